Source: an optimization exercise on an open RTL-to-GDS flow (aim: small area). Production flows keep margins and buffers that such runs may drop. At most, simulation tests tie the RTL to the original design; equivalence was not proved. The runs stand in the order in which they began. Some may have run side by side, so a run need not build on the results above it, and the first need not be the original design. The series may have gaps, and a smaller design here may also do less where the tests do not look. Only the layout flow was run in run 1; the RTL was not checked for function there. Power is estimated from default activity; no workload was simulated.

## design/flow/design.v

```verilog
`timescale 1ns / 1ps
module mac_unit(clk,rst,load_wght,ifmap_in,wght_in,psum_in,ifmap_out,wght_out,psum_out);
parameter wd=8,in=4,fi=3;
input clk,rst,load_wght;
input signed [wd-1:0] ifmap_in,wght_in;
input signed [2*wd-1:0] psum_in;
output signed [wd-1:0] ifmap_out,wght_out;
output signed [2*wd-1:0] psum_out;
reg signed [2*wd-1:0] psum_out;
reg signed [wd-1:0] ifmap_r,wght_r;
wire signed [2*wd-1:0] mulout,psum;
wire signed [2*wd:0] addout;
always @(posedge clk or posedge rst) 
begin
    if (rst) 
    begin
        ifmap_r<={wd{1'd0}};  
        wght_r<={wd{1'd0}};  
        psum_out<={(2*wd-1){1'd0}};  
    end 
    else 
    begin
        ifmap_r<=ifmap_in;
        psum_out<=psum;
        if (load_wght) 
        begin
            wght_r<=wght_in;
        end 
        else 
        begin
            wght_r<=wght_r;
        end
    end
end
assign mulout=ifmap_r*wght_r;
assign addout={psum_in[2*wd-1],psum_in}+{mulout[2*wd-1],mulout};
assign psum=addout[2*wd-1:0];
assign ifmap_out=ifmap_r;
assign wght_out=wght_r;
endmodule
`timescale 1ns / 1ps
module tilting_registers(clk,rst,D0_in,D1_in,D2_in,D3_in,D4_in,D5_in,D6_in,D7_in,D0_out,D1_out,D2_out,D3_out,D4_out,D5_out,D6_out,D7_out);
parameter wl=8;
input clk,rst;
input [wl-1:0] D0_in,D1_in,D2_in,D3_in,D4_in,D5_in,D6_in,D7_in;
output [wl-1:0] D0_out,D1_out,D2_out,D3_out,D4_out,D5_out,D6_out,D7_out;
reg [wl-1:0] D1R0;
reg [wl-1:0] D2R0,D2R1;
reg [wl-1:0] D3R0,D3R1,D3R2;
reg [wl-1:0] D4R0,D4R1,D4R2,D4R3;
reg [wl-1:0] D5R0,D5R1,D5R2,D5R3,D5R4;
reg [wl-1:0] D6R0,D6R1,D6R2,D6R3,D6R4,D6R5;
reg [wl-1:0] D7R0,D7R1,D7R2,D7R3,D7R4,D7R5,D7R6;
always @(posedge clk or posedge rst) 
begin
    if (rst) 
    begin
        D1R0<={wl{1'b0}};
        D2R0<={wl{1'b0}};
        D2R1<={wl{1'b0}};
        D3R0<={wl{1'b0}};
        D3R1<={wl{1'b0}};
        D3R2<={wl{1'b0}};
        D4R0<={wl{1'b0}};
        D4R1<={wl{1'b0}};
        D4R2<={wl{1'b0}};
        D4R3<={wl{1'b0}};
        D5R0<={wl{1'b0}};
        D5R1<={wl{1'b0}};
        D5R2<={wl{1'b0}};
        D5R3<={wl{1'b0}};
        D5R4<={wl{1'b0}};
        D6R0<={wl{1'b0}};
        D6R1<={wl{1'b0}};
        D6R2<={wl{1'b0}};
        D6R3<={wl{1'b0}};
        D6R4<={wl{1'b0}};
        D6R5<={wl{1'b0}};
        D7R0<={wl{1'b0}};
        D7R1<={wl{1'b0}};
        D7R2<={wl{1'b0}};
        D7R3<={wl{1'b0}};
        D7R4<={wl{1'b0}};
        D7R5<={wl{1'b0}};
        D7R6<={wl{1'b0}};
    end 
    else 
    begin
        D1R0<=D1_in;
        D2R0<=D2_in;
        D2R1<=D2R0;
        D3R0<=D3_in;
        D3R1<=D3R0;
        D3R2<=D3R1;
        D4R0<=D4_in;
        D4R1<=D4R0;
        D4R2<=D4R1;
        D4R3<=D4R2;
        D5R0<=D5_in;
        D5R1<=D5R0;
        D5R2<=D5R1;
        D5R3<=D5R2;
        D5R4<=D5R3;
        D6R0<=D6_in;
        D6R1<=D6R0;
        D6R2<=D6R1;
        D6R3<=D6R2;
        D6R4<=D6R3;
        D6R5<=D6R4;
        D7R0<=D7_in;
        D7R1<=D7R0;
        D7R2<=D7R1;
        D7R3<=D7R2;
        D7R4<=D7R3;
        D7R5<=D7R4;
        D7R6<=D7R5;
    end
end
assign D0_out=D0_in;
assign D1_out=D1R0;
assign D2_out=D2R1;
assign D3_out=D3R2;
assign D4_out=D4R3;
assign D5_out=D5R4;
assign D6_out=D6R5;
assign D7_out=D7R6;
endmodule
`timescale 1ns / 1ps
module systolic_pe_array(clk,rst,load_wght,ifmap0,ifmap1,ifmap2,ifmap3,ifmap4,ifmap5,ifmap6,ifmap7,wght0,wght1,wght2,wght3,wght4,wght5,wght6,wght7,sum_in0,sum_in1,sum_in2,sum_in3,sum_in4,sum_in5,sum_in6,sum_in7,accum0,accum1,accum2,accum3,accum4,accum5,accum6,accum7);
parameter wd=8,in=4,fi=3;
input clk,rst,load_wght;
input signed [wd-1:0] ifmap0,ifmap1,ifmap2,ifmap3,ifmap4,ifmap5,ifmap6,ifmap7;
input signed [wd-1:0] wght0,wght1,wght2,wght3,wght4,wght5,wght6,wght7;
input signed [2*wd-1:0] sum_in0,sum_in1,sum_in2,sum_in3,sum_in4,sum_in5,sum_in6,sum_in7;
output signed [2*wd-1:0] accum0,accum1,accum2,accum3,accum4,accum5,accum6,accum7;
wire signed [wd-1:0] ifmap_tl0,ifmap_tl1,ifmap_tl2,ifmap_tl3,ifmap_tl4,ifmap_tl5,ifmap_tl6,ifmap_tl7;
wire signed [wd-1:0] ifmap_w00,ifmap_w01,ifmap_w02,ifmap_w03,ifmap_w04,ifmap_w05,ifmap_w06,ifmap_w07;
wire signed [wd-1:0] ifmap_w10,ifmap_w11,ifmap_w12,ifmap_w13,ifmap_w14,ifmap_w15,ifmap_w16,ifmap_w17;
wire signed [wd-1:0] ifmap_w20,ifmap_w21,ifmap_w22,ifmap_w23,ifmap_w24,ifmap_w25,ifmap_w26,ifmap_w27;
wire signed [wd-1:0] ifmap_w30,ifmap_w31,ifmap_w32,ifmap_w33,ifmap_w34,ifmap_w35,ifmap_w36,ifmap_w37;
wire signed [wd-1:0] ifmap_w40,ifmap_w41,ifmap_w42,ifmap_w43,ifmap_w44,ifmap_w45,ifmap_w46,ifmap_w47;
wire signed [wd-1:0] ifmap_w50,ifmap_w51,ifmap_w52,ifmap_w53,ifmap_w54,ifmap_w55,ifmap_w56,ifmap_w57;
wire signed [wd-1:0] ifmap_w60,ifmap_w61,ifmap_w62,ifmap_w63,ifmap_w64,ifmap_w65,ifmap_w66,ifmap_w67;
wire signed [wd-1:0] ifmap_w70,ifmap_w71,ifmap_w72,ifmap_w73,ifmap_w74,ifmap_w75,ifmap_w76,ifmap_w77;
wire signed [wd-1:0] wght_w00,wght_w01,wght_w02,wght_w03,wght_w04,wght_w05,wght_w06,wght_w07;
wire signed [wd-1:0] wght_w10,wght_w11,wght_w12,wght_w13,wght_w14,wght_w15,wght_w16,wght_w17;
wire signed [wd-1:0] wght_w20,wght_w21,wght_w22,wght_w23,wght_w24,wght_w25,wght_w26,wght_w27;
wire signed [wd-1:0] wght_w30,wght_w31,wght_w32,wght_w33,wght_w34,wght_w35,wght_w36,wght_w37;
wire signed [wd-1:0] wght_w40,wght_w41,wght_w42,wght_w43,wght_w44,wght_w45,wght_w46,wght_w47;
wire signed [wd-1:0] wght_w50,wght_w51,wght_w52,wght_w53,wght_w54,wght_w55,wght_w56,wght_w57;
wire signed [wd-1:0] wght_w60,wght_w61,wght_w62,wght_w63,wght_w64,wght_w65,wght_w66,wght_w67;
wire signed [wd-1:0] wght_w70,wght_w71,wght_w72,wght_w73,wght_w74,wght_w75,wght_w76,wght_w77;
wire signed [2*wd-1:0] psum_tl0,psum_tl1,psum_tl2,psum_tl3,psum_tl4,psum_tl5,psum_tl6,psum_tl7;
reg signed [2*wd-1:0] psum_bf0,psum_bf1,psum_bf2,psum_bf3,psum_bf4,psum_bf5,psum_bf6,psum_bf7;
wire signed [2*wd-1:0] psum_w00,psum_w01,psum_w02,psum_w03,psum_w04,psum_w05,psum_w06,psum_w07;
wire signed [2*wd-1:0] psum_w10,psum_w11,psum_w12,psum_w13,psum_w14,psum_w15,psum_w16,psum_w17;
wire signed [2*wd-1:0] psum_w20,psum_w21,psum_w22,psum_w23,psum_w24,psum_w25,psum_w26,psum_w27;
wire signed [2*wd-1:0] psum_w30,psum_w31,psum_w32,psum_w33,psum_w34,psum_w35,psum_w36,psum_w37;
wire signed [2*wd-1:0] psum_w40,psum_w41,psum_w42,psum_w43,psum_w44,psum_w45,psum_w46,psum_w47;
wire signed [2*wd-1:0] psum_w50,psum_w51,psum_w52,psum_w53,psum_w54,psum_w55,psum_w56,psum_w57;
wire signed [2*wd-1:0] psum_w60,psum_w61,psum_w62,psum_w63,psum_w64,psum_w65,psum_w66,psum_w67;
wire signed [2*wd-1:0] psum_w70,psum_w71,psum_w72,psum_w73,psum_w74,psum_w75,psum_w76,psum_w77;
mac_unit mac00(.clk(clk),.rst(rst),.load_wght(load_wght),.ifmap_in(ifmap_tl0),.wght_in(wght0),   .psum_in(psum_bf0),.ifmap_out(ifmap_w00),.wght_out(wght_w00),.psum_out(psum_w00));
mac_unit mac01(.clk(clk),.rst(rst),.load_wght(load_wght),.ifmap_in(ifmap_tl1),.wght_in(wght_w00),.psum_in(psum_w00),.ifmap_out(ifmap_w01),.wght_out(wght_w01),.psum_out(psum_w01));
mac_unit mac02(.clk(clk),.rst(rst),.load_wght(load_wght),.ifmap_in(ifmap_tl2),.wght_in(wght_w01),.psum_in(psum_w01),.ifmap_out(ifmap_w02),.wght_out(wght_w02),.psum_out(psum_w02));
mac_unit mac03(.clk(clk),.rst(rst),.load_wght(load_wght),.ifmap_in(ifmap_tl3),.wght_in(wght_w02),.psum_in(psum_w02),.ifmap_out(ifmap_w03),.wght_out(wght_w03),.psum_out(psum_w03));
mac_unit mac04(.clk(clk),.rst(rst),.load_wght(load_wght),.ifmap_in(ifmap_tl4),.wght_in(wght_w03),.psum_in(psum_w03),.ifmap_out(ifmap_w04),.wght_out(wght_w04),.psum_out(psum_w04));
mac_unit mac05(.clk(clk),.rst(rst),.load_wght(load_wght),.ifmap_in(ifmap_tl5),.wght_in(wght_w04),.psum_in(psum_w04),.ifmap_out(ifmap_w05),.wght_out(wght_w05),.psum_out(psum_w05));
mac_unit mac06(.clk(clk),.rst(rst),.load_wght(load_wght),.ifmap_in(ifmap_tl6),.wght_in(wght_w05),.psum_in(psum_w05),.ifmap_out(ifmap_w06),.wght_out(wght_w06),.psum_out(psum_w06));
mac_unit mac07(.clk(clk),.rst(rst),.load_wght(load_wght),.ifmap_in(ifmap_tl7),.wght_in(wght_w06),.psum_in(psum_w06),.ifmap_out(ifmap_w07),.wght_out(wght_w07),.psum_out(psum_w07));
mac_unit mac10(.clk(clk),.rst(rst),.load_wght(load_wght),.ifmap_in(ifmap_w00),.wght_in(wght1),   .psum_in(psum_bf1),.ifmap_out(ifmap_w10),.wght_out(wght_w10),.psum_out(psum_w10));
mac_unit mac11(.clk(clk),.rst(rst),.load_wght(load_wght),.ifmap_in(ifmap_w01),.wght_in(wght_w10),.psum_in(psum_w10),.ifmap_out(ifmap_w11),.wght_out(wght_w11),.psum_out(psum_w11));
mac_unit mac12(.clk(clk),.rst(rst),.load_wght(load_wght),.ifmap_in(ifmap_w02),.wght_in(wght_w11),.psum_in(psum_w11),.ifmap_out(ifmap_w12),.wght_out(wght_w12),.psum_out(psum_w12));
mac_unit mac13(.clk(clk),.rst(rst),.load_wght(load_wght),.ifmap_in(ifmap_w03),.wght_in(wght_w12),.psum_in(psum_w12),.ifmap_out(ifmap_w13),.wght_out(wght_w13),.psum_out(psum_w13));
mac_unit mac14(.clk(clk),.rst(rst),.load_wght(load_wght),.ifmap_in(ifmap_w04),.wght_in(wght_w13),.psum_in(psum_w13),.ifmap_out(ifmap_w14),.wght_out(wght_w14),.psum_out(psum_w14));
mac_unit mac15(.clk(clk),.rst(rst),.load_wght(load_wght),.ifmap_in(ifmap_w05),.wght_in(wght_w14),.psum_in(psum_w14),.ifmap_out(ifmap_w15),.wght_out(wght_w15),.psum_out(psum_w15));
mac_unit mac16(.clk(clk),.rst(rst),.load_wght(load_wght),.ifmap_in(ifmap_w06),.wght_in(wght_w15),.psum_in(psum_w15),.ifmap_out(ifmap_w16),.wght_out(wght_w16),.psum_out(psum_w16));
mac_unit mac17(.clk(clk),.rst(rst),.load_wght(load_wght),.ifmap_in(ifmap_w07),.wght_in(wght_w16),.psum_in(psum_w16),.ifmap_out(ifmap_w17),.wght_out(wght_w17),.psum_out(psum_w17));
mac_unit mac20(.clk(clk),.rst(rst),.load_wght(load_wght),.ifmap_in(ifmap_w10),.wght_in(wght2),   .psum_in(psum_bf2),.ifmap_out(ifmap_w20),.wght_out(wght_w20),.psum_out(psum_w20));
mac_unit mac21(.clk(clk),.rst(rst),.load_wght(load_wght),.ifmap_in(ifmap_w11),.wght_in(wght_w20),.psum_in(psum_w20),.ifmap_out(ifmap_w21),.wght_out(wght_w21),.psum_out(psum_w21));
mac_unit mac22(.clk(clk),.rst(rst),.load_wght(load_wght),.ifmap_in(ifmap_w12),.wght_in(wght_w21),.psum_in(psum_w21),.ifmap_out(ifmap_w22),.wght_out(wght_w22),.psum_out(psum_w22));
mac_unit mac23(.clk(clk),.rst(rst),.load_wght(load_wght),.ifmap_in(ifmap_w13),.wght_in(wght_w22),.psum_in(psum_w22),.ifmap_out(ifmap_w23),.wght_out(wght_w23),.psum_out(psum_w23));
mac_unit mac24(.clk(clk),.rst(rst),.load_wght(load_wght),.ifmap_in(ifmap_w14),.wght_in(wght_w23),.psum_in(psum_w23),.ifmap_out(ifmap_w24),.wght_out(wght_w24),.psum_out(psum_w24));
mac_unit mac25(.clk(clk),.rst(rst),.load_wght(load_wght),.ifmap_in(ifmap_w15),.wght_in(wght_w24),.psum_in(psum_w24),.ifmap_out(ifmap_w25),.wght_out(wght_w25),.psum_out(psum_w25));
mac_unit mac26(.clk(clk),.rst(rst),.load_wght(load_wght),.ifmap_in(ifmap_w16),.wght_in(wght_w25),.psum_in(psum_w25),.ifmap_out(ifmap_w26),.wght_out(wght_w26),.psum_out(psum_w26));
mac_unit mac27(.clk(clk),.rst(rst),.load_wght(load_wght),.ifmap_in(ifmap_w17),.wght_in(wght_w26),.psum_in(psum_w26),.ifmap_out(ifmap_w27),.wght_out(wght_w27),.psum_out(psum_w27));
mac_unit mac30(.clk(clk),.rst(rst),.load_wght(load_wght),.ifmap_in(ifmap_w20),.wght_in(wght3),   .psum_in(psum_bf3),.ifmap_out(ifmap_w30),.wght_out(wght_w30),.psum_out(psum_w30));
mac_unit mac31(.clk(clk),.rst(rst),.load_wght(load_wght),.ifmap_in(ifmap_w21),.wght_in(wght_w30),.psum_in(psum_w30),.ifmap_out(ifmap_w31),.wght_out(wght_w31),.psum_out(psum_w31));
mac_unit mac32(.clk(clk),.rst(rst),.load_wght(load_wght),.ifmap_in(ifmap_w22),.wght_in(wght_w31),.psum_in(psum_w31),.ifmap_out(ifmap_w32),.wght_out(wght_w32),.psum_out(psum_w32));
mac_unit mac33(.clk(clk),.rst(rst),.load_wght(load_wght),.ifmap_in(ifmap_w23),.wght_in(wght_w32),.psum_in(psum_w32),.ifmap_out(ifmap_w33),.wght_out(wght_w33),.psum_out(psum_w33));
mac_unit mac34(.clk(clk),.rst(rst),.load_wght(load_wght),.ifmap_in(ifmap_w24),.wght_in(wght_w33),.psum_in(psum_w33),.ifmap_out(ifmap_w34),.wght_out(wght_w34),.psum_out(psum_w34));
mac_unit mac35(.clk(clk),.rst(rst),.load_wght(load_wght),.ifmap_in(ifmap_w25),.wght_in(wght_w34),.psum_in(psum_w34),.ifmap_out(ifmap_w35),.wght_out(wght_w35),.psum_out(psum_w35));
mac_unit mac36(.clk(clk),.rst(rst),.load_wght(load_wght),.ifmap_in(ifmap_w26),.wght_in(wght_w35),.psum_in(psum_w35),.ifmap_out(ifmap_w36),.wght_out(wght_w36),.psum_out(psum_w36));
mac_unit mac37(.clk(clk),.rst(rst),.load_wght(load_wght),.ifmap_in(ifmap_w27),.wght_in(wght_w36),.psum_in(psum_w36),.ifmap_out(ifmap_w37),.wght_out(wght_w37),.psum_out(psum_w37));
mac_unit mac40(.clk(clk),.rst(rst),.load_wght(load_wght),.ifmap_in(ifmap_w30),.wght_in(wght4),   .psum_in(psum_bf4),.ifmap_out(ifmap_w40),.wght_out(wght_w40),.psum_out(psum_w40));
mac_unit mac41(.clk(clk),.rst(rst),.load_wght(load_wght),.ifmap_in(ifmap_w31),.wght_in(wght_w40),.psum_in(psum_w40),.ifmap_out(ifmap_w41),.wght_out(wght_w41),.psum_out(psum_w41));
mac_unit mac42(.clk(clk),.rst(rst),.load_wght(load_wght),.ifmap_in(ifmap_w32),.wght_in(wght_w41),.psum_in(psum_w41),.ifmap_out(ifmap_w42),.wght_out(wght_w42),.psum_out(psum_w42));
mac_unit mac43(.clk(clk),.rst(rst),.load_wght(load_wght),.ifmap_in(ifmap_w33),.wght_in(wght_w42),.psum_in(psum_w42),.ifmap_out(ifmap_w43),.wght_out(wght_w43),.psum_out(psum_w43));
mac_unit mac44(.clk(clk),.rst(rst),.load_wght(load_wght),.ifmap_in(ifmap_w34),.wght_in(wght_w43),.psum_in(psum_w43),.ifmap_out(ifmap_w44),.wght_out(wght_w44),.psum_out(psum_w44));
mac_unit mac45(.clk(clk),.rst(rst),.load_wght(load_wght),.ifmap_in(ifmap_w35),.wght_in(wght_w44),.psum_in(psum_w44),.ifmap_out(ifmap_w45),.wght_out(wght_w45),.psum_out(psum_w45));
mac_unit mac46(.clk(clk),.rst(rst),.load_wght(load_wght),.ifmap_in(ifmap_w36),.wght_in(wght_w45),.psum_in(psum_w45),.ifmap_out(ifmap_w46),.wght_out(wght_w46),.psum_out(psum_w46));
mac_unit mac47(.clk(clk),.rst(rst),.load_wght(load_wght),.ifmap_in(ifmap_w37),.wght_in(wght_w46),.psum_in(psum_w46),.ifmap_out(ifmap_w47),.wght_out(wght_w47),.psum_out(psum_w47));
mac_unit mac50(.clk(clk),.rst(rst),.load_wght(load_wght),.ifmap_in(ifmap_w40),.wght_in(wght5),   .psum_in(psum_bf5),.ifmap_out(ifmap_w50),.wght_out(wght_w50),.psum_out(psum_w50));
mac_unit mac51(.clk(clk),.rst(rst),.load_wght(load_wght),.ifmap_in(ifmap_w41),.wght_in(wght_w50),.psum_in(psum_w50),.ifmap_out(ifmap_w51),.wght_out(wght_w51),.psum_out(psum_w51));
mac_unit mac52(.clk(clk),.rst(rst),.load_wght(load_wght),.ifmap_in(ifmap_w42),.wght_in(wght_w51),.psum_in(psum_w51),.ifmap_out(ifmap_w52),.wght_out(wght_w52),.psum_out(psum_w52));
mac_unit mac53(.clk(clk),.rst(rst),.load_wght(load_wght),.ifmap_in(ifmap_w43),.wght_in(wght_w52),.psum_in(psum_w52),.ifmap_out(ifmap_w53),.wght_out(wght_w53),.psum_out(psum_w53));
mac_unit mac54(.clk(clk),.rst(rst),.load_wght(load_wght),.ifmap_in(ifmap_w44),.wght_in(wght_w53),.psum_in(psum_w53),.ifmap_out(ifmap_w54),.wght_out(wght_w54),.psum_out(psum_w54));
mac_unit mac55(.clk(clk),.rst(rst),.load_wght(load_wght),.ifmap_in(ifmap_w45),.wght_in(wght_w54),.psum_in(psum_w54),.ifmap_out(ifmap_w55),.wght_out(wght_w55),.psum_out(psum_w55));
mac_unit mac56(.clk(clk),.rst(rst),.load_wght(load_wght),.ifmap_in(ifmap_w46),.wght_in(wght_w55),.psum_in(psum_w55),.ifmap_out(ifmap_w56),.wght_out(wght_w56),.psum_out(psum_w56));
mac_unit mac57(.clk(clk),.rst(rst),.load_wght(load_wght),.ifmap_in(ifmap_w47),.wght_in(wght_w56),.psum_in(psum_w56),.ifmap_out(ifmap_w57),.wght_out(wght_w57),.psum_out(psum_w57));
mac_unit mac60(.clk(clk),.rst(rst),.load_wght(load_wght),.ifmap_in(ifmap_w50),.wght_in(wght6),   .psum_in(psum_bf6),.ifmap_out(ifmap_w60),.wght_out(wght_w60),.psum_out(psum_w60));
mac_unit mac61(.clk(clk),.rst(rst),.load_wght(load_wght),.ifmap_in(ifmap_w51),.wght_in(wght_w60),.psum_in(psum_w60),.ifmap_out(ifmap_w61),.wght_out(wght_w61),.psum_out(psum_w61));
mac_unit mac62(.clk(clk),.rst(rst),.load_wght(load_wght),.ifmap_in(ifmap_w52),.wght_in(wght_w61),.psum_in(psum_w61),.ifmap_out(ifmap_w62),.wght_out(wght_w62),.psum_out(psum_w62));
mac_unit mac63(.clk(clk),.rst(rst),.load_wght(load_wght),.ifmap_in(ifmap_w53),.wght_in(wght_w62),.psum_in(psum_w62),.ifmap_out(ifmap_w63),.wght_out(wght_w63),.psum_out(psum_w63));
mac_unit mac64(.clk(clk),.rst(rst),.load_wght(load_wght),.ifmap_in(ifmap_w54),.wght_in(wght_w63),.psum_in(psum_w63),.ifmap_out(ifmap_w64),.wght_out(wght_w64),.psum_out(psum_w64));
mac_unit mac65(.clk(clk),.rst(rst),.load_wght(load_wght),.ifmap_in(ifmap_w55),.wght_in(wght_w64),.psum_in(psum_w64),.ifmap_out(ifmap_w65),.wght_out(wght_w65),.psum_out(psum_w65));
mac_unit mac66(.clk(clk),.rst(rst),.load_wght(load_wght),.ifmap_in(ifmap_w56),.wght_in(wght_w65),.psum_in(psum_w65),.ifmap_out(ifmap_w66),.wght_out(wght_w66),.psum_out(psum_w66));
mac_unit mac67(.clk(clk),.rst(rst),.load_wght(load_wght),.ifmap_in(ifmap_w57),.wght_in(wght_w66),.psum_in(psum_w66),.ifmap_out(ifmap_w67),.wght_out(wght_w67),.psum_out(psum_w67));
mac_unit mac70(.clk(clk),.rst(rst),.load_wght(load_wght),.ifmap_in(ifmap_w60),.wght_in(wght7),   .psum_in(psum_bf7),.ifmap_out(ifmap_w70),.wght_out(wght_w70),.psum_out(psum_w70));
mac_unit mac71(.clk(clk),.rst(rst),.load_wght(load_wght),.ifmap_in(ifmap_w61),.wght_in(wght_w70),.psum_in(psum_w70),.ifmap_out(ifmap_w71),.wght_out(wght_w71),.psum_out(psum_w71));
mac_unit mac72(.clk(clk),.rst(rst),.load_wght(load_wght),.ifmap_in(ifmap_w62),.wght_in(wght_w71),.psum_in(psum_w71),.ifmap_out(ifmap_w72),.wght_out(wght_w72),.psum_out(psum_w72));
mac_unit mac73(.clk(clk),.rst(rst),.load_wght(load_wght),.ifmap_in(ifmap_w63),.wght_in(wght_w72),.psum_in(psum_w72),.ifmap_out(ifmap_w73),.wght_out(wght_w73),.psum_out(psum_w73));
mac_unit mac74(.clk(clk),.rst(rst),.load_wght(load_wght),.ifmap_in(ifmap_w64),.wght_in(wght_w73),.psum_in(psum_w73),.ifmap_out(ifmap_w74),.wght_out(wght_w74),.psum_out(psum_w74));
mac_unit mac75(.clk(clk),.rst(rst),.load_wght(load_wght),.ifmap_in(ifmap_w65),.wght_in(wght_w74),.psum_in(psum_w74),.ifmap_out(ifmap_w75),.wght_out(wght_w75),.psum_out(psum_w75));
mac_unit mac76(.clk(clk),.rst(rst),.load_wght(load_wght),.ifmap_in(ifmap_w66),.wght_in(wght_w75),.psum_in(psum_w75),.ifmap_out(ifmap_w76),.wght_out(wght_w76),.psum_out(psum_w76));
mac_unit mac77(.clk(clk),.rst(rst),.load_wght(load_wght),.ifmap_in(ifmap_w67),.wght_in(wght_w76),.psum_in(psum_w76),.ifmap_out(ifmap_w77),.wght_out(wght_w77),.psum_out(psum_w77));
tilting_registers #(.wl(wd)) tilt_in(.clk(clk),.rst(rst),.D0_in(ifmap0),.D1_in(ifmap1),.D2_in(ifmap2),.D3_in(ifmap3),.D4_in(ifmap4),.D5_in(ifmap5),.D6_in(ifmap6),.D7_in(ifmap7),.D0_out(ifmap_tl0),.D1_out(ifmap_tl1),.D2_out(ifmap_tl2),.D3_out(ifmap_tl3),.D4_out(ifmap_tl4),.D5_out(ifmap_tl5),.D6_out(ifmap_tl6),.D7_out(ifmap_tl7));
tilting_registers #(.wl(2*wd)) tilt_out(.clk(clk),.rst(rst),.D0_in(psum_w77),.D1_in(psum_w67),.D2_in(psum_w57),.D3_in(psum_w47),.D4_in(psum_w37),.D5_in(psum_w27),.D6_in(psum_w17),.D7_in(psum_w07),.D0_out(accum7),.D1_out(accum6),.D2_out(accum5),.D3_out(accum4),.D4_out(accum3),.D5_out(accum2),.D6_out(accum1),.D7_out(accum0));
tilting_registers #(.wl(2*wd)) tilt_sumin(.clk(clk),.rst(rst),.D0_in(sum_in0),.D1_in(sum_in1),.D2_in(sum_in2),.D3_in(sum_in3),.D4_in(sum_in4),.D5_in(sum_in5),.D6_in(sum_in6),.D7_in(sum_in7),.D0_out(psum_tl0),.D1_out(psum_tl1),.D2_out(psum_tl2),.D3_out(psum_tl3),.D4_out(psum_tl4),.D5_out(psum_tl5),.D6_out(psum_tl6),.D7_out(psum_tl7));
always @(posedge clk) 
begin
    psum_bf0<=psum_tl0;
    psum_bf1<=psum_tl1;
    psum_bf2<=psum_tl2;
    psum_bf3<=psum_tl3;
    psum_bf4<=psum_tl4;
    psum_bf5<=psum_tl5;
    psum_bf6<=psum_tl6;
    psum_bf7<=psum_tl7;
end
endmodule
```

## design/flow/run.sh

```bash
#!/bin/bash
# synth_recipe.tcl (not shown) runs the flow's synth.tcl, then flattens the netlist and writes it again
# the make line also repeats each setting of config.mk as NAME=value (left out here)
make -C /OpenROAD-flow-scripts/flow DESIGN_CONFIG=/design/flow/config.mk WORK_HOME=/design/flow/orfs CLKGATE_MAP_FILE= SYNTH_SCRIPT=/design/flow/synth_recipe.tcl finish
```

## design/flow/config.mk

```make
export PLATFORM = sky130hd
export DESIGN_NAME = systolic_pe_array
export DESIGN_NICKNAME = systolic_pe_array
export VERILOG_FILES = /design/flow/design.v
export SDC_FILE = /design/flow/constraint.sdc
export NUM_CORES = 4
export LEC_CHECK = 0
export CAP_MARGIN = 20
export CORE_MARGIN = 2
export CORE_UTILIZATION = 40
export SLEW_MARGIN = 20
```

## design/flow/constraint.sdc

```tcl
create_clock -name core_clock -period 5.5 [get_ports {clk}]
set_input_delay 1.1000 -clock core_clock [delete_from_list [all_inputs] [get_ports {clk}]]
set_output_delay 1.1000 -clock core_clock [all_outputs]
set_load 0.01 [all_outputs]
```

==> run_summary.xml, run 1 <==
<?xml version="1.0" encoding="UTF-8"?>
<metrics>
  <group name="outcome">
    <metric name="run_status" unit="">no timing/DRC/antenna violations</metric>
  </group>
  <group name="timing">
    <metric name="worst_slew_pin_slew" unit="ns">1.079</metric>
    <metric name="slew_headroom" unit="%">28.04</metric>
    <metric name="fin_skew" unit="ns">0.08348</metric>
    <metric name="fin_hold_ws" unit="ns">0.2989</metric>
    <metric name="rsz0062_at_grt" unit="">no</metric>
    <metric name="report.final.hold_viol_count" unit="">0</metric>
    <metric name="setup_tns" unit="ns">0</metric>
    <metric name="finalMaxSlewViolations" unit="">0</metric>
    <metric name="timing.fmax" unit="MHz">193.8</metric>
    <metric name="final.period_utilization" unit="%">93.82</metric>
    <metric name="setup_viol" unit="">0</metric>
    <metric name="final_period_minus_worst_setup_slack" unit="ns">5.160</metric>
  </group>
  <group name="synthesis">
    <metric name="synth_compound_gate_area_share" unit="%">3.258</metric>
    <metric name="synth.area.top_cells" unit="">sky130_fd_sc_hd__fa_1 (33%), sky130_fd_sc_hd__dfrtp_1 (29%), sky130_fd_sc_hd__ha_1 (11%), sky130_fd_sc_hd__inv_1 (6.4%), sky130_fd_sc_hd__and2_1 (4.7%)</metric>
    <metric name="synth.yosys.seq_area_share" unit="%">30.00</metric>
    <metric name="synth_top_family_by_area" unit="">adder cells</metric>
    <metric name="post_synth_mux_area_share" unit="%">2.323</metric>
    <metric name="netlist.top_cell.by_area" unit="">sky130_fd_sc_hd__fa_1</metric>
    <metric name="postSynthRegisterBits" unit="">3296</metric>
    <metric name="yosys_warnings" unit="">4</metric>
    <metric name="synth_xor_area_share" unit="%">4.148</metric>
    <metric name="mappedNetlistArea" unit="sq um">272800</metric>
    <metric name="synth_simple_gate_area_share" unit="%">9.105</metric>
    <metric name="count_of_flip_flops_with_a_built_in_enable_after_synthesis" unit="">0</metric>
    <metric name="postSynthCellCount" unit="">23230</metric>
    <metric name="asyncSetResetFlopFracSynth" unit="%">96.12</metric>
    <metric name="synth_most_common_cell" unit="">sky130_fd_sc_hd__inv_1</metric>
    <metric name="syn_avg_cell_area" unit="sq um">11.74</metric>
    <metric name="synthFlopType" unit="">sky130_fd_sc_hd__dfrtp_1</metric>
    <metric name="synth_cell_type_count" unit="">65</metric>
    <metric name="synth_adder_area_share" unit="%">44.20</metric>
    <metric name="synthDominantCellAreaShare" unit="%">33.34</metric>
    <metric name="synth_commonest_cells" unit="">sky130_fd_sc_hd__inv_1 (4684), sky130_fd_sc_hd__fa_1 (4544), sky130_fd_sc_hd__dfrtp_1 (3168)</metric>
  </group>
  <group name="min_path">
    <metric name="timing.hold.worst_endpoint" unit="">tilt_out.D3R2[0]</metric>
    <metric name="hold_path_class" unit="">reg2reg</metric>
    <metric name="hold_depth" unit="">0</metric>
    <metric name="hold_start" unit="">tilt_out.D3R1[0]</metric>
  </group>
  <group name="floorplanning">
    <metric name="ios" unit="">387</metric>
    <metric name="die_area" unit="sq um">688700</metric>
    <metric name="placement_rows" unit="">303</metric>
    <metric name="floorplan.initialDensity" unit="%">40.11</metric>
    <metric name="fp.coreArea" unit="sq um">680100</metric>
    <metric name="die-width" unit="microns">829.9</metric>
    <metric name="dieHeight" unit="microns">829.9</metric>
  </group>
  <group name="grt">
    <metric name="grt_overflow_total" unit="">0</metric>
    <metric name="first_global_vias" unit="">180500</metric>
    <metric name="antenna_found_initial" unit="">17</metric>
    <metric name="gr-usage-all-layers" unit="%">16.12</metric>
    <metric name="grt_max_degree" unit="">123</metric>
    <metric name="grt_pass1_wl" unit="microns">923600</metric>
  </group>
  <group name="clock_tree">
    <metric name="worstSkewPairLatency" unit="ns">1.05</metric>
    <metric name="numCtsBuffers" unit="">389</metric>
    <metric name="cts-htree-levels" unit="">5</metric>
    <metric name="cts_max_path_buffers" unit="">4</metric>
    <metric name="cts_tree" unit="">yes</metric>
    <metric name="cts.reportedPaths.clkPinSlew" unit="ns">0.06</metric>
    <metric name="postCtsHoldBufs" unit="">0</metric>
    <metric name="cts.root.buffer_cell" unit="">sky130_fd_sc_hd__clkbuf_16</metric>
    <metric name="tritoncts_num_sinks" unit="">3296</metric>
  </group>
  <group name="worst_setup_path">
    <metric name="endpoint_kind" unit="">flip-flop</metric>
    <metric name="path_delay_family" unit="">adder cells</metric>
    <metric name="timing.reg2reg.worst_path_depth" unit="">15</metric>
    <metric name="crit_chain" unit="">and2_1, fa_1, inv_1, fa_1, fa_1, fa_1, inv_1, fa_1, ha_1, inv_1, o21ai_0, a2111oi_0, o21bai_1, a21oi_1, xnor2_1</metric>
    <metric name="worst_setup_slack_for_register_to_register_paths" unit="ns">0.34</metric>
    <metric name="critical_path_peak_fanout" unit="">9</metric>
    <metric name="r2r-end" unit="">mac70.psum_out[14]</metric>
    <metric name="critical_path_class" unit="">reg2reg</metric>
    <metric name="r2r_start" unit="">mac70.ifmap_r[7]</metric>
    <metric name="worstSetupStartpointType" unit="">flip-flop</metric>
    <metric name="critPathMaxStageDelay" unit="ns">0.57</metric>
    <metric name="worstSetupPathDepth" unit="">15</metric>
    <metric name="critPathMostFrequentCell" unit="">sky130_fd_sc_hd__fa_1</metric>
    <metric name="worst-endpoint-required" unit="ns">6.46</metric>
    <metric name="critical_path.slowest_cell" unit="">sky130_fd_sc_hd__a2111oi_0</metric>
    <metric name="worst-path-buf-inv" unit="">3</metric>
    <metric name="worst_ep_arrival_time" unit="ns">6.12</metric>
  </group>
  <group name="route">
    <metric name="drtIter0Drc" unit="">5819</metric>
    <metric name="remaining_drc_errors" unit="">0</metric>
    <metric name="detail-route-antenna-nets" unit="">0</metric>
    <metric name="dr.pass1.iters" unit="">5</metric>
    <metric name="dr_total_vias" unit="">156300</metric>
    <metric name="routed_via_density" unit="">4.698</metric>
    <metric name="finalWirelength" unit="microns">526700</metric>
    <metric name="post_drt_wl_per_cell" unit="microns">15.83</metric>
  </group>
  <group name="placed_design">
    <metric name="port_buffers" unit="">386</metric>
    <metric name="place_inst" unit="">32560</metric>
    <metric name="gp_routability_congestion" unit="">0.8218</metric>
    <metric name="detailed_place_hpwl" unit="microns">424500</metric>
  </group>
  <group name="cells_and_area">
    <metric name="fillCellCount" unit="">62900</metric>
    <metric name="layout.cells.non_filler" unit="">33270</metric>
    <metric name="syn_to_final_growth" unit="%">11.15</metric>
    <metric name="design.final.nets" unit="">31120</metric>
    <metric name="drive_above_1_share" unit="%">6.728</metric>
  </group>
  <group name="flow_run">
    <metric name="max_cap_viol" unit="">0</metric>
  </group>
</metrics>
## cell families after synthesis
group           after synthesis
fa+ha+maj                  6912
buf+inv                    5062
flops                      3296
mux                         563
simple gates               4800
xor+xnor                   1292
compound gates             1306
## routing by layer
layer  wire length, microns  track usage [%]  up-vias
li1                       -                -    71700
met1                 235800            21.44    82230
met2                 265100            28.72     1683
met3                  14580            1.581      707
met4                  11150            3.349        8
met5                     54                0        -
## through the flow
step / worst slack, ns / util (%) / instance area, sq um
after global placement: 0.3594 / 42.54 / 289400
after detailed placement: 0.2966 / 42.54 / 289400
final: 0.3397 / 44.59 / 303200
after global routing: 0.003227 / 44.59 / 303200
after CTS: 0.2762 / 44.59 / 303200
after floorplan: -39.70 / - / 272800
## cell usage in the layout, fill, tap and decap left out, types with 128 or more instances in the layout
master / instances
sky130_fd_sc_hd__o21ai_0: 257
sky130_fd_sc_hd__mux2_2: 562
sky130_fd_sc_hd__inv_1: 4683
sky130_fd_sc_hd__and2_1: 2038
sky130_fd_sc_hd__buf_4: 291
sky130_fd_sc_hd__xor2_1: 165
sky130_fd_sc_hd__nor2_1: 332
sky130_fd_sc_hd__ha_1: 2368
sky130_fd_sc_hd__dfxtp_1: 128
sky130_fd_sc_hd__clkbuf_16: 390
sky130_fd_sc_hd__nand2_1: 1728
sky130_fd_sc_hd__fa_1: 4544
sky130_fd_sc_hd__dfrtp_1: 3168
sky130_fd_sc_hd__xnor2_1: 1127
sky130_fd_sc_hd__nand2b_1: 236
sky130_fd_sc_hd__nor2b_1: 370
sky130_fd_sc_hd__a21o_1: 160
sky130_fd_sc_hd__a21oi_1: 354
sky130_fd_sc_hd__clkdlybuf4s50_1: 385
## final cells by class
| cell class | instances | area (sq um) | share of cell area [%] |
|---|---|---|---|
| Antenna cell | 3 | 7.507 | 0.002476 |
| Sequential cell | 3296 | 81840 | 26.99 |
| Timing Repair Buffer | 709 | 6694 | 2.207 |
| Clock inverter | 209 | 3115 | 1.027 |
| Clock buffer | 502 | 10770 | 3.552 |
| Multi-Input combinational cell | 14870 | 172000 | 56.71 |
| Inverter | 4684 | 17590 | 5.799 |
| Tap cell | 8997 | 11260 | 3.712 |
## repair_timing
| action | 4_1_cts | 5_1_grt |
|---|---|---|
| buffers inserted | 0 | 0 |
| endpoints found under the setup margin | 0 | 2 |
| resized for setup | 0 | 2 |
## worst max-delay path by stage
stage | startpoint | to | slack, ns
after floorplan | rst | mac00.ifmap_r[0] | -39.70
after global placement | mac40.ifmap_r[7] | mac40.psum_out[14] | 0.36
after detailed placement | mac40.ifmap_r[7] | mac40.psum_out[14] | 0.30
after CTS | mac40.ifmap_r[7] | mac40.psum_out[14] | 0.28
after global routing | mac32.wght_r[1] | mac32.psum_out[15] | 0.003
final | mac70.ifmap_r[7] | mac70.psum_out[14] | 0.34
Power of run 1 is not shown: default switching activity piles up to over one toggle a cycle in this logic, so the estimate is an artifact.
==> inputs of run 2 (changes only) <==
==> design/flow/design.v (replaced) <==
module pe_first(x, w, pi, po);
input [7:0] x, w;
input [15:0] pi;
output [17:0] po;
wire n1, n2, n3, n4, n5, n6, n7, n8, n9, n10, n11, n12, n13, n14, n15, n16, n17, n18, n19, n20, n21, n22, n23, n24, n25, n26, n27, n28, n29, n30, n31, n32, n33, n34, n35, n36, n37, n38, n39, n40, n41, n42, n43, n44, n45, n46, n47, n48, n49, n50, n51, n52, n53, n54, n55, n56, n57, n58, n59, n60, n61, n62, n63, n64, n65, n66, n67, n68, n69, n70, n71, n72, n73, n74, n75, n76, n77, n78, n79, n80, n81, n82, n83, n84, n85, n86, n87, n88, n89, n90, n91, n92, n93, n94, n95, n96, n97, n98, n99, n100, n101, n102, n103, n104, n105, n106, n107, n108, n109, n110, n111, n112, n113, n114, n115, n116, n117, n118, n119, n120, n121, n122, n123, n124, n125, n126, n127, n128, n129, n130, n131, n132, n133, n134, n135, n136, n137, n138, n139, n140, n141, n142, n143, n144, n145, n146, n147, n148, n149, n150, n151, n152, n153, n154, n155, n156, n157, n158, n159, n160, n161, n162, n163, n164, n165, n166, n167, n168, n169, n170, n171, n172, n173, n174, n175, n176, n177, n178, n179, n180, n181, n182, n183, n184, n185, n186, n187, n188, n189, n190, n191, n192, n193, n194, n195, n196, n197, n198, n199, n200, n201, n202;
assign n1 = (x[0] & w[0]);
assign n2 = (x[0] & w[1]);
assign n3 = (x[0] & w[2]);
assign n4 = (x[0] & w[3]);
assign n5 = (x[0] & w[4]);
assign n6 = (x[0] & w[5]);
assign n7 = (x[0] & w[6]);
assign n8 = ~(x[0] & w[7]);
assign n9 = (x[1] & w[0]);
assign n10 = (x[1] & w[1]);
assign n11 = (x[1] & w[2]);
assign n12 = (x[1] & w[3]);
assign n13 = (x[1] & w[4]);
assign n14 = (x[1] & w[5]);
assign n15 = (x[1] & w[6]);
assign n16 = ~(x[1] & w[7]);
assign n17 = (x[2] & w[0]);
assign n18 = (x[2] & w[1]);
assign n19 = (x[2] & w[2]);
assign n20 = (x[2] & w[3]);
assign n21 = (x[2] & w[4]);
assign n22 = (x[2] & w[5]);
assign n23 = (x[2] & w[6]);
assign n24 = ~(x[2] & w[7]);
assign n25 = (x[3] & w[0]);
assign n26 = (x[3] & w[1]);
assign n27 = (x[3] & w[2]);
assign n28 = (x[3] & w[3]);
assign n29 = (x[3] & w[4]);
assign n30 = (x[3] & w[5]);
assign n31 = (x[3] & w[6]);
assign n32 = ~(x[3] & w[7]);
assign n33 = (x[4] & w[0]);
assign n34 = (x[4] & w[1]);
assign n35 = (x[4] & w[2]);
assign n36 = (x[4] & w[3]);
assign n37 = (x[4] & w[4]);
assign n38 = (x[4] & w[5]);
assign n39 = (x[4] & w[6]);
assign n40 = ~(x[4] & w[7]);
assign n41 = (x[5] & w[0]);
assign n42 = (x[5] & w[1]);
assign n43 = (x[5] & w[2]);
assign n44 = (x[5] & w[3]);
assign n45 = (x[5] & w[4]);
assign n46 = (x[5] & w[5]);
assign n47 = (x[5] & w[6]);
assign n48 = ~(x[5] & w[7]);
assign n49 = (x[6] & w[0]);
assign n50 = (x[6] & w[1]);
assign n51 = (x[6] & w[2]);
assign n52 = (x[6] & w[3]);
assign n53 = (x[6] & w[4]);
assign n54 = (x[6] & w[5]);
assign n55 = (x[6] & w[6]);
assign n56 = ~(x[6] & w[7]);
assign n57 = ~(x[7] & w[0]);
assign n58 = ~(x[7] & w[1]);
assign n59 = ~(x[7] & w[2]);
assign n60 = ~(x[7] & w[3]);
assign n61 = ~(x[7] & w[4]);
assign n62 = ~(x[7] & w[5]);
assign n63 = ~(x[7] & w[6]);
assign n64 = (x[7] & w[7]);
assign n65 = pi[0] ^ n1;
assign n66 = pi[0] & n1;
assign n67 = pi[1] ^ n2 ^ n9;
assign n68 = (pi[1] & n2) | (pi[1] & n9) | (n2 & n9);
assign n69 = n66 ^ n67;
assign n70 = n66 & n67;
assign n71 = pi[2] ^ n3 ^ n10;
assign n72 = (pi[2] & n3) | (pi[2] & n10) | (n3 & n10);
assign n73 = n17 ^ n68 ^ n71;
assign n74 = (n17 & n68) | (n17 & n71) | (n68 & n71);
assign n75 = n70 ^ n73;
assign n76 = n70 & n73;
assign n77 = pi[3] ^ n4 ^ n11;
assign n78 = (pi[3] & n4) | (pi[3] & n11) | (n4 & n11);
assign n79 = n18 ^ n25 ^ n72;
assign n80 = (n18 & n25) | (n18 & n72) | (n25 & n72);
assign n81 = n77 ^ n74 ^ n79;
assign n82 = (n77 & n74) | (n77 & n79) | (n74 & n79);
assign n83 = n76 ^ n81;
assign n84 = n76 & n81;
assign n85 = pi[4] ^ n5 ^ n12;
assign n86 = (pi[4] & n5) | (pi[4] & n12) | (n5 & n12);
assign n87 = n19 ^ n26 ^ n33;
assign n88 = (n19 & n26) | (n19 & n33) | (n26 & n33);
assign n89 = n78 ^ n85 ^ n87;
assign n90 = (n78 & n85) | (n78 & n87) | (n85 & n87);
assign n91 = n80 ^ n89 ^ n82;
assign n92 = (n80 & n89) | (n80 & n82) | (n89 & n82);
assign n93 = n84 ^ n91;
assign n94 = n84 & n91;
assign n95 = pi[5] ^ n6 ^ n13;
assign n96 = (pi[5] & n6) | (pi[5] & n13) | (n6 & n13);
assign n97 = n20 ^ n27 ^ n34;
assign n98 = (n20 & n27) | (n20 & n34) | (n27 & n34);
assign n99 = n41 ^ n86 ^ n88;
assign n100 = (n41 & n86) | (n41 & n88) | (n86 & n88);
assign n101 = n95 ^ n97 ^ n90;
assign n102 = (n95 & n97) | (n95 & n90) | (n97 & n90);
assign n103 = n99 ^ n101 ^ n92;
assign n104 = (n99 & n101) | (n99 & n92) | (n101 & n92);
assign n105 = n94 ^ n103;
assign n106 = n94 & n103;
assign n107 = pi[6] ^ n7 ^ n14;
assign n108 = (pi[6] & n7) | (pi[6] & n14) | (n7 & n14);
assign n109 = n21 ^ n28 ^ n35;
assign n110 = (n21 & n28) | (n21 & n35) | (n28 & n35);
assign n111 = n42 ^ n49 ^ n96;
assign n112 = (n42 & n49) | (n42 & n96) | (n49 & n96);
assign n113 = n98 ^ n107 ^ n109;
assign n114 = (n98 & n107) | (n98 & n109) | (n107 & n109);
assign n115 = n100 ^ n111 ^ n113;
assign n116 = (n100 & n111) | (n100 & n113) | (n111 & n113);
assign n117 = n102 ^ n115 ^ n104;
assign n118 = (n102 & n115) | (n102 & n104) | (n115 & n104);
assign n119 = pi[7] ^ n8 ^ n15;
assign n120 = (pi[7] & n8) | (pi[7] & n15) | (n8 & n15);
assign n121 = n22 ^ n29 ^ n36;
assign n122 = (n22 & n29) | (n22 & n36) | (n29 & n36);
assign n123 = n43 ^ n50 ^ n57;
assign n124 = (n43 & n50) | (n43 & n57) | (n50 & n57);
assign n125 = n108 ^ n110 ^ n119;
assign n126 = (n108 & n110) | (n108 & n119) | (n110 & n119);
assign n127 = n121 ^ n123 ^ n112;
assign n128 = (n121 & n123) | (n121 & n112) | (n123 & n112);
assign n129 = n114 ^ n125 ^ n127;
assign n130 = (n114 & n125) | (n114 & n127) | (n125 & n127);
assign n131 = n116 ^ n129 ^ n118;
assign n132 = (n116 & n129) | (n116 & n118) | (n129 & n118);
assign n133 = pi[8] ^ n16 ^ n23;
assign n134 = (pi[8] & n16) | (pi[8] & n23) | (n16 & n23);
assign n135 = n30 ^ n37 ^ n44;
assign n136 = (n30 & n37) | (n30 & n44) | (n37 & n44);
assign n137 = n51 ^ n58 ^ n120;
assign n138 = (n51 & n58) | (n51 & n120) | (n58 & n120);
assign n139 = n122 ^ n124 ^ n133;
assign n140 = (n122 & n124) | (n122 & n133) | (n124 & n133);
assign n141 = n135 ^ n126 ^ n137;
assign n142 = (n135 & n126) | (n135 & n137) | (n126 & n137);
assign n143 = n139 ^ n128 ^ n141;
assign n144 = (n139 & n128) | (n139 & n141) | (n128 & n141);
assign n145 = n130 ^ n143 ^ n132;
assign n146 = (n130 & n143) | (n130 & n132) | (n143 & n132);
assign n147 = pi[9] ^ n24 ^ n31;
assign n148 = (pi[9] & n24) | (pi[9] & n31) | (n24 & n31);
assign n149 = n38 ^ n45 ^ n52;
assign n150 = (n38 & n45) | (n38 & n52) | (n45 & n52);
assign n151 = n59 ^ n134 ^ n136;
assign n152 = (n59 & n134) | (n59 & n136) | (n134 & n136);
assign n153 = n147 ^ n149 ^ n138;
assign n154 = (n147 & n149) | (n147 & n138) | (n149 & n138);
assign n155 = n140 ^ n151 ^ n142;
assign n156 = (n140 & n151) | (n140 & n142) | (n151 & n142);
assign n157 = n153 ^ n144 ^ n155;
assign n158 = (n153 & n144) | (n153 & n155) | (n144 & n155);
assign n159 = n157 ^ n146;
assign n160 = n157 & n146;
assign n161 = pi[10] ^ n32 ^ n39;
assign n162 = (pi[10] & n32) | (pi[10] & n39) | (n32 & n39);
assign n163 = n46 ^ n53 ^ n60;
assign n164 = (n46 & n53) | (n46 & n60) | (n53 & n60);
assign n165 = n148 ^ n150 ^ n161;
assign n166 = (n148 & n150) | (n148 & n161) | (n150 & n161);
assign n167 = n163 ^ n152 ^ n165;
assign n168 = (n163 & n152) | (n163 & n165) | (n152 & n165);
assign n169 = n154 ^ n167 ^ n156;
assign n170 = (n154 & n167) | (n154 & n156) | (n167 & n156);
assign n171 = n158 ^ n169 ^ n160;
assign n172 = (n158 & n169) | (n158 & n160) | (n169 & n160);
assign n173 = pi[11] ^ n40 ^ n47;
assign n174 = (pi[11] & n40) | (pi[11] & n47) | (n40 & n47);
assign n175 = n54 ^ n61 ^ n162;
assign n176 = (n54 & n61) | (n54 & n162) | (n61 & n162);
assign n177 = n164 ^ n173 ^ n166;
assign n178 = (n164 & n173) | (n164 & n166) | (n173 & n166);
assign n179 = n175 ^ n168 ^ n177;
assign n180 = (n175 & n168) | (n175 & n177) | (n168 & n177);
assign n181 = n179 ^ n170;
assign n182 = n179 & n170;
assign n183 = pi[12] ^ n48 ^ n55;
assign n184 = (pi[12] & n48) | (pi[12] & n55) | (n48 & n55);
assign n185 = n62 ^ n174 ^ n183;
assign n186 = (n62 & n174) | (n62 & n183) | (n174 & n183);
assign n187 = n176 ^ n185 ^ n178;
assign n188 = (n176 & n185) | (n176 & n178) | (n185 & n178);
assign n189 = n180 ^ n187 ^ n182;
assign n190 = (n180 & n187) | (n180 & n182) | (n187 & n182);
assign n191 = pi[13] ^ n56 ^ n63;
assign n192 = (pi[13] & n56) | (pi[13] & n63) | (n56 & n63);
assign n193 = n184 ^ n191 ^ n186;
assign n194 = (n184 & n191) | (n184 & n186) | (n191 & n186);
assign n195 = n193 ^ n188 ^ n190;
assign n196 = (n193 & n188) | (n193 & n190) | (n188 & n190);
assign n197 = pi[14] ^ n64 ^ n192;
assign n198 = (pi[14] & n64) | (pi[14] & n192) | (n64 & n192);
assign n199 = n197 ^ n194 ^ n196;
assign n200 = (n197 & n194) | (n197 & n196) | (n194 & n196);
assign n201 = pi[15] ^ n198;
assign n202 = n201 ^ n200;
assign po = {n172, n117, n202, n199, n195, n189, n181, n171, n159, n145, n131, n106, n105, n93, n83, n75, n69, n65};
endmodule
module pe_mid(x, w, pi, po);
input [7:0] x, w;
input [17:0] pi;
output [17:0] po;
wire n1, n2, n3, n4, n5, n6, n7, n8, n9, n10, n11, n12, n13, n14, n15, n16, n17, n18, n19, n20, n21, n22, n23, n24, n25, n26, n27, n28, n29, n30, n31, n32, n33, n34, n35, n36, n37, n38, n39, n40, n41, n42, n43, n44, n45, n46, n47, n48, n49, n50, n51, n52, n53, n54, n55, n56, n57, n58, n59, n60, n61, n62, n63, n64, n65, n66, n67, n68, n69, n70, n71, n72, n73, n74, n75, n76, n77, n78, n79, n80, n81, n82, n83, n84, n85, n86, n87, n88, n89, n90, n91, n92, n93, n94, n95, n96, n97, n98, n99, n100, n101, n102, n103, n104, n105, n106, n107, n108, n109, n110, n111, n112, n113, n114, n115, n116, n117, n118, n119, n120, n121, n122, n123, n124, n125, n126, n127, n128, n129, n130, n131, n132, n133, n134, n135, n136, n137, n138, n139, n140, n141, n142, n143, n144, n145, n146, n147, n148, n149, n150, n151, n152, n153, n154, n155, n156, n157, n158, n159, n160, n161, n162, n163, n164, n165, n166, n167, n168, n169, n170, n171, n172, n173, n174, n175, n176, n177, n178, n179, n180, n181, n182, n183, n184, n185, n186, n187, n188, n189, n190, n191, n192, n193, n194, n195, n196, n197, n198, n199, n200, n201, n202, n203, n204, n205, n206, n207, n208;
assign n1 = (x[0] & w[0]);
assign n2 = (x[0] & w[1]);
assign n3 = (x[0] & w[2]);
assign n4 = (x[0] & w[3]);
assign n5 = (x[0] & w[4]);
assign n6 = (x[0] & w[5]);
assign n7 = (x[0] & w[6]);
assign n8 = ~(x[0] & w[7]);
assign n9 = (x[1] & w[0]);
assign n10 = (x[1] & w[1]);
assign n11 = (x[1] & w[2]);
assign n12 = (x[1] & w[3]);
assign n13 = (x[1] & w[4]);
assign n14 = (x[1] & w[5]);
assign n15 = (x[1] & w[6]);
assign n16 = ~(x[1] & w[7]);
assign n17 = (x[2] & w[0]);
assign n18 = (x[2] & w[1]);
assign n19 = (x[2] & w[2]);
assign n20 = (x[2] & w[3]);
assign n21 = (x[2] & w[4]);
assign n22 = (x[2] & w[5]);
assign n23 = (x[2] & w[6]);
assign n24 = ~(x[2] & w[7]);
assign n25 = (x[3] & w[0]);
assign n26 = (x[3] & w[1]);
assign n27 = (x[3] & w[2]);
assign n28 = (x[3] & w[3]);
assign n29 = (x[3] & w[4]);
assign n30 = (x[3] & w[5]);
assign n31 = (x[3] & w[6]);
assign n32 = ~(x[3] & w[7]);
assign n33 = (x[4] & w[0]);
assign n34 = (x[4] & w[1]);
assign n35 = (x[4] & w[2]);
assign n36 = (x[4] & w[3]);
assign n37 = (x[4] & w[4]);
assign n38 = (x[4] & w[5]);
assign n39 = (x[4] & w[6]);
assign n40 = ~(x[4] & w[7]);
assign n41 = (x[5] & w[0]);
assign n42 = (x[5] & w[1]);
assign n43 = (x[5] & w[2]);
assign n44 = (x[5] & w[3]);
assign n45 = (x[5] & w[4]);
assign n46 = (x[5] & w[5]);
assign n47 = (x[5] & w[6]);
assign n48 = ~(x[5] & w[7]);
assign n49 = (x[6] & w[0]);
assign n50 = (x[6] & w[1]);
assign n51 = (x[6] & w[2]);
assign n52 = (x[6] & w[3]);
assign n53 = (x[6] & w[4]);
assign n54 = (x[6] & w[5]);
assign n55 = (x[6] & w[6]);
assign n56 = ~(x[6] & w[7]);
assign n57 = ~(x[7] & w[0]);
assign n58 = ~(x[7] & w[1]);
assign n59 = ~(x[7] & w[2]);
assign n60 = ~(x[7] & w[3]);
assign n61 = ~(x[7] & w[4]);
assign n62 = ~(x[7] & w[5]);
assign n63 = ~(x[7] & w[6]);
assign n64 = (x[7] & w[7]);
assign n65 = pi[0] ^ n1;
assign n66 = pi[0] & n1;
assign n67 = pi[1] ^ n2 ^ n9;
assign n68 = (pi[1] & n2) | (pi[1] & n9) | (n2 & n9);
assign n69 = n66 ^ n67;
assign n70 = n66 & n67;
assign n71 = pi[2] ^ n3 ^ n10;
assign n72 = (pi[2] & n3) | (pi[2] & n10) | (n3 & n10);
assign n73 = n17 ^ n68 ^ n71;
assign n74 = (n17 & n68) | (n17 & n71) | (n68 & n71);
assign n75 = n70 ^ n73;
assign n76 = n70 & n73;
assign n77 = pi[3] ^ n4 ^ n11;
assign n78 = (pi[3] & n4) | (pi[3] & n11) | (n4 & n11);
assign n79 = n18 ^ n25 ^ n72;
assign n80 = (n18 & n25) | (n18 & n72) | (n25 & n72);
assign n81 = n77 ^ n74 ^ n79;
assign n82 = (n77 & n74) | (n77 & n79) | (n74 & n79);
assign n83 = n76 ^ n81;
assign n84 = n76 & n81;
assign n85 = pi[4] ^ n5 ^ n12;
assign n86 = (pi[4] & n5) | (pi[4] & n12) | (n5 & n12);
assign n87 = n19 ^ n26 ^ n33;
assign n88 = (n19 & n26) | (n19 & n33) | (n26 & n33);
assign n89 = n78 ^ n85 ^ n87;
assign n90 = (n78 & n85) | (n78 & n87) | (n85 & n87);
assign n91 = n80 ^ n89 ^ n82;
assign n92 = (n80 & n89) | (n80 & n82) | (n89 & n82);
assign n93 = n84 ^ n91;
assign n94 = n84 & n91;
assign n95 = pi[5] ^ n6 ^ n13;
assign n96 = (pi[5] & n6) | (pi[5] & n13) | (n6 & n13);
assign n97 = n20 ^ n27 ^ n34;
assign n98 = (n20 & n27) | (n20 & n34) | (n27 & n34);
assign n99 = n41 ^ n86 ^ n88;
assign n100 = (n41 & n86) | (n41 & n88) | (n86 & n88);
assign n101 = n95 ^ n97 ^ n90;
assign n102 = (n95 & n97) | (n95 & n90) | (n97 & n90);
assign n103 = n99 ^ n101 ^ n92;
assign n104 = (n99 & n101) | (n99 & n92) | (n101 & n92);
assign n105 = n94 ^ n103;
assign n106 = n94 & n103;
assign n107 = pi[6] ^ pi[16] ^ n7;
assign n108 = (pi[6] & pi[16]) | (pi[6] & n7) | (pi[16] & n7);
assign n109 = n14 ^ n21 ^ n28;
assign n110 = (n14 & n21) | (n14 & n28) | (n21 & n28);
assign n111 = n35 ^ n42 ^ n49;
assign n112 = (n35 & n42) | (n35 & n49) | (n42 & n49);
assign n113 = n96 ^ n98 ^ n107;
assign n114 = (n96 & n98) | (n96 & n107) | (n98 & n107);
assign n115 = n109 ^ n111 ^ n100;
assign n116 = (n109 & n111) | (n109 & n100) | (n111 & n100);
assign n117 = n113 ^ n102 ^ n115;
assign n118 = (n113 & n102) | (n113 & n115) | (n102 & n115);
assign n119 = n117 ^ n104;
assign n120 = n117 & n104;
assign n121 = pi[7] ^ n8 ^ n15;
assign n122 = (pi[7] & n8) | (pi[7] & n15) | (n8 & n15);
assign n123 = n22 ^ n29 ^ n36;
assign n124 = (n22 & n29) | (n22 & n36) | (n29 & n36);
assign n125 = n43 ^ n50 ^ n57;
assign n126 = (n43 & n50) | (n43 & n57) | (n50 & n57);
assign n127 = n108 ^ n110 ^ n112;
assign n128 = (n108 & n110) | (n108 & n112) | (n110 & n112);
assign n129 = n121 ^ n123 ^ n125;
assign n130 = (n121 & n123) | (n121 & n125) | (n123 & n125);
assign n131 = n114 ^ n127 ^ n129;
assign n132 = (n114 & n127) | (n114 & n129) | (n127 & n129);
assign n133 = n116 ^ n131 ^ n118;
assign n134 = (n116 & n131) | (n116 & n118) | (n131 & n118);
assign n135 = n133 ^ n120;
assign n136 = n133 & n120;
assign n137 = pi[8] ^ n16 ^ n23;
assign n138 = (pi[8] & n16) | (pi[8] & n23) | (n16 & n23);
assign n139 = n30 ^ n37 ^ n44;
assign n140 = (n30 & n37) | (n30 & n44) | (n37 & n44);
assign n141 = n51 ^ n58 ^ n122;
assign n142 = (n51 & n58) | (n51 & n122) | (n58 & n122);
assign n143 = n124 ^ n126 ^ n137;
assign n144 = (n124 & n126) | (n124 & n137) | (n126 & n137);
assign n145 = n139 ^ n128 ^ n130;
assign n146 = (n139 & n128) | (n139 & n130) | (n128 & n130);
assign n147 = n141 ^ n143 ^ n132;
assign n148 = (n141 & n143) | (n141 & n132) | (n143 & n132);
assign n149 = n145 ^ n147 ^ n134;
assign n150 = (n145 & n147) | (n145 & n134) | (n147 & n134);
assign n151 = n136 ^ n149;
assign n152 = n136 & n149;
assign n153 = pi[9] ^ n24 ^ n31;
assign n154 = (pi[9] & n24) | (pi[9] & n31) | (n24 & n31);
assign n155 = n38 ^ n45 ^ n52;
assign n156 = (n38 & n45) | (n38 & n52) | (n45 & n52);
assign n157 = n59 ^ n138 ^ n140;
assign n158 = (n59 & n138) | (n59 & n140) | (n138 & n140);
assign n159 = n153 ^ n155 ^ n142;
assign n160 = (n153 & n155) | (n153 & n142) | (n155 & n142);
assign n161 = n144 ^ n157 ^ n146;
assign n162 = (n144 & n157) | (n144 & n146) | (n157 & n146);
assign n163 = n159 ^ n148 ^ n161;
assign n164 = (n159 & n148) | (n159 & n161) | (n148 & n161);
assign n165 = n163 ^ n150 ^ n152;
assign n166 = (n163 & n150) | (n163 & n152) | (n150 & n152);
assign n167 = pi[10] ^ n32 ^ n39;
assign n168 = (pi[10] & n32) | (pi[10] & n39) | (n32 & n39);
assign n169 = n46 ^ n53 ^ n60;
assign n170 = (n46 & n53) | (n46 & n60) | (n53 & n60);
assign n171 = n154 ^ n156 ^ n167;
assign n172 = (n154 & n156) | (n154 & n167) | (n156 & n167);
assign n173 = n169 ^ n158 ^ n171;
assign n174 = (n169 & n158) | (n169 & n171) | (n158 & n171);
assign n175 = n160 ^ n173 ^ n162;
assign n176 = (n160 & n173) | (n160 & n162) | (n173 & n162);
assign n177 = n164 ^ n175 ^ n166;
assign n178 = (n164 & n175) | (n164 & n166) | (n175 & n166);
assign n179 = pi[11] ^ pi[17] ^ n40;
assign n180 = (pi[11] & pi[17]) | (pi[11] & n40) | (pi[17] & n40);
assign n181 = n47 ^ n54 ^ n61;
assign n182 = (n47 & n54) | (n47 & n61) | (n54 & n61);
assign n183 = n168 ^ n170 ^ n179;
assign n184 = (n168 & n170) | (n168 & n179) | (n170 & n179);
assign n185 = n181 ^ n172 ^ n183;
assign n186 = (n181 & n172) | (n181 & n183) | (n172 & n183);
assign n187 = n174 ^ n185 ^ n176;
assign n188 = (n174 & n185) | (n174 & n176) | (n185 & n176);
assign n189 = pi[12] ^ n48 ^ n55;
assign n190 = (pi[12] & n48) | (pi[12] & n55) | (n48 & n55);
assign n191 = n62 ^ n180 ^ n182;
assign n192 = (n62 & n180) | (n62 & n182) | (n180 & n182);
assign n193 = n189 ^ n184 ^ n191;
assign n194 = (n189 & n184) | (n189 & n191) | (n184 & n191);
assign n195 = n186 ^ n193 ^ n188;
assign n196 = (n186 & n193) | (n186 & n188) | (n193 & n188);
assign n197 = pi[13] ^ n56 ^ n63;
assign n198 = (pi[13] & n56) | (pi[13] & n63) | (n56 & n63);
assign n199 = n190 ^ n197 ^ n192;
assign n200 = (n190 & n197) | (n190 & n192) | (n197 & n192);
assign n201 = n194 ^ n199 ^ n196;
assign n202 = (n194 & n199) | (n194 & n196) | (n199 & n196);
assign n203 = pi[14] ^ n64 ^ n198;
assign n204 = (pi[14] & n64) | (pi[14] & n198) | (n64 & n198);
assign n205 = n203 ^ n200 ^ n202;
assign n206 = (n203 & n200) | (n203 & n202) | (n200 & n202);
assign n207 = pi[15] ^ n204;
assign n208 = n207 ^ n206;
assign po = {n178, n106, n208, n205, n201, n195, n187, n177, n165, n151, n135, n119, n105, n93, n83, n75, n69, n65};
endmodule
module pe_resolve(pi, po);
input [17:0] pi;
output [15:0] po;
wire r1, r2, r3, r4, r5, r6, r7, r8, r9, r10, r11, r12, r13, r14, r15, r16, r17, r18, r19, r20, r21;
assign r1 = pi[6] ^ pi[16];
assign r2 = pi[6] & pi[16];
assign r3 = pi[7] ^ r2;
assign r4 = pi[7] & r2;
assign r5 = pi[8] ^ r4;
assign r6 = pi[8] & r4;
assign r7 = pi[9] ^ r6;
assign r8 = pi[9] & r6;
assign r9 = pi[10] ^ r8;
assign r10 = pi[10] & r8;
assign r11 = 1'b1 ^ pi[11] ^ pi[17];
assign r12 = (1'b1 & pi[11]) | (1'b1 & pi[17]) | (pi[11] & pi[17]);
assign r13 = r11 ^ r10;
assign r14 = r11 & r10;
assign r15 = pi[12] ^ r12 ^ r14;
assign r16 = (pi[12] & r12) | (pi[12] & r14) | (r12 & r14);
assign r17 = pi[13] ^ r16;
assign r18 = pi[13] & r16;
assign r19 = pi[14] ^ r18;
assign r20 = pi[14] & r18;
assign r21 = pi[15] ^ r20;
assign po = {r21, r19, r17, r15, r13, r9, r7, r5, r3, r1, pi[5], pi[4], pi[3], pi[2], pi[1], pi[0]};
endmodule
module systolic_pe_array(clk,rst,load_wght,ifmap0,ifmap1,ifmap2,ifmap3,ifmap4,ifmap5,ifmap6,ifmap7,wght0,wght1,wght2,wght3,wght4,wght5,wght6,wght7,sum_in0,sum_in1,sum_in2,sum_in3,sum_in4,sum_in5,sum_in6,sum_in7,accum0,accum1,accum2,accum3,accum4,accum5,accum6,accum7);
input clk, rst, load_wght;
input [7:0] ifmap0, ifmap1, ifmap2, ifmap3, ifmap4, ifmap5, ifmap6, ifmap7;
input [7:0] wght0, wght1, wght2, wght3, wght4, wght5, wght6, wght7;
input [15:0] sum_in0, sum_in1, sum_in2, sum_in3, sum_in4, sum_in5, sum_in6, sum_in7;
output [15:0] accum0, accum1, accum2, accum3, accum4, accum5, accum6, accum7;
reg [4:0] cnt;
always @(posedge clk or posedge rst)
    if (rst) cnt <= 5'd0;
    else if (!cnt[4]) cnt <= cnt + 5'd1;
wire vld = cnt[4];
wire vld0 = cnt[4] | (&cnt[3:0]);
reg [7:0] w0_0, w0_1, w0_2, w0_3, w0_4, w0_5, w0_6, w0_7;
reg [7:0] w1_0, w1_1, w1_2, w1_3, w1_4, w1_5, w1_6, w1_7;
reg [7:0] w2_0, w2_1, w2_2, w2_3, w2_4, w2_5, w2_6, w2_7;
reg [7:0] w3_0, w3_1, w3_2, w3_3, w3_4, w3_5, w3_6, w3_7;
reg [7:0] w4_0, w4_1, w4_2, w4_3, w4_4, w4_5, w4_6, w4_7;
reg [7:0] w5_0, w5_1, w5_2, w5_3, w5_4, w5_5, w5_6, w5_7;
reg [7:0] w6_0, w6_1, w6_2, w6_3, w6_4, w6_5, w6_6, w6_7;
reg [7:0] w7_0, w7_1, w7_2, w7_3, w7_4, w7_5, w7_6, w7_7;
always @(posedge clk)
    if (rst) begin
        w0_0 <= 8'd0; w0_1 <= 8'd0; w0_2 <= 8'd0; w0_3 <= 8'd0; w0_4 <= 8'd0; w0_5 <= 8'd0; w0_6 <= 8'd0; w0_7 <= 8'd0;
        w1_0 <= 8'd0; w1_1 <= 8'd0; w1_2 <= 8'd0; w1_3 <= 8'd0; w1_4 <= 8'd0; w1_5 <= 8'd0; w1_6 <= 8'd0; w1_7 <= 8'd0;
        w2_0 <= 8'd0; w2_1 <= 8'd0; w2_2 <= 8'd0; w2_3 <= 8'd0; w2_4 <= 8'd0; w2_5 <= 8'd0; w2_6 <= 8'd0; w2_7 <= 8'd0;
        w3_0 <= 8'd0; w3_1 <= 8'd0; w3_2 <= 8'd0; w3_3 <= 8'd0; w3_4 <= 8'd0; w3_5 <= 8'd0; w3_6 <= 8'd0; w3_7 <= 8'd0;
        w4_0 <= 8'd0; w4_1 <= 8'd0; w4_2 <= 8'd0; w4_3 <= 8'd0; w4_4 <= 8'd0; w4_5 <= 8'd0; w4_6 <= 8'd0; w4_7 <= 8'd0;
        w5_0 <= 8'd0; w5_1 <= 8'd0; w5_2 <= 8'd0; w5_3 <= 8'd0; w5_4 <= 8'd0; w5_5 <= 8'd0; w5_6 <= 8'd0; w5_7 <= 8'd0;
        w6_0 <= 8'd0; w6_1 <= 8'd0; w6_2 <= 8'd0; w6_3 <= 8'd0; w6_4 <= 8'd0; w6_5 <= 8'd0; w6_6 <= 8'd0; w6_7 <= 8'd0;
        w7_0 <= 8'd0; w7_1 <= 8'd0; w7_2 <= 8'd0; w7_3 <= 8'd0; w7_4 <= 8'd0; w7_5 <= 8'd0; w7_6 <= 8'd0; w7_7 <= 8'd0;
    end else if (load_wght) begin
        w0_0 <= wght0; w0_1 <= w0_0; w0_2 <= w0_1; w0_3 <= w0_2; w0_4 <= w0_3; w0_5 <= w0_4; w0_6 <= w0_5; w0_7 <= w0_6;
        w1_0 <= wght1; w1_1 <= w1_0; w1_2 <= w1_1; w1_3 <= w1_2; w1_4 <= w1_3; w1_5 <= w1_4; w1_6 <= w1_5; w1_7 <= w1_6;
        w2_0 <= wght2; w2_1 <= w2_0; w2_2 <= w2_1; w2_3 <= w2_2; w2_4 <= w2_3; w2_5 <= w2_4; w2_6 <= w2_5; w2_7 <= w2_6;
        w3_0 <= wght3; w3_1 <= w3_0; w3_2 <= w3_1; w3_3 <= w3_2; w3_4 <= w3_3; w3_5 <= w3_4; w3_6 <= w3_5; w3_7 <= w3_6;
        w4_0 <= wght4; w4_1 <= w4_0; w4_2 <= w4_1; w4_3 <= w4_2; w4_4 <= w4_3; w4_5 <= w4_4; w4_6 <= w4_5; w4_7 <= w4_6;
        w5_0 <= wght5; w5_1 <= w5_0; w5_2 <= w5_1; w5_3 <= w5_2; w5_4 <= w5_3; w5_5 <= w5_4; w5_6 <= w5_5; w5_7 <= w5_6;
        w6_0 <= wght6; w6_1 <= w6_0; w6_2 <= w6_1; w6_3 <= w6_2; w6_4 <= w6_3; w6_5 <= w6_4; w6_6 <= w6_5; w6_7 <= w6_6;
        w7_0 <= wght7; w7_1 <= w7_0; w7_2 <= w7_1; w7_3 <= w7_2; w7_4 <= w7_3; w7_5 <= w7_4; w7_6 <= w7_5; w7_7 <= w7_6;
    end
reg [7:0] x0_1, x0_2, x0_3, x0_4, x0_5, x0_6, x0_7, x0_8;
reg [7:0] x1_1, x1_2, x1_3, x1_4, x1_5, x1_6, x1_7, x1_8, x1_9;
reg [7:0] x2_1, x2_2, x2_3, x2_4, x2_5, x2_6, x2_7, x2_8, x2_9, x2_10;
reg [7:0] x3_1, x3_2, x3_3, x3_4, x3_5, x3_6, x3_7, x3_8, x3_9, x3_10, x3_11;
reg [7:0] x4_1, x4_2, x4_3, x4_4, x4_5, x4_6, x4_7, x4_8, x4_9, x4_10, x4_11, x4_12;
reg [7:0] x5_1, x5_2, x5_3, x5_4, x5_5, x5_6, x5_7, x5_8, x5_9, x5_10, x5_11, x5_12, x5_13;
reg [7:0] x6_1, x6_2, x6_3, x6_4, x6_5, x6_6, x6_7, x6_8, x6_9, x6_10, x6_11, x6_12, x6_13, x6_14;
reg [7:0] x7_1, x7_2, x7_3, x7_4, x7_5, x7_6, x7_7, x7_8, x7_9, x7_10, x7_11, x7_12, x7_13, x7_14, x7_15;
always @(posedge clk) begin
    x0_1 <= ifmap0; x0_2 <= x0_1; x0_3 <= x0_2; x0_4 <= x0_3; x0_5 <= x0_4; x0_6 <= x0_5; x0_7 <= x0_6; x0_8 <= x0_7;
    x1_1 <= ifmap1; x1_2 <= x1_1; x1_3 <= x1_2; x1_4 <= x1_3; x1_5 <= x1_4; x1_6 <= x1_5; x1_7 <= x1_6; x1_8 <= x1_7; x1_9 <= x1_8;
    x2_1 <= ifmap2; x2_2 <= x2_1; x2_3 <= x2_2; x2_4 <= x2_3; x2_5 <= x2_4; x2_6 <= x2_5; x2_7 <= x2_6; x2_8 <= x2_7; x2_9 <= x2_8; x2_10 <= x2_9;
    x3_1 <= ifmap3; x3_2 <= x3_1; x3_3 <= x3_2; x3_4 <= x3_3; x3_5 <= x3_4; x3_6 <= x3_5; x3_7 <= x3_6; x3_8 <= x3_7; x3_9 <= x3_8; x3_10 <= x3_9; x3_11 <= x3_10;
    x4_1 <= ifmap4; x4_2 <= x4_1; x4_3 <= x4_2; x4_4 <= x4_3; x4_5 <= x4_4; x4_6 <= x4_5; x4_7 <= x4_6; x4_8 <= x4_7; x4_9 <= x4_8; x4_10 <= x4_9; x4_11 <= x4_10; x4_12 <= x4_11;
    x5_1 <= ifmap5; x5_2 <= x5_1; x5_3 <= x5_2; x5_4 <= x5_3; x5_5 <= x5_4; x5_6 <= x5_5; x5_7 <= x5_6; x5_8 <= x5_7; x5_9 <= x5_8; x5_10 <= x5_9; x5_11 <= x5_10; x5_12 <= x5_11; x5_13 <= x5_12;
    x6_1 <= ifmap6; x6_2 <= x6_1; x6_3 <= x6_2; x6_4 <= x6_3; x6_5 <= x6_4; x6_6 <= x6_5; x6_7 <= x6_6; x6_8 <= x6_7; x6_9 <= x6_8; x6_10 <= x6_9; x6_11 <= x6_10; x6_12 <= x6_11; x6_13 <= x6_12; x6_14 <= x6_13;
    x7_1 <= ifmap7; x7_2 <= x7_1; x7_3 <= x7_2; x7_4 <= x7_3; x7_5 <= x7_4; x7_6 <= x7_5; x7_7 <= x7_6; x7_8 <= x7_7; x7_9 <= x7_8; x7_10 <= x7_9; x7_11 <= x7_10; x7_12 <= x7_11; x7_13 <= x7_12; x7_14 <= x7_13; x7_15 <= x7_14;
end
reg [15:0] s0_1;
always @(posedge clk) begin
    s0_1 <= sum_in0;
end
wire [17:0] m0_0;
reg [17:0] p0_0;
pe_first u0_0(.x(x0_1), .w(w0_0), .pi(s0_1), .po(m0_0));
always @(posedge clk) p0_0 <= m0_0;
wire [17:0] m0_1;
reg [17:0] p0_1;
pe_mid u0_1(.x(x1_2), .w(w0_1), .pi(p0_0), .po(m0_1));
always @(posedge clk) p0_1 <= m0_1;
wire [17:0] m0_2;
reg [17:0] p0_2;
pe_mid u0_2(.x(x2_3), .w(w0_2), .pi(p0_1), .po(m0_2));
always @(posedge clk) p0_2 <= m0_2;
wire [17:0] m0_3;
reg [17:0] p0_3;
pe_mid u0_3(.x(x3_4), .w(w0_3), .pi(p0_2), .po(m0_3));
always @(posedge clk) p0_3 <= m0_3;
wire [17:0] m0_4;
reg [17:0] p0_4;
pe_mid u0_4(.x(x4_5), .w(w0_4), .pi(p0_3), .po(m0_4));
always @(posedge clk) p0_4 <= m0_4;
wire [17:0] m0_5;
reg [17:0] p0_5;
pe_mid u0_5(.x(x5_6), .w(w0_5), .pi(p0_4), .po(m0_5));
always @(posedge clk) p0_5 <= m0_5;
wire [17:0] m0_6;
reg [17:0] p0_6;
pe_mid u0_6(.x(x6_7), .w(w0_6), .pi(p0_5), .po(m0_6));
always @(posedge clk) p0_6 <= m0_6;
wire [17:0] m0_7;
reg [17:0] p0_7;
pe_mid u0_7(.x(x7_8), .w(w0_7), .pi(p0_6), .po(m0_7));
always @(posedge clk) p0_7 <= m0_7;
wire [15:0] f0;
pe_resolve v0(.pi(p0_7), .po(f0));
reg [15:0] q0_1, q0_2, q0_3, q0_4, q0_5, q0_6, q0_7;
always @(posedge clk) begin
    q0_1 <= f0; q0_2 <= q0_1; q0_3 <= q0_2; q0_4 <= q0_3; q0_5 <= q0_4; q0_6 <= q0_5; q0_7 <= q0_6;
end
assign accum0 = q0_7 & {16{vld0}};
reg [15:0] s1_1, s1_2;
always @(posedge clk) begin
    s1_1 <= sum_in1; s1_2 <= s1_1;
end
wire [17:0] m1_0;
reg [17:0] p1_0;
pe_first u1_0(.x(x0_2), .w(w1_0), .pi(s1_2), .po(m1_0));
always @(posedge clk) p1_0 <= m1_0;
wire [17:0] m1_1;
reg [17:0] p1_1;
pe_mid u1_1(.x(x1_3), .w(w1_1), .pi(p1_0), .po(m1_1));
always @(posedge clk) p1_1 <= m1_1;
wire [17:0] m1_2;
reg [17:0] p1_2;
pe_mid u1_2(.x(x2_4), .w(w1_2), .pi(p1_1), .po(m1_2));
always @(posedge clk) p1_2 <= m1_2;
wire [17:0] m1_3;
reg [17:0] p1_3;
pe_mid u1_3(.x(x3_5), .w(w1_3), .pi(p1_2), .po(m1_3));
always @(posedge clk) p1_3 <= m1_3;
wire [17:0] m1_4;
reg [17:0] p1_4;
pe_mid u1_4(.x(x4_6), .w(w1_4), .pi(p1_3), .po(m1_4));
always @(posedge clk) p1_4 <= m1_4;
wire [17:0] m1_5;
reg [17:0] p1_5;
pe_mid u1_5(.x(x5_7), .w(w1_5), .pi(p1_4), .po(m1_5));
always @(posedge clk) p1_5 <= m1_5;
wire [17:0] m1_6;
reg [17:0] p1_6;
pe_mid u1_6(.x(x6_8), .w(w1_6), .pi(p1_5), .po(m1_6));
always @(posedge clk) p1_6 <= m1_6;
wire [17:0] m1_7;
reg [17:0] p1_7;
pe_mid u1_7(.x(x7_9), .w(w1_7), .pi(p1_6), .po(m1_7));
always @(posedge clk) p1_7 <= m1_7;
wire [15:0] f1;
pe_resolve v1(.pi(p1_7), .po(f1));
reg [15:0] q1_1, q1_2, q1_3, q1_4, q1_5, q1_6;
always @(posedge clk) begin
    q1_1 <= f1; q1_2 <= q1_1; q1_3 <= q1_2; q1_4 <= q1_3; q1_5 <= q1_4; q1_6 <= q1_5;
end
assign accum1 = q1_6 & {16{vld}};
reg [15:0] s2_1, s2_2, s2_3;
always @(posedge clk) begin
    s2_1 <= sum_in2; s2_2 <= s2_1; s2_3 <= s2_2;
end
wire [17:0] m2_0;
reg [17:0] p2_0;
pe_first u2_0(.x(x0_3), .w(w2_0), .pi(s2_3), .po(m2_0));
always @(posedge clk) p2_0 <= m2_0;
wire [17:0] m2_1;
reg [17:0] p2_1;
pe_mid u2_1(.x(x1_4), .w(w2_1), .pi(p2_0), .po(m2_1));
always @(posedge clk) p2_1 <= m2_1;
wire [17:0] m2_2;
reg [17:0] p2_2;
pe_mid u2_2(.x(x2_5), .w(w2_2), .pi(p2_1), .po(m2_2));
always @(posedge clk) p2_2 <= m2_2;
wire [17:0] m2_3;
reg [17:0] p2_3;
pe_mid u2_3(.x(x3_6), .w(w2_3), .pi(p2_2), .po(m2_3));
always @(posedge clk) p2_3 <= m2_3;
wire [17:0] m2_4;
reg [17:0] p2_4;
pe_mid u2_4(.x(x4_7), .w(w2_4), .pi(p2_3), .po(m2_4));
always @(posedge clk) p2_4 <= m2_4;
wire [17:0] m2_5;
reg [17:0] p2_5;
pe_mid u2_5(.x(x5_8), .w(w2_5), .pi(p2_4), .po(m2_5));
always @(posedge clk) p2_5 <= m2_5;
wire [17:0] m2_6;
reg [17:0] p2_6;
pe_mid u2_6(.x(x6_9), .w(w2_6), .pi(p2_5), .po(m2_6));
always @(posedge clk) p2_6 <= m2_6;
wire [17:0] m2_7;
reg [17:0] p2_7;
pe_mid u2_7(.x(x7_10), .w(w2_7), .pi(p2_6), .po(m2_7));
always @(posedge clk) p2_7 <= m2_7;
wire [15:0] f2;
pe_resolve v2(.pi(p2_7), .po(f2));
reg [15:0] q2_1, q2_2, q2_3, q2_4, q2_5;
always @(posedge clk) begin
    q2_1 <= f2; q2_2 <= q2_1; q2_3 <= q2_2; q2_4 <= q2_3; q2_5 <= q2_4;
end
assign accum2 = q2_5 & {16{vld}};
reg [15:0] s3_1, s3_2, s3_3, s3_4;
always @(posedge clk) begin
    s3_1 <= sum_in3; s3_2 <= s3_1; s3_3 <= s3_2; s3_4 <= s3_3;
end
wire [17:0] m3_0;
reg [17:0] p3_0;
pe_first u3_0(.x(x0_4), .w(w3_0), .pi(s3_4), .po(m3_0));
always @(posedge clk) p3_0 <= m3_0;
wire [17:0] m3_1;
reg [17:0] p3_1;
pe_mid u3_1(.x(x1_5), .w(w3_1), .pi(p3_0), .po(m3_1));
always @(posedge clk) p3_1 <= m3_1;
wire [17:0] m3_2;
reg [17:0] p3_2;
pe_mid u3_2(.x(x2_6), .w(w3_2), .pi(p3_1), .po(m3_2));
always @(posedge clk) p3_2 <= m3_2;
wire [17:0] m3_3;
reg [17:0] p3_3;
pe_mid u3_3(.x(x3_7), .w(w3_3), .pi(p3_2), .po(m3_3));
always @(posedge clk) p3_3 <= m3_3;
wire [17:0] m3_4;
reg [17:0] p3_4;
pe_mid u3_4(.x(x4_8), .w(w3_4), .pi(p3_3), .po(m3_4));
always @(posedge clk) p3_4 <= m3_4;
wire [17:0] m3_5;
reg [17:0] p3_5;
pe_mid u3_5(.x(x5_9), .w(w3_5), .pi(p3_4), .po(m3_5));
always @(posedge clk) p3_5 <= m3_5;
wire [17:0] m3_6;
reg [17:0] p3_6;
pe_mid u3_6(.x(x6_10), .w(w3_6), .pi(p3_5), .po(m3_6));
always @(posedge clk) p3_6 <= m3_6;
wire [17:0] m3_7;
reg [17:0] p3_7;
pe_mid u3_7(.x(x7_11), .w(w3_7), .pi(p3_6), .po(m3_7));
always @(posedge clk) p3_7 <= m3_7;
wire [15:0] f3;
pe_resolve v3(.pi(p3_7), .po(f3));
reg [15:0] q3_1, q3_2, q3_3, q3_4;
always @(posedge clk) begin
    q3_1 <= f3; q3_2 <= q3_1; q3_3 <= q3_2; q3_4 <= q3_3;
end
assign accum3 = q3_4 & {16{vld}};
reg [15:0] s4_1, s4_2, s4_3, s4_4, s4_5;
always @(posedge clk) begin
    s4_1 <= sum_in4; s4_2 <= s4_1; s4_3 <= s4_2; s4_4 <= s4_3; s4_5 <= s4_4;
end
wire [17:0] m4_0;
reg [17:0] p4_0;
pe_first u4_0(.x(x0_5), .w(w4_0), .pi(s4_5), .po(m4_0));
always @(posedge clk) p4_0 <= m4_0;
wire [17:0] m4_1;
reg [17:0] p4_1;
pe_mid u4_1(.x(x1_6), .w(w4_1), .pi(p4_0), .po(m4_1));
always @(posedge clk) p4_1 <= m4_1;
wire [17:0] m4_2;
reg [17:0] p4_2;
pe_mid u4_2(.x(x2_7), .w(w4_2), .pi(p4_1), .po(m4_2));
always @(posedge clk) p4_2 <= m4_2;
wire [17:0] m4_3;
reg [17:0] p4_3;
pe_mid u4_3(.x(x3_8), .w(w4_3), .pi(p4_2), .po(m4_3));
always @(posedge clk) p4_3 <= m4_3;
wire [17:0] m4_4;
reg [17:0] p4_4;
pe_mid u4_4(.x(x4_9), .w(w4_4), .pi(p4_3), .po(m4_4));
always @(posedge clk) p4_4 <= m4_4;
wire [17:0] m4_5;
reg [17:0] p4_5;
pe_mid u4_5(.x(x5_10), .w(w4_5), .pi(p4_4), .po(m4_5));
always @(posedge clk) p4_5 <= m4_5;
wire [17:0] m4_6;
reg [17:0] p4_6;
pe_mid u4_6(.x(x6_11), .w(w4_6), .pi(p4_5), .po(m4_6));
always @(posedge clk) p4_6 <= m4_6;
wire [17:0] m4_7;
reg [17:0] p4_7;
pe_mid u4_7(.x(x7_12), .w(w4_7), .pi(p4_6), .po(m4_7));
always @(posedge clk) p4_7 <= m4_7;
wire [15:0] f4;
pe_resolve v4(.pi(p4_7), .po(f4));
reg [15:0] q4_1, q4_2, q4_3;
always @(posedge clk) begin
    q4_1 <= f4; q4_2 <= q4_1; q4_3 <= q4_2;
end
assign accum4 = q4_3 & {16{vld}};
reg [15:0] s5_1, s5_2, s5_3, s5_4, s5_5, s5_6;
always @(posedge clk) begin
    s5_1 <= sum_in5; s5_2 <= s5_1; s5_3 <= s5_2; s5_4 <= s5_3; s5_5 <= s5_4; s5_6 <= s5_5;
end
wire [17:0] m5_0;
reg [17:0] p5_0;
pe_first u5_0(.x(x0_6), .w(w5_0), .pi(s5_6), .po(m5_0));
always @(posedge clk) p5_0 <= m5_0;
wire [17:0] m5_1;
reg [17:0] p5_1;
pe_mid u5_1(.x(x1_7), .w(w5_1), .pi(p5_0), .po(m5_1));
always @(posedge clk) p5_1 <= m5_1;
wire [17:0] m5_2;
reg [17:0] p5_2;
pe_mid u5_2(.x(x2_8), .w(w5_2), .pi(p5_1), .po(m5_2));
always @(posedge clk) p5_2 <= m5_2;
wire [17:0] m5_3;
reg [17:0] p5_3;
pe_mid u5_3(.x(x3_9), .w(w5_3), .pi(p5_2), .po(m5_3));
always @(posedge clk) p5_3 <= m5_3;
wire [17:0] m5_4;
reg [17:0] p5_4;
pe_mid u5_4(.x(x4_10), .w(w5_4), .pi(p5_3), .po(m5_4));
always @(posedge clk) p5_4 <= m5_4;
wire [17:0] m5_5;
reg [17:0] p5_5;
pe_mid u5_5(.x(x5_11), .w(w5_5), .pi(p5_4), .po(m5_5));
always @(posedge clk) p5_5 <= m5_5;
wire [17:0] m5_6;
reg [17:0] p5_6;
pe_mid u5_6(.x(x6_12), .w(w5_6), .pi(p5_5), .po(m5_6));
always @(posedge clk) p5_6 <= m5_6;
wire [17:0] m5_7;
reg [17:0] p5_7;
pe_mid u5_7(.x(x7_13), .w(w5_7), .pi(p5_6), .po(m5_7));
always @(posedge clk) p5_7 <= m5_7;
wire [15:0] f5;
pe_resolve v5(.pi(p5_7), .po(f5));
reg [15:0] q5_1, q5_2;
always @(posedge clk) begin
    q5_1 <= f5; q5_2 <= q5_1;
end
assign accum5 = q5_2 & {16{vld}};
reg [15:0] s6_1, s6_2, s6_3, s6_4, s6_5, s6_6, s6_7;
always @(posedge clk) begin
    s6_1 <= sum_in6; s6_2 <= s6_1; s6_3 <= s6_2; s6_4 <= s6_3; s6_5 <= s6_4; s6_6 <= s6_5; s6_7 <= s6_6;
end
wire [17:0] m6_0;
reg [17:0] p6_0;
pe_first u6_0(.x(x0_7), .w(w6_0), .pi(s6_7), .po(m6_0));
always @(posedge clk) p6_0 <= m6_0;
wire [17:0] m6_1;
reg [17:0] p6_1;
pe_mid u6_1(.x(x1_8), .w(w6_1), .pi(p6_0), .po(m6_1));
always @(posedge clk) p6_1 <= m6_1;
wire [17:0] m6_2;
reg [17:0] p6_2;
pe_mid u6_2(.x(x2_9), .w(w6_2), .pi(p6_1), .po(m6_2));
always @(posedge clk) p6_2 <= m6_2;
wire [17:0] m6_3;
reg [17:0] p6_3;
pe_mid u6_3(.x(x3_10), .w(w6_3), .pi(p6_2), .po(m6_3));
always @(posedge clk) p6_3 <= m6_3;
wire [17:0] m6_4;
reg [17:0] p6_4;
pe_mid u6_4(.x(x4_11), .w(w6_4), .pi(p6_3), .po(m6_4));
always @(posedge clk) p6_4 <= m6_4;
wire [17:0] m6_5;
reg [17:0] p6_5;
pe_mid u6_5(.x(x5_12), .w(w6_5), .pi(p6_4), .po(m6_5));
always @(posedge clk) p6_5 <= m6_5;
wire [17:0] m6_6;
reg [17:0] p6_6;
pe_mid u6_6(.x(x6_13), .w(w6_6), .pi(p6_5), .po(m6_6));
always @(posedge clk) p6_6 <= m6_6;
wire [17:0] m6_7;
reg [17:0] p6_7;
pe_mid u6_7(.x(x7_14), .w(w6_7), .pi(p6_6), .po(m6_7));
always @(posedge clk) p6_7 <= m6_7;
wire [15:0] f6;
pe_resolve v6(.pi(p6_7), .po(f6));
reg [15:0] q6_1;
always @(posedge clk) begin
    q6_1 <= f6;
end
assign accum6 = q6_1 & {16{vld}};
reg [15:0] s7_1, s7_2, s7_3, s7_4, s7_5, s7_6, s7_7, s7_8;
always @(posedge clk) begin
    s7_1 <= sum_in7; s7_2 <= s7_1; s7_3 <= s7_2; s7_4 <= s7_3; s7_5 <= s7_4; s7_6 <= s7_5; s7_7 <= s7_6; s7_8 <= s7_7;
end
wire [17:0] m7_0;
reg [17:0] p7_0;
pe_first u7_0(.x(x0_8), .w(w7_0), .pi(s7_8), .po(m7_0));
always @(posedge clk) p7_0 <= m7_0;
wire [17:0] m7_1;
reg [17:0] p7_1;
pe_mid u7_1(.x(x1_9), .w(w7_1), .pi(p7_0), .po(m7_1));
always @(posedge clk) p7_1 <= m7_1;
wire [17:0] m7_2;
reg [17:0] p7_2;
pe_mid u7_2(.x(x2_10), .w(w7_2), .pi(p7_1), .po(m7_2));
always @(posedge clk) p7_2 <= m7_2;
wire [17:0] m7_3;
reg [17:0] p7_3;
pe_mid u7_3(.x(x3_11), .w(w7_3), .pi(p7_2), .po(m7_3));
always @(posedge clk) p7_3 <= m7_3;
wire [17:0] m7_4;
reg [17:0] p7_4;
pe_mid u7_4(.x(x4_12), .w(w7_4), .pi(p7_3), .po(m7_4));
always @(posedge clk) p7_4 <= m7_4;
wire [17:0] m7_5;
reg [17:0] p7_5;
pe_mid u7_5(.x(x5_13), .w(w7_5), .pi(p7_4), .po(m7_5));
always @(posedge clk) p7_5 <= m7_5;
wire [17:0] m7_6;
reg [17:0] p7_6;
pe_mid u7_6(.x(x6_14), .w(w7_6), .pi(p7_5), .po(m7_6));
always @(posedge clk) p7_6 <= m7_6;
wire [17:0] m7_7;
reg [17:0] p7_7;
pe_mid u7_7(.x(x7_15), .w(w7_7), .pi(p7_6), .po(m7_7));
always @(posedge clk) p7_7 <= m7_7;
wire [15:0] f7;
pe_resolve v7(.pi(p7_7), .po(f7));
assign accum7 = f7 & {16{vld}};
endmodule
==> run 2 against run 1 <==
  * Via count shrank 28%
  * Sequential cell count grew 133
  * Still clean
  * First-iteration DRC count shrank 28%
  * Setup slack gained 0.12 ns
  * Cell count shrank 23%
  * Worst hold slack lost 0.0068 ns
==> run_summary.xml, run 2 <==
<?xml version="1.0" encoding="UTF-8"?>
<metrics>
  <group name="power_and_ir_drop">
    <metric name="power_leakage" unit="nW">106.9</metric>
    <metric name="cellPowerDensity" unit="nW/um^2">468.6</metric>
    <metric name="vdd.ir_drop.worst" unit="V">0.0003311</metric>
  </group>
  <group name="cells_and_area">
    <metric name="drive_above_1_share" unit="%">4.532</metric>
    <metric name="fillCellCount" unit="">47150</metric>
    <metric name="syn_to_final_growth" unit="%">11.97</metric>
    <metric name="design.final.nets" unit="">23450</metric>
    <metric name="final_common_cell" unit="">sky130_fd_sc_hd__inv_1</metric>
    <metric name="finalCoreUtilization" unit="%">45.03</metric>
    <metric name="final_area" unit="sq um">229600</metric>
    <metric name="commonest_cells_after_routing_fill_and_taps_aside" unit="">sky130_fd_sc_hd__inv_1 (4204), sky130_fd_sc_hd__fa_1 (3960), sky130_fd_sc_hd__dfxtp_1 (3424)</metric>
  </group>
  <group name="timing">
    <metric name="setup_viol" unit="">0</metric>
    <metric name="report.final.hold_viol_count" unit="">0</metric>
    <metric name="final_period_minus_worst_setup_slack" unit="ns">5.041</metric>
    <metric name="final.period_utilization" unit="%">91.66</metric>
    <metric name="slew_headroom" unit="%">44.93</metric>
    <metric name="finalMaxSlewViolations" unit="">0</metric>
    <metric name="fin_hold_ws" unit="ns">0.2921</metric>
    <metric name="setup_tns" unit="ns">0</metric>
    <metric name="rsz0062_at_grt" unit="">no</metric>
    <metric name="worst_slew_pin_slew" unit="ns">0.8260</metric>
    <metric name="fin_skew" unit="ns">0.05369</metric>
    <metric name="timing.fmax" unit="MHz">198.4</metric>
  </group>
  <group name="outcome">
    <metric name="run_status" unit="">no timing/DRC/antenna violations</metric>
  </group>
  <group name="min_path">
    <metric name="hold_path_class" unit="">reg2reg</metric>
    <metric name="hold_depth" unit="">0</metric>
    <metric name="hold_start" unit="">s6_1[3]</metric>
    <metric name="timing.hold.worst_endpoint" unit="">s6_2[3]</metric>
  </group>
  <group name="clock_tree">
    <metric name="cts_max_path_buffers" unit="">4</metric>
    <metric name="cts_post_setup_buffers_inserted" unit="">0</metric>
    <metric name="cts.root.buffer_cell" unit="">sky130_fd_sc_hd__clkbuf_16</metric>
    <metric name="post_cts_resized" unit="">0</metric>
    <metric name="worstSkewPairLatency" unit="ns">0.99</metric>
    <metric name="tritoncts_num_sinks" unit="">3429</metric>
    <metric name="postCtsHoldBufs" unit="">0</metric>
    <metric name="cts.reportedPaths.clkPinSlew" unit="ns">0.06</metric>
    <metric name="numCtsBuffers" unit="">382</metric>
    <metric name="cts_tree" unit="">yes</metric>
    <metric name="cts-htree-levels" unit="">5</metric>
  </group>
  <group name="placed_design">
    <metric name="gp_routability_congestion" unit="">0.8177</metric>
    <metric name="place_area" unit="sq um">215800</metric>
    <metric name="port_buffers" unit="">386</metric>
    <metric name="detailed_place_hpwl" unit="microns">306700</metric>
  </group>
  <group name="synthesis">
    <metric name="synth_top_family_by_area" unit="">adder cells</metric>
    <metric name="postSynthCellCount" unit="">18270</metric>
    <metric name="synth_simple_gate_area_share" unit="%">11.61</metric>
    <metric name="synth_adder_area_share" unit="%">42.58</metric>
    <metric name="synth_most_common_cell" unit="">sky130_fd_sc_hd__inv_1</metric>
    <metric name="asyncSetResetFlopFracSynth" unit="%">0.1458</metric>
    <metric name="synthFlopType" unit="">sky130_fd_sc_hd__dfxtp_1</metric>
    <metric name="synth_xor_area_share" unit="%">0.5938</metric>
    <metric name="netlist.top_cell.by_area" unit="">sky130_fd_sc_hd__fa_1</metric>
    <metric name="synth.yosys.seq_area_share" unit="%">33.49</metric>
    <metric name="synth_commonest_cells" unit="">sky130_fd_sc_hd__inv_1 (4204), sky130_fd_sc_hd__fa_1 (3960), sky130_fd_sc_hd__dfxtp_1 (3424)</metric>
    <metric name="post_synth_mux_area_share" unit="%">2.505</metric>
    <metric name="synth_cell_type_count" unit="">23</metric>
    <metric name="mappedNetlistArea" unit="sq um">205000</metric>
    <metric name="synth.area.top_cells" unit="">sky130_fd_sc_hd__fa_1 (39%), sky130_fd_sc_hd__dfxtp_1 (33%), sky130_fd_sc_hd__inv_1 (7.7%), sky130_fd_sc_hd__and2_1 (7.3%), sky130_fd_sc_hd__ha_1 (3.9%)</metric>
    <metric name="syn_avg_cell_area" unit="sq um">11.22</metric>
    <metric name="count_of_flip_flops_with_a_built_in_enable_after_synthesis" unit="">0</metric>
    <metric name="postSynthRegisterBits" unit="">3429</metric>
    <metric name="yosys_warnings" unit="">1</metric>
    <metric name="synth_compound_gate_area_share" unit="%">0.01037</metric>
    <metric name="synthDominantCellAreaShare" unit="%">38.67</metric>
  </group>
  <group name="grt">
    <metric name="gr-usage-all-layers" unit="%">15.76</metric>
    <metric name="first_global_vias" unit="">126000</metric>
    <metric name="grt_pass1_wl" unit="microns">667500</metric>
    <metric name="grt_overflow_total" unit="">0</metric>
    <metric name="antenna_found_initial" unit="">32</metric>
    <metric name="grt_max_degree" unit="">122</metric>
  </group>
  <group name="route">
    <metric name="remaining_drc_errors" unit="">0</metric>
    <metric name="post_drt_wl_per_cell" unit="microns">15.56</metric>
    <metric name="drtIter0Drc" unit="">4193</metric>
    <metric name="dr.pass1.iters" unit="">6</metric>
    <metric name="detail-route-antenna-nets" unit="">0</metric>
    <metric name="routed_via_density" unit="">4.413</metric>
    <metric name="dr_total_vias" unit="">113200</metric>
    <metric name="finalWirelength" unit="microns">399000</metric>
  </group>
  <group name="worst_setup_path">
    <metric name="worstSetupStartpointType" unit="">flip-flop</metric>
    <metric name="r2r-end" unit="">p6_1[15]</metric>
    <metric name="worst_ep_arrival_time" unit="ns">5.90</metric>
    <metric name="endpoint_kind" unit="">flip-flop</metric>
    <metric name="critical_path_class" unit="">reg2reg</metric>
    <metric name="r2r_start" unit="">x1_8[3]</metric>
    <metric name="worst-endpoint-required" unit="ns">6.36</metric>
    <metric name="critical_path_peak_fanout" unit="">9</metric>
    <metric name="timing.reg2reg.worst_path_depth" unit="">12</metric>
    <metric name="worst_setup_slack_for_register_to_register_paths" unit="ns">0.46</metric>
  </group>
  <group name="floorplanning">
    <metric name="ios" unit="">387</metric>
    <metric name="dieHeight" unit="microns">719.9</metric>
    <metric name="fp.coreArea" unit="sq um">509800</metric>
    <metric name="die_area" unit="sq um">518300</metric>
    <metric name="die-width" unit="microns">719.9</metric>
    <metric name="placement_rows" unit="">262</metric>
    <metric name="floorplan.initialDensity" unit="%">40.22</metric>
  </group>
  <group name="flow_run">
    <metric name="max_cap_viol" unit="">0</metric>
  </group>
</metrics>
==> run 2: worst max-delay path: stages, from the launching register on <==
cell	delay [ns]
sky130_fd_sc_hd__dfxtp_1	0.66
sky130_fd_sc_hd__and2_1	0.22
sky130_fd_sc_hd__fa_1	0.44
sky130_fd_sc_hd__fa_1	0.55
sky130_fd_sc_hd__inv_1	0.06
sky130_fd_sc_hd__fa_1	0.49
sky130_fd_sc_hd__fa_1	0.43
sky130_fd_sc_hd__fa_1	0.46
sky130_fd_sc_hd__fa_1	0.46
sky130_fd_sc_hd__fa_1	0.46
sky130_fd_sc_hd__fa_1	0.44
sky130_fd_sc_hd__xor2_1	0.16
sky130_fd_sc_hd__xnor2_1	0.12
==> run 2: cells by family after synthesis <==
family / Yosys count
and+or+nand+nor: 4738
DFF: 3429
muxes: 513
xor gates and xnor gates: 139
AOI/OAI and AO/OA: 1
adders and majority gates: 4601
buffers and inverters: 4844
==> run 2: worst max path at each step <==
stage                  from  endpoint  slack (ns)  depth (start not counted)
floorplan           w0_1[7]  p0_1[15]        0.71                         13
global route        x1_3[3]  p1_1[15]        0.16                         15
detailed placement  x1_3[3]  p1_1[15]        0.38                         12
finish              x1_8[3]  p6_1[15]        0.46                         12
CTS                 x1_3[3]  p1_1[15]        0.37                         12
global placement    x1_6[4]  p4_1[15]        0.45                         12
==> run 2: where the power goes <==
part           internal (mW)  switching, mW  total, mW  leakage [nW]
Clock                   16.3           11.0       27.3          6.65
Sequential              32.1           3.10       35.2          28.8
Combinational           20.8           24.2       45.0          71.5
Total                   69.3           38.3        108           107
==> run 2: final cells by class <==
cell class,count,area [sq um],area share (%)
Clock inverter,204,2977,1.297
Sequential cell,3429,68670,29.92
Tap cell,6732,8423,3.669
Timing Repair Buffer,581,5475,2.385
Inverter,4204,15780,6.874
Clock buffer,501,10750,4.683
Antenna cell,6,15.01,0.006540
Multi-Input combinational cell,9992,117500,51.17
==> run 2: per-layer routing <==
metal | track usage, % | up-vias | wire length, microns
met1 | 21.62 | 58570 | 180700
met2 | 26.33 | 1608 | 193200
met4 | 3.486 | 20 | 8481
met5 | 0 | - | 125
li1 | - | 52420 | -
met3 | 2.528 | 589 | 16460
==> run 2: per-stage QoR <==
step,setup WS [ns],std cells,total power [mW]
5_1_grt,0.1603,25640,119.2
4_1_cts,0.3720,25640,110.5
6_report,0.4587,25650,107.6
3_3_place_gp,0.4476,24940,81.31
2_1_floorplan,0.7112,18270,67.41
3_5_place_dp,0.3816,24940,82.46
## Run 3: large edit since run 2, in outline
design/flow/design.v: 850 -> 1658 lines; modules unchanged: 0
  fa_cell: new, 6 lines
  ha_cell: new, 6 lines
  pe_k0: new, 149 lines
  pe_k1: new, 153 lines
  pe_k2: new, 153 lines
  pe_k3: new, 153 lines, not shown
  pe_k4: new, 153 lines, not shown
  pe_k5: new, 153 lines, not shown
  pe_k6: new, 153 lines, not shown
  pe_k7: new, 153 lines, not shown
  pe_resolve: edited, 27 -> 26 lines
  systolic_pe_array: edited, 399 -> 400 lines, shown in part
  removed: pe_first, pe_mid
==> module fa_cell as of run 3 <==
module fa_cell(a, b, c, s, co);
input a, b, c;
output s, co;
assign s = a ^ b ^ c;
assign co = (a & b) | (a & c) | (b & c);
endmodule
==> module ha_cell as of run 3 <==
module ha_cell(a, b, s, co);
input a, b;
output s, co;
assign s = a ^ b;
assign co = a & b;
endmodule
==> module pe_k0 as of run 3 <==
module pe_k0(x, w, pi, po);
input [7:0] x, w;
input [15:0] pi;
output [17:0] po;
wire n1, n2, n3, n4, n5, n6, n7, n8, n9, n10, n11, n12, n13, n14, n15, n16, n17, n18, n19, n20, n21, n22, n23, n24, n25, n26, n27, n28, n29, n30, n31, n32, n33, n34, n35, n36, n37, n38, n39, n40, n41, n42, n43, n44, n45, n46, n47, n48, n49, n50, n51, n52, n53, n54, n55, n56, n57, n58, n59, n60, n61, n62, n63, n64, n65, n66, n67, n68, n69, n70, n71, n72, n73, n74, n75, n76, n77, n78, n79, n80, n81, n82, n83, n84, n85, n86, n87, n88, n89, n90, n91, n92, n93, n94, n95, n96, n97, n98, n99, n100, n101, n102, n103, n104, n105, n106, n107, n108, n109, n110, n111, n112, n113, n114, n115, n116, n117, n118, n119, n120, n121, n122, n123, n124, n125, n126, n127, n128, n129, n130, n131, n132, n133, n134, n135, n136, n137, n138, n139, n140, n141, n142, n143, n144, n145, n146, n147, n148, n149, n150, n151, n152, n153, n154, n155, n156, n157, n158, n159, n160, n161, n162, n163, n164, n165, n166, n167, n168, n169, n170, n171, n172, n173, n174, n175, n176, n177, n178, n179, n180, n181, n182, n183, n184, n185, n186, n187, n188, n189, n190, n191, n192, n193, n194, n195, n196, n197, n198, n199, n200, n201, n202;
assign n1 = ~(x[0] & w[0]);
assign n2 = ~(x[0] & w[1]);
assign n3 = ~(x[0] & w[2]);
assign n4 = ~(x[0] & w[3]);
assign n5 = ~(x[0] & w[4]);
assign n6 = ~(x[0] & w[5]);
assign n7 = ~(x[0] & w[6]);
assign n8 = x[0] & w[7];
assign n9 = ~(x[1] & w[0]);
assign n10 = ~(x[1] & w[1]);
assign n11 = ~(x[1] & w[2]);
assign n12 = ~(x[1] & w[3]);
assign n13 = ~(x[1] & w[4]);
assign n14 = ~(x[1] & w[5]);
assign n15 = ~(x[1] & w[6]);
assign n16 = x[1] & w[7];
assign n17 = ~(x[2] & w[0]);
assign n18 = ~(x[2] & w[1]);
assign n19 = ~(x[2] & w[2]);
assign n20 = ~(x[2] & w[3]);
assign n21 = ~(x[2] & w[4]);
assign n22 = ~(x[2] & w[5]);
assign n23 = ~(x[2] & w[6]);
assign n24 = x[2] & w[7];
assign n25 = ~(x[3] & w[0]);
assign n26 = ~(x[3] & w[1]);
assign n27 = ~(x[3] & w[2]);
assign n28 = ~(x[3] & w[3]);
assign n29 = ~(x[3] & w[4]);
assign n30 = ~(x[3] & w[5]);
assign n31 = ~(x[3] & w[6]);
assign n32 = x[3] & w[7];
assign n33 = ~(x[4] & w[0]);
assign n34 = ~(x[4] & w[1]);
assign n35 = ~(x[4] & w[2]);
assign n36 = ~(x[4] & w[3]);
assign n37 = ~(x[4] & w[4]);
assign n38 = ~(x[4] & w[5]);
assign n39 = ~(x[4] & w[6]);
assign n40 = x[4] & w[7];
assign n41 = ~(x[5] & w[0]);
assign n42 = ~(x[5] & w[1]);
assign n43 = ~(x[5] & w[2]);
assign n44 = ~(x[5] & w[3]);
assign n45 = ~(x[5] & w[4]);
assign n46 = ~(x[5] & w[5]);
assign n47 = ~(x[5] & w[6]);
assign n48 = x[5] & w[7];
assign n49 = ~(x[6] & w[0]);
assign n50 = ~(x[6] & w[1]);
assign n51 = ~(x[6] & w[2]);
assign n52 = ~(x[6] & w[3]);
assign n53 = ~(x[6] & w[4]);
assign n54 = ~(x[6] & w[5]);
assign n55 = ~(x[6] & w[6]);
assign n56 = x[6] & w[7];
assign n57 = x[7] & w[0];
assign n58 = x[7] & w[1];
assign n59 = x[7] & w[2];
assign n60 = x[7] & w[3];
assign n61 = x[7] & w[4];
assign n62 = x[7] & w[5];
assign n63 = x[7] & w[6];
assign n64 = ~(x[7] & w[7]);
assign n65 = ~(pi[0] ^ n1);
assign n66 = pi[0] | n1;
fa_cell fn67(.a(pi[1]), .b(n2), .c(n9), .s(n67), .co(n68));
assign n69 = ~(n66 ^ n67);
assign n70 = n66 | n67;
fa_cell fn71(.a(pi[2]), .b(n3), .c(n10), .s(n71), .co(n72));
fa_cell fn73(.a(n17), .b(n68), .c(n71), .s(n73), .co(n74));
assign n75 = ~(n70 ^ n73);
assign n76 = n70 | n73;
fa_cell fn77(.a(pi[3]), .b(n4), .c(n11), .s(n77), .co(n78));
fa_cell fn79(.a(n18), .b(n25), .c(n72), .s(n79), .co(n80));
fa_cell fn81(.a(n77), .b(n74), .c(n79), .s(n81), .co(n82));
assign n83 = ~(n76 ^ n81);
assign n84 = n76 | n81;
fa_cell fn85(.a(pi[4]), .b(n5), .c(n12), .s(n85), .co(n86));
fa_cell fn87(.a(n19), .b(n26), .c(n33), .s(n87), .co(n88));
fa_cell fn89(.a(n78), .b(n85), .c(n87), .s(n89), .co(n90));
fa_cell fn91(.a(n80), .b(n89), .c(n82), .s(n91), .co(n92));
assign n93 = ~(n84 ^ n91);
assign n94 = n84 | n91;
fa_cell fn95(.a(pi[5]), .b(n6), .c(n13), .s(n95), .co(n96));
fa_cell fn97(.a(n20), .b(n27), .c(n34), .s(n97), .co(n98));
fa_cell fn99(.a(n41), .b(n86), .c(n88), .s(n99), .co(n100));
fa_cell fn101(.a(n95), .b(n97), .c(n90), .s(n101), .co(n102));
fa_cell fn103(.a(n99), .b(n101), .c(n92), .s(n103), .co(n104));
assign n105 = ~(n94 ^ n103);
assign n106 = n94 | n103;
fa_cell fn107(.a(pi[6]), .b(n7), .c(n14), .s(n107), .co(n108));
fa_cell fn109(.a(n21), .b(n28), .c(n35), .s(n109), .co(n110));
fa_cell fn111(.a(n42), .b(n49), .c(n96), .s(n111), .co(n112));
fa_cell fn113(.a(n98), .b(n107), .c(n109), .s(n113), .co(n114));
fa_cell fn115(.a(n100), .b(n111), .c(n113), .s(n115), .co(n116));
fa_cell fn117(.a(n102), .b(n115), .c(n104), .s(n117), .co(n118));
fa_cell fn119(.a(pi[7]), .b(n8), .c(n15), .s(n119), .co(n120));
fa_cell fn121(.a(n22), .b(n29), .c(n36), .s(n121), .co(n122));
fa_cell fn123(.a(n43), .b(n50), .c(n57), .s(n123), .co(n124));
fa_cell fn125(.a(n108), .b(n110), .c(n119), .s(n125), .co(n126));
fa_cell fn127(.a(n121), .b(n123), .c(n112), .s(n127), .co(n128));
fa_cell fn129(.a(n114), .b(n125), .c(n127), .s(n129), .co(n130));
fa_cell fn131(.a(n116), .b(n129), .c(n118), .s(n131), .co(n132));
fa_cell fn133(.a(pi[8]), .b(n16), .c(n23), .s(n133), .co(n134));
fa_cell fn135(.a(n30), .b(n37), .c(n44), .s(n135), .co(n136));
fa_cell fn137(.a(n51), .b(n58), .c(n120), .s(n137), .co(n138));
fa_cell fn139(.a(n122), .b(n124), .c(n133), .s(n139), .co(n140));
fa_cell fn141(.a(n135), .b(n126), .c(n137), .s(n141), .co(n142));
fa_cell fn143(.a(n139), .b(n128), .c(n141), .s(n143), .co(n144));
fa_cell fn145(.a(n130), .b(n143), .c(n132), .s(n145), .co(n146));
fa_cell fn147(.a(pi[9]), .b(n24), .c(n31), .s(n147), .co(n148));
fa_cell fn149(.a(n38), .b(n45), .c(n52), .s(n149), .co(n150));
fa_cell fn151(.a(n59), .b(n134), .c(n136), .s(n151), .co(n152));
fa_cell fn153(.a(n147), .b(n149), .c(n138), .s(n153), .co(n154));
fa_cell fn155(.a(n140), .b(n151), .c(n142), .s(n155), .co(n156));
fa_cell fn157(.a(n153), .b(n144), .c(n155), .s(n157), .co(n158));
assign n159 = ~(n157 ^ n146);
assign n160 = n157 | n146;
fa_cell fn161(.a(pi[10]), .b(n32), .c(n39), .s(n161), .co(n162));
fa_cell fn163(.a(n46), .b(n53), .c(n60), .s(n163), .co(n164));
fa_cell fn165(.a(n148), .b(n150), .c(n161), .s(n165), .co(n166));
fa_cell fn167(.a(n163), .b(n152), .c(n165), .s(n167), .co(n168));
fa_cell fn169(.a(n154), .b(n167), .c(n156), .s(n169), .co(n170));
fa_cell fn171(.a(n158), .b(n169), .c(n160), .s(n171), .co(n172));
fa_cell fn173(.a(pi[11]), .b(n40), .c(n47), .s(n173), .co(n174));
fa_cell fn175(.a(n54), .b(n61), .c(n162), .s(n175), .co(n176));
fa_cell fn177(.a(n164), .b(n173), .c(n166), .s(n177), .co(n178));
fa_cell fn179(.a(n175), .b(n168), .c(n177), .s(n179), .co(n180));
assign n181 = ~(n179 ^ n170);
assign n182 = n179 | n170;
fa_cell fn183(.a(pi[12]), .b(n48), .c(n55), .s(n183), .co(n184));
fa_cell fn185(.a(n62), .b(n174), .c(n183), .s(n185), .co(n186));
fa_cell fn187(.a(n176), .b(n185), .c(n178), .s(n187), .co(n188));
fa_cell fn189(.a(n180), .b(n187), .c(n182), .s(n189), .co(n190));
fa_cell fn191(.a(pi[13]), .b(n56), .c(n63), .s(n191), .co(n192));
fa_cell fn193(.a(n184), .b(n191), .c(n186), .s(n193), .co(n194));
fa_cell fn195(.a(n193), .b(n188), .c(n190), .s(n195), .co(n196));
fa_cell fn197(.a(pi[14]), .b(n64), .c(n192), .s(n197), .co(n198));
fa_cell fn199(.a(n197), .b(n194), .c(n196), .s(n199), .co(n200));
assign n201 = pi[15] ^ n198;
assign n202 = n201 ^ n200;
assign po = {n181, n117, n202, n199, n195, n189, n172, n171, n159, n145, n131, n106, n105, n93, n83, n75, n69, n65};
endmodule
==> module pe_k1 as of run 3 <==
module pe_k1(x, w, pi, po);
input [7:0] x, w;
input [17:0] pi;
output [17:0] po;
wire n1, n2, n3, n4, n5, n6, n7, n8, n9, n10, n11, n12, n13, n14, n15, n16, n17, n18, n19, n20, n21, n22, n23, n24, n25, n26, n27, n28, n29, n30, n31, n32, n33, n34, n35, n36, n37, n38, n39, n40, n41, n42, n43, n44, n45, n46, n47, n48, n49, n50, n51, n52, n53, n54, n55, n56, n57, n58, n59, n60, n61, n62, n63, n64, n65, n66, n67, n68, n69, n70, n71, n72, n73, n74, n75, n76, n77, n78, n79, n80, n81, n82, n83, n84, n85, n86, n87, n88, n89, n90, n91, n92, n93, n94, n95, n96, n97, n98, n99, n100, n101, n102, n103, n104, n105, n106, n107, n108, n109, n110, n111, n112, n113, n114, n115, n116, n117, n118, n119, n120, n121, n122, n123, n124, n125, n126, n127, n128, n129, n130, n131, n132, n133, n134, n135, n136, n137, n138, n139, n140, n141, n142, n143, n144, n145, n146, n147, n148, n149, n150, n151, n152, n153, n154, n155, n156, n157, n158, n159, n160, n161, n162, n163, n164, n165, n166, n167, n168, n169, n170, n171, n172, n173, n174, n175, n176, n177, n178, n179, n180, n181, n182, n183, n184, n185, n186, n187, n188, n189, n190, n191, n192, n193, n194, n195, n196, n197, n198, n199, n200, n201, n202, n203, n204, n205, n206, n207, n208;
assign n1 = ~(x[0] & w[0]);
assign n2 = ~(x[0] & w[1]);
assign n3 = ~(x[0] & w[2]);
assign n4 = ~(x[0] & w[3]);
assign n5 = ~(x[0] & w[4]);
assign n6 = ~(x[0] & w[5]);
assign n7 = ~(x[0] & w[6]);
assign n8 = x[0] & w[7];
assign n9 = ~(x[1] & w[0]);
assign n10 = ~(x[1] & w[1]);
assign n11 = ~(x[1] & w[2]);
assign n12 = ~(x[1] & w[3]);
assign n13 = ~(x[1] & w[4]);
assign n14 = ~(x[1] & w[5]);
assign n15 = ~(x[1] & w[6]);
assign n16 = x[1] & w[7];
assign n17 = ~(x[2] & w[0]);
assign n18 = ~(x[2] & w[1]);
assign n19 = ~(x[2] & w[2]);
assign n20 = ~(x[2] & w[3]);
assign n21 = ~(x[2] & w[4]);
assign n22 = ~(x[2] & w[5]);
assign n23 = ~(x[2] & w[6]);
assign n24 = x[2] & w[7];
assign n25 = ~(x[3] & w[0]);
assign n26 = ~(x[3] & w[1]);
assign n27 = ~(x[3] & w[2]);
assign n28 = ~(x[3] & w[3]);
assign n29 = ~(x[3] & w[4]);
assign n30 = ~(x[3] & w[5]);
assign n31 = ~(x[3] & w[6]);
assign n32 = x[3] & w[7];
assign n33 = ~(x[4] & w[0]);
assign n34 = ~(x[4] & w[1]);
assign n35 = ~(x[4] & w[2]);
assign n36 = ~(x[4] & w[3]);
assign n37 = ~(x[4] & w[4]);
assign n38 = ~(x[4] & w[5]);
assign n39 = ~(x[4] & w[6]);
assign n40 = x[4] & w[7];
assign n41 = ~(x[5] & w[0]);
assign n42 = ~(x[5] & w[1]);
assign n43 = ~(x[5] & w[2]);
assign n44 = ~(x[5] & w[3]);
assign n45 = ~(x[5] & w[4]);
assign n46 = ~(x[5] & w[5]);
assign n47 = ~(x[5] & w[6]);
assign n48 = x[5] & w[7];
assign n49 = ~(x[6] & w[0]);
assign n50 = ~(x[6] & w[1]);
assign n51 = ~(x[6] & w[2]);
assign n52 = ~(x[6] & w[3]);
assign n53 = ~(x[6] & w[4]);
assign n54 = ~(x[6] & w[5]);
assign n55 = ~(x[6] & w[6]);
assign n56 = x[6] & w[7];
assign n57 = x[7] & w[0];
assign n58 = x[7] & w[1];
assign n59 = x[7] & w[2];
assign n60 = x[7] & w[3];
assign n61 = x[7] & w[4];
assign n62 = x[7] & w[5];
assign n63 = x[7] & w[6];
assign n64 = ~(x[7] & w[7]);
assign n65 = ~(pi[0] ^ n1);
assign n66 = pi[0] | n1;
fa_cell fn67(.a(pi[1]), .b(n2), .c(n9), .s(n67), .co(n68));
assign n69 = ~(n66 ^ n67);
assign n70 = n66 | n67;
fa_cell fn71(.a(pi[2]), .b(n3), .c(n10), .s(n71), .co(n72));
fa_cell fn73(.a(n17), .b(n68), .c(n71), .s(n73), .co(n74));
assign n75 = ~(n70 ^ n73);
assign n76 = n70 | n73;
fa_cell fn77(.a(pi[3]), .b(n4), .c(n11), .s(n77), .co(n78));
fa_cell fn79(.a(n18), .b(n25), .c(n72), .s(n79), .co(n80));
fa_cell fn81(.a(n77), .b(n74), .c(n79), .s(n81), .co(n82));
assign n83 = ~(n76 ^ n81);
assign n84 = n76 | n81;
fa_cell fn85(.a(pi[4]), .b(n5), .c(n12), .s(n85), .co(n86));
fa_cell fn87(.a(n19), .b(n26), .c(n33), .s(n87), .co(n88));
fa_cell fn89(.a(n78), .b(n85), .c(n87), .s(n89), .co(n90));
fa_cell fn91(.a(n80), .b(n89), .c(n82), .s(n91), .co(n92));
assign n93 = ~(n84 ^ n91);
assign n94 = n84 | n91;
fa_cell fn95(.a(pi[5]), .b(n6), .c(n13), .s(n95), .co(n96));
fa_cell fn97(.a(n20), .b(n27), .c(n34), .s(n97), .co(n98));
fa_cell fn99(.a(n41), .b(n86), .c(n88), .s(n99), .co(n100));
fa_cell fn101(.a(n95), .b(n97), .c(n90), .s(n101), .co(n102));
fa_cell fn103(.a(n99), .b(n101), .c(n92), .s(n103), .co(n104));
assign n105 = ~(n94 ^ n103);
assign n106 = n94 | n103;
fa_cell fn107(.a(pi[6]), .b(pi[16]), .c(n7), .s(n107), .co(n108));
fa_cell fn109(.a(n14), .b(n21), .c(n28), .s(n109), .co(n110));
fa_cell fn111(.a(n35), .b(n42), .c(n49), .s(n111), .co(n112));
fa_cell fn113(.a(n96), .b(n98), .c(n107), .s(n113), .co(n114));
fa_cell fn115(.a(n109), .b(n111), .c(n100), .s(n115), .co(n116));
fa_cell fn117(.a(n113), .b(n102), .c(n115), .s(n117), .co(n118));
assign n119 = ~(n117 ^ n104);
assign n120 = n117 | n104;
fa_cell fn121(.a(pi[7]), .b(n8), .c(n15), .s(n121), .co(n122));
fa_cell fn123(.a(n22), .b(n29), .c(n36), .s(n123), .co(n124));
fa_cell fn125(.a(n43), .b(n50), .c(n57), .s(n125), .co(n126));
fa_cell fn127(.a(n108), .b(n110), .c(n112), .s(n127), .co(n128));
fa_cell fn129(.a(n121), .b(n123), .c(n125), .s(n129), .co(n130));
fa_cell fn131(.a(n114), .b(n127), .c(n129), .s(n131), .co(n132));
fa_cell fn133(.a(n116), .b(n131), .c(n118), .s(n133), .co(n134));
assign n135 = ~(n133 ^ n120);
assign n136 = n133 | n120;
fa_cell fn137(.a(pi[8]), .b(n16), .c(n23), .s(n137), .co(n138));
fa_cell fn139(.a(n30), .b(n37), .c(n44), .s(n139), .co(n140));
fa_cell fn141(.a(n51), .b(n58), .c(n122), .s(n141), .co(n142));
fa_cell fn143(.a(n124), .b(n126), .c(n137), .s(n143), .co(n144));
fa_cell fn145(.a(n139), .b(n128), .c(n130), .s(n145), .co(n146));
fa_cell fn147(.a(n141), .b(n143), .c(n132), .s(n147), .co(n148));
fa_cell fn149(.a(n145), .b(n147), .c(n134), .s(n149), .co(n150));
assign n151 = ~(n136 ^ n149);
assign n152 = n136 | n149;
fa_cell fn153(.a(pi[9]), .b(n24), .c(n31), .s(n153), .co(n154));
fa_cell fn155(.a(n38), .b(n45), .c(n52), .s(n155), .co(n156));
fa_cell fn157(.a(n59), .b(n138), .c(n140), .s(n157), .co(n158));
fa_cell fn159(.a(n153), .b(n155), .c(n142), .s(n159), .co(n160));
fa_cell fn161(.a(n144), .b(n157), .c(n146), .s(n161), .co(n162));
fa_cell fn163(.a(n159), .b(n148), .c(n161), .s(n163), .co(n164));
fa_cell fn165(.a(n163), .b(n150), .c(n152), .s(n165), .co(n166));
fa_cell fn167(.a(pi[10]), .b(n32), .c(n39), .s(n167), .co(n168));
fa_cell fn169(.a(n46), .b(n53), .c(n60), .s(n169), .co(n170));
fa_cell fn171(.a(n154), .b(n156), .c(n167), .s(n171), .co(n172));
fa_cell fn173(.a(n169), .b(n158), .c(n171), .s(n173), .co(n174));
fa_cell fn175(.a(n160), .b(n173), .c(n162), .s(n175), .co(n176));
fa_cell fn177(.a(n164), .b(n175), .c(n166), .s(n177), .co(n178));
fa_cell fn179(.a(pi[11]), .b(pi[17]), .c(n40), .s(n179), .co(n180));
fa_cell fn181(.a(n47), .b(n54), .c(n61), .s(n181), .co(n182));
fa_cell fn183(.a(n168), .b(n170), .c(n179), .s(n183), .co(n184));
fa_cell fn185(.a(n181), .b(n172), .c(n183), .s(n185), .co(n186));
fa_cell fn187(.a(n174), .b(n185), .c(n176), .s(n187), .co(n188));
fa_cell fn189(.a(pi[12]), .b(n48), .c(n55), .s(n189), .co(n190));
fa_cell fn191(.a(n62), .b(n180), .c(n182), .s(n191), .co(n192));
fa_cell fn193(.a(n189), .b(n184), .c(n191), .s(n193), .co(n194));
fa_cell fn195(.a(n186), .b(n193), .c(n188), .s(n195), .co(n196));
fa_cell fn197(.a(pi[13]), .b(n56), .c(n63), .s(n197), .co(n198));
fa_cell fn199(.a(n190), .b(n197), .c(n192), .s(n199), .co(n200));
fa_cell fn201(.a(n194), .b(n199), .c(n196), .s(n201), .co(n202));
fa_cell fn203(.a(pi[14]), .b(n64), .c(n198), .s(n203), .co(n204));
fa_cell fn205(.a(n203), .b(n200), .c(n202), .s(n205), .co(n206));
assign n207 = pi[15] ^ n204;
assign n208 = n207 ^ n206;
assign po = {n187, n119, n208, n205, n201, n195, n178, n177, n165, n151, n135, n106, n105, n93, n83, n75, n69, n65};
endmodule
==> module pe_k2 as of run 3 <==
module pe_k2(x, w, pi, po);
input [7:0] x, w;
input [17:0] pi;
output [17:0] po;
wire n1, n2, n3, n4, n5, n6, n7, n8, n9, n10, n11, n12, n13, n14, n15, n16, n17, n18, n19, n20, n21, n22, n23, n24, n25, n26, n27, n28, n29, n30, n31, n32, n33, n34, n35, n36, n37, n38, n39, n40, n41, n42, n43, n44, n45, n46, n47, n48, n49, n50, n51, n52, n53, n54, n55, n56, n57, n58, n59, n60, n61, n62, n63, n64, n65, n66, n67, n68, n69, n70, n71, n72, n73, n74, n75, n76, n77, n78, n79, n80, n81, n82, n83, n84, n85, n86, n87, n88, n89, n90, n91, n92, n93, n94, n95, n96, n97, n98, n99, n100, n101, n102, n103, n104, n105, n106, n107, n108, n109, n110, n111, n112, n113, n114, n115, n116, n117, n118, n119, n120, n121, n122, n123, n124, n125, n126, n127, n128, n129, n130, n131, n132, n133, n134, n135, n136, n137, n138, n139, n140, n141, n142, n143, n144, n145, n146, n147, n148, n149, n150, n151, n152, n153, n154, n155, n156, n157, n158, n159, n160, n161, n162, n163, n164, n165, n166, n167, n168, n169, n170, n171, n172, n173, n174, n175, n176, n177, n178, n179, n180, n181, n182, n183, n184, n185, n186, n187, n188, n189, n190, n191, n192, n193, n194, n195, n196, n197, n198, n199, n200, n201, n202, n203, n204, n205, n206, n207, n208;
assign n1 = ~(x[0] & w[0]);
assign n2 = ~(x[0] & w[1]);
assign n3 = ~(x[0] & w[2]);
assign n4 = ~(x[0] & w[3]);
assign n5 = ~(x[0] & w[4]);
assign n6 = ~(x[0] & w[5]);
assign n7 = ~(x[0] & w[6]);
assign n8 = x[0] & w[7];
assign n9 = ~(x[1] & w[0]);
assign n10 = ~(x[1] & w[1]);
assign n11 = ~(x[1] & w[2]);
assign n12 = ~(x[1] & w[3]);
assign n13 = ~(x[1] & w[4]);
assign n14 = ~(x[1] & w[5]);
assign n15 = ~(x[1] & w[6]);
assign n16 = x[1] & w[7];
assign n17 = ~(x[2] & w[0]);
assign n18 = ~(x[2] & w[1]);
assign n19 = ~(x[2] & w[2]);
assign n20 = ~(x[2] & w[3]);
assign n21 = ~(x[2] & w[4]);
assign n22 = ~(x[2] & w[5]);
assign n23 = ~(x[2] & w[6]);
assign n24 = x[2] & w[7];
assign n25 = ~(x[3] & w[0]);
assign n26 = ~(x[3] & w[1]);
assign n27 = ~(x[3] & w[2]);
assign n28 = ~(x[3] & w[3]);
assign n29 = ~(x[3] & w[4]);
assign n30 = ~(x[3] & w[5]);
assign n31 = ~(x[3] & w[6]);
assign n32 = x[3] & w[7];
assign n33 = ~(x[4] & w[0]);
assign n34 = ~(x[4] & w[1]);
assign n35 = ~(x[4] & w[2]);
assign n36 = ~(x[4] & w[3]);
assign n37 = ~(x[4] & w[4]);
assign n38 = ~(x[4] & w[5]);
assign n39 = ~(x[4] & w[6]);
assign n40 = x[4] & w[7];
assign n41 = ~(x[5] & w[0]);
assign n42 = ~(x[5] & w[1]);
assign n43 = ~(x[5] & w[2]);
assign n44 = ~(x[5] & w[3]);
assign n45 = ~(x[5] & w[4]);
assign n46 = ~(x[5] & w[5]);
assign n47 = ~(x[5] & w[6]);
assign n48 = x[5] & w[7];
assign n49 = ~(x[6] & w[0]);
assign n50 = ~(x[6] & w[1]);
assign n51 = ~(x[6] & w[2]);
assign n52 = ~(x[6] & w[3]);
assign n53 = ~(x[6] & w[4]);
assign n54 = ~(x[6] & w[5]);
assign n55 = ~(x[6] & w[6]);
assign n56 = x[6] & w[7];
assign n57 = x[7] & w[0];
assign n58 = x[7] & w[1];
assign n59 = x[7] & w[2];
assign n60 = x[7] & w[3];
assign n61 = x[7] & w[4];
assign n62 = x[7] & w[5];
assign n63 = x[7] & w[6];
assign n64 = ~(x[7] & w[7]);
assign n65 = ~(pi[0] ^ n1);
assign n66 = pi[0] | n1;
fa_cell fn67(.a(pi[1]), .b(n2), .c(n9), .s(n67), .co(n68));
assign n69 = ~(n66 ^ n67);
assign n70 = n66 | n67;
fa_cell fn71(.a(pi[2]), .b(n3), .c(n10), .s(n71), .co(n72));
fa_cell fn73(.a(n17), .b(n68), .c(n71), .s(n73), .co(n74));
assign n75 = ~(n70 ^ n73);
assign n76 = n70 | n73;
fa_cell fn77(.a(pi[3]), .b(n4), .c(n11), .s(n77), .co(n78));
fa_cell fn79(.a(n18), .b(n25), .c(n72), .s(n79), .co(n80));
fa_cell fn81(.a(n77), .b(n74), .c(n79), .s(n81), .co(n82));
assign n83 = ~(n76 ^ n81);
assign n84 = n76 | n81;
fa_cell fn85(.a(pi[4]), .b(n5), .c(n12), .s(n85), .co(n86));
fa_cell fn87(.a(n19), .b(n26), .c(n33), .s(n87), .co(n88));
fa_cell fn89(.a(n78), .b(n85), .c(n87), .s(n89), .co(n90));
fa_cell fn91(.a(n80), .b(n89), .c(n82), .s(n91), .co(n92));
assign n93 = ~(n84 ^ n91);
assign n94 = n84 | n91;
fa_cell fn95(.a(pi[5]), .b(n6), .c(n13), .s(n95), .co(n96));
fa_cell fn97(.a(n20), .b(n27), .c(n34), .s(n97), .co(n98));
fa_cell fn99(.a(n41), .b(n86), .c(n88), .s(n99), .co(n100));
fa_cell fn101(.a(n95), .b(n97), .c(n90), .s(n101), .co(n102));
fa_cell fn103(.a(n99), .b(n101), .c(n92), .s(n103), .co(n104));
assign n105 = ~(n94 ^ n103);
assign n106 = n94 | n103;
fa_cell fn107(.a(pi[6]), .b(pi[16]), .c(n7), .s(n107), .co(n108));
fa_cell fn109(.a(n14), .b(n21), .c(n28), .s(n109), .co(n110));
fa_cell fn111(.a(n35), .b(n42), .c(n49), .s(n111), .co(n112));
fa_cell fn113(.a(n96), .b(n98), .c(n107), .s(n113), .co(n114));
fa_cell fn115(.a(n109), .b(n111), .c(n100), .s(n115), .co(n116));
fa_cell fn117(.a(n113), .b(n102), .c(n115), .s(n117), .co(n118));
assign n119 = ~(n117 ^ n104);
assign n120 = n117 | n104;
fa_cell fn121(.a(pi[7]), .b(n8), .c(n15), .s(n121), .co(n122));
fa_cell fn123(.a(n22), .b(n29), .c(n36), .s(n123), .co(n124));
fa_cell fn125(.a(n43), .b(n50), .c(n57), .s(n125), .co(n126));
fa_cell fn127(.a(n108), .b(n110), .c(n112), .s(n127), .co(n128));
fa_cell fn129(.a(n121), .b(n123), .c(n125), .s(n129), .co(n130));
fa_cell fn131(.a(n114), .b(n127), .c(n129), .s(n131), .co(n132));
fa_cell fn133(.a(n116), .b(n131), .c(n118), .s(n133), .co(n134));
assign n135 = ~(n133 ^ n120);
assign n136 = n133 | n120;
fa_cell fn137(.a(pi[8]), .b(n16), .c(n23), .s(n137), .co(n138));
fa_cell fn139(.a(n30), .b(n37), .c(n44), .s(n139), .co(n140));
fa_cell fn141(.a(n51), .b(n58), .c(n122), .s(n141), .co(n142));
fa_cell fn143(.a(n124), .b(n126), .c(n137), .s(n143), .co(n144));
fa_cell fn145(.a(n139), .b(n128), .c(n130), .s(n145), .co(n146));
fa_cell fn147(.a(n141), .b(n143), .c(n132), .s(n147), .co(n148));
fa_cell fn149(.a(n145), .b(n147), .c(n134), .s(n149), .co(n150));
assign n151 = ~(n136 ^ n149);
assign n152 = n136 | n149;
fa_cell fn153(.a(pi[9]), .b(n24), .c(n31), .s(n153), .co(n154));
fa_cell fn155(.a(n38), .b(n45), .c(n52), .s(n155), .co(n156));
fa_cell fn157(.a(n59), .b(n138), .c(n140), .s(n157), .co(n158));
fa_cell fn159(.a(n153), .b(n155), .c(n142), .s(n159), .co(n160));
fa_cell fn161(.a(n144), .b(n157), .c(n146), .s(n161), .co(n162));
fa_cell fn163(.a(n159), .b(n148), .c(n161), .s(n163), .co(n164));
fa_cell fn165(.a(n163), .b(n150), .c(n152), .s(n165), .co(n166));
fa_cell fn167(.a(pi[10]), .b(n32), .c(n39), .s(n167), .co(n168));
fa_cell fn169(.a(n46), .b(n53), .c(n60), .s(n169), .co(n170));
fa_cell fn171(.a(n154), .b(n156), .c(n167), .s(n171), .co(n172));
fa_cell fn173(.a(n169), .b(n158), .c(n171), .s(n173), .co(n174));
fa_cell fn175(.a(n160), .b(n173), .c(n162), .s(n175), .co(n176));
fa_cell fn177(.a(n164), .b(n175), .c(n166), .s(n177), .co(n178));
fa_cell fn179(.a(pi[11]), .b(pi[17]), .c(n40), .s(n179), .co(n180));
fa_cell fn181(.a(n47), .b(n54), .c(n61), .s(n181), .co(n182));
fa_cell fn183(.a(n168), .b(n170), .c(n179), .s(n183), .co(n184));
fa_cell fn185(.a(n181), .b(n172), .c(n183), .s(n185), .co(n186));
fa_cell fn187(.a(n174), .b(n185), .c(n176), .s(n187), .co(n188));
fa_cell fn189(.a(pi[12]), .b(n48), .c(n55), .s(n189), .co(n190));
fa_cell fn191(.a(n62), .b(n180), .c(n182), .s(n191), .co(n192));
fa_cell fn193(.a(n189), .b(n184), .c(n191), .s(n193), .co(n194));
fa_cell fn195(.a(n186), .b(n193), .c(n188), .s(n195), .co(n196));
fa_cell fn197(.a(pi[13]), .b(n56), .c(n63), .s(n197), .co(n198));
fa_cell fn199(.a(n190), .b(n197), .c(n192), .s(n199), .co(n200));
fa_cell fn201(.a(n194), .b(n199), .c(n196), .s(n201), .co(n202));
fa_cell fn203(.a(pi[14]), .b(n64), .c(n198), .s(n203), .co(n204));
fa_cell fn205(.a(n203), .b(n200), .c(n202), .s(n205), .co(n206));
assign n207 = pi[15] ^ n204;
assign n208 = n207 ^ n206;
assign po = {n187, n119, n208, n205, n201, n195, n178, n177, n165, n151, n135, n106, n105, n93, n83, n75, n69, n65};
endmodule
==> module pe_resolve as of run 3 <==
module pe_resolve(pi, po);
input [17:0] pi;
output [15:0] po;
wire n1, n2, n3, n4, n5, n6, n7, n8, n9, n10, n11, n12, n13, n14, n15, n16, n17, n18, n19, n20, n21, n22;
assign n1 = ~(pi[6] ^ pi[16]);
assign n2 = pi[6] | pi[16];
assign n3 = ~(pi[7] ^ n2);
assign n4 = pi[7] | n2;
assign n5 = ~(pi[8] ^ n4);
assign n6 = pi[8] | n4;
assign n7 = ~(pi[9] ^ n6);
assign n8 = pi[9] | n6;
assign n9 = ~(pi[10] ^ n8);
assign n10 = pi[10] | n8;
assign n11 = ~1'b1;
fa_cell fn12(.a(n11), .b(pi[11]), .c(pi[17]), .s(n12), .co(n13));
assign n14 = ~(n12 ^ n10);
assign n15 = n12 | n10;
fa_cell fn16(.a(pi[12]), .b(n13), .c(n15), .s(n16), .co(n17));
assign n18 = ~(pi[13] ^ n17);
assign n19 = pi[13] | n17;
assign n20 = ~(pi[14] ^ n19);
assign n21 = pi[14] | n19;
assign n22 = pi[15] ^ n21;
assign po = {n22, n20, n18, n16, n14, n9, n7, n5, n3, n1, pi[5], pi[4], pi[3], pi[2], pi[1], pi[0]};
endmodule
==> module systolic_pe_array, changes in run 3, first 47 of 411 lines <==
@@ -57,39 +57,40 @@
     x7_1 <= ifmap7; x7_2 <= x7_1; x7_3 <= x7_2; x7_4 <= x7_3; x7_5 <= x7_4; x7_6 <= x7_5; x7_7 <= x7_6; x7_8 <= x7_7; x7_9 <= x7_8; x7_10 <= x7_9; x7_11 <= x7_10; x7_12 <= x7_11; x7_13 <= x7_12; x7_14 <= x7_13; x7_15 <= x7_14;
 end
+localparam [15:0] TRUEPOL = 16'b1000000000000000;
 reg [15:0] s0_1;
 always @(posedge clk) begin
-    s0_1 <= sum_in0;
+    s0_1 <= ~sum_in0;
 end
 wire [17:0] m0_0;
 reg [17:0] p0_0;
-pe_first u0_0(.x(x0_1), .w(w0_0), .pi(s0_1), .po(m0_0));
+pe_k0 u0_0(.x(x0_1), .w(w0_0), .pi(s0_1), .po(m0_0));
 always @(posedge clk) p0_0 <= m0_0;
 wire [17:0] m0_1;
 reg [17:0] p0_1;
-pe_mid u0_1(.x(x1_2), .w(w0_1), .pi(p0_0), .po(m0_1));
+pe_k1 u0_1(.x(x1_2), .w(w0_1), .pi(p0_0), .po(m0_1));
 always @(posedge clk) p0_1 <= m0_1;
 wire [17:0] m0_2;
 reg [17:0] p0_2;
-pe_mid u0_2(.x(x2_3), .w(w0_2), .pi(p0_1), .po(m0_2));
+pe_k2 u0_2(.x(x2_3), .w(w0_2), .pi(p0_1), .po(m0_2));
 always @(posedge clk) p0_2 <= m0_2;
 wire [17:0] m0_3;
 reg [17:0] p0_3;
-pe_mid u0_3(.x(x3_4), .w(w0_3), .pi(p0_2), .po(m0_3));
+pe_k3 u0_3(.x(x3_4), .w(w0_3), .pi(p0_2), .po(m0_3));
 always @(posedge clk) p0_3 <= m0_3;
 wire [17:0] m0_4;
 reg [17:0] p0_4;
-pe_mid u0_4(.x(x4_5), .w(w0_4), .pi(p0_3), .po(m0_4));
+pe_k4 u0_4(.x(x4_5), .w(w0_4), .pi(p0_3), .po(m0_4));
 always @(posedge clk) p0_4 <= m0_4;
 wire [17:0] m0_5;
 reg [17:0] p0_5;
-pe_mid u0_5(.x(x5_6), .w(w0_5), .pi(p0_4), .po(m0_5));
+pe_k5 u0_5(.x(x5_6), .w(w0_5), .pi(p0_4), .po(m0_5));
 always @(posedge clk) p0_5 <= m0_5;
 wire [17:0] m0_6;
 reg [17:0] p0_6;
-pe_mid u0_6(.x(x6_7), .w(w0_6), .pi(p0_5), .po(m0_6));
+pe_k6 u0_6(.x(x6_7), .w(w0_6), .pi(p0_5), .po(m0_6));
 always @(posedge clk) p0_6 <= m0_6;
 wire [17:0] m0_7;
 reg [17:0] p0_7;
-pe_mid u0_7(.x(x7_8), .w(w0_7), .pi(p0_6), .po(m0_7));
removed: design/flow/run.sh
==> design/flow/flow/run.sh (new file) <==
#!/bin/bash
set -euo pipefail
W=$PWD
export MY_FLOW_DIR=$W/flow
grep -q 'SYNTH_SCRIPT=' standard.sh
sed -e "s#SYNTH_SCRIPT=[^ ]*#SYNTH_SCRIPT=$W/flow/synth.tcl ADDER_MAP_FILE=#" standard.sh > my_standard.sh
bash my_standard.sh "$@" > flow_make.log 2>&1
==> design/flow/flow/cells_map.v (new file) <==
// Maps the design's adder cells onto the library's adder cells.
module fa_cell(a, b, c, s, co);
input a, b, c;
output s, co;
sky130_fd_sc_hd__fa_1 _TECHMAP_REPLACE_ (.A(a), .B(b), .CIN(c), .SUM(s), .COUT(co));
endmodule

module ha_cell(a, b, s, co);
input a, b;
output s, co;
sky130_fd_sc_hd__ha_1 _TECHMAP_REPLACE_ (.A(a), .B(b), .SUM(s), .COUT(co));
endmodule
==> design/flow/flow/synth.tcl (new file) <==
# The standard synthesis (synth_recipe.tcl), except:
#  - before the first synth call, the design's fa_cell/ha_cell instances become the library's
#    full/half adder cells (cells_map.v), so the adder trees keep the structure the RTL gives;
#  - synth's fine step skips its generic "abc -fast".
# Registers are untouched, so they keep the standard synthesis's names and cell types.
set ::my_mapped 0
proc synth {args} {
  if {!$::my_mapped} {
    set ::my_mapped 1
    yosys techmap -map $::env(MY_FLOW_DIR)/cells_map.v
    yosys hierarchy -top $::env(DESIGN_NAME)
  }
  if {[lsearch -exact $args "fine:"] >= 0} {
    yosys synth -nofsm -noshare -noabc {*}$args
  } else {
    yosys synth -nofsm -noshare {*}$args
  }
}
source $::env(SCRIPTS_DIR)/synth.tcl
# left out here: clear keep_hierarchy, flatten, clean up, hide names made inside functions, write 1_2_yosys.v
==> design/flow/standard.sh (new file) <==
#!/bin/bash
# synth_recipe.tcl (not shown) runs the flow's synth.tcl, then flattens the netlist and writes it again
# the make line also repeats each setting of config.mk as NAME=value (left out here)
make -C /OpenROAD-flow-scripts/flow DESIGN_CONFIG=/design/flow/config.mk WORK_HOME=/design/flow/orfs CLKGATE_MAP_FILE= SYNTH_SCRIPT=/design/flow/synth_recipe.tcl "${@:-finish}"
==> run 3 against run 2 <==
  * Wire length is 2.2% higher
  * Die area shrank 8.2%
  * Sequential share of layout area is 2.5 points higher
  * Combinational power down 5.3%
  * Sequential cell count did not move
  * Area after synthesis down 8.2%
  * Largest cell class unchanged
  * Worst hold slack worse by 0.020 ns
  * Cell count shrank 15%
  * Sequential power increased by 2%
  * Still clean on timing, DRC and antenna
  * Cell area fell by 7.7%
  * Via count fell by 7.8%
  * Fmax decreased by 3.8%
==> run_summary.xml, run 3 <==
<?xml version="1.0" encoding="UTF-8"?>
<metrics>
  <group name="synthesis">
    <metric name="synth.yosys.seq_area_share" unit="%">36.49</metric>
    <metric name="yosys_warnings" unit="">1</metric>
    <metric name="synth_most_common_cell" unit="">sky130_fd_sc_hd__fa_1</metric>
    <metric name="syn_avg_cell_area" unit="sq um">12.33</metric>
    <metric name="synthFlopType" unit="">sky130_fd_sc_hd__dfxtp_1</metric>
    <metric name="count_of_flip_flops_with_a_built_in_enable_after_synthesis" unit="">0</metric>
    <metric name="synth_commonest_cells" unit="">sky130_fd_sc_hd__fa_1 (3968), sky130_fd_sc_hd__dfxtp_1 (3424), sky130_fd_sc_hd__nand2_1 (3394)</metric>
    <metric name="postSynthCellCount" unit="">15270</metric>
    <metric name="postSynthRegisterBits" unit="">3429</metric>
    <metric name="netlist.top_cell.by_area" unit="">sky130_fd_sc_hd__fa_1</metric>
    <metric name="asyncSetResetFlopFracSynth" unit="%">0.1458</metric>
    <metric name="mappedNetlistArea" unit="sq um">188200</metric>
    <metric name="synthDominantCellAreaShare" unit="%">42.21</metric>
    <metric name="synth.area.top_cells" unit="">sky130_fd_sc_hd__fa_1 (42%), sky130_fd_sc_hd__dfxtp_1 (36%), sky130_fd_sc_hd__nand2_1 (6.8%), sky130_fd_sc_hd__and2_1 (3.0%), sky130_fd_sc_hd__mux2i_1 (2.7%)</metric>
    <metric name="synth_cell_type_count" unit="">35</metric>
  </group>
  <group name="floorplanning">
    <metric name="floorplan.initialDensity" unit="%">40.21</metric>
    <metric name="dieHeight" unit="microns">689.9</metric>
    <metric name="fp.coreArea" unit="sq um">467900</metric>
    <metric name="placement_rows" unit="">251</metric>
    <metric name="die-width" unit="microns">689.9</metric>
    <metric name="die_area" unit="sq um">475900</metric>
    <metric name="ios" unit="">387</metric>
  </group>
  <group name="timing">
    <metric name="finalMaxSlewViolations" unit="">0</metric>
    <metric name="setup_viol" unit="">0</metric>
    <metric name="final_period_minus_worst_setup_slack" unit="ns">5.242</metric>
    <metric name="report.final.hold_viol_count" unit="">0</metric>
    <metric name="final.period_utilization" unit="%">95.31</metric>
    <metric name="timing.fmax" unit="MHz">190.8</metric>
    <metric name="rsz0062_at_grt" unit="">no</metric>
    <metric name="worst_slew_pin_slew" unit="ns">1.148</metric>
    <metric name="slew_headroom" unit="%">23.48</metric>
    <metric name="fin_skew" unit="ns">0.07716</metric>
    <metric name="setup_tns" unit="ns">0</metric>
  </group>
  <group name="clock_tree">
    <metric name="cts-htree-levels" unit="">5</metric>
    <metric name="cts_max_path_buffers" unit="">4</metric>
    <metric name="worstSkewPairLatency" unit="ns">0.99</metric>
    <metric name="post_cts_resized" unit="">0</metric>
    <metric name="cts_tree" unit="">yes</metric>
    <metric name="postCtsHoldBufs" unit="">0</metric>
    <metric name="cts.reportedPaths.clkPinSlew" unit="ns">0.06</metric>
    <metric name="cts.root.buffer_cell" unit="">sky130_fd_sc_hd__clkbuf_16</metric>
    <metric name="cts_post_setup_buffers_inserted" unit="">0</metric>
    <metric name="numCtsBuffers" unit="">373</metric>
    <metric name="tritoncts_num_sinks" unit="">3429</metric>
  </group>
  <group name="power_and_ir_drop">
    <metric name="cellPowerDensity" unit="nW/um^2">497.8</metric>
    <metric name="power_leakage" unit="nW">71.79</metric>
    <metric name="vdd.ir_drop.worst" unit="V">0.0003382</metric>
  </group>
  <group name="worst_setup_path">
    <metric name="worstSetupStartpointType" unit="">flip-flop</metric>
    <metric name="timing.reg2reg.worst_path_depth" unit="">12</metric>
    <metric name="worst_ep_arrival_time" unit="ns">4.14</metric>
    <metric name="worst-endpoint-required" unit="ns">4.40</metric>
    <metric name="endpoint_kind" unit="">output pin</metric>
    <metric name="critical_path_peak_fanout" unit="">4</metric>
    <metric name="critical_path_class" unit="">reg2out</metric>
  </group>
  <group name="placed_design">
    <metric name="gp_routability_congestion" unit="">0.8553</metric>
    <metric name="detailed_place_hpwl" unit="microns">318300</metric>
    <metric name="place_inst" unit="">21140</metric>
    <metric name="place_area" unit="sq um">198300</metric>
    <metric name="port_buffers" unit="">386</metric>
  </group>
  <group name="route">
    <metric name="routed_via_density" unit="">4.775</metric>
    <metric name="remaining_drc_errors" unit="">0</metric>
    <metric name="detail-route-antenna-nets" unit="">0</metric>
    <metric name="post_drt_wl_per_cell" unit="microns">18.66</metric>
    <metric name="finalWirelength" unit="microns">407800</metric>
    <metric name="drtIter0Drc" unit="">4892</metric>
    <metric name="dr_total_vias" unit="">104300</metric>
    <metric name="dr.pass1.iters" unit="">7</metric>
  </group>
  <group name="grt">
    <metric name="gr-usage-all-layers" unit="%">17.56</metric>
    <metric name="grt_overflow_total" unit="">0</metric>
    <metric name="first_global_vias" unit="">117900</metric>
    <metric name="grt_max_degree" unit="">129</metric>
    <metric name="grt_pass1_wl" unit="microns">658900</metric>
    <metric name="antenna_found_initial" unit="">25</metric>
  </group>
  <group name="cells_and_area">
    <metric name="layout.cells.non_filler" unit="">21850</metric>
    <metric name="final_area" unit="sq um">211900</metric>
    <metric name="syn_to_final_growth" unit="%">12.60</metric>
    <metric name="commonest_cells_after_routing_fill_and_taps_aside" unit="">sky130_fd_sc_hd__fa_1 (3968), sky130_fd_sc_hd__dfxtp_1 (3424), sky130_fd_sc_hd__nand2_1 (3394)</metric>
    <metric name="final_common_cell" unit="">sky130_fd_sc_hd__fa_1</metric>
    <metric name="drive_above_1_share" unit="%">6.879</metric>
    <metric name="fillCellCount" unit="">42310</metric>
    <metric name="design.final.nets" unit="">19540</metric>
  </group>
  <group name="min_path">
    <metric name="hold_depth" unit="">0</metric>
    <metric name="hold_path_class" unit="">reg2reg</metric>
  </group>
  <group name="flow_run">
    <metric name="max_cap_viol" unit="">0</metric>
  </group>
  <group name="outcome">
    <metric name="run_status" unit="">no timing/DRC/antenna violations</metric>
  </group>
</metrics>
[run 3: through the flow]
stage / util, % / setup WS, ns / power, mW / hold WS, ns
global route: 45.27 / 0.1019 / 115.6 / 0.2680
detailed placement: 42.38 / 0.3469 / 81.10 / 0.3121
finish: 45.28 / 0.2578 / 105.5 / 0.2726
global placement: 42.38 / 0.3290 / 79.87 / 0.3104
floorplan: - / 0.8479 / 67.65 / 0.3096
CTS: 45.27 / 0.1436 / 108.3 / 0.2726
[run 3: worst max-delay path: stages (launching register included)]
cell                              delay (ns)
sky130_fd_sc_hd__dfxtp_1                0.34
sky130_fd_sc_hd__or4_4                  0.57
sky130_fd_sc_hd__or3_4                  0.36
sky130_fd_sc_hd__or2_1                  0.23
sky130_fd_sc_hd__fa_1                   0.41
sky130_fd_sc_hd__or3_1                  0.40
sky130_fd_sc_hd__and2_1                 0.17
sky130_fd_sc_hd__nor3_1                 0.14
sky130_fd_sc_hd__clkdlybuf4s50_1        0.58
[run 3: area by class of cell]
| cell class | instances | area [sq um] | area share, % |
|---|---|---|---|
| clock inverters | 189 | 2924 | 1.380 |
| multi-input cells | 10690 | 115100 | 54.33 |
| clock buffers | 500 | 10570 | 4.990 |
| flip-flops and latches | 3429 | 68670 | 32.41 |
| diodes | 26 | 65.06 | 0.03071 |
| well taps | 6198 | 7755 | 3.660 |
| repair buffers | 688 | 6279 | 2.963 |
| inverters | 131 | 494.2 | 0.2332 |
[run 3: power breakdown]
group          switching, mW  internal [mW]
logic                   21.0           21.7
registers               3.86           32.2
clock network           10.8           16.0
total                   35.6           69.8
[run 3: worst paths after layout]
kind	startpoint	endpoint	slack [ns]
setup / recovery	p7_7[6]	accum7[15]	0.26
hold / removal	x6_2[7]	x6_3[7]	0.27
setup reg to reg	x1_6[1]	p4_1[15]	0.35
hold reg to reg	x6_2[7]	x6_3[7]	0.27
max in group asynchronous	rst	cnt[1]	4.20
min in group asynchronous	rst	cnt[3]	1.08
[run 3: cells by family after synthesis]
family,Yosys count,synth area share [%]
other,1,0.001993
muxes,513,2.729
xor gates and xnor gates,568,2.644
adders and majority gates,3968,42.21
DFF,3429,36.49
buffers and inverters,1154,2.340
and+or+nand+nor,5431,12.84
AOI/OAI and AO/OA,202,0.7407
[run 3: layer usage]
layer  routed length (microns)  track usage (%)
met1                    164600            21.62
met2                    211000            31.36
met3                     15500            2.112
met4                     16780            6.991
met5                        27                0
==> run 4: too many edits to list; what changed since run 3 <==
design/flow/design.v: 1658 -> 1304 lines; modules unchanged: 2
  bpp_n: new, 5 lines
  bpp_p: new, 5 lines
  bpp0_n: new, 5 lines
  bpp8_p: new, 5 lines
  pe_k0: edited, 149 -> 106 lines
  pe_k1: edited, 153 -> 107 lines
  pe_k2: edited, 153 -> 107 lines
  pe_k3: edited, 153 -> 107 lines, not shown
  pe_k4: edited, 153 -> 107 lines, not shown
  pe_k5: edited, 153 -> 107 lines, not shown
  pe_k6: edited, 153 -> 107 lines, not shown
  pe_k7: edited, 153 -> 107 lines, not shown
  pe_resolve: edited, 26 -> 17 lines
  systolic_pe_array: edited, 400 -> 400 lines, shown in part
==> module bpp_n as of run 4 <==
module bpp_n(one, two, a, b, neg, y);
input one, two, a, b, neg;
output y;
assign y = ~(((one & a) | (two & b)) ^ neg);
endmodule
==> module bpp_p as of run 4 <==
module bpp_p(one, two, a, b, neg, y);
input one, two, a, b, neg;
output y;
assign y = ((one & a) | (two & b)) ^ neg;
endmodule
==> module bpp0_n as of run 4 <==
module bpp0_n(one, a, neg, y);
input one, a, neg;
output y;
assign y = ~((one & a) ^ neg);
endmodule
==> module bpp8_p as of run 4 <==
module bpp8_p(one, two, a, neg, y);
input one, two, a, neg;
output y;
assign y = ((one | two) & a) ^ neg;
endmodule
==> module pe_k0 as of run 4 <==
module pe_k0(x, w, pi, po);
input [7:0] x, w;
input [15:0] pi;
output [16:0] po;
wire n1, n2, n3, n4, n5, n6, n7, n8, n9, n10, n11, n12, n13, n14, n15, n16, n17, n18, n19, n20, n21, n22, n23, n24, n25, n26, n27, n28, n29, n30, n31, n32, n33, n34, n35, n36, n37, n38, n39, n40, n41, n42, n43, n44, n45, n46, n47, n48, n49, n50, n51, n52, n53, n54, n55, n56, n57, n58, n59, n60, n61, n62, n63, n64, n65, n66, n67, n68, n69, n70, n71, n72, n73, n74, n75, n76, n77, n78, n79, n80, n81, n82, n83, n84, n85, n86, n87, n88, n89, n90, n91, n92, n93, n94, n95, n96, n97, n98, n99, n100, n101, n102, n103, n104, n105, n106, n107, n108, n109, n110, n111, n112, n113, n114, n115, n116, n117, n118, n119, n120, n121, n122, n123, n124;
wire one0 = x[0] ^ 1'b0;
wire two0 = ~one0 & (x[1] ^ x[0]);
wire neg0 = x[1];
bpp0_n bn1(.one(one0), .a(w[0]), .neg(neg0), .y(n1));
bpp_n bn2(.one(one0), .two(two0), .a(w[1]), .b(w[0]), .neg(neg0), .y(n2));
bpp_n bn3(.one(one0), .two(two0), .a(w[2]), .b(w[1]), .neg(neg0), .y(n3));
bpp_n bn4(.one(one0), .two(two0), .a(w[3]), .b(w[2]), .neg(neg0), .y(n4));
bpp_n bn5(.one(one0), .two(two0), .a(w[4]), .b(w[3]), .neg(neg0), .y(n5));
bpp_n bn6(.one(one0), .two(two0), .a(w[5]), .b(w[4]), .neg(neg0), .y(n6));
bpp_n bn7(.one(one0), .two(two0), .a(w[6]), .b(w[5]), .neg(neg0), .y(n7));
bpp_n bn8(.one(one0), .two(two0), .a(w[7]), .b(w[6]), .neg(neg0), .y(n8));
bpp8_p bn9(.one(one0), .two(two0), .a(w[7]), .neg(neg0), .y(n9));
assign n10 = ~neg0;
wire one1 = x[2] ^ x[1];
wire two1 = ~one1 & (x[3] ^ x[2]);
wire neg1 = x[3];
bpp0_n bn11(.one(one1), .a(w[0]), .neg(neg1), .y(n11));
bpp_n bn12(.one(one1), .two(two1), .a(w[1]), .b(w[0]), .neg(neg1), .y(n12));
bpp_n bn13(.one(one1), .two(two1), .a(w[2]), .b(w[1]), .neg(neg1), .y(n13));
bpp_n bn14(.one(one1), .two(two1), .a(w[3]), .b(w[2]), .neg(neg1), .y(n14));
bpp_n bn15(.one(one1), .two(two1), .a(w[4]), .b(w[3]), .neg(neg1), .y(n15));
bpp_n bn16(.one(one1), .two(two1), .a(w[5]), .b(w[4]), .neg(neg1), .y(n16));
bpp_n bn17(.one(one1), .two(two1), .a(w[6]), .b(w[5]), .neg(neg1), .y(n17));
bpp_n bn18(.one(one1), .two(two1), .a(w[7]), .b(w[6]), .neg(neg1), .y(n18));
bpp8_p bn19(.one(one1), .two(two1), .a(w[7]), .neg(neg1), .y(n19));
assign n20 = ~neg1;
wire one2 = x[4] ^ x[3];
wire two2 = ~one2 & (x[5] ^ x[4]);
wire neg2 = x[5];
bpp0_n bn21(.one(one2), .a(w[0]), .neg(neg2), .y(n21));
bpp_n bn22(.one(one2), .two(two2), .a(w[1]), .b(w[0]), .neg(neg2), .y(n22));
bpp_n bn23(.one(one2), .two(two2), .a(w[2]), .b(w[1]), .neg(neg2), .y(n23));
bpp_n bn24(.one(one2), .two(two2), .a(w[3]), .b(w[2]), .neg(neg2), .y(n24));
bpp_n bn25(.one(one2), .two(two2), .a(w[4]), .b(w[3]), .neg(neg2), .y(n25));
bpp_n bn26(.one(one2), .two(two2), .a(w[5]), .b(w[4]), .neg(neg2), .y(n26));
bpp_n bn27(.one(one2), .two(two2), .a(w[6]), .b(w[5]), .neg(neg2), .y(n27));
bpp_n bn28(.one(one2), .two(two2), .a(w[7]), .b(w[6]), .neg(neg2), .y(n28));
bpp8_p bn29(.one(one2), .two(two2), .a(w[7]), .neg(neg2), .y(n29));
assign n30 = ~neg2;
wire one3 = x[6] ^ x[5];
wire two3 = ~one3 & (x[7] ^ x[6]);
wire neg3 = x[7];
bpp0_n bn31(.one(one3), .a(w[0]), .neg(neg3), .y(n31));
bpp_n bn32(.one(one3), .two(two3), .a(w[1]), .b(w[0]), .neg(neg3), .y(n32));
bpp_n bn33(.one(one3), .two(two3), .a(w[2]), .b(w[1]), .neg(neg3), .y(n33));
bpp_n bn34(.one(one3), .two(two3), .a(w[3]), .b(w[2]), .neg(neg3), .y(n34));
bpp_n bn35(.one(one3), .two(two3), .a(w[4]), .b(w[3]), .neg(neg3), .y(n35));
bpp_n bn36(.one(one3), .two(two3), .a(w[5]), .b(w[4]), .neg(neg3), .y(n36));
bpp_n bn37(.one(one3), .two(two3), .a(w[6]), .b(w[5]), .neg(neg3), .y(n37));
bpp_n bn38(.one(one3), .two(two3), .a(w[7]), .b(w[6]), .neg(neg3), .y(n38));
bpp8_p bn39(.one(one3), .two(two3), .a(w[7]), .neg(neg3), .y(n39));
assign n40 = ~neg3;
fa_cell fn41(.a(pi[0]), .b(n10), .c(n1), .s(n41), .co(n42));
fa_cell fn43(.a(pi[1]), .b(n2), .c(n42), .s(n43), .co(n44));
fa_cell fn45(.a(pi[2]), .b(n20), .c(n3), .s(n45), .co(n46));
fa_cell fn47(.a(n11), .b(n45), .c(n44), .s(n47), .co(n48));
fa_cell fn49(.a(pi[3]), .b(n4), .c(n12), .s(n49), .co(n50));
fa_cell fn51(.a(n46), .b(n49), .c(n48), .s(n51), .co(n52));
fa_cell fn53(.a(pi[4]), .b(n30), .c(n5), .s(n53), .co(n54));
fa_cell fn55(.a(n13), .b(n21), .c(n50), .s(n55), .co(n56));
fa_cell fn57(.a(n53), .b(n55), .c(n52), .s(n57), .co(n58));
fa_cell fn59(.a(pi[5]), .b(n6), .c(n14), .s(n59), .co(n60));
fa_cell fn61(.a(n22), .b(n54), .c(n59), .s(n61), .co(n62));
fa_cell fn63(.a(n56), .b(n61), .c(n58), .s(n63), .co(n64));
fa_cell fn65(.a(pi[6]), .b(n40), .c(n7), .s(n65), .co(n66));
fa_cell fn67(.a(n15), .b(n23), .c(n31), .s(n67), .co(n68));
fa_cell fn69(.a(n60), .b(n65), .c(n67), .s(n69), .co(n70));
fa_cell fn71(.a(n62), .b(n69), .c(n64), .s(n71), .co(n72));
fa_cell fn73(.a(pi[7]), .b(n8), .c(n16), .s(n73), .co(n74));
fa_cell fn75(.a(n24), .b(n32), .c(n66), .s(n75), .co(n76));
fa_cell fn77(.a(n68), .b(n73), .c(n70), .s(n77), .co(n78));
fa_cell fn79(.a(n75), .b(n77), .c(n72), .s(n79), .co(n80));
fa_cell fn81(.a(pi[8]), .b(n9), .c(n17), .s(n81), .co(n82));
fa_cell fn83(.a(n25), .b(n33), .c(n74), .s(n83), .co(n84));
fa_cell fn85(.a(n81), .b(n76), .c(n83), .s(n85), .co(n86));
fa_cell fn87(.a(n78), .b(n85), .c(n80), .s(n87), .co(n88));
fa_cell fn89(.a(pi[9]), .b(n18), .c(n26), .s(n89), .co(n90));
fa_cell fn91(.a(n34), .b(n82), .c(n89), .s(n91), .co(n92));
fa_cell fn93(.a(n84), .b(n91), .c(n86), .s(n93), .co(n94));
assign n95 = ~(n93 ^ n88);
assign n96 = n93 | n88;
fa_cell fn97(.a(pi[10]), .b(n19), .c(n27), .s(n97), .co(n98));
fa_cell fn99(.a(n35), .b(n90), .c(n97), .s(n99), .co(n100));
fa_cell fn101(.a(n92), .b(n99), .c(n94), .s(n101), .co(n102));
fa_cell fn103(.a(pi[11]), .b(n28), .c(n36), .s(n103), .co(n104));
fa_cell fn105(.a(n98), .b(n103), .c(n100), .s(n105), .co(n106));
assign n107 = ~(n105 ^ n102);
assign n108 = n105 | n102;
fa_cell fn109(.a(pi[12]), .b(n29), .c(n37), .s(n109), .co(n110));
fa_cell fn111(.a(n104), .b(n109), .c(n106), .s(n111), .co(n112));
assign n113 = ~(n111 ^ n108);
assign n114 = n111 | n108;
fa_cell fn115(.a(pi[13]), .b(n38), .c(n110), .s(n115), .co(n116));
fa_cell fn117(.a(n115), .b(n112), .c(n114), .s(n117), .co(n118));
fa_cell fn119(.a(pi[14]), .b(n39), .c(n116), .s(n119), .co(n120));
assign n121 = ~(n119 ^ n118);
assign n122 = n119 | n118;
assign n123 = pi[15] ^ n120;
assign n124 = n123 ^ n122;
assign po = {n101, n124, n121, n117, n113, n107, n96, n95, n87, n79, n71, n63, n57, n51, n47, n43, n41};
endmodule
==> module pe_k1 as of run 4 <==
module pe_k1(x, w, pi, po);
input [7:0] x, w;
input [16:0] pi;
output [16:0] po;
wire n1, n2, n3, n4, n5, n6, n7, n8, n9, n10, n11, n12, n13, n14, n15, n16, n17, n18, n19, n20, n21, n22, n23, n24, n25, n26, n27, n28, n29, n30, n31, n32, n33, n34, n35, n36, n37, n38, n39, n40, n41, n42, n43, n44, n45, n46, n47, n48, n49, n50, n51, n52, n53, n54, n55, n56, n57, n58, n59, n60, n61, n62, n63, n64, n65, n66, n67, n68, n69, n70, n71, n72, n73, n74, n75, n76, n77, n78, n79, n80, n81, n82, n83, n84, n85, n86, n87, n88, n89, n90, n91, n92, n93, n94, n95, n96, n97, n98, n99, n100, n101, n102, n103, n104, n105, n106, n107, n108, n109, n110, n111, n112, n113, n114, n115, n116, n117, n118, n119, n120, n121, n122, n123, n124, n125, n126;
wire one0 = x[0] ^ 1'b0;
wire two0 = ~one0 & (x[1] ^ x[0]);
wire neg0 = x[1];
bpp0_n bn1(.one(one0), .a(w[0]), .neg(neg0), .y(n1));
bpp_n bn2(.one(one0), .two(two0), .a(w[1]), .b(w[0]), .neg(neg0), .y(n2));
bpp_n bn3(.one(one0), .two(two0), .a(w[2]), .b(w[1]), .neg(neg0), .y(n3));
bpp_n bn4(.one(one0), .two(two0), .a(w[3]), .b(w[2]), .neg(neg0), .y(n4));
bpp_n bn5(.one(one0), .two(two0), .a(w[4]), .b(w[3]), .neg(neg0), .y(n5));
bpp_n bn6(.one(one0), .two(two0), .a(w[5]), .b(w[4]), .neg(neg0), .y(n6));
bpp_n bn7(.one(one0), .two(two0), .a(w[6]), .b(w[5]), .neg(neg0), .y(n7));
bpp_n bn8(.one(one0), .two(two0), .a(w[7]), .b(w[6]), .neg(neg0), .y(n8));
bpp8_p bn9(.one(one0), .two(two0), .a(w[7]), .neg(neg0), .y(n9));
assign n10 = ~neg0;
wire one1 = x[2] ^ x[1];
wire two1 = ~one1 & (x[3] ^ x[2]);
wire neg1 = x[3];
bpp0_n bn11(.one(one1), .a(w[0]), .neg(neg1), .y(n11));
bpp_n bn12(.one(one1), .two(two1), .a(w[1]), .b(w[0]), .neg(neg1), .y(n12));
bpp_n bn13(.one(one1), .two(two1), .a(w[2]), .b(w[1]), .neg(neg1), .y(n13));
bpp_n bn14(.one(one1), .two(two1), .a(w[3]), .b(w[2]), .neg(neg1), .y(n14));
bpp_n bn15(.one(one1), .two(two1), .a(w[4]), .b(w[3]), .neg(neg1), .y(n15));
bpp_n bn16(.one(one1), .two(two1), .a(w[5]), .b(w[4]), .neg(neg1), .y(n16));
bpp_n bn17(.one(one1), .two(two1), .a(w[6]), .b(w[5]), .neg(neg1), .y(n17));
bpp_n bn18(.one(one1), .two(two1), .a(w[7]), .b(w[6]), .neg(neg1), .y(n18));
bpp8_p bn19(.one(one1), .two(two1), .a(w[7]), .neg(neg1), .y(n19));
assign n20 = ~neg1;
wire one2 = x[4] ^ x[3];
wire two2 = ~one2 & (x[5] ^ x[4]);
wire neg2 = x[5];
bpp0_n bn21(.one(one2), .a(w[0]), .neg(neg2), .y(n21));
bpp_n bn22(.one(one2), .two(two2), .a(w[1]), .b(w[0]), .neg(neg2), .y(n22));
bpp_n bn23(.one(one2), .two(two2), .a(w[2]), .b(w[1]), .neg(neg2), .y(n23));
bpp_n bn24(.one(one2), .two(two2), .a(w[3]), .b(w[2]), .neg(neg2), .y(n24));
bpp_n bn25(.one(one2), .two(two2), .a(w[4]), .b(w[3]), .neg(neg2), .y(n25));
bpp_n bn26(.one(one2), .two(two2), .a(w[5]), .b(w[4]), .neg(neg2), .y(n26));
bpp_n bn27(.one(one2), .two(two2), .a(w[6]), .b(w[5]), .neg(neg2), .y(n27));
bpp_n bn28(.one(one2), .two(two2), .a(w[7]), .b(w[6]), .neg(neg2), .y(n28));
bpp8_p bn29(.one(one2), .two(two2), .a(w[7]), .neg(neg2), .y(n29));
assign n30 = ~neg2;
wire one3 = x[6] ^ x[5];
wire two3 = ~one3 & (x[7] ^ x[6]);
wire neg3 = x[7];
bpp0_n bn31(.one(one3), .a(w[0]), .neg(neg3), .y(n31));
bpp_n bn32(.one(one3), .two(two3), .a(w[1]), .b(w[0]), .neg(neg3), .y(n32));
bpp_n bn33(.one(one3), .two(two3), .a(w[2]), .b(w[1]), .neg(neg3), .y(n33));
bpp_n bn34(.one(one3), .two(two3), .a(w[3]), .b(w[2]), .neg(neg3), .y(n34));
bpp_n bn35(.one(one3), .two(two3), .a(w[4]), .b(w[3]), .neg(neg3), .y(n35));
bpp_n bn36(.one(one3), .two(two3), .a(w[5]), .b(w[4]), .neg(neg3), .y(n36));
bpp_n bn37(.one(one3), .two(two3), .a(w[6]), .b(w[5]), .neg(neg3), .y(n37));
bpp_n bn38(.one(one3), .two(two3), .a(w[7]), .b(w[6]), .neg(neg3), .y(n38));
bpp8_p bn39(.one(one3), .two(two3), .a(w[7]), .neg(neg3), .y(n39));
assign n40 = ~neg3;
fa_cell fn41(.a(pi[0]), .b(n10), .c(n1), .s(n41), .co(n42));
fa_cell fn43(.a(pi[1]), .b(n2), .c(n42), .s(n43), .co(n44));
fa_cell fn45(.a(pi[2]), .b(n20), .c(n3), .s(n45), .co(n46));
fa_cell fn47(.a(n11), .b(n45), .c(n44), .s(n47), .co(n48));
fa_cell fn49(.a(pi[3]), .b(n4), .c(n12), .s(n49), .co(n50));
fa_cell fn51(.a(n46), .b(n49), .c(n48), .s(n51), .co(n52));
fa_cell fn53(.a(pi[4]), .b(n30), .c(n5), .s(n53), .co(n54));
fa_cell fn55(.a(n13), .b(n21), .c(n50), .s(n55), .co(n56));
fa_cell fn57(.a(n53), .b(n55), .c(n52), .s(n57), .co(n58));
fa_cell fn59(.a(pi[5]), .b(n6), .c(n14), .s(n59), .co(n60));
fa_cell fn61(.a(n22), .b(n54), .c(n59), .s(n61), .co(n62));
fa_cell fn63(.a(n56), .b(n61), .c(n58), .s(n63), .co(n64));
fa_cell fn65(.a(pi[6]), .b(n40), .c(n7), .s(n65), .co(n66));
fa_cell fn67(.a(n15), .b(n23), .c(n31), .s(n67), .co(n68));
fa_cell fn69(.a(n60), .b(n65), .c(n67), .s(n69), .co(n70));
fa_cell fn71(.a(n62), .b(n69), .c(n64), .s(n71), .co(n72));
fa_cell fn73(.a(pi[7]), .b(n8), .c(n16), .s(n73), .co(n74));
fa_cell fn75(.a(n24), .b(n32), .c(n66), .s(n75), .co(n76));
fa_cell fn77(.a(n68), .b(n73), .c(n70), .s(n77), .co(n78));
fa_cell fn79(.a(n75), .b(n77), .c(n72), .s(n79), .co(n80));
fa_cell fn81(.a(pi[8]), .b(n9), .c(n17), .s(n81), .co(n82));
fa_cell fn83(.a(n25), .b(n33), .c(n74), .s(n83), .co(n84));
fa_cell fn85(.a(n81), .b(n76), .c(n83), .s(n85), .co(n86));
fa_cell fn87(.a(n78), .b(n85), .c(n80), .s(n87), .co(n88));
fa_cell fn89(.a(pi[9]), .b(n18), .c(n26), .s(n89), .co(n90));
fa_cell fn91(.a(n34), .b(n82), .c(n89), .s(n91), .co(n92));
fa_cell fn93(.a(n84), .b(n91), .c(n86), .s(n93), .co(n94));
assign n95 = ~(n93 ^ n88);
assign n96 = n93 | n88;
fa_cell fn97(.a(pi[10]), .b(pi[16]), .c(n19), .s(n97), .co(n98));
fa_cell fn99(.a(n27), .b(n35), .c(n90), .s(n99), .co(n100));
fa_cell fn101(.a(n97), .b(n92), .c(n99), .s(n101), .co(n102));
assign n103 = ~(n101 ^ n94);
assign n104 = n101 | n94;
fa_cell fn105(.a(pi[11]), .b(n28), .c(n36), .s(n105), .co(n106));
fa_cell fn107(.a(n98), .b(n105), .c(n100), .s(n107), .co(n108));
fa_cell fn109(.a(n102), .b(n107), .c(n104), .s(n109), .co(n110));
fa_cell fn111(.a(pi[12]), .b(n29), .c(n37), .s(n111), .co(n112));
fa_cell fn113(.a(n106), .b(n111), .c(n108), .s(n113), .co(n114));
assign n115 = ~(n113 ^ n110);
assign n116 = n113 | n110;
fa_cell fn117(.a(pi[13]), .b(n38), .c(n112), .s(n117), .co(n118));
fa_cell fn119(.a(n117), .b(n114), .c(n116), .s(n119), .co(n120));
fa_cell fn121(.a(pi[14]), .b(n39), .c(n118), .s(n121), .co(n122));
assign n123 = ~(n121 ^ n120);
assign n124 = n121 | n120;
assign n125 = pi[15] ^ n122;
assign n126 = n125 ^ n124;
assign po = {n103, n126, n123, n119, n115, n109, n96, n95, n87, n79, n71, n63, n57, n51, n47, n43, n41};
endmodule
==> module pe_k2 as of run 4 <==
module pe_k2(x, w, pi, po);
input [7:0] x, w;
input [16:0] pi;
output [16:0] po;
wire n1, n2, n3, n4, n5, n6, n7, n8, n9, n10, n11, n12, n13, n14, n15, n16, n17, n18, n19, n20, n21, n22, n23, n24, n25, n26, n27, n28, n29, n30, n31, n32, n33, n34, n35, n36, n37, n38, n39, n40, n41, n42, n43, n44, n45, n46, n47, n48, n49, n50, n51, n52, n53, n54, n55, n56, n57, n58, n59, n60, n61, n62, n63, n64, n65, n66, n67, n68, n69, n70, n71, n72, n73, n74, n75, n76, n77, n78, n79, n80, n81, n82, n83, n84, n85, n86, n87, n88, n89, n90, n91, n92, n93, n94, n95, n96, n97, n98, n99, n100, n101, n102, n103, n104, n105, n106, n107, n108, n109, n110, n111, n112, n113, n114, n115, n116, n117, n118, n119, n120, n121, n122, n123, n124, n125, n126;
wire one0 = x[0] ^ 1'b0;
wire two0 = ~one0 & (x[1] ^ x[0]);
wire neg0 = x[1];
bpp0_n bn1(.one(one0), .a(w[0]), .neg(neg0), .y(n1));
bpp_n bn2(.one(one0), .two(two0), .a(w[1]), .b(w[0]), .neg(neg0), .y(n2));
bpp_n bn3(.one(one0), .two(two0), .a(w[2]), .b(w[1]), .neg(neg0), .y(n3));
bpp_n bn4(.one(one0), .two(two0), .a(w[3]), .b(w[2]), .neg(neg0), .y(n4));
bpp_n bn5(.one(one0), .two(two0), .a(w[4]), .b(w[3]), .neg(neg0), .y(n5));
bpp_n bn6(.one(one0), .two(two0), .a(w[5]), .b(w[4]), .neg(neg0), .y(n6));
bpp_n bn7(.one(one0), .two(two0), .a(w[6]), .b(w[5]), .neg(neg0), .y(n7));
bpp_n bn8(.one(one0), .two(two0), .a(w[7]), .b(w[6]), .neg(neg0), .y(n8));
bpp8_p bn9(.one(one0), .two(two0), .a(w[7]), .neg(neg0), .y(n9));
assign n10 = ~neg0;
wire one1 = x[2] ^ x[1];
wire two1 = ~one1 & (x[3] ^ x[2]);
wire neg1 = x[3];
bpp0_n bn11(.one(one1), .a(w[0]), .neg(neg1), .y(n11));
bpp_n bn12(.one(one1), .two(two1), .a(w[1]), .b(w[0]), .neg(neg1), .y(n12));
bpp_n bn13(.one(one1), .two(two1), .a(w[2]), .b(w[1]), .neg(neg1), .y(n13));
bpp_n bn14(.one(one1), .two(two1), .a(w[3]), .b(w[2]), .neg(neg1), .y(n14));
bpp_n bn15(.one(one1), .two(two1), .a(w[4]), .b(w[3]), .neg(neg1), .y(n15));
bpp_n bn16(.one(one1), .two(two1), .a(w[5]), .b(w[4]), .neg(neg1), .y(n16));
bpp_n bn17(.one(one1), .two(two1), .a(w[6]), .b(w[5]), .neg(neg1), .y(n17));
bpp_n bn18(.one(one1), .two(two1), .a(w[7]), .b(w[6]), .neg(neg1), .y(n18));
bpp8_p bn19(.one(one1), .two(two1), .a(w[7]), .neg(neg1), .y(n19));
assign n20 = ~neg1;
wire one2 = x[4] ^ x[3];
wire two2 = ~one2 & (x[5] ^ x[4]);
wire neg2 = x[5];
bpp0_n bn21(.one(one2), .a(w[0]), .neg(neg2), .y(n21));
bpp_n bn22(.one(one2), .two(two2), .a(w[1]), .b(w[0]), .neg(neg2), .y(n22));
bpp_n bn23(.one(one2), .two(two2), .a(w[2]), .b(w[1]), .neg(neg2), .y(n23));
bpp_n bn24(.one(one2), .two(two2), .a(w[3]), .b(w[2]), .neg(neg2), .y(n24));
bpp_n bn25(.one(one2), .two(two2), .a(w[4]), .b(w[3]), .neg(neg2), .y(n25));
bpp_n bn26(.one(one2), .two(two2), .a(w[5]), .b(w[4]), .neg(neg2), .y(n26));
bpp_n bn27(.one(one2), .two(two2), .a(w[6]), .b(w[5]), .neg(neg2), .y(n27));
bpp_n bn28(.one(one2), .two(two2), .a(w[7]), .b(w[6]), .neg(neg2), .y(n28));
bpp8_p bn29(.one(one2), .two(two2), .a(w[7]), .neg(neg2), .y(n29));
assign n30 = ~neg2;
wire one3 = x[6] ^ x[5];
wire two3 = ~one3 & (x[7] ^ x[6]);
wire neg3 = x[7];
bpp0_n bn31(.one(one3), .a(w[0]), .neg(neg3), .y(n31));
bpp_n bn32(.one(one3), .two(two3), .a(w[1]), .b(w[0]), .neg(neg3), .y(n32));
bpp_n bn33(.one(one3), .two(two3), .a(w[2]), .b(w[1]), .neg(neg3), .y(n33));
bpp_n bn34(.one(one3), .two(two3), .a(w[3]), .b(w[2]), .neg(neg3), .y(n34));
bpp_n bn35(.one(one3), .two(two3), .a(w[4]), .b(w[3]), .neg(neg3), .y(n35));
bpp_n bn36(.one(one3), .two(two3), .a(w[5]), .b(w[4]), .neg(neg3), .y(n36));
bpp_n bn37(.one(one3), .two(two3), .a(w[6]), .b(w[5]), .neg(neg3), .y(n37));
bpp_n bn38(.one(one3), .two(two3), .a(w[7]), .b(w[6]), .neg(neg3), .y(n38));
bpp8_p bn39(.one(one3), .two(two3), .a(w[7]), .neg(neg3), .y(n39));
assign n40 = ~neg3;
fa_cell fn41(.a(pi[0]), .b(n10), .c(n1), .s(n41), .co(n42));
fa_cell fn43(.a(pi[1]), .b(n2), .c(n42), .s(n43), .co(n44));
fa_cell fn45(.a(pi[2]), .b(n20), .c(n3), .s(n45), .co(n46));
fa_cell fn47(.a(n11), .b(n45), .c(n44), .s(n47), .co(n48));
fa_cell fn49(.a(pi[3]), .b(n4), .c(n12), .s(n49), .co(n50));
fa_cell fn51(.a(n46), .b(n49), .c(n48), .s(n51), .co(n52));
fa_cell fn53(.a(pi[4]), .b(n30), .c(n5), .s(n53), .co(n54));
fa_cell fn55(.a(n13), .b(n21), .c(n50), .s(n55), .co(n56));
fa_cell fn57(.a(n53), .b(n55), .c(n52), .s(n57), .co(n58));
fa_cell fn59(.a(pi[5]), .b(n6), .c(n14), .s(n59), .co(n60));
fa_cell fn61(.a(n22), .b(n54), .c(n59), .s(n61), .co(n62));
fa_cell fn63(.a(n56), .b(n61), .c(n58), .s(n63), .co(n64));
fa_cell fn65(.a(pi[6]), .b(n40), .c(n7), .s(n65), .co(n66));
fa_cell fn67(.a(n15), .b(n23), .c(n31), .s(n67), .co(n68));
fa_cell fn69(.a(n60), .b(n65), .c(n67), .s(n69), .co(n70));
fa_cell fn71(.a(n62), .b(n69), .c(n64), .s(n71), .co(n72));
fa_cell fn73(.a(pi[7]), .b(n8), .c(n16), .s(n73), .co(n74));
fa_cell fn75(.a(n24), .b(n32), .c(n66), .s(n75), .co(n76));
fa_cell fn77(.a(n68), .b(n73), .c(n70), .s(n77), .co(n78));
fa_cell fn79(.a(n75), .b(n77), .c(n72), .s(n79), .co(n80));
fa_cell fn81(.a(pi[8]), .b(n9), .c(n17), .s(n81), .co(n82));
fa_cell fn83(.a(n25), .b(n33), .c(n74), .s(n83), .co(n84));
fa_cell fn85(.a(n81), .b(n76), .c(n83), .s(n85), .co(n86));
fa_cell fn87(.a(n78), .b(n85), .c(n80), .s(n87), .co(n88));
fa_cell fn89(.a(pi[9]), .b(n18), .c(n26), .s(n89), .co(n90));
fa_cell fn91(.a(n34), .b(n82), .c(n89), .s(n91), .co(n92));
fa_cell fn93(.a(n84), .b(n91), .c(n86), .s(n93), .co(n94));
assign n95 = ~(n93 ^ n88);
assign n96 = n93 | n88;
fa_cell fn97(.a(pi[10]), .b(pi[16]), .c(n19), .s(n97), .co(n98));
fa_cell fn99(.a(n27), .b(n35), .c(n90), .s(n99), .co(n100));
fa_cell fn101(.a(n97), .b(n92), .c(n99), .s(n101), .co(n102));
assign n103 = ~(n101 ^ n94);
assign n104 = n101 | n94;
fa_cell fn105(.a(pi[11]), .b(n28), .c(n36), .s(n105), .co(n106));
fa_cell fn107(.a(n98), .b(n105), .c(n100), .s(n107), .co(n108));
fa_cell fn109(.a(n102), .b(n107), .c(n104), .s(n109), .co(n110));
fa_cell fn111(.a(pi[12]), .b(n29), .c(n37), .s(n111), .co(n112));
fa_cell fn113(.a(n106), .b(n111), .c(n108), .s(n113), .co(n114));
assign n115 = ~(n113 ^ n110);
assign n116 = n113 | n110;
fa_cell fn117(.a(pi[13]), .b(n38), .c(n112), .s(n117), .co(n118));
fa_cell fn119(.a(n117), .b(n114), .c(n116), .s(n119), .co(n120));
fa_cell fn121(.a(pi[14]), .b(n39), .c(n118), .s(n121), .co(n122));
assign n123 = ~(n121 ^ n120);
assign n124 = n121 | n120;
assign n125 = pi[15] ^ n122;
assign n126 = n125 ^ n124;
assign po = {n103, n126, n123, n119, n115, n109, n96, n95, n87, n79, n71, n63, n57, n51, n47, n43, n41};
endmodule
==> module pe_resolve as of run 4 <==
module pe_resolve(pi, po);
input [16:0] pi;
output [15:0] po;
wire n1, n2, n3, n4, n5, n6, n7, n8, n9, n10, n11, n12, n13, n14;
assign n1 = ~(pi[10] ^ pi[16]);
assign n2 = pi[10] | pi[16];
assign n3 = ~1'b1;
fa_cell fn4(.a(n3), .b(pi[11]), .c(n2), .s(n4), .co(n5));
assign n6 = ~1'b1;
fa_cell fn7(.a(n6), .b(pi[12]), .c(n5), .s(n7), .co(n8));
assign n9 = ~(pi[13] ^ n8);
assign n10 = pi[13] | n8;
assign n11 = ~1'b1;
fa_cell fn12(.a(n11), .b(pi[14]), .c(n10), .s(n12), .co(n13));
assign n14 = pi[15] ^ n13;
assign po = {n14, n12, n9, n7, n4, n1, pi[9], pi[8], pi[7], pi[6], pi[5], pi[4], pi[3], pi[2], pi[1], pi[0]};
endmodule
==> module systolic_pe_array, changes in run 4, first 67 of 408 lines <==
@@ -62,34 +62,34 @@
     s0_1 <= ~sum_in0;
 end
-wire [17:0] m0_0;
-reg [17:0] p0_0;
+wire [16:0] m0_0;
+reg [16:0] p0_0;
 pe_k0 u0_0(.x(x0_1), .w(w0_0), .pi(s0_1), .po(m0_0));
 always @(posedge clk) p0_0 <= m0_0;
-wire [17:0] m0_1;
-reg [17:0] p0_1;
+wire [16:0] m0_1;
+reg [16:0] p0_1;
 pe_k1 u0_1(.x(x1_2), .w(w0_1), .pi(p0_0), .po(m0_1));
 always @(posedge clk) p0_1 <= m0_1;
-wire [17:0] m0_2;
-reg [17:0] p0_2;
+wire [16:0] m0_2;
+reg [16:0] p0_2;
 pe_k2 u0_2(.x(x2_3), .w(w0_2), .pi(p0_1), .po(m0_2));
 always @(posedge clk) p0_2 <= m0_2;
-wire [17:0] m0_3;
-reg [17:0] p0_3;
+wire [16:0] m0_3;
+reg [16:0] p0_3;
 pe_k3 u0_3(.x(x3_4), .w(w0_3), .pi(p0_2), .po(m0_3));
 always @(posedge clk) p0_3 <= m0_3;
-wire [17:0] m0_4;
-reg [17:0] p0_4;
+wire [16:0] m0_4;
+reg [16:0] p0_4;
 pe_k4 u0_4(.x(x4_5), .w(w0_4), .pi(p0_3), .po(m0_4));
 always @(posedge clk) p0_4 <= m0_4;
-wire [17:0] m0_5;
-reg [17:0] p0_5;
+wire [16:0] m0_5;
+reg [16:0] p0_5;
 pe_k5 u0_5(.x(x5_6), .w(w0_5), .pi(p0_4), .po(m0_5));
 always @(posedge clk) p0_5 <= m0_5;
-wire [17:0] m0_6;
-reg [17:0] p0_6;
+wire [16:0] m0_6;
+reg [16:0] p0_6;
 pe_k6 u0_6(.x(x6_7), .w(w0_6), .pi(p0_5), .po(m0_6));
 always @(posedge clk) p0_6 <= m0_6;
-wire [17:0] m0_7;
-reg [17:0] p0_7;
+wire [16:0] m0_7;
+reg [16:0] p0_7;
 pe_k7 u0_7(.x(x7_8), .w(w0_7), .pi(p0_6), .po(m0_7));
 always @(posedge clk) p0_7 <= m0_7;
@@ -105,34 +105,34 @@
     s1_1 <= ~sum_in1; s1_2 <= s1_1;
 end
-wire [17:0] m1_0;
-reg [17:0] p1_0;
+wire [16:0] m1_0;
+reg [16:0] p1_0;
 pe_k0 u1_0(.x(x0_2), .w(w1_0), .pi(s1_2), .po(m1_0));
 always @(posedge clk) p1_0 <= m1_0;
-wire [17:0] m1_1;
-reg [17:0] p1_1;
+wire [16:0] m1_1;
+reg [16:0] p1_1;
 pe_k1 u1_1(.x(x1_3), .w(w1_1), .pi(p1_0), .po(m1_1));
 always @(posedge clk) p1_1 <= m1_1;
-wire [17:0] m1_2;
==> design/flow/flow/run.sh (replaced) <==
#!/bin/bash
set -euo pipefail
W=$PWD
export MY_FLOW_DIR=$W/flow
grep -q 'SYNTH_SCRIPT=' standard.sh
sed -e "s#SYNTH_SCRIPT=[^ ]*#SYNTH_SCRIPT=$W/flow/synth.tcl ADDER_MAP_FILE= 'BUFFER_PORTS_ARGS=-buffer_cell sky130_fd_sc_hd__buf_1'#" standard.sh > my_standard.sh
bash my_standard.sh "$@" > flow_make.log 2>&1
--- a/design/flow/flow/cells_map.v
+++ b/design/flow/flow/cells_map.v
@@ -11,2 +11,34 @@
 sky130_fd_sc_hd__ha_1 _TECHMAP_REPLACE_ (.A(a), .B(b), .SUM(s), .COUT(co));
 endmodule
+
+module bpp_n(one, two, a, b, neg, y);
+input one, two, a, b, neg;
+output y;
+wire mn;
+sky130_fd_sc_hd__a22oi_1 g0 (.A1(one), .A2(a), .B1(two), .B2(b), .Y(mn));
+sky130_fd_sc_hd__xor2_1 g1 (.A(mn), .B(neg), .X(y));
+endmodule
+
+module bpp_p(one, two, a, b, neg, y);
+input one, two, a, b, neg;
+output y;
+wire mn;
+sky130_fd_sc_hd__a22oi_1 g0 (.A1(one), .A2(a), .B1(two), .B2(b), .Y(mn));
+sky130_fd_sc_hd__xnor2_1 g1 (.A(mn), .B(neg), .Y(y));
+endmodule
+
+module bpp0_n(one, a, neg, y);
+input one, a, neg;
+output y;
+wire mn;
+sky130_fd_sc_hd__nand2_1 g0 (.A(one), .B(a), .Y(mn));
+sky130_fd_sc_hd__xor2_1 g1 (.A(mn), .B(neg), .X(y));
+endmodule
+
+module bpp8_p(one, two, a, neg, y);
+input one, two, a, neg;
+output y;
+wire mn;
+sky130_fd_sc_hd__o21ai_1 g0 (.A1(one), .A2(two), .B1(a), .Y(mn));
+sky130_fd_sc_hd__xnor2_1 g1 (.A(mn), .B(neg), .Y(y));
+endmodule
--- a/design/flow/config.mk
+++ b/design/flow/config.mk
@@ -8,4 +8,7 @@
 export CAP_MARGIN = 20
 export CORE_MARGIN = 2
-export CORE_UTILIZATION = 40
+export CORE_UTILIZATION = 55
+export CTS_BUF_LIST = sky130_fd_sc_hd__clkbuf_8
+export CTS_CLUSTER_DIAMETER = 50
+export CTS_CLUSTER_SIZE = 18
 export SLEW_MARGIN = 20
==> run 4 against run 3 <==
  * Critical path type is now reg2reg
  * Worst hold slack worse by 0.15 ns
  * Combinational power up 5.4%
  * Cell area down 8.5%
  * Still clean on timing, DRC and antenna
  * Area after synthesis down 7.9%
  * Highest routed layer unchanged
  * Fmax up 0.40%
==> run_summary.xml, run 4 <==
<?xml version="1.0" encoding="UTF-8"?>
<metrics>
  <group name="floorplanning">
    <metric name="placement_rows" unit="">206</metric>
    <metric name="ios" unit="">387</metric>
    <metric name="dieHeight" unit="microns">565.5</metric>
    <metric name="die-width" unit="microns">565.5</metric>
    <metric name="fp.coreArea" unit="sq um">314200</metric>
    <metric name="die_area" unit="sq um">319700</metric>
    <metric name="floorplan.initialDensity" unit="%">55.18</metric>
  </group>
  <group name="power_and_ir_drop">
    <metric name="power_leakage" unit="nW">70.40</metric>
    <metric name="vdd.ir_drop.worst" unit="V">0.0004053</metric>
    <metric name="cellPowerDensity" unit="nW/um^2">517.8</metric>
  </group>
  <group name="min_path">
    <metric name="hold_start" unit="">ifmap0[6]</metric>
    <metric name="hold_path_class" unit="">in2reg</metric>
  </group>
  <group name="worst_setup_path">
    <metric name="worst-endpoint-required" unit="ns">6.50</metric>
    <metric name="r2r_start" unit="">x3_6[2]</metric>
    <metric name="worst_setup_path_startpoint" unit="">x3_6[2]</metric>
    <metric name="endpoint_kind" unit="">flip-flop</metric>
    <metric name="worstSetupStartpointType" unit="">flip-flop</metric>
    <metric name="critical_path_peak_fanout" unit="">8</metric>
    <metric name="worst_ep_arrival_time" unit="ns">6.22</metric>
    <metric name="critical_path_class" unit="">reg2reg</metric>
  </group>
  <group name="flow_run">
    <metric name="max_cap_viol" unit="">0</metric>
  </group>
  <group name="cells_and_area">
    <metric name="fillCellCount" unit="">25270</metric>
    <metric name="drive_above_1_share" unit="%">10.25</metric>
    <metric name="design.final.nets" unit="">17770</metric>
    <metric name="layout.cells.non_filler" unit="">19520</metric>
    <metric name="final_area" unit="sq um">193900</metric>
    <metric name="final_common_cell" unit="">sky130_fd_sc_hd__dfxtp_1</metric>
    <metric name="commonest_cells_after_routing_fill_and_taps_aside" unit="">sky130_fd_sc_hd__dfxtp_1 (3360), sky130_fd_sc_hd__fa_1 (2448), sky130_fd_sc_hd__xor2_1 (2314)</metric>
    <metric name="syn_to_final_growth" unit="%">11.86</metric>
  </group>
  <group name="timing">
    <metric name="report.final.hold_viol_count" unit="">0</metric>
    <metric name="rsz0062_at_grt" unit="">no</metric>
    <metric name="final_period_minus_worst_setup_slack" unit="ns">5.222</metric>
    <metric name="worst_slew_pin_slew" unit="ns">1.161</metric>
    <metric name="setup_viol" unit="">0</metric>
    <metric name="finalMaxSlewViolations" unit="">0</metric>
    <metric name="setup_tns" unit="ns">0</metric>
    <metric name="timing.fmax" unit="MHz">191.5</metric>
    <metric name="fin_skew" unit="ns">0.05934</metric>
    <metric name="final.period_utilization" unit="%">94.94</metric>
    <metric name="slew_headroom" unit="%">21.79</metric>
  </group>
  <group name="synthesis">
    <metric name="count_of_flip_flops_with_a_built_in_enable_after_synthesis" unit="">0</metric>
    <metric name="synth.area.top_cells" unit="">sky130_fd_sc_hd__dfxtp_1 (39%), sky130_fd_sc_hd__fa_1 (28%), sky130_fd_sc_hd__xor2_1 (12%), sky130_fd_sc_hd__a22oi_1 (7.8%), sky130_fd_sc_hd__xnor2_1 (3.0%)</metric>
    <metric name="postSynthRegisterBits" unit="">3365</metric>
    <metric name="synth.yosys.seq_area_share" unit="%">38.87</metric>
    <metric name="synthFlopType" unit="">sky130_fd_sc_hd__dfxtp_1</metric>
    <metric name="postSynthCellCount" unit="">13610</metric>
    <metric name="synth_most_common_cell" unit="">sky130_fd_sc_hd__dfxtp_1</metric>
    <metric name="yosys_warnings" unit="">1</metric>
    <metric name="mappedNetlistArea" unit="sq um">173400</metric>
    <metric name="syn_avg_cell_area" unit="sq um">12.74</metric>
    <metric name="synth_commonest_cells" unit="">sky130_fd_sc_hd__dfxtp_1 (3360), sky130_fd_sc_hd__fa_1 (2448), sky130_fd_sc_hd__xor2_1 (2314)</metric>
    <metric name="asyncSetResetFlopFracSynth" unit="%">0.1486</metric>
    <metric name="synthDominantCellAreaShare" unit="%">38.80</metric>
    <metric name="netlist.top_cell.by_area" unit="">sky130_fd_sc_hd__dfxtp_1</metric>
    <metric name="synth_cell_type_count" unit="">28</metric>
  </group>
  <group name="clock_tree">
    <metric name="cts.root.buffer_cell" unit="">sky130_fd_sc_hd__clkbuf_8</metric>
    <metric name="cts.reportedPaths.clkPinSlew" unit="ns">0.09</metric>
    <metric name="tritoncts_num_sinks" unit="">3365</metric>
    <metric name="cts_tree" unit="">yes</metric>
    <metric name="cts_post_setup_buffers_inserted" unit="">0</metric>
    <metric name="numCtsBuffers" unit="">366</metric>
    <metric name="cts-htree-levels" unit="">5</metric>
    <metric name="worstSkewPairLatency" unit="ns">1.11</metric>
    <metric name="cts_max_path_buffers" unit="">4</metric>
  </group>
  <group name="placed_design">
    <metric name="place_inst" unit="">18790</metric>
    <metric name="port_buffers" unit="">386</metric>
    <metric name="place_area" unit="sq um">184600</metric>
    <metric name="detailed_place_hpwl" unit="microns">296000</metric>
    <metric name="gp_routability_congestion" unit="">0.8692</metric>
  </group>
  <group name="route">
    <metric name="drtIter0Drc" unit="">7264</metric>
    <metric name="dr.pass1.iters" unit="">6</metric>
    <metric name="finalWirelength" unit="microns">386800</metric>
    <metric name="detail-route-antenna-nets" unit="">0</metric>
    <metric name="post_drt_wl_per_cell" unit="microns">19.82</metric>
    <metric name="routed_via_density" unit="">5.396</metric>
    <metric name="remaining_drc_errors" unit="">0</metric>
    <metric name="dr_total_vias" unit="">105300</metric>
  </group>
  <group name="grt">
    <metric name="antenna_found_initial" unit="">8</metric>
    <metric name="grt_overflow_total" unit="">0</metric>
    <metric name="first_global_vias" unit="">113400</metric>
    <metric name="grt_max_degree" unit="">154</metric>
    <metric name="gr-usage-all-layers" unit="%">24.58</metric>
    <metric name="grt_pass1_wl" unit="microns">628200</metric>
  </group>
  <group name="outcome">
    <metric name="run_status" unit="">no timing/DRC/antenna violations</metric>
  </group>
</metrics>
run 4: metrics by stage:
step | hold slack (ns) | utilization [%] | power (mW) | worst slack (ns)
floorplan | 0.3096 | - | 68.38 | 0.5405
global placement | 0.3098 | 58.75 | 83.09 | 0.4546
detailed placement | 0.3121 | 58.75 | 84.00 | 0.3498
CTS | 0.001053 | 61.72 | 103.0 | 0.3243
global route | 0.07406 | 61.72 | 109.7 | 0.004362
finish | 0.1185 | 61.73 | 100.4 | 0.2785
run 4: final cells by class:
cell class	count	area [sq um]	area share [%]
sequential	3365	67390	34.75
clock inverter	265	3317	1.710
timing repair buffer	1192	7772	4.007
multi-input combinational	9752	103500	53.34
antenna	7	17.52	0.009032
inverter	386	1449	0.7470
clock buffer	388	5340	2.753
tap	4160	5205	2.684
run 4: path summary, 6_finish.rpt:
path                       endpoint  slack, ns  cells after the start
min                         x0_1[6]       0.12                      1
max in group asynchronous    cnt[4]       4.28                      3
min reg2reg                 s2_3[7]       0.30                      0
max                        p2_3[15]       0.28                     14
max reg2reg                p2_3[15]       0.28                     14
min in group asynchronous    cnt[4]       0.99                      3
run 4: cell families (layout without fill, tap and decap cells):
family | after synthesis | after routing | synth area share (%)
adders and majority gates | 2448 | 2448 | 28.27
xor gates and xnor gates | 2900 | 2900 | 14.65
other | 1 | 31 | 0.002163
muxes | 512 | 512 | 2.956
and+or+nand+nor | 1619 | 1619 | 4.656
buffers and inverters | 514 | 2231 | 1.518
DFF | 3365 | 3365 | 38.87
AOI/OAI and AO/OA | 2249 | 2249 | 9.085
run 4: critical path, stage by stage (launching register included):
cell and delay [ns]:
sky130_fd_sc_hd__dfxtp_1 0.39, sky130_fd_sc_hd__nand2b_1 0.17, sky130_fd_sc_hd__o21ai_0 0.82, sky130_fd_sc_hd__a22oi_1 0.18
sky130_fd_sc_hd__xor2_1 0.24, sky130_fd_sc_hd__fa_1 0.40, sky130_fd_sc_hd__fa_1 0.48, sky130_fd_sc_hd__fa_1 0.41
sky130_fd_sc_hd__fa_1 0.41, sky130_fd_sc_hd__or2_2 0.30, sky130_fd_sc_hd__fa_1 0.40, sky130_fd_sc_hd__or2_2 0.30
sky130_fd_sc_hd__fa_1 0.40, sky130_fd_sc_hd__nor2_1 0.13, sky130_fd_sc_hd__xnor2_1 0.12
run 4: repair_timing:
action / 4_1_cts / 5_1_grt
endpoints found under the hold margin: 66 / 0
hold buffers: 66 / 0
setup endpoints to repair: 0 / 0
resized for setup: 0 / 0
run 4: per-layer routing:
layer / global-route usage [%] / up-vias / part of all wire, %
li1: - / 48610 / -
met1: 32.85 / 53410 / 43
met2: 42.69 / 2663 / 50
met3: 2.371 / 605 / 3.9
met4: 6.822 / 6 / 2.8
met5: 0 / - / 0.011
run 4: report_power, final:
part	internal [mW]	switching [mW]	leakage (nW)
clock network	8.31	10.4	4.36
registers	32.5	4.40	28.2
logic	22.3	22.6	37.8
==> inputs of run 5 (changes only) <==
--- a/design/flow/config.mk
+++ b/design/flow/config.mk
@@ -9,6 +9,6 @@
 export CORE_MARGIN = 2
 export CORE_UTILIZATION = 55
-export CTS_BUF_LIST = sky130_fd_sc_hd__clkbuf_8
-export CTS_CLUSTER_DIAMETER = 50
-export CTS_CLUSTER_SIZE = 18
+export CTS_BUF_LIST = sky130_fd_sc_hd__clkbuf_16
+export CTS_CLUSTER_DIAMETER = 80
+export CTS_CLUSTER_SIZE = 30
 export SLEW_MARGIN = 20
==> run 5 against run 4 <==
  * Still clean on timing, DRC and antenna
  * Sequential share of layout area up 0.60 points
  * Combinational power barely moved
  * Non-clock buffer count down 66
  * Highest routed layer unchanged
==> run_summary.xml, run 5 <==
<?xml version="1.0" encoding="UTF-8"?>
<metrics>
  <group name="route">
    <metric name="routed_via_density" unit="">5.441</metric>
    <metric name="routedLengthMet1" unit="microns">167400</metric>
    <metric name="dr.pass1.iters" unit="">6</metric>
    <metric name="met3_wirelength" unit="microns">15320</metric>
    <metric name="detail-route-antenna-nets" unit="">0</metric>
    <metric name="met2RoutedLength" unit="microns">193200</metric>
    <metric name="dr_total_vias" unit="">103800</metric>
    <metric name="topRoutingLayerUsed" unit="">met5</metric>
    <metric name="remaining_drc_errors" unit="">0</metric>
    <metric name="drtIter0Drc" unit="">7275</metric>
    <metric name="finalWirelength" unit="microns">384100</metric>
    <metric name="post_drt_wl_per_cell" unit="microns">20.13</metric>
  </group>
  <group name="clock_tree">
    <metric name="cts_max_path_buffers" unit="">4</metric>
    <metric name="cts_tree" unit="">yes</metric>
    <metric name="postCtsHoldBufs" unit="">0</metric>
    <metric name="cts_post_setup_buffers_inserted" unit="">0</metric>
    <metric name="tritoncts_num_sinks" unit="">3365</metric>
    <metric name="numCtsBuffers" unit="">175</metric>
    <metric name="worstSkewPairLatency" unit="ns">0.91</metric>
    <metric name="cts-htree-levels" unit="">4</metric>
    <metric name="cts.reportedPaths.clkPinSlew" unit="ns">0.10</metric>
    <metric name="cts.root.buffer_cell" unit="">sky130_fd_sc_hd__clkbuf_16</metric>
    <metric name="post_cts_resized" unit="">0</metric>
  </group>
  <group name="timing">
    <metric name="timing.fmax" unit="MHz">192.8</metric>
    <metric name="setup_viol" unit="">0</metric>
    <metric name="slew_headroom" unit="%">22.85</metric>
    <metric name="final.period_utilization" unit="%">94.31</metric>
    <metric name="finalMaxSlewViolations" unit="">0</metric>
    <metric name="worst_slew_pin_slew" unit="ns">1.145</metric>
    <metric name="report.final.hold_viol_count" unit="">0</metric>
    <metric name="setup_tns" unit="ns">0</metric>
    <metric name="final_period_minus_worst_setup_slack" unit="ns">5.187</metric>
    <metric name="fin_skew" unit="ns">0.03814</metric>
    <metric name="rsz0062_at_grt" unit="">no</metric>
  </group>
  <group name="cells_and_area">
    <metric name="final_common_cell" unit="">sky130_fd_sc_hd__dfxtp_1</metric>
    <metric name="syn_to_final_growth" unit="%">9.976</metric>
    <metric name="commonest_cells_after_routing_fill_and_taps_aside" unit="">sky130_fd_sc_hd__dfxtp_1 (3360), sky130_fd_sc_hd__fa_1 (2448), sky130_fd_sc_hd__xor2_1 (2314)</metric>
    <metric name="drive_above_1_share" unit="%">8.136</metric>
    <metric name="design.final.nets" unit="">17510</metric>
    <metric name="finalCoreUtilization" unit="%">60.69</metric>
  </group>
  <group name="floorplanning">
    <metric name="placement_rows" unit="">206</metric>
    <metric name="dieHeight" unit="microns">565.5</metric>
    <metric name="die_area" unit="sq um">319700</metric>
    <metric name="floorplan.initialDensity" unit="%">55.18</metric>
    <metric name="fp.coreArea" unit="sq um">314200</metric>
    <metric name="ios" unit="">387</metric>
    <metric name="die-width" unit="microns">565.5</metric>
  </group>
  <group name="worst_setup_path">
    <metric name="crit_chain" unit="">nand2b_1, o21ai_0, a22oi_1, xor2_1, fa_1, fa_1, fa_1, fa_1, or2_2, fa_1, or2_2, fa_1, nor2_1, xnor2_1</metric>
    <metric name="r2r_start" unit="">x3_6[2]</metric>
    <metric name="worst_ep_arrival_time" unit="ns">6.00</metric>
    <metric name="worst-path-buf-inv" unit="">0</metric>
    <metric name="worst_setup_path_startpoint" unit="">x3_6[2]</metric>
    <metric name="endpoint_kind" unit="">flip-flop</metric>
    <metric name="worstSetupStartpointType" unit="">flip-flop</metric>
    <metric name="critPathMaxStageDelay" unit="ns">0.81</metric>
    <metric name="path_delay_family" unit="">adder cells</metric>
    <metric name="critPathMostFrequentCell" unit="">sky130_fd_sc_hd__fa_1</metric>
    <metric name="worst-endpoint-required" unit="ns">6.31</metric>
    <metric name="critical_path_class" unit="">reg2reg</metric>
    <metric name="critical_path.slowest_cell" unit="">sky130_fd_sc_hd__o21ai_0</metric>
    <metric name="critical_path_peak_fanout" unit="">8</metric>
  </group>
  <group name="synthesis">
    <metric name="synth.yosys.seq_area_share" unit="%">38.87</metric>
    <metric name="synth_compound_gate_area_share" unit="%">9.085</metric>
    <metric name="synth_top_family_by_area" unit="">adder cells</metric>
    <metric name="synth_commonest_cells" unit="">sky130_fd_sc_hd__dfxtp_1 (3360), sky130_fd_sc_hd__fa_1 (2448), sky130_fd_sc_hd__xor2_1 (2314)</metric>
    <metric name="synth_cell_type_count" unit="">28</metric>
    <metric name="post_synth_mux_area_share" unit="%">2.956</metric>
    <metric name="synthDominantCellAreaShare" unit="%">38.80</metric>
    <metric name="synthFlopType" unit="">sky130_fd_sc_hd__dfxtp_1</metric>
    <metric name="yosys_warnings" unit="">1</metric>
    <metric name="count_of_flip_flops_with_a_built_in_enable_after_synthesis" unit="">0</metric>
    <metric name="synth_simple_gate_area_share" unit="%">4.656</metric>
    <metric name="asyncSetResetFlopFracSynth" unit="%">0.1486</metric>
    <metric name="mappedNetlistArea" unit="sq um">173400</metric>
    <metric name="synth.area.top_cells" unit="">sky130_fd_sc_hd__dfxtp_1 (39%), sky130_fd_sc_hd__fa_1 (28%), sky130_fd_sc_hd__xor2_1 (12%), sky130_fd_sc_hd__a22oi_1 (7.8%), sky130_fd_sc_hd__xnor2_1 (3.0%)</metric>
    <metric name="netlist.top_cell.by_area" unit="">sky130_fd_sc_hd__dfxtp_1</metric>
    <metric name="postSynthRegisterBits" unit="">3365</metric>
    <metric name="postSynthCellCount" unit="">13610</metric>
    <metric name="synth_most_common_cell" unit="">sky130_fd_sc_hd__dfxtp_1</metric>
    <metric name="synth_adder_area_share" unit="%">28.27</metric>
    <metric name="synth_xor_area_share" unit="%">14.65</metric>
    <metric name="syn_avg_cell_area" unit="sq um">12.74</metric>
  </group>
  <group name="placed_design">
    <metric name="port_buffers" unit="">386</metric>
    <metric name="gp_routability_congestion" unit="">0.8692</metric>
    <metric name="detailed_place_hpwl" unit="microns">296000</metric>
  </group>
  <group name="grt">
    <metric name="grt_max_degree" unit="">154</metric>
    <metric name="grt_overflow_total" unit="">0</metric>
    <metric name="first_global_vias" unit="">111300</metric>
    <metric name="grt_pass1_wl" unit="microns">622700</metric>
    <metric name="antenna_found_initial" unit="">8</metric>
    <metric name="gr-usage-all-layers" unit="%">24.39</metric>
  </group>
  <group name="flow_run">
    <metric name="max_cap_viol" unit="">0</metric>
  </group>
  <group name="power_and_ir_drop">
    <metric name="vdd.ir_drop.worst" unit="V">0.0003485</metric>
    <metric name="power_leakage" unit="nW">68.72</metric>
    <metric name="cellPowerDensity" unit="nW/um^2">510.1</metric>
  </group>
  <group name="min_path">
    <metric name="hold_path_class" unit="">in2reg</metric>
    <metric name="hold_start" unit="">ifmap2[2]</metric>
  </group>
  <group name="outcome">
    <metric name="run_status" unit="">no timing/DRC/antenna violations</metric>
  </group>
</metrics>
## run 5: area by class of cell
cell class	count	area (sq um)
inverter	386	1449
clock inverter	112	1550
antenna	4	10.01
multi-input combinational	9752	103500
fill	25420	123500
sequential	3365	67390
tap	4160	5205
clock buffer	180	4504
timing repair buffer	1126	7112
## run 5: per-stage QoR
stage / total power, mW / hold slack [ns] / worst slack, ns / instances / area, sq um
6_report: 97.26 / 0.2673 / 0.3130 / 19090 / 190700
5_1_grt: 106.3 / 0.2052 / 0.01738 / 19080 / 190700
4_1_cts: 99.69 / 0.1804 / 0.3271 / 19080 / 190700
3_5_place_dp: 84.00 / 0.3121 / 0.3498 / 18790 / 184600
3_3_place_gp: 83.09 / 0.3098 / 0.4546 / 18790 / 184600
2_1_floorplan: 68.38 / 0.3096 / 0.5405 / 13630 / 173500
## run 5: power by group
part           leakage [nW]  internal (mW)  switching [mW]
Sequential             28.2           32.5            4.40
Combinational          37.5           22.3            22.7
Clock                  2.95           6.64            8.84
## run 5: cell families after synthesis
| kind of cell | Yosys count |
|---|---|
| AOI/OAI and AO/OA | 2249 |
| xor gates and xnor gates | 2900 |
| adders and majority gates | 2448 |
| buffers and inverters | 514 |
| DFF | 3365 |
| muxes | 512 |
| other | 1 |
| and+or+nand+nor | 1619 |
## run 5: worst paths after layout
check | slack, ns | cells past startpoint | end
max in group asynchronous | 4.11 | 3 | cnt[4]
worst min register to register | 0.31 | 0 | q3_1[7]
worst max register to register | 0.31 | 14 | p2_3[15]
min in group asynchronous | 1.16 | 3 | cnt[2]
worst min-delay path | 0.27 | 1 | x2_1[2]
worst max-delay path | 0.31 | 14 | p2_3[15]
## run 5: per-layer routing
metal	up-vias	track usage, %
met2	2463	42.74
met4	4	5.095
met5	-	0
met1	53000	32.90
li1	47920	-
met3	451	2.359
==> inputs of run 6 (changes only) <==
==> design/flow/flow/run.sh (replaced) <==
#!/bin/bash
set -euo pipefail
W=$PWD
export MY_FLOW_DIR=$W/flow
grep -q 'SYNTH_SCRIPT=' standard.sh
sed -e "s#SYNTH_SCRIPT=[^ ]*#SYNTH_SCRIPT=$W/flow/synth.tcl ADDER_MAP_FILE= 'BUFFER_PORTS_ARGS=-buffer_cell sky130_fd_sc_hd__buf_1' 'CTS_ARGS=-sink_clustering_enable -repair_clock_nets -dont_use_dummy_load -sink_clustering_size 30 -sink_clustering_max_diameter 80 -buf_list sky130_fd_sc_hd__clkbuf_16'#" standard.sh > my_standard.sh
bash my_standard.sh "$@" > flow_make.log 2>&1
--- a/design/flow/config.mk
+++ b/design/flow/config.mk
@@ -12,3 +12,4 @@
 export CTS_CLUSTER_DIAMETER = 80
 export CTS_CLUSTER_SIZE = 30
+export GPL_TIMING_DRIVEN = 0
 export SLEW_MARGIN = 20
==> run 6 against run 5 <==
  * Still clean on timing, DRC and antenna
  * Critical path depth is 1 lower
  * Cell count is 3.8% lower
  * Fmax shrank 2.2%
  * Sequential share of layout area increased by 1.2 points
  * Clock power down 15%
  * Sequential cell count unchanged
  * Clock-buffer cell count fell by 2
  * First-iteration DRC count grew 3.6%
  * Largest cell class unchanged
==> run_summary.xml, run 6 <==
<?xml version="1.0" encoding="UTF-8"?>
<metrics>
  <group name="synthesis">
    <metric name="mappedNetlistArea" unit="sq um">173400</metric>
    <metric name="netlist.top_cell.by_area" unit="">sky130_fd_sc_hd__dfxtp_1</metric>
    <metric name="syn_avg_cell_area" unit="sq um">12.74</metric>
    <metric name="synth_most_common_cell" unit="">sky130_fd_sc_hd__dfxtp_1</metric>
    <metric name="synthDominantCellAreaShare" unit="%">38.80</metric>
    <metric name="synth_cell_type_count" unit="">28</metric>
    <metric name="synth.yosys.seq_area_share" unit="%">38.87</metric>
    <metric name="postSynthCellCount" unit="">13610</metric>
    <metric name="asyncSetResetFlopFracSynth" unit="%">0.1486</metric>
    <metric name="synth.area.top_cells" unit="">sky130_fd_sc_hd__dfxtp_1 (39%), sky130_fd_sc_hd__fa_1 (28%), sky130_fd_sc_hd__xor2_1 (12%), sky130_fd_sc_hd__a22oi_1 (7.8%), sky130_fd_sc_hd__xnor2_1 (3.0%)</metric>
    <metric name="yosys_warnings" unit="">1</metric>
    <metric name="count_of_flip_flops_with_a_built_in_enable_after_synthesis" unit="">0</metric>
    <metric name="synthFlopType" unit="">sky130_fd_sc_hd__dfxtp_1</metric>
    <metric name="synth_commonest_cells" unit="">sky130_fd_sc_hd__dfxtp_1 (3360), sky130_fd_sc_hd__fa_1 (2448), sky130_fd_sc_hd__xor2_1 (2314)</metric>
    <metric name="postSynthRegisterBits" unit="">3365</metric>
  </group>
  <group name="worst_setup_path">
    <metric name="endpoint_kind" unit="">flip-flop</metric>
    <metric name="crit_chain" unit="">inv_1, nor2_1, a22oi_1, xor2_1, fa_1, fa_1, fa_1, fa_1, fa_1, fa_1, fa_1, fa_1, or2_2</metric>
    <metric name="timing.reg2reg.worst_path_depth" unit="">13</metric>
    <metric name="worstSetupStartpointType" unit="">flip-flop</metric>
    <metric name="critPathMaxStageDelay" unit="ns">0.58</metric>
    <metric name="worst_ep_arrival_time" unit="ns">6.05</metric>
    <metric name="critPathMostFrequentCell" unit="">sky130_fd_sc_hd__fa_1</metric>
    <metric name="worst-endpoint-required" unit="ns">6.24</metric>
    <metric name="critical_path_class" unit="">reg2reg</metric>
    <metric name="critical_path_peak_fanout" unit="">14</metric>
    <metric name="critical_path.slowest_cell" unit="">sky130_fd_sc_hd__dfxtp_2</metric>
  </group>
  <group name="clock_tree">
    <metric name="cts-htree-levels" unit="">4</metric>
    <metric name="numCtsBuffers" unit="">178</metric>
    <metric name="cts.reportedPaths.clkPinSlew" unit="ns">0.10</metric>
    <metric name="worstSkewPairLatency" unit="ns">0.91</metric>
    <metric name="cts_tree" unit="">yes</metric>
    <metric name="cts_max_path_buffers" unit="">4</metric>
    <metric name="cts_post_setup_buffers_inserted" unit="">0</metric>
    <metric name="cts.root.buffer_cell" unit="">sky130_fd_sc_hd__clkbuf_16</metric>
    <metric name="tritoncts_num_sinks" unit="">3365</metric>
  </group>
  <group name="timing">
    <metric name="finalMaxSlewViolations" unit="">0</metric>
    <metric name="setup_tns" unit="ns">0</metric>
    <metric name="final_period_minus_worst_setup_slack" unit="ns">5.306</metric>
    <metric name="slew_headroom" unit="%">31.45</metric>
    <metric name="worst_slew_pin_slew" unit="ns">1.018</metric>
    <metric name="timing.fmax" unit="MHz">188.5</metric>
    <metric name="final.period_utilization" unit="%">96.46</metric>
    <metric name="report.final.hold_viol_count" unit="">0</metric>
    <metric name="fin_skew" unit="ns">0.08191</metric>
    <metric name="setup_viol" unit="">0</metric>
  </group>
  <group name="route">
    <metric name="dr_total_vias" unit="">101900</metric>
    <metric name="routed_via_density" unit="">5.549</metric>
    <metric name="finalWirelength" unit="microns">384800</metric>
    <metric name="remaining_drc_errors" unit="">0</metric>
    <metric name="drtIter0Drc" unit="">7536</metric>
    <metric name="dr.pass1.iters" unit="">7</metric>
    <metric name="detail-route-antenna-nets" unit="">0</metric>
    <metric name="post_drt_wl_per_cell" unit="microns">20.96</metric>
  </group>
  <group name="grt">
    <metric name="first_global_vias" unit="">109200</metric>
    <metric name="grt_max_degree" unit="">31</metric>
    <metric name="grt_pass1_wl" unit="microns">620300</metric>
    <metric name="gr-usage-all-layers" unit="%">24.49</metric>
    <metric name="antenna_found_initial" unit="">12</metric>
    <metric name="grt_overflow_total" unit="">0</metric>
  </group>
  <group name="floorplanning">
    <metric name="die-width" unit="microns">565.5</metric>
    <metric name="dieHeight" unit="microns">565.5</metric>
    <metric name="die_area" unit="sq um">319700</metric>
    <metric name="floorplan.initialDensity" unit="%">55.18</metric>
    <metric name="ios" unit="">387</metric>
    <metric name="placement_rows" unit="">206</metric>
    <metric name="fp.coreArea" unit="sq um">314200</metric>
  </group>
  <group name="cells_and_area">
    <metric name="drive_above_1_share" unit="%">4.431</metric>
    <metric name="final_common_cell" unit="">sky130_fd_sc_hd__dfxtp_1</metric>
    <metric name="syn_to_final_growth" unit="%">6.620</metric>
    <metric name="design.final.nets" unit="">16900</metric>
    <metric name="commonest_cells_after_routing_fill_and_taps_aside" unit="">sky130_fd_sc_hd__dfxtp_1 (3241), sky130_fd_sc_hd__fa_1 (2448), sky130_fd_sc_hd__xor2_1 (2308)</metric>
  </group>
  <group name="power_and_ir_drop">
    <metric name="power_leakage" unit="nW">64.88</metric>
    <metric name="cellPowerDensity" unit="nW/um^2">515.7</metric>
    <metric name="totalPowerFinal" unit="mW">95.33</metric>
    <metric name="vdd.ir_drop.worst" unit="V">0.0003626</metric>
  </group>
  <group name="flow_run">
    <metric name="max_cap_viol" unit="">0</metric>
  </group>
  <group name="placed_design">
    <metric name="detailed_place_hpwl" unit="microns">299500</metric>
    <metric name="port_buffers" unit="">384</metric>
    <metric name="gp_routability_congestion" unit="">0.8712</metric>
  </group>
  <group name="min_path">
    <metric name="hold_path_class" unit="">reg2reg</metric>
    <metric name="hold_depth" unit="">0</metric>
  </group>
  <group name="outcome">
    <metric name="run_status" unit="">no timing/DRC/antenna violations</metric>
  </group>
</metrics>
[run 6: cell types whose count changed in the layout (fill, tap and decap cells not counted), sizes merged]
| cell | delta |
|---|---|
| buf | -632 |
| inv | -64 |
| clkinv | -41 |
| clkbuf | +17 |
| clkinvlp | -4 |
| bufinv | -3 |
[run 6: what timing repair did]
action,in CTS,in global routing
endpoints found under the setup margin,90,257
hold buffers,0,0
gates resized for setup,71,193
[run 6: final cells by class]
| cell class | count | area (sq um) |
|---|---|---|
| fill | 25720 | 129300 |
| antenna | 4 | 10.01 |
| sequential | 3365 | 67540 |
| inverter | 386 | 1449 |
| timing repair buffer | 385 | 1469 |
| multi-input combinational | 9752 | 103500 |
| buffer | 128 | 1192 |
| clock buffer | 178 | 4454 |
| tap | 4160 | 5205 |
[run 6: through the flow]
step,hold slack (ns),utilization (%),area (sq um),worst slack [ns],cells
global placement,0.3095,57.33,180100,-0.1793,18180
CTS,0.1823,58.77,184600,0.0004321,18350
global route,0.2245,58.83,184900,-0.02821,18360
finish,0.2531,58.84,184900,0.1944,18360
detailed placement,0.3121,57.34,180200,-0.2864,18180
floorplan,0.3096,-,173500,0.5405,13630
[run 6: power by group]
part / leakage [nW] / total [mW] / switching (mW) / internal, mW
sequential: 28.2 / 37.2 / 4.76 / 32.5
clock: 2.19 / 13.2 / 7.44 / 5.76
combinational: 34.4 / 44.9 / 22.7 / 22.1
[run 6: cells by family (layout without fill, tap and decap cells)]
family	after synthesis	after routing	share of synthesized area, %
AOI/OAI and AO/OA	2249	2249	9.085
xor gates and xnor gates	2900	2900	14.65
adders and majority gates	2448	2448	28.27
buffers and inverters	514	1077	1.518
DFF	3365	3365	38.87
muxes	512	512	2.956
other	1	28	0.002163
and+or+nand+nor	1619	1619	4.656
[run 6: metal layers]
metal	wire length, microns	track usage (%)
met5	0	0
met1	162700	32.31
met4	13230	7.791
met3	15560	2.224
met2	193300	42.65
[run 6: worst paths after layout]
kind / from / to / slack (ns)
setup / recovery: x1_4[1] / p2_1[10] / 0.19
hold / removal: x3_1[7] / x3_2[7] / 0.25
setup reg to reg: x1_4[1] / p2_1[10] / 0.19
hold reg to reg: x3_1[7] / x3_2[7] / 0.25
max in group asynchronous: rst / cnt[0] / 3.57
min in group asynchronous: rst / cnt[4] / 1.34
[run 6: worst max-delay path: cells and delay by family, from the launching register on]
kind            cells  cell delay (ns)
fa+ha+maj           8             3.32
compound gates      1             0.16
flops               1             0.58
buf+inv             1             0.14
simple gates        2             0.75
xor+xnor            1             0.23
==> inputs of run 7 (changes only) <==
--- a/design/flow/config.mk
+++ b/design/flow/config.mk
@@ -8,5 +8,5 @@
 export CAP_MARGIN = 20
 export CORE_MARGIN = 2
-export CORE_UTILIZATION = 55
+export CORE_UTILIZATION = 65
 export CTS_BUF_LIST = sky130_fd_sc_hd__clkbuf_16
 export CTS_CLUSTER_DIAMETER = 80
==> run 7 against run 6 <==
  * Still clean on timing, DRC and antenna
  * Synthesized cell count unchanged
  * Clock skew up 0.028 ns
  * Fmax down 0.53%
  * Sequential cell count unchanged
  * Cell area down 0.55%
  * Die area down 15%
  * Wire length down 1.8%
  * First-iteration DRC count up 7.0%
  * Critical endpoint is now p5_5[15]
  * Largest power group unchanged
==> run_summary.xml, run 7 <==
<?xml version="1.0" encoding="UTF-8"?>
<metrics>
  <group name="outcome">
    <metric name="run_status" unit="">no timing/DRC/antenna violations</metric>
  </group>
  <group name="worst_setup_path">
    <metric name="worst-endpoint-required" unit="ns">6.28</metric>
    <metric name="worstSetupStartpointType" unit="">flip-flop</metric>
    <metric name="critical_path_class" unit="">reg2reg</metric>
    <metric name="critical_path_peak_fanout" unit="">16</metric>
    <metric name="endpoint_kind" unit="">flip-flop</metric>
    <metric name="worst_setup_slack_for_register_to_register_paths" unit="ns">0.17</metric>
    <metric name="worst_ep_arrival_time" unit="ns">6.11</metric>
    <metric name="r2r-end" unit="">p5_5[15]</metric>
    <metric name="timing.reg2reg.worst_path_depth" unit="">13</metric>
    <metric name="r2r_start" unit="">x5_11[5]</metric>
  </group>
  <group name="route">
    <metric name="remaining_drc_errors" unit="">0</metric>
    <metric name="detail-route-antenna-nets" unit="">0</metric>
    <metric name="finalWirelength" unit="microns">378000</metric>
    <metric name="routed_via_density" unit="">5.823</metric>
    <metric name="dr_total_vias" unit="">103200</metric>
    <metric name="post_drt_wl_per_cell" unit="microns">21.33</metric>
    <metric name="dr.pass1.iters" unit="">6</metric>
    <metric name="drtIter0Drc" unit="">8060</metric>
  </group>
  <group name="clock_tree">
    <metric name="post_cts_resized" unit="">73</metric>
    <metric name="cts_tree" unit="">yes</metric>
    <metric name="numCtsBuffers" unit="">170</metric>
    <metric name="cts_max_path_buffers" unit="">4</metric>
    <metric name="worstSkewPairLatency" unit="ns">0.92</metric>
    <metric name="tritoncts_num_sinks" unit="">3365</metric>
    <metric name="cts.reportedPaths.clkPinSlew" unit="ns">0.10</metric>
    <metric name="postCtsHoldBufs" unit="">0</metric>
    <metric name="cts_post_setup_buffers_inserted" unit="">0</metric>
    <metric name="cts.root.buffer_cell" unit="">sky130_fd_sc_hd__clkbuf_16</metric>
    <metric name="cts-htree-levels" unit="">4</metric>
  </group>
  <group name="timing">
    <metric name="worst_slew_pin_slew" unit="ns">1.075</metric>
    <metric name="report.final.hold_viol_count" unit="">0</metric>
    <metric name="slew_headroom" unit="%">28.33</metric>
    <metric name="finalWorstSetupSlack" unit="ns">0.1662</metric>
    <metric name="finalMaxSlewViolations" unit="">0</metric>
    <metric name="timing.fmax" unit="MHz">187.5</metric>
    <metric name="fin_hold_ws" unit="ns">0.2950</metric>
    <metric name="setup_tns" unit="ns">0</metric>
    <metric name="setup_viol" unit="">0</metric>
    <metric name="final_period_minus_worst_setup_slack" unit="ns">5.334</metric>
    <metric name="final.period_utilization" unit="%">96.98</metric>
    <metric name="fin_skew" unit="ns">0.1099</metric>
  </group>
  <group name="floorplanning">
    <metric name="floorplan.initialDensity" unit="%">65.35</metric>
    <metric name="ios" unit="">387</metric>
    <metric name="fp.coreArea" unit="sq um">265300</metric>
    <metric name="die-width" unit="microns">520.5</metric>
    <metric name="dieHeight" unit="microns">520.5</metric>
    <metric name="placement_rows" unit="">189</metric>
    <metric name="die_area" unit="sq um">270900</metric>
  </group>
  <group name="cells_and_area">
    <metric name="final_common_cell" unit="">sky130_fd_sc_hd__dfxtp_1</metric>
    <metric name="commonest_cells_after_routing_fill_and_taps_aside" unit="">sky130_fd_sc_hd__dfxtp_1 (3235), sky130_fd_sc_hd__fa_1 (2448), sky130_fd_sc_hd__xor2_1 (2311)</metric>
    <metric name="final_area" unit="sq um">183900</metric>
    <metric name="layout.cells.non_filler" unit="">17730</metric>
    <metric name="finalCoreUtilization" unit="%">69.29</metric>
    <metric name="syn_to_final_growth" unit="%">6.038</metric>
    <metric name="design.final.nets" unit="">16900</metric>
    <metric name="drive_above_1_share" unit="%">4.412</metric>
  </group>
  <group name="min_path">
    <metric name="hold_start" unit="">ifmap0[2]</metric>
    <metric name="timing.hold.worst_endpoint" unit="">x0_1[2]</metric>
    <metric name="hold_path_class" unit="">in2reg</metric>
    <metric name="hold_depth" unit="">1</metric>
  </group>
  <group name="power_and_ir_drop">
    <metric name="power_leakage" unit="nW">64.77</metric>
    <metric name="totalPowerFinal" unit="mW">95.37</metric>
    <metric name="cellPowerDensity" unit="nW/um^2">518.7</metric>
    <metric name="vdd.ir_drop.worst" unit="V">0.0003910</metric>
  </group>
  <group name="placed_design">
    <metric name="preCtsSetupSlack" unit="ns">-0.3076</metric>
    <metric name="detailed_place_hpwl" unit="microns">293900</metric>
    <metric name="place_area" unit="sq um">179300</metric>
    <metric name="port_buffers" unit="">384</metric>
    <metric name="place_inst" unit="">17550</metric>
    <metric name="gp_routability_congestion" unit="">0.8928</metric>
  </group>
  <group name="synthesis">
    <metric name="synthDominantCellAreaShare" unit="%">38.80</metric>
    <metric name="synth.yosys.seq_area_share" unit="%">38.87</metric>
    <metric name="synth.area.top_cells" unit="">sky130_fd_sc_hd__dfxtp_1 (39%), sky130_fd_sc_hd__fa_1 (28%), sky130_fd_sc_hd__xor2_1 (12%), sky130_fd_sc_hd__a22oi_1 (7.8%), sky130_fd_sc_hd__xnor2_1 (3.0%)</metric>
    <metric name="synth_cell_type_count" unit="">28</metric>
    <metric name="netlist.top_cell.by_area" unit="">sky130_fd_sc_hd__dfxtp_1</metric>
    <metric name="postSynthCellCount" unit="">13610</metric>
    <metric name="asyncSetResetFlopFracSynth" unit="%">0.1486</metric>
    <metric name="syn_avg_cell_area" unit="sq um">12.74</metric>
    <metric name="synthFlopType" unit="">sky130_fd_sc_hd__dfxtp_1</metric>
    <metric name="synth_commonest_cells" unit="">sky130_fd_sc_hd__dfxtp_1 (3360), sky130_fd_sc_hd__fa_1 (2448), sky130_fd_sc_hd__xor2_1 (2314)</metric>
    <metric name="yosys_warnings" unit="">1</metric>
    <metric name="count_of_flip_flops_with_a_built_in_enable_after_synthesis" unit="">0</metric>
    <metric name="postSynthRegisterBits" unit="">3365</metric>
    <metric name="synth_most_common_cell" unit="">sky130_fd_sc_hd__dfxtp_1</metric>
    <metric name="mappedNetlistArea" unit="sq um">173400</metric>
  </group>
  <group name="grt">
    <metric name="grt_pass1_wl" unit="microns">614600</metric>
    <metric name="gr-usage-all-layers" unit="%">28.47</metric>
    <metric name="first_global_vias" unit="">110200</metric>
    <metric name="antenna_found_initial" unit="">14</metric>
    <metric name="grt_overflow_total" unit="">0</metric>
    <metric name="grt_max_degree" unit="">31</metric>
  </group>
  <group name="flow_run">
    <metric name="max_cap_viol" unit="">0</metric>
  </group>
</metrics>
[run 7: cell count changes in the layout (fill, tap and decap cells not counted), sizes merged]
| cell | before | now |
|---|---|---|
| clkbuf | 199 | 192 |
| diode | 4 | 5 |
[run 7: where the power goes]
group / internal (mW) / total, mW / switching (mW)
logic: 22.2 / 45.3 / 23.1
clock network: 5.52 / 12.8 / 7.29
registers: 32.5 / 37.2 / 4.76
[run 7: worst max-delay path: stages, from the launching register on]
cell	delay (ns)
sky130_fd_sc_hd__dfxtp_1	0.83
sky130_fd_sc_hd__nand2b_1	0.10
sky130_fd_sc_hd__o21ai_0	0.83
sky130_fd_sc_hd__a22oi_1	0.18
sky130_fd_sc_hd__xor2_1	0.23
sky130_fd_sc_hd__fa_1	0.54
sky130_fd_sc_hd__fa_1	0.45
sky130_fd_sc_hd__fa_1	0.43
sky130_fd_sc_hd__or2_2	0.29
sky130_fd_sc_hd__fa_1	0.40
sky130_fd_sc_hd__or2_2	0.30
sky130_fd_sc_hd__fa_1	0.40
sky130_fd_sc_hd__nor2_1	0.13
sky130_fd_sc_hd__xnor2_1	0.13
[run 7: area by class of cell]
cell class / count / area [sq um]
tap: 3533 / 4420
timing repair buffer: 386 / 1451
sequential: 3365 / 67550
clock buffer: 170 / 4254
multi-input combinational: 9752 / 103500
antenna: 5 / 12.51
buffer: 128 / 1190
fill: 19480 / 81480
inverter: 386 / 1449
[run 7: cells by family (layout without fill, tap and decap cells)]
family                   Yosys count  count (layout)  share of synthesized area [%]
flip-flops                      3365            3365                          38.87
XOR/XNOR                        2900            2900                          14.65
adder cells (fa/ha/maj)         2448            2448                          28.27
AO/OA/AOI/OAI                   2249            2249                          9.085
AND/OR/NAND/NOR                 1619            1619                          4.656
buffers and inverters            514            1070                          1.518
multiplexers                     512             512                          2.956
other                              1              29                       0.002163
[run 7: per-layer routing]
metal  up-vias  GRT usage, %  part of all wire (%)
li1      46500             -                     -
met1     52790         39.17                    42
met2      3291         47.34                    48
met3       638         3.498                   5.5
met4         2         9.097                   3.5
met5         -             0                0.0034
[run 7: how the worst max path moves through the flow]
stage                     startpoint       end  slack (ns)  cells after the start
after floorplan              x0_1[1]  p0_0[10]        0.54                     13
after global placement      x7_10[3]  p2_7[14]       -0.15                     13
after detailed placement     x7_8[3]  p0_7[15]       -0.31                     14
after CTS                   x6_10[5]  p3_6[14]      0.0009                     12
after global routing         x0_1[3]  p0_0[10]       -0.03                     12
final                       x5_11[5]  p5_5[15]        0.17                     13
==> inputs of run 8 (changes only) <==
==> design/flow/design.v (replaced) <==
module fa_cell(a, b, c, s, co);
input a, b, c;
output s, co;
assign s = a ^ b ^ c;
assign co = (a & b) | (a & c) | (b & c);
endmodule
module ha_cell(a, b, s, co);
input a, b;
output s, co;
assign s = a ^ b;
assign co = a & b;
endmodule
module bpp_n(one, two, a, b, neg, y);
input one, two, a, b, neg;
output y;
assign y = ~(((one & a) | (two & b)) ^ neg);
endmodule
module bpp_p(one, two, a, b, neg, y);
input one, two, a, b, neg;
output y;
assign y = ((one & a) | (two & b)) ^ neg;
endmodule
module bpp0_p(one, a, neg, y);
input one, a, neg;
output y;
assign y = (one & a) ^ neg;
endmodule
module bpp8_n(one, two, a, neg, y);
input one, two, a, neg;
output y;
assign y = ~(((one | two) & a) ^ neg);
endmodule
module pe_k0(x, w, pi, po);
input [7:0] x, w;
input [15:0] pi;
output [16:0] po;
wire n1, n2, n3, n4, n5, n6, n7, n8, n9, n10, n11, n12, n13, n14, n15, n16, n17, n18, n19, n20, n21, n22, n23, n24, n25, n26, n27, n28, n29, n30, n31, n32, n33, n34, n35, n36, n37, n38, n39, n40, n41, n42, n43, n44, n45, n46, n47, n48, n49, n50, n51, n52, n53, n54, n55, n56, n57, n58, n59, n60, n61, n62, n63, n64, n65, n66, n67, n68, n69, n70, n71, n72, n73, n74, n75, n76, n77, n78, n79, n80, n81, n82, n83, n84, n85, n86, n87, n88, n89, n90, n91, n92, n93, n94, n95, n96, n97, n98, n99, n100, n101, n102, n103, n104, n105, n106, n107, n108, n109, n110, n111, n112, n113, n114, n115, n116, n117, n118, n119, n120;
wire one0 = x[0] ^ 1'b0;
wire two0 = ~one0 & (x[1] ^ x[0]);
wire neg0 = x[1];
bpp0_p bn1(.one(one0), .a(w[0]), .neg(neg0), .y(n1));
bpp_p bn2(.one(one0), .two(two0), .a(w[1]), .b(w[0]), .neg(neg0), .y(n2));
bpp_p bn3(.one(one0), .two(two0), .a(w[2]), .b(w[1]), .neg(neg0), .y(n3));
bpp_p bn4(.one(one0), .two(two0), .a(w[3]), .b(w[2]), .neg(neg0), .y(n4));
bpp_p bn5(.one(one0), .two(two0), .a(w[4]), .b(w[3]), .neg(neg0), .y(n5));
bpp_p bn6(.one(one0), .two(two0), .a(w[5]), .b(w[4]), .neg(neg0), .y(n6));
bpp_p bn7(.one(one0), .two(two0), .a(w[6]), .b(w[5]), .neg(neg0), .y(n7));
bpp_p bn8(.one(one0), .two(two0), .a(w[7]), .b(w[6]), .neg(neg0), .y(n8));
bpp8_n bn9(.one(one0), .two(two0), .a(w[7]), .neg(neg0), .y(n9));
wire one1 = x[2] ^ x[1];
wire two1 = ~one1 & (x[3] ^ x[2]);
wire neg1 = x[3];
bpp0_p bn10(.one(one1), .a(w[0]), .neg(neg1), .y(n10));
bpp_p bn11(.one(one1), .two(two1), .a(w[1]), .b(w[0]), .neg(neg1), .y(n11));
bpp_p bn12(.one(one1), .two(two1), .a(w[2]), .b(w[1]), .neg(neg1), .y(n12));
bpp_p bn13(.one(one1), .two(two1), .a(w[3]), .b(w[2]), .neg(neg1), .y(n13));
bpp_p bn14(.one(one1), .two(two1), .a(w[4]), .b(w[3]), .neg(neg1), .y(n14));
bpp_p bn15(.one(one1), .two(two1), .a(w[5]), .b(w[4]), .neg(neg1), .y(n15));
bpp_p bn16(.one(one1), .two(two1), .a(w[6]), .b(w[5]), .neg(neg1), .y(n16));
bpp_p bn17(.one(one1), .two(two1), .a(w[7]), .b(w[6]), .neg(neg1), .y(n17));
bpp8_n bn18(.one(one1), .two(two1), .a(w[7]), .neg(neg1), .y(n18));
wire one2 = x[4] ^ x[3];
wire two2 = ~one2 & (x[5] ^ x[4]);
wire neg2 = x[5];
bpp0_p bn19(.one(one2), .a(w[0]), .neg(neg2), .y(n19));
bpp_p bn20(.one(one2), .two(two2), .a(w[1]), .b(w[0]), .neg(neg2), .y(n20));
bpp_p bn21(.one(one2), .two(two2), .a(w[2]), .b(w[1]), .neg(neg2), .y(n21));
bpp_p bn22(.one(one2), .two(two2), .a(w[3]), .b(w[2]), .neg(neg2), .y(n22));
bpp_p bn23(.one(one2), .two(two2), .a(w[4]), .b(w[3]), .neg(neg2), .y(n23));
bpp_p bn24(.one(one2), .two(two2), .a(w[5]), .b(w[4]), .neg(neg2), .y(n24));
bpp_p bn25(.one(one2), .two(two2), .a(w[6]), .b(w[5]), .neg(neg2), .y(n25));
bpp_p bn26(.one(one2), .two(two2), .a(w[7]), .b(w[6]), .neg(neg2), .y(n26));
bpp8_n bn27(.one(one2), .two(two2), .a(w[7]), .neg(neg2), .y(n27));
wire one3 = x[6] ^ x[5];
wire two3 = ~one3 & (x[7] ^ x[6]);
wire neg3 = x[7];
bpp0_p bn28(.one(one3), .a(w[0]), .neg(neg3), .y(n28));
bpp_p bn29(.one(one3), .two(two3), .a(w[1]), .b(w[0]), .neg(neg3), .y(n29));
bpp_p bn30(.one(one3), .two(two3), .a(w[2]), .b(w[1]), .neg(neg3), .y(n30));
bpp_p bn31(.one(one3), .two(two3), .a(w[3]), .b(w[2]), .neg(neg3), .y(n31));
bpp_p bn32(.one(one3), .two(two3), .a(w[4]), .b(w[3]), .neg(neg3), .y(n32));
bpp_p bn33(.one(one3), .two(two3), .a(w[5]), .b(w[4]), .neg(neg3), .y(n33));
bpp_p bn34(.one(one3), .two(two3), .a(w[6]), .b(w[5]), .neg(neg3), .y(n34));
bpp_p bn35(.one(one3), .two(two3), .a(w[7]), .b(w[6]), .neg(neg3), .y(n35));
bpp8_n bn36(.one(one3), .two(two3), .a(w[7]), .neg(neg3), .y(n36));
fa_cell fn37(.a(pi[0]), .b(neg0), .c(n1), .s(n37), .co(n38));
fa_cell fn39(.a(pi[1]), .b(n2), .c(n38), .s(n39), .co(n40));
fa_cell fn41(.a(pi[2]), .b(neg1), .c(n3), .s(n41), .co(n42));
fa_cell fn43(.a(n10), .b(n41), .c(n40), .s(n43), .co(n44));
fa_cell fn45(.a(pi[3]), .b(n4), .c(n11), .s(n45), .co(n46));
fa_cell fn47(.a(n42), .b(n45), .c(n44), .s(n47), .co(n48));
fa_cell fn49(.a(pi[4]), .b(neg2), .c(n5), .s(n49), .co(n50));
fa_cell fn51(.a(n12), .b(n19), .c(n46), .s(n51), .co(n52));
fa_cell fn53(.a(n49), .b(n51), .c(n48), .s(n53), .co(n54));
fa_cell fn55(.a(pi[5]), .b(n6), .c(n13), .s(n55), .co(n56));
fa_cell fn57(.a(n20), .b(n50), .c(n55), .s(n57), .co(n58));
fa_cell fn59(.a(n52), .b(n57), .c(n54), .s(n59), .co(n60));
fa_cell fn61(.a(pi[6]), .b(neg3), .c(n7), .s(n61), .co(n62));
fa_cell fn63(.a(n14), .b(n21), .c(n28), .s(n63), .co(n64));
fa_cell fn65(.a(n56), .b(n61), .c(n63), .s(n65), .co(n66));
fa_cell fn67(.a(n58), .b(n65), .c(n60), .s(n67), .co(n68));
fa_cell fn69(.a(pi[7]), .b(n8), .c(n15), .s(n69), .co(n70));
fa_cell fn71(.a(n22), .b(n29), .c(n62), .s(n71), .co(n72));
fa_cell fn73(.a(n64), .b(n69), .c(n66), .s(n73), .co(n74));
fa_cell fn75(.a(n71), .b(n73), .c(n68), .s(n75), .co(n76));
fa_cell fn77(.a(pi[8]), .b(n9), .c(n16), .s(n77), .co(n78));
fa_cell fn79(.a(n23), .b(n30), .c(n70), .s(n79), .co(n80));
fa_cell fn81(.a(n77), .b(n72), .c(n79), .s(n81), .co(n82));
fa_cell fn83(.a(n74), .b(n81), .c(n76), .s(n83), .co(n84));
fa_cell fn85(.a(pi[9]), .b(n17), .c(n24), .s(n85), .co(n86));
fa_cell fn87(.a(n31), .b(n78), .c(n85), .s(n87), .co(n88));
fa_cell fn89(.a(n80), .b(n87), .c(n82), .s(n89), .co(n90));
ha_cell hn91(.a(n89), .b(n84), .s(n91), .co(n92));
fa_cell fn93(.a(pi[10]), .b(n18), .c(n25), .s(n93), .co(n94));
fa_cell fn95(.a(n32), .b(n86), .c(n93), .s(n95), .co(n96));
fa_cell fn97(.a(n88), .b(n95), .c(n90), .s(n97), .co(n98));
fa_cell fn99(.a(pi[11]), .b(n26), .c(n33), .s(n99), .co(n100));
fa_cell fn101(.a(n94), .b(n99), .c(n96), .s(n101), .co(n102));
ha_cell hn103(.a(n101), .b(n98), .s(n103), .co(n104));
fa_cell fn105(.a(pi[12]), .b(n27), .c(n34), .s(n105), .co(n106));
fa_cell fn107(.a(n100), .b(n105), .c(n102), .s(n107), .co(n108));
ha_cell hn109(.a(n107), .b(n104), .s(n109), .co(n110));
fa_cell fn111(.a(pi[13]), .b(n35), .c(n106), .s(n111), .co(n112));
fa_cell fn113(.a(n111), .b(n108), .c(n110), .s(n113), .co(n114));
fa_cell fn115(.a(pi[14]), .b(n36), .c(n112), .s(n115), .co(n116));
ha_cell hn117(.a(n115), .b(n114), .s(n117), .co(n118));
assign n119 = pi[15] ^ n116;
assign n120 = n119 ^ n118;
assign po = {n97, n120, n117, n113, n109, n103, n92, n91, n83, n75, n67, n59, n53, n47, n43, n39, n37};
endmodule
module pe_k1(x, w, pi, po);
input [7:0] x, w;
input [16:0] pi;
output [16:0] po;
wire n1, n2, n3, n4, n5, n6, n7, n8, n9, n10, n11, n12, n13, n14, n15, n16, n17, n18, n19, n20, n21, n22, n23, n24, n25, n26, n27, n28, n29, n30, n31, n32, n33, n34, n35, n36, n37, n38, n39, n40, n41, n42, n43, n44, n45, n46, n47, n48, n49, n50, n51, n52, n53, n54, n55, n56, n57, n58, n59, n60, n61, n62, n63, n64, n65, n66, n67, n68, n69, n70, n71, n72, n73, n74, n75, n76, n77, n78, n79, n80, n81, n82, n83, n84, n85, n86, n87, n88, n89, n90, n91, n92, n93, n94, n95, n96, n97, n98, n99, n100, n101, n102, n103, n104, n105, n106, n107, n108, n109, n110, n111, n112, n113, n114, n115, n116, n117, n118, n119, n120, n121, n122;
wire one0 = x[0] ^ 1'b0;
wire two0 = ~one0 & (x[1] ^ x[0]);
wire neg0 = x[1];
bpp0_p bn1(.one(one0), .a(w[0]), .neg(neg0), .y(n1));
bpp_p bn2(.one(one0), .two(two0), .a(w[1]), .b(w[0]), .neg(neg0), .y(n2));
bpp_p bn3(.one(one0), .two(two0), .a(w[2]), .b(w[1]), .neg(neg0), .y(n3));
bpp_p bn4(.one(one0), .two(two0), .a(w[3]), .b(w[2]), .neg(neg0), .y(n4));
bpp_p bn5(.one(one0), .two(two0), .a(w[4]), .b(w[3]), .neg(neg0), .y(n5));
bpp_p bn6(.one(one0), .two(two0), .a(w[5]), .b(w[4]), .neg(neg0), .y(n6));
bpp_p bn7(.one(one0), .two(two0), .a(w[6]), .b(w[5]), .neg(neg0), .y(n7));
bpp_p bn8(.one(one0), .two(two0), .a(w[7]), .b(w[6]), .neg(neg0), .y(n8));
bpp8_n bn9(.one(one0), .two(two0), .a(w[7]), .neg(neg0), .y(n9));
wire one1 = x[2] ^ x[1];
wire two1 = ~one1 & (x[3] ^ x[2]);
wire neg1 = x[3];
bpp0_p bn10(.one(one1), .a(w[0]), .neg(neg1), .y(n10));
bpp_p bn11(.one(one1), .two(two1), .a(w[1]), .b(w[0]), .neg(neg1), .y(n11));
bpp_p bn12(.one(one1), .two(two1), .a(w[2]), .b(w[1]), .neg(neg1), .y(n12));
bpp_p bn13(.one(one1), .two(two1), .a(w[3]), .b(w[2]), .neg(neg1), .y(n13));
bpp_p bn14(.one(one1), .two(two1), .a(w[4]), .b(w[3]), .neg(neg1), .y(n14));
bpp_p bn15(.one(one1), .two(two1), .a(w[5]), .b(w[4]), .neg(neg1), .y(n15));
bpp_p bn16(.one(one1), .two(two1), .a(w[6]), .b(w[5]), .neg(neg1), .y(n16));
bpp_p bn17(.one(one1), .two(two1), .a(w[7]), .b(w[6]), .neg(neg1), .y(n17));
bpp8_n bn18(.one(one1), .two(two1), .a(w[7]), .neg(neg1), .y(n18));
wire one2 = x[4] ^ x[3];
wire two2 = ~one2 & (x[5] ^ x[4]);
wire neg2 = x[5];
bpp0_p bn19(.one(one2), .a(w[0]), .neg(neg2), .y(n19));
bpp_p bn20(.one(one2), .two(two2), .a(w[1]), .b(w[0]), .neg(neg2), .y(n20));
bpp_p bn21(.one(one2), .two(two2), .a(w[2]), .b(w[1]), .neg(neg2), .y(n21));
bpp_p bn22(.one(one2), .two(two2), .a(w[3]), .b(w[2]), .neg(neg2), .y(n22));
bpp_p bn23(.one(one2), .two(two2), .a(w[4]), .b(w[3]), .neg(neg2), .y(n23));
bpp_p bn24(.one(one2), .two(two2), .a(w[5]), .b(w[4]), .neg(neg2), .y(n24));
bpp_p bn25(.one(one2), .two(two2), .a(w[6]), .b(w[5]), .neg(neg2), .y(n25));
bpp_p bn26(.one(one2), .two(two2), .a(w[7]), .b(w[6]), .neg(neg2), .y(n26));
bpp8_n bn27(.one(one2), .two(two2), .a(w[7]), .neg(neg2), .y(n27));
wire one3 = x[6] ^ x[5];
wire two3 = ~one3 & (x[7] ^ x[6]);
wire neg3 = x[7];
bpp0_p bn28(.one(one3), .a(w[0]), .neg(neg3), .y(n28));
bpp_p bn29(.one(one3), .two(two3), .a(w[1]), .b(w[0]), .neg(neg3), .y(n29));
bpp_p bn30(.one(one3), .two(two3), .a(w[2]), .b(w[1]), .neg(neg3), .y(n30));
bpp_p bn31(.one(one3), .two(two3), .a(w[3]), .b(w[2]), .neg(neg3), .y(n31));
bpp_p bn32(.one(one3), .two(two3), .a(w[4]), .b(w[3]), .neg(neg3), .y(n32));
bpp_p bn33(.one(one3), .two(two3), .a(w[5]), .b(w[4]), .neg(neg3), .y(n33));
bpp_p bn34(.one(one3), .two(two3), .a(w[6]), .b(w[5]), .neg(neg3), .y(n34));
bpp_p bn35(.one(one3), .two(two3), .a(w[7]), .b(w[6]), .neg(neg3), .y(n35));
bpp8_n bn36(.one(one3), .two(two3), .a(w[7]), .neg(neg3), .y(n36));
fa_cell fn37(.a(pi[0]), .b(neg0), .c(n1), .s(n37), .co(n38));
fa_cell fn39(.a(pi[1]), .b(n2), .c(n38), .s(n39), .co(n40));
fa_cell fn41(.a(pi[2]), .b(neg1), .c(n3), .s(n41), .co(n42));
fa_cell fn43(.a(n10), .b(n41), .c(n40), .s(n43), .co(n44));
fa_cell fn45(.a(pi[3]), .b(n4), .c(n11), .s(n45), .co(n46));
fa_cell fn47(.a(n42), .b(n45), .c(n44), .s(n47), .co(n48));
fa_cell fn49(.a(pi[4]), .b(neg2), .c(n5), .s(n49), .co(n50));
fa_cell fn51(.a(n12), .b(n19), .c(n46), .s(n51), .co(n52));
fa_cell fn53(.a(n49), .b(n51), .c(n48), .s(n53), .co(n54));
fa_cell fn55(.a(pi[5]), .b(n6), .c(n13), .s(n55), .co(n56));
fa_cell fn57(.a(n20), .b(n50), .c(n55), .s(n57), .co(n58));
fa_cell fn59(.a(n52), .b(n57), .c(n54), .s(n59), .co(n60));
fa_cell fn61(.a(pi[6]), .b(neg3), .c(n7), .s(n61), .co(n62));
fa_cell fn63(.a(n14), .b(n21), .c(n28), .s(n63), .co(n64));
fa_cell fn65(.a(n56), .b(n61), .c(n63), .s(n65), .co(n66));
fa_cell fn67(.a(n58), .b(n65), .c(n60), .s(n67), .co(n68));
fa_cell fn69(.a(pi[7]), .b(n8), .c(n15), .s(n69), .co(n70));
fa_cell fn71(.a(n22), .b(n29), .c(n62), .s(n71), .co(n72));
fa_cell fn73(.a(n64), .b(n69), .c(n66), .s(n73), .co(n74));
fa_cell fn75(.a(n71), .b(n73), .c(n68), .s(n75), .co(n76));
fa_cell fn77(.a(pi[8]), .b(n9), .c(n16), .s(n77), .co(n78));
fa_cell fn79(.a(n23), .b(n30), .c(n70), .s(n79), .co(n80));
fa_cell fn81(.a(n77), .b(n72), .c(n79), .s(n81), .co(n82));
fa_cell fn83(.a(n74), .b(n81), .c(n76), .s(n83), .co(n84));
fa_cell fn85(.a(pi[9]), .b(n17), .c(n24), .s(n85), .co(n86));
fa_cell fn87(.a(n31), .b(n78), .c(n85), .s(n87), .co(n88));
fa_cell fn89(.a(n80), .b(n87), .c(n82), .s(n89), .co(n90));
ha_cell hn91(.a(n89), .b(n84), .s(n91), .co(n92));
fa_cell fn93(.a(pi[10]), .b(pi[16]), .c(n18), .s(n93), .co(n94));
fa_cell fn95(.a(n25), .b(n32), .c(n86), .s(n95), .co(n96));
fa_cell fn97(.a(n93), .b(n88), .c(n95), .s(n97), .co(n98));
ha_cell hn99(.a(n97), .b(n90), .s(n99), .co(n100));
fa_cell fn101(.a(pi[11]), .b(n26), .c(n33), .s(n101), .co(n102));
fa_cell fn103(.a(n94), .b(n101), .c(n96), .s(n103), .co(n104));
fa_cell fn105(.a(n98), .b(n103), .c(n100), .s(n105), .co(n106));
fa_cell fn107(.a(pi[12]), .b(n27), .c(n34), .s(n107), .co(n108));
fa_cell fn109(.a(n102), .b(n107), .c(n104), .s(n109), .co(n110));
ha_cell hn111(.a(n109), .b(n106), .s(n111), .co(n112));
fa_cell fn113(.a(pi[13]), .b(n35), .c(n108), .s(n113), .co(n114));
fa_cell fn115(.a(n113), .b(n110), .c(n112), .s(n115), .co(n116));
fa_cell fn117(.a(pi[14]), .b(n36), .c(n114), .s(n117), .co(n118));
ha_cell hn119(.a(n117), .b(n116), .s(n119), .co(n120));
assign n121 = pi[15] ^ n118;
assign n122 = n121 ^ n120;
assign po = {n99, n122, n119, n115, n111, n105, n92, n91, n83, n75, n67, n59, n53, n47, n43, n39, n37};
endmodule
module pe_k2(x, w, pi, po);
input [7:0] x, w;
input [16:0] pi;
output [16:0] po;
wire n1, n2, n3, n4, n5, n6, n7, n8, n9, n10, n11, n12, n13, n14, n15, n16, n17, n18, n19, n20, n21, n22, n23, n24, n25, n26, n27, n28, n29, n30, n31, n32, n33, n34, n35, n36, n37, n38, n39, n40, n41, n42, n43, n44, n45, n46, n47, n48, n49, n50, n51, n52, n53, n54, n55, n56, n57, n58, n59, n60, n61, n62, n63, n64, n65, n66, n67, n68, n69, n70, n71, n72, n73, n74, n75, n76, n77, n78, n79, n80, n81, n82, n83, n84, n85, n86, n87, n88, n89, n90, n91, n92, n93, n94, n95, n96, n97, n98, n99, n100, n101, n102, n103, n104, n105, n106, n107, n108, n109, n110, n111, n112, n113, n114, n115, n116, n117, n118, n119, n120, n121, n122;
wire one0 = x[0] ^ 1'b0;
wire two0 = ~one0 & (x[1] ^ x[0]);
wire neg0 = x[1];
bpp0_p bn1(.one(one0), .a(w[0]), .neg(neg0), .y(n1));
bpp_p bn2(.one(one0), .two(two0), .a(w[1]), .b(w[0]), .neg(neg0), .y(n2));
bpp_p bn3(.one(one0), .two(two0), .a(w[2]), .b(w[1]), .neg(neg0), .y(n3));
bpp_p bn4(.one(one0), .two(two0), .a(w[3]), .b(w[2]), .neg(neg0), .y(n4));
bpp_p bn5(.one(one0), .two(two0), .a(w[4]), .b(w[3]), .neg(neg0), .y(n5));
bpp_p bn6(.one(one0), .two(two0), .a(w[5]), .b(w[4]), .neg(neg0), .y(n6));
bpp_p bn7(.one(one0), .two(two0), .a(w[6]), .b(w[5]), .neg(neg0), .y(n7));
bpp_p bn8(.one(one0), .two(two0), .a(w[7]), .b(w[6]), .neg(neg0), .y(n8));
bpp8_n bn9(.one(one0), .two(two0), .a(w[7]), .neg(neg0), .y(n9));
wire one1 = x[2] ^ x[1];
wire two1 = ~one1 & (x[3] ^ x[2]);
wire neg1 = x[3];
bpp0_p bn10(.one(one1), .a(w[0]), .neg(neg1), .y(n10));
bpp_p bn11(.one(one1), .two(two1), .a(w[1]), .b(w[0]), .neg(neg1), .y(n11));
bpp_p bn12(.one(one1), .two(two1), .a(w[2]), .b(w[1]), .neg(neg1), .y(n12));
bpp_p bn13(.one(one1), .two(two1), .a(w[3]), .b(w[2]), .neg(neg1), .y(n13));
bpp_p bn14(.one(one1), .two(two1), .a(w[4]), .b(w[3]), .neg(neg1), .y(n14));
bpp_p bn15(.one(one1), .two(two1), .a(w[5]), .b(w[4]), .neg(neg1), .y(n15));
bpp_p bn16(.one(one1), .two(two1), .a(w[6]), .b(w[5]), .neg(neg1), .y(n16));
bpp_p bn17(.one(one1), .two(two1), .a(w[7]), .b(w[6]), .neg(neg1), .y(n17));
bpp8_n bn18(.one(one1), .two(two1), .a(w[7]), .neg(neg1), .y(n18));
wire one2 = x[4] ^ x[3];
wire two2 = ~one2 & (x[5] ^ x[4]);
wire neg2 = x[5];
bpp0_p bn19(.one(one2), .a(w[0]), .neg(neg2), .y(n19));
bpp_p bn20(.one(one2), .two(two2), .a(w[1]), .b(w[0]), .neg(neg2), .y(n20));
bpp_p bn21(.one(one2), .two(two2), .a(w[2]), .b(w[1]), .neg(neg2), .y(n21));
bpp_p bn22(.one(one2), .two(two2), .a(w[3]), .b(w[2]), .neg(neg2), .y(n22));
bpp_p bn23(.one(one2), .two(two2), .a(w[4]), .b(w[3]), .neg(neg2), .y(n23));
bpp_p bn24(.one(one2), .two(two2), .a(w[5]), .b(w[4]), .neg(neg2), .y(n24));
bpp_p bn25(.one(one2), .two(two2), .a(w[6]), .b(w[5]), .neg(neg2), .y(n25));
bpp_p bn26(.one(one2), .two(two2), .a(w[7]), .b(w[6]), .neg(neg2), .y(n26));
bpp8_n bn27(.one(one2), .two(two2), .a(w[7]), .neg(neg2), .y(n27));
wire one3 = x[6] ^ x[5];
wire two3 = ~one3 & (x[7] ^ x[6]);
wire neg3 = x[7];
bpp0_p bn28(.one(one3), .a(w[0]), .neg(neg3), .y(n28));
bpp_p bn29(.one(one3), .two(two3), .a(w[1]), .b(w[0]), .neg(neg3), .y(n29));
bpp_p bn30(.one(one3), .two(two3), .a(w[2]), .b(w[1]), .neg(neg3), .y(n30));
bpp_p bn31(.one(one3), .two(two3), .a(w[3]), .b(w[2]), .neg(neg3), .y(n31));
bpp_p bn32(.one(one3), .two(two3), .a(w[4]), .b(w[3]), .neg(neg3), .y(n32));
bpp_p bn33(.one(one3), .two(two3), .a(w[5]), .b(w[4]), .neg(neg3), .y(n33));
bpp_p bn34(.one(one3), .two(two3), .a(w[6]), .b(w[5]), .neg(neg3), .y(n34));
bpp_p bn35(.one(one3), .two(two3), .a(w[7]), .b(w[6]), .neg(neg3), .y(n35));
bpp8_n bn36(.one(one3), .two(two3), .a(w[7]), .neg(neg3), .y(n36));
fa_cell fn37(.a(pi[0]), .b(neg0), .c(n1), .s(n37), .co(n38));
fa_cell fn39(.a(pi[1]), .b(n2), .c(n38), .s(n39), .co(n40));
fa_cell fn41(.a(pi[2]), .b(neg1), .c(n3), .s(n41), .co(n42));
fa_cell fn43(.a(n10), .b(n41), .c(n40), .s(n43), .co(n44));
fa_cell fn45(.a(pi[3]), .b(n4), .c(n11), .s(n45), .co(n46));
fa_cell fn47(.a(n42), .b(n45), .c(n44), .s(n47), .co(n48));
fa_cell fn49(.a(pi[4]), .b(neg2), .c(n5), .s(n49), .co(n50));
fa_cell fn51(.a(n12), .b(n19), .c(n46), .s(n51), .co(n52));
fa_cell fn53(.a(n49), .b(n51), .c(n48), .s(n53), .co(n54));
fa_cell fn55(.a(pi[5]), .b(n6), .c(n13), .s(n55), .co(n56));
fa_cell fn57(.a(n20), .b(n50), .c(n55), .s(n57), .co(n58));
fa_cell fn59(.a(n52), .b(n57), .c(n54), .s(n59), .co(n60));
fa_cell fn61(.a(pi[6]), .b(neg3), .c(n7), .s(n61), .co(n62));
fa_cell fn63(.a(n14), .b(n21), .c(n28), .s(n63), .co(n64));
fa_cell fn65(.a(n56), .b(n61), .c(n63), .s(n65), .co(n66));
fa_cell fn67(.a(n58), .b(n65), .c(n60), .s(n67), .co(n68));
fa_cell fn69(.a(pi[7]), .b(n8), .c(n15), .s(n69), .co(n70));
fa_cell fn71(.a(n22), .b(n29), .c(n62), .s(n71), .co(n72));
fa_cell fn73(.a(n64), .b(n69), .c(n66), .s(n73), .co(n74));
fa_cell fn75(.a(n71), .b(n73), .c(n68), .s(n75), .co(n76));
fa_cell fn77(.a(pi[8]), .b(n9), .c(n16), .s(n77), .co(n78));
fa_cell fn79(.a(n23), .b(n30), .c(n70), .s(n79), .co(n80));
fa_cell fn81(.a(n77), .b(n72), .c(n79), .s(n81), .co(n82));
fa_cell fn83(.a(n74), .b(n81), .c(n76), .s(n83), .co(n84));
fa_cell fn85(.a(pi[9]), .b(n17), .c(n24), .s(n85), .co(n86));
fa_cell fn87(.a(n31), .b(n78), .c(n85), .s(n87), .co(n88));
fa_cell fn89(.a(n80), .b(n87), .c(n82), .s(n89), .co(n90));
ha_cell hn91(.a(n89), .b(n84), .s(n91), .co(n92));
fa_cell fn93(.a(pi[10]), .b(pi[16]), .c(n18), .s(n93), .co(n94));
fa_cell fn95(.a(n25), .b(n32), .c(n86), .s(n95), .co(n96));
fa_cell fn97(.a(n93), .b(n88), .c(n95), .s(n97), .co(n98));
ha_cell hn99(.a(n97), .b(n90), .s(n99), .co(n100));
fa_cell fn101(.a(pi[11]), .b(n26), .c(n33), .s(n101), .co(n102));
fa_cell fn103(.a(n94), .b(n101), .c(n96), .s(n103), .co(n104));
fa_cell fn105(.a(n98), .b(n103), .c(n100), .s(n105), .co(n106));
fa_cell fn107(.a(pi[12]), .b(n27), .c(n34), .s(n107), .co(n108));
fa_cell fn109(.a(n102), .b(n107), .c(n104), .s(n109), .co(n110));
ha_cell hn111(.a(n109), .b(n106), .s(n111), .co(n112));
fa_cell fn113(.a(pi[13]), .b(n35), .c(n108), .s(n113), .co(n114));
fa_cell fn115(.a(n113), .b(n110), .c(n112), .s(n115), .co(n116));
fa_cell fn117(.a(pi[14]), .b(n36), .c(n114), .s(n117), .co(n118));
ha_cell hn119(.a(n117), .b(n116), .s(n119), .co(n120));
assign n121 = pi[15] ^ n118;
assign n122 = n121 ^ n120;
assign po = {n99, n122, n119, n115, n111, n105, n92, n91, n83, n75, n67, n59, n53, n47, n43, n39, n37};
endmodule
module pe_k3(x, w, pi, po);
input [7:0] x, w;
input [16:0] pi;
output [16:0] po;
wire n1, n2, n3, n4, n5, n6, n7, n8, n9, n10, n11, n12, n13, n14, n15, n16, n17, n18, n19, n20, n21, n22, n23, n24, n25, n26, n27, n28, n29, n30, n31, n32, n33, n34, n35, n36, n37, n38, n39, n40, n41, n42, n43, n44, n45, n46, n47, n48, n49, n50, n51, n52, n53, n54, n55, n56, n57, n58, n59, n60, n61, n62, n63, n64, n65, n66, n67, n68, n69, n70, n71, n72, n73, n74, n75, n76, n77, n78, n79, n80, n81, n82, n83, n84, n85, n86, n87, n88, n89, n90, n91, n92, n93, n94, n95, n96, n97, n98, n99, n100, n101, n102, n103, n104, n105, n106, n107, n108, n109, n110, n111, n112, n113, n114, n115, n116, n117, n118, n119, n120, n121, n122;
wire one0 = x[0] ^ 1'b0;
wire two0 = ~one0 & (x[1] ^ x[0]);
wire neg0 = x[1];
bpp0_p bn1(.one(one0), .a(w[0]), .neg(neg0), .y(n1));
bpp_p bn2(.one(one0), .two(two0), .a(w[1]), .b(w[0]), .neg(neg0), .y(n2));
bpp_p bn3(.one(one0), .two(two0), .a(w[2]), .b(w[1]), .neg(neg0), .y(n3));
bpp_p bn4(.one(one0), .two(two0), .a(w[3]), .b(w[2]), .neg(neg0), .y(n4));
bpp_p bn5(.one(one0), .two(two0), .a(w[4]), .b(w[3]), .neg(neg0), .y(n5));
bpp_p bn6(.one(one0), .two(two0), .a(w[5]), .b(w[4]), .neg(neg0), .y(n6));
bpp_p bn7(.one(one0), .two(two0), .a(w[6]), .b(w[5]), .neg(neg0), .y(n7));
bpp_p bn8(.one(one0), .two(two0), .a(w[7]), .b(w[6]), .neg(neg0), .y(n8));
bpp8_n bn9(.one(one0), .two(two0), .a(w[7]), .neg(neg0), .y(n9));
wire one1 = x[2] ^ x[1];
wire two1 = ~one1 & (x[3] ^ x[2]);
wire neg1 = x[3];
bpp0_p bn10(.one(one1), .a(w[0]), .neg(neg1), .y(n10));
bpp_p bn11(.one(one1), .two(two1), .a(w[1]), .b(w[0]), .neg(neg1), .y(n11));
bpp_p bn12(.one(one1), .two(two1), .a(w[2]), .b(w[1]), .neg(neg1), .y(n12));
bpp_p bn13(.one(one1), .two(two1), .a(w[3]), .b(w[2]), .neg(neg1), .y(n13));
bpp_p bn14(.one(one1), .two(two1), .a(w[4]), .b(w[3]), .neg(neg1), .y(n14));
bpp_p bn15(.one(one1), .two(two1), .a(w[5]), .b(w[4]), .neg(neg1), .y(n15));
bpp_p bn16(.one(one1), .two(two1), .a(w[6]), .b(w[5]), .neg(neg1), .y(n16));
bpp_p bn17(.one(one1), .two(two1), .a(w[7]), .b(w[6]), .neg(neg1), .y(n17));
bpp8_n bn18(.one(one1), .two(two1), .a(w[7]), .neg(neg1), .y(n18));
wire one2 = x[4] ^ x[3];
wire two2 = ~one2 & (x[5] ^ x[4]);
wire neg2 = x[5];
bpp0_p bn19(.one(one2), .a(w[0]), .neg(neg2), .y(n19));
bpp_p bn20(.one(one2), .two(two2), .a(w[1]), .b(w[0]), .neg(neg2), .y(n20));
bpp_p bn21(.one(one2), .two(two2), .a(w[2]), .b(w[1]), .neg(neg2), .y(n21));
bpp_p bn22(.one(one2), .two(two2), .a(w[3]), .b(w[2]), .neg(neg2), .y(n22));
bpp_p bn23(.one(one2), .two(two2), .a(w[4]), .b(w[3]), .neg(neg2), .y(n23));
bpp_p bn24(.one(one2), .two(two2), .a(w[5]), .b(w[4]), .neg(neg2), .y(n24));
bpp_p bn25(.one(one2), .two(two2), .a(w[6]), .b(w[5]), .neg(neg2), .y(n25));
bpp_p bn26(.one(one2), .two(two2), .a(w[7]), .b(w[6]), .neg(neg2), .y(n26));
bpp8_n bn27(.one(one2), .two(two2), .a(w[7]), .neg(neg2), .y(n27));
wire one3 = x[6] ^ x[5];
wire two3 = ~one3 & (x[7] ^ x[6]);
wire neg3 = x[7];
bpp0_p bn28(.one(one3), .a(w[0]), .neg(neg3), .y(n28));
bpp_p bn29(.one(one3), .two(two3), .a(w[1]), .b(w[0]), .neg(neg3), .y(n29));
bpp_p bn30(.one(one3), .two(two3), .a(w[2]), .b(w[1]), .neg(neg3), .y(n30));
bpp_p bn31(.one(one3), .two(two3), .a(w[3]), .b(w[2]), .neg(neg3), .y(n31));
bpp_p bn32(.one(one3), .two(two3), .a(w[4]), .b(w[3]), .neg(neg3), .y(n32));
bpp_p bn33(.one(one3), .two(two3), .a(w[5]), .b(w[4]), .neg(neg3), .y(n33));
bpp_p bn34(.one(one3), .two(two3), .a(w[6]), .b(w[5]), .neg(neg3), .y(n34));
bpp_p bn35(.one(one3), .two(two3), .a(w[7]), .b(w[6]), .neg(neg3), .y(n35));
bpp8_n bn36(.one(one3), .two(two3), .a(w[7]), .neg(neg3), .y(n36));
fa_cell fn37(.a(pi[0]), .b(neg0), .c(n1), .s(n37), .co(n38));
fa_cell fn39(.a(pi[1]), .b(n2), .c(n38), .s(n39), .co(n40));
fa_cell fn41(.a(pi[2]), .b(neg1), .c(n3), .s(n41), .co(n42));
fa_cell fn43(.a(n10), .b(n41), .c(n40), .s(n43), .co(n44));
fa_cell fn45(.a(pi[3]), .b(n4), .c(n11), .s(n45), .co(n46));
fa_cell fn47(.a(n42), .b(n45), .c(n44), .s(n47), .co(n48));
fa_cell fn49(.a(pi[4]), .b(neg2), .c(n5), .s(n49), .co(n50));
fa_cell fn51(.a(n12), .b(n19), .c(n46), .s(n51), .co(n52));
fa_cell fn53(.a(n49), .b(n51), .c(n48), .s(n53), .co(n54));
fa_cell fn55(.a(pi[5]), .b(n6), .c(n13), .s(n55), .co(n56));
fa_cell fn57(.a(n20), .b(n50), .c(n55), .s(n57), .co(n58));
fa_cell fn59(.a(n52), .b(n57), .c(n54), .s(n59), .co(n60));
fa_cell fn61(.a(pi[6]), .b(neg3), .c(n7), .s(n61), .co(n62));
fa_cell fn63(.a(n14), .b(n21), .c(n28), .s(n63), .co(n64));
fa_cell fn65(.a(n56), .b(n61), .c(n63), .s(n65), .co(n66));
fa_cell fn67(.a(n58), .b(n65), .c(n60), .s(n67), .co(n68));
fa_cell fn69(.a(pi[7]), .b(n8), .c(n15), .s(n69), .co(n70));
fa_cell fn71(.a(n22), .b(n29), .c(n62), .s(n71), .co(n72));
fa_cell fn73(.a(n64), .b(n69), .c(n66), .s(n73), .co(n74));
fa_cell fn75(.a(n71), .b(n73), .c(n68), .s(n75), .co(n76));
fa_cell fn77(.a(pi[8]), .b(n9), .c(n16), .s(n77), .co(n78));
fa_cell fn79(.a(n23), .b(n30), .c(n70), .s(n79), .co(n80));
fa_cell fn81(.a(n77), .b(n72), .c(n79), .s(n81), .co(n82));
fa_cell fn83(.a(n74), .b(n81), .c(n76), .s(n83), .co(n84));
fa_cell fn85(.a(pi[9]), .b(n17), .c(n24), .s(n85), .co(n86));
fa_cell fn87(.a(n31), .b(n78), .c(n85), .s(n87), .co(n88));
fa_cell fn89(.a(n80), .b(n87), .c(n82), .s(n89), .co(n90));
ha_cell hn91(.a(n89), .b(n84), .s(n91), .co(n92));
fa_cell fn93(.a(pi[10]), .b(pi[16]), .c(n18), .s(n93), .co(n94));
fa_cell fn95(.a(n25), .b(n32), .c(n86), .s(n95), .co(n96));
fa_cell fn97(.a(n93), .b(n88), .c(n95), .s(n97), .co(n98));
ha_cell hn99(.a(n97), .b(n90), .s(n99), .co(n100));
fa_cell fn101(.a(pi[11]), .b(n26), .c(n33), .s(n101), .co(n102));
fa_cell fn103(.a(n94), .b(n101), .c(n96), .s(n103), .co(n104));
fa_cell fn105(.a(n98), .b(n103), .c(n100), .s(n105), .co(n106));
fa_cell fn107(.a(pi[12]), .b(n27), .c(n34), .s(n107), .co(n108));
fa_cell fn109(.a(n102), .b(n107), .c(n104), .s(n109), .co(n110));
ha_cell hn111(.a(n109), .b(n106), .s(n111), .co(n112));
fa_cell fn113(.a(pi[13]), .b(n35), .c(n108), .s(n113), .co(n114));
fa_cell fn115(.a(n113), .b(n110), .c(n112), .s(n115), .co(n116));
fa_cell fn117(.a(pi[14]), .b(n36), .c(n114), .s(n117), .co(n118));
ha_cell hn119(.a(n117), .b(n116), .s(n119), .co(n120));
assign n121 = pi[15] ^ n118;
assign n122 = n121 ^ n120;
assign po = {n99, n122, n119, n115, n111, n105, n92, n91, n83, n75, n67, n59, n53, n47, n43, n39, n37};
endmodule
module pe_k4(x, w, pi, po);
input [7:0] x, w;
input [16:0] pi;
output [16:0] po;
wire n1, n2, n3, n4, n5, n6, n7, n8, n9, n10, n11, n12, n13, n14, n15, n16, n17, n18, n19, n20, n21, n22, n23, n24, n25, n26, n27, n28, n29, n30, n31, n32, n33, n34, n35, n36, n37, n38, n39, n40, n41, n42, n43, n44, n45, n46, n47, n48, n49, n50, n51, n52, n53, n54, n55, n56, n57, n58, n59, n60, n61, n62, n63, n64, n65, n66, n67, n68, n69, n70, n71, n72, n73, n74, n75, n76, n77, n78, n79, n80, n81, n82, n83, n84, n85, n86, n87, n88, n89, n90, n91, n92, n93, n94, n95, n96, n97, n98, n99, n100, n101, n102, n103, n104, n105, n106, n107, n108, n109, n110, n111, n112, n113, n114, n115, n116, n117, n118, n119, n120, n121, n122;
wire one0 = x[0] ^ 1'b0;
wire two0 = ~one0 & (x[1] ^ x[0]);
wire neg0 = x[1];
bpp0_p bn1(.one(one0), .a(w[0]), .neg(neg0), .y(n1));
bpp_p bn2(.one(one0), .two(two0), .a(w[1]), .b(w[0]), .neg(neg0), .y(n2));
bpp_p bn3(.one(one0), .two(two0), .a(w[2]), .b(w[1]), .neg(neg0), .y(n3));
bpp_p bn4(.one(one0), .two(two0), .a(w[3]), .b(w[2]), .neg(neg0), .y(n4));
bpp_p bn5(.one(one0), .two(two0), .a(w[4]), .b(w[3]), .neg(neg0), .y(n5));
bpp_p bn6(.one(one0), .two(two0), .a(w[5]), .b(w[4]), .neg(neg0), .y(n6));
bpp_p bn7(.one(one0), .two(two0), .a(w[6]), .b(w[5]), .neg(neg0), .y(n7));
bpp_p bn8(.one(one0), .two(two0), .a(w[7]), .b(w[6]), .neg(neg0), .y(n8));
bpp8_n bn9(.one(one0), .two(two0), .a(w[7]), .neg(neg0), .y(n9));
wire one1 = x[2] ^ x[1];
wire two1 = ~one1 & (x[3] ^ x[2]);
wire neg1 = x[3];
bpp0_p bn10(.one(one1), .a(w[0]), .neg(neg1), .y(n10));
bpp_p bn11(.one(one1), .two(two1), .a(w[1]), .b(w[0]), .neg(neg1), .y(n11));
bpp_p bn12(.one(one1), .two(two1), .a(w[2]), .b(w[1]), .neg(neg1), .y(n12));
bpp_p bn13(.one(one1), .two(two1), .a(w[3]), .b(w[2]), .neg(neg1), .y(n13));
bpp_p bn14(.one(one1), .two(two1), .a(w[4]), .b(w[3]), .neg(neg1), .y(n14));
bpp_p bn15(.one(one1), .two(two1), .a(w[5]), .b(w[4]), .neg(neg1), .y(n15));
bpp_p bn16(.one(one1), .two(two1), .a(w[6]), .b(w[5]), .neg(neg1), .y(n16));
bpp_p bn17(.one(one1), .two(two1), .a(w[7]), .b(w[6]), .neg(neg1), .y(n17));
bpp8_n bn18(.one(one1), .two(two1), .a(w[7]), .neg(neg1), .y(n18));
wire one2 = x[4] ^ x[3];
wire two2 = ~one2 & (x[5] ^ x[4]);
wire neg2 = x[5];
bpp0_p bn19(.one(one2), .a(w[0]), .neg(neg2), .y(n19));
bpp_p bn20(.one(one2), .two(two2), .a(w[1]), .b(w[0]), .neg(neg2), .y(n20));
bpp_p bn21(.one(one2), .two(two2), .a(w[2]), .b(w[1]), .neg(neg2), .y(n21));
bpp_p bn22(.one(one2), .two(two2), .a(w[3]), .b(w[2]), .neg(neg2), .y(n22));
bpp_p bn23(.one(one2), .two(two2), .a(w[4]), .b(w[3]), .neg(neg2), .y(n23));
bpp_p bn24(.one(one2), .two(two2), .a(w[5]), .b(w[4]), .neg(neg2), .y(n24));
bpp_p bn25(.one(one2), .two(two2), .a(w[6]), .b(w[5]), .neg(neg2), .y(n25));
bpp_p bn26(.one(one2), .two(two2), .a(w[7]), .b(w[6]), .neg(neg2), .y(n26));
bpp8_n bn27(.one(one2), .two(two2), .a(w[7]), .neg(neg2), .y(n27));
wire one3 = x[6] ^ x[5];
wire two3 = ~one3 & (x[7] ^ x[6]);
wire neg3 = x[7];
bpp0_p bn28(.one(one3), .a(w[0]), .neg(neg3), .y(n28));
bpp_p bn29(.one(one3), .two(two3), .a(w[1]), .b(w[0]), .neg(neg3), .y(n29));
bpp_p bn30(.one(one3), .two(two3), .a(w[2]), .b(w[1]), .neg(neg3), .y(n30));
bpp_p bn31(.one(one3), .two(two3), .a(w[3]), .b(w[2]), .neg(neg3), .y(n31));
bpp_p bn32(.one(one3), .two(two3), .a(w[4]), .b(w[3]), .neg(neg3), .y(n32));
bpp_p bn33(.one(one3), .two(two3), .a(w[5]), .b(w[4]), .neg(neg3), .y(n33));
bpp_p bn34(.one(one3), .two(two3), .a(w[6]), .b(w[5]), .neg(neg3), .y(n34));
bpp_p bn35(.one(one3), .two(two3), .a(w[7]), .b(w[6]), .neg(neg3), .y(n35));
bpp8_n bn36(.one(one3), .two(two3), .a(w[7]), .neg(neg3), .y(n36));
fa_cell fn37(.a(pi[0]), .b(neg0), .c(n1), .s(n37), .co(n38));
fa_cell fn39(.a(pi[1]), .b(n2), .c(n38), .s(n39), .co(n40));
fa_cell fn41(.a(pi[2]), .b(neg1), .c(n3), .s(n41), .co(n42));
fa_cell fn43(.a(n10), .b(n41), .c(n40), .s(n43), .co(n44));
fa_cell fn45(.a(pi[3]), .b(n4), .c(n11), .s(n45), .co(n46));
fa_cell fn47(.a(n42), .b(n45), .c(n44), .s(n47), .co(n48));
fa_cell fn49(.a(pi[4]), .b(neg2), .c(n5), .s(n49), .co(n50));
fa_cell fn51(.a(n12), .b(n19), .c(n46), .s(n51), .co(n52));
fa_cell fn53(.a(n49), .b(n51), .c(n48), .s(n53), .co(n54));
fa_cell fn55(.a(pi[5]), .b(n6), .c(n13), .s(n55), .co(n56));
fa_cell fn57(.a(n20), .b(n50), .c(n55), .s(n57), .co(n58));
fa_cell fn59(.a(n52), .b(n57), .c(n54), .s(n59), .co(n60));
fa_cell fn61(.a(pi[6]), .b(neg3), .c(n7), .s(n61), .co(n62));
fa_cell fn63(.a(n14), .b(n21), .c(n28), .s(n63), .co(n64));
fa_cell fn65(.a(n56), .b(n61), .c(n63), .s(n65), .co(n66));
fa_cell fn67(.a(n58), .b(n65), .c(n60), .s(n67), .co(n68));
fa_cell fn69(.a(pi[7]), .b(n8), .c(n15), .s(n69), .co(n70));
fa_cell fn71(.a(n22), .b(n29), .c(n62), .s(n71), .co(n72));
fa_cell fn73(.a(n64), .b(n69), .c(n66), .s(n73), .co(n74));
fa_cell fn75(.a(n71), .b(n73), .c(n68), .s(n75), .co(n76));
fa_cell fn77(.a(pi[8]), .b(n9), .c(n16), .s(n77), .co(n78));
fa_cell fn79(.a(n23), .b(n30), .c(n70), .s(n79), .co(n80));
fa_cell fn81(.a(n77), .b(n72), .c(n79), .s(n81), .co(n82));
fa_cell fn83(.a(n74), .b(n81), .c(n76), .s(n83), .co(n84));
fa_cell fn85(.a(pi[9]), .b(n17), .c(n24), .s(n85), .co(n86));
fa_cell fn87(.a(n31), .b(n78), .c(n85), .s(n87), .co(n88));
fa_cell fn89(.a(n80), .b(n87), .c(n82), .s(n89), .co(n90));
ha_cell hn91(.a(n89), .b(n84), .s(n91), .co(n92));
fa_cell fn93(.a(pi[10]), .b(pi[16]), .c(n18), .s(n93), .co(n94));
fa_cell fn95(.a(n25), .b(n32), .c(n86), .s(n95), .co(n96));
fa_cell fn97(.a(n93), .b(n88), .c(n95), .s(n97), .co(n98));
ha_cell hn99(.a(n97), .b(n90), .s(n99), .co(n100));
fa_cell fn101(.a(pi[11]), .b(n26), .c(n33), .s(n101), .co(n102));
fa_cell fn103(.a(n94), .b(n101), .c(n96), .s(n103), .co(n104));
fa_cell fn105(.a(n98), .b(n103), .c(n100), .s(n105), .co(n106));
fa_cell fn107(.a(pi[12]), .b(n27), .c(n34), .s(n107), .co(n108));
fa_cell fn109(.a(n102), .b(n107), .c(n104), .s(n109), .co(n110));
ha_cell hn111(.a(n109), .b(n106), .s(n111), .co(n112));
fa_cell fn113(.a(pi[13]), .b(n35), .c(n108), .s(n113), .co(n114));
fa_cell fn115(.a(n113), .b(n110), .c(n112), .s(n115), .co(n116));
fa_cell fn117(.a(pi[14]), .b(n36), .c(n114), .s(n117), .co(n118));
ha_cell hn119(.a(n117), .b(n116), .s(n119), .co(n120));
assign n121 = pi[15] ^ n118;
assign n122 = n121 ^ n120;
assign po = {n99, n122, n119, n115, n111, n105, n92, n91, n83, n75, n67, n59, n53, n47, n43, n39, n37};
endmodule
module pe_k5(x, w, pi, po);
input [7:0] x, w;
input [16:0] pi;
output [16:0] po;
wire n1, n2, n3, n4, n5, n6, n7, n8, n9, n10, n11, n12, n13, n14, n15, n16, n17, n18, n19, n20, n21, n22, n23, n24, n25, n26, n27, n28, n29, n30, n31, n32, n33, n34, n35, n36, n37, n38, n39, n40, n41, n42, n43, n44, n45, n46, n47, n48, n49, n50, n51, n52, n53, n54, n55, n56, n57, n58, n59, n60, n61, n62, n63, n64, n65, n66, n67, n68, n69, n70, n71, n72, n73, n74, n75, n76, n77, n78, n79, n80, n81, n82, n83, n84, n85, n86, n87, n88, n89, n90, n91, n92, n93, n94, n95, n96, n97, n98, n99, n100, n101, n102, n103, n104, n105, n106, n107, n108, n109, n110, n111, n112, n113, n114, n115, n116, n117, n118, n119, n120, n121, n122;
wire one0 = x[0] ^ 1'b0;
wire two0 = ~one0 & (x[1] ^ x[0]);
wire neg0 = x[1];
bpp0_p bn1(.one(one0), .a(w[0]), .neg(neg0), .y(n1));
bpp_p bn2(.one(one0), .two(two0), .a(w[1]), .b(w[0]), .neg(neg0), .y(n2));
bpp_p bn3(.one(one0), .two(two0), .a(w[2]), .b(w[1]), .neg(neg0), .y(n3));
bpp_p bn4(.one(one0), .two(two0), .a(w[3]), .b(w[2]), .neg(neg0), .y(n4));
bpp_p bn5(.one(one0), .two(two0), .a(w[4]), .b(w[3]), .neg(neg0), .y(n5));
bpp_p bn6(.one(one0), .two(two0), .a(w[5]), .b(w[4]), .neg(neg0), .y(n6));
bpp_p bn7(.one(one0), .two(two0), .a(w[6]), .b(w[5]), .neg(neg0), .y(n7));
bpp_p bn8(.one(one0), .two(two0), .a(w[7]), .b(w[6]), .neg(neg0), .y(n8));
bpp8_n bn9(.one(one0), .two(two0), .a(w[7]), .neg(neg0), .y(n9));
wire one1 = x[2] ^ x[1];
wire two1 = ~one1 & (x[3] ^ x[2]);
wire neg1 = x[3];
bpp0_p bn10(.one(one1), .a(w[0]), .neg(neg1), .y(n10));
bpp_p bn11(.one(one1), .two(two1), .a(w[1]), .b(w[0]), .neg(neg1), .y(n11));
bpp_p bn12(.one(one1), .two(two1), .a(w[2]), .b(w[1]), .neg(neg1), .y(n12));
bpp_p bn13(.one(one1), .two(two1), .a(w[3]), .b(w[2]), .neg(neg1), .y(n13));
bpp_p bn14(.one(one1), .two(two1), .a(w[4]), .b(w[3]), .neg(neg1), .y(n14));
bpp_p bn15(.one(one1), .two(two1), .a(w[5]), .b(w[4]), .neg(neg1), .y(n15));
bpp_p bn16(.one(one1), .two(two1), .a(w[6]), .b(w[5]), .neg(neg1), .y(n16));
bpp_p bn17(.one(one1), .two(two1), .a(w[7]), .b(w[6]), .neg(neg1), .y(n17));
bpp8_n bn18(.one(one1), .two(two1), .a(w[7]), .neg(neg1), .y(n18));
wire one2 = x[4] ^ x[3];
wire two2 = ~one2 & (x[5] ^ x[4]);
wire neg2 = x[5];
bpp0_p bn19(.one(one2), .a(w[0]), .neg(neg2), .y(n19));
bpp_p bn20(.one(one2), .two(two2), .a(w[1]), .b(w[0]), .neg(neg2), .y(n20));
bpp_p bn21(.one(one2), .two(two2), .a(w[2]), .b(w[1]), .neg(neg2), .y(n21));
bpp_p bn22(.one(one2), .two(two2), .a(w[3]), .b(w[2]), .neg(neg2), .y(n22));
bpp_p bn23(.one(one2), .two(two2), .a(w[4]), .b(w[3]), .neg(neg2), .y(n23));
bpp_p bn24(.one(one2), .two(two2), .a(w[5]), .b(w[4]), .neg(neg2), .y(n24));
bpp_p bn25(.one(one2), .two(two2), .a(w[6]), .b(w[5]), .neg(neg2), .y(n25));
bpp_p bn26(.one(one2), .two(two2), .a(w[7]), .b(w[6]), .neg(neg2), .y(n26));
bpp8_n bn27(.one(one2), .two(two2), .a(w[7]), .neg(neg2), .y(n27));
wire one3 = x[6] ^ x[5];
wire two3 = ~one3 & (x[7] ^ x[6]);
wire neg3 = x[7];
bpp0_p bn28(.one(one3), .a(w[0]), .neg(neg3), .y(n28));
bpp_p bn29(.one(one3), .two(two3), .a(w[1]), .b(w[0]), .neg(neg3), .y(n29));
bpp_p bn30(.one(one3), .two(two3), .a(w[2]), .b(w[1]), .neg(neg3), .y(n30));
bpp_p bn31(.one(one3), .two(two3), .a(w[3]), .b(w[2]), .neg(neg3), .y(n31));
bpp_p bn32(.one(one3), .two(two3), .a(w[4]), .b(w[3]), .neg(neg3), .y(n32));
bpp_p bn33(.one(one3), .two(two3), .a(w[5]), .b(w[4]), .neg(neg3), .y(n33));
bpp_p bn34(.one(one3), .two(two3), .a(w[6]), .b(w[5]), .neg(neg3), .y(n34));
bpp_p bn35(.one(one3), .two(two3), .a(w[7]), .b(w[6]), .neg(neg3), .y(n35));
bpp8_n bn36(.one(one3), .two(two3), .a(w[7]), .neg(neg3), .y(n36));
fa_cell fn37(.a(pi[0]), .b(neg0), .c(n1), .s(n37), .co(n38));
fa_cell fn39(.a(pi[1]), .b(n2), .c(n38), .s(n39), .co(n40));
fa_cell fn41(.a(pi[2]), .b(neg1), .c(n3), .s(n41), .co(n42));
fa_cell fn43(.a(n10), .b(n41), .c(n40), .s(n43), .co(n44));
fa_cell fn45(.a(pi[3]), .b(n4), .c(n11), .s(n45), .co(n46));
fa_cell fn47(.a(n42), .b(n45), .c(n44), .s(n47), .co(n48));
fa_cell fn49(.a(pi[4]), .b(neg2), .c(n5), .s(n49), .co(n50));
fa_cell fn51(.a(n12), .b(n19), .c(n46), .s(n51), .co(n52));
fa_cell fn53(.a(n49), .b(n51), .c(n48), .s(n53), .co(n54));
fa_cell fn55(.a(pi[5]), .b(n6), .c(n13), .s(n55), .co(n56));
fa_cell fn57(.a(n20), .b(n50), .c(n55), .s(n57), .co(n58));
fa_cell fn59(.a(n52), .b(n57), .c(n54), .s(n59), .co(n60));
fa_cell fn61(.a(pi[6]), .b(neg3), .c(n7), .s(n61), .co(n62));
fa_cell fn63(.a(n14), .b(n21), .c(n28), .s(n63), .co(n64));
fa_cell fn65(.a(n56), .b(n61), .c(n63), .s(n65), .co(n66));
fa_cell fn67(.a(n58), .b(n65), .c(n60), .s(n67), .co(n68));
fa_cell fn69(.a(pi[7]), .b(n8), .c(n15), .s(n69), .co(n70));
fa_cell fn71(.a(n22), .b(n29), .c(n62), .s(n71), .co(n72));
fa_cell fn73(.a(n64), .b(n69), .c(n66), .s(n73), .co(n74));
fa_cell fn75(.a(n71), .b(n73), .c(n68), .s(n75), .co(n76));
fa_cell fn77(.a(pi[8]), .b(n9), .c(n16), .s(n77), .co(n78));
fa_cell fn79(.a(n23), .b(n30), .c(n70), .s(n79), .co(n80));
fa_cell fn81(.a(n77), .b(n72), .c(n79), .s(n81), .co(n82));
fa_cell fn83(.a(n74), .b(n81), .c(n76), .s(n83), .co(n84));
fa_cell fn85(.a(pi[9]), .b(n17), .c(n24), .s(n85), .co(n86));
fa_cell fn87(.a(n31), .b(n78), .c(n85), .s(n87), .co(n88));
fa_cell fn89(.a(n80), .b(n87), .c(n82), .s(n89), .co(n90));
ha_cell hn91(.a(n89), .b(n84), .s(n91), .co(n92));
fa_cell fn93(.a(pi[10]), .b(pi[16]), .c(n18), .s(n93), .co(n94));
fa_cell fn95(.a(n25), .b(n32), .c(n86), .s(n95), .co(n96));
fa_cell fn97(.a(n93), .b(n88), .c(n95), .s(n97), .co(n98));
ha_cell hn99(.a(n97), .b(n90), .s(n99), .co(n100));
fa_cell fn101(.a(pi[11]), .b(n26), .c(n33), .s(n101), .co(n102));
fa_cell fn103(.a(n94), .b(n101), .c(n96), .s(n103), .co(n104));
fa_cell fn105(.a(n98), .b(n103), .c(n100), .s(n105), .co(n106));
fa_cell fn107(.a(pi[12]), .b(n27), .c(n34), .s(n107), .co(n108));
fa_cell fn109(.a(n102), .b(n107), .c(n104), .s(n109), .co(n110));
ha_cell hn111(.a(n109), .b(n106), .s(n111), .co(n112));
fa_cell fn113(.a(pi[13]), .b(n35), .c(n108), .s(n113), .co(n114));
fa_cell fn115(.a(n113), .b(n110), .c(n112), .s(n115), .co(n116));
fa_cell fn117(.a(pi[14]), .b(n36), .c(n114), .s(n117), .co(n118));
ha_cell hn119(.a(n117), .b(n116), .s(n119), .co(n120));
assign n121 = pi[15] ^ n118;
assign n122 = n121 ^ n120;
assign po = {n99, n122, n119, n115, n111, n105, n92, n91, n83, n75, n67, n59, n53, n47, n43, n39, n37};
endmodule
module pe_k6(x, w, pi, po);
input [7:0] x, w;
input [16:0] pi;
output [16:0] po;
wire n1, n2, n3, n4, n5, n6, n7, n8, n9, n10, n11, n12, n13, n14, n15, n16, n17, n18, n19, n20, n21, n22, n23, n24, n25, n26, n27, n28, n29, n30, n31, n32, n33, n34, n35, n36, n37, n38, n39, n40, n41, n42, n43, n44, n45, n46, n47, n48, n49, n50, n51, n52, n53, n54, n55, n56, n57, n58, n59, n60, n61, n62, n63, n64, n65, n66, n67, n68, n69, n70, n71, n72, n73, n74, n75, n76, n77, n78, n79, n80, n81, n82, n83, n84, n85, n86, n87, n88, n89, n90, n91, n92, n93, n94, n95, n96, n97, n98, n99, n100, n101, n102, n103, n104, n105, n106, n107, n108, n109, n110, n111, n112, n113, n114, n115, n116, n117, n118, n119, n120, n121, n122;
wire one0 = x[0] ^ 1'b0;
wire two0 = ~one0 & (x[1] ^ x[0]);
wire neg0 = x[1];
bpp0_p bn1(.one(one0), .a(w[0]), .neg(neg0), .y(n1));
bpp_p bn2(.one(one0), .two(two0), .a(w[1]), .b(w[0]), .neg(neg0), .y(n2));
bpp_p bn3(.one(one0), .two(two0), .a(w[2]), .b(w[1]), .neg(neg0), .y(n3));
bpp_p bn4(.one(one0), .two(two0), .a(w[3]), .b(w[2]), .neg(neg0), .y(n4));
bpp_p bn5(.one(one0), .two(two0), .a(w[4]), .b(w[3]), .neg(neg0), .y(n5));
bpp_p bn6(.one(one0), .two(two0), .a(w[5]), .b(w[4]), .neg(neg0), .y(n6));
bpp_p bn7(.one(one0), .two(two0), .a(w[6]), .b(w[5]), .neg(neg0), .y(n7));
bpp_p bn8(.one(one0), .two(two0), .a(w[7]), .b(w[6]), .neg(neg0), .y(n8));
bpp8_n bn9(.one(one0), .two(two0), .a(w[7]), .neg(neg0), .y(n9));
wire one1 = x[2] ^ x[1];
wire two1 = ~one1 & (x[3] ^ x[2]);
wire neg1 = x[3];
bpp0_p bn10(.one(one1), .a(w[0]), .neg(neg1), .y(n10));
bpp_p bn11(.one(one1), .two(two1), .a(w[1]), .b(w[0]), .neg(neg1), .y(n11));
bpp_p bn12(.one(one1), .two(two1), .a(w[2]), .b(w[1]), .neg(neg1), .y(n12));
bpp_p bn13(.one(one1), .two(two1), .a(w[3]), .b(w[2]), .neg(neg1), .y(n13));
bpp_p bn14(.one(one1), .two(two1), .a(w[4]), .b(w[3]), .neg(neg1), .y(n14));
bpp_p bn15(.one(one1), .two(two1), .a(w[5]), .b(w[4]), .neg(neg1), .y(n15));
bpp_p bn16(.one(one1), .two(two1), .a(w[6]), .b(w[5]), .neg(neg1), .y(n16));
bpp_p bn17(.one(one1), .two(two1), .a(w[7]), .b(w[6]), .neg(neg1), .y(n17));
bpp8_n bn18(.one(one1), .two(two1), .a(w[7]), .neg(neg1), .y(n18));
wire one2 = x[4] ^ x[3];
wire two2 = ~one2 & (x[5] ^ x[4]);
wire neg2 = x[5];
bpp0_p bn19(.one(one2), .a(w[0]), .neg(neg2), .y(n19));
bpp_p bn20(.one(one2), .two(two2), .a(w[1]), .b(w[0]), .neg(neg2), .y(n20));
bpp_p bn21(.one(one2), .two(two2), .a(w[2]), .b(w[1]), .neg(neg2), .y(n21));
bpp_p bn22(.one(one2), .two(two2), .a(w[3]), .b(w[2]), .neg(neg2), .y(n22));
bpp_p bn23(.one(one2), .two(two2), .a(w[4]), .b(w[3]), .neg(neg2), .y(n23));
bpp_p bn24(.one(one2), .two(two2), .a(w[5]), .b(w[4]), .neg(neg2), .y(n24));
bpp_p bn25(.one(one2), .two(two2), .a(w[6]), .b(w[5]), .neg(neg2), .y(n25));
bpp_p bn26(.one(one2), .two(two2), .a(w[7]), .b(w[6]), .neg(neg2), .y(n26));
bpp8_n bn27(.one(one2), .two(two2), .a(w[7]), .neg(neg2), .y(n27));
wire one3 = x[6] ^ x[5];
wire two3 = ~one3 & (x[7] ^ x[6]);
wire neg3 = x[7];
bpp0_p bn28(.one(one3), .a(w[0]), .neg(neg3), .y(n28));
bpp_p bn29(.one(one3), .two(two3), .a(w[1]), .b(w[0]), .neg(neg3), .y(n29));
bpp_p bn30(.one(one3), .two(two3), .a(w[2]), .b(w[1]), .neg(neg3), .y(n30));
bpp_p bn31(.one(one3), .two(two3), .a(w[3]), .b(w[2]), .neg(neg3), .y(n31));
bpp_p bn32(.one(one3), .two(two3), .a(w[4]), .b(w[3]), .neg(neg3), .y(n32));
bpp_p bn33(.one(one3), .two(two3), .a(w[5]), .b(w[4]), .neg(neg3), .y(n33));
bpp_p bn34(.one(one3), .two(two3), .a(w[6]), .b(w[5]), .neg(neg3), .y(n34));
bpp_p bn35(.one(one3), .two(two3), .a(w[7]), .b(w[6]), .neg(neg3), .y(n35));
bpp8_n bn36(.one(one3), .two(two3), .a(w[7]), .neg(neg3), .y(n36));
fa_cell fn37(.a(pi[0]), .b(neg0), .c(n1), .s(n37), .co(n38));
fa_cell fn39(.a(pi[1]), .b(n2), .c(n38), .s(n39), .co(n40));
fa_cell fn41(.a(pi[2]), .b(neg1), .c(n3), .s(n41), .co(n42));
fa_cell fn43(.a(n10), .b(n41), .c(n40), .s(n43), .co(n44));
fa_cell fn45(.a(pi[3]), .b(n4), .c(n11), .s(n45), .co(n46));
fa_cell fn47(.a(n42), .b(n45), .c(n44), .s(n47), .co(n48));
fa_cell fn49(.a(pi[4]), .b(neg2), .c(n5), .s(n49), .co(n50));
fa_cell fn51(.a(n12), .b(n19), .c(n46), .s(n51), .co(n52));
fa_cell fn53(.a(n49), .b(n51), .c(n48), .s(n53), .co(n54));
fa_cell fn55(.a(pi[5]), .b(n6), .c(n13), .s(n55), .co(n56));
fa_cell fn57(.a(n20), .b(n50), .c(n55), .s(n57), .co(n58));
fa_cell fn59(.a(n52), .b(n57), .c(n54), .s(n59), .co(n60));
fa_cell fn61(.a(pi[6]), .b(neg3), .c(n7), .s(n61), .co(n62));
fa_cell fn63(.a(n14), .b(n21), .c(n28), .s(n63), .co(n64));
fa_cell fn65(.a(n56), .b(n61), .c(n63), .s(n65), .co(n66));
fa_cell fn67(.a(n58), .b(n65), .c(n60), .s(n67), .co(n68));
fa_cell fn69(.a(pi[7]), .b(n8), .c(n15), .s(n69), .co(n70));
fa_cell fn71(.a(n22), .b(n29), .c(n62), .s(n71), .co(n72));
fa_cell fn73(.a(n64), .b(n69), .c(n66), .s(n73), .co(n74));
fa_cell fn75(.a(n71), .b(n73), .c(n68), .s(n75), .co(n76));
fa_cell fn77(.a(pi[8]), .b(n9), .c(n16), .s(n77), .co(n78));
fa_cell fn79(.a(n23), .b(n30), .c(n70), .s(n79), .co(n80));
fa_cell fn81(.a(n77), .b(n72), .c(n79), .s(n81), .co(n82));
fa_cell fn83(.a(n74), .b(n81), .c(n76), .s(n83), .co(n84));
fa_cell fn85(.a(pi[9]), .b(n17), .c(n24), .s(n85), .co(n86));
fa_cell fn87(.a(n31), .b(n78), .c(n85), .s(n87), .co(n88));
fa_cell fn89(.a(n80), .b(n87), .c(n82), .s(n89), .co(n90));
ha_cell hn91(.a(n89), .b(n84), .s(n91), .co(n92));
fa_cell fn93(.a(pi[10]), .b(pi[16]), .c(n18), .s(n93), .co(n94));
fa_cell fn95(.a(n25), .b(n32), .c(n86), .s(n95), .co(n96));
fa_cell fn97(.a(n93), .b(n88), .c(n95), .s(n97), .co(n98));
ha_cell hn99(.a(n97), .b(n90), .s(n99), .co(n100));
fa_cell fn101(.a(pi[11]), .b(n26), .c(n33), .s(n101), .co(n102));
fa_cell fn103(.a(n94), .b(n101), .c(n96), .s(n103), .co(n104));
fa_cell fn105(.a(n98), .b(n103), .c(n100), .s(n105), .co(n106));
fa_cell fn107(.a(pi[12]), .b(n27), .c(n34), .s(n107), .co(n108));
fa_cell fn109(.a(n102), .b(n107), .c(n104), .s(n109), .co(n110));
ha_cell hn111(.a(n109), .b(n106), .s(n111), .co(n112));
fa_cell fn113(.a(pi[13]), .b(n35), .c(n108), .s(n113), .co(n114));
fa_cell fn115(.a(n113), .b(n110), .c(n112), .s(n115), .co(n116));
fa_cell fn117(.a(pi[14]), .b(n36), .c(n114), .s(n117), .co(n118));
ha_cell hn119(.a(n117), .b(n116), .s(n119), .co(n120));
assign n121 = pi[15] ^ n118;
assign n122 = n121 ^ n120;
assign po = {n99, n122, n119, n115, n111, n105, n92, n91, n83, n75, n67, n59, n53, n47, n43, n39, n37};
endmodule
module pe_k7(x, w, pi, po);
input [7:0] x, w;
input [16:0] pi;
output [16:0] po;
wire n1, n2, n3, n4, n5, n6, n7, n8, n9, n10, n11, n12, n13, n14, n15, n16, n17, n18, n19, n20, n21, n22, n23, n24, n25, n26, n27, n28, n29, n30, n31, n32, n33, n34, n35, n36, n37, n38, n39, n40, n41, n42, n43, n44, n45, n46, n47, n48, n49, n50, n51, n52, n53, n54, n55, n56, n57, n58, n59, n60, n61, n62, n63, n64, n65, n66, n67, n68, n69, n70, n71, n72, n73, n74, n75, n76, n77, n78, n79, n80, n81, n82, n83, n84, n85, n86, n87, n88, n89, n90, n91, n92, n93, n94, n95, n96, n97, n98, n99, n100, n101, n102, n103, n104, n105, n106, n107, n108, n109, n110, n111, n112, n113, n114, n115, n116, n117, n118, n119, n120, n121, n122;
wire one0 = x[0] ^ 1'b0;
wire two0 = ~one0 & (x[1] ^ x[0]);
wire neg0 = x[1];
bpp0_p bn1(.one(one0), .a(w[0]), .neg(neg0), .y(n1));
bpp_p bn2(.one(one0), .two(two0), .a(w[1]), .b(w[0]), .neg(neg0), .y(n2));
bpp_p bn3(.one(one0), .two(two0), .a(w[2]), .b(w[1]), .neg(neg0), .y(n3));
bpp_p bn4(.one(one0), .two(two0), .a(w[3]), .b(w[2]), .neg(neg0), .y(n4));
bpp_p bn5(.one(one0), .two(two0), .a(w[4]), .b(w[3]), .neg(neg0), .y(n5));
bpp_p bn6(.one(one0), .two(two0), .a(w[5]), .b(w[4]), .neg(neg0), .y(n6));
bpp_p bn7(.one(one0), .two(two0), .a(w[6]), .b(w[5]), .neg(neg0), .y(n7));
bpp_p bn8(.one(one0), .two(two0), .a(w[7]), .b(w[6]), .neg(neg0), .y(n8));
bpp8_n bn9(.one(one0), .two(two0), .a(w[7]), .neg(neg0), .y(n9));
wire one1 = x[2] ^ x[1];
wire two1 = ~one1 & (x[3] ^ x[2]);
wire neg1 = x[3];
bpp0_p bn10(.one(one1), .a(w[0]), .neg(neg1), .y(n10));
bpp_p bn11(.one(one1), .two(two1), .a(w[1]), .b(w[0]), .neg(neg1), .y(n11));
bpp_p bn12(.one(one1), .two(two1), .a(w[2]), .b(w[1]), .neg(neg1), .y(n12));
bpp_p bn13(.one(one1), .two(two1), .a(w[3]), .b(w[2]), .neg(neg1), .y(n13));
bpp_p bn14(.one(one1), .two(two1), .a(w[4]), .b(w[3]), .neg(neg1), .y(n14));
bpp_p bn15(.one(one1), .two(two1), .a(w[5]), .b(w[4]), .neg(neg1), .y(n15));
bpp_p bn16(.one(one1), .two(two1), .a(w[6]), .b(w[5]), .neg(neg1), .y(n16));
bpp_p bn17(.one(one1), .two(two1), .a(w[7]), .b(w[6]), .neg(neg1), .y(n17));
bpp8_n bn18(.one(one1), .two(two1), .a(w[7]), .neg(neg1), .y(n18));
wire one2 = x[4] ^ x[3];
wire two2 = ~one2 & (x[5] ^ x[4]);
wire neg2 = x[5];
bpp0_p bn19(.one(one2), .a(w[0]), .neg(neg2), .y(n19));
bpp_p bn20(.one(one2), .two(two2), .a(w[1]), .b(w[0]), .neg(neg2), .y(n20));
bpp_p bn21(.one(one2), .two(two2), .a(w[2]), .b(w[1]), .neg(neg2), .y(n21));
bpp_p bn22(.one(one2), .two(two2), .a(w[3]), .b(w[2]), .neg(neg2), .y(n22));
bpp_p bn23(.one(one2), .two(two2), .a(w[4]), .b(w[3]), .neg(neg2), .y(n23));
bpp_p bn24(.one(one2), .two(two2), .a(w[5]), .b(w[4]), .neg(neg2), .y(n24));
bpp_p bn25(.one(one2), .two(two2), .a(w[6]), .b(w[5]), .neg(neg2), .y(n25));
bpp_p bn26(.one(one2), .two(two2), .a(w[7]), .b(w[6]), .neg(neg2), .y(n26));
bpp8_n bn27(.one(one2), .two(two2), .a(w[7]), .neg(neg2), .y(n27));
wire one3 = x[6] ^ x[5];
wire two3 = ~one3 & (x[7] ^ x[6]);
wire neg3 = x[7];
bpp0_p bn28(.one(one3), .a(w[0]), .neg(neg3), .y(n28));
bpp_p bn29(.one(one3), .two(two3), .a(w[1]), .b(w[0]), .neg(neg3), .y(n29));
bpp_p bn30(.one(one3), .two(two3), .a(w[2]), .b(w[1]), .neg(neg3), .y(n30));
bpp_p bn31(.one(one3), .two(two3), .a(w[3]), .b(w[2]), .neg(neg3), .y(n31));
bpp_p bn32(.one(one3), .two(two3), .a(w[4]), .b(w[3]), .neg(neg3), .y(n32));
bpp_p bn33(.one(one3), .two(two3), .a(w[5]), .b(w[4]), .neg(neg3), .y(n33));
bpp_p bn34(.one(one3), .two(two3), .a(w[6]), .b(w[5]), .neg(neg3), .y(n34));
bpp_p bn35(.one(one3), .two(two3), .a(w[7]), .b(w[6]), .neg(neg3), .y(n35));
bpp8_n bn36(.one(one3), .two(two3), .a(w[7]), .neg(neg3), .y(n36));
fa_cell fn37(.a(pi[0]), .b(neg0), .c(n1), .s(n37), .co(n38));
fa_cell fn39(.a(pi[1]), .b(n2), .c(n38), .s(n39), .co(n40));
fa_cell fn41(.a(pi[2]), .b(neg1), .c(n3), .s(n41), .co(n42));
fa_cell fn43(.a(n10), .b(n41), .c(n40), .s(n43), .co(n44));
fa_cell fn45(.a(pi[3]), .b(n4), .c(n11), .s(n45), .co(n46));
fa_cell fn47(.a(n42), .b(n45), .c(n44), .s(n47), .co(n48));
fa_cell fn49(.a(pi[4]), .b(neg2), .c(n5), .s(n49), .co(n50));
fa_cell fn51(.a(n12), .b(n19), .c(n46), .s(n51), .co(n52));
fa_cell fn53(.a(n49), .b(n51), .c(n48), .s(n53), .co(n54));
fa_cell fn55(.a(pi[5]), .b(n6), .c(n13), .s(n55), .co(n56));
fa_cell fn57(.a(n20), .b(n50), .c(n55), .s(n57), .co(n58));
fa_cell fn59(.a(n52), .b(n57), .c(n54), .s(n59), .co(n60));
fa_cell fn61(.a(pi[6]), .b(neg3), .c(n7), .s(n61), .co(n62));
fa_cell fn63(.a(n14), .b(n21), .c(n28), .s(n63), .co(n64));
fa_cell fn65(.a(n56), .b(n61), .c(n63), .s(n65), .co(n66));
fa_cell fn67(.a(n58), .b(n65), .c(n60), .s(n67), .co(n68));
fa_cell fn69(.a(pi[7]), .b(n8), .c(n15), .s(n69), .co(n70));
fa_cell fn71(.a(n22), .b(n29), .c(n62), .s(n71), .co(n72));
fa_cell fn73(.a(n64), .b(n69), .c(n66), .s(n73), .co(n74));
fa_cell fn75(.a(n71), .b(n73), .c(n68), .s(n75), .co(n76));
fa_cell fn77(.a(pi[8]), .b(n9), .c(n16), .s(n77), .co(n78));
fa_cell fn79(.a(n23), .b(n30), .c(n70), .s(n79), .co(n80));
fa_cell fn81(.a(n77), .b(n72), .c(n79), .s(n81), .co(n82));
fa_cell fn83(.a(n74), .b(n81), .c(n76), .s(n83), .co(n84));
fa_cell fn85(.a(pi[9]), .b(n17), .c(n24), .s(n85), .co(n86));
fa_cell fn87(.a(n31), .b(n78), .c(n85), .s(n87), .co(n88));
fa_cell fn89(.a(n80), .b(n87), .c(n82), .s(n89), .co(n90));
ha_cell hn91(.a(n89), .b(n84), .s(n91), .co(n92));
fa_cell fn93(.a(pi[10]), .b(pi[16]), .c(n18), .s(n93), .co(n94));
fa_cell fn95(.a(n25), .b(n32), .c(n86), .s(n95), .co(n96));
fa_cell fn97(.a(n93), .b(n88), .c(n95), .s(n97), .co(n98));
ha_cell hn99(.a(n97), .b(n90), .s(n99), .co(n100));
fa_cell fn101(.a(pi[11]), .b(n26), .c(n33), .s(n101), .co(n102));
fa_cell fn103(.a(n94), .b(n101), .c(n96), .s(n103), .co(n104));
fa_cell fn105(.a(n98), .b(n103), .c(n100), .s(n105), .co(n106));
fa_cell fn107(.a(pi[12]), .b(n27), .c(n34), .s(n107), .co(n108));
fa_cell fn109(.a(n102), .b(n107), .c(n104), .s(n109), .co(n110));
ha_cell hn111(.a(n109), .b(n106), .s(n111), .co(n112));
fa_cell fn113(.a(pi[13]), .b(n35), .c(n108), .s(n113), .co(n114));
fa_cell fn115(.a(n113), .b(n110), .c(n112), .s(n115), .co(n116));
fa_cell fn117(.a(pi[14]), .b(n36), .c(n114), .s(n117), .co(n118));
ha_cell hn119(.a(n117), .b(n116), .s(n119), .co(n120));
assign n121 = pi[15] ^ n118;
assign n122 = n121 ^ n120;
assign po = {n99, n122, n119, n115, n111, n105, n92, n91, n83, n75, n67, n59, n53, n47, n43, n39, n37};
endmodule
module pe_resolve(pi, po);
input [16:0] pi;
output [15:0] po;
wire n1, n2, n3, n4, n5, n6, n7, n8, n9, n10, n11;
ha_cell hn1(.a(pi[10]), .b(pi[16]), .s(n1), .co(n2));
fa_cell fn3(.a(1'b1), .b(pi[11]), .c(n2), .s(n3), .co(n4));
fa_cell fn5(.a(1'b1), .b(pi[12]), .c(n4), .s(n5), .co(n6));
ha_cell hn7(.a(pi[13]), .b(n6), .s(n7), .co(n8));
fa_cell fn9(.a(1'b1), .b(pi[14]), .c(n8), .s(n9), .co(n10));
assign n11 = pi[15] ^ n10;
assign po = {n11, n9, n7, n5, n3, n1, pi[9], pi[8], pi[7], pi[6], pi[5], pi[4], pi[3], pi[2], pi[1], pi[0]};
endmodule
module systolic_pe_array(clk,rst,load_wght,ifmap0,ifmap1,ifmap2,ifmap3,ifmap4,ifmap5,ifmap6,ifmap7,wght0,wght1,wght2,wght3,wght4,wght5,wght6,wght7,sum_in0,sum_in1,sum_in2,sum_in3,sum_in4,sum_in5,sum_in6,sum_in7,accum0,accum1,accum2,accum3,accum4,accum5,accum6,accum7);
input clk, rst, load_wght;
input [7:0] ifmap0, ifmap1, ifmap2, ifmap3, ifmap4, ifmap5, ifmap6, ifmap7;
input [7:0] wght0, wght1, wght2, wght3, wght4, wght5, wght6, wght7;
input [15:0] sum_in0, sum_in1, sum_in2, sum_in3, sum_in4, sum_in5, sum_in6, sum_in7;
output [15:0] accum0, accum1, accum2, accum3, accum4, accum5, accum6, accum7;
reg [4:0] cnt;
always @(posedge clk or posedge rst)
    if (rst) cnt <= 5'd0;
    else if (!cnt[4]) cnt <= cnt + 5'd1;
wire vld = cnt[4];
wire vld0 = cnt[4] | (&cnt[3:0]);
reg [7:0] w0_0, w0_1, w0_2, w0_3, w0_4, w0_5, w0_6, w0_7;
reg [7:0] w1_0, w1_1, w1_2, w1_3, w1_4, w1_5, w1_6, w1_7;
reg [7:0] w2_0, w2_1, w2_2, w2_3, w2_4, w2_5, w2_6, w2_7;
reg [7:0] w3_0, w3_1, w3_2, w3_3, w3_4, w3_5, w3_6, w3_7;
reg [7:0] w4_0, w4_1, w4_2, w4_3, w4_4, w4_5, w4_6, w4_7;
reg [7:0] w5_0, w5_1, w5_2, w5_3, w5_4, w5_5, w5_6, w5_7;
reg [7:0] w6_0, w6_1, w6_2, w6_3, w6_4, w6_5, w6_6, w6_7;
reg [7:0] w7_0, w7_1, w7_2, w7_3, w7_4, w7_5, w7_6, w7_7;
always @(posedge clk)
    if (rst) begin
        w0_0 <= 8'd0; w0_1 <= 8'd0; w0_2 <= 8'd0; w0_3 <= 8'd0; w0_4 <= 8'd0; w0_5 <= 8'd0; w0_6 <= 8'd0; w0_7 <= 8'd0;
        w1_0 <= 8'd0; w1_1 <= 8'd0; w1_2 <= 8'd0; w1_3 <= 8'd0; w1_4 <= 8'd0; w1_5 <= 8'd0; w1_6 <= 8'd0; w1_7 <= 8'd0;
        w2_0 <= 8'd0; w2_1 <= 8'd0; w2_2 <= 8'd0; w2_3 <= 8'd0; w2_4 <= 8'd0; w2_5 <= 8'd0; w2_6 <= 8'd0; w2_7 <= 8'd0;
        w3_0 <= 8'd0; w3_1 <= 8'd0; w3_2 <= 8'd0; w3_3 <= 8'd0; w3_4 <= 8'd0; w3_5 <= 8'd0; w3_6 <= 8'd0; w3_7 <= 8'd0;
        w4_0 <= 8'd0; w4_1 <= 8'd0; w4_2 <= 8'd0; w4_3 <= 8'd0; w4_4 <= 8'd0; w4_5 <= 8'd0; w4_6 <= 8'd0; w4_7 <= 8'd0;
        w5_0 <= 8'd0; w5_1 <= 8'd0; w5_2 <= 8'd0; w5_3 <= 8'd0; w5_4 <= 8'd0; w5_5 <= 8'd0; w5_6 <= 8'd0; w5_7 <= 8'd0;
        w6_0 <= 8'd0; w6_1 <= 8'd0; w6_2 <= 8'd0; w6_3 <= 8'd0; w6_4 <= 8'd0; w6_5 <= 8'd0; w6_6 <= 8'd0; w6_7 <= 8'd0;
        w7_0 <= 8'd0; w7_1 <= 8'd0; w7_2 <= 8'd0; w7_3 <= 8'd0; w7_4 <= 8'd0; w7_5 <= 8'd0; w7_6 <= 8'd0; w7_7 <= 8'd0;
    end else if (load_wght) begin
        w0_0 <= wght0; w0_1 <= w0_0; w0_2 <= w0_1; w0_3 <= w0_2; w0_4 <= w0_3; w0_5 <= w0_4; w0_6 <= w0_5; w0_7 <= w0_6;
        w1_0 <= wght1; w1_1 <= w1_0; w1_2 <= w1_1; w1_3 <= w1_2; w1_4 <= w1_3; w1_5 <= w1_4; w1_6 <= w1_5; w1_7 <= w1_6;
        w2_0 <= wght2; w2_1 <= w2_0; w2_2 <= w2_1; w2_3 <= w2_2; w2_4 <= w2_3; w2_5 <= w2_4; w2_6 <= w2_5; w2_7 <= w2_6;
        w3_0 <= wght3; w3_1 <= w3_0; w3_2 <= w3_1; w3_3 <= w3_2; w3_4 <= w3_3; w3_5 <= w3_4; w3_6 <= w3_5; w3_7 <= w3_6;
        w4_0 <= wght4; w4_1 <= w4_0; w4_2 <= w4_1; w4_3 <= w4_2; w4_4 <= w4_3; w4_5 <= w4_4; w4_6 <= w4_5; w4_7 <= w4_6;
        w5_0 <= wght5; w5_1 <= w5_0; w5_2 <= w5_1; w5_3 <= w5_2; w5_4 <= w5_3; w5_5 <= w5_4; w5_6 <= w5_5; w5_7 <= w5_6;
        w6_0 <= wght6; w6_1 <= w6_0; w6_2 <= w6_1; w6_3 <= w6_2; w6_4 <= w6_3; w6_5 <= w6_4; w6_6 <= w6_5; w6_7 <= w6_6;
        w7_0 <= wght7; w7_1 <= w7_0; w7_2 <= w7_1; w7_3 <= w7_2; w7_4 <= w7_3; w7_5 <= w7_4; w7_6 <= w7_5; w7_7 <= w7_6;
    end
reg [7:0] x0_1, x0_2, x0_3, x0_4, x0_5, x0_6, x0_7, x0_8;
reg [7:0] x1_1, x1_2, x1_3, x1_4, x1_5, x1_6, x1_7, x1_8, x1_9;
reg [7:0] x2_1, x2_2, x2_3, x2_4, x2_5, x2_6, x2_7, x2_8, x2_9, x2_10;
reg [7:0] x3_1, x3_2, x3_3, x3_4, x3_5, x3_6, x3_7, x3_8, x3_9, x3_10, x3_11;
reg [7:0] x4_1, x4_2, x4_3, x4_4, x4_5, x4_6, x4_7, x4_8, x4_9, x4_10, x4_11, x4_12;
reg [7:0] x5_1, x5_2, x5_3, x5_4, x5_5, x5_6, x5_7, x5_8, x5_9, x5_10, x5_11, x5_12, x5_13;
reg [7:0] x6_1, x6_2, x6_3, x6_4, x6_5, x6_6, x6_7, x6_8, x6_9, x6_10, x6_11, x6_12, x6_13, x6_14;
reg [7:0] x7_1, x7_2, x7_3, x7_4, x7_5, x7_6, x7_7, x7_8, x7_9, x7_10, x7_11, x7_12, x7_13, x7_14, x7_15;
always @(posedge clk) begin
    x0_1 <= ifmap0; x0_2 <= x0_1; x0_3 <= x0_2; x0_4 <= x0_3; x0_5 <= x0_4; x0_6 <= x0_5; x0_7 <= x0_6; x0_8 <= x0_7;
    x1_1 <= ifmap1; x1_2 <= x1_1; x1_3 <= x1_2; x1_4 <= x1_3; x1_5 <= x1_4; x1_6 <= x1_5; x1_7 <= x1_6; x1_8 <= x1_7; x1_9 <= x1_8;
    x2_1 <= ifmap2; x2_2 <= x2_1; x2_3 <= x2_2; x2_4 <= x2_3; x2_5 <= x2_4; x2_6 <= x2_5; x2_7 <= x2_6; x2_8 <= x2_7; x2_9 <= x2_8; x2_10 <= x2_9;
    x3_1 <= ifmap3; x3_2 <= x3_1; x3_3 <= x3_2; x3_4 <= x3_3; x3_5 <= x3_4; x3_6 <= x3_5; x3_7 <= x3_6; x3_8 <= x3_7; x3_9 <= x3_8; x3_10 <= x3_9; x3_11 <= x3_10;
    x4_1 <= ifmap4; x4_2 <= x4_1; x4_3 <= x4_2; x4_4 <= x4_3; x4_5 <= x4_4; x4_6 <= x4_5; x4_7 <= x4_6; x4_8 <= x4_7; x4_9 <= x4_8; x4_10 <= x4_9; x4_11 <= x4_10; x4_12 <= x4_11;
    x5_1 <= ifmap5; x5_2 <= x5_1; x5_3 <= x5_2; x5_4 <= x5_3; x5_5 <= x5_4; x5_6 <= x5_5; x5_7 <= x5_6; x5_8 <= x5_7; x5_9 <= x5_8; x5_10 <= x5_9; x5_11 <= x5_10; x5_12 <= x5_11; x5_13 <= x5_12;
    x6_1 <= ifmap6; x6_2 <= x6_1; x6_3 <= x6_2; x6_4 <= x6_3; x6_5 <= x6_4; x6_6 <= x6_5; x6_7 <= x6_6; x6_8 <= x6_7; x6_9 <= x6_8; x6_10 <= x6_9; x6_11 <= x6_10; x6_12 <= x6_11; x6_13 <= x6_12; x6_14 <= x6_13;
    x7_1 <= ifmap7; x7_2 <= x7_1; x7_3 <= x7_2; x7_4 <= x7_3; x7_5 <= x7_4; x7_6 <= x7_5; x7_7 <= x7_6; x7_8 <= x7_7; x7_9 <= x7_8; x7_10 <= x7_9; x7_11 <= x7_10; x7_12 <= x7_11; x7_13 <= x7_12; x7_14 <= x7_13; x7_15 <= x7_14;
end
localparam [15:0] TRUEPOL = 16'b1111111111111111;
reg [15:0] s0_1;
always @(posedge clk) begin
    s0_1 <= sum_in0;
end
wire [16:0] m0_0;
reg [16:0] p0_0;
pe_k0 u0_0(.x(x0_1), .w(w0_0), .pi(s0_1), .po(m0_0));
always @(posedge clk) p0_0 <= m0_0;
wire [16:0] m0_1;
reg [16:0] p0_1;
pe_k1 u0_1(.x(x1_2), .w(w0_1), .pi(p0_0), .po(m0_1));
always @(posedge clk) p0_1 <= m0_1;
wire [16:0] m0_2;
reg [16:0] p0_2;
pe_k2 u0_2(.x(x2_3), .w(w0_2), .pi(p0_1), .po(m0_2));
always @(posedge clk) p0_2 <= m0_2;
wire [16:0] m0_3;
reg [16:0] p0_3;
pe_k3 u0_3(.x(x3_4), .w(w0_3), .pi(p0_2), .po(m0_3));
always @(posedge clk) p0_3 <= m0_3;
wire [16:0] m0_4;
reg [16:0] p0_4;
pe_k4 u0_4(.x(x4_5), .w(w0_4), .pi(p0_3), .po(m0_4));
always @(posedge clk) p0_4 <= m0_4;
wire [16:0] m0_5;
reg [16:0] p0_5;
pe_k5 u0_5(.x(x5_6), .w(w0_5), .pi(p0_4), .po(m0_5));
always @(posedge clk) p0_5 <= m0_5;
wire [16:0] m0_6;
reg [16:0] p0_6;
pe_k6 u0_6(.x(x6_7), .w(w0_6), .pi(p0_5), .po(m0_6));
always @(posedge clk) p0_6 <= m0_6;
wire [16:0] m0_7;
reg [16:0] p0_7;
pe_k7 u0_7(.x(x7_8), .w(w0_7), .pi(p0_6), .po(m0_7));
always @(posedge clk) p0_7 <= m0_7;
wire [15:0] f0;
pe_resolve v0(.pi(p0_7), .po(f0));
reg [15:0] q0_1, q0_2, q0_3, q0_4, q0_5, q0_6, q0_7;
always @(posedge clk) begin
    q0_1 <= f0; q0_2 <= q0_1; q0_3 <= q0_2; q0_4 <= q0_3; q0_5 <= q0_4; q0_6 <= q0_5; q0_7 <= q0_6;
end
assign accum0 = ~(q0_7 ^ TRUEPOL) & {16{vld0}};
reg [15:0] s1_1, s1_2;
always @(posedge clk) begin
    s1_1 <= sum_in1; s1_2 <= s1_1;
end
wire [16:0] m1_0;
reg [16:0] p1_0;
pe_k0 u1_0(.x(x0_2), .w(w1_0), .pi(s1_2), .po(m1_0));
always @(posedge clk) p1_0 <= m1_0;
wire [16:0] m1_1;
reg [16:0] p1_1;
pe_k1 u1_1(.x(x1_3), .w(w1_1), .pi(p1_0), .po(m1_1));
always @(posedge clk) p1_1 <= m1_1;
wire [16:0] m1_2;
reg [16:0] p1_2;
pe_k2 u1_2(.x(x2_4), .w(w1_2), .pi(p1_1), .po(m1_2));
always @(posedge clk) p1_2 <= m1_2;
wire [16:0] m1_3;
reg [16:0] p1_3;
pe_k3 u1_3(.x(x3_5), .w(w1_3), .pi(p1_2), .po(m1_3));
always @(posedge clk) p1_3 <= m1_3;
wire [16:0] m1_4;
reg [16:0] p1_4;
pe_k4 u1_4(.x(x4_6), .w(w1_4), .pi(p1_3), .po(m1_4));
always @(posedge clk) p1_4 <= m1_4;
wire [16:0] m1_5;
reg [16:0] p1_5;
pe_k5 u1_5(.x(x5_7), .w(w1_5), .pi(p1_4), .po(m1_5));
always @(posedge clk) p1_5 <= m1_5;
wire [16:0] m1_6;
reg [16:0] p1_6;
pe_k6 u1_6(.x(x6_8), .w(w1_6), .pi(p1_5), .po(m1_6));
always @(posedge clk) p1_6 <= m1_6;
wire [16:0] m1_7;
reg [16:0] p1_7;
pe_k7 u1_7(.x(x7_9), .w(w1_7), .pi(p1_6), .po(m1_7));
always @(posedge clk) p1_7 <= m1_7;
wire [15:0] f1;
pe_resolve v1(.pi(p1_7), .po(f1));
reg [15:0] q1_1, q1_2, q1_3, q1_4, q1_5, q1_6;
always @(posedge clk) begin
    q1_1 <= f1; q1_2 <= q1_1; q1_3 <= q1_2; q1_4 <= q1_3; q1_5 <= q1_4; q1_6 <= q1_5;
end
assign accum1 = ~(q1_6 ^ TRUEPOL) & {16{vld}};
reg [15:0] s2_1, s2_2, s2_3;
always @(posedge clk) begin
    s2_1 <= sum_in2; s2_2 <= s2_1; s2_3 <= s2_2;
end
wire [16:0] m2_0;
reg [16:0] p2_0;
pe_k0 u2_0(.x(x0_3), .w(w2_0), .pi(s2_3), .po(m2_0));
always @(posedge clk) p2_0 <= m2_0;
wire [16:0] m2_1;
reg [16:0] p2_1;
pe_k1 u2_1(.x(x1_4), .w(w2_1), .pi(p2_0), .po(m2_1));
always @(posedge clk) p2_1 <= m2_1;
wire [16:0] m2_2;
reg [16:0] p2_2;
pe_k2 u2_2(.x(x2_5), .w(w2_2), .pi(p2_1), .po(m2_2));
always @(posedge clk) p2_2 <= m2_2;
wire [16:0] m2_3;
reg [16:0] p2_3;
pe_k3 u2_3(.x(x3_6), .w(w2_3), .pi(p2_2), .po(m2_3));
always @(posedge clk) p2_3 <= m2_3;
wire [16:0] m2_4;
reg [16:0] p2_4;
pe_k4 u2_4(.x(x4_7), .w(w2_4), .pi(p2_3), .po(m2_4));
always @(posedge clk) p2_4 <= m2_4;
wire [16:0] m2_5;
reg [16:0] p2_5;
pe_k5 u2_5(.x(x5_8), .w(w2_5), .pi(p2_4), .po(m2_5));
always @(posedge clk) p2_5 <= m2_5;
wire [16:0] m2_6;
reg [16:0] p2_6;
pe_k6 u2_6(.x(x6_9), .w(w2_6), .pi(p2_5), .po(m2_6));
always @(posedge clk) p2_6 <= m2_6;
wire [16:0] m2_7;
reg [16:0] p2_7;
pe_k7 u2_7(.x(x7_10), .w(w2_7), .pi(p2_6), .po(m2_7));
always @(posedge clk) p2_7 <= m2_7;
wire [15:0] f2;
pe_resolve v2(.pi(p2_7), .po(f2));
reg [15:0] q2_1, q2_2, q2_3, q2_4, q2_5;
always @(posedge clk) begin
    q2_1 <= f2; q2_2 <= q2_1; q2_3 <= q2_2; q2_4 <= q2_3; q2_5 <= q2_4;
end
assign accum2 = ~(q2_5 ^ TRUEPOL) & {16{vld}};
reg [15:0] s3_1, s3_2, s3_3, s3_4;
always @(posedge clk) begin
    s3_1 <= sum_in3; s3_2 <= s3_1; s3_3 <= s3_2; s3_4 <= s3_3;
end
wire [16:0] m3_0;
reg [16:0] p3_0;
pe_k0 u3_0(.x(x0_4), .w(w3_0), .pi(s3_4), .po(m3_0));
always @(posedge clk) p3_0 <= m3_0;
wire [16:0] m3_1;
reg [16:0] p3_1;
pe_k1 u3_1(.x(x1_5), .w(w3_1), .pi(p3_0), .po(m3_1));
always @(posedge clk) p3_1 <= m3_1;
wire [16:0] m3_2;
reg [16:0] p3_2;
pe_k2 u3_2(.x(x2_6), .w(w3_2), .pi(p3_1), .po(m3_2));
always @(posedge clk) p3_2 <= m3_2;
wire [16:0] m3_3;
reg [16:0] p3_3;
pe_k3 u3_3(.x(x3_7), .w(w3_3), .pi(p3_2), .po(m3_3));
always @(posedge clk) p3_3 <= m3_3;
wire [16:0] m3_4;
reg [16:0] p3_4;
pe_k4 u3_4(.x(x4_8), .w(w3_4), .pi(p3_3), .po(m3_4));
always @(posedge clk) p3_4 <= m3_4;
wire [16:0] m3_5;
reg [16:0] p3_5;
pe_k5 u3_5(.x(x5_9), .w(w3_5), .pi(p3_4), .po(m3_5));
always @(posedge clk) p3_5 <= m3_5;
wire [16:0] m3_6;
reg [16:0] p3_6;
pe_k6 u3_6(.x(x6_10), .w(w3_6), .pi(p3_5), .po(m3_6));
always @(posedge clk) p3_6 <= m3_6;
wire [16:0] m3_7;
reg [16:0] p3_7;
pe_k7 u3_7(.x(x7_11), .w(w3_7), .pi(p3_6), .po(m3_7));
always @(posedge clk) p3_7 <= m3_7;
wire [15:0] f3;
pe_resolve v3(.pi(p3_7), .po(f3));
reg [15:0] q3_1, q3_2, q3_3, q3_4;
always @(posedge clk) begin
    q3_1 <= f3; q3_2 <= q3_1; q3_3 <= q3_2; q3_4 <= q3_3;
end
assign accum3 = ~(q3_4 ^ TRUEPOL) & {16{vld}};
reg [15:0] s4_1, s4_2, s4_3, s4_4, s4_5;
always @(posedge clk) begin
    s4_1 <= sum_in4; s4_2 <= s4_1; s4_3 <= s4_2; s4_4 <= s4_3; s4_5 <= s4_4;
end
wire [16:0] m4_0;
reg [16:0] p4_0;
pe_k0 u4_0(.x(x0_5), .w(w4_0), .pi(s4_5), .po(m4_0));
always @(posedge clk) p4_0 <= m4_0;
wire [16:0] m4_1;
reg [16:0] p4_1;
pe_k1 u4_1(.x(x1_6), .w(w4_1), .pi(p4_0), .po(m4_1));
always @(posedge clk) p4_1 <= m4_1;
wire [16:0] m4_2;
reg [16:0] p4_2;
pe_k2 u4_2(.x(x2_7), .w(w4_2), .pi(p4_1), .po(m4_2));
always @(posedge clk) p4_2 <= m4_2;
wire [16:0] m4_3;
reg [16:0] p4_3;
pe_k3 u4_3(.x(x3_8), .w(w4_3), .pi(p4_2), .po(m4_3));
always @(posedge clk) p4_3 <= m4_3;
wire [16:0] m4_4;
reg [16:0] p4_4;
pe_k4 u4_4(.x(x4_9), .w(w4_4), .pi(p4_3), .po(m4_4));
always @(posedge clk) p4_4 <= m4_4;
wire [16:0] m4_5;
reg [16:0] p4_5;
pe_k5 u4_5(.x(x5_10), .w(w4_5), .pi(p4_4), .po(m4_5));
always @(posedge clk) p4_5 <= m4_5;
wire [16:0] m4_6;
reg [16:0] p4_6;
pe_k6 u4_6(.x(x6_11), .w(w4_6), .pi(p4_5), .po(m4_6));
always @(posedge clk) p4_6 <= m4_6;
wire [16:0] m4_7;
reg [16:0] p4_7;
pe_k7 u4_7(.x(x7_12), .w(w4_7), .pi(p4_6), .po(m4_7));
always @(posedge clk) p4_7 <= m4_7;
wire [15:0] f4;
pe_resolve v4(.pi(p4_7), .po(f4));
reg [15:0] q4_1, q4_2, q4_3;
always @(posedge clk) begin
    q4_1 <= f4; q4_2 <= q4_1; q4_3 <= q4_2;
end
assign accum4 = ~(q4_3 ^ TRUEPOL) & {16{vld}};
reg [15:0] s5_1, s5_2, s5_3, s5_4, s5_5, s5_6;
always @(posedge clk) begin
    s5_1 <= sum_in5; s5_2 <= s5_1; s5_3 <= s5_2; s5_4 <= s5_3; s5_5 <= s5_4; s5_6 <= s5_5;
end
wire [16:0] m5_0;
reg [16:0] p5_0;
pe_k0 u5_0(.x(x0_6), .w(w5_0), .pi(s5_6), .po(m5_0));
always @(posedge clk) p5_0 <= m5_0;
wire [16:0] m5_1;
reg [16:0] p5_1;
pe_k1 u5_1(.x(x1_7), .w(w5_1), .pi(p5_0), .po(m5_1));
always @(posedge clk) p5_1 <= m5_1;
wire [16:0] m5_2;
reg [16:0] p5_2;
pe_k2 u5_2(.x(x2_8), .w(w5_2), .pi(p5_1), .po(m5_2));
always @(posedge clk) p5_2 <= m5_2;
wire [16:0] m5_3;
reg [16:0] p5_3;
pe_k3 u5_3(.x(x3_9), .w(w5_3), .pi(p5_2), .po(m5_3));
always @(posedge clk) p5_3 <= m5_3;
wire [16:0] m5_4;
reg [16:0] p5_4;
pe_k4 u5_4(.x(x4_10), .w(w5_4), .pi(p5_3), .po(m5_4));
always @(posedge clk) p5_4 <= m5_4;
wire [16:0] m5_5;
reg [16:0] p5_5;
pe_k5 u5_5(.x(x5_11), .w(w5_5), .pi(p5_4), .po(m5_5));
always @(posedge clk) p5_5 <= m5_5;
wire [16:0] m5_6;
reg [16:0] p5_6;
pe_k6 u5_6(.x(x6_12), .w(w5_6), .pi(p5_5), .po(m5_6));
always @(posedge clk) p5_6 <= m5_6;
wire [16:0] m5_7;
reg [16:0] p5_7;
pe_k7 u5_7(.x(x7_13), .w(w5_7), .pi(p5_6), .po(m5_7));
always @(posedge clk) p5_7 <= m5_7;
wire [15:0] f5;
pe_resolve v5(.pi(p5_7), .po(f5));
reg [15:0] q5_1, q5_2;
always @(posedge clk) begin
    q5_1 <= f5; q5_2 <= q5_1;
end
assign accum5 = ~(q5_2 ^ TRUEPOL) & {16{vld}};
reg [15:0] s6_1, s6_2, s6_3, s6_4, s6_5, s6_6, s6_7;
always @(posedge clk) begin
    s6_1 <= sum_in6; s6_2 <= s6_1; s6_3 <= s6_2; s6_4 <= s6_3; s6_5 <= s6_4; s6_6 <= s6_5; s6_7 <= s6_6;
end
wire [16:0] m6_0;
reg [16:0] p6_0;
pe_k0 u6_0(.x(x0_7), .w(w6_0), .pi(s6_7), .po(m6_0));
always @(posedge clk) p6_0 <= m6_0;
wire [16:0] m6_1;
reg [16:0] p6_1;
pe_k1 u6_1(.x(x1_8), .w(w6_1), .pi(p6_0), .po(m6_1));
always @(posedge clk) p6_1 <= m6_1;
wire [16:0] m6_2;
reg [16:0] p6_2;
pe_k2 u6_2(.x(x2_9), .w(w6_2), .pi(p6_1), .po(m6_2));
always @(posedge clk) p6_2 <= m6_2;
wire [16:0] m6_3;
reg [16:0] p6_3;
pe_k3 u6_3(.x(x3_10), .w(w6_3), .pi(p6_2), .po(m6_3));
always @(posedge clk) p6_3 <= m6_3;
wire [16:0] m6_4;
reg [16:0] p6_4;
pe_k4 u6_4(.x(x4_11), .w(w6_4), .pi(p6_3), .po(m6_4));
always @(posedge clk) p6_4 <= m6_4;
wire [16:0] m6_5;
reg [16:0] p6_5;
pe_k5 u6_5(.x(x5_12), .w(w6_5), .pi(p6_4), .po(m6_5));
always @(posedge clk) p6_5 <= m6_5;
wire [16:0] m6_6;
reg [16:0] p6_6;
pe_k6 u6_6(.x(x6_13), .w(w6_6), .pi(p6_5), .po(m6_6));
always @(posedge clk) p6_6 <= m6_6;
wire [16:0] m6_7;
reg [16:0] p6_7;
pe_k7 u6_7(.x(x7_14), .w(w6_7), .pi(p6_6), .po(m6_7));
always @(posedge clk) p6_7 <= m6_7;
wire [15:0] f6;
pe_resolve v6(.pi(p6_7), .po(f6));
reg [15:0] q6_1;
always @(posedge clk) begin
    q6_1 <= f6;
end
assign accum6 = ~(q6_1 ^ TRUEPOL) & {16{vld}};
reg [15:0] s7_1, s7_2, s7_3, s7_4, s7_5, s7_6, s7_7, s7_8;
always @(posedge clk) begin
    s7_1 <= sum_in7; s7_2 <= s7_1; s7_3 <= s7_2; s7_4 <= s7_3; s7_5 <= s7_4; s7_6 <= s7_5; s7_7 <= s7_6; s7_8 <= s7_7;
end
wire [16:0] m7_0;
reg [16:0] p7_0;
pe_k0 u7_0(.x(x0_8), .w(w7_0), .pi(s7_8), .po(m7_0));
always @(posedge clk) p7_0 <= m7_0;
wire [16:0] m7_1;
reg [16:0] p7_1;
pe_k1 u7_1(.x(x1_9), .w(w7_1), .pi(p7_0), .po(m7_1));
always @(posedge clk) p7_1 <= m7_1;
wire [16:0] m7_2;
reg [16:0] p7_2;
pe_k2 u7_2(.x(x2_10), .w(w7_2), .pi(p7_1), .po(m7_2));
always @(posedge clk) p7_2 <= m7_2;
wire [16:0] m7_3;
reg [16:0] p7_3;
pe_k3 u7_3(.x(x3_11), .w(w7_3), .pi(p7_2), .po(m7_3));
always @(posedge clk) p7_3 <= m7_3;
wire [16:0] m7_4;
reg [16:0] p7_4;
pe_k4 u7_4(.x(x4_12), .w(w7_4), .pi(p7_3), .po(m7_4));
always @(posedge clk) p7_4 <= m7_4;
wire [16:0] m7_5;
reg [16:0] p7_5;
pe_k5 u7_5(.x(x5_13), .w(w7_5), .pi(p7_4), .po(m7_5));
always @(posedge clk) p7_5 <= m7_5;
wire [16:0] m7_6;
reg [16:0] p7_6;
pe_k6 u7_6(.x(x6_14), .w(w7_6), .pi(p7_5), .po(m7_6));
always @(posedge clk) p7_6 <= m7_6;
wire [16:0] m7_7;
reg [16:0] p7_7;
pe_k7 u7_7(.x(x7_15), .w(w7_7), .pi(p7_6), .po(m7_7));
always @(posedge clk) p7_7 <= m7_7;
wire [15:0] f7;
pe_resolve v7(.pi(p7_7), .po(f7));
assign accum7 = ~(f7 ^ TRUEPOL) & {16{vld}};
endmodule
--- a/design/flow/flow/cells_map.v
+++ b/design/flow/flow/cells_map.v
@@ -43,2 +43,18 @@
 sky130_fd_sc_hd__xnor2_1 g1 (.A(mn), .B(neg), .Y(y));
 endmodule
+
+module bpp0_p(one, a, neg, y);
+input one, a, neg;
+output y;
+wire mn;
+sky130_fd_sc_hd__nand2_1 g0 (.A(one), .B(a), .Y(mn));
+sky130_fd_sc_hd__xnor2_1 g1 (.A(mn), .B(neg), .Y(y));
+endmodule
+
+module bpp8_n(one, two, a, neg, y);
+input one, two, a, neg;
+output y;
+wire mn;
+sky130_fd_sc_hd__o21ai_1 g0 (.A1(one), .A2(two), .B1(a), .Y(mn));
+sky130_fd_sc_hd__xor2_1 g1 (.A(mn), .B(neg), .X(y));
+endmodule
==> run 8 against run 7 <==
  * Still clean
  * Wire length is 1.1% lower
  * Non-clock buffer count shrank 1
  * Core utilization hardly changed
  * Synthesized cell count decreased by 4.8%
  * Largest power group unchanged
==> run_summary.xml, run 8 <==
<?xml version="1.0" encoding="UTF-8"?>
<metrics>
  <group name="cells_and_area">
    <metric name="design.final.nets" unit="">16510</metric>
    <metric name="multiInputGateArea" unit="sq um">102800</metric>
    <metric name="ff_latch_area" unit="sq um">67570</metric>
    <metric name="syn_to_final_growth" unit="%">6.119</metric>
    <metric name="drive_above_1_share" unit="%">3.259</metric>
    <metric name="fillCellCount" unit="">19120</metric>
    <metric name="commonest_cells_after_routing_fill_and_taps_aside" unit="">sky130_fd_sc_hd__dfxtp_1 (3218), sky130_fd_sc_hd__fa_1 (2448), sky130_fd_sc_hd__xnor2_1 (2180)</metric>
    <metric name="final_common_cell" unit="">sky130_fd_sc_hd__dfxtp_1</metric>
  </group>
  <group name="worst_setup_path">
    <metric name="cp-endpoint" unit="">p1_6[9]</metric>
    <metric name="r2r-end" unit="">p1_6[9]</metric>
    <metric name="worst_ep_arrival_time" unit="ns">6.05</metric>
    <metric name="crit_chain" unit="">nor2b_1, a22oi_1, xnor2_1, fa_1, fa_1, fa_1, fa_1, fa_1, fa_1, fa_1, fa_1, ha_1</metric>
    <metric name="critical_path_class" unit="">reg2reg</metric>
    <metric name="critical_path_peak_fanout" unit="">15</metric>
    <metric name="path_delay_family" unit="">adder cells</metric>
    <metric name="critPathMostFrequentCell" unit="">sky130_fd_sc_hd__fa_1</metric>
    <metric name="critical_path.slowest_cell" unit="">sky130_fd_sc_hd__nor2b_1</metric>
    <metric name="worst-path-buf-inv" unit="">0</metric>
    <metric name="r2r_start" unit="">x6_8[1]</metric>
    <metric name="endpoint_kind" unit="">flip-flop</metric>
    <metric name="worstSetupStartpointType" unit="">flip-flop</metric>
    <metric name="critPathMaxStageDelay" unit="ns">0.62</metric>
    <metric name="worst_setup_slack_for_register_to_register_paths" unit="ns">0.20</metric>
    <metric name="worst-endpoint-required" unit="ns">6.25</metric>
    <metric name="worst_setup_path_startpoint" unit="">x6_8[1]</metric>
    <metric name="timing.reg2reg.worst_path_depth" unit="">12</metric>
    <metric name="worstSetupPathDepth" unit="">12</metric>
  </group>
  <group name="timing">
    <metric name="finalWorstSetupSlack" unit="ns">0.2050</metric>
    <metric name="slew_headroom" unit="%">23.40</metric>
    <metric name="report.final.hold_viol_count" unit="">0</metric>
    <metric name="fin_skew" unit="ns">0.09831</metric>
    <metric name="final.period_utilization" unit="%">96.27</metric>
    <metric name="setup_tns" unit="ns">0</metric>
    <metric name="setup_viol" unit="">0</metric>
    <metric name="worst_slew_pin_slew" unit="ns">1.149</metric>
    <metric name="rsz0062_at_grt" unit="">no</metric>
    <metric name="timing.fmax" unit="MHz">188.9</metric>
    <metric name="fin_hold_ws" unit="ns">0.2631</metric>
    <metric name="finalMaxSlewViolations" unit="">0</metric>
    <metric name="final_period_minus_worst_setup_slack" unit="ns">5.295</metric>
  </group>
  <group name="grt">
    <metric name="grt_pass1_wl" unit="microns">589500</metric>
    <metric name="antenna_found_initial" unit="">13</metric>
    <metric name="grt_max_degree" unit="">31</metric>
    <metric name="first_global_vias" unit="">103700</metric>
    <metric name="gr-usage-all-layers" unit="%">28.01</metric>
    <metric name="grt_overflow_total" unit="">0</metric>
  </group>
  <group name="placed_design">
    <metric name="gp_routability_congestion" unit="">0.8981</metric>
    <metric name="port_buffers" unit="">384</metric>
    <metric name="detailed_place_hpwl" unit="microns">287900</metric>
    <metric name="preCtsSetupSlack" unit="ns">-0.07088</metric>
  </group>
  <group name="clock_tree">
    <metric name="tritoncts_num_sinks" unit="">3365</metric>
    <metric name="postCtsHoldBufs" unit="">0</metric>
    <metric name="cts_post_setup_buffers_inserted" unit="">0</metric>
    <metric name="cts.root.buffer_cell" unit="">sky130_fd_sc_hd__clkbuf_16</metric>
    <metric name="cts_max_path_buffers" unit="">4</metric>
    <metric name="numCtsBuffers" unit="">170</metric>
    <metric name="cts.reportedPaths.clkPinSlew" unit="ns">0.10</metric>
    <metric name="cts-htree-levels" unit="">4</metric>
    <metric name="cts_tree" unit="">yes</metric>
    <metric name="worstSkewPairLatency" unit="ns">0.92</metric>
  </group>
  <group name="route">
    <metric name="drtIter0Drc" unit="">8669</metric>
    <metric name="detail-route-antenna-nets" unit="">0</metric>
    <metric name="remaining_drc_errors" unit="">0</metric>
    <metric name="dr_total_vias" unit="">100400</metric>
    <metric name="routed_via_density" unit="">5.889</metric>
    <metric name="finalWirelength" unit="microns">373900</metric>
    <metric name="post_drt_wl_per_cell" unit="microns">21.93</metric>
    <metric name="dr.pass1.iters" unit="">7</metric>
  </group>
  <group name="synthesis">
    <metric name="synth.area.top_cells" unit="">sky130_fd_sc_hd__dfxtp_1 (39%), sky130_fd_sc_hd__fa_1 (29%), sky130_fd_sc_hd__xnor2_1 (11%), sky130_fd_sc_hd__a22oi_1 (7.9%), sky130_fd_sc_hd__mux2i_1 (3.0%)</metric>
    <metric name="synthDominantCellAreaShare" unit="%">39.29</metric>
    <metric name="count_of_flip_flops_with_a_built_in_enable_after_synthesis" unit="">0</metric>
    <metric name="postSynthCellCount" unit="">12950</metric>
    <metric name="netlist.top_cell.by_area" unit="">sky130_fd_sc_hd__dfxtp_1</metric>
    <metric name="synth_most_common_cell" unit="">sky130_fd_sc_hd__dfxtp_1</metric>
    <metric name="synth_commonest_cells" unit="">sky130_fd_sc_hd__dfxtp_1 (3360), sky130_fd_sc_hd__fa_1 (2448), sky130_fd_sc_hd__xnor2_1 (2180)</metric>
    <metric name="yosys_warnings" unit="">1</metric>
    <metric name="asyncSetResetFlopFracSynth" unit="%">0.1486</metric>
    <metric name="mappedNetlistArea" unit="sq um">171200</metric>
    <metric name="postSynthRegisterBits" unit="">3365</metric>
    <metric name="synthFlopType" unit="">sky130_fd_sc_hd__dfxtp_1</metric>
    <metric name="synth_cell_type_count" unit="">28</metric>
    <metric name="syn_avg_cell_area" unit="sq um">13.22</metric>
    <metric name="synth.yosys.seq_area_share" unit="%">39.37</metric>
  </group>
  <group name="min_path">
    <metric name="hold_path_class" unit="">in2reg</metric>
  </group>
  <group name="floorplanning">
    <metric name="floorplan.initialDensity" unit="%">65.33</metric>
    <metric name="die_area" unit="sq um">267500</metric>
    <metric name="fp.coreArea" unit="sq um">262000</metric>
    <metric name="ios" unit="">387</metric>
    <metric name="die-width" unit="microns">517.2</metric>
    <metric name="dieHeight" unit="microns">517.2</metric>
    <metric name="placement_rows" unit="">188</metric>
  </group>
  <group name="flow_run">
    <metric name="max_cap_viol" unit="">0</metric>
  </group>
  <group name="power_and_ir_drop">
    <metric name="cellPowerDensity" unit="nW/um^2">496.9</metric>
    <metric name="vdd.ir_drop.worst" unit="V">0.0003856</metric>
    <metric name="totalPowerFinal" unit="mW">90.27</metric>
    <metric name="power_leakage" unit="nW">64.80</metric>
  </group>
  <group name="outcome">
    <metric name="run_status" unit="">no timing/DRC/antenna violations</metric>
  </group>
</metrics>
## run 8: cell type report
class / count / area share (%)
multi-input cells: 9480 / 56.58
flip-flops and latches: 3365 / 37.19
well taps: 3515 / 2.421
clock buffers: 170 / 2.342
repair buffers: 385 / 0.8045
plain buffers: 128 / 0.6536
diodes: 4 / 0.005510
inverters: 2 / 0.004133
## run 8: cell families (layout without fill, tap and decap cells)
group	count (synthesis)	count (layout)	synth area share, %
buffers and inverters	130	685	0.6944
other	1	28	0.002191
AO/OA/AOI/OAI	2241	2241	9.318
adder cells (fa/ha/maj)	2720	2720	30.62
AND/OR/NAND/NOR	1347	1347	3.522
XOR/XNOR	2636	2636	13.49
flip-flops	3365	3365	39.37
multiplexers	512	512	2.994
## run 8: timing repair
item	4_1_cts	5_1_grt
gates cloned	0	0
endpoints found under the setup margin	19	189
resized for setup	20	138
## run 8: stage by stage
stage	utilization [%]	instance area, sq um	std cells
after detailed placement	67.60	177100	16880
after global routing	69.32	181700	17050
after CTS	69.23	181400	17050
final	69.32	181700	17050
after global placement	67.59	177100	16870
after floorplan	-	171300	12980
## run 8: where the power goes
part           leakage, nW  internal (mW)  total [mW]  switching [mW]
Sequential            28.2           32.5        37.2            4.71
Clock                 2.09           5.52        12.8            7.32
Combinational         34.5           19.4        40.2            20.8
## run 8: worst min-delay path by stage
| stage | cells after the start | end | from |
|---|---|---|---|
| after floorplan | 0 | q0_1[0] | p0_7[0] |
| after global placement | 0 | s5_2[1] | s5_1[1] |
| after detailed placement | 0 | q0_2[2] | q0_1[2] |
| after CTS | 1 | x7_1[5] | ifmap7[5] |
| after global routing | 1 | x7_1[2] | ifmap7[2] |
| final | 1 | x7_1[3] | ifmap7[3] |
## run 8: layer usage
metal | vias up | global-route usage [%] | wire (microns) | share of wire, %
met2 | 3306 | 43.90 | 174800 | 47
met3 | 532 | 3.814 | 22120 | 5.9
li1 | 45160 | - | - | -
met1 | 51410 | 40.89 | 164800 | 44
met5 | - | 0 | 8 | 0.0021
met4 | 2 | 8.287 | 12140 | 3.2
## run 8: worst reg2reg max path, delay by kind of cell, from the launching register on
| family | cells | cell delay, ns |
|---|---|---|
| compound gates | 1 | 0.17 |
| simple gates | 1 | 0.62 |
| fa+ha+maj | 9 | 3.52 |
| flops | 1 | 0.61 |
| xor+xnor | 1 | 0.24 |
==> inputs of run 9 (changes only) <==
--- a/design/flow/config.mk
+++ b/design/flow/config.mk
@@ -8,5 +8,5 @@
 export CAP_MARGIN = 20
 export CORE_MARGIN = 2
-export CORE_UTILIZATION = 65
+export CORE_UTILIZATION = 75
 export CTS_BUF_LIST = sky130_fd_sc_hd__clkbuf_16
 export CTS_CLUSTER_DIAMETER = 80
==> run 9 against run 8 <==
  * The layout now fails its checks (antenna rules)
  * Non-clock buffer count did not move
  * Critical path depth up 3
  * Clock skew increased by 0.0074 ns
  * Critical path type unchanged
  * Highest routed layer is now met4
==> run_summary.xml, run 9 <==
<?xml version="1.0" encoding="UTF-8"?>
<metrics>
  <group name="floorplanning">
    <metric name="placement_rows" unit="">175</metric>
    <metric name="floorplan.initialDensity" unit="%">75.39</metric>
    <metric name="die-width" unit="microns">481.8</metric>
    <metric name="fp.coreArea" unit="sq um">227100</metric>
    <metric name="dieHeight" unit="microns">481.8</metric>
    <metric name="die_area" unit="sq um">232100</metric>
    <metric name="ios" unit="">387</metric>
  </group>
  <group name="clock_tree">
    <metric name="tritoncts_num_sinks" unit="">3365</metric>
    <metric name="worstSkewPairLatency" unit="ns">0.88</metric>
    <metric name="cts.root.buffer_cell" unit="">sky130_fd_sc_hd__clkbuf_16</metric>
    <metric name="cts.reportedPaths.clkPinSlew" unit="ns">0.10</metric>
    <metric name="cts-htree-levels" unit="">4</metric>
    <metric name="cts_tree" unit="">yes</metric>
    <metric name="cts_max_path_buffers" unit="">3</metric>
    <metric name="cts_post_setup_buffers_inserted" unit="">0</metric>
    <metric name="numCtsBuffers" unit="">158</metric>
  </group>
  <group name="synthesis">
    <metric name="yosys_warnings" unit="">1</metric>
    <metric name="postSynthRegisterBits" unit="">3365</metric>
    <metric name="syn_avg_cell_area" unit="sq um">13.22</metric>
    <metric name="synth_cell_type_count" unit="">28</metric>
    <metric name="synth_xor_area_share" unit="%">13.49</metric>
    <metric name="netlist.top_cell.by_area" unit="">sky130_fd_sc_hd__dfxtp_1</metric>
    <metric name="synth.area.top_cells" unit="">sky130_fd_sc_hd__dfxtp_1 (39%), sky130_fd_sc_hd__fa_1 (29%), sky130_fd_sc_hd__xnor2_1 (11%), sky130_fd_sc_hd__a22oi_1 (7.9%), sky130_fd_sc_hd__mux2i_1 (3.0%)</metric>
    <metric name="synthFlopType" unit="">sky130_fd_sc_hd__dfxtp_1</metric>
    <metric name="synthDominantCellAreaShare" unit="%">39.29</metric>
    <metric name="synth_most_common_cell" unit="">sky130_fd_sc_hd__dfxtp_1</metric>
    <metric name="synth_top_family_by_area" unit="">adder cells</metric>
    <metric name="synth_compound_gate_area_share" unit="%">9.318</metric>
    <metric name="synth.yosys.seq_area_share" unit="%">39.37</metric>
    <metric name="mappedNetlistArea" unit="sq um">171200</metric>
    <metric name="postSynthCellCount" unit="">12950</metric>
    <metric name="synth_simple_gate_area_share" unit="%">3.522</metric>
    <metric name="asyncSetResetFlopFracSynth" unit="%">0.1486</metric>
    <metric name="count_of_flip_flops_with_a_built_in_enable_after_synthesis" unit="">0</metric>
    <metric name="synth_commonest_cells" unit="">sky130_fd_sc_hd__dfxtp_1 (3360), sky130_fd_sc_hd__fa_1 (2448), sky130_fd_sc_hd__xnor2_1 (2180)</metric>
    <metric name="post_synth_mux_area_share" unit="%">2.994</metric>
    <metric name="synth_adder_area_share" unit="%">30.62</metric>
  </group>
  <group name="worst_setup_path">
    <metric name="timing.reg2reg.worst_path_depth" unit="">15</metric>
    <metric name="crit_chain" unit="">nand2_1, o22ai_2, a22oi_1, xnor2_1, fa_1, fa_1, fa_1, fa_1, ha_1, fa_1, ha_1, fa_1, ha_1, xnor2_1, xnor2_1</metric>
    <metric name="endpoint_kind" unit="">flip-flop</metric>
    <metric name="critical_path.slowest_cell" unit="">sky130_fd_sc_hd__dfxtp_2</metric>
    <metric name="critPathMaxStageDelay" unit="ns">0.65</metric>
    <metric name="worst_ep_arrival_time" unit="ns">6.09</metric>
    <metric name="worst-path-buf-inv" unit="">0</metric>
    <metric name="r2r_start" unit="">x6_7[1]</metric>
    <metric name="worst_setup_slack_for_register_to_register_paths" unit="ns">0.12</metric>
    <metric name="r2r-end" unit="">p0_6[15]</metric>
    <metric name="critical_path_class" unit="">reg2reg</metric>
    <metric name="worst-endpoint-required" unit="ns">6.22</metric>
    <metric name="path_delay_family" unit="">adder cells</metric>
    <metric name="worstSetupStartpointType" unit="">flip-flop</metric>
    <metric name="worst_setup_path_startpoint" unit="">x6_7[1]</metric>
    <metric name="cp-endpoint" unit="">p0_6[15]</metric>
    <metric name="critical_path_peak_fanout" unit="">15</metric>
    <metric name="critPathMostFrequentCell" unit="">sky130_fd_sc_hd__fa_1</metric>
    <metric name="worstSetupPathDepth" unit="">15</metric>
  </group>
  <group name="timing">
    <metric name="final.period_utilization" unit="%">97.75</metric>
    <metric name="setup_tns" unit="ns">0</metric>
    <metric name="finalWorstSetupSlack" unit="ns">0.1240</metric>
    <metric name="timing.fmax" unit="MHz">186.0</metric>
    <metric name="fin_skew" unit="ns">0.1057</metric>
    <metric name="report.final.hold_viol_count" unit="">0</metric>
    <metric name="worst_slew_pin_slew" unit="ns">1.205</metric>
    <metric name="final_period_minus_worst_setup_slack" unit="ns">5.376</metric>
    <metric name="finalMaxSlewViolations" unit="">0</metric>
    <metric name="slew_headroom" unit="%">19.69</metric>
    <metric name="setup_viol" unit="">0</metric>
  </group>
  <group name="route">
    <metric name="post_drt_wl_per_cell" unit="microns">23.07</metric>
    <metric name="dr.pass1.iters" unit="">6</metric>
    <metric name="drtIter0Drc" unit="">10200</metric>
    <metric name="routed_via_density" unit="">6.218</metric>
    <metric name="detail-route-antenna-nets" unit="">1</metric>
    <metric name="remaining_drc_errors" unit="">0</metric>
    <metric name="finalWirelength" unit="microns">381500</metric>
    <metric name="dr_total_vias" unit="">102800</metric>
  </group>
  <group name="grt">
    <metric name="gr-usage-all-layers" unit="%">33.06</metric>
    <metric name="grt_util_met2" unit="%">53.24</metric>
    <metric name="first_global_vias" unit="">108200</metric>
    <metric name="grtUsageMet1" unit="%">47.15</metric>
    <metric name="grt_max_degree" unit="">31</metric>
    <metric name="global_route.peak_usage_layer" unit="">met2</metric>
    <metric name="grt_overflow_total" unit="">0</metric>
    <metric name="antenna_found_initial" unit="">8</metric>
    <metric name="grt_pass1_wl" unit="microns">603600</metric>
    <metric name="met3_usage" unit="%">4.722</metric>
  </group>
  <group name="power_and_ir_drop">
    <metric name="cellPowerDensity" unit="nW/um^2">498.2</metric>
    <metric name="power_leakage" unit="nW">64.68</metric>
    <metric name="totalPowerFinal" unit="mW">90.09</metric>
    <metric name="vdd.ir_drop.worst" unit="V">0.0004151</metric>
  </group>
  <group name="cells_and_area">
    <metric name="final_common_cell" unit="">sky130_fd_sc_hd__dfxtp_1</metric>
    <metric name="design.final.nets" unit="">16500</metric>
    <metric name="drive_above_1_share" unit="%">3.373</metric>
    <metric name="syn_to_final_growth" unit="%">5.642</metric>
    <metric name="commonest_cells_after_routing_fill_and_taps_aside" unit="">sky130_fd_sc_hd__dfxtp_1 (3206), sky130_fd_sc_hd__fa_1 (2448), sky130_fd_sc_hd__xnor2_1 (2180)</metric>
  </group>
  <group name="placed_design">
    <metric name="preCtsSetupSlack" unit="ns">-0.2760</metric>
    <metric name="port_buffers" unit="">384</metric>
    <metric name="gp_routability_congestion" unit="">0.9122</metric>
    <metric name="detailed_place_hpwl" unit="microns">286800</metric>
  </group>
  <group name="outcome">
    <metric name="so.violations" unit="">antenna rules</metric>
    <metric name="run_status" unit="">complete, but fails checks</metric>
  </group>
  <group name="flow_run">
    <metric name="max_cap_viol" unit="">0</metric>
  </group>
  <group name="min_path">
    <metric name="hold_path_class" unit="">reg2reg</metric>
  </group>
</metrics>
## run 9: area by class of cell
type	count	area [sq um]
inverters	2	7.507
well taps	3009	3765
clock buffers	158	3954
multi-input cells	9480	102800
repair buffers	385	1469
flip-flops and latches	3365	67590
diodes	13	32.53
fillers	13570	46220
plain buffers	128	1189
## run 9: metrics by stage
stage | hold WS [ns] | utilization (%) | instances | cell area [sq um]
3_3_place_gp | 0.3095 | 77.72 | 16370 | 176500
2_1_floorplan | 0.3096 | - | 12980 | 171300
3_5_place_dp | 0.3121 | 77.74 | 16370 | 176500
4_1_cts | 0.2438 | 79.50 | 16530 | 180500
5_1_grt | 0.2666 | 79.63 | 16530 | 180800
6_report | 0.2827 | 79.64 | 16540 | 180800
## run 9: worst min path at each step
stage | startpoint | depth (start not counted) | endpoint | slack (ns)
floorplan | p0_7[0] | 0 | q0_1[0] | 0.31
global placement | x3_2[4] | 0 | x3_3[4] | 0.31
detailed placement | q0_2[13] | 0 | q0_3[13] | 0.31
CTS | ifmap7[6] | 1 | x7_1[6] | 0.24
global route | ifmap7[0] | 1 | x7_1[0] | 0.27
finish | x6_6[5] | 0 | x6_7[5] | 0.28
## run 9: timing repair
item                       in CTS  in global routing
gates resized for setup        39                149
hold buffers                    0                  0
pin swaps                       0                  0
setup endpoints to repair      46                175
## run 9: per-layer routing
metal	vias to the layer above	share of wire (%)
li1	45110	-
met1	52840	41
met2	4235	48
met3	661	7.0
met4	0	3.3
met5	-	0
## run 9: cell families (layout without fill, tap and decap cells)
family / count (synthesis) / count (layout)
other cells: 1 / 37
simple gates: 1347 / 1347
fa+ha+maj: 2720 / 2720
mux: 512 / 512
compound gates: 2241 / 2241
buf+inv: 130 / 673
flops: 3365 / 3365
xor+xnor: 2636 / 2636
## run 9: power by group
| part | internal, mW | switching [mW] | total, mW | leakage (nW) |
|---|---|---|---|---|
| sequential | 32.5 | 4.90 | 37.4 | 28.2 |
| combinational | 19.5 | 20.9 | 40.3 | 34.5 |
| clock | 5.14 | 7.23 | 12.4 | 1.95 |
==> inputs of run 10 (changes only) <==
--- a/design/flow/design.v
+++ b/design/flow/design.v
@@ -834,4 +834,811 @@
 assign po = {n11, n9, n7, n5, n3, n1, pi[9], pi[8], pi[7], pi[6], pi[5], pi[4], pi[3], pi[2], pi[1], pi[0]};
 endmodule
+module pe7_k0(x, w, pi, po);
+input [7:0] x, w;
+input [15:0] pi;
+output [18:0] po;
+wire n1, n2, n3, n4, n5, n6, n7, n8, n9, n10, n11, n12, n13, n14, n15, n16, n17, n18, n19, n20, n21, n22, n23, n24, n25, n26, n27, n28, n29, n30, n31, n32, n33, n34, n35, n36, n37, n38, n39, n40, n41, n42, n43, n44, n45, n46, n47, n48, n49, n50, n51, n52, n53, n54, n55, n56, n57, n58, n59, n60, n61, n62, n63, n64, n65, n66, n67, n68, n69, n70, n71, n72, n73, n74, n75, n76, n77, n78, n79, n80, n81, n82, n83, n84, n85, n86, n87, n88, n89, n90, n91, n92, n93, n94, n95, n96, n97, n98, n99, n100, n101, n102, n103, n104, n105, n106, n107, n108, n109, n110, n111, n112, n113, n114, n115, n116;
+wire one0 = x[0] ^ 1'b0;
+wire two0 = ~one0 & (x[1] ^ x[0]);
+wire neg0 = x[1];
+bpp0_p bn1(.one(one0), .a(w[0]), .neg(neg0), .y(n1));
+bpp_p bn2(.one(one0), .two(two0), .a(w[1]), .b(w[0]), .neg(neg0), .y(n2));
+bpp_p bn3(.one(one0), .two(two0), .a(w[2]), .b(w[1]), .neg(neg0), .y(n3));
+bpp_p bn4(.one(one0), .two(two0), .a(w[3]), .b(w[2]), .neg(neg0), .y(n4));
+bpp_p bn5(.one(one0), .two(two0), .a(w[4]), .b(w[3]), .neg(neg0), .y(n5));
+bpp_p bn6(.one(one0), .two(two0), .a(w[5]), .b(w[4]), .neg(neg0), .y(n6));
+bpp_p bn7(.one(one0), .two(two0), .a(w[6]), .b(w[5]), .neg(neg0), .y(n7));
+bpp_p bn8(.one(one0), .two(two0), .a(w[7]), .b(w[6]), .neg(neg0), .y(n8));
+bpp8_n bn9(.one(one0), .two(two0), .a(w[7]), .neg(neg0), .y(n9));
+wire one1 = x[2] ^ x[1];
+wire two1 = ~one1 & (x[3] ^ x[2]);
+wire neg1 = x[3];
+bpp0_p bn10(.one(one1), .a(w[0]), .neg(neg1), .y(n10));
+bpp_p bn11(.one(one1), .two(two1), .a(w[1]), .b(w[0]), .neg(neg1), .y(n11));
+bpp_p bn12(.one(one1), .two(two1), .a(w[2]), .b(w[1]), .neg(neg1), .y(n12));
+bpp_p bn13(.one(one1), .two(two1), .a(w[3]), .b(w[2]), .neg(neg1), .y(n13));
+bpp_p bn14(.one(one1), .two(two1), .a(w[4]), .b(w[3]), .neg(neg1), .y(n14));
+bpp_p bn15(.one(one1), .two(two1), .a(w[5]), .b(w[4]), .neg(neg1), .y(n15));
+bpp_p bn16(.one(one1), .two(two1), .a(w[6]), .b(w[5]), .neg(neg1), .y(n16));
+bpp_p bn17(.one(one1), .two(two1), .a(w[7]), .b(w[6]), .neg(neg1), .y(n17));
+bpp8_n bn18(.one(one1), .two(two1), .a(w[7]), .neg(neg1), .y(n18));
+wire one2 = x[4] ^ x[3];
+wire two2 = ~one2 & (x[5] ^ x[4]);
+wire neg2 = x[5];
+bpp0_p bn19(.one(one2), .a(w[0]), .neg(neg2), .y(n19));
+bpp_p bn20(.one(one2), .two(two2), .a(w[1]), .b(w[0]), .neg(neg2), .y(n20));
+bpp_p bn21(.one(one2), .two(two2), .a(w[2]), .b(w[1]), .neg(neg2), .y(n21));
+bpp_p bn22(.one(one2), .two(two2), .a(w[3]), .b(w[2]), .neg(neg2), .y(n22));
+bpp_p bn23(.one(one2), .two(two2), .a(w[4]), .b(w[3]), .neg(neg2), .y(n23));
+bpp_p bn24(.one(one2), .two(two2), .a(w[5]), .b(w[4]), .neg(neg2), .y(n24));
+bpp_p bn25(.one(one2), .two(two2), .a(w[6]), .b(w[5]), .neg(neg2), .y(n25));
+bpp_p bn26(.one(one2), .two(two2), .a(w[7]), .b(w[6]), .neg(neg2), .y(n26));
+bpp8_n bn27(.one(one2), .two(two2), .a(w[7]), .neg(neg2), .y(n27));
+wire one3 = x[6] ^ x[5];
+wire two3 = ~one3 & (x[7] ^ x[6]);
+wire neg3 = x[7];
+bpp0_p bn28(.one(one3), .a(w[0]), .neg(neg3), .y(n28));
+bpp_p bn29(.one(one3), .two(two3), .a(w[1]), .b(w[0]), .neg(neg3), .y(n29));
+bpp_p bn30(.one(one3), .two(two3), .a(w[2]), .b(w[1]), .neg(neg3), .y(n30));
+bpp_p bn31(.one(one3), .two(two3), .a(w[3]), .b(w[2]), .neg(neg3), .y(n31));
+bpp_p bn32(.one(one3), .two(two3), .a(w[4]), .b(w[3]), .neg(neg3), .y(n32));
+bpp_p bn33(.one(one3), .two(two3), .a(w[5]), .b(w[4]), .neg(neg3), .y(n33));
+bpp_p bn34(.one(one3), .two(two3), .a(w[6]), .b(w[5]), .neg(neg3), .y(n34));
+bpp_p bn35(.one(one3), .two(two3), .a(w[7]), .b(w[6]), .neg(neg3), .y(n35));
+bpp8_n bn36(.one(one3), .two(two3), .a(w[7]), .neg(neg3), .y(n36));
+fa_cell fn37(.a(pi[0]), .b(neg0), .c(n1), .s(n37), .co(n38));
+fa_cell fn39(.a(pi[1]), .b(n2), .c(n38), .s(n39), .co(n40));
+fa_cell fn41(.a(pi[2]), .b(neg1), .c(n3), .s(n41), .co(n42));
+fa_cell fn43(.a(n10), .b(n41), .c(n40), .s(n43), .co(n44));
+fa_cell fn45(.a(pi[3]), .b(n4), .c(n11), .s(n45), .co(n46));
+fa_cell fn47(.a(n42), .b(n45), .c(n44), .s(n47), .co(n48));
+fa_cell fn49(.a(pi[4]), .b(neg2), .c(n5), .s(n49), .co(n50));
+fa_cell fn51(.a(n12), .b(n19), .c(n46), .s(n51), .co(n52));
+fa_cell fn53(.a(n49), .b(n51), .c(n48), .s(n53), .co(n54));
+fa_cell fn55(.a(pi[5]), .b(n6), .c(n13), .s(n55), .co(n56));
+fa_cell fn57(.a(n20), .b(n50), .c(n55), .s(n57), .co(n58));
+ha_cell hn59(.a(n52), .b(n57), .s(n59), .co(n60));
+fa_cell fn61(.a(pi[6]), .b(neg3), .c(n7), .s(n61), .co(n62));
+fa_cell fn63(.a(n14), .b(n21), .c(n28), .s(n63), .co(n64));
+fa_cell fn65(.a(n56), .b(n61), .c(n63), .s(n65), .co(n66));
+fa_cell fn67(.a(n58), .b(n65), .c(n60), .s(n67), .co(n68));
+fa_cell fn69(.a(pi[7]), .b(n8), .c(n15), .s(n69), .co(n70));
+fa_cell fn71(.a(n22), .b(n29), .c(n62), .s(n71), .co(n72));
+fa_cell fn73(.a(n64), .b(n69), .c(n66), .s(n73), .co(n74));
+fa_cell fn75(.a(n71), .b(n73), .c(n68), .s(n75), .co(n76));
+fa_cell fn77(.a(pi[8]), .b(n9), .c(n16), .s(n77), .co(n78));
+fa_cell fn79(.a(n23), .b(n30), .c(n70), .s(n79), .co(n80));
+fa_cell fn81(.a(n77), .b(n72), .c(n79), .s(n81), .co(n82));
+fa_cell fn83(.a(n74), .b(n81), .c(n76), .s(n83), .co(n84));
+fa_cell fn85(.a(pi[9]), .b(n17), .c(n24), .s(n85), .co(n86));
+fa_cell fn87(.a(n31), .b(n78), .c(n85), .s(n87), .co(n88));
+fa_cell fn89(.a(n80), .b(n87), .c(n82), .s(n89), .co(n90));
+fa_cell fn91(.a(pi[10]), .b(n18), .c(n25), .s(n91), .co(n92));
+fa_cell fn93(.a(n32), .b(n86), .c(n91), .s(n93), .co(n94));
+fa_cell fn95(.a(n88), .b(n93), .c(n90), .s(n95), .co(n96));
+fa_cell fn97(.a(pi[11]), .b(n26), .c(n33), .s(n97), .co(n98));
+fa_cell fn99(.a(n92), .b(n97), .c(n94), .s(n99), .co(n100));
+ha_cell hn101(.a(n99), .b(n96), .s(n101), .co(n102));
+fa_cell fn103(.a(pi[12]), .b(n27), .c(n34), .s(n103), .co(n104));
+fa_cell fn105(.a(n98), .b(n103), .c(n100), .s(n105), .co(n106));
+fa_cell fn107(.a(pi[13]), .b(n35), .c(n104), .s(n107), .co(n108));
+ha_cell hn109(.a(n107), .b(n106), .s(n109), .co(n110));
+fa_cell fn111(.a(pi[14]), .b(n36), .c(n108), .s(n111), .co(n112));
+ha_cell hn113(.a(n111), .b(n110), .s(n113), .co(n114));
+assign n115 = pi[15] ^ n112;
+assign n116 = n115 ^ n114;
+assign po = {n105, n89, n59, n116, n113, n109, n102, n101, n95, n84, n83, n75, n67, n54, n53, n47, n43, n39, n37};
+endmodule
+module pe7_k1(x, w, pi, po);
+input [7:0] x, w;
+input [18:0] pi;
+output [18:0] po;
+wire n1, n2, n3, n4, n5, n6, n7, n8, n9, n10, n11, n12, n13, n14, n15, n16, n17, n18, n19, n20, n21, n22, n23, n24, n25, n26, n27, n28, n29, n30, n31, n32, n33, n34, n35, n36, n37, n38, n39, n40, n41, n42, n43, n44, n45, n46, n47, n48, n49, n50, n51, n52, n53, n54, n55, n56, n57, n58, n59, n60, n61, n62, n63, n64, n65, n66, n67, n68, n69, n70, n71, n72, n73, n74, n75, n76, n77, n78, n79, n80, n81, n82, n83, n84, n85, n86, n87, n88, n89, n90, n91, n92, n93, n94, n95, n96, n97, n98, n99, n100, n101, n102, n103, n104, n105, n106, n107, n108, n109, n110, n111, n112, n113, n114, n115, n116, n117, n118, n119, n120, n121, n122;
+wire one0 = x[0] ^ 1'b0;
+wire two0 = ~one0 & (x[1] ^ x[0]);
+wire neg0 = x[1];
+bpp0_p bn1(.one(one0), .a(w[0]), .neg(neg0), .y(n1));
+bpp_p bn2(.one(one0), .two(two0), .a(w[1]), .b(w[0]), .neg(neg0), .y(n2));
+bpp_p bn3(.one(one0), .two(two0), .a(w[2]), .b(w[1]), .neg(neg0), .y(n3));
+bpp_p bn4(.one(one0), .two(two0), .a(w[3]), .b(w[2]), .neg(neg0), .y(n4));
+bpp_p bn5(.one(one0), .two(two0), .a(w[4]), .b(w[3]), .neg(neg0), .y(n5));
+bpp_p bn6(.one(one0), .two(two0), .a(w[5]), .b(w[4]), .neg(neg0), .y(n6));
+bpp_p bn7(.one(one0), .two(two0), .a(w[6]), .b(w[5]), .neg(neg0), .y(n7));
+bpp_p bn8(.one(one0), .two(two0), .a(w[7]), .b(w[6]), .neg(neg0), .y(n8));
+bpp8_n bn9(.one(one0), .two(two0), .a(w[7]), .neg(neg0), .y(n9));
+wire one1 = x[2] ^ x[1];
+wire two1 = ~one1 & (x[3] ^ x[2]);
+wire neg1 = x[3];
+bpp0_p bn10(.one(one1), .a(w[0]), .neg(neg1), .y(n10));
+bpp_p bn11(.one(one1), .two(two1), .a(w[1]), .b(w[0]), .neg(neg1), .y(n11));
+bpp_p bn12(.one(one1), .two(two1), .a(w[2]), .b(w[1]), .neg(neg1), .y(n12));
+bpp_p bn13(.one(one1), .two(two1), .a(w[3]), .b(w[2]), .neg(neg1), .y(n13));
+bpp_p bn14(.one(one1), .two(two1), .a(w[4]), .b(w[3]), .neg(neg1), .y(n14));
+bpp_p bn15(.one(one1), .two(two1), .a(w[5]), .b(w[4]), .neg(neg1), .y(n15));
+bpp_p bn16(.one(one1), .two(two1), .a(w[6]), .b(w[5]), .neg(neg1), .y(n16));
+bpp_p bn17(.one(one1), .two(two1), .a(w[7]), .b(w[6]), .neg(neg1), .y(n17));
+bpp8_n bn18(.one(one1), .two(two1), .a(w[7]), .neg(neg1), .y(n18));
+wire one2 = x[4] ^ x[3];
+wire two2 = ~one2 & (x[5] ^ x[4]);
+wire neg2 = x[5];
+bpp0_p bn19(.one(one2), .a(w[0]), .neg(neg2), .y(n19));
+bpp_p bn20(.one(one2), .two(two2), .a(w[1]), .b(w[0]), .neg(neg2), .y(n20));
+bpp_p bn21(.one(one2), .two(two2), .a(w[2]), .b(w[1]), .neg(neg2), .y(n21));
+bpp_p bn22(.one(one2), .two(two2), .a(w[3]), .b(w[2]), .neg(neg2), .y(n22));
+bpp_p bn23(.one(one2), .two(two2), .a(w[4]), .b(w[3]), .neg(neg2), .y(n23));
+bpp_p bn24(.one(one2), .two(two2), .a(w[5]), .b(w[4]), .neg(neg2), .y(n24));
+bpp_p bn25(.one(one2), .two(two2), .a(w[6]), .b(w[5]), .neg(neg2), .y(n25));
+bpp_p bn26(.one(one2), .two(two2), .a(w[7]), .b(w[6]), .neg(neg2), .y(n26));
+bpp8_n bn27(.one(one2), .two(two2), .a(w[7]), .neg(neg2), .y(n27));
+wire one3 = x[6] ^ x[5];
+wire two3 = ~one3 & (x[7] ^ x[6]);
+wire neg3 = x[7];
+bpp0_p bn28(.one(one3), .a(w[0]), .neg(neg3), .y(n28));
+bpp_p bn29(.one(one3), .two(two3), .a(w[1]), .b(w[0]), .neg(neg3), .y(n29));
+bpp_p bn30(.one(one3), .two(two3), .a(w[2]), .b(w[1]), .neg(neg3), .y(n30));
+bpp_p bn31(.one(one3), .two(two3), .a(w[3]), .b(w[2]), .neg(neg3), .y(n31));
+bpp_p bn32(.one(one3), .two(two3), .a(w[4]), .b(w[3]), .neg(neg3), .y(n32));
+bpp_p bn33(.one(one3), .two(two3), .a(w[5]), .b(w[4]), .neg(neg3), .y(n33));
+bpp_p bn34(.one(one3), .two(two3), .a(w[6]), .b(w[5]), .neg(neg3), .y(n34));
+bpp_p bn35(.one(one3), .two(two3), .a(w[7]), .b(w[6]), .neg(neg3), .y(n35));
+bpp8_n bn36(.one(one3), .two(two3), .a(w[7]), .neg(neg3), .y(n36));
+fa_cell fn37(.a(pi[0]), .b(neg0), .c(n1), .s(n37), .co(n38));
+fa_cell fn39(.a(pi[1]), .b(n2), .c(n38), .s(n39), .co(n40));
+fa_cell fn41(.a(pi[2]), .b(neg1), .c(n3), .s(n41), .co(n42));
+fa_cell fn43(.a(n10), .b(n41), .c(n40), .s(n43), .co(n44));
+fa_cell fn45(.a(pi[3]), .b(n4), .c(n11), .s(n45), .co(n46));
+fa_cell fn47(.a(n42), .b(n45), .c(n44), .s(n47), .co(n48));
+fa_cell fn49(.a(pi[4]), .b(neg2), .c(n5), .s(n49), .co(n50));
+fa_cell fn51(.a(n12), .b(n19), .c(n46), .s(n51), .co(n52));
+fa_cell fn53(.a(n49), .b(n51), .c(n48), .s(n53), .co(n54));
+fa_cell fn55(.a(pi[5]), .b(pi[16]), .c(n6), .s(n55), .co(n56));
+fa_cell fn57(.a(n13), .b(n20), .c(n50), .s(n57), .co(n58));
+fa_cell fn59(.a(n55), .b(n52), .c(n57), .s(n59), .co(n60));
+fa_cell fn61(.a(pi[6]), .b(neg3), .c(n7), .s(n61), .co(n62));
+fa_cell fn63(.a(n14), .b(n21), .c(n28), .s(n63), .co(n64));
+fa_cell fn65(.a(n56), .b(n61), .c(n63), .s(n65), .co(n66));
+fa_cell fn67(.a(n58), .b(n65), .c(n60), .s(n67), .co(n68));
+fa_cell fn69(.a(pi[7]), .b(n8), .c(n15), .s(n69), .co(n70));
+fa_cell fn71(.a(n22), .b(n29), .c(n62), .s(n71), .co(n72));
+fa_cell fn73(.a(n64), .b(n69), .c(n66), .s(n73), .co(n74));
+fa_cell fn75(.a(n71), .b(n73), .c(n68), .s(n75), .co(n76));
+fa_cell fn77(.a(pi[8]), .b(n9), .c(n16), .s(n77), .co(n78));
+fa_cell fn79(.a(n23), .b(n30), .c(n70), .s(n79), .co(n80));
+fa_cell fn81(.a(n77), .b(n72), .c(n79), .s(n81), .co(n82));
+fa_cell fn83(.a(n74), .b(n81), .c(n76), .s(n83), .co(n84));
+fa_cell fn85(.a(pi[9]), .b(pi[17]), .c(n17), .s(n85), .co(n86));
+fa_cell fn87(.a(n24), .b(n31), .c(n78), .s(n87), .co(n88));
+fa_cell fn89(.a(n85), .b(n80), .c(n87), .s(n89), .co(n90));
+ha_cell hn91(.a(n82), .b(n89), .s(n91), .co(n92));
+fa_cell fn93(.a(pi[10]), .b(n18), .c(n25), .s(n93), .co(n94));
+fa_cell fn95(.a(n32), .b(n86), .c(n93), .s(n95), .co(n96));
+fa_cell fn97(.a(n88), .b(n95), .c(n90), .s(n97), .co(n98));
+ha_cell hn99(.a(n92), .b(n97), .s(n99), .co(n100));
+fa_cell fn101(.a(pi[11]), .b(n26), .c(n33), .s(n101), .co(n102));
+fa_cell fn103(.a(n94), .b(n101), .c(n96), .s(n103), .co(n104));
+fa_cell fn105(.a(n103), .b(n98), .c(n100), .s(n105), .co(n106));
+fa_cell fn107(.a(pi[12]), .b(pi[18]), .c(n27), .s(n107), .co(n108));
+fa_cell fn109(.a(n34), .b(n102), .c(n107), .s(n109), .co(n110));
+ha_cell hn111(.a(n109), .b(n104), .s(n111), .co(n112));
+fa_cell fn113(.a(pi[13]), .b(n35), .c(n108), .s(n113), .co(n114));
+fa_cell fn115(.a(n110), .b(n113), .c(n112), .s(n115), .co(n116));
+fa_cell fn117(.a(pi[14]), .b(n36), .c(n114), .s(n117), .co(n118));
+ha_cell hn119(.a(n117), .b(n116), .s(n119), .co(n120));
+assign n121 = pi[15] ^ n118;
+assign n122 = n121 ^ n120;
+assign po = {n111, n91, n59, n122, n119, n115, n106, n105, n99, n84, n83, n75, n67, n54, n53, n47, n43, n39, n37};
+endmodule
+module pe7_k2(x, w, pi, po);
+input [7:0] x, w;
+input [18:0] pi;
+output [18:0] po;
+wire n1, n2, n3, n4, n5, n6, n7, n8, n9, n10, n11, n12, n13, n14, n15, n16, n17, n18, n19, n20, n21, n22, n23, n24, n25, n26, n27, n28, n29, n30, n31, n32, n33, n34, n35, n36, n37, n38, n39, n40, n41, n42, n43, n44, n45, n46, n47, n48, n49, n50, n51, n52, n53, n54, n55, n56, n57, n58, n59, n60, n61, n62, n63, n64, n65, n66, n67, n68, n69, n70, n71, n72, n73, n74, n75, n76, n77, n78, n79, n80, n81, n82, n83, n84, n85, n86, n87, n88, n89, n90, n91, n92, n93, n94, n95, n96, n97, n98, n99, n100, n101, n102, n103, n104, n105, n106, n107, n108, n109, n110, n111, n112, n113, n114, n115, n116, n117, n118, n119, n120, n121, n122;
+wire one0 = x[0] ^ 1'b0;
+wire two0 = ~one0 & (x[1] ^ x[0]);
+wire neg0 = x[1];
+bpp0_p bn1(.one(one0), .a(w[0]), .neg(neg0), .y(n1));
+bpp_p bn2(.one(one0), .two(two0), .a(w[1]), .b(w[0]), .neg(neg0), .y(n2));
+bpp_p bn3(.one(one0), .two(two0), .a(w[2]), .b(w[1]), .neg(neg0), .y(n3));
+bpp_p bn4(.one(one0), .two(two0), .a(w[3]), .b(w[2]), .neg(neg0), .y(n4));
+bpp_p bn5(.one(one0), .two(two0), .a(w[4]), .b(w[3]), .neg(neg0), .y(n5));
+bpp_p bn6(.one(one0), .two(two0), .a(w[5]), .b(w[4]), .neg(neg0), .y(n6));
+bpp_p bn7(.one(one0), .two(two0), .a(w[6]), .b(w[5]), .neg(neg0), .y(n7));
+bpp_p bn8(.one(one0), .two(two0), .a(w[7]), .b(w[6]), .neg(neg0), .y(n8));
+bpp8_n bn9(.one(one0), .two(two0), .a(w[7]), .neg(neg0), .y(n9));
+wire one1 = x[2] ^ x[1];
+wire two1 = ~one1 & (x[3] ^ x[2]);
+wire neg1 = x[3];
+bpp0_p bn10(.one(one1), .a(w[0]), .neg(neg1), .y(n10));
+bpp_p bn11(.one(one1), .two(two1), .a(w[1]), .b(w[0]), .neg(neg1), .y(n11));
+bpp_p bn12(.one(one1), .two(two1), .a(w[2]), .b(w[1]), .neg(neg1), .y(n12));
+bpp_p bn13(.one(one1), .two(two1), .a(w[3]), .b(w[2]), .neg(neg1), .y(n13));
+bpp_p bn14(.one(one1), .two(two1), .a(w[4]), .b(w[3]), .neg(neg1), .y(n14));
+bpp_p bn15(.one(one1), .two(two1), .a(w[5]), .b(w[4]), .neg(neg1), .y(n15));
+bpp_p bn16(.one(one1), .two(two1), .a(w[6]), .b(w[5]), .neg(neg1), .y(n16));
+bpp_p bn17(.one(one1), .two(two1), .a(w[7]), .b(w[6]), .neg(neg1), .y(n17));
+bpp8_n bn18(.one(one1), .two(two1), .a(w[7]), .neg(neg1), .y(n18));
+wire one2 = x[4] ^ x[3];
+wire two2 = ~one2 & (x[5] ^ x[4]);
+wire neg2 = x[5];
+bpp0_p bn19(.one(one2), .a(w[0]), .neg(neg2), .y(n19));
+bpp_p bn20(.one(one2), .two(two2), .a(w[1]), .b(w[0]), .neg(neg2), .y(n20));
+bpp_p bn21(.one(one2), .two(two2), .a(w[2]), .b(w[1]), .neg(neg2), .y(n21));
+bpp_p bn22(.one(one2), .two(two2), .a(w[3]), .b(w[2]), .neg(neg2), .y(n22));
+bpp_p bn23(.one(one2), .two(two2), .a(w[4]), .b(w[3]), .neg(neg2), .y(n23));
+bpp_p bn24(.one(one2), .two(two2), .a(w[5]), .b(w[4]), .neg(neg2), .y(n24));
+bpp_p bn25(.one(one2), .two(two2), .a(w[6]), .b(w[5]), .neg(neg2), .y(n25));
+bpp_p bn26(.one(one2), .two(two2), .a(w[7]), .b(w[6]), .neg(neg2), .y(n26));
+bpp8_n bn27(.one(one2), .two(two2), .a(w[7]), .neg(neg2), .y(n27));
+wire one3 = x[6] ^ x[5];
+wire two3 = ~one3 & (x[7] ^ x[6]);
+wire neg3 = x[7];
+bpp0_p bn28(.one(one3), .a(w[0]), .neg(neg3), .y(n28));
+bpp_p bn29(.one(one3), .two(two3), .a(w[1]), .b(w[0]), .neg(neg3), .y(n29));
+bpp_p bn30(.one(one3), .two(two3), .a(w[2]), .b(w[1]), .neg(neg3), .y(n30));
+bpp_p bn31(.one(one3), .two(two3), .a(w[3]), .b(w[2]), .neg(neg3), .y(n31));
+bpp_p bn32(.one(one3), .two(two3), .a(w[4]), .b(w[3]), .neg(neg3), .y(n32));
+bpp_p bn33(.one(one3), .two(two3), .a(w[5]), .b(w[4]), .neg(neg3), .y(n33));
+bpp_p bn34(.one(one3), .two(two3), .a(w[6]), .b(w[5]), .neg(neg3), .y(n34));
+bpp_p bn35(.one(one3), .two(two3), .a(w[7]), .b(w[6]), .neg(neg3), .y(n35));
+bpp8_n bn36(.one(one3), .two(two3), .a(w[7]), .neg(neg3), .y(n36));
+fa_cell fn37(.a(pi[0]), .b(neg0), .c(n1), .s(n37), .co(n38));
+fa_cell fn39(.a(pi[1]), .b(n2), .c(n38), .s(n39), .co(n40));
+fa_cell fn41(.a(pi[2]), .b(neg1), .c(n3), .s(n41), .co(n42));
+fa_cell fn43(.a(n10), .b(n41), .c(n40), .s(n43), .co(n44));
+fa_cell fn45(.a(pi[3]), .b(n4), .c(n11), .s(n45), .co(n46));
+fa_cell fn47(.a(n42), .b(n45), .c(n44), .s(n47), .co(n48));
+fa_cell fn49(.a(pi[4]), .b(neg2), .c(n5), .s(n49), .co(n50));
+fa_cell fn51(.a(n12), .b(n19), .c(n46), .s(n51), .co(n52));
+fa_cell fn53(.a(n49), .b(n51), .c(n48), .s(n53), .co(n54));
+fa_cell fn55(.a(pi[5]), .b(pi[16]), .c(n6), .s(n55), .co(n56));
+fa_cell fn57(.a(n13), .b(n20), .c(n50), .s(n57), .co(n58));
+fa_cell fn59(.a(n55), .b(n52), .c(n57), .s(n59), .co(n60));
+fa_cell fn61(.a(pi[6]), .b(neg3), .c(n7), .s(n61), .co(n62));
+fa_cell fn63(.a(n14), .b(n21), .c(n28), .s(n63), .co(n64));
+fa_cell fn65(.a(n56), .b(n61), .c(n63), .s(n65), .co(n66));
+fa_cell fn67(.a(n58), .b(n65), .c(n60), .s(n67), .co(n68));
+fa_cell fn69(.a(pi[7]), .b(n8), .c(n15), .s(n69), .co(n70));
+fa_cell fn71(.a(n22), .b(n29), .c(n62), .s(n71), .co(n72));
+fa_cell fn73(.a(n64), .b(n69), .c(n66), .s(n73), .co(n74));
+fa_cell fn75(.a(n71), .b(n73), .c(n68), .s(n75), .co(n76));
+fa_cell fn77(.a(pi[8]), .b(n9), .c(n16), .s(n77), .co(n78));
+fa_cell fn79(.a(n23), .b(n30), .c(n70), .s(n79), .co(n80));
+fa_cell fn81(.a(n77), .b(n72), .c(n79), .s(n81), .co(n82));
+fa_cell fn83(.a(n74), .b(n81), .c(n76), .s(n83), .co(n84));
+fa_cell fn85(.a(pi[9]), .b(pi[17]), .c(n17), .s(n85), .co(n86));
+fa_cell fn87(.a(n24), .b(n31), .c(n78), .s(n87), .co(n88));
+fa_cell fn89(.a(n85), .b(n80), .c(n87), .s(n89), .co(n90));
+ha_cell hn91(.a(n82), .b(n89), .s(n91), .co(n92));
+fa_cell fn93(.a(pi[10]), .b(n18), .c(n25), .s(n93), .co(n94));
+fa_cell fn95(.a(n32), .b(n86), .c(n93), .s(n95), .co(n96));
+fa_cell fn97(.a(n88), .b(n95), .c(n90), .s(n97), .co(n98));
+ha_cell hn99(.a(n92), .b(n97), .s(n99), .co(n100));
+fa_cell fn101(.a(pi[11]), .b(n26), .c(n33), .s(n101), .co(n102));
+fa_cell fn103(.a(n94), .b(n101), .c(n96), .s(n103), .co(n104));
+fa_cell fn105(.a(n103), .b(n98), .c(n100), .s(n105), .co(n106));
+fa_cell fn107(.a(pi[12]), .b(pi[18]), .c(n27), .s(n107), .co(n108));
+fa_cell fn109(.a(n34), .b(n102), .c(n107), .s(n109), .co(n110));
+ha_cell hn111(.a(n109), .b(n104), .s(n111), .co(n112));
+fa_cell fn113(.a(pi[13]), .b(n35), .c(n108), .s(n113), .co(n114));
+fa_cell fn115(.a(n110), .b(n113), .c(n112), .s(n115), .co(n116));
+fa_cell fn117(.a(pi[14]), .b(n36), .c(n114), .s(n117), .co(n118));
+ha_cell hn119(.a(n117), .b(n116), .s(n119), .co(n120));
+assign n121 = pi[15] ^ n118;
+assign n122 = n121 ^ n120;
+assign po = {n111, n91, n59, n122, n119, n115, n106, n105, n99, n84, n83, n75, n67, n54, n53, n47, n43, n39, n37};
+endmodule
+module pe7_k3(x, w, pi, po);
+input [7:0] x, w;
+input [18:0] pi;
+output [18:0] po;
+wire n1, n2, n3, n4, n5, n6, n7, n8, n9, n10, n11, n12, n13, n14, n15, n16, n17, n18, n19, n20, n21, n22, n23, n24, n25, n26, n27, n28, n29, n30, n31, n32, n33, n34, n35, n36, n37, n38, n39, n40, n41, n42, n43, n44, n45, n46, n47, n48, n49, n50, n51, n52, n53, n54, n55, n56, n57, n58, n59, n60, n61, n62, n63, n64, n65, n66, n67, n68, n69, n70, n71, n72, n73, n74, n75, n76, n77, n78, n79, n80, n81, n82, n83, n84, n85, n86, n87, n88, n89, n90, n91, n92, n93, n94, n95, n96, n97, n98, n99, n100, n101, n102, n103, n104, n105, n106, n107, n108, n109, n110, n111, n112, n113, n114, n115, n116, n117, n118, n119, n120, n121, n122;
+wire one0 = x[0] ^ 1'b0;
+wire two0 = ~one0 & (x[1] ^ x[0]);
+wire neg0 = x[1];
+bpp0_p bn1(.one(one0), .a(w[0]), .neg(neg0), .y(n1));
+bpp_p bn2(.one(one0), .two(two0), .a(w[1]), .b(w[0]), .neg(neg0), .y(n2));
+bpp_p bn3(.one(one0), .two(two0), .a(w[2]), .b(w[1]), .neg(neg0), .y(n3));
+bpp_p bn4(.one(one0), .two(two0), .a(w[3]), .b(w[2]), .neg(neg0), .y(n4));
+bpp_p bn5(.one(one0), .two(two0), .a(w[4]), .b(w[3]), .neg(neg0), .y(n5));
+bpp_p bn6(.one(one0), .two(two0), .a(w[5]), .b(w[4]), .neg(neg0), .y(n6));
+bpp_p bn7(.one(one0), .two(two0), .a(w[6]), .b(w[5]), .neg(neg0), .y(n7));
+bpp_p bn8(.one(one0), .two(two0), .a(w[7]), .b(w[6]), .neg(neg0), .y(n8));
+bpp8_n bn9(.one(one0), .two(two0), .a(w[7]), .neg(neg0), .y(n9));
+wire one1 = x[2] ^ x[1];
+wire two1 = ~one1 & (x[3] ^ x[2]);
+wire neg1 = x[3];
+bpp0_p bn10(.one(one1), .a(w[0]), .neg(neg1), .y(n10));
+bpp_p bn11(.one(one1), .two(two1), .a(w[1]), .b(w[0]), .neg(neg1), .y(n11));
+bpp_p bn12(.one(one1), .two(two1), .a(w[2]), .b(w[1]), .neg(neg1), .y(n12));
+bpp_p bn13(.one(one1), .two(two1), .a(w[3]), .b(w[2]), .neg(neg1), .y(n13));
+bpp_p bn14(.one(one1), .two(two1), .a(w[4]), .b(w[3]), .neg(neg1), .y(n14));
+bpp_p bn15(.one(one1), .two(two1), .a(w[5]), .b(w[4]), .neg(neg1), .y(n15));
+bpp_p bn16(.one(one1), .two(two1), .a(w[6]), .b(w[5]), .neg(neg1), .y(n16));
+bpp_p bn17(.one(one1), .two(two1), .a(w[7]), .b(w[6]), .neg(neg1), .y(n17));
+bpp8_n bn18(.one(one1), .two(two1), .a(w[7]), .neg(neg1), .y(n18));
+wire one2 = x[4] ^ x[3];
+wire two2 = ~one2 & (x[5] ^ x[4]);
+wire neg2 = x[5];
+bpp0_p bn19(.one(one2), .a(w[0]), .neg(neg2), .y(n19));
+bpp_p bn20(.one(one2), .two(two2), .a(w[1]), .b(w[0]), .neg(neg2), .y(n20));
+bpp_p bn21(.one(one2), .two(two2), .a(w[2]), .b(w[1]), .neg(neg2), .y(n21));
+bpp_p bn22(.one(one2), .two(two2), .a(w[3]), .b(w[2]), .neg(neg2), .y(n22));
+bpp_p bn23(.one(one2), .two(two2), .a(w[4]), .b(w[3]), .neg(neg2), .y(n23));
+bpp_p bn24(.one(one2), .two(two2), .a(w[5]), .b(w[4]), .neg(neg2), .y(n24));
+bpp_p bn25(.one(one2), .two(two2), .a(w[6]), .b(w[5]), .neg(neg2), .y(n25));
+bpp_p bn26(.one(one2), .two(two2), .a(w[7]), .b(w[6]), .neg(neg2), .y(n26));
+bpp8_n bn27(.one(one2), .two(two2), .a(w[7]), .neg(neg2), .y(n27));
+wire one3 = x[6] ^ x[5];
+wire two3 = ~one3 & (x[7] ^ x[6]);
+wire neg3 = x[7];
+bpp0_p bn28(.one(one3), .a(w[0]), .neg(neg3), .y(n28));
+bpp_p bn29(.one(one3), .two(two3), .a(w[1]), .b(w[0]), .neg(neg3), .y(n29));
+bpp_p bn30(.one(one3), .two(two3), .a(w[2]), .b(w[1]), .neg(neg3), .y(n30));
+bpp_p bn31(.one(one3), .two(two3), .a(w[3]), .b(w[2]), .neg(neg3), .y(n31));
+bpp_p bn32(.one(one3), .two(two3), .a(w[4]), .b(w[3]), .neg(neg3), .y(n32));
+bpp_p bn33(.one(one3), .two(two3), .a(w[5]), .b(w[4]), .neg(neg3), .y(n33));
+bpp_p bn34(.one(one3), .two(two3), .a(w[6]), .b(w[5]), .neg(neg3), .y(n34));
+bpp_p bn35(.one(one3), .two(two3), .a(w[7]), .b(w[6]), .neg(neg3), .y(n35));
+bpp8_n bn36(.one(one3), .two(two3), .a(w[7]), .neg(neg3), .y(n36));
+fa_cell fn37(.a(pi[0]), .b(neg0), .c(n1), .s(n37), .co(n38));
+fa_cell fn39(.a(pi[1]), .b(n2), .c(n38), .s(n39), .co(n40));
+fa_cell fn41(.a(pi[2]), .b(neg1), .c(n3), .s(n41), .co(n42));
+fa_cell fn43(.a(n10), .b(n41), .c(n40), .s(n43), .co(n44));
+fa_cell fn45(.a(pi[3]), .b(n4), .c(n11), .s(n45), .co(n46));
+fa_cell fn47(.a(n42), .b(n45), .c(n44), .s(n47), .co(n48));
+fa_cell fn49(.a(pi[4]), .b(neg2), .c(n5), .s(n49), .co(n50));
+fa_cell fn51(.a(n12), .b(n19), .c(n46), .s(n51), .co(n52));
+fa_cell fn53(.a(n49), .b(n51), .c(n48), .s(n53), .co(n54));
+fa_cell fn55(.a(pi[5]), .b(pi[16]), .c(n6), .s(n55), .co(n56));
+fa_cell fn57(.a(n13), .b(n20), .c(n50), .s(n57), .co(n58));
+fa_cell fn59(.a(n55), .b(n52), .c(n57), .s(n59), .co(n60));
+fa_cell fn61(.a(pi[6]), .b(neg3), .c(n7), .s(n61), .co(n62));
+fa_cell fn63(.a(n14), .b(n21), .c(n28), .s(n63), .co(n64));
+fa_cell fn65(.a(n56), .b(n61), .c(n63), .s(n65), .co(n66));
+fa_cell fn67(.a(n58), .b(n65), .c(n60), .s(n67), .co(n68));
+fa_cell fn69(.a(pi[7]), .b(n8), .c(n15), .s(n69), .co(n70));
+fa_cell fn71(.a(n22), .b(n29), .c(n62), .s(n71), .co(n72));
+fa_cell fn73(.a(n64), .b(n69), .c(n66), .s(n73), .co(n74));
+fa_cell fn75(.a(n71), .b(n73), .c(n68), .s(n75), .co(n76));
+fa_cell fn77(.a(pi[8]), .b(n9), .c(n16), .s(n77), .co(n78));
+fa_cell fn79(.a(n23), .b(n30), .c(n70), .s(n79), .co(n80));
+fa_cell fn81(.a(n77), .b(n72), .c(n79), .s(n81), .co(n82));
+fa_cell fn83(.a(n74), .b(n81), .c(n76), .s(n83), .co(n84));
+fa_cell fn85(.a(pi[9]), .b(pi[17]), .c(n17), .s(n85), .co(n86));
+fa_cell fn87(.a(n24), .b(n31), .c(n78), .s(n87), .co(n88));
+fa_cell fn89(.a(n85), .b(n80), .c(n87), .s(n89), .co(n90));
+ha_cell hn91(.a(n82), .b(n89), .s(n91), .co(n92));
+fa_cell fn93(.a(pi[10]), .b(n18), .c(n25), .s(n93), .co(n94));
+fa_cell fn95(.a(n32), .b(n86), .c(n93), .s(n95), .co(n96));
+fa_cell fn97(.a(n88), .b(n95), .c(n90), .s(n97), .co(n98));
+ha_cell hn99(.a(n92), .b(n97), .s(n99), .co(n100));
+fa_cell fn101(.a(pi[11]), .b(n26), .c(n33), .s(n101), .co(n102));
+fa_cell fn103(.a(n94), .b(n101), .c(n96), .s(n103), .co(n104));
+fa_cell fn105(.a(n103), .b(n98), .c(n100), .s(n105), .co(n106));
+fa_cell fn107(.a(pi[12]), .b(pi[18]), .c(n27), .s(n107), .co(n108));
+fa_cell fn109(.a(n34), .b(n102), .c(n107), .s(n109), .co(n110));
+ha_cell hn111(.a(n109), .b(n104), .s(n111), .co(n112));
+fa_cell fn113(.a(pi[13]), .b(n35), .c(n108), .s(n113), .co(n114));
+fa_cell fn115(.a(n110), .b(n113), .c(n112), .s(n115), .co(n116));
+fa_cell fn117(.a(pi[14]), .b(n36), .c(n114), .s(n117), .co(n118));
+ha_cell hn119(.a(n117), .b(n116), .s(n119), .co(n120));
+assign n121 = pi[15] ^ n118;
+assign n122 = n121 ^ n120;
+assign po = {n111, n91, n59, n122, n119, n115, n106, n105, n99, n84, n83, n75, n67, n54, n53, n47, n43, n39, n37};
+endmodule
+module pe7_k4(x, w, pi, po);
+input [7:0] x, w;
+input [18:0] pi;
+output [18:0] po;
+wire n1, n2, n3, n4, n5, n6, n7, n8, n9, n10, n11, n12, n13, n14, n15, n16, n17, n18, n19, n20, n21, n22, n23, n24, n25, n26, n27, n28, n29, n30, n31, n32, n33, n34, n35, n36, n37, n38, n39, n40, n41, n42, n43, n44, n45, n46, n47, n48, n49, n50, n51, n52, n53, n54, n55, n56, n57, n58, n59, n60, n61, n62, n63, n64, n65, n66, n67, n68, n69, n70, n71, n72, n73, n74, n75, n76, n77, n78, n79, n80, n81, n82, n83, n84, n85, n86, n87, n88, n89, n90, n91, n92, n93, n94, n95, n96, n97, n98, n99, n100, n101, n102, n103, n104, n105, n106, n107, n108, n109, n110, n111, n112, n113, n114, n115, n116, n117, n118, n119, n120, n121, n122;
+wire one0 = x[0] ^ 1'b0;
+wire two0 = ~one0 & (x[1] ^ x[0]);
+wire neg0 = x[1];
+bpp0_p bn1(.one(one0), .a(w[0]), .neg(neg0), .y(n1));
+bpp_p bn2(.one(one0), .two(two0), .a(w[1]), .b(w[0]), .neg(neg0), .y(n2));
+bpp_p bn3(.one(one0), .two(two0), .a(w[2]), .b(w[1]), .neg(neg0), .y(n3));
+bpp_p bn4(.one(one0), .two(two0), .a(w[3]), .b(w[2]), .neg(neg0), .y(n4));
+bpp_p bn5(.one(one0), .two(two0), .a(w[4]), .b(w[3]), .neg(neg0), .y(n5));
+bpp_p bn6(.one(one0), .two(two0), .a(w[5]), .b(w[4]), .neg(neg0), .y(n6));
+bpp_p bn7(.one(one0), .two(two0), .a(w[6]), .b(w[5]), .neg(neg0), .y(n7));
+bpp_p bn8(.one(one0), .two(two0), .a(w[7]), .b(w[6]), .neg(neg0), .y(n8));
+bpp8_n bn9(.one(one0), .two(two0), .a(w[7]), .neg(neg0), .y(n9));
+wire one1 = x[2] ^ x[1];
+wire two1 = ~one1 & (x[3] ^ x[2]);
+wire neg1 = x[3];
+bpp0_p bn10(.one(one1), .a(w[0]), .neg(neg1), .y(n10));
+bpp_p bn11(.one(one1), .two(two1), .a(w[1]), .b(w[0]), .neg(neg1), .y(n11));
+bpp_p bn12(.one(one1), .two(two1), .a(w[2]), .b(w[1]), .neg(neg1), .y(n12));
+bpp_p bn13(.one(one1), .two(two1), .a(w[3]), .b(w[2]), .neg(neg1), .y(n13));
+bpp_p bn14(.one(one1), .two(two1), .a(w[4]), .b(w[3]), .neg(neg1), .y(n14));
+bpp_p bn15(.one(one1), .two(two1), .a(w[5]), .b(w[4]), .neg(neg1), .y(n15));
+bpp_p bn16(.one(one1), .two(two1), .a(w[6]), .b(w[5]), .neg(neg1), .y(n16));
+bpp_p bn17(.one(one1), .two(two1), .a(w[7]), .b(w[6]), .neg(neg1), .y(n17));
+bpp8_n bn18(.one(one1), .two(two1), .a(w[7]), .neg(neg1), .y(n18));
+wire one2 = x[4] ^ x[3];
+wire two2 = ~one2 & (x[5] ^ x[4]);
+wire neg2 = x[5];
+bpp0_p bn19(.one(one2), .a(w[0]), .neg(neg2), .y(n19));
+bpp_p bn20(.one(one2), .two(two2), .a(w[1]), .b(w[0]), .neg(neg2), .y(n20));
+bpp_p bn21(.one(one2), .two(two2), .a(w[2]), .b(w[1]), .neg(neg2), .y(n21));
+bpp_p bn22(.one(one2), .two(two2), .a(w[3]), .b(w[2]), .neg(neg2), .y(n22));
+bpp_p bn23(.one(one2), .two(two2), .a(w[4]), .b(w[3]), .neg(neg2), .y(n23));
+bpp_p bn24(.one(one2), .two(two2), .a(w[5]), .b(w[4]), .neg(neg2), .y(n24));
+bpp_p bn25(.one(one2), .two(two2), .a(w[6]), .b(w[5]), .neg(neg2), .y(n25));
+bpp_p bn26(.one(one2), .two(two2), .a(w[7]), .b(w[6]), .neg(neg2), .y(n26));
+bpp8_n bn27(.one(one2), .two(two2), .a(w[7]), .neg(neg2), .y(n27));
+wire one3 = x[6] ^ x[5];
+wire two3 = ~one3 & (x[7] ^ x[6]);
+wire neg3 = x[7];
+bpp0_p bn28(.one(one3), .a(w[0]), .neg(neg3), .y(n28));
+bpp_p bn29(.one(one3), .two(two3), .a(w[1]), .b(w[0]), .neg(neg3), .y(n29));
+bpp_p bn30(.one(one3), .two(two3), .a(w[2]), .b(w[1]), .neg(neg3), .y(n30));
+bpp_p bn31(.one(one3), .two(two3), .a(w[3]), .b(w[2]), .neg(neg3), .y(n31));
+bpp_p bn32(.one(one3), .two(two3), .a(w[4]), .b(w[3]), .neg(neg3), .y(n32));
+bpp_p bn33(.one(one3), .two(two3), .a(w[5]), .b(w[4]), .neg(neg3), .y(n33));
+bpp_p bn34(.one(one3), .two(two3), .a(w[6]), .b(w[5]), .neg(neg3), .y(n34));
+bpp_p bn35(.one(one3), .two(two3), .a(w[7]), .b(w[6]), .neg(neg3), .y(n35));
+bpp8_n bn36(.one(one3), .two(two3), .a(w[7]), .neg(neg3), .y(n36));
+fa_cell fn37(.a(pi[0]), .b(neg0), .c(n1), .s(n37), .co(n38));
+fa_cell fn39(.a(pi[1]), .b(n2), .c(n38), .s(n39), .co(n40));
+fa_cell fn41(.a(pi[2]), .b(neg1), .c(n3), .s(n41), .co(n42));
+fa_cell fn43(.a(n10), .b(n41), .c(n40), .s(n43), .co(n44));
+fa_cell fn45(.a(pi[3]), .b(n4), .c(n11), .s(n45), .co(n46));
+fa_cell fn47(.a(n42), .b(n45), .c(n44), .s(n47), .co(n48));
+fa_cell fn49(.a(pi[4]), .b(neg2), .c(n5), .s(n49), .co(n50));
+fa_cell fn51(.a(n12), .b(n19), .c(n46), .s(n51), .co(n52));
+fa_cell fn53(.a(n49), .b(n51), .c(n48), .s(n53), .co(n54));
+fa_cell fn55(.a(pi[5]), .b(pi[16]), .c(n6), .s(n55), .co(n56));
+fa_cell fn57(.a(n13), .b(n20), .c(n50), .s(n57), .co(n58));
+fa_cell fn59(.a(n55), .b(n52), .c(n57), .s(n59), .co(n60));
+fa_cell fn61(.a(pi[6]), .b(neg3), .c(n7), .s(n61), .co(n62));
+fa_cell fn63(.a(n14), .b(n21), .c(n28), .s(n63), .co(n64));
+fa_cell fn65(.a(n56), .b(n61), .c(n63), .s(n65), .co(n66));
+fa_cell fn67(.a(n58), .b(n65), .c(n60), .s(n67), .co(n68));
+fa_cell fn69(.a(pi[7]), .b(n8), .c(n15), .s(n69), .co(n70));
+fa_cell fn71(.a(n22), .b(n29), .c(n62), .s(n71), .co(n72));
+fa_cell fn73(.a(n64), .b(n69), .c(n66), .s(n73), .co(n74));
+fa_cell fn75(.a(n71), .b(n73), .c(n68), .s(n75), .co(n76));
+fa_cell fn77(.a(pi[8]), .b(n9), .c(n16), .s(n77), .co(n78));
+fa_cell fn79(.a(n23), .b(n30), .c(n70), .s(n79), .co(n80));
+fa_cell fn81(.a(n77), .b(n72), .c(n79), .s(n81), .co(n82));
+fa_cell fn83(.a(n74), .b(n81), .c(n76), .s(n83), .co(n84));
+fa_cell fn85(.a(pi[9]), .b(pi[17]), .c(n17), .s(n85), .co(n86));
+fa_cell fn87(.a(n24), .b(n31), .c(n78), .s(n87), .co(n88));
+fa_cell fn89(.a(n85), .b(n80), .c(n87), .s(n89), .co(n90));
+ha_cell hn91(.a(n82), .b(n89), .s(n91), .co(n92));
+fa_cell fn93(.a(pi[10]), .b(n18), .c(n25), .s(n93), .co(n94));
+fa_cell fn95(.a(n32), .b(n86), .c(n93), .s(n95), .co(n96));
+fa_cell fn97(.a(n88), .b(n95), .c(n90), .s(n97), .co(n98));
+ha_cell hn99(.a(n92), .b(n97), .s(n99), .co(n100));
+fa_cell fn101(.a(pi[11]), .b(n26), .c(n33), .s(n101), .co(n102));
+fa_cell fn103(.a(n94), .b(n101), .c(n96), .s(n103), .co(n104));
+fa_cell fn105(.a(n103), .b(n98), .c(n100), .s(n105), .co(n106));
+fa_cell fn107(.a(pi[12]), .b(pi[18]), .c(n27), .s(n107), .co(n108));
+fa_cell fn109(.a(n34), .b(n102), .c(n107), .s(n109), .co(n110));
+ha_cell hn111(.a(n109), .b(n104), .s(n111), .co(n112));
+fa_cell fn113(.a(pi[13]), .b(n35), .c(n108), .s(n113), .co(n114));
+fa_cell fn115(.a(n110), .b(n113), .c(n112), .s(n115), .co(n116));
+fa_cell fn117(.a(pi[14]), .b(n36), .c(n114), .s(n117), .co(n118));
+ha_cell hn119(.a(n117), .b(n116), .s(n119), .co(n120));
+assign n121 = pi[15] ^ n118;
+assign n122 = n121 ^ n120;
+assign po = {n111, n91, n59, n122, n119, n115, n106, n105, n99, n84, n83, n75, n67, n54, n53, n47, n43, n39, n37};
+endmodule
+module pe7_k5(x, w, pi, po);
+input [7:0] x, w;
+input [18:0] pi;
+output [18:0] po;
+wire n1, n2, n3, n4, n5, n6, n7, n8, n9, n10, n11, n12, n13, n14, n15, n16, n17, n18, n19, n20, n21, n22, n23, n24, n25, n26, n27, n28, n29, n30, n31, n32, n33, n34, n35, n36, n37, n38, n39, n40, n41, n42, n43, n44, n45, n46, n47, n48, n49, n50, n51, n52, n53, n54, n55, n56, n57, n58, n59, n60, n61, n62, n63, n64, n65, n66, n67, n68, n69, n70, n71, n72, n73, n74, n75, n76, n77, n78, n79, n80, n81, n82, n83, n84, n85, n86, n87, n88, n89, n90, n91, n92, n93, n94, n95, n96, n97, n98, n99, n100, n101, n102, n103, n104, n105, n106, n107, n108, n109, n110, n111, n112, n113, n114, n115, n116, n117, n118, n119, n120, n121, n122;
+wire one0 = x[0] ^ 1'b0;
+wire two0 = ~one0 & (x[1] ^ x[0]);
+wire neg0 = x[1];
+bpp0_p bn1(.one(one0), .a(w[0]), .neg(neg0), .y(n1));
+bpp_p bn2(.one(one0), .two(two0), .a(w[1]), .b(w[0]), .neg(neg0), .y(n2));
+bpp_p bn3(.one(one0), .two(two0), .a(w[2]), .b(w[1]), .neg(neg0), .y(n3));
+bpp_p bn4(.one(one0), .two(two0), .a(w[3]), .b(w[2]), .neg(neg0), .y(n4));
+bpp_p bn5(.one(one0), .two(two0), .a(w[4]), .b(w[3]), .neg(neg0), .y(n5));
+bpp_p bn6(.one(one0), .two(two0), .a(w[5]), .b(w[4]), .neg(neg0), .y(n6));
+bpp_p bn7(.one(one0), .two(two0), .a(w[6]), .b(w[5]), .neg(neg0), .y(n7));
+bpp_p bn8(.one(one0), .two(two0), .a(w[7]), .b(w[6]), .neg(neg0), .y(n8));
+bpp8_n bn9(.one(one0), .two(two0), .a(w[7]), .neg(neg0), .y(n9));
+wire one1 = x[2] ^ x[1];
+wire two1 = ~one1 & (x[3] ^ x[2]);
+wire neg1 = x[3];
+bpp0_p bn10(.one(one1), .a(w[0]), .neg(neg1), .y(n10));
+bpp_p bn11(.one(one1), .two(two1), .a(w[1]), .b(w[0]), .neg(neg1), .y(n11));
+bpp_p bn12(.one(one1), .two(two1), .a(w[2]), .b(w[1]), .neg(neg1), .y(n12));
+bpp_p bn13(.one(one1), .two(two1), .a(w[3]), .b(w[2]), .neg(neg1), .y(n13));
+bpp_p bn14(.one(one1), .two(two1), .a(w[4]), .b(w[3]), .neg(neg1), .y(n14));
+bpp_p bn15(.one(one1), .two(two1), .a(w[5]), .b(w[4]), .neg(neg1), .y(n15));
+bpp_p bn16(.one(one1), .two(two1), .a(w[6]), .b(w[5]), .neg(neg1), .y(n16));
+bpp_p bn17(.one(one1), .two(two1), .a(w[7]), .b(w[6]), .neg(neg1), .y(n17));
+bpp8_n bn18(.one(one1), .two(two1), .a(w[7]), .neg(neg1), .y(n18));
+wire one2 = x[4] ^ x[3];
+wire two2 = ~one2 & (x[5] ^ x[4]);
+wire neg2 = x[5];
+bpp0_p bn19(.one(one2), .a(w[0]), .neg(neg2), .y(n19));
+bpp_p bn20(.one(one2), .two(two2), .a(w[1]), .b(w[0]), .neg(neg2), .y(n20));
+bpp_p bn21(.one(one2), .two(two2), .a(w[2]), .b(w[1]), .neg(neg2), .y(n21));
+bpp_p bn22(.one(one2), .two(two2), .a(w[3]), .b(w[2]), .neg(neg2), .y(n22));
+bpp_p bn23(.one(one2), .two(two2), .a(w[4]), .b(w[3]), .neg(neg2), .y(n23));
+bpp_p bn24(.one(one2), .two(two2), .a(w[5]), .b(w[4]), .neg(neg2), .y(n24));
+bpp_p bn25(.one(one2), .two(two2), .a(w[6]), .b(w[5]), .neg(neg2), .y(n25));
+bpp_p bn26(.one(one2), .two(two2), .a(w[7]), .b(w[6]), .neg(neg2), .y(n26));
+bpp8_n bn27(.one(one2), .two(two2), .a(w[7]), .neg(neg2), .y(n27));
+wire one3 = x[6] ^ x[5];
+wire two3 = ~one3 & (x[7] ^ x[6]);
+wire neg3 = x[7];
+bpp0_p bn28(.one(one3), .a(w[0]), .neg(neg3), .y(n28));
+bpp_p bn29(.one(one3), .two(two3), .a(w[1]), .b(w[0]), .neg(neg3), .y(n29));
+bpp_p bn30(.one(one3), .two(two3), .a(w[2]), .b(w[1]), .neg(neg3), .y(n30));
+bpp_p bn31(.one(one3), .two(two3), .a(w[3]), .b(w[2]), .neg(neg3), .y(n31));
+bpp_p bn32(.one(one3), .two(two3), .a(w[4]), .b(w[3]), .neg(neg3), .y(n32));
+bpp_p bn33(.one(one3), .two(two3), .a(w[5]), .b(w[4]), .neg(neg3), .y(n33));
+bpp_p bn34(.one(one3), .two(two3), .a(w[6]), .b(w[5]), .neg(neg3), .y(n34));
+bpp_p bn35(.one(one3), .two(two3), .a(w[7]), .b(w[6]), .neg(neg3), .y(n35));
+bpp8_n bn36(.one(one3), .two(two3), .a(w[7]), .neg(neg3), .y(n36));
+fa_cell fn37(.a(pi[0]), .b(neg0), .c(n1), .s(n37), .co(n38));
+fa_cell fn39(.a(pi[1]), .b(n2), .c(n38), .s(n39), .co(n40));
+fa_cell fn41(.a(pi[2]), .b(neg1), .c(n3), .s(n41), .co(n42));
+fa_cell fn43(.a(n10), .b(n41), .c(n40), .s(n43), .co(n44));
+fa_cell fn45(.a(pi[3]), .b(n4), .c(n11), .s(n45), .co(n46));
+fa_cell fn47(.a(n42), .b(n45), .c(n44), .s(n47), .co(n48));
+fa_cell fn49(.a(pi[4]), .b(neg2), .c(n5), .s(n49), .co(n50));
+fa_cell fn51(.a(n12), .b(n19), .c(n46), .s(n51), .co(n52));
+fa_cell fn53(.a(n49), .b(n51), .c(n48), .s(n53), .co(n54));
+fa_cell fn55(.a(pi[5]), .b(pi[16]), .c(n6), .s(n55), .co(n56));
+fa_cell fn57(.a(n13), .b(n20), .c(n50), .s(n57), .co(n58));
+fa_cell fn59(.a(n55), .b(n52), .c(n57), .s(n59), .co(n60));
+fa_cell fn61(.a(pi[6]), .b(neg3), .c(n7), .s(n61), .co(n62));
+fa_cell fn63(.a(n14), .b(n21), .c(n28), .s(n63), .co(n64));
+fa_cell fn65(.a(n56), .b(n61), .c(n63), .s(n65), .co(n66));
+fa_cell fn67(.a(n58), .b(n65), .c(n60), .s(n67), .co(n68));
+fa_cell fn69(.a(pi[7]), .b(n8), .c(n15), .s(n69), .co(n70));
+fa_cell fn71(.a(n22), .b(n29), .c(n62), .s(n71), .co(n72));
+fa_cell fn73(.a(n64), .b(n69), .c(n66), .s(n73), .co(n74));
+fa_cell fn75(.a(n71), .b(n73), .c(n68), .s(n75), .co(n76));
+fa_cell fn77(.a(pi[8]), .b(n9), .c(n16), .s(n77), .co(n78));
+fa_cell fn79(.a(n23), .b(n30), .c(n70), .s(n79), .co(n80));
+fa_cell fn81(.a(n77), .b(n72), .c(n79), .s(n81), .co(n82));
+fa_cell fn83(.a(n74), .b(n81), .c(n76), .s(n83), .co(n84));
+fa_cell fn85(.a(pi[9]), .b(pi[17]), .c(n17), .s(n85), .co(n86));
+fa_cell fn87(.a(n24), .b(n31), .c(n78), .s(n87), .co(n88));
+fa_cell fn89(.a(n85), .b(n80), .c(n87), .s(n89), .co(n90));
+ha_cell hn91(.a(n82), .b(n89), .s(n91), .co(n92));
+fa_cell fn93(.a(pi[10]), .b(n18), .c(n25), .s(n93), .co(n94));
+fa_cell fn95(.a(n32), .b(n86), .c(n93), .s(n95), .co(n96));
+fa_cell fn97(.a(n88), .b(n95), .c(n90), .s(n97), .co(n98));
+ha_cell hn99(.a(n92), .b(n97), .s(n99), .co(n100));
+fa_cell fn101(.a(pi[11]), .b(n26), .c(n33), .s(n101), .co(n102));
+fa_cell fn103(.a(n94), .b(n101), .c(n96), .s(n103), .co(n104));
+fa_cell fn105(.a(n103), .b(n98), .c(n100), .s(n105), .co(n106));
+fa_cell fn107(.a(pi[12]), .b(pi[18]), .c(n27), .s(n107), .co(n108));
+fa_cell fn109(.a(n34), .b(n102), .c(n107), .s(n109), .co(n110));
+ha_cell hn111(.a(n109), .b(n104), .s(n111), .co(n112));
+fa_cell fn113(.a(pi[13]), .b(n35), .c(n108), .s(n113), .co(n114));
+fa_cell fn115(.a(n110), .b(n113), .c(n112), .s(n115), .co(n116));
+fa_cell fn117(.a(pi[14]), .b(n36), .c(n114), .s(n117), .co(n118));
+ha_cell hn119(.a(n117), .b(n116), .s(n119), .co(n120));
+assign n121 = pi[15] ^ n118;
+assign n122 = n121 ^ n120;
+assign po = {n111, n91, n59, n122, n119, n115, n106, n105, n99, n84, n83, n75, n67, n54, n53, n47, n43, n39, n37};
+endmodule
+module pe7_k6(x, w, pi, po);
+input [7:0] x, w;
+input [18:0] pi;
+output [18:0] po;
+wire n1, n2, n3, n4, n5, n6, n7, n8, n9, n10, n11, n12, n13, n14, n15, n16, n17, n18, n19, n20, n21, n22, n23, n24, n25, n26, n27, n28, n29, n30, n31, n32, n33, n34, n35, n36, n37, n38, n39, n40, n41, n42, n43, n44, n45, n46, n47, n48, n49, n50, n51, n52, n53, n54, n55, n56, n57, n58, n59, n60, n61, n62, n63, n64, n65, n66, n67, n68, n69, n70, n71, n72, n73, n74, n75, n76, n77, n78, n79, n80, n81, n82, n83, n84, n85, n86, n87, n88, n89, n90, n91, n92, n93, n94, n95, n96, n97, n98, n99, n100, n101, n102, n103, n104, n105, n106, n107, n108, n109, n110, n111, n112, n113, n114, n115, n116, n117, n118, n119, n120, n121, n122;
+wire one0 = x[0] ^ 1'b0;
+wire two0 = ~one0 & (x[1] ^ x[0]);
+wire neg0 = x[1];
+bpp0_p bn1(.one(one0), .a(w[0]), .neg(neg0), .y(n1));
+bpp_p bn2(.one(one0), .two(two0), .a(w[1]), .b(w[0]), .neg(neg0), .y(n2));
+bpp_p bn3(.one(one0), .two(two0), .a(w[2]), .b(w[1]), .neg(neg0), .y(n3));
+bpp_p bn4(.one(one0), .two(two0), .a(w[3]), .b(w[2]), .neg(neg0), .y(n4));
+bpp_p bn5(.one(one0), .two(two0), .a(w[4]), .b(w[3]), .neg(neg0), .y(n5));
+bpp_p bn6(.one(one0), .two(two0), .a(w[5]), .b(w[4]), .neg(neg0), .y(n6));
+bpp_p bn7(.one(one0), .two(two0), .a(w[6]), .b(w[5]), .neg(neg0), .y(n7));
+bpp_p bn8(.one(one0), .two(two0), .a(w[7]), .b(w[6]), .neg(neg0), .y(n8));
+bpp8_n bn9(.one(one0), .two(two0), .a(w[7]), .neg(neg0), .y(n9));
+wire one1 = x[2] ^ x[1];
+wire two1 = ~one1 & (x[3] ^ x[2]);
+wire neg1 = x[3];
+bpp0_p bn10(.one(one1), .a(w[0]), .neg(neg1), .y(n10));
+bpp_p bn11(.one(one1), .two(two1), .a(w[1]), .b(w[0]), .neg(neg1), .y(n11));
+bpp_p bn12(.one(one1), .two(two1), .a(w[2]), .b(w[1]), .neg(neg1), .y(n12));
+bpp_p bn13(.one(one1), .two(two1), .a(w[3]), .b(w[2]), .neg(neg1), .y(n13));
+bpp_p bn14(.one(one1), .two(two1), .a(w[4]), .b(w[3]), .neg(neg1), .y(n14));
+bpp_p bn15(.one(one1), .two(two1), .a(w[5]), .b(w[4]), .neg(neg1), .y(n15));
+bpp_p bn16(.one(one1), .two(two1), .a(w[6]), .b(w[5]), .neg(neg1), .y(n16));
+bpp_p bn17(.one(one1), .two(two1), .a(w[7]), .b(w[6]), .neg(neg1), .y(n17));
+bpp8_n bn18(.one(one1), .two(two1), .a(w[7]), .neg(neg1), .y(n18));
+wire one2 = x[4] ^ x[3];
+wire two2 = ~one2 & (x[5] ^ x[4]);
+wire neg2 = x[5];
+bpp0_p bn19(.one(one2), .a(w[0]), .neg(neg2), .y(n19));
+bpp_p bn20(.one(one2), .two(two2), .a(w[1]), .b(w[0]), .neg(neg2), .y(n20));
+bpp_p bn21(.one(one2), .two(two2), .a(w[2]), .b(w[1]), .neg(neg2), .y(n21));
+bpp_p bn22(.one(one2), .two(two2), .a(w[3]), .b(w[2]), .neg(neg2), .y(n22));
+bpp_p bn23(.one(one2), .two(two2), .a(w[4]), .b(w[3]), .neg(neg2), .y(n23));
+bpp_p bn24(.one(one2), .two(two2), .a(w[5]), .b(w[4]), .neg(neg2), .y(n24));
+bpp_p bn25(.one(one2), .two(two2), .a(w[6]), .b(w[5]), .neg(neg2), .y(n25));
+bpp_p bn26(.one(one2), .two(two2), .a(w[7]), .b(w[6]), .neg(neg2), .y(n26));
+bpp8_n bn27(.one(one2), .two(two2), .a(w[7]), .neg(neg2), .y(n27));
+wire one3 = x[6] ^ x[5];
+wire two3 = ~one3 & (x[7] ^ x[6]);
+wire neg3 = x[7];
+bpp0_p bn28(.one(one3), .a(w[0]), .neg(neg3), .y(n28));
+bpp_p bn29(.one(one3), .two(two3), .a(w[1]), .b(w[0]), .neg(neg3), .y(n29));
+bpp_p bn30(.one(one3), .two(two3), .a(w[2]), .b(w[1]), .neg(neg3), .y(n30));
+bpp_p bn31(.one(one3), .two(two3), .a(w[3]), .b(w[2]), .neg(neg3), .y(n31));
+bpp_p bn32(.one(one3), .two(two3), .a(w[4]), .b(w[3]), .neg(neg3), .y(n32));
+bpp_p bn33(.one(one3), .two(two3), .a(w[5]), .b(w[4]), .neg(neg3), .y(n33));
+bpp_p bn34(.one(one3), .two(two3), .a(w[6]), .b(w[5]), .neg(neg3), .y(n34));
+bpp_p bn35(.one(one3), .two(two3), .a(w[7]), .b(w[6]), .neg(neg3), .y(n35));
+bpp8_n bn36(.one(one3), .two(two3), .a(w[7]), .neg(neg3), .y(n36));
+fa_cell fn37(.a(pi[0]), .b(neg0), .c(n1), .s(n37), .co(n38));
+fa_cell fn39(.a(pi[1]), .b(n2), .c(n38), .s(n39), .co(n40));
+fa_cell fn41(.a(pi[2]), .b(neg1), .c(n3), .s(n41), .co(n42));
+fa_cell fn43(.a(n10), .b(n41), .c(n40), .s(n43), .co(n44));
+fa_cell fn45(.a(pi[3]), .b(n4), .c(n11), .s(n45), .co(n46));
+fa_cell fn47(.a(n42), .b(n45), .c(n44), .s(n47), .co(n48));
+fa_cell fn49(.a(pi[4]), .b(neg2), .c(n5), .s(n49), .co(n50));
+fa_cell fn51(.a(n12), .b(n19), .c(n46), .s(n51), .co(n52));
+fa_cell fn53(.a(n49), .b(n51), .c(n48), .s(n53), .co(n54));
+fa_cell fn55(.a(pi[5]), .b(pi[16]), .c(n6), .s(n55), .co(n56));
+fa_cell fn57(.a(n13), .b(n20), .c(n50), .s(n57), .co(n58));
+fa_cell fn59(.a(n55), .b(n52), .c(n57), .s(n59), .co(n60));
+fa_cell fn61(.a(pi[6]), .b(neg3), .c(n7), .s(n61), .co(n62));
+fa_cell fn63(.a(n14), .b(n21), .c(n28), .s(n63), .co(n64));
+fa_cell fn65(.a(n56), .b(n61), .c(n63), .s(n65), .co(n66));
+fa_cell fn67(.a(n58), .b(n65), .c(n60), .s(n67), .co(n68));
+fa_cell fn69(.a(pi[7]), .b(n8), .c(n15), .s(n69), .co(n70));
+fa_cell fn71(.a(n22), .b(n29), .c(n62), .s(n71), .co(n72));
+fa_cell fn73(.a(n64), .b(n69), .c(n66), .s(n73), .co(n74));
+fa_cell fn75(.a(n71), .b(n73), .c(n68), .s(n75), .co(n76));
+fa_cell fn77(.a(pi[8]), .b(n9), .c(n16), .s(n77), .co(n78));
+fa_cell fn79(.a(n23), .b(n30), .c(n70), .s(n79), .co(n80));
+fa_cell fn81(.a(n77), .b(n72), .c(n79), .s(n81), .co(n82));
+fa_cell fn83(.a(n74), .b(n81), .c(n76), .s(n83), .co(n84));
+fa_cell fn85(.a(pi[9]), .b(pi[17]), .c(n17), .s(n85), .co(n86));
+fa_cell fn87(.a(n24), .b(n31), .c(n78), .s(n87), .co(n88));
+fa_cell fn89(.a(n85), .b(n80), .c(n87), .s(n89), .co(n90));
+ha_cell hn91(.a(n82), .b(n89), .s(n91), .co(n92));
+fa_cell fn93(.a(pi[10]), .b(n18), .c(n25), .s(n93), .co(n94));
+fa_cell fn95(.a(n32), .b(n86), .c(n93), .s(n95), .co(n96));
+fa_cell fn97(.a(n88), .b(n95), .c(n90), .s(n97), .co(n98));
+ha_cell hn99(.a(n92), .b(n97), .s(n99), .co(n100));
+fa_cell fn101(.a(pi[11]), .b(n26), .c(n33), .s(n101), .co(n102));
+fa_cell fn103(.a(n94), .b(n101), .c(n96), .s(n103), .co(n104));
+fa_cell fn105(.a(n103), .b(n98), .c(n100), .s(n105), .co(n106));
+fa_cell fn107(.a(pi[12]), .b(pi[18]), .c(n27), .s(n107), .co(n108));
+fa_cell fn109(.a(n34), .b(n102), .c(n107), .s(n109), .co(n110));
+ha_cell hn111(.a(n109), .b(n104), .s(n111), .co(n112));
+fa_cell fn113(.a(pi[13]), .b(n35), .c(n108), .s(n113), .co(n114));
+fa_cell fn115(.a(n110), .b(n113), .c(n112), .s(n115), .co(n116));
+fa_cell fn117(.a(pi[14]), .b(n36), .c(n114), .s(n117), .co(n118));
+ha_cell hn119(.a(n117), .b(n116), .s(n119), .co(n120));
+assign n121 = pi[15] ^ n118;
+assign n122 = n121 ^ n120;
+assign po = {n111, n91, n59, n122, n119, n115, n106, n105, n99, n84, n83, n75, n67, n54, n53, n47, n43, n39, n37};
+endmodule
+module pe7_k7(x, w, pi, po);
+input [7:0] x, w;
+input [18:0] pi;
+output [18:0] po;
+wire n1, n2, n3, n4, n5, n6, n7, n8, n9, n10, n11, n12, n13, n14, n15, n16, n17, n18, n19, n20, n21, n22, n23, n24, n25, n26, n27, n28, n29, n30, n31, n32, n33, n34, n35, n36, n37, n38, n39, n40, n41, n42, n43, n44, n45, n46, n47, n48, n49, n50, n51, n52, n53, n54, n55, n56, n57, n58, n59, n60, n61, n62, n63, n64, n65, n66, n67, n68, n69, n70, n71, n72, n73, n74, n75, n76, n77, n78, n79, n80, n81, n82, n83, n84, n85, n86, n87, n88, n89, n90, n91, n92, n93, n94, n95, n96, n97, n98, n99, n100, n101, n102, n103, n104, n105, n106, n107, n108, n109, n110, n111, n112, n113, n114, n115, n116, n117, n118, n119, n120, n121, n122;
+wire one0 = x[0] ^ 1'b0;
+wire two0 = ~one0 & (x[1] ^ x[0]);
+wire neg0 = x[1];
+bpp0_p bn1(.one(one0), .a(w[0]), .neg(neg0), .y(n1));
+bpp_p bn2(.one(one0), .two(two0), .a(w[1]), .b(w[0]), .neg(neg0), .y(n2));
+bpp_p bn3(.one(one0), .two(two0), .a(w[2]), .b(w[1]), .neg(neg0), .y(n3));
+bpp_p bn4(.one(one0), .two(two0), .a(w[3]), .b(w[2]), .neg(neg0), .y(n4));
+bpp_p bn5(.one(one0), .two(two0), .a(w[4]), .b(w[3]), .neg(neg0), .y(n5));
+bpp_p bn6(.one(one0), .two(two0), .a(w[5]), .b(w[4]), .neg(neg0), .y(n6));
+bpp_p bn7(.one(one0), .two(two0), .a(w[6]), .b(w[5]), .neg(neg0), .y(n7));
+bpp_p bn8(.one(one0), .two(two0), .a(w[7]), .b(w[6]), .neg(neg0), .y(n8));
+bpp8_n bn9(.one(one0), .two(two0), .a(w[7]), .neg(neg0), .y(n9));
+wire one1 = x[2] ^ x[1];
+wire two1 = ~one1 & (x[3] ^ x[2]);
+wire neg1 = x[3];
+bpp0_p bn10(.one(one1), .a(w[0]), .neg(neg1), .y(n10));
+bpp_p bn11(.one(one1), .two(two1), .a(w[1]), .b(w[0]), .neg(neg1), .y(n11));
+bpp_p bn12(.one(one1), .two(two1), .a(w[2]), .b(w[1]), .neg(neg1), .y(n12));
+bpp_p bn13(.one(one1), .two(two1), .a(w[3]), .b(w[2]), .neg(neg1), .y(n13));
+bpp_p bn14(.one(one1), .two(two1), .a(w[4]), .b(w[3]), .neg(neg1), .y(n14));
+bpp_p bn15(.one(one1), .two(two1), .a(w[5]), .b(w[4]), .neg(neg1), .y(n15));
+bpp_p bn16(.one(one1), .two(two1), .a(w[6]), .b(w[5]), .neg(neg1), .y(n16));
+bpp_p bn17(.one(one1), .two(two1), .a(w[7]), .b(w[6]), .neg(neg1), .y(n17));
+bpp8_n bn18(.one(one1), .two(two1), .a(w[7]), .neg(neg1), .y(n18));
+wire one2 = x[4] ^ x[3];
+wire two2 = ~one2 & (x[5] ^ x[4]);
+wire neg2 = x[5];
+bpp0_p bn19(.one(one2), .a(w[0]), .neg(neg2), .y(n19));
+bpp_p bn20(.one(one2), .two(two2), .a(w[1]), .b(w[0]), .neg(neg2), .y(n20));
+bpp_p bn21(.one(one2), .two(two2), .a(w[2]), .b(w[1]), .neg(neg2), .y(n21));
+bpp_p bn22(.one(one2), .two(two2), .a(w[3]), .b(w[2]), .neg(neg2), .y(n22));
+bpp_p bn23(.one(one2), .two(two2), .a(w[4]), .b(w[3]), .neg(neg2), .y(n23));
+bpp_p bn24(.one(one2), .two(two2), .a(w[5]), .b(w[4]), .neg(neg2), .y(n24));
+bpp_p bn25(.one(one2), .two(two2), .a(w[6]), .b(w[5]), .neg(neg2), .y(n25));
+bpp_p bn26(.one(one2), .two(two2), .a(w[7]), .b(w[6]), .neg(neg2), .y(n26));
+bpp8_n bn27(.one(one2), .two(two2), .a(w[7]), .neg(neg2), .y(n27));
+wire one3 = x[6] ^ x[5];
+wire two3 = ~one3 & (x[7] ^ x[6]);
+wire neg3 = x[7];
+bpp0_p bn28(.one(one3), .a(w[0]), .neg(neg3), .y(n28));
+bpp_p bn29(.one(one3), .two(two3), .a(w[1]), .b(w[0]), .neg(neg3), .y(n29));
+bpp_p bn30(.one(one3), .two(two3), .a(w[2]), .b(w[1]), .neg(neg3), .y(n30));
+bpp_p bn31(.one(one3), .two(two3), .a(w[3]), .b(w[2]), .neg(neg3), .y(n31));
+bpp_p bn32(.one(one3), .two(two3), .a(w[4]), .b(w[3]), .neg(neg3), .y(n32));
+bpp_p bn33(.one(one3), .two(two3), .a(w[5]), .b(w[4]), .neg(neg3), .y(n33));
+bpp_p bn34(.one(one3), .two(two3), .a(w[6]), .b(w[5]), .neg(neg3), .y(n34));
+bpp_p bn35(.one(one3), .two(two3), .a(w[7]), .b(w[6]), .neg(neg3), .y(n35));
+bpp8_n bn36(.one(one3), .two(two3), .a(w[7]), .neg(neg3), .y(n36));
+fa_cell fn37(.a(pi[0]), .b(neg0), .c(n1), .s(n37), .co(n38));
+fa_cell fn39(.a(pi[1]), .b(n2), .c(n38), .s(n39), .co(n40));
+fa_cell fn41(.a(pi[2]), .b(neg1), .c(n3), .s(n41), .co(n42));
+fa_cell fn43(.a(n10), .b(n41), .c(n40), .s(n43), .co(n44));
+fa_cell fn45(.a(pi[3]), .b(n4), .c(n11), .s(n45), .co(n46));
+fa_cell fn47(.a(n42), .b(n45), .c(n44), .s(n47), .co(n48));
+fa_cell fn49(.a(pi[4]), .b(neg2), .c(n5), .s(n49), .co(n50));
+fa_cell fn51(.a(n12), .b(n19), .c(n46), .s(n51), .co(n52));
+fa_cell fn53(.a(n49), .b(n51), .c(n48), .s(n53), .co(n54));
+fa_cell fn55(.a(pi[5]), .b(pi[16]), .c(n6), .s(n55), .co(n56));
+fa_cell fn57(.a(n13), .b(n20), .c(n50), .s(n57), .co(n58));
+fa_cell fn59(.a(n55), .b(n52), .c(n57), .s(n59), .co(n60));
+fa_cell fn61(.a(pi[6]), .b(neg3), .c(n7), .s(n61), .co(n62));
+fa_cell fn63(.a(n14), .b(n21), .c(n28), .s(n63), .co(n64));
+fa_cell fn65(.a(n56), .b(n61), .c(n63), .s(n65), .co(n66));
+fa_cell fn67(.a(n58), .b(n65), .c(n60), .s(n67), .co(n68));
+fa_cell fn69(.a(pi[7]), .b(n8), .c(n15), .s(n69), .co(n70));
+fa_cell fn71(.a(n22), .b(n29), .c(n62), .s(n71), .co(n72));
+fa_cell fn73(.a(n64), .b(n69), .c(n66), .s(n73), .co(n74));
+fa_cell fn75(.a(n71), .b(n73), .c(n68), .s(n75), .co(n76));
+fa_cell fn77(.a(pi[8]), .b(n9), .c(n16), .s(n77), .co(n78));
+fa_cell fn79(.a(n23), .b(n30), .c(n70), .s(n79), .co(n80));
+fa_cell fn81(.a(n77), .b(n72), .c(n79), .s(n81), .co(n82));
+fa_cell fn83(.a(n74), .b(n81), .c(n76), .s(n83), .co(n84));
+fa_cell fn85(.a(pi[9]), .b(pi[17]), .c(n17), .s(n85), .co(n86));
+fa_cell fn87(.a(n24), .b(n31), .c(n78), .s(n87), .co(n88));
+fa_cell fn89(.a(n85), .b(n80), .c(n87), .s(n89), .co(n90));
+ha_cell hn91(.a(n82), .b(n89), .s(n91), .co(n92));
+fa_cell fn93(.a(pi[10]), .b(n18), .c(n25), .s(n93), .co(n94));
+fa_cell fn95(.a(n32), .b(n86), .c(n93), .s(n95), .co(n96));
+fa_cell fn97(.a(n88), .b(n95), .c(n90), .s(n97), .co(n98));
+ha_cell hn99(.a(n92), .b(n97), .s(n99), .co(n100));
+fa_cell fn101(.a(pi[11]), .b(n26), .c(n33), .s(n101), .co(n102));
+fa_cell fn103(.a(n94), .b(n101), .c(n96), .s(n103), .co(n104));
+fa_cell fn105(.a(n103), .b(n98), .c(n100), .s(n105), .co(n106));
+fa_cell fn107(.a(pi[12]), .b(pi[18]), .c(n27), .s(n107), .co(n108));
+fa_cell fn109(.a(n34), .b(n102), .c(n107), .s(n109), .co(n110));
+ha_cell hn111(.a(n109), .b(n104), .s(n111), .co(n112));
+fa_cell fn113(.a(pi[13]), .b(n35), .c(n108), .s(n113), .co(n114));
+fa_cell fn115(.a(n110), .b(n113), .c(n112), .s(n115), .co(n116));
+fa_cell fn117(.a(pi[14]), .b(n36), .c(n114), .s(n117), .co(n118));
+ha_cell hn119(.a(n117), .b(n116), .s(n119), .co(n120));
+assign n121 = pi[15] ^ n118;
+assign n122 = n121 ^ n120;
+assign po = {n111, n91, n59, n122, n119, n115, n106, n105, n99, n84, n83, n75, n67, n54, n53, n47, n43, n39, n37};
+endmodule
+module pe7_resolve(pi, po);
+input [18:0] pi;
+output [15:0] po;
+wire n1, n2, n3, n4, n5, n6, n7, n8, n9, n10, n11, n12, n13, n14, n15, n16, n17, n18, n19, n20, n21, n22, n23;
+ha_cell hn1(.a(pi[5]), .b(pi[16]), .s(n1), .co(n2));
+ha_cell hn3(.a(pi[6]), .b(n2), .s(n3), .co(n4));
+ha_cell hn5(.a(pi[7]), .b(n4), .s(n5), .co(n6));
+ha_cell hn7(.a(pi[8]), .b(n6), .s(n7), .co(n8));
+fa_cell fn9(.a(pi[9]), .b(pi[17]), .c(n8), .s(n9), .co(n10));
+ha_cell hn11(.a(pi[10]), .b(n10), .s(n11), .co(n12));
+fa_cell fn13(.a(1'b1), .b(pi[11]), .c(n12), .s(n13), .co(n14));
+fa_cell fn15(.a(1'b1), .b(pi[12]), .c(pi[18]), .s(n15), .co(n16));
+ha_cell hn17(.a(n15), .b(n14), .s(n17), .co(n18));
+fa_cell fn19(.a(pi[13]), .b(n16), .c(n18), .s(n19), .co(n20));
+fa_cell fn21(.a(1'b1), .b(pi[14]), .c(n20), .s(n21), .co(n22));
+assign n23 = pi[15] ^ n22;
+assign po = {n23, n21, n19, n17, n13, n11, n9, n7, n5, n3, n1, pi[4], pi[3], pi[2], pi[1], pi[0]};
+endmodule
 module systolic_pe_array(clk,rst,load_wght,ifmap0,ifmap1,ifmap2,ifmap3,ifmap4,ifmap5,ifmap6,ifmap7,wght0,wght1,wght2,wght3,wght4,wght5,wght6,wght7,sum_in0,sum_in1,sum_in2,sum_in3,sum_in4,sum_in5,sum_in6,sum_in7,accum0,accum1,accum2,accum3,accum4,accum5,accum6,accum7);
 input clk, rst, load_wght;
@@ -874,23 +1681,32 @@
         w7_0 <= wght7; w7_1 <= w7_0; w7_2 <= w7_1; w7_3 <= w7_2; w7_4 <= w7_3; w7_5 <= w7_4; w7_6 <= w7_5; w7_7 <= w7_6;
     end
-reg [7:0] x0_1, x0_2, x0_3, x0_4, x0_5, x0_6, x0_7, x0_8;
-reg [7:0] x1_1, x1_2, x1_3, x1_4, x1_5, x1_6, x1_7, x1_8, x1_9;
-reg [7:0] x2_1, x2_2, x2_3, x2_4, x2_5, x2_6, x2_7, x2_8, x2_9, x2_10;
-reg [7:0] x3_1, x3_2, x3_3, x3_4, x3_5, x3_6, x3_7, x3_8, x3_9, x3_10, x3_11;
-reg [7:0] x4_1, x4_2, x4_3, x4_4, x4_5, x4_6, x4_7, x4_8, x4_9, x4_10, x4_11, x4_12;
-reg [7:0] x5_1, x5_2, x5_3, x5_4, x5_5, x5_6, x5_7, x5_8, x5_9, x5_10, x5_11, x5_12, x5_13;
-reg [7:0] x6_1, x6_2, x6_3, x6_4, x6_5, x6_6, x6_7, x6_8, x6_9, x6_10, x6_11, x6_12, x6_13, x6_14;
-reg [7:0] x7_1, x7_2, x7_3, x7_4, x7_5, x7_6, x7_7, x7_8, x7_9, x7_10, x7_11, x7_12, x7_13, x7_14, x7_15;
-always @(posedge clk) begin
-    x0_1 <= ifmap0; x0_2 <= x0_1; x0_3 <= x0_2; x0_4 <= x0_3; x0_5 <= x0_4; x0_6 <= x0_5; x0_7 <= x0_6; x0_8 <= x0_7;
-    x1_1 <= ifmap1; x1_2 <= x1_1; x1_3 <= x1_2; x1_4 <= x1_3; x1_5 <= x1_4; x1_6 <= x1_5; x1_7 <= x1_6; x1_8 <= x1_7; x1_9 <= x1_8;
-    x2_1 <= ifmap2; x2_2 <= x2_1; x2_3 <= x2_2; x2_4 <= x2_3; x2_5 <= x2_4; x2_6 <= x2_5; x2_7 <= x2_6; x2_8 <= x2_7; x2_9 <= x2_8; x2_10 <= x2_9;
-    x3_1 <= ifmap3; x3_2 <= x3_1; x3_3 <= x3_2; x3_4 <= x3_3; x3_5 <= x3_4; x3_6 <= x3_5; x3_7 <= x3_6; x3_8 <= x3_7; x3_9 <= x3_8; x3_10 <= x3_9; x3_11 <= x3_10;
-    x4_1 <= ifmap4; x4_2 <= x4_1; x4_3 <= x4_2; x4_4 <= x4_3; x4_5 <= x4_4; x4_6 <= x4_5; x4_7 <= x4_6; x4_8 <= x4_7; x4_9 <= x4_8; x4_10 <= x4_9; x4_11 <= x4_10; x4_12 <= x4_11;
-    x5_1 <= ifmap5; x5_2 <= x5_1; x5_3 <= x5_2; x5_4 <= x5_3; x5_5 <= x5_4; x5_6 <= x5_5; x5_7 <= x5_6; x5_8 <= x5_7; x5_9 <= x5_8; x5_10 <= x5_9; x5_11 <= x5_10; x5_12 <= x5_11; x5_13 <= x5_12;
-    x6_1 <= ifmap6; x6_2 <= x6_1; x6_3 <= x6_2; x6_4 <= x6_3; x6_5 <= x6_4; x6_6 <= x6_5; x6_7 <= x6_6; x6_8 <= x6_7; x6_9 <= x6_8; x6_10 <= x6_9; x6_11 <= x6_10; x6_12 <= x6_11; x6_13 <= x6_12; x6_14 <= x6_13;
-    x7_1 <= ifmap7; x7_2 <= x7_1; x7_3 <= x7_2; x7_4 <= x7_3; x7_5 <= x7_4; x7_6 <= x7_5; x7_7 <= x7_6; x7_8 <= x7_7; x7_9 <= x7_8; x7_10 <= x7_9; x7_11 <= x7_10; x7_12 <= x7_11; x7_13 <= x7_12; x7_14 <= x7_13; x7_15 <= x7_14;
+wire [7:0] wn7_0 = rst ? 8'd0 : load_wght ? wght7 : w7_0;
+wire [7:0] wn7_1 = rst ? 8'd0 : load_wght ? w7_0 : w7_1;
+wire [7:0] wn7_2 = rst ? 8'd0 : load_wght ? w7_1 : w7_2;
+wire [7:0] wn7_3 = rst ? 8'd0 : load_wght ? w7_2 : w7_3;
+wire [7:0] wn7_4 = rst ? 8'd0 : load_wght ? w7_3 : w7_4;
+wire [7:0] wn7_5 = rst ? 8'd0 : load_wght ? w7_4 : w7_5;
+wire [7:0] wn7_6 = rst ? 8'd0 : load_wght ? w7_5 : w7_6;
+wire [7:0] wn7_7 = rst ? 8'd0 : load_wght ? w7_6 : w7_7;
+reg [7:0] x0_1, x0_2, x0_3, x0_4, x0_5, x0_6, x0_7;
+reg [7:0] x1_1, x1_2, x1_3, x1_4, x1_5, x1_6, x1_7, x1_8;
+reg [7:0] x2_1, x2_2, x2_3, x2_4, x2_5, x2_6, x2_7, x2_8, x2_9;
+reg [7:0] x3_1, x3_2, x3_3, x3_4, x3_5, x3_6, x3_7, x3_8, x3_9, x3_10;
+reg [7:0] x4_1, x4_2, x4_3, x4_4, x4_5, x4_6, x4_7, x4_8, x4_9, x4_10, x4_11;
+reg [7:0] x5_1, x5_2, x5_3, x5_4, x5_5, x5_6, x5_7, x5_8, x5_9, x5_10, x5_11, x5_12;
+reg [7:0] x6_1, x6_2, x6_3, x6_4, x6_5, x6_6, x6_7, x6_8, x6_9, x6_10, x6_11, x6_12, x6_13;
+reg [7:0] x7_1, x7_2, x7_3, x7_4, x7_5, x7_6, x7_7, x7_8, x7_9, x7_10, x7_11, x7_12, x7_13, x7_14;
+always @(posedge clk) begin
+    x0_1 <= ifmap0; x0_2 <= x0_1; x0_3 <= x0_2; x0_4 <= x0_3; x0_5 <= x0_4; x0_6 <= x0_5; x0_7 <= x0_6;
+    x1_1 <= ifmap1; x1_2 <= x1_1; x1_3 <= x1_2; x1_4 <= x1_3; x1_5 <= x1_4; x1_6 <= x1_5; x1_7 <= x1_6; x1_8 <= x1_7;
+    x2_1 <= ifmap2; x2_2 <= x2_1; x2_3 <= x2_2; x2_4 <= x2_3; x2_5 <= x2_4; x2_6 <= x2_5; x2_7 <= x2_6; x2_8 <= x2_7; x2_9 <= x2_8;
+    x3_1 <= ifmap3; x3_2 <= x3_1; x3_3 <= x3_2; x3_4 <= x3_3; x3_5 <= x3_4; x3_6 <= x3_5; x3_7 <= x3_6; x3_8 <= x3_7; x3_9 <= x3_8; x3_10 <= x3_9;
+    x4_1 <= ifmap4; x4_2 <= x4_1; x4_3 <= x4_2; x4_4 <= x4_3; x4_5 <= x4_4; x4_6 <= x4_5; x4_7 <= x4_6; x4_8 <= x4_7; x4_9 <= x4_8; x4_10 <= x4_9; x4_11 <= x4_10;
+    x5_1 <= ifmap5; x5_2 <= x5_1; x5_3 <= x5_2; x5_4 <= x5_3; x5_5 <= x5_4; x5_6 <= x5_5; x5_7 <= x5_6; x5_8 <= x5_7; x5_9 <= x5_8; x5_10 <= x5_9; x5_11 <= x5_10; x5_12 <= x5_11;
+    x6_1 <= ifmap6; x6_2 <= x6_1; x6_3 <= x6_2; x6_4 <= x6_3; x6_5 <= x6_4; x6_6 <= x6_5; x6_7 <= x6_6; x6_8 <= x6_7; x6_9 <= x6_8; x6_10 <= x6_9; x6_11 <= x6_10; x6_12 <= x6_11; x6_13 <= x6_12;
+    x7_1 <= ifmap7; x7_2 <= x7_1; x7_3 <= x7_2; x7_4 <= x7_3; x7_5 <= x7_4; x7_6 <= x7_5; x7_7 <= x7_6; x7_8 <= x7_7; x7_9 <= x7_8; x7_10 <= x7_9; x7_11 <= x7_10; x7_12 <= x7_11; x7_13 <= x7_12; x7_14 <= x7_13;
 end
 localparam [15:0] TRUEPOL = 16'b1111111111111111;
+localparam [15:0] TRUEPOL7 = 16'b1111111111111111;
 reg [15:0] s0_1;
 always @(posedge clk) begin
@@ -1194,42 +2010,44 @@
 end
 assign accum6 = ~(q6_1 ^ TRUEPOL) & {16{vld}};
-reg [15:0] s7_1, s7_2, s7_3, s7_4, s7_5, s7_6, s7_7, s7_8;
+reg [15:0] s7_1, s7_2, s7_3, s7_4, s7_5, s7_6, s7_7;
 always @(posedge clk) begin
-    s7_1 <= sum_in7; s7_2 <= s7_1; s7_3 <= s7_2; s7_4 <= s7_3; s7_5 <= s7_4; s7_6 <= s7_5; s7_7 <= s7_6; s7_8 <= s7_7;
+    s7_1 <= sum_in7; s7_2 <= s7_1; s7_3 <= s7_2; s7_4 <= s7_3; s7_5 <= s7_4; s7_6 <= s7_5; s7_7 <= s7_6;
 end
-wire [16:0] m7_0;
-reg [16:0] p7_0;
-pe_k0 u7_0(.x(x0_8), .w(w7_0), .pi(s7_8), .po(m7_0));
+wire [18:0] m7_0;
+reg [18:0] p7_0;
+pe7_k0 u7_0(.x(x0_7), .w(wn7_0), .pi(s7_7), .po(m7_0));
 always @(posedge clk) p7_0 <= m7_0;
-wire [16:0] m7_1;
-reg [16:0] p7_1;
-pe_k1 u7_1(.x(x1_9), .w(w7_1), .pi(p7_0), .po(m7_1));
+wire [18:0] m7_1;
+reg [18:0] p7_1;
+pe7_k1 u7_1(.x(x1_8), .w(wn7_1), .pi(p7_0), .po(m7_1));
 always @(posedge clk) p7_1 <= m7_1;
-wire [16:0] m7_2;
-reg [16:0] p7_2;
-pe_k2 u7_2(.x(x2_10), .w(w7_2), .pi(p7_1), .po(m7_2));
+wire [18:0] m7_2;
+reg [18:0] p7_2;
+pe7_k2 u7_2(.x(x2_9), .w(wn7_2), .pi(p7_1), .po(m7_2));
 always @(posedge clk) p7_2 <= m7_2;
-wire [16:0] m7_3;
-reg [16:0] p7_3;
-pe_k3 u7_3(.x(x3_11), .w(w7_3), .pi(p7_2), .po(m7_3));
+wire [18:0] m7_3;
+reg [18:0] p7_3;
+pe7_k3 u7_3(.x(x3_10), .w(wn7_3), .pi(p7_2), .po(m7_3));
 always @(posedge clk) p7_3 <= m7_3;
-wire [16:0] m7_4;
-reg [16:0] p7_4;
-pe_k4 u7_4(.x(x4_12), .w(w7_4), .pi(p7_3), .po(m7_4));
+wire [18:0] m7_4;
+reg [18:0] p7_4;
+pe7_k4 u7_4(.x(x4_11), .w(wn7_4), .pi(p7_3), .po(m7_4));
 always @(posedge clk) p7_4 <= m7_4;
-wire [16:0] m7_5;
-reg [16:0] p7_5;
-pe_k5 u7_5(.x(x5_13), .w(w7_5), .pi(p7_4), .po(m7_5));
+wire [18:0] m7_5;
+reg [18:0] p7_5;
+pe7_k5 u7_5(.x(x5_12), .w(wn7_5), .pi(p7_4), .po(m7_5));
 always @(posedge clk) p7_5 <= m7_5;
-wire [16:0] m7_6;
-reg [16:0] p7_6;
-pe_k6 u7_6(.x(x6_14), .w(w7_6), .pi(p7_5), .po(m7_6));
+wire [18:0] m7_6;
+reg [18:0] p7_6;
+pe7_k6 u7_6(.x(x6_13), .w(wn7_6), .pi(p7_5), .po(m7_6));
 always @(posedge clk) p7_6 <= m7_6;
-wire [16:0] m7_7;
-reg [16:0] p7_7;
-pe_k7 u7_7(.x(x7_15), .w(w7_7), .pi(p7_6), .po(m7_7));
+wire [18:0] m7_7;
+reg [18:0] p7_7;
+pe7_k7 u7_7(.x(x7_14), .w(wn7_7), .pi(p7_6), .po(m7_7));
 always @(posedge clk) p7_7 <= m7_7;
 wire [15:0] f7;
-pe_resolve v7(.pi(p7_7), .po(f7));
-assign accum7 = ~(f7 ^ TRUEPOL) & {16{vld}};
+pe7_resolve v7(.pi(p7_7), .po(f7));
+reg [15:0] q7_1;
+always @(posedge clk) q7_1 <= f7;
+assign accum7 = ~(q7_1 ^ TRUEPOL7) & {16{vld}};
 endmodule
--- a/design/flow/config.mk
+++ b/design/flow/config.mk
@@ -8,5 +8,5 @@
 export CAP_MARGIN = 20
 export CORE_MARGIN = 2
-export CORE_UTILIZATION = 75
+export CORE_UTILIZATION = 65
 export CTS_BUF_LIST = sky130_fd_sc_hd__clkbuf_16
 export CTS_CLUSTER_DIAMETER = 80
==> run 10 against run 9 <==
  * Now clean on timing, DRC and antenna
  * Sequential cell count decreased by 48
  * Register-to-register slack improved by 0.05 ns
  * Synthesized cell count decreased by 1.1%
  * Area after synthesis decreased by 0.91%
  * Cell area decreased by 0.23%
  * Cell count increased by 1.5%
  * Clock power about the same
  * Sequential share of layout area decreased by 0.43 points
  * Sequential power decreased by 1%
  * Critical endpoint is now p6_0[15]
  * Largest cell class unchanged
  * Largest power group unchanged
==> run_summary.xml, run 10 <==
<?xml version="1.0" encoding="UTF-8"?>
<metrics>
  <group name="outcome">
    <metric name="run_status" unit="">no timing/DRC/antenna violations</metric>
  </group>
  <group name="route">
    <metric name="dr_total_vias" unit="">97810</metric>
    <metric name="met2RoutedLength" unit="microns">155700</metric>
    <metric name="met3_wirelength" unit="microns">20140</metric>
    <metric name="dr.pass1.iters" unit="">7</metric>
    <metric name="detail-route-antenna-nets" unit="">0</metric>
    <metric name="remaining_drc_errors" unit="">0</metric>
    <metric name="routed_via_density" unit="">5.827</metric>
    <metric name="finalWirelength" unit="microns">351400</metric>
    <metric name="routedLengthMet1" unit="microns">167900</metric>
    <metric name="topRoutingLayerUsed" unit="">met5</metric>
    <metric name="post_drt_wl_per_cell" unit="microns">20.94</metric>
    <metric name="drtIter0Drc" unit="">7944</metric>
  </group>
  <group name="worst_setup_path">
    <metric name="worstSetupStartpointType" unit="">flip-flop</metric>
    <metric name="critical_path_peak_fanout" unit="">25</metric>
    <metric name="timing.reg2reg.worst_path_depth" unit="">15</metric>
    <metric name="cp-endpoint" unit="">p6_0[15]</metric>
    <metric name="r2r-end" unit="">p6_0[15]</metric>
    <metric name="worst_setup_slack_for_register_to_register_paths" unit="ns">0.17</metric>
    <metric name="worst_ep_arrival_time" unit="ns">6.08</metric>
    <metric name="r2r_start" unit="">x0_7[3]</metric>
    <metric name="worst-endpoint-required" unit="ns">6.25</metric>
    <metric name="critical_path_class" unit="">reg2reg</metric>
    <metric name="endpoint_kind" unit="">flip-flop</metric>
    <metric name="worst_setup_path_startpoint" unit="">x0_7[3]</metric>
  </group>
  <group name="min_path">
    <metric name="hold_path_class" unit="">reg2reg</metric>
    <metric name="hold_depth" unit="">0</metric>
  </group>
  <group name="clock_tree">
    <metric name="cts_max_path_buffers" unit="">3</metric>
    <metric name="cts_tree" unit="">yes</metric>
    <metric name="cts.root.buffer_cell" unit="">sky130_fd_sc_hd__clkbuf_16</metric>
    <metric name="cts-htree-levels" unit="">4</metric>
    <metric name="cts.reportedPaths.clkPinSlew" unit="ns">0.10</metric>
    <metric name="tritoncts_num_sinks" unit="">3317</metric>
    <metric name="numCtsBuffers" unit="">164</metric>
    <metric name="cts_post_setup_buffers_inserted" unit="">0</metric>
    <metric name="worstSkewPairLatency" unit="ns">0.86</metric>
  </group>
  <group name="synthesis">
    <metric name="synth.area.top_cells" unit="">sky130_fd_sc_hd__dfxtp_1 (39%), sky130_fd_sc_hd__fa_1 (29%), sky130_fd_sc_hd__xnor2_1 (11%), sky130_fd_sc_hd__a22oi_1 (7.9%), sky130_fd_sc_hd__mux2i_1 (3.0%)</metric>
    <metric name="synth_compound_gate_area_share" unit="%">9.316</metric>
    <metric name="synth.yosys.seq_area_share" unit="%">39.16</metric>
    <metric name="asyncSetResetFlopFracSynth" unit="%">0.1507</metric>
    <metric name="synth_cell_type_count" unit="">28</metric>
    <metric name="count_of_flip_flops_with_a_built_in_enable_after_synthesis" unit="">0</metric>
    <metric name="synth_most_common_cell" unit="">sky130_fd_sc_hd__dfxtp_1</metric>
    <metric name="mappedNetlistArea" unit="sq um">169600</metric>
    <metric name="synth_top_family_by_area" unit="">adder cells</metric>
    <metric name="post_synth_mux_area_share" unit="%">3.021</metric>
    <metric name="yosys_warnings" unit="">1</metric>
    <metric name="synth_adder_area_share" unit="%">30.93</metric>
    <metric name="synthDominantCellAreaShare" unit="%">39.09</metric>
    <metric name="synth_xor_area_share" unit="%">13.49</metric>
    <metric name="postSynthCellCount" unit="">12800</metric>
    <metric name="syn_avg_cell_area" unit="sq um">13.25</metric>
    <metric name="synth_commonest_cells" unit="">sky130_fd_sc_hd__dfxtp_1 (3312), sky130_fd_sc_hd__fa_1 (2448), sky130_fd_sc_hd__xnor2_1 (2180)</metric>
    <metric name="netlist.top_cell.by_area" unit="">sky130_fd_sc_hd__dfxtp_1</metric>
    <metric name="synth_simple_gate_area_share" unit="%">3.383</metric>
    <metric name="synthFlopType" unit="">sky130_fd_sc_hd__dfxtp_1</metric>
    <metric name="postSynthRegisterBits" unit="">3317</metric>
  </group>
  <group name="placed_design">
    <metric name="detailed_place_hpwl" unit="microns">271300</metric>
    <metric name="preCtsSetupSlack" unit="ns">-0.5349</metric>
    <metric name="place_inst" unit="">16620</metric>
    <metric name="port_buffers" unit="">384</metric>
    <metric name="gp_routability_congestion" unit="">0.8803</metric>
    <metric name="place_area" unit="sq um">175900</metric>
  </group>
  <group name="power_and_ir_drop">
    <metric name="power.switching" unit="mW">32.71</metric>
    <metric name="totalPowerFinal" unit="mW">89.73</metric>
    <metric name="sequential_share_of_power" unit="%">41.1</metric>
    <metric name="power.share.switching" unit="%">36.45</metric>
    <metric name="power_leakage" unit="nW">64.25</metric>
    <metric name="p_clk_share" unit="%">13.8</metric>
    <metric name="vdd.ir_drop.worst" unit="V">0.0004184</metric>
    <metric name="power_report.internal_total" unit="mW">57.02</metric>
    <metric name="cellPowerDensity" unit="nW/um^2">497.3</metric>
    <metric name="combinationalPowerShare" unit="%">45.0</metric>
  </group>
  <group name="timing">
    <metric name="final_period_minus_worst_setup_slack" unit="ns">5.328</metric>
    <metric name="setup_viol" unit="">0</metric>
    <metric name="finalWorstSetupSlack" unit="ns">0.1719</metric>
    <metric name="report.final.hold_viol_count" unit="">0</metric>
    <metric name="fin_skew" unit="ns">0.07950</metric>
    <metric name="slew_headroom" unit="%">18.37</metric>
    <metric name="finalMaxSlewViolations" unit="">0</metric>
    <metric name="setup_tns" unit="ns">0</metric>
    <metric name="worst_slew_pin_slew" unit="ns">1.224</metric>
    <metric name="rsz0062_at_grt" unit="">no</metric>
    <metric name="final.period_utilization" unit="%">96.87</metric>
    <metric name="timing.fmax" unit="MHz">187.7</metric>
  </group>
  <group name="floorplanning">
    <metric name="floorplan.initialDensity" unit="%">65.37</metric>
    <metric name="placement_rows" unit="">187</metric>
    <metric name="dieHeight" unit="microns">514.8</metric>
    <metric name="ios" unit="">387</metric>
    <metric name="fp.coreArea" unit="sq um">259500</metric>
    <metric name="die-width" unit="microns">514.8</metric>
    <metric name="die_area" unit="sq um">265100</metric>
  </group>
  <group name="grt">
    <metric name="grt_max_degree" unit="">31</metric>
    <metric name="grt_pass1_wl" unit="microns">570500</metric>
    <metric name="first_global_vias" unit="">102700</metric>
    <metric name="grt_overflow_total" unit="">0</metric>
    <metric name="gr-usage-all-layers" unit="%">26.79</metric>
    <metric name="antenna_found_initial" unit="">4</metric>
  </group>
  <group name="cells_and_area">
    <metric name="final_common_cell" unit="">sky130_fd_sc_hd__dfxtp_1</metric>
    <metric name="drive_above_1_share" unit="%">3.595</metric>
    <metric name="syn_to_final_growth" unit="%">6.373</metric>
    <metric name="design.final.nets" unit="">16370</metric>
    <metric name="commonest_cells_after_routing_fill_and_taps_aside" unit="">sky130_fd_sc_hd__dfxtp_1 (3173), sky130_fd_sc_hd__fa_1 (2448), sky130_fd_sc_hd__xnor2_1 (2180)</metric>
    <metric name="final_area" unit="sq um">180400</metric>
    <metric name="layout.cells.non_filler" unit="">16790</metric>
  </group>
  <group name="flow_run">
    <metric name="max_cap_viol" unit="">0</metric>
  </group>
</metrics>
run 10: logic make-up (layout without fill, tap and decap cells):
kind of cell | count (synthesis) | count (layout)
DFF | 3317 | 3317
adders and majority gates | 2724 | 2724
xor gates and xnor gates | 2612 | 2612
AOI/OAI and AO/OA | 2217 | 2217
and+or+nand+nor | 1291 | 1291
muxes | 512 | 512
buffers and inverters | 130 | 683
other | 1 | 27
run 10: what timing repair did:
item	4_1_cts	5_1_grt
resized for setup	29	136
setup endpoints to repair	31	165
hold buffers	0	0
run 10: worst min-delay path by stage:
stage / from / end / slack, ns
after floorplan: p0_7[0] / q0_1[0] / 0.31
after global placement: s6_3[15] / s6_4[15] / 0.31
after detailed placement: q0_3[0] / q0_4[0] / 0.31
after CTS: sum_in6[15] / s6_1[15] / 0.22
after global routing: sum_in7[9] / s7_1[9] / 0.25
final: x4_4[4] / x4_5[4] / 0.30
run 10: layer usage:
metal  global-route usage [%]  vias to the layer above
met4                    5.750                        2
met2                    40.61                     3009
met3                    3.295                      387
met1                    41.55                    49810
li1                         -                    44600
met5                        0                        -
run 10: metrics by stage:
stage | utilization [%] | hold slack [ns]
floorplan | - | 0.3096
global placement | 67.60 | 0.3097
detailed placement | 67.78 | 0.3121
CTS | 69.42 | 0.2162
global route | 69.54 | 0.2499
finish | 69.54 | 0.2955
run 10: cell type report:
cell class	instances	area (sq um)
Multi-Input combinational cell	9380	102700
Fill cell	18550	79040
Sequential cell	3317	66650
Tap cell	3402	4257
Clock buffer	164	4104
Timing Repair Buffer	389	1515
Buffer	128	1186
Inverter	2	7.507
Antenna cell	3	7.507
run 10: power by group through the flow:
stage / logic (mW) / clock network [mW] / registers, mW
3_3_place_gp: 38.4 / 0 / 37.3
6_report: 40.4 / 12.4 / 36.9
5_1_grt: 46.9 / 13.6 / 37.6
3_5_place_dp: 40.3 / 0 / 37.6
2_1_floorplan: 27.3 / 0 / 35.6
4_1_cts: 40.9 / 12.8 / 37.0
run 10: worst max-delay path, cell delays in order (launching register included):
cell and delay (ns):
sky130_fd_sc_hd__dfxtp_4 0.64, sky130_fd_sc_hd__nand2b_1 0.15, sky130_fd_sc_hd__o22ai_2 0.63, sky130_fd_sc_hd__a22oi_1 0.17
sky130_fd_sc_hd__xnor2_1 0.20, sky130_fd_sc_hd__fa_1 0.40, sky130_fd_sc_hd__fa_1 0.46, sky130_fd_sc_hd__fa_1 0.39
sky130_fd_sc_hd__fa_1 0.38, sky130_fd_sc_hd__fa_1 0.37, sky130_fd_sc_hd__ha_1 0.19, sky130_fd_sc_hd__ha_1 0.18
sky130_fd_sc_hd__fa_1 0.36, sky130_fd_sc_hd__ha_1 0.20, sky130_fd_sc_hd__xnor2_1 0.13, sky130_fd_sc_hd__xnor2_1 0.30
==> inputs of run 11 (changes only) <==
--- a/design/flow/config.mk
+++ b/design/flow/config.mk
@@ -6,5 +6,5 @@
 export NUM_CORES = 4
 export LEC_CHECK = 0
-export CAP_MARGIN = 20
+export CAP_MARGIN = 10
 export CORE_MARGIN = 2
 export CORE_UTILIZATION = 65
@@ -13,3 +13,3 @@
 export CTS_CLUSTER_SIZE = 30
 export GPL_TIMING_DRIVEN = 0
-export SLEW_MARGIN = 20
+export SLEW_MARGIN = 10
==> run 11 against run 10 <==
  * Fmax decreased by 0.16%
  * Non-clock buffer count increased by 2
  * Cell area about the same
  * Critical path depth decreased by 1
  * Combinational power about the same
  * Die area unchanged
  * Global-route usage about the same
  * Via count increased by 0.36%
  * Core utilization about the same
  * First-iteration DRC count decreased by 2.4%
  * Power about the same
  * Sequential share of layout area about the same
  * Critical path type unchanged
  * Largest power group unchanged
==> run_summary.xml, run 11 <==
<?xml version="1.0" encoding="UTF-8"?>
<metrics>
  <group name="clock_tree">
    <metric name="worstSkewPairLatency" unit="ns">0.86</metric>
    <metric name="cts.reportedPaths.clkPinSlew" unit="ns">0.10</metric>
    <metric name="cts_post_setup_buffers_inserted" unit="">0</metric>
    <metric name="tritoncts_num_sinks" unit="">3317</metric>
    <metric name="postCtsHoldBufs" unit="">0</metric>
    <metric name="cts_max_path_buffers" unit="">3</metric>
    <metric name="numCtsBuffers" unit="">165</metric>
    <metric name="cts-htree-levels" unit="">4</metric>
    <metric name="cts_tree" unit="">yes</metric>
    <metric name="post_cts_resized" unit="">40</metric>
    <metric name="cts.root.buffer_cell" unit="">sky130_fd_sc_hd__clkbuf_16</metric>
  </group>
  <group name="worst_setup_path">
    <metric name="critical_path_class" unit="">reg2reg</metric>
    <metric name="endpoint_kind" unit="">flip-flop</metric>
    <metric name="worst-endpoint-required" unit="ns">6.20</metric>
    <metric name="worst-path-buf-inv" unit="">0</metric>
    <metric name="worst_setup_path_startpoint" unit="">x4_11[5]</metric>
    <metric name="worstSetupStartpointType" unit="">flip-flop</metric>
    <metric name="worst_setup_slack_for_register_to_register_paths" unit="ns">0.16</metric>
    <metric name="critical_path.slowest_cell" unit="">sky130_fd_sc_hd__dfxtp_2</metric>
    <metric name="critical_path_peak_fanout" unit="">25</metric>
    <metric name="crit_chain" unit="">nand2b_1, o22ai_2, a22oi_1, xnor2_1, fa_1, fa_1, fa_1, ha_1, fa_1, ha_1, fa_1, ha_1, xnor2_1, xnor2_1</metric>
    <metric name="path_delay_family" unit="">adder cells</metric>
    <metric name="critPathMostFrequentCell" unit="">sky130_fd_sc_hd__fa_1</metric>
    <metric name="critPathMaxStageDelay" unit="ns">0.87</metric>
    <metric name="r2r_start" unit="">x4_11[5]</metric>
    <metric name="worst_ep_arrival_time" unit="ns">6.04</metric>
  </group>
  <group name="placed_design">
    <metric name="gp_routability_congestion" unit="">0.8803</metric>
    <metric name="port_buffers" unit="">384</metric>
    <metric name="detailed_place_hpwl" unit="microns">271400</metric>
  </group>
  <group name="grt">
    <metric name="grt_max_degree" unit="">31</metric>
    <metric name="grt_overflow_total" unit="">0</metric>
    <metric name="first_global_vias" unit="">102700</metric>
    <metric name="gr-usage-all-layers" unit="%">26.78</metric>
    <metric name="antenna_found_initial" unit="">3</metric>
    <metric name="grt_pass1_wl" unit="microns">570400</metric>
  </group>
  <group name="floorplanning">
    <metric name="floorplan.initialDensity" unit="%">65.37</metric>
    <metric name="die_area" unit="sq um">265100</metric>
    <metric name="dieHeight" unit="microns">514.8</metric>
    <metric name="die-width" unit="microns">514.8</metric>
    <metric name="ios" unit="">387</metric>
    <metric name="placement_rows" unit="">187</metric>
    <metric name="fp.coreArea" unit="sq um">259500</metric>
  </group>
  <group name="route">
    <metric name="drtIter0Drc" unit="">7751</metric>
    <metric name="finalWirelength" unit="microns">351300</metric>
    <metric name="detail-route-antenna-nets" unit="">0</metric>
    <metric name="dr.pass1.iters" unit="">8</metric>
    <metric name="routed_via_density" unit="">5.847</metric>
    <metric name="post_drt_wl_per_cell" unit="microns">20.93</metric>
    <metric name="dr_total_vias" unit="">98160</metric>
    <metric name="remaining_drc_errors" unit="">0</metric>
  </group>
  <group name="cells_and_area">
    <metric name="multiInputGateArea" unit="sq um">102700</metric>
    <metric name="final_common_cell" unit="">sky130_fd_sc_hd__dfxtp_1</metric>
    <metric name="commonest_cells_after_routing_fill_and_taps_aside" unit="">sky130_fd_sc_hd__dfxtp_1 (3174), sky130_fd_sc_hd__fa_1 (2448), sky130_fd_sc_hd__xnor2_1 (2180)</metric>
    <metric name="ff_latch_area" unit="sq um">66650</metric>
    <metric name="syn_to_final_growth" unit="%">6.360</metric>
    <metric name="design.final.nets" unit="">16370</metric>
    <metric name="finalCoreUtilization" unit="%">69.53</metric>
    <metric name="fillCellCount" unit="">18670</metric>
    <metric name="drive_above_1_share" unit="%">3.579</metric>
  </group>
  <group name="power_and_ir_drop">
    <metric name="vdd.ir_drop.worst" unit="V">0.0004082</metric>
    <metric name="cellPowerDensity" unit="nW/um^2">497.6</metric>
    <metric name="totalPowerFinal" unit="mW">89.78</metric>
    <metric name="power_leakage" unit="nW">64.25</metric>
  </group>
  <group name="timing">
    <metric name="slew_headroom" unit="%">16.29</metric>
    <metric name="report.final.hold_viol_count" unit="">0</metric>
    <metric name="final.period_utilization" unit="%">97.03</metric>
    <metric name="final_period_minus_worst_setup_slack" unit="ns">5.337</metric>
    <metric name="worst_slew_pin_slew" unit="ns">1.256</metric>
    <metric name="fin_skew" unit="ns">0.08399</metric>
    <metric name="fin_hold_ws" unit="ns">0.2923</metric>
    <metric name="rsz0062_at_grt" unit="">no</metric>
    <metric name="finalMaxSlewViolations" unit="">0</metric>
    <metric name="setup_viol" unit="">0</metric>
    <metric name="timing.fmax" unit="MHz">187.4</metric>
  </group>
  <group name="min_path">
    <metric name="hold_start" unit="">x6_5[7]</metric>
    <metric name="hold_path_class" unit="">reg2reg</metric>
  </group>
  <group name="synthesis">
    <metric name="synth_cell_type_count" unit="">28</metric>
    <metric name="postSynthCellCount" unit="">12800</metric>
    <metric name="syn_avg_cell_area" unit="sq um">13.25</metric>
    <metric name="synthDominantCellAreaShare" unit="%">39.09</metric>
    <metric name="synth_most_common_cell" unit="">sky130_fd_sc_hd__dfxtp_1</metric>
    <metric name="netlist.top_cell.by_area" unit="">sky130_fd_sc_hd__dfxtp_1</metric>
    <metric name="count_of_flip_flops_with_a_built_in_enable_after_synthesis" unit="">0</metric>
    <metric name="asyncSetResetFlopFracSynth" unit="%">0.1507</metric>
    <metric name="synth_commonest_cells" unit="">sky130_fd_sc_hd__dfxtp_1 (3312), sky130_fd_sc_hd__fa_1 (2448), sky130_fd_sc_hd__xnor2_1 (2180)</metric>
    <metric name="synthFlopType" unit="">sky130_fd_sc_hd__dfxtp_1</metric>
    <metric name="mappedNetlistArea" unit="sq um">169600</metric>
    <metric name="synth.area.top_cells" unit="">sky130_fd_sc_hd__dfxtp_1 (39%), sky130_fd_sc_hd__fa_1 (29%), sky130_fd_sc_hd__xnor2_1 (11%), sky130_fd_sc_hd__a22oi_1 (7.9%), sky130_fd_sc_hd__mux2i_1 (3.0%)</metric>
    <metric name="yosys_warnings" unit="">1</metric>
    <metric name="postSynthRegisterBits" unit="">3317</metric>
    <metric name="synth.yosys.seq_area_share" unit="%">39.16</metric>
  </group>
  <group name="outcome">
    <metric name="run_status" unit="">no timing/DRC/antenna violations</metric>
  </group>
  <group name="flow_run">
    <metric name="max_cap_viol" unit="">0</metric>
  </group>
</metrics>
## run 11: cell count changes in the layout (fill, tap and decap cells not counted), sizes merged
cell,previous run,this run
clkbuf,186,188
buf,495,496
diode,3,4
## run 11: cell type report
class	instances	area share, %
Multi-Input combinational cell	9380	56.91
Sequential cell	3317	36.94
Tap cell	3402	2.359
Clock buffer	165	2.289
Timing Repair Buffer	391	0.8322
Buffer	128	0.6575
Antenna cell	4	0.005548
Inverter	2	0.004161
## run 11: cells by family after synthesis
group / synth area share [%]
adders and majority gates: 30.93
muxes: 3.021
DFF: 39.16
AOI/OAI and AO/OA: 9.316
and+or+nand+nor: 3.383
other: 0.002211
buffers and inverters: 0.7008
xor gates and xnor gates: 13.49
## run 11: report_power, final
part	leakage [nW]	internal, mW	switching (mW)
Sequential	27.8	32.2	4.71
Combinational	34.4	19.5	20.9
Clock	2.03	5.34	7.08
## run 11: routing by layer
layer	global-route usage, %	wire, microns	vias up
li1	-	-	44630
met1	41.65	168800	50030
met2	40.61	156000	3144
met3	3.302	19470	350
met4	5.399	7038	2
met5	0	13	-
## run 11: final timing paths
check,end,depth (start not counted)
setup / recovery,p6_4[15],14
hold / removal,x6_6[7],0
setup reg to reg,p6_4[15],14
hold reg to reg,x6_6[7],0
max in group asynchronous,cnt[4],4
min in group asynchronous,cnt[2],4
## run 11: stage by stage
stage	setup WS [ns]	std cells	area (sq um)	setup TNS, ns
after detailed placement	-0.8663	16620	175800	-28.39
after global routing	0.002430	16790	180400	0
after CTS	0.009234	16790	180100	0
after global placement	-1.748	16610	175400	-55.41
after floorplan	0.1249	12830	169700	0
final	0.1632	16790	180400	0
==> inputs of run 12 (changes only) <==
==> design/flow/flow/run.sh (replaced) <==
#!/bin/bash
set -euo pipefail
W=$PWD
export MY_FLOW_DIR=$W/flow
grep -q 'SYNTH_SCRIPT=' standard.sh
sed -e "s#SYNTH_SCRIPT=[^ ]*#SYNTH_SCRIPT=$W/flow/synth.tcl ADDER_MAP_FILE= 'BUFFER_PORTS_ARGS=-buffer_cell sky130_fd_sc_hd__buf_1' 'CTS_ARGS=-sink_clustering_enable -repair_clock_nets -dont_use_dummy_load -sink_clustering_size 34 -sink_clustering_max_diameter 80 -buf_list sky130_fd_sc_hd__clkbuf_16'#" standard.sh > my_standard.sh
bash my_standard.sh "$@" > flow_make.log 2>&1
--- a/design/flow/config.mk
+++ b/design/flow/config.mk
@@ -6,10 +6,10 @@
 export NUM_CORES = 4
 export LEC_CHECK = 0
-export CAP_MARGIN = 10
+export CAP_MARGIN = 20
 export CORE_MARGIN = 2
 export CORE_UTILIZATION = 65
 export CTS_BUF_LIST = sky130_fd_sc_hd__clkbuf_16
 export CTS_CLUSTER_DIAMETER = 80
-export CTS_CLUSTER_SIZE = 30
+export CTS_CLUSTER_SIZE = 34
 export GPL_TIMING_DRIVEN = 0
-export SLEW_MARGIN = 10
+export SLEW_MARGIN = 20
==> run 12 against run 11 <==
  * Still clean
  * Clock-buffer cell count fell by 7
  * Combinational power is essentially flat
  * Cell count about the same
  * Via count is 0.43% lower
  * Critical endpoint is now p6_0[15]
  * Highest routed layer is now met4
==> run_summary.xml, run 12 <==
<?xml version="1.0" encoding="UTF-8"?>
<metrics>
  <group name="grt">
    <metric name="gr-usage-all-layers" unit="%">26.67</metric>
    <metric name="grt_max_degree" unit="">35</metric>
    <metric name="antenna_found_initial" unit="">3</metric>
    <metric name="grt_overflow_total" unit="">0</metric>
    <metric name="grt_pass1_wl" unit="microns">568400</metric>
    <metric name="first_global_vias" unit="">102400</metric>
  </group>
  <group name="route">
    <metric name="post_drt_wl_per_cell" unit="microns">20.90</metric>
    <metric name="drtIter0Drc" unit="">7834</metric>
    <metric name="remaining_drc_errors" unit="">0</metric>
    <metric name="finalWirelength" unit="microns">350700</metric>
    <metric name="detail-route-antenna-nets" unit="">0</metric>
    <metric name="routed_via_density" unit="">5.824</metric>
    <metric name="dr_total_vias" unit="">97730</metric>
    <metric name="dr.pass1.iters" unit="">6</metric>
  </group>
  <group name="clock_tree">
    <metric name="cts_tree" unit="">yes</metric>
    <metric name="postCtsHoldBufs" unit="">0</metric>
    <metric name="worstSkewPairLatency" unit="ns">0.85</metric>
    <metric name="cts.reportedPaths.clkPinSlew" unit="ns">0.11</metric>
    <metric name="cts-htree-levels" unit="">4</metric>
    <metric name="tritoncts_num_sinks" unit="">3317</metric>
    <metric name="numCtsBuffers" unit="">158</metric>
    <metric name="cts.root.buffer_cell" unit="">sky130_fd_sc_hd__clkbuf_16</metric>
    <metric name="cts_max_path_buffers" unit="">3</metric>
  </group>
  <group name="floorplanning">
    <metric name="dieHeight" unit="microns">514.8</metric>
    <metric name="die_area" unit="sq um">265100</metric>
    <metric name="die-width" unit="microns">514.8</metric>
    <metric name="ios" unit="">387</metric>
    <metric name="fp.coreArea" unit="sq um">259500</metric>
    <metric name="placement_rows" unit="">187</metric>
    <metric name="floorplan.initialDensity" unit="%">65.37</metric>
  </group>
  <group name="cells_and_area">
    <metric name="syn_to_final_growth" unit="%">6.285</metric>
    <metric name="commonest_cells_after_routing_fill_and_taps_aside" unit="">sky130_fd_sc_hd__dfxtp_1 (3173), sky130_fd_sc_hd__fa_1 (2448), sky130_fd_sc_hd__xnor2_1 (2180)</metric>
    <metric name="drive_above_1_share" unit="%">3.552</metric>
    <metric name="final_common_cell" unit="">sky130_fd_sc_hd__dfxtp_1</metric>
    <metric name="layout.cells.non_filler" unit="">16780</metric>
    <metric name="finalCoreUtilization" unit="%">69.48</metric>
    <metric name="design.final.nets" unit="">16360</metric>
  </group>
  <group name="synthesis">
    <metric name="postSynthCellCount" unit="">12800</metric>
    <metric name="netlist.top_cell.by_area" unit="">sky130_fd_sc_hd__dfxtp_1</metric>
    <metric name="synth_simple_gate_area_share" unit="%">3.383</metric>
    <metric name="synthDominantCellAreaShare" unit="%">39.09</metric>
    <metric name="mappedNetlistArea" unit="sq um">169600</metric>
    <metric name="synth.area.top_cells" unit="">sky130_fd_sc_hd__dfxtp_1 (39%), sky130_fd_sc_hd__fa_1 (29%), sky130_fd_sc_hd__xnor2_1 (11%), sky130_fd_sc_hd__a22oi_1 (7.9%), sky130_fd_sc_hd__mux2i_1 (3.0%)</metric>
    <metric name="synth_top_family_by_area" unit="">adder cells</metric>
    <metric name="asyncSetResetFlopFracSynth" unit="%">0.1507</metric>
    <metric name="count_of_flip_flops_with_a_built_in_enable_after_synthesis" unit="">0</metric>
    <metric name="synth_most_common_cell" unit="">sky130_fd_sc_hd__dfxtp_1</metric>
    <metric name="synth_commonest_cells" unit="">sky130_fd_sc_hd__dfxtp_1 (3312), sky130_fd_sc_hd__fa_1 (2448), sky130_fd_sc_hd__xnor2_1 (2180)</metric>
    <metric name="synth_xor_area_share" unit="%">13.49</metric>
    <metric name="synthFlopType" unit="">sky130_fd_sc_hd__dfxtp_1</metric>
    <metric name="post_synth_mux_area_share" unit="%">3.021</metric>
    <metric name="synth_compound_gate_area_share" unit="%">9.316</metric>
    <metric name="postSynthRegisterBits" unit="">3317</metric>
    <metric name="yosys_warnings" unit="">1</metric>
    <metric name="syn_avg_cell_area" unit="sq um">13.25</metric>
    <metric name="synth.yosys.seq_area_share" unit="%">39.16</metric>
    <metric name="synth_adder_area_share" unit="%">30.93</metric>
    <metric name="synth_cell_type_count" unit="">28</metric>
  </group>
  <group name="power_and_ir_drop">
    <metric name="cellPowerDensity" unit="nW/um^2">496.4</metric>
    <metric name="power_leakage" unit="nW">64.17</metric>
    <metric name="vdd.ir_drop.worst" unit="V">0.0003894</metric>
  </group>
  <group name="worst_setup_path">
    <metric name="critical_path_peak_fanout" unit="">24</metric>
    <metric name="r2r_start" unit="">x0_7[1]</metric>
    <metric name="worstSetupStartpointType" unit="">flip-flop</metric>
    <metric name="worst-path-buf-inv" unit="">0</metric>
    <metric name="endpoint_kind" unit="">flip-flop</metric>
    <metric name="critPathMostFrequentCell" unit="">sky130_fd_sc_hd__fa_1</metric>
    <metric name="worst_setup_path_startpoint" unit="">x0_7[1]</metric>
    <metric name="timing.reg2reg.worst_path_depth" unit="">15</metric>
    <metric name="path_delay_family" unit="">adder cells</metric>
    <metric name="crit_chain" unit="">nand2_1, o22ai_2, a22oi_1, xnor2_1, fa_1, fa_1, fa_1, fa_1, fa_1, ha_1, ha_1, fa_1, ha_1, xnor2_1, xnor2_1</metric>
    <metric name="worst-endpoint-required" unit="ns">6.24</metric>
    <metric name="critPathMaxStageDelay" unit="ns">0.66</metric>
    <metric name="critical_path.slowest_cell" unit="">sky130_fd_sc_hd__o22ai_2</metric>
    <metric name="critical_path_class" unit="">reg2reg</metric>
    <metric name="worst_ep_arrival_time" unit="ns">6.05</metric>
    <metric name="worstSetupPathDepth" unit="">15</metric>
  </group>
  <group name="timing">
    <metric name="final.period_utilization" unit="%">96.63</metric>
    <metric name="slew_headroom" unit="%">18.85</metric>
    <metric name="fin_hold_ws" unit="ns">0.2893</metric>
    <metric name="report.final.hold_viol_count" unit="">0</metric>
    <metric name="final_period_minus_worst_setup_slack" unit="ns">5.314</metric>
    <metric name="setup_viol" unit="">0</metric>
    <metric name="timing.fmax" unit="MHz">188.2</metric>
    <metric name="fin_skew" unit="ns">0.09945</metric>
    <metric name="finalMaxSlewViolations" unit="">0</metric>
    <metric name="worst_slew_pin_slew" unit="ns">1.217</metric>
  </group>
  <group name="min_path">
    <metric name="hold_path_class" unit="">reg2reg</metric>
    <metric name="hold_depth" unit="">0</metric>
    <metric name="hold_start" unit="">s7_5[13]</metric>
  </group>
  <group name="flow_run">
    <metric name="max_cap_viol" unit="">0</metric>
  </group>
  <group name="placed_design">
    <metric name="place_inst" unit="">16620</metric>
    <metric name="gp_routability_congestion" unit="">0.8803</metric>
    <metric name="port_buffers" unit="">384</metric>
    <metric name="detailed_place_hpwl" unit="microns">271300</metric>
  </group>
  <group name="outcome">
    <metric name="run_status" unit="">no timing/DRC/antenna violations</metric>
  </group>
</metrics>
[run 12: cell counts after synthesis]
Identical to the previous run, type by type.
[run 12: worst paths after layout]
kind                       slack (ns)       end
max                              0.19  p6_0[15]
max in group asynchronous        3.52    cnt[0]
min reg2reg                      0.29  s7_6[13]
min in group asynchronous        1.44    cnt[1]
max reg2reg                      0.19  p6_0[15]
min                              0.29  s7_6[13]
[run 12: what timing repair did]
item	in CTS	in global routing
cloned	0	0
pin swaps	0	0
setup endpoints to repair	34	164
gates resized for setup	31	133
buffers inserted	0	0
[run 12: cell type report]
class	count	area (sq um)
multi-input combinational	9380	102700
fill	18540	79190
sequential	3317	66650
tap	3402	4257
clock buffer	158	3954
timing repair buffer	389	1515
buffer	128	1186
antenna	4	10.01
inverter	2	7.507
[run 12: layer usage]
metal / vias up / global-route usage (%) / share of wire (%) / wire (microns)
li1: 44600 / - / - / -
met1: 49800 / 41.59 / 48 / 168700
met2: 2964 / 40.41 / 44 / 155500
met3: 371 / 3.123 / 5.4 / 19030
met4: 0 / 5.455 / 2.1 / 7498
met5: - / 0 / 0 / 0
[run 12: metrics by stage]
stage	total power [mW]	area [sq um]	setup slack [ns]	setup TNS, ns
2_1_floorplan	62.96	169700	0.1249	0
3_3_place_gp	75.77	175400	-1.748	-55.41
3_5_place_dp	77.85	175900	-0.5349	-19.31
4_1_cts	90.47	180000	0.002285	0
5_1_grt	97.79	180300	-0.006868	-0.006868
6_report	89.49	180300	0.1856	0
[run 12: cell families (layout without fill, tap and decap cells)]
family / count (synthesis) / count (layout)
flops: 3317 / 3317
compound gates: 2217 / 2217
other cells: 1 / 28
simple gates: 1291 / 1291
buf+inv: 130 / 677
mux: 512 / 512
xor+xnor: 2612 / 2612
fa+ha+maj: 2724 / 2724
[run 12: where the power goes]
part	internal, mW	leakage [nW]	switching (mW)
Clock	5.13	1.95	7.02
Sequential	32.2	27.8	4.70
Combinational	19.5	34.4	20.9

[separate check: timing with driven ports]
In the flow no input, the clock included, has a driving cell. The finished layouts below were timed again as built, in two steps. Step 1 assumes that a clkbuf_16 drives the clock port and a buf_2 every other input. Step 2 also shifts input and output timing later by t, the mid clock arrival at the registers, as if the neighbouring blocks saw the same clock. a / b / c = ideal ports / drivers / drivers and shift; a / b = the first two.
run	t, ns	setup WS [ns]	pins driven straight from the clock port
run 1	1.118	0.340 / 0.340 / 0.340	1
run 2	1.098	0.459 / 0.459 / 0.459	1
run 3	1.083	0.258 / 0.138 / 0.355	1
run 4	1.185	0.278 / 0.278 / 0.278	1
run 5	0.990	0.313 / 0.313 / 0.313	1
run 6	0.972	0.194 / 0.194 / 0.194	1
run 7	0.964	0.166 / 0.166 / 0.166	1
run 8	0.962	0.205 / 0.205 / 0.205	1
run 9	0.922	0.124 / 0.124 / 0.124	1
run 10	0.932	0.172 / 0.172 / -0.552	1
run 11	0.931	0.163 / 0.163 / -0.627	1
run 12	0.909	0.186 / 0.186 / -0.528	1
With both steps, setup timing fails in run 10, run 11 and run 12, where it was met with ideal ports. For run 11, which loses most, drivers alone change the setup slack by 0.000 ns; drivers and shift together by -0.790 ns.
